Source: an optimization exercise on an open RTL-to-GDS flow (aim: small area). Production flows keep margins and buffers that such runs may drop. Where RTL was checked, it was by simulation tests only, not by an equivalence proof against the original. The runs stand in the order in which they began. Some may have run side by side, so a run need not build on the results above it, and the first need not be the original design. Not every run is shown, and edits may drop behaviour that the tests do not exercise. The RTL of run 1 was laid out without a check of its function.

## design/flow/run.sh

```bash
#!/bin/bash
# synth_recipe.tcl (not shown) runs the flow's synth.tcl, then flattens the netlist and writes it again
# the make line also repeats each setting of config.mk as NAME=value (left out here)
make -C /OpenROAD-flow-scripts/flow DESIGN_CONFIG=/design/flow/config.mk WORK_HOME=/design/flow/orfs CLKGATE_MAP_FILE= SYNTH_SCRIPT=/design/flow/synth_recipe.tcl finish
```

## design/flow/config.mk

```make
export PLATFORM = sky130hd
export DESIGN_NAME = pe_tile_new_unq1
export DESIGN_NICKNAME = pe_tile_new_unq1
export VERILOG_FILES = /design/flow/design.v
export SDC_FILE = /design/flow/constraint.sdc
export NUM_CORES = 4
export LEC_CHECK = 0
export CAP_MARGIN = 20
export CORE_MARGIN = 2
export CORE_UTILIZATION = 40
export SLEW_MARGIN = 20
```

## design/flow/constraint.sdc

```tcl
create_clock -name core_clock -period 20.0 [get_ports {clk}]
set_input_delay 4.0000 -clock core_clock [delete_from_list [all_inputs] [get_ports {clk}]]
set_output_delay 4.0000 -clock core_clock [all_outputs]
set_load 0.01 [all_outputs]
```

## design/flow/design.v

```verilog
module test_full_add  #(
  parameter DataWidth = 16
) (
  input  [DataWidth-1:0]        a,
  input  [DataWidth-1:0]        b,
  input                         c_in,
  output logic [DataWidth-1:0]  res,
  output logic                  c_out
);
assign {c_out, res} = a + b + c_in;
endmodule
module  test_cmpr(
  input  a_msb,
  input  b_msb,
  input  diff_msb,
  input  is_signed,
  input  eq,
  output lte,
  output gte
);
logic lte_signed;
logic lte_unsigned;
logic gte_signed;
logic gte_unsigned;
assign lte_unsigned = (~(a_msb ^ b_msb) & diff_msb) |
                      (~a_msb & b_msb) |
                      eq;
assign lte_signed   = (~(a_msb ^ b_msb) & diff_msb) |
                      (a_msb & ~b_msb) |
                      eq;
assign gte_unsigned = (~(a_msb ^ b_msb) & ~diff_msb) |
                      (a_msb & ~b_msb);
assign gte_signed   = (~(a_msb ^ b_msb) & ~diff_msb) |
                      (~a_msb & b_msb);
assign lte = is_signed ? lte_signed : lte_unsigned;
assign gte = is_signed ? gte_signed : gte_unsigned;
endmodule
module  test_mult_add  #(
  parameter DataWidth = 16
) (
  input                  is_signed,
  input  [DataWidth-1:0] a,
  input  [DataWidth-1:0] b,
  output logic [2*DataWidth-1:0] res,
  output logic                   c_out
);
  logic signed [2*(DataWidth+1)-1:0] res_signed;
  logic [1:0] nc_res_signed_msb;
  assign nc_res_signed_msb = res_signed[2*(DataWidth+1)-1:2*(DataWidth+1)-2];
  logic signed [DataWidth:0] a_ext;
  logic signed [DataWidth:0] b_ext;
  assign a_ext = $signed({is_signed & a[DataWidth-1], a});
  assign b_ext = $signed({is_signed & b[DataWidth-1], b});
  assign res_signed = a_ext*b_ext;
  assign res = $unsigned(res_signed[2*DataWidth-1:0]);
  assign c_out = 1'b0;
endmodule
module  test_shifter_unq1  #(
  parameter DataWidth = 16,
  parameter B_MSB = $clog2(DataWidth)-1+0
) (
  input                  is_signed,
  input                  dir_left,
  input  [DataWidth-1:0] a,
  input  [B_MSB:0]       b,
  output logic [DataWidth-1:0] res
);
logic [DataWidth-1:0] lshift_val;
logic [DataWidth-1:0] rshift_val;
logic [DataWidth-1:0] shift_inp;
logic [DataWidth-1:0] shift_res;
logic [DataWidth-1:0] a_reverse;
assign shift_inp = dir_left ? a_reverse : a;
assign shift_res =  is_signed ? (shift_inp >>> b): (shift_inp >> b); 
assign rshift_val = shift_res; 
genvar g_i;
generate
  for(g_i = 0; g_i < DataWidth; g_i++) begin: GEN_L_SHIFT
    assign a_reverse[g_i]  = a[DataWidth-1-g_i];
    assign lshift_val[g_i] = shift_res[DataWidth-1-g_i];
  end
endgenerate
assign res = dir_left ? lshift_val: rshift_val;
endmodule
module   test_pe_comp_unq1  #(
  parameter DataWidth = 16
) (
  input [8:0]                    op_code,
  input  [DataWidth-1:0]         op_a,
  input  [DataWidth-1:0]         op_b,
  input                          op_d_p,
  output logic [DataWidth-1:0]   res,
  output logic                   res_p
);
localparam DATA_MSB      = DataWidth - 1;
localparam PE_ADD_OP     = 6'h0;
localparam PE_SUB_OP     = 6'h1;
localparam PE_ABS_OP     = 6'h3;
localparam PE_GTE_MAX_OP = 6'h4;
localparam PE_LTE_MIN_OP = 6'h5;
localparam PE_EQ_OP      = 6'h6;
localparam PE_SEL_OP     = 6'h8;
localparam PE_RSHFT_OP   = 6'hF;
localparam PE_LSHFT_OP   = 6'h11;
localparam PE_MULT_0_OP  = 6'hB;
localparam PE_MULT_1_OP  = 6'hC;
localparam PE_MULT_2_OP  = 6'hD;
localparam PE_RELU       = 6'hE;
localparam PE_OR_OP      = 6'h12;
localparam PE_AND_OP     = 6'h13;
localparam PE_XOR_OP     = 6'h14;
logic [2*DataWidth-1:0] mult_res;
logic [8:0]        nc_op_code;
assign             nc_op_code = op_code;
logic [DATA_MSB:0] res_w;
logic              res_p_w;
logic                 is_signed;
logic                 cmpr_lte;
logic                 cmpr_gte;
logic                 cmpr_eq;
localparam NUM_ADDERS = 1;
localparam ADD_MSB = NUM_ADDERS - 1;
logic [DATA_MSB:0]  add_a     [ADD_MSB:0];
logic [DATA_MSB:0]  add_b     [ADD_MSB:0];
logic               add_c_in  [ADD_MSB:0];
wire [DATA_MSB:0]  add_res   [ADD_MSB:0];
wire               add_c_out [ADD_MSB:0];
genvar ggg;
generate
  for(ggg=0;ggg<NUM_ADDERS;ggg=ggg+1) begin : GEN_ADD
  test_full_add #(.DataWidth(DataWidth)) full_add
    (
      .a     (add_a[ggg]),
      .b     (add_b[ggg]),
      .c_in  (add_c_in[ggg]),
      .res   (add_res[ggg]),
      .c_out (add_c_out[ggg])
    );
  end
endgenerate
assign cmpr_eq   =  ~|(op_a ^ op_b);
test_cmpr  cmpr
(
  .a_msb     (op_a[DATA_MSB]),
  .b_msb     (op_b[DATA_MSB]),
  .diff_msb  (add_res[0][DATA_MSB]),
  .is_signed (is_signed),
  .eq        (cmpr_eq),
  .lte       (cmpr_lte),
  .gte       (cmpr_gte)
);
logic                 mult_c_out;
test_mult_add #(.DataWidth(DataWidth)) test_mult_add
(
  .is_signed (is_signed),
  .a  (op_a),
  .b  (op_b),
  .res   (mult_res),
  .c_out (mult_c_out)
);
logic [DATA_MSB:0] shift_res;
test_shifter_unq1 #(.DataWidth(DataWidth)) test_shifter
(
  .is_signed (is_signed),
  .dir_left(op_code[5:0]==PE_LSHFT_OP),
  .a  (op_a),
  .b   (op_b[$clog2(DataWidth)-1+0:0]),
  .res (shift_res)
);
assign is_signed   = op_code[6];
logic diff_sign;
assign diff_sign = add_res[0][DATA_MSB];
always_comb begin : proc_alu
  add_a[0] = op_a;
  add_b[0] = op_b;
  add_c_in[0] = 1'b0;
  res_w   = add_res[ADD_MSB];
  res_p_w = add_c_out[ADD_MSB];
  unique case (op_code[5:0])
    PE_ADD_OP: begin
        add_c_in[0] = op_d_p;
        res_p_w     = add_c_out[0];
      end
    PE_SUB_OP: begin
        add_b[0]    = ~op_b;
        add_c_in[0] = 1'b1;
      end
    PE_ABS_OP: begin
        add_a[0]    = ~op_a;
        add_c_in[0] = 1'b1;
        res_p_w     = op_a[DATA_MSB];
        res_w       = diff_sign ? op_a : add_res[0];
    end
    PE_GTE_MAX_OP: begin
        add_b[0]    = ~op_b;
        add_c_in[0] = 1'b1;
        res_p_w     = cmpr_gte;
        res_w       = res_p_w ? op_a : op_b;
      end
    PE_LTE_MIN_OP: begin
        add_b[0]    = ~op_b;
        add_c_in[0] = 1'b1;
        res_p_w     = cmpr_lte;
        res_w       = res_p_w ? op_a : op_b;
      end
    PE_EQ_OP: begin
        res_p_w = cmpr_eq;
        res_w   = op_b;
      end
    PE_SEL_OP: begin
        res_w = op_d_p ? op_a : op_b;
      end
    PE_RSHFT_OP: begin
        res_w = shift_res;
      end
    PE_LSHFT_OP: begin
        res_w = shift_res;
      end
    PE_MULT_0_OP: begin
        res_w   = mult_res[DATA_MSB:0];
        res_p_w = mult_c_out;
      end
    PE_MULT_1_OP: begin
        res_w   = mult_res[3*DataWidth/2-1:DataWidth/2];
        res_p_w = mult_c_out;
      end
    PE_MULT_2_OP: begin
        res_w   = mult_res[2*DataWidth-1:DataWidth];
        res_p_w = mult_c_out;
      end
    PE_RELU: begin
        res_w   = diff_sign ? mult_res[2*DataWidth-1:DataWidth] : op_a;
        res_p_w = op_a[DATA_MSB];
      end
    PE_OR_OP: begin
        res_w = op_a | op_b;
      end
    PE_AND_OP: begin
        res_w = op_a & op_b;
      end
    PE_XOR_OP: begin
        res_w = op_a ^ op_b;
      end
    default: begin
        res_w   = op_a;
        res_p_w = op_d_p;
      end
  endcase
end
assign res   = res_w;
assign res_p = res_p_w;
endmodule
module  test_opt_reg  #(
  parameter DataWidth = 16
) (
  input                  clk,
  input                  clk_en,
  input                  rst_n,
  input                  load,
  input  [DataWidth-1:0] val,
  input  [1:0]           mode,
  input        [DataWidth-1:0] data_in,
  output logic [DataWidth-1:0] res
);
logic [DataWidth-1:0] data_in_reg;
logic [DataWidth-1:0] data_in_reg_next;
logic                 data_in_le;
localparam REG_VALID  = 2'h1;  
localparam REG_BYPASS = 2'h2;  
localparam REG_DELAY  = 2'h3;  
assign data_in_reg_next = load ? val : data_in;
assign data_in_le       = load | (mode == REG_DELAY) |
                          ((mode == REG_VALID) & clk_en);
always_ff @(posedge clk) begin  
   if(data_in_le) begin
      data_in_reg <= data_in_reg_next;
   end
end
assign res = (mode == REG_BYPASS) ? data_in : data_in_reg;
endmodule
module  test_lut  #(
  parameter DataWidth = 16
) (
  input                  cfg_clk,
  input                  cfg_rst_n,
  input  [31:0]          cfg_d,
  input  [7:0]           cfg_a,
  input                  cfg_en,
  input  [DataWidth-1:0] op_a_in,
  input  [DataWidth-1:0] op_b_in,
  input               op_c_in,
  output logic [DataWidth-1:0] res
);
genvar ggg;
generate
  for (ggg = 0; ggg < DataWidth; ggg = ggg +1) begin : GEN_LUT
    logic [7:0] lut;
    always_ff @(posedge cfg_clk or negedge cfg_rst_n) begin
      if(~cfg_rst_n) begin
        lut   <= 8'h0;
      end else if(cfg_en && (cfg_a == $unsigned(ggg/4)) ) begin
        lut   <= cfg_d[7: 0];
      end
    end
     assign res[ggg] = 0;
  end
endgenerate
logic [31:0] nc_cfg_d;
assign nc_cfg_d = cfg_d;
endmodule
module   test_pe_unq1  #(
  parameter DataWidth = 16
) (
  input                clk,
  input                rst_n,
  input                clk_en,
  input         [31:0] cfg_d,
  input         [7:0]  cfg_a,
  input                cfg_en,
  input  [DataWidth-1:0]        data0, 
  input  [DataWidth-1:0]        data1, 
  input                         bit0, 
  input                         bit1, 
  input                         bit2, 
  output logic [DataWidth-1:0]  res,
  output logic                  res_p
);
logic  [DataWidth-1:0]        op_a;
logic  [DataWidth-1:0]        op_b;
logic                         op_d_p;
logic                         op_e_p;
logic                         op_f_p;
logic [DataWidth-1:0] comp_res;
logic                 comp_res_p;
logic                 res_p_w;
logic [15:0] inp_code;
logic [15:0] op_code;
always_ff @(posedge clk) begin  
   if(cfg_en && (&cfg_a)) begin
    inp_code <= cfg_d[31:16];
    op_code  <= cfg_d[15:0];
  end
end
logic [15:0] nc_inp_code;
assign nc_inp_code = inp_code;
logic [15:0] nc_op_code;
assign nc_op_code = op_code;
test_opt_reg #(.DataWidth(DataWidth)) test_opt_reg_a
(
  .clk        (clk),
  .clk_en     (clk_en),
  .rst_n      (rst_n),
  .load       (cfg_en && (cfg_a == 8'hF0)),
  .val        (cfg_d[DataWidth-1:0]),
  .mode       (inp_code[1:0]),
  .data_in    (data0), 
  .res        (op_a)
);
logic                 op_b_ld;
logic [DataWidth-1:0] op_b_val;
  assign op_b_ld  = cfg_en && (cfg_a == 8'hF1);
  assign op_b_val = cfg_d[DataWidth-1:0];
test_opt_reg #(.DataWidth(DataWidth)) test_opt_reg_b
(
  .clk        (clk),
  .clk_en     (clk_en),
  .rst_n      (rst_n),
  .load       (op_b_ld),
  .val        (op_b_val),
  .mode       (inp_code[3:2]),
  .data_in    (data1), 
  .res        (op_b)
);
test_opt_reg #(.DataWidth(1)) test_opt_reg_d
(
  .clk        (clk),
  .clk_en     (clk_en),
  .rst_n      (rst_n),
  .load       (cfg_en && (cfg_a == 8'hF3)),
  .val        (cfg_d[0]),
  .mode       (inp_code[9:8]),
  .data_in    (bit0), 
  .res        (op_d_p)
);
test_opt_reg #(.DataWidth(1)) test_opt_reg_e
(
  .clk        (clk),
  .clk_en     (clk_en),
  .rst_n      (rst_n),
  .load       (cfg_en && (cfg_a == 8'hF4)),
  .val        (cfg_d[0]),
  .mode       (inp_code[11:10]),
  .data_in    (bit1), 
  .res        (op_e_p)
);
test_opt_reg #(.DataWidth(1)) test_opt_reg_f
(
  .clk        (clk),
  .clk_en     (clk_en),
  .rst_n      (rst_n),
  .load       (cfg_en && (cfg_a == 8'hF5)),
  .val        (cfg_d[0]),
  .mode       (inp_code[13:12]),
  .data_in    (bit2), 
  .res        (op_f_p)
);
test_pe_comp_unq1  test_pe_comp
(
  .op_code (op_code[8:0]),
  .op_a     (op_a),
  .op_b     (op_b),
  .op_d_p   (op_d_p),
  .res      (comp_res),
  .res_p    (comp_res_p)
);
logic res_lut;
test_lut #(.DataWidth(1)) test_lut
(
  .cfg_clk  (clk),
  .cfg_rst_n(rst_n),
  .cfg_d    (cfg_d),
  .cfg_a    (cfg_a),
  .cfg_en   (cfg_en),
  .op_a_in  (op_d_p),
  .op_b_in  (op_e_p),
  .op_c_in  (op_f_p),
  .res      (res_lut)
);
  assign res_p_w = op_code[8] ? res_lut : comp_res_p;
  assign res   = comp_res;
  assign res_p = res_p_w;
endmodule
module cb_unq1 (
clk, reset,
in_0,
in_1,
in_2,
in_3,
in_4,
in_5,
in_6,
in_7,
in_8,
in_9,
out,
config_addr,
config_data,
config_en
);
  input  clk;
  input  reset;
  input  config_en;
  input [31:0] config_data;
  /*verilator lint_off UNUSED*/
  input [31:0] config_addr;
  /*verilator lint_on UNUSED*/
  output reg [15:0] out;
  input [15:0] in_0;
  input [15:0] in_1;
  input [15:0] in_2;
  input [15:0] in_3;
  input [15:0] in_4;
  input [15:0] in_5;
  input [15:0] in_6;
  input [15:0] in_7;
  input [15:0] in_8;
  input [15:0] in_9;
  /*verilator lint_off UNUSED*/
  reg [31:0] config_cb;
  /*verilator lint_on UNUSED*/
  always @(posedge clk) begin
    if (reset==1'b1) begin
      config_cb <= 32'd0;
    end else begin
      if (config_en==1'b1) begin
         case (config_addr[31:24])
           8'd0: config_cb[31:0] <= config_data;
           default: ;
         endcase
      end
    end
  end
  always @(*) begin
    case (config_cb[3:0])
        4'd0: out = in_0;
        4'd1: out = in_1;
        4'd2: out = in_2;
        4'd3: out = in_3;
        4'd4: out = in_4;
        4'd5: out = in_5;
        4'd6: out = in_6;
        4'd7: out = in_7;
        4'd8: out = in_8;
        4'd9: out = in_9;
        default: out = config_cb[19:4];
    endcase
  end
endmodule
module cb_unq2 (
clk, reset,
in_0,
in_1,
in_2,
in_3,
in_4,
in_5,
in_6,
in_7,
in_8,
in_9,
out,
config_addr,
config_data,
config_en
);
  input  clk;
  input  reset;
  input  config_en;
  input [31:0] config_data;
  /*verilator lint_off UNUSED*/
  input [31:0] config_addr;
  /*verilator lint_on UNUSED*/
  output reg [0:0] out;
  input [0:0] in_0;
  input [0:0] in_1;
  input [0:0] in_2;
  input [0:0] in_3;
  input [0:0] in_4;
  input [0:0] in_5;
  input [0:0] in_6;
  input [0:0] in_7;
  input [0:0] in_8;
  input [0:0] in_9;
  /*verilator lint_off UNUSED*/
  reg [31:0] config_cb;
  /*verilator lint_on UNUSED*/
  always @(posedge clk) begin
    if (reset==1'b1) begin
      config_cb <= 32'd0;
    end else begin
      if (config_en==1'b1) begin
         case (config_addr[31:24])
           8'd0: config_cb[31:0] <= config_data;
           default: ;
         endcase
      end
    end
  end
  always @(*) begin
    case (config_cb[3:0])
        4'd0: out = in_0;
        4'd1: out = in_1;
        4'd2: out = in_2;
        4'd3: out = in_3;
        4'd4: out = in_4;
        4'd5: out = in_5;
        4'd6: out = in_6;
        4'd7: out = in_7;
        4'd8: out = in_8;
        4'd9: out = in_9;
        default: out = config_cb[4:4];
    endcase
  end
endmodule
module sb_unq1 (
clk, reset,
pe_output_0,
out_0_0,
in_0_0,
out_0_1,
in_0_1,
out_0_2,
in_0_2,
out_0_3,
in_0_3,
out_0_4,
in_0_4,
out_1_0,
in_1_0,
out_1_1,
in_1_1,
out_1_2,
in_1_2,
out_1_3,
in_1_3,
out_1_4,
in_1_4,
out_2_0,
in_2_0,
out_2_1,
in_2_1,
out_2_2,
in_2_2,
out_2_3,
in_2_3,
out_2_4,
in_2_4,
out_3_0,
in_3_0,
out_3_1,
in_3_1,
out_3_2,
in_3_2,
out_3_3,
in_3_3,
out_3_4,
in_3_4,
config_addr,
config_data,
config_en,
reg_1_0,
reg_1_1,
reg_1_2,
reg_1_3,
reg_1_4,
reg_2_0,
reg_2_1,
reg_2_2,
reg_2_3,
reg_2_4
);
  input  clk;
  input  reset;
  input  config_en;
  input [31:0] config_data;
  /*verilator lint_off UNUSED*/
  input [31:0] config_addr;
  /*verilator lint_on UNUSED*/
  input [15:0] pe_output_0;
  output [15:0] out_0_0;
  input [15:0] in_0_0;
  output [15:0] out_0_1;
  input [15:0] in_0_1;
  output [15:0] out_0_2;
  input [15:0] in_0_2;
  output [15:0] out_0_3;
  input [15:0] in_0_3;
  output [15:0] out_0_4;
  input [15:0] in_0_4;
  output [15:0] out_1_0;
  input [15:0] in_1_0;
  output [15:0] out_1_1;
  input [15:0] in_1_1;
  output [15:0] out_1_2;
  input [15:0] in_1_2;
  output [15:0] out_1_3;
  input [15:0] in_1_3;
  output [15:0] out_1_4;
  input [15:0] in_1_4;
  output [15:0] out_2_0;
  input [15:0] in_2_0;
  output [15:0] out_2_1;
  input [15:0] in_2_1;
  output [15:0] out_2_2;
  input [15:0] in_2_2;
  output [15:0] out_2_3;
  input [15:0] in_2_3;
  output [15:0] out_2_4;
  input [15:0] in_2_4;
  output [15:0] out_3_0;
  input [15:0] in_3_0;
  output [15:0] out_3_1;
  input [15:0] in_3_1;
  output [15:0] out_3_2;
  input [15:0] in_3_2;
  output [15:0] out_3_3;
  input [15:0] in_3_3;
  output [15:0] out_3_4;
  input [15:0] in_3_4;
  /*verilator lint_off UNUSED*/
  reg [63:0] config_sb;
  /*verilator lint_on UNUSED*/
  always @(posedge clk) begin
    if (reset==1'b1) begin
      config_sb <= 64'd0;
    end else begin
      if (config_en==1'b1) begin
         case (config_addr[31:24])
           8'd0: config_sb[31:0] <= config_data;
           8'd1: config_sb[63:32] <= config_data;
           default: ;
         endcase
      end
    end
  end
  reg [15:0] out_0_0_i;
  always @(*) begin
    case (config_sb[1:0])
        2'd0: out_0_0_i = in_1_0;
        2'd1: out_0_0_i = in_2_0;
        2'd2: out_0_0_i = in_3_0;
        2'd3: out_0_0_i = pe_output_0;
    endcase
  end
  reg [15:0] out_0_0_id1;
  always @(posedge clk) begin
    out_0_0_id1 <= out_0_0_i;
  end
  assign out_0_0 = config_sb[40]?out_0_0_id1:out_0_0_i; 
  reg [15:0] out_0_1_i;
  always @(*) begin
    case (config_sb[3:2])
        2'd0: out_0_1_i = in_1_1;
        2'd1: out_0_1_i = in_2_1;
        2'd2: out_0_1_i = in_3_1;
        2'd3: out_0_1_i = pe_output_0;
    endcase
  end
  reg [15:0] out_0_1_id1;
  always @(posedge clk) begin
    out_0_1_id1 <= out_0_1_i;
  end
  assign out_0_1 = config_sb[41]?out_0_1_id1:out_0_1_i; 
  reg [15:0] out_0_2_i;
  always @(*) begin
    case (config_sb[5:4])
        2'd0: out_0_2_i = in_1_2;
        2'd1: out_0_2_i = in_2_2;
        2'd2: out_0_2_i = in_3_2;
        2'd3: out_0_2_i = pe_output_0;
    endcase
  end
  reg [15:0] out_0_2_id1;
  always @(posedge clk) begin
    out_0_2_id1 <= out_0_2_i;
  end
  assign out_0_2 = config_sb[42]?out_0_2_id1:out_0_2_i; 
  reg [15:0] out_0_3_i;
  always @(*) begin
    case (config_sb[7:6])
        2'd0: out_0_3_i = in_1_3;
        2'd1: out_0_3_i = in_2_3;
        2'd2: out_0_3_i = in_3_3;
        2'd3: out_0_3_i = pe_output_0;
    endcase
  end
  reg [15:0] out_0_3_id1;
  always @(posedge clk) begin
    out_0_3_id1 <= out_0_3_i;
  end
  assign out_0_3 = config_sb[43]?out_0_3_id1:out_0_3_i; 
  reg [15:0] out_0_4_i;
  always @(*) begin
    case (config_sb[9:8])
        2'd0: out_0_4_i = in_1_4;
        2'd1: out_0_4_i = in_2_4;
        2'd2: out_0_4_i = in_3_4;
        2'd3: out_0_4_i = pe_output_0;
    endcase
  end
  reg [15:0] out_0_4_id1;
  always @(posedge clk) begin
    out_0_4_id1 <= out_0_4_i;
  end
  assign out_0_4 = config_sb[44]?out_0_4_id1:out_0_4_i; 
  reg [15:0] out_1_0_i;
  always @(*) begin
    case (config_sb[11:10])
        2'd0: out_1_0_i = in_0_0;
        2'd1: out_1_0_i = in_2_0;
        2'd2: out_1_0_i = in_3_0;
        2'd3: out_1_0_i = pe_output_0;
    endcase
  end
  reg [15:0] out_1_0_id1;
  always @(posedge clk) begin
    out_1_0_id1 <= out_1_0_i;
  end
  assign out_1_0 = config_sb[45]?out_1_0_id1:out_1_0_i; 
  reg [15:0] out_1_1_i;
  always @(*) begin
    case (config_sb[13:12])
        2'd0: out_1_1_i = in_0_1;
        2'd1: out_1_1_i = in_2_1;
        2'd2: out_1_1_i = in_3_1;
        2'd3: out_1_1_i = pe_output_0;
    endcase
  end
  reg [15:0] out_1_1_id1;
  always @(posedge clk) begin
    out_1_1_id1 <= out_1_1_i;
  end
  assign out_1_1 = config_sb[46]?out_1_1_id1:out_1_1_i; 
  reg [15:0] out_1_2_i;
  always @(*) begin
    case (config_sb[15:14])
        2'd0: out_1_2_i = in_0_2;
        2'd1: out_1_2_i = in_2_2;
        2'd2: out_1_2_i = in_3_2;
        2'd3: out_1_2_i = pe_output_0;
    endcase
  end
  reg [15:0] out_1_2_id1;
  always @(posedge clk) begin
    out_1_2_id1 <= out_1_2_i;
  end
  assign out_1_2 = config_sb[47]?out_1_2_id1:out_1_2_i; 
  reg [15:0] out_1_3_i;
  always @(*) begin
    case (config_sb[17:16])
        2'd0: out_1_3_i = in_0_3;
        2'd1: out_1_3_i = in_2_3;
        2'd2: out_1_3_i = in_3_3;
        2'd3: out_1_3_i = pe_output_0;
    endcase
  end
  reg [15:0] out_1_3_id1;
  always @(posedge clk) begin
    out_1_3_id1 <= out_1_3_i;
  end
  assign out_1_3 = config_sb[48]?out_1_3_id1:out_1_3_i; 
  reg [15:0] out_1_4_i;
  always @(*) begin
    case (config_sb[19:18])
        2'd0: out_1_4_i = in_0_4;
        2'd1: out_1_4_i = in_2_4;
        2'd2: out_1_4_i = in_3_4;
        2'd3: out_1_4_i = pe_output_0;
    endcase
  end
  reg [15:0] out_1_4_id1;
  always @(posedge clk) begin
    out_1_4_id1 <= out_1_4_i;
  end
  assign out_1_4 = config_sb[49]?out_1_4_id1:out_1_4_i; 
  reg [15:0] out_2_0_i;
  always @(*) begin
    case (config_sb[21:20])
        2'd0: out_2_0_i = in_0_0;
        2'd1: out_2_0_i = in_1_0;
        2'd2: out_2_0_i = in_3_0;
        2'd3: out_2_0_i = pe_output_0;
    endcase
  end
  reg [15:0] out_2_0_id1;
  always @(posedge clk) begin
    out_2_0_id1 <= out_2_0_i;
  end
  assign out_2_0 = config_sb[50]?out_2_0_id1:out_2_0_i; 
  reg [15:0] out_2_1_i;
  always @(*) begin
    case (config_sb[23:22])
        2'd0: out_2_1_i = in_0_1;
        2'd1: out_2_1_i = in_1_1;
        2'd2: out_2_1_i = in_3_1;
        2'd3: out_2_1_i = pe_output_0;
    endcase
  end
  reg [15:0] out_2_1_id1;
  always @(posedge clk) begin
    out_2_1_id1 <= out_2_1_i;
  end
  assign out_2_1 = config_sb[51]?out_2_1_id1:out_2_1_i; 
  reg [15:0] out_2_2_i;
  always @(*) begin
    case (config_sb[25:24])
        2'd0: out_2_2_i = in_0_2;
        2'd1: out_2_2_i = in_1_2;
        2'd2: out_2_2_i = in_3_2;
        2'd3: out_2_2_i = pe_output_0;
    endcase
  end
  reg [15:0] out_2_2_id1;
  always @(posedge clk) begin
    out_2_2_id1 <= out_2_2_i;
  end
  assign out_2_2 = config_sb[52]?out_2_2_id1:out_2_2_i; 
  reg [15:0] out_2_3_i;
  always @(*) begin
    case (config_sb[27:26])
        2'd0: out_2_3_i = in_0_3;
        2'd1: out_2_3_i = in_1_3;
        2'd2: out_2_3_i = in_3_3;
        2'd3: out_2_3_i = pe_output_0;
    endcase
  end
  reg [15:0] out_2_3_id1;
  always @(posedge clk) begin
    out_2_3_id1 <= out_2_3_i;
  end
  assign out_2_3 = config_sb[53]?out_2_3_id1:out_2_3_i; 
  reg [15:0] out_2_4_i;
  always @(*) begin
    case (config_sb[29:28])
        2'd0: out_2_4_i = in_0_4;
        2'd1: out_2_4_i = in_1_4;
        2'd2: out_2_4_i = in_3_4;
        2'd3: out_2_4_i = pe_output_0;
    endcase
  end
  reg [15:0] out_2_4_id1;
  always @(posedge clk) begin
    out_2_4_id1 <= out_2_4_i;
  end
  assign out_2_4 = config_sb[54]?out_2_4_id1:out_2_4_i; 
  reg [15:0] out_3_0_i;
  always @(*) begin
    case (config_sb[31:30])
        2'd0: out_3_0_i = in_0_0;
        2'd1: out_3_0_i = in_1_0;
        2'd2: out_3_0_i = in_2_0;
        2'd3: out_3_0_i = pe_output_0;
    endcase
  end
  reg [15:0] out_3_0_id1;
  always @(posedge clk) begin
    out_3_0_id1 <= out_3_0_i;
  end
  assign out_3_0 = config_sb[55]?out_3_0_id1:out_3_0_i; 
  reg [15:0] out_3_1_i;
  always @(*) begin
    case (config_sb[33:32])
        2'd0: out_3_1_i = in_0_1;
        2'd1: out_3_1_i = in_1_1;
        2'd2: out_3_1_i = in_2_1;
        2'd3: out_3_1_i = pe_output_0;
    endcase
  end
  reg [15:0] out_3_1_id1;
  always @(posedge clk) begin
    out_3_1_id1 <= out_3_1_i;
  end
  assign out_3_1 = config_sb[56]?out_3_1_id1:out_3_1_i; 
  reg [15:0] out_3_2_i;
  always @(*) begin
    case (config_sb[35:34])
        2'd0: out_3_2_i = in_0_2;
        2'd1: out_3_2_i = in_1_2;
        2'd2: out_3_2_i = in_2_2;
        2'd3: out_3_2_i = pe_output_0;
    endcase
  end
  reg [15:0] out_3_2_id1;
  always @(posedge clk) begin
    out_3_2_id1 <= out_3_2_i;
  end
  assign out_3_2 = config_sb[57]?out_3_2_id1:out_3_2_i; 
  reg [15:0] out_3_3_i;
  always @(*) begin
    case (config_sb[37:36])
        2'd0: out_3_3_i = in_0_3;
        2'd1: out_3_3_i = in_1_3;
        2'd2: out_3_3_i = in_2_3;
        2'd3: out_3_3_i = pe_output_0;
    endcase
  end
  reg [15:0] out_3_3_id1;
  always @(posedge clk) begin
    out_3_3_id1 <= out_3_3_i;
  end
  assign out_3_3 = config_sb[58]?out_3_3_id1:out_3_3_i; 
  reg [15:0] out_3_4_i;
  always @(*) begin
    case (config_sb[39:38])
        2'd0: out_3_4_i = in_0_4;
        2'd1: out_3_4_i = in_1_4;
        2'd2: out_3_4_i = in_2_4;
        2'd3: out_3_4_i = pe_output_0;
    endcase
  end
  reg [15:0] out_3_4_id1;
  always @(posedge clk) begin
    out_3_4_id1 <= out_3_4_i;
  end
  assign out_3_4 = config_sb[59]?out_3_4_id1:out_3_4_i; 
  output [15:0] reg_1_0;
  assign reg_1_0 = out_1_0_id1;
  output [15:0] reg_1_1;
  assign reg_1_1 = out_1_1_id1;
  output [15:0] reg_1_2;
  assign reg_1_2 = out_1_2_id1;
  output [15:0] reg_1_3;
  assign reg_1_3 = out_1_3_id1;
  output [15:0] reg_1_4;
  assign reg_1_4 = out_1_4_id1;
  output [15:0] reg_2_0;
  assign reg_2_0 = out_2_0_id1;
  output [15:0] reg_2_1;
  assign reg_2_1 = out_2_1_id1;
  output [15:0] reg_2_2;
  assign reg_2_2 = out_2_2_id1;
  output [15:0] reg_2_3;
  assign reg_2_3 = out_2_3_id1;
  output [15:0] reg_2_4;
  assign reg_2_4 = out_2_4_id1;
endmodule
module sb_unq2 (
clk, reset,
pe_output_0,
out_0_0,
in_0_0,
out_0_1,
in_0_1,
out_0_2,
in_0_2,
out_0_3,
in_0_3,
out_0_4,
in_0_4,
out_1_0,
in_1_0,
out_1_1,
in_1_1,
out_1_2,
in_1_2,
out_1_3,
in_1_3,
out_1_4,
in_1_4,
out_2_0,
in_2_0,
out_2_1,
in_2_1,
out_2_2,
in_2_2,
out_2_3,
in_2_3,
out_2_4,
in_2_4,
out_3_0,
in_3_0,
out_3_1,
in_3_1,
out_3_2,
in_3_2,
out_3_3,
in_3_3,
out_3_4,
in_3_4,
config_addr,
config_data,
config_en,
reg_1_0,
reg_1_1,
reg_1_2,
reg_1_3,
reg_1_4,
reg_2_0,
reg_2_1,
reg_2_2,
reg_2_3,
reg_2_4
);
  input  clk;
  input  reset;
  input  config_en;
  input [31:0] config_data;
  /*verilator lint_off UNUSED*/
  input [31:0] config_addr;
  /*verilator lint_on UNUSED*/
  input [0:0] pe_output_0;
  output [0:0] out_0_0;
  input [0:0] in_0_0;
  output [0:0] out_0_1;
  input [0:0] in_0_1;
  output [0:0] out_0_2;
  input [0:0] in_0_2;
  output [0:0] out_0_3;
  input [0:0] in_0_3;
  output [0:0] out_0_4;
  input [0:0] in_0_4;
  output [0:0] out_1_0;
  input [0:0] in_1_0;
  output [0:0] out_1_1;
  input [0:0] in_1_1;
  output [0:0] out_1_2;
  input [0:0] in_1_2;
  output [0:0] out_1_3;
  input [0:0] in_1_3;
  output [0:0] out_1_4;
  input [0:0] in_1_4;
  output [0:0] out_2_0;
  input [0:0] in_2_0;
  output [0:0] out_2_1;
  input [0:0] in_2_1;
  output [0:0] out_2_2;
  input [0:0] in_2_2;
  output [0:0] out_2_3;
  input [0:0] in_2_3;
  output [0:0] out_2_4;
  input [0:0] in_2_4;
  output [0:0] out_3_0;
  input [0:0] in_3_0;
  output [0:0] out_3_1;
  input [0:0] in_3_1;
  output [0:0] out_3_2;
  input [0:0] in_3_2;
  output [0:0] out_3_3;
  input [0:0] in_3_3;
  output [0:0] out_3_4;
  input [0:0] in_3_4;
  /*verilator lint_off UNUSED*/
  reg [63:0] config_sb;
  /*verilator lint_on UNUSED*/
  always @(posedge clk) begin
    if (reset==1'b1) begin
      config_sb <= 64'd0;
    end else begin
      if (config_en==1'b1) begin
         case (config_addr[31:24])
           8'd0: config_sb[31:0] <= config_data;
           8'd1: config_sb[63:32] <= config_data;
           default: ;
         endcase
      end
    end
  end
  reg [0:0] out_0_0_i;
  always @(*) begin
    case (config_sb[1:0])
        2'd0: out_0_0_i = in_1_0;
        2'd1: out_0_0_i = in_2_0;
        2'd2: out_0_0_i = in_3_0;
        2'd3: out_0_0_i = pe_output_0;
    endcase
  end
  reg [0:0] out_0_0_id1;
  always @(posedge clk) begin
    out_0_0_id1 <= out_0_0_i;
  end
  assign out_0_0 = config_sb[40]?out_0_0_id1:out_0_0_i; 
  reg [0:0] out_0_1_i;
  always @(*) begin
    case (config_sb[3:2])
        2'd0: out_0_1_i = in_1_1;
        2'd1: out_0_1_i = in_2_1;
        2'd2: out_0_1_i = in_3_1;
        2'd3: out_0_1_i = pe_output_0;
    endcase
  end
  reg [0:0] out_0_1_id1;
  always @(posedge clk) begin
    out_0_1_id1 <= out_0_1_i;
  end
  assign out_0_1 = config_sb[41]?out_0_1_id1:out_0_1_i; 
  reg [0:0] out_0_2_i;
  always @(*) begin
    case (config_sb[5:4])
        2'd0: out_0_2_i = in_1_2;
        2'd1: out_0_2_i = in_2_2;
        2'd2: out_0_2_i = in_3_2;
        2'd3: out_0_2_i = pe_output_0;
    endcase
  end
  reg [0:0] out_0_2_id1;
  always @(posedge clk) begin
    out_0_2_id1 <= out_0_2_i;
  end
  assign out_0_2 = config_sb[42]?out_0_2_id1:out_0_2_i; 
  reg [0:0] out_0_3_i;
  always @(*) begin
    case (config_sb[7:6])
        2'd0: out_0_3_i = in_1_3;
        2'd1: out_0_3_i = in_2_3;
        2'd2: out_0_3_i = in_3_3;
        2'd3: out_0_3_i = pe_output_0;
    endcase
  end
  reg [0:0] out_0_3_id1;
  always @(posedge clk) begin
    out_0_3_id1 <= out_0_3_i;
  end
  assign out_0_3 = config_sb[43]?out_0_3_id1:out_0_3_i; 
  reg [0:0] out_0_4_i;
  always @(*) begin
    case (config_sb[9:8])
        2'd0: out_0_4_i = in_1_4;
        2'd1: out_0_4_i = in_2_4;
        2'd2: out_0_4_i = in_3_4;
        2'd3: out_0_4_i = pe_output_0;
    endcase
  end
  reg [0:0] out_0_4_id1;
  always @(posedge clk) begin
    out_0_4_id1 <= out_0_4_i;
  end
  assign out_0_4 = config_sb[44]?out_0_4_id1:out_0_4_i; 
  reg [0:0] out_1_0_i;
  always @(*) begin
    case (config_sb[11:10])
        2'd0: out_1_0_i = in_0_0;
        2'd1: out_1_0_i = in_2_0;
        2'd2: out_1_0_i = in_3_0;
        2'd3: out_1_0_i = pe_output_0;
    endcase
  end
  reg [0:0] out_1_0_id1;
  always @(posedge clk) begin
    out_1_0_id1 <= out_1_0_i;
  end
  assign out_1_0 = config_sb[45]?out_1_0_id1:out_1_0_i; 
  reg [0:0] out_1_1_i;
  always @(*) begin
    case (config_sb[13:12])
        2'd0: out_1_1_i = in_0_1;
        2'd1: out_1_1_i = in_2_1;
        2'd2: out_1_1_i = in_3_1;
        2'd3: out_1_1_i = pe_output_0;
    endcase
  end
  reg [0:0] out_1_1_id1;
  always @(posedge clk) begin
    out_1_1_id1 <= out_1_1_i;
  end
  assign out_1_1 = config_sb[46]?out_1_1_id1:out_1_1_i; 
  reg [0:0] out_1_2_i;
  always @(*) begin
    case (config_sb[15:14])
        2'd0: out_1_2_i = in_0_2;
        2'd1: out_1_2_i = in_2_2;
        2'd2: out_1_2_i = in_3_2;
        2'd3: out_1_2_i = pe_output_0;
    endcase
  end
  reg [0:0] out_1_2_id1;
  always @(posedge clk) begin
    out_1_2_id1 <= out_1_2_i;
  end
  assign out_1_2 = config_sb[47]?out_1_2_id1:out_1_2_i; 
  reg [0:0] out_1_3_i;
  always @(*) begin
    case (config_sb[17:16])
        2'd0: out_1_3_i = in_0_3;
        2'd1: out_1_3_i = in_2_3;
        2'd2: out_1_3_i = in_3_3;
        2'd3: out_1_3_i = pe_output_0;
    endcase
  end
  reg [0:0] out_1_3_id1;
  always @(posedge clk) begin
    out_1_3_id1 <= out_1_3_i;
  end
  assign out_1_3 = config_sb[48]?out_1_3_id1:out_1_3_i; 
  reg [0:0] out_1_4_i;
  always @(*) begin
    case (config_sb[19:18])
        2'd0: out_1_4_i = in_0_4;
        2'd1: out_1_4_i = in_2_4;
        2'd2: out_1_4_i = in_3_4;
        2'd3: out_1_4_i = pe_output_0;
    endcase
  end
  reg [0:0] out_1_4_id1;
  always @(posedge clk) begin
    out_1_4_id1 <= out_1_4_i;
  end
  assign out_1_4 = config_sb[49]?out_1_4_id1:out_1_4_i; 
  reg [0:0] out_2_0_i;
  always @(*) begin
    case (config_sb[21:20])
        2'd0: out_2_0_i = in_0_0;
        2'd1: out_2_0_i = in_1_0;
        2'd2: out_2_0_i = in_3_0;
        2'd3: out_2_0_i = pe_output_0;
    endcase
  end
  reg [0:0] out_2_0_id1;
  always @(posedge clk) begin
    out_2_0_id1 <= out_2_0_i;
  end
  assign out_2_0 = config_sb[50]?out_2_0_id1:out_2_0_i; 
  reg [0:0] out_2_1_i;
  always @(*) begin
    case (config_sb[23:22])
        2'd0: out_2_1_i = in_0_1;
        2'd1: out_2_1_i = in_1_1;
        2'd2: out_2_1_i = in_3_1;
        2'd3: out_2_1_i = pe_output_0;
    endcase
  end
  reg [0:0] out_2_1_id1;
  always @(posedge clk) begin
    out_2_1_id1 <= out_2_1_i;
  end
  assign out_2_1 = config_sb[51]?out_2_1_id1:out_2_1_i; 
  reg [0:0] out_2_2_i;
  always @(*) begin
    case (config_sb[25:24])
        2'd0: out_2_2_i = in_0_2;
        2'd1: out_2_2_i = in_1_2;
        2'd2: out_2_2_i = in_3_2;
        2'd3: out_2_2_i = pe_output_0;
    endcase
  end
  reg [0:0] out_2_2_id1;
  always @(posedge clk) begin
    out_2_2_id1 <= out_2_2_i;
  end
  assign out_2_2 = config_sb[52]?out_2_2_id1:out_2_2_i; 
  reg [0:0] out_2_3_i;
  always @(*) begin
    case (config_sb[27:26])
        2'd0: out_2_3_i = in_0_3;
        2'd1: out_2_3_i = in_1_3;
        2'd2: out_2_3_i = in_3_3;
        2'd3: out_2_3_i = pe_output_0;
    endcase
  end
  reg [0:0] out_2_3_id1;
  always @(posedge clk) begin
    out_2_3_id1 <= out_2_3_i;
  end
  assign out_2_3 = config_sb[53]?out_2_3_id1:out_2_3_i; 
  reg [0:0] out_2_4_i;
  always @(*) begin
    case (config_sb[29:28])
        2'd0: out_2_4_i = in_0_4;
        2'd1: out_2_4_i = in_1_4;
        2'd2: out_2_4_i = in_3_4;
        2'd3: out_2_4_i = pe_output_0;
    endcase
  end
  reg [0:0] out_2_4_id1;
  always @(posedge clk) begin
    out_2_4_id1 <= out_2_4_i;
  end
  assign out_2_4 = config_sb[54]?out_2_4_id1:out_2_4_i; 
  reg [0:0] out_3_0_i;
  always @(*) begin
    case (config_sb[31:30])
        2'd0: out_3_0_i = in_0_0;
        2'd1: out_3_0_i = in_1_0;
        2'd2: out_3_0_i = in_2_0;
        2'd3: out_3_0_i = pe_output_0;
    endcase
  end
  reg [0:0] out_3_0_id1;
  always @(posedge clk) begin
    out_3_0_id1 <= out_3_0_i;
  end
  assign out_3_0 = config_sb[55]?out_3_0_id1:out_3_0_i; 
  reg [0:0] out_3_1_i;
  always @(*) begin
    case (config_sb[33:32])
        2'd0: out_3_1_i = in_0_1;
        2'd1: out_3_1_i = in_1_1;
        2'd2: out_3_1_i = in_2_1;
        2'd3: out_3_1_i = pe_output_0;
    endcase
  end
  reg [0:0] out_3_1_id1;
  always @(posedge clk) begin
    out_3_1_id1 <= out_3_1_i;
  end
  assign out_3_1 = config_sb[56]?out_3_1_id1:out_3_1_i; 
  reg [0:0] out_3_2_i;
  always @(*) begin
    case (config_sb[35:34])
        2'd0: out_3_2_i = in_0_2;
        2'd1: out_3_2_i = in_1_2;
        2'd2: out_3_2_i = in_2_2;
        2'd3: out_3_2_i = pe_output_0;
    endcase
  end
  reg [0:0] out_3_2_id1;
  always @(posedge clk) begin
    out_3_2_id1 <= out_3_2_i;
  end
  assign out_3_2 = config_sb[57]?out_3_2_id1:out_3_2_i; 
  reg [0:0] out_3_3_i;
  always @(*) begin
    case (config_sb[37:36])
        2'd0: out_3_3_i = in_0_3;
        2'd1: out_3_3_i = in_1_3;
        2'd2: out_3_3_i = in_2_3;
        2'd3: out_3_3_i = pe_output_0;
    endcase
  end
  reg [0:0] out_3_3_id1;
  always @(posedge clk) begin
    out_3_3_id1 <= out_3_3_i;
  end
  assign out_3_3 = config_sb[58]?out_3_3_id1:out_3_3_i; 
  reg [0:0] out_3_4_i;
  always @(*) begin
    case (config_sb[39:38])
        2'd0: out_3_4_i = in_0_4;
        2'd1: out_3_4_i = in_1_4;
        2'd2: out_3_4_i = in_2_4;
        2'd3: out_3_4_i = pe_output_0;
    endcase
  end
  reg [0:0] out_3_4_id1;
  always @(posedge clk) begin
    out_3_4_id1 <= out_3_4_i;
  end
  assign out_3_4 = config_sb[59]?out_3_4_id1:out_3_4_i; 
  output [0:0] reg_1_0;
  assign reg_1_0 = out_1_0_id1;
  output [0:0] reg_1_1;
  assign reg_1_1 = out_1_1_id1;
  output [0:0] reg_1_2;
  assign reg_1_2 = out_1_2_id1;
  output [0:0] reg_1_3;
  assign reg_1_3 = out_1_3_id1;
  output [0:0] reg_1_4;
  assign reg_1_4 = out_1_4_id1;
  output [0:0] reg_2_0;
  assign reg_2_0 = out_2_0_id1;
  output [0:0] reg_2_1;
  assign reg_2_1 = out_2_1_id1;
  output [0:0] reg_2_2;
  assign reg_2_2 = out_2_2_id1;
  output [0:0] reg_2_3;
  assign reg_2_3 = out_2_3_id1;
  output [0:0] reg_2_4;
  assign reg_2_4 = out_2_4_id1;
endmodule
module pe_tile_new_unq1 (
clk,
config_addr,
config_data,
out_BUS16_S0_T0,
in_BUS16_S0_T0,
out_BUS16_S0_T1,
in_BUS16_S0_T1,
out_BUS16_S0_T2,
in_BUS16_S0_T2,
out_BUS16_S0_T3,
in_BUS16_S0_T3,
out_BUS16_S0_T4,
in_BUS16_S0_T4,
out_BUS16_S1_T0,
in_BUS16_S1_T0,
out_BUS16_S1_T1,
in_BUS16_S1_T1,
out_BUS16_S1_T2,
in_BUS16_S1_T2,
out_BUS16_S1_T3,
in_BUS16_S1_T3,
out_BUS16_S1_T4,
in_BUS16_S1_T4,
out_BUS16_S2_T0,
in_BUS16_S2_T0,
out_BUS16_S2_T1,
in_BUS16_S2_T1,
out_BUS16_S2_T2,
in_BUS16_S2_T2,
out_BUS16_S2_T3,
in_BUS16_S2_T3,
out_BUS16_S2_T4,
in_BUS16_S2_T4,
out_BUS16_S3_T0,
in_BUS16_S3_T0,
out_BUS16_S3_T1,
in_BUS16_S3_T1,
out_BUS16_S3_T2,
in_BUS16_S3_T2,
out_BUS16_S3_T3,
in_BUS16_S3_T3,
out_BUS16_S3_T4,
in_BUS16_S3_T4,
out_BUS1_S0_T0,
in_BUS1_S0_T0,
out_BUS1_S0_T1,
in_BUS1_S0_T1,
out_BUS1_S0_T2,
in_BUS1_S0_T2,
out_BUS1_S0_T3,
in_BUS1_S0_T3,
out_BUS1_S0_T4,
in_BUS1_S0_T4,
out_BUS1_S1_T0,
in_BUS1_S1_T0,
out_BUS1_S1_T1,
in_BUS1_S1_T1,
out_BUS1_S1_T2,
in_BUS1_S1_T2,
out_BUS1_S1_T3,
in_BUS1_S1_T3,
out_BUS1_S1_T4,
in_BUS1_S1_T4,
out_BUS1_S2_T0,
in_BUS1_S2_T0,
out_BUS1_S2_T1,
in_BUS1_S2_T1,
out_BUS1_S2_T2,
in_BUS1_S2_T2,
out_BUS1_S2_T3,
in_BUS1_S2_T3,
out_BUS1_S2_T4,
in_BUS1_S2_T4,
out_BUS1_S3_T0,
in_BUS1_S3_T0,
out_BUS1_S3_T1,
in_BUS1_S3_T1,
out_BUS1_S3_T2,
in_BUS1_S3_T2,
out_BUS1_S3_T3,
in_BUS1_S3_T3,
out_BUS1_S3_T4,
in_BUS1_S3_T4,
reset,
tile_id
);
  input clk;
  input [31:0] config_addr;
  input [31:0] config_data;
  output [15:0] out_BUS16_S0_T0;
  input [15:0] in_BUS16_S0_T0;
  output [15:0] out_BUS16_S0_T1;
  input [15:0] in_BUS16_S0_T1;
  output [15:0] out_BUS16_S0_T2;
  input [15:0] in_BUS16_S0_T2;
  output [15:0] out_BUS16_S0_T3;
  input [15:0] in_BUS16_S0_T3;
  output [15:0] out_BUS16_S0_T4;
  input [15:0] in_BUS16_S0_T4;
  output [15:0] out_BUS16_S1_T0;
  input [15:0] in_BUS16_S1_T0;
  output [15:0] out_BUS16_S1_T1;
  input [15:0] in_BUS16_S1_T1;
  output [15:0] out_BUS16_S1_T2;
  input [15:0] in_BUS16_S1_T2;
  output [15:0] out_BUS16_S1_T3;
  input [15:0] in_BUS16_S1_T3;
  output [15:0] out_BUS16_S1_T4;
  input [15:0] in_BUS16_S1_T4;
  output [15:0] out_BUS16_S2_T0;
  input [15:0] in_BUS16_S2_T0;
  output [15:0] out_BUS16_S2_T1;
  input [15:0] in_BUS16_S2_T1;
  output [15:0] out_BUS16_S2_T2;
  input [15:0] in_BUS16_S2_T2;
  output [15:0] out_BUS16_S2_T3;
  input [15:0] in_BUS16_S2_T3;
  output [15:0] out_BUS16_S2_T4;
  input [15:0] in_BUS16_S2_T4;
  output [15:0] out_BUS16_S3_T0;
  input [15:0] in_BUS16_S3_T0;
  output [15:0] out_BUS16_S3_T1;
  input [15:0] in_BUS16_S3_T1;
  output [15:0] out_BUS16_S3_T2;
  input [15:0] in_BUS16_S3_T2;
  output [15:0] out_BUS16_S3_T3;
  input [15:0] in_BUS16_S3_T3;
  output [15:0] out_BUS16_S3_T4;
  input [15:0] in_BUS16_S3_T4;
  output [0:0] out_BUS1_S0_T0;
  input [0:0] in_BUS1_S0_T0;
  output [0:0] out_BUS1_S0_T1;
  input [0:0] in_BUS1_S0_T1;
  output [0:0] out_BUS1_S0_T2;
  input [0:0] in_BUS1_S0_T2;
  output [0:0] out_BUS1_S0_T3;
  input [0:0] in_BUS1_S0_T3;
  output [0:0] out_BUS1_S0_T4;
  input [0:0] in_BUS1_S0_T4;
  output [0:0] out_BUS1_S1_T0;
  input [0:0] in_BUS1_S1_T0;
  output [0:0] out_BUS1_S1_T1;
  input [0:0] in_BUS1_S1_T1;
  output [0:0] out_BUS1_S1_T2;
  input [0:0] in_BUS1_S1_T2;
  output [0:0] out_BUS1_S1_T3;
  input [0:0] in_BUS1_S1_T3;
  output [0:0] out_BUS1_S1_T4;
  input [0:0] in_BUS1_S1_T4;
  output [0:0] out_BUS1_S2_T0;
  input [0:0] in_BUS1_S2_T0;
  output [0:0] out_BUS1_S2_T1;
  input [0:0] in_BUS1_S2_T1;
  output [0:0] out_BUS1_S2_T2;
  input [0:0] in_BUS1_S2_T2;
  output [0:0] out_BUS1_S2_T3;
  input [0:0] in_BUS1_S2_T3;
  output [0:0] out_BUS1_S2_T4;
  input [0:0] in_BUS1_S2_T4;
  output [0:0] out_BUS1_S3_T0;
  input [0:0] in_BUS1_S3_T0;
  output [0:0] out_BUS1_S3_T1;
  input [0:0] in_BUS1_S3_T1;
  output [0:0] out_BUS1_S3_T2;
  input [0:0] in_BUS1_S3_T2;
  output [0:0] out_BUS1_S3_T3;
  input [0:0] in_BUS1_S3_T3;
  output [0:0] out_BUS1_S3_T4;
  input [0:0] in_BUS1_S3_T4;
  input [15:0] tile_id;
  input reset;
  wire [15:0] fb_BUS16_S1_T0;
  wire [15:0] fb_BUS16_S1_T1;
  wire [15:0] fb_BUS16_S1_T2;
  wire [15:0] fb_BUS16_S1_T3;
  wire [15:0] fb_BUS16_S1_T4;
  wire [15:0] fb_BUS16_S2_T0;
  wire [15:0] fb_BUS16_S2_T1;
  wire [15:0] fb_BUS16_S2_T2;
  wire [15:0] fb_BUS16_S2_T3;
  wire [15:0] fb_BUS16_S2_T4;
  wire [0:0] fb_BUS1_S1_T0;
  wire [0:0] fb_BUS1_S1_T1;
  wire [0:0] fb_BUS1_S1_T2;
  wire [0:0] fb_BUS1_S1_T3;
  wire [0:0] fb_BUS1_S1_T4;
  wire [0:0] fb_BUS1_S2_T0;
  wire [0:0] fb_BUS1_S2_T1;
  wire [0:0] fb_BUS1_S2_T2;
  wire [0:0] fb_BUS1_S2_T3;
  wire [0:0] fb_BUS1_S2_T4;
  reg config_en_pe;
   always @(*) begin
     if (reset) begin
        config_en_pe = 1'b0;
     end else begin
        if ((config_addr[15:0]==tile_id)&&(config_addr[23:16]==8'd0)) begin
          config_en_pe = 1'b1;
        end else begin
          config_en_pe = 1'b0;
        end
     end
   end
  /*verilator lint_off UNUSED*/
  reg [31:0] opcode;
  /*verilator lint_on UNUSED*/
  always @(posedge clk) begin
    if (reset) begin
       opcode <= 32'd0;
    end else begin
       if ((config_addr[15:0]==tile_id)&&(config_addr[23:16]==8'd1)) begin
         opcode <= config_data;
       end
    end
  end
  reg config_en_cb_data0;
  always @(*) begin
    if (reset) begin
       config_en_cb_data0 = 1'b0;
    end else begin
       if ((config_addr[15:0]==tile_id)&&(config_addr[23:16]==8'd2)) begin
         config_en_cb_data0 = 1'b1;
       end else begin
         config_en_cb_data0 = 1'b0;
       end
    end
  end
  wire [15:0] data0;
  cb_unq1  cb_data0
  (
    .clk(clk),
    .reset(reset),
    .out(data0),
    .in_0(in_BUS16_S2_T0),
    .in_1(in_BUS16_S2_T1),
    .in_2(in_BUS16_S2_T2),
    .in_3(in_BUS16_S2_T3),
    .in_4(in_BUS16_S2_T4),
    .in_5(fb_BUS16_S2_T0),
    .in_6(fb_BUS16_S2_T1),
    .in_7(fb_BUS16_S2_T2),
    .in_8(fb_BUS16_S2_T3),
    .in_9(fb_BUS16_S2_T4),
    .config_addr(config_addr),
    .config_data(config_data),
    .config_en(config_en_cb_data0)
  );
  reg config_en_cb_data1;
  always @(*) begin
    if (reset) begin
       config_en_cb_data1 = 1'b0;
    end else begin
       if ((config_addr[15:0]==tile_id)&&(config_addr[23:16]==8'd3)) begin
         config_en_cb_data1 = 1'b1;
       end else begin
         config_en_cb_data1 = 1'b0;
       end
    end
  end
  wire [15:0] data1;
  cb_unq1  cb_data1
  (
    .clk(clk),
    .reset(reset),
    .out(data1),
    .in_0(in_BUS16_S1_T0),
    .in_1(in_BUS16_S1_T1),
    .in_2(in_BUS16_S1_T2),
    .in_3(in_BUS16_S1_T3),
    .in_4(in_BUS16_S1_T4),
    .in_5(fb_BUS16_S1_T0),
    .in_6(fb_BUS16_S1_T1),
    .in_7(fb_BUS16_S1_T2),
    .in_8(fb_BUS16_S1_T3),
    .in_9(fb_BUS16_S1_T4),
    .config_addr(config_addr),
    .config_data(config_data),
    .config_en(config_en_cb_data1)
  );
  reg config_en_cb_bit0;
  always @(*) begin
    if (reset) begin
       config_en_cb_bit0 = 1'b0;
    end else begin
       if ((config_addr[15:0]==tile_id)&&(config_addr[23:16]==8'd4)) begin
         config_en_cb_bit0 = 1'b1;
       end else begin
         config_en_cb_bit0 = 1'b0;
       end
    end
  end
  wire bit0;
  cb_unq2  cb_bit0
  (
    .clk(clk),
    .reset(reset),
    .out(bit0),
    .in_0(in_BUS1_S2_T0),
    .in_1(in_BUS1_S2_T1),
    .in_2(in_BUS1_S2_T2),
    .in_3(in_BUS1_S2_T3),
    .in_4(in_BUS1_S2_T4),
    .in_5(fb_BUS1_S2_T0),
    .in_6(fb_BUS1_S2_T1),
    .in_7(fb_BUS1_S2_T2),
    .in_8(fb_BUS1_S2_T3),
    .in_9(fb_BUS1_S2_T4),
    .config_addr(config_addr),
    .config_data(config_data),
    .config_en(config_en_cb_bit0)
  );
  reg config_en_cb_bit1;
  always @(*) begin
    if (reset) begin
       config_en_cb_bit1 = 1'b0;
    end else begin
       if ((config_addr[15:0]==tile_id)&&(config_addr[23:16]==8'd5)) begin
         config_en_cb_bit1 = 1'b1;
       end else begin
         config_en_cb_bit1 = 1'b0;
       end
    end
  end
  wire bit1;
  cb_unq2  cb_bit1
  (
    .clk(clk),
    .reset(reset),
    .out(bit1),
    .in_0(in_BUS1_S1_T0),
    .in_1(in_BUS1_S1_T1),
    .in_2(in_BUS1_S1_T2),
    .in_3(in_BUS1_S1_T3),
    .in_4(in_BUS1_S1_T4),
    .in_5(fb_BUS1_S1_T0),
    .in_6(fb_BUS1_S1_T1),
    .in_7(fb_BUS1_S1_T2),
    .in_8(fb_BUS1_S1_T3),
    .in_9(fb_BUS1_S1_T4),
    .config_addr(config_addr),
    .config_data(config_data),
    .config_en(config_en_cb_bit1)
  );
  reg config_en_cb_bit2;
  always @(*) begin
    if (reset) begin
       config_en_cb_bit2 = 1'b0;
    end else begin
       if ((config_addr[15:0]==tile_id)&&(config_addr[23:16]==8'd6)) begin
         config_en_cb_bit2 = 1'b1;
       end else begin
         config_en_cb_bit2 = 1'b0;
       end
    end
  end
  wire bit2;
  cb_unq2  cb_bit2
  (
    .clk(clk),
    .reset(reset),
    .out(bit2),
    .in_0(in_BUS1_S2_T0),
    .in_1(in_BUS1_S2_T1),
    .in_2(in_BUS1_S2_T2),
    .in_3(in_BUS1_S2_T3),
    .in_4(in_BUS1_S2_T4),
    .in_5(fb_BUS1_S2_T0),
    .in_6(fb_BUS1_S2_T1),
    .in_7(fb_BUS1_S2_T2),
    .in_8(fb_BUS1_S2_T3),
    .in_9(fb_BUS1_S2_T4),
    .config_addr(config_addr),
    .config_data(config_data),
    .config_en(config_en_cb_bit2)
  );
  reg config_en_sb_wide;
  always @(*) begin
    if (reset) begin
       config_en_sb_wide = 1'b0;
    end else begin
       if ((config_addr[15:0]==tile_id)&&(config_addr[23:16]==8'd7)) begin
         config_en_sb_wide = 1'b1;
       end else begin
         config_en_sb_wide = 1'b0;
       end
    end
  end
  wire [15:0] pe_out_res;
  sb_unq1  sb_wide
  (
    .reg_1_0(fb_BUS16_S1_T0),
    .reg_1_1(fb_BUS16_S1_T1),
    .reg_1_2(fb_BUS16_S1_T2),
    .reg_1_3(fb_BUS16_S1_T3),
    .reg_1_4(fb_BUS16_S1_T4),
    .reg_2_0(fb_BUS16_S2_T0),
    .reg_2_1(fb_BUS16_S2_T1),
    .reg_2_2(fb_BUS16_S2_T2),
    .reg_2_3(fb_BUS16_S2_T3),
    .reg_2_4(fb_BUS16_S2_T4),
    .clk(clk),
    .reset(reset),
    .pe_output_0(pe_out_res),
    .out_0_0(out_BUS16_S0_T0),
    .in_0_0(in_BUS16_S0_T0),
    .out_0_1(out_BUS16_S0_T1),
    .in_0_1(in_BUS16_S0_T1),
    .out_0_2(out_BUS16_S0_T2),
    .in_0_2(in_BUS16_S0_T2),
    .out_0_3(out_BUS16_S0_T3),
    .in_0_3(in_BUS16_S0_T3),
    .out_0_4(out_BUS16_S0_T4),
    .in_0_4(in_BUS16_S0_T4),
    .out_1_0(out_BUS16_S1_T0),
    .in_1_0(in_BUS16_S1_T0),
    .out_1_1(out_BUS16_S1_T1),
    .in_1_1(in_BUS16_S1_T1),
    .out_1_2(out_BUS16_S1_T2),
    .in_1_2(in_BUS16_S1_T2),
    .out_1_3(out_BUS16_S1_T3),
    .in_1_3(in_BUS16_S1_T3),
    .out_1_4(out_BUS16_S1_T4),
    .in_1_4(in_BUS16_S1_T4),
    .out_2_0(out_BUS16_S2_T0),
    .in_2_0(in_BUS16_S2_T0),
    .out_2_1(out_BUS16_S2_T1),
    .in_2_1(in_BUS16_S2_T1),
    .out_2_2(out_BUS16_S2_T2),
    .in_2_2(in_BUS16_S2_T2),
    .out_2_3(out_BUS16_S2_T3),
    .in_2_3(in_BUS16_S2_T3),
    .out_2_4(out_BUS16_S2_T4),
    .in_2_4(in_BUS16_S2_T4),
    .out_3_0(out_BUS16_S3_T0),
    .in_3_0(in_BUS16_S3_T0),
    .out_3_1(out_BUS16_S3_T1),
    .in_3_1(in_BUS16_S3_T1),
    .out_3_2(out_BUS16_S3_T2),
    .in_3_2(in_BUS16_S3_T2),
    .out_3_3(out_BUS16_S3_T3),
    .in_3_3(in_BUS16_S3_T3),
    .out_3_4(out_BUS16_S3_T4),
    .in_3_4(in_BUS16_S3_T4),
    .config_addr(config_addr),
    .config_data(config_data),
    .config_en(config_en_sb_wide)
  );
  reg config_en_sb_1bit;
  always @(*) begin
    if (reset) begin
       config_en_sb_1bit = 1'b0;
    end else begin
       if ((config_addr[15:0]==tile_id)&&(config_addr[23:16]==8'd8)) begin
         config_en_sb_1bit = 1'b1;
       end else begin
         config_en_sb_1bit = 1'b0;
       end
    end
  end
  wire pe_out_res_p;
  sb_unq2  sb_1b
  (
    .reg_1_0(fb_BUS1_S1_T0),
    .reg_1_1(fb_BUS1_S1_T1),
    .reg_1_2(fb_BUS1_S1_T2),
    .reg_1_3(fb_BUS1_S1_T3),
    .reg_1_4(fb_BUS1_S1_T4),
    .reg_2_0(fb_BUS1_S2_T0),
    .reg_2_1(fb_BUS1_S2_T1),
    .reg_2_2(fb_BUS1_S2_T2),
    .reg_2_3(fb_BUS1_S2_T3),
    .reg_2_4(fb_BUS1_S2_T4),
    .clk(clk),
    .reset(reset),
    .pe_output_0(pe_out_res_p),
    .out_0_0(out_BUS1_S0_T0),
    .in_0_0(in_BUS1_S0_T0),
    .out_0_1(out_BUS1_S0_T1),
    .in_0_1(in_BUS1_S0_T1),
    .out_0_2(out_BUS1_S0_T2),
    .in_0_2(in_BUS1_S0_T2),
    .out_0_3(out_BUS1_S0_T3),
    .in_0_3(in_BUS1_S0_T3),
    .out_0_4(out_BUS1_S0_T4),
    .in_0_4(in_BUS1_S0_T4),
    .out_1_0(out_BUS1_S1_T0),
    .in_1_0(in_BUS1_S1_T0),
    .out_1_1(out_BUS1_S1_T1),
    .in_1_1(in_BUS1_S1_T1),
    .out_1_2(out_BUS1_S1_T2),
    .in_1_2(in_BUS1_S1_T2),
    .out_1_3(out_BUS1_S1_T3),
    .in_1_3(in_BUS1_S1_T3),
    .out_1_4(out_BUS1_S1_T4),
    .in_1_4(in_BUS1_S1_T4),
    .out_2_0(out_BUS1_S2_T0),
    .in_2_0(in_BUS1_S2_T0),
    .out_2_1(out_BUS1_S2_T1),
    .in_2_1(in_BUS1_S2_T1),
    .out_2_2(out_BUS1_S2_T2),
    .in_2_2(in_BUS1_S2_T2),
    .out_2_3(out_BUS1_S2_T3),
    .in_2_3(in_BUS1_S2_T3),
    .out_2_4(out_BUS1_S2_T4),
    .in_2_4(in_BUS1_S2_T4),
    .out_3_0(out_BUS1_S3_T0),
    .in_3_0(in_BUS1_S3_T0),
    .out_3_1(out_BUS1_S3_T1),
    .in_3_1(in_BUS1_S3_T1),
    .out_3_2(out_BUS1_S3_T2),
    .in_3_2(in_BUS1_S3_T2),
    .out_3_3(out_BUS1_S3_T3),
    .in_3_3(in_BUS1_S3_T3),
    .out_3_4(out_BUS1_S3_T4),
    .in_3_4(in_BUS1_S3_T4),
    .config_addr(config_addr),
    .config_data(config_data),
    .config_en(config_en_sb_1bit)
  );
test_pe_unq1  test_pe
 (
  .clk(clk),
  .rst_n(~reset),
  .clk_en(1'b1),
  .cfg_d(config_data[31:0]),
  .cfg_a(config_addr[31:24]),
  .cfg_en(config_en_pe),
  .data0(data0),
  .data1(data1),
  .bit0(bit0),
  .bit1(bit1),
  .bit2(bit2),
  .res(pe_out_res),
  .res_p(pe_out_res_p)
);
endmodule
```

==> results.json, run 1 <==
{
  "cts_buffers": 71,
  "syn_inst": 6355,
  "cp-start-kind": "input pin",
  "avgSynthCellArea_sq_um": 8.027,
  "synth_largest_area_cell": "dfxtp_1",
  "globalplace.congestion": 1.054,
  "worstMarginPinSlew_ns": 1.262,
  "drt_iter0_drc": 8918,
  "timing_worst_setup_path_type": "in -> out",
  "tritoncts": "built",
  "fmax_mhz": 53.16,
  "synth_area_sq_um": 51010,
  "antenna_left": 0,
  "die-area_sq_um": 130400,
  "drive_gt1_frac": 0.09501,
  "synth_warnings": 16,
  "synth-async-reset-ratio": 0,
  "reg_top3": "sb_1b.config_sb x60, sb_wide.config_sb x60",
  "cp.required_ns": 16.00,
  "grt_max_degree": 90,
  "core_area_sq_um": 127000,
  "antenna_found_initial": 31,
  "port_buffers": 761,
  "clock-root-buffer": "clkbuf_16",
  "final.min_clock_period_ns": 18.81,
  "htreeDepth": 3,
  "drc": 0,
  "area_growth_pct": 23.29,
  "design_area_sq_um": 62890,
  "synth-seq-area-share": 0.2259,
  "synth_common_cells": "nor2_1 (812), nand2_1 (579), mux2i_1 (536), dfxtp_1 (505), a21oi_1 (491)",
  "drt-total-wl_mm": 302.5,
  "cpPeakStageDelay_ns": 0.69,
  "die_x_microns": 361.1,
  "placed_area_sq_um": 60430,
  "crit_path_end_kind": "output pin",
  "synth_ff_type": "dfxtp_1",
  "grt-ovfl-total": 0,
  "yosys.area.top_type_share": 0.1982,
  "grt_pass1_wl_mm": 414.9,
  "cts_resized": 0,
  "yosysMostFrequentCell": "nor2_1",
  "track_usage": 0.4444,
  "setup-tns-final_ns": 0,
  "synth_edf_count": 47,
  "fp-row-count": 131,
  "period_share": 0.9405,
  "clock_sinks": 552,
  "cp_common_cell": "fa_1",
  "slew_viol_final": 0,
  "dr.pass1.iters": 6,
  "fin_nets": 7695,
  "vias": 56610,
  "io-pin-count": 762,
  "vias_per_cell": 6.586,
  "die_h_microns": 361.1,
  "cts_setup_buffers": 0,
  "final_cells": 8595,
  "initial_core_util": 0.4016,
  "status": "complete, no violations",
  "slew_headroom": 0.1534,
  "hp-class": "reg -> reg",
  "post_cts_hold_buffer_count": 0,
  "grt_pass1_vias": 52870,
  "grt_setup_unrepaired": "no",
  "hold_viol": 0,
  "setup_violations": 0,
  "ys_seq_elements": 552,
  "finish.utilization": 0.4951,
  "max_cap_viol_count": 0,
  "cp.arrival_ns": 14.81,
  "synth_cell_types": 117,
  "place_inst": 8447,
  "yosys-top-cells-area": "dfxtp_1 (20%), fa_1 (11%), mux2i_1 (11%)",
  "clkLatencyLatePin_ns": 0.69,
  "crit_slowest_cell": "nand2_2",
  "clkTransAtPathRegs_ns": 0.06,
  "fin_skew_ns": 0.08493,
  "place_hpwl_mm": 230.8,
  "crit_fanout": 17,
  "post_drt_wl_per_cell_microns": 35.19,
  "max-clock-path-buffers": 3
}
layer usage:
metal | GRT usage | vias to the layer above | wire length, microns
li1 | - | 23460 | -
met1 | 0.6016 | 27770 | 119700
met2 | 0.6236 | 4416 | 121900
met3 | 0.1357 | 940 | 40630
met4 | 0.2501 | 24 | 20070
met5 | 0 | - | 140
metrics by stage:
step / hold slack, ns / setup slack (ns)
floorplan: 0.4551 / 4.467
finish: 0.4547 / 1.190
CTS: 0.4548 / 1.574
global route: 0.4978 / 1.050
global placement: 0.4431 / 1.716
detailed placement: 0.4472 / 1.599
kinds of logic after synthesis:
kind of cell,count (synthesis),share of synthesized area
AND/OR/NAND/NOR,1965,0.1753
AO/OA/AOI/OAI,1698,0.2173
buffers and inverters,948,0.07472
multiplexers,682,0.1470
flip-flops,552,0.2259
adder cells (fa/ha/maj),415,0.1436
XOR/XNOR,95,0.01631
worst max-delay path: cells and delay by family:
family,cells,cell delay [ns]
buffers and inverters,9,2.47
adder cells (fa/ha/maj),7,3.26
AND/OR/NAND/NOR,6,1.60
AO/OA/AOI/OAI,12,3.43
layout make-up:
type / count / area (sq um)
Fill cell: 12350 / 64140
Multi-Input combinational cell: 4855 / 35950
Sequential cell: 552 / 11530
Timing Repair Buffer: 979 / 9392
Tap cell: 1662 / 2079
Clock buffer: 97 / 2007
Inverter: 399 / 1498
Clock inverter: 33 / 391.6
Antenna cell: 18 / 45.04
cell usage in the layout (no fill, tap or decap), types with 20 or more instances in the layout:
cell type        count
nor2_1             808
clkdlybuf4s50_1    760
nand2_1            578
mux2i_1            536
dfxtp_1            496
a21oi_1            488
inv_1              381
o21ai_0            343
fa_1               284
buf_4              207
ha_1               131
o221ai_1           117
nor3_1             111
o21ai_1            110
mux2_2             101
xnor2_1             76
clkbuf_16           73
nor2b_1             71
a211oi_1            66
a221o_1             57
nand3_1             56
nand3b_1            49
o22ai_1             49
edfxtp_1            47
a221oi_1            46
a21o_1              45
nor3b_1             44
o21ai_2             43
mux4_2              42
a31oi_1             41
and2_1              38
nand2b_1            37
a22oi_1             34
o31ai_1             28
o311ai_0            27
nor4b_1             22
or3_1               21
nand4_1             20
a31o_2              20
path summary, 6_finish.rpt:
kind / startpoint / to / slack (ns) / depth (start not counted)
max reg2reg: cb_data0.config_cb[1] / sb_wide.out_2_0_id1[12] / 8.05 / 29
min reg2reg: sb_wide.config_sb[17] / sb_wide.config_sb[17] / 0.45 / 2
max: in_BUS16_S2_T2[5] / out_BUS16_S3_T1[12] / 1.19 / 34
min: sb_wide.config_sb[17] / sb_wide.config_sb[17] / 0.45 / 2
Power of run 1 is not shown: the default activity estimate is doubtful for this run.
==> inputs of run 2 (changes only) <==
==> design/flow/design.v (replaced) <==
module pe_tile_new_unq1 (
clk,
config_addr,
config_data,
out_BUS16_S0_T0,
in_BUS16_S0_T0,
out_BUS16_S0_T1,
in_BUS16_S0_T1,
out_BUS16_S0_T2,
in_BUS16_S0_T2,
out_BUS16_S0_T3,
in_BUS16_S0_T3,
out_BUS16_S0_T4,
in_BUS16_S0_T4,
out_BUS16_S1_T0,
in_BUS16_S1_T0,
out_BUS16_S1_T1,
in_BUS16_S1_T1,
out_BUS16_S1_T2,
in_BUS16_S1_T2,
out_BUS16_S1_T3,
in_BUS16_S1_T3,
out_BUS16_S1_T4,
in_BUS16_S1_T4,
out_BUS16_S2_T0,
in_BUS16_S2_T0,
out_BUS16_S2_T1,
in_BUS16_S2_T1,
out_BUS16_S2_T2,
in_BUS16_S2_T2,
out_BUS16_S2_T3,
in_BUS16_S2_T3,
out_BUS16_S2_T4,
in_BUS16_S2_T4,
out_BUS16_S3_T0,
in_BUS16_S3_T0,
out_BUS16_S3_T1,
in_BUS16_S3_T1,
out_BUS16_S3_T2,
in_BUS16_S3_T2,
out_BUS16_S3_T3,
in_BUS16_S3_T3,
out_BUS16_S3_T4,
in_BUS16_S3_T4,
out_BUS1_S0_T0,
in_BUS1_S0_T0,
out_BUS1_S0_T1,
in_BUS1_S0_T1,
out_BUS1_S0_T2,
in_BUS1_S0_T2,
out_BUS1_S0_T3,
in_BUS1_S0_T3,
out_BUS1_S0_T4,
in_BUS1_S0_T4,
out_BUS1_S1_T0,
in_BUS1_S1_T0,
out_BUS1_S1_T1,
in_BUS1_S1_T1,
out_BUS1_S1_T2,
in_BUS1_S1_T2,
out_BUS1_S1_T3,
in_BUS1_S1_T3,
out_BUS1_S1_T4,
in_BUS1_S1_T4,
out_BUS1_S2_T0,
in_BUS1_S2_T0,
out_BUS1_S2_T1,
in_BUS1_S2_T1,
out_BUS1_S2_T2,
in_BUS1_S2_T2,
out_BUS1_S2_T3,
in_BUS1_S2_T3,
out_BUS1_S2_T4,
in_BUS1_S2_T4,
out_BUS1_S3_T0,
in_BUS1_S3_T0,
out_BUS1_S3_T1,
in_BUS1_S3_T1,
out_BUS1_S3_T2,
in_BUS1_S3_T2,
out_BUS1_S3_T3,
in_BUS1_S3_T3,
out_BUS1_S3_T4,
in_BUS1_S3_T4,
reset,
tile_id
);
  input clk;
  input [31:0] config_addr;
  input [31:0] config_data;
  output [15:0] out_BUS16_S0_T0;
  input [15:0] in_BUS16_S0_T0;
  output [15:0] out_BUS16_S0_T1;
  input [15:0] in_BUS16_S0_T1;
  output [15:0] out_BUS16_S0_T2;
  input [15:0] in_BUS16_S0_T2;
  output [15:0] out_BUS16_S0_T3;
  input [15:0] in_BUS16_S0_T3;
  output [15:0] out_BUS16_S0_T4;
  input [15:0] in_BUS16_S0_T4;
  output [15:0] out_BUS16_S1_T0;
  input [15:0] in_BUS16_S1_T0;
  output [15:0] out_BUS16_S1_T1;
  input [15:0] in_BUS16_S1_T1;
  output [15:0] out_BUS16_S1_T2;
  input [15:0] in_BUS16_S1_T2;
  output [15:0] out_BUS16_S1_T3;
  input [15:0] in_BUS16_S1_T3;
  output [15:0] out_BUS16_S1_T4;
  input [15:0] in_BUS16_S1_T4;
  output [15:0] out_BUS16_S2_T0;
  input [15:0] in_BUS16_S2_T0;
  output [15:0] out_BUS16_S2_T1;
  input [15:0] in_BUS16_S2_T1;
  output [15:0] out_BUS16_S2_T2;
  input [15:0] in_BUS16_S2_T2;
  output [15:0] out_BUS16_S2_T3;
  input [15:0] in_BUS16_S2_T3;
  output [15:0] out_BUS16_S2_T4;
  input [15:0] in_BUS16_S2_T4;
  output [15:0] out_BUS16_S3_T0;
  input [15:0] in_BUS16_S3_T0;
  output [15:0] out_BUS16_S3_T1;
  input [15:0] in_BUS16_S3_T1;
  output [15:0] out_BUS16_S3_T2;
  input [15:0] in_BUS16_S3_T2;
  output [15:0] out_BUS16_S3_T3;
  input [15:0] in_BUS16_S3_T3;
  output [15:0] out_BUS16_S3_T4;
  input [15:0] in_BUS16_S3_T4;
  output [0:0] out_BUS1_S0_T0;
  input [0:0] in_BUS1_S0_T0;
  output [0:0] out_BUS1_S0_T1;
  input [0:0] in_BUS1_S0_T1;
  output [0:0] out_BUS1_S0_T2;
  input [0:0] in_BUS1_S0_T2;
  output [0:0] out_BUS1_S0_T3;
  input [0:0] in_BUS1_S0_T3;
  output [0:0] out_BUS1_S0_T4;
  input [0:0] in_BUS1_S0_T4;
  output [0:0] out_BUS1_S1_T0;
  input [0:0] in_BUS1_S1_T0;
  output [0:0] out_BUS1_S1_T1;
  input [0:0] in_BUS1_S1_T1;
  output [0:0] out_BUS1_S1_T2;
  input [0:0] in_BUS1_S1_T2;
  output [0:0] out_BUS1_S1_T3;
  input [0:0] in_BUS1_S1_T3;
  output [0:0] out_BUS1_S1_T4;
  input [0:0] in_BUS1_S1_T4;
  output [0:0] out_BUS1_S2_T0;
  input [0:0] in_BUS1_S2_T0;
  output [0:0] out_BUS1_S2_T1;
  input [0:0] in_BUS1_S2_T1;
  output [0:0] out_BUS1_S2_T2;
  input [0:0] in_BUS1_S2_T2;
  output [0:0] out_BUS1_S2_T3;
  input [0:0] in_BUS1_S2_T3;
  output [0:0] out_BUS1_S2_T4;
  input [0:0] in_BUS1_S2_T4;
  output [0:0] out_BUS1_S3_T0;
  input [0:0] in_BUS1_S3_T0;
  output [0:0] out_BUS1_S3_T1;
  input [0:0] in_BUS1_S3_T1;
  output [0:0] out_BUS1_S3_T2;
  input [0:0] in_BUS1_S3_T2;
  output [0:0] out_BUS1_S3_T3;
  input [0:0] in_BUS1_S3_T3;
  output [0:0] out_BUS1_S3_T4;
  input [0:0] in_BUS1_S3_T4;
  input [15:0] tile_id;
  input reset;
  wire [15:0] in16 [0:19];
  wire        in1  [0:19];
  wire [15:0] o16  [0:19];
  wire        o1   [0:19];
  assign in16[0] = in_BUS16_S0_T0;
  assign in1[0] = in_BUS1_S0_T0;
  assign out_BUS16_S0_T0 = o16[0];
  assign out_BUS1_S0_T0 = o1[0];
  assign in16[1] = in_BUS16_S0_T1;
  assign in1[1] = in_BUS1_S0_T1;
  assign out_BUS16_S0_T1 = o16[1];
  assign out_BUS1_S0_T1 = o1[1];
  assign in16[2] = in_BUS16_S0_T2;
  assign in1[2] = in_BUS1_S0_T2;
  assign out_BUS16_S0_T2 = o16[2];
  assign out_BUS1_S0_T2 = o1[2];
  assign in16[3] = in_BUS16_S0_T3;
  assign in1[3] = in_BUS1_S0_T3;
  assign out_BUS16_S0_T3 = o16[3];
  assign out_BUS1_S0_T3 = o1[3];
  assign in16[4] = in_BUS16_S0_T4;
  assign in1[4] = in_BUS1_S0_T4;
  assign out_BUS16_S0_T4 = o16[4];
  assign out_BUS1_S0_T4 = o1[4];
  assign in16[5] = in_BUS16_S1_T0;
  assign in1[5] = in_BUS1_S1_T0;
  assign out_BUS16_S1_T0 = o16[5];
  assign out_BUS1_S1_T0 = o1[5];
  assign in16[6] = in_BUS16_S1_T1;
  assign in1[6] = in_BUS1_S1_T1;
  assign out_BUS16_S1_T1 = o16[6];
  assign out_BUS1_S1_T1 = o1[6];
  assign in16[7] = in_BUS16_S1_T2;
  assign in1[7] = in_BUS1_S1_T2;
  assign out_BUS16_S1_T2 = o16[7];
  assign out_BUS1_S1_T2 = o1[7];
  assign in16[8] = in_BUS16_S1_T3;
  assign in1[8] = in_BUS1_S1_T3;
  assign out_BUS16_S1_T3 = o16[8];
  assign out_BUS1_S1_T3 = o1[8];
  assign in16[9] = in_BUS16_S1_T4;
  assign in1[9] = in_BUS1_S1_T4;
  assign out_BUS16_S1_T4 = o16[9];
  assign out_BUS1_S1_T4 = o1[9];
  assign in16[10] = in_BUS16_S2_T0;
  assign in1[10] = in_BUS1_S2_T0;
  assign out_BUS16_S2_T0 = o16[10];
  assign out_BUS1_S2_T0 = o1[10];
  assign in16[11] = in_BUS16_S2_T1;
  assign in1[11] = in_BUS1_S2_T1;
  assign out_BUS16_S2_T1 = o16[11];
  assign out_BUS1_S2_T1 = o1[11];
  assign in16[12] = in_BUS16_S2_T2;
  assign in1[12] = in_BUS1_S2_T2;
  assign out_BUS16_S2_T2 = o16[12];
  assign out_BUS1_S2_T2 = o1[12];
  assign in16[13] = in_BUS16_S2_T3;
  assign in1[13] = in_BUS1_S2_T3;
  assign out_BUS16_S2_T3 = o16[13];
  assign out_BUS1_S2_T3 = o1[13];
  assign in16[14] = in_BUS16_S2_T4;
  assign in1[14] = in_BUS1_S2_T4;
  assign out_BUS16_S2_T4 = o16[14];
  assign out_BUS1_S2_T4 = o1[14];
  assign in16[15] = in_BUS16_S3_T0;
  assign in1[15] = in_BUS1_S3_T0;
  assign out_BUS16_S3_T0 = o16[15];
  assign out_BUS1_S3_T0 = o1[15];
  assign in16[16] = in_BUS16_S3_T1;
  assign in1[16] = in_BUS1_S3_T1;
  assign out_BUS16_S3_T1 = o16[16];
  assign out_BUS1_S3_T1 = o1[16];
  assign in16[17] = in_BUS16_S3_T2;
  assign in1[17] = in_BUS1_S3_T2;
  assign out_BUS16_S3_T2 = o16[17];
  assign out_BUS1_S3_T2 = o1[17];
  assign in16[18] = in_BUS16_S3_T3;
  assign in1[18] = in_BUS1_S3_T3;
  assign out_BUS16_S3_T3 = o16[18];
  assign out_BUS1_S3_T3 = o1[18];
  assign in16[19] = in_BUS16_S3_T4;
  assign in1[19] = in_BUS1_S3_T4;
  assign out_BUS16_S3_T4 = o16[19];
  assign out_BUS1_S3_T4 = o1[19];
  wire        hit  = (config_addr[15:0] == tile_id) & ~reset;
  wire [7:0]  blk  = config_addr[23:16];
  wire [7:0]  fld  = config_addr[31:24];
  wire [31:0] cdat = config_data & {32{~reset}};
  wire we_sb16_lo = reset | (hit & (blk == 8'd7) & (fld == 8'd0));
  wire we_sb16_hi = reset | (hit & (blk == 8'd7) & (fld == 8'd1));
  wire we_sb1_lo  = reset | (hit & (blk == 8'd8) & (fld == 8'd0));
  wire we_sb1_hi  = reset | (hit & (blk == 8'd8) & (fld == 8'd1));
  wire we_cba     = reset | (hit & (blk == 8'd2) & (fld == 8'd0));
  wire we_cbb     = reset | (hit & (blk == 8'd3) & (fld == 8'd0));
  wire we_cbd     = reset | (hit & (blk == 8'd4) & (fld == 8'd0));
  wire pe_hit     = hit & (blk == 8'd0);
  wire we_code    = pe_hit & (fld == 8'hFF);
  wire ld_a       = pe_hit & (fld == 8'hF0);
  wire ld_b       = pe_hit & (fld == 8'hF1);
  wire ld_d       = pe_hit & (fld == 8'hF3);
  reg [39:0] sb16_sel;
  reg [19:0] sb16_rg;
  reg [39:0] sb1_sel;
  reg [19:0] sb1_rg;
  always @(posedge clk) begin
    if (we_sb16_lo) sb16_sel[31:0] <= cdat[31:0];
    if (we_sb16_hi) begin sb16_sel[39:32] <= cdat[7:0]; sb16_rg <= cdat[27:8]; end
    if (we_sb1_lo)  sb1_sel[31:0]  <= cdat[31:0];
    if (we_sb1_hi)  begin sb1_sel[39:32]  <= cdat[7:0]; sb1_rg  <= cdat[27:8]; end
  end
  wire       cb_cst_in = cdat[3] & (cdat[2] | cdat[1]);
  wire [3:0] cb_v_in   = cb_cst_in ? cdat[7:4] : cdat[3:0];
  reg        cba_cst, cbb_cst;
  reg [15:0] cba_v, cbb_v;
  reg [3:0]  cbd_c;
  always @(posedge clk) begin
    if (we_cba) begin cba_cst <= cb_cst_in; cba_v <= {cdat[19:8], cb_v_in}; end
    if (we_cbb) begin cbb_cst <= cb_cst_in; cbb_v <= {cdat[19:8], cb_v_in}; end
    if (we_cbd) cbd_c <= cb_cst_in ? {3'b101, cdat[4]} : cdat[3:0];
  end
  wire [15:0] res;
  wire        res_p;
  wire [15:0] pipe16 [0:19];
  wire        pipe1  [0:19];
  genvar k;
  generate for (k = 0; k < 20; k = k + 1) begin : g_sb
    localparam integer S = k / 5;
    localparam integer T = k % 5;
    localparam integer A0 = 5 * ((S == 0) ? 1 : 0) + T;
    localparam integer A1 = 5 * ((S <= 1) ? 2 : 1) + T;
    localparam integer A2 = 5 * ((S == 3) ? 2 : 3) + T;
    wire [1:0] sl = sb16_sel[2*k+1:2*k];
    wire e0 = (sl == 2'd0), e1 = (sl == 2'd1), e2 = (sl == 2'd2), e3 = (sl == 2'd3);
    wire [15:0] src = ({16{e0}} & in16[A0]) | ({16{e1}} & in16[A1]) |
                      ({16{e2}} & in16[A2]) | ({16{e3}} & res);
    reg [15:0] q;
    always @(posedge clk) q <= src;
    assign pipe16[k] = q;
    assign o16[k] = sb16_rg[k] ? q : src;
    wire [1:0] sl1 = sb1_sel[2*k+1:2*k];
    wire src1 = (sl1 == 2'd0) ? in1[A0] : (sl1 == 2'd1) ? in1[A1] :
                (sl1 == 2'd2) ? in1[A2] : res_p;
    reg q1;
    always @(posedge clk) q1 <= src1;
    assign pipe1[k] = q1;
    assign o1[k] = sb1_rg[k] ? q1 : src1;
  end endgenerate
  function automatic [15:0] cb16(input cst, input [15:0] v,
      input [15:0] i0, input [15:0] i1, input [15:0] i2, input [15:0] i3, input [15:0] i4,
      input [15:0] f0, input [15:0] f1, input [15:0] f2, input [15:0] f3, input [15:0] f4);
    reg [9:0] e;
    begin
      e[0] = ~cst & (v[3:0] == 4'd0);
      e[1] = ~cst & (v[3:0] == 4'd1);
      e[2] = ~cst & (v[3:0] == 4'd2);
      e[3] = ~cst & (v[3:0] == 4'd3);
      e[4] = ~cst & (v[3:0] == 4'd4);
      e[5] = ~cst & (v[3:0] == 4'd5);
      e[6] = ~cst & (v[3:0] == 4'd6);
      e[7] = ~cst & (v[3:0] == 4'd7);
      e[8] = ~cst & v[3] & ~v[0];
      e[9] = ~cst & v[3] & v[0];
      cb16 = ({16{cst}} & v) |
             ({16{e[0]}} & i0) | ({16{e[1]}} & i1) | ({16{e[2]}} & i2) | ({16{e[3]}} & i3) |
             ({16{e[4]}} & i4) | ({16{e[5]}} & f0) | ({16{e[6]}} & f1) | ({16{e[7]}} & f2) |
             ({16{e[8]}} & f3) | ({16{e[9]}} & f4);
    end
  endfunction
  wire [15:0] data0 = cb16(cba_cst, cba_v, in16[10], in16[11], in16[12], in16[13], in16[14],
                           pipe16[10], pipe16[11], pipe16[12], pipe16[13], pipe16[14]);
  wire [15:0] data1 = cb16(cbb_cst, cbb_v, in16[5], in16[6], in16[7], in16[8], in16[9],
                           pipe16[5], pipe16[6], pipe16[7], pipe16[8], pipe16[9]);
  reg bit0;
  always @(*) begin
    case (cbd_c)
      4'd0: bit0 = in1[10];
      4'd1: bit0 = in1[11];
      4'd2: bit0 = in1[12];
      4'd3: bit0 = in1[13];
      4'd4: bit0 = in1[14];
      4'd5: bit0 = pipe1[10];
      4'd6: bit0 = pipe1[11];
      4'd7: bit0 = pipe1[12];
      4'd8: bit0 = pipe1[13];
      4'd9: bit0 = pipe1[14];
      default: bit0 = cbd_c[0];
    endcase
  end
  reg [5:0]  op;
  reg        sgn;
  reg        pz;         
  reg [1:0]  mode_a, mode_b, mode_d;
  reg [15:0] ra, rb;
  reg        rd;
  always @(posedge clk) begin
    if (we_code) begin
      op  <= config_data[5:0];
      sgn <= config_data[6];
      pz  <= config_data[8];
      mode_a <= config_data[17:16];
      mode_b <= config_data[19:18];
      mode_d <= config_data[25:24];
    end
    if (ld_a | mode_a[0]) ra <= ld_a ? config_data[15:0] : data0;
    if (ld_b | mode_b[0]) rb <= ld_b ? config_data[15:0] : data1;
    if (ld_d | mode_d[0]) rd <= ld_d ? config_data[0] : bit0;
  end
  wire [15:0] a = (mode_a == 2'd2) ? data0 : ra;
  wire [15:0] b = (mode_b == 2'd2) ? data1 : rb;
  wire        d = (mode_d == 2'd2) ? bit0  : rd;
  wire o_add  = (op == 6'h00);
  wire o_sub  = (op == 6'h01);
  wire o_abs  = (op == 6'h03);
  wire o_max  = (op == 6'h04);
  wire o_min  = (op == 6'h05);
  wire o_eq   = (op == 6'h06);
  wire o_sel  = (op == 6'h08);
  wire o_rsh  = (op == 6'h0F);
  wire o_lsh  = (op == 6'h11);
  wire o_m0   = (op == 6'h0B);
  wire o_m1   = (op == 6'h0C);
  wire o_m2   = (op == 6'h0D);
  wire o_relu = (op == 6'h0E);
  wire o_or   = (op == 6'h12);
  wire o_and  = (op == 6'h13);
  wire o_xor  = (op == 6'h14);
  wire o_dflt = ~(o_add | o_sub | o_abs | o_max | o_min | o_eq | o_sel | o_rsh | o_lsh |
                  o_m0 | o_m1 | o_m2 | o_relu | o_or | o_and | o_xor);
  wire inv_a = o_abs;
  wire inv_b = o_sub | o_max | o_min | o_eq;
  wire cin   = o_add ? d : (o_sub | o_abs | o_max | o_min | o_eq);
  wire [15:0] xa = a ^ {16{inv_a}};
  wire [15:0] xb = b ^ {16{inv_b}};
  wire [16:0] ac;
  wire [15:0] S;
  assign ac[0] = cin;
  genvar g;
  generate for (g = 0; g < 16; g = g + 1) begin : g_add
    assign S[g] = xa[g] ^ xb[g] ^ ac[g];
    assign ac[g+1] = (xa[g] & xb[g]) | (xa[g] & ac[g]) | (xb[g] & ac[g]);
  end endgenerate
  wire cout = ac[16];
  wire s15  = S[15];
  wire eq   = ~|S;           
  wire a15 = a[15], b15 = b[15];
  wire lte = sgn ? ((~(a15 ^ b15) & s15) | (a15 & ~b15) | eq)
                 : ((~(a15 ^ b15) & s15) | (~a15 & b15) | eq);
  wire gte = sgn ? ((~(a15 ^ b15) & ~s15) | (~a15 & b15))
                 : ((~(a15 ^ b15) & ~s15) | (a15 & ~b15));
  wire        shf  = o_rsh | o_lsh;
  wire [3:0]  n    = b[3:0];
  wire [3:0]  m    = o_rsh ? (4'd0 - n) : n;
  wire [15:0] oh   = 16'd1 << m;
  wire [15:0] mb   = shf ? oh : b;
  wire        msgn = sgn & ~shf;
  wire [15:0] ma   = a;
  wire [31:0] P;
  wire mpp_0_0 = ma[0] & mb[0];
  wire mpp_0_1 = ma[1] & mb[0];
  wire mpp_0_2 = ma[2] & mb[0];
  wire mpp_0_3 = ma[3] & mb[0];
  wire mpp_0_4 = ma[4] & mb[0];
  wire mpp_0_5 = ma[5] & mb[0];
  wire mpp_0_6 = ma[6] & mb[0];
  wire mpp_0_7 = ma[7] & mb[0];
  wire mpp_0_8 = ma[8] & mb[0];
  wire mpp_0_9 = ma[9] & mb[0];
  wire mpp_0_10 = ma[10] & mb[0];
  wire mpp_0_11 = ma[11] & mb[0];
  wire mpp_0_12 = ma[12] & mb[0];
  wire mpp_0_13 = ma[13] & mb[0];
  wire mpp_0_14 = ma[14] & mb[0];
  wire mpp_0_15 = (ma[15] & mb[0]) ^ msgn;
  wire mpp_1_0 = ma[0] & mb[1];
  wire mpp_1_1 = ma[1] & mb[1];
  wire mpp_1_2 = ma[2] & mb[1];
  wire mpp_1_3 = ma[3] & mb[1];
  wire mpp_1_4 = ma[4] & mb[1];
  wire mpp_1_5 = ma[5] & mb[1];
  wire mpp_1_6 = ma[6] & mb[1];
  wire mpp_1_7 = ma[7] & mb[1];
  wire mpp_1_8 = ma[8] & mb[1];
  wire mpp_1_9 = ma[9] & mb[1];
  wire mpp_1_10 = ma[10] & mb[1];
  wire mpp_1_11 = ma[11] & mb[1];
  wire mpp_1_12 = ma[12] & mb[1];
  wire mpp_1_13 = ma[13] & mb[1];
  wire mpp_1_14 = ma[14] & mb[1];
  wire mpp_1_15 = (ma[15] & mb[1]) ^ msgn;
  wire mpp_2_0 = ma[0] & mb[2];
  wire mpp_2_1 = ma[1] & mb[2];
  wire mpp_2_2 = ma[2] & mb[2];
  wire mpp_2_3 = ma[3] & mb[2];
  wire mpp_2_4 = ma[4] & mb[2];
  wire mpp_2_5 = ma[5] & mb[2];
  wire mpp_2_6 = ma[6] & mb[2];
  wire mpp_2_7 = ma[7] & mb[2];
  wire mpp_2_8 = ma[8] & mb[2];
  wire mpp_2_9 = ma[9] & mb[2];
  wire mpp_2_10 = ma[10] & mb[2];
  wire mpp_2_11 = ma[11] & mb[2];
  wire mpp_2_12 = ma[12] & mb[2];
  wire mpp_2_13 = ma[13] & mb[2];
  wire mpp_2_14 = ma[14] & mb[2];
  wire mpp_2_15 = (ma[15] & mb[2]) ^ msgn;
  wire mpp_3_0 = ma[0] & mb[3];
  wire mpp_3_1 = ma[1] & mb[3];
  wire mpp_3_2 = ma[2] & mb[3];
  wire mpp_3_3 = ma[3] & mb[3];
  wire mpp_3_4 = ma[4] & mb[3];
  wire mpp_3_5 = ma[5] & mb[3];
  wire mpp_3_6 = ma[6] & mb[3];
  wire mpp_3_7 = ma[7] & mb[3];
  wire mpp_3_8 = ma[8] & mb[3];
  wire mpp_3_9 = ma[9] & mb[3];
  wire mpp_3_10 = ma[10] & mb[3];
  wire mpp_3_11 = ma[11] & mb[3];
  wire mpp_3_12 = ma[12] & mb[3];
  wire mpp_3_13 = ma[13] & mb[3];
  wire mpp_3_14 = ma[14] & mb[3];
  wire mpp_3_15 = (ma[15] & mb[3]) ^ msgn;
  wire mpp_4_0 = ma[0] & mb[4];
  wire mpp_4_1 = ma[1] & mb[4];
  wire mpp_4_2 = ma[2] & mb[4];
  wire mpp_4_3 = ma[3] & mb[4];
  wire mpp_4_4 = ma[4] & mb[4];
  wire mpp_4_5 = ma[5] & mb[4];
  wire mpp_4_6 = ma[6] & mb[4];
  wire mpp_4_7 = ma[7] & mb[4];
  wire mpp_4_8 = ma[8] & mb[4];
  wire mpp_4_9 = ma[9] & mb[4];
  wire mpp_4_10 = ma[10] & mb[4];
  wire mpp_4_11 = ma[11] & mb[4];
  wire mpp_4_12 = ma[12] & mb[4];
  wire mpp_4_13 = ma[13] & mb[4];
  wire mpp_4_14 = ma[14] & mb[4];
  wire mpp_4_15 = (ma[15] & mb[4]) ^ msgn;
  wire mpp_5_0 = ma[0] & mb[5];
  wire mpp_5_1 = ma[1] & mb[5];
  wire mpp_5_2 = ma[2] & mb[5];
  wire mpp_5_3 = ma[3] & mb[5];
  wire mpp_5_4 = ma[4] & mb[5];
  wire mpp_5_5 = ma[5] & mb[5];
  wire mpp_5_6 = ma[6] & mb[5];
  wire mpp_5_7 = ma[7] & mb[5];
  wire mpp_5_8 = ma[8] & mb[5];
  wire mpp_5_9 = ma[9] & mb[5];
  wire mpp_5_10 = ma[10] & mb[5];
  wire mpp_5_11 = ma[11] & mb[5];
  wire mpp_5_12 = ma[12] & mb[5];
  wire mpp_5_13 = ma[13] & mb[5];
  wire mpp_5_14 = ma[14] & mb[5];
  wire mpp_5_15 = (ma[15] & mb[5]) ^ msgn;
  wire mpp_6_0 = ma[0] & mb[6];
  wire mpp_6_1 = ma[1] & mb[6];
  wire mpp_6_2 = ma[2] & mb[6];
  wire mpp_6_3 = ma[3] & mb[6];
  wire mpp_6_4 = ma[4] & mb[6];
  wire mpp_6_5 = ma[5] & mb[6];
  wire mpp_6_6 = ma[6] & mb[6];
  wire mpp_6_7 = ma[7] & mb[6];
  wire mpp_6_8 = ma[8] & mb[6];
  wire mpp_6_9 = ma[9] & mb[6];
  wire mpp_6_10 = ma[10] & mb[6];
  wire mpp_6_11 = ma[11] & mb[6];
  wire mpp_6_12 = ma[12] & mb[6];
  wire mpp_6_13 = ma[13] & mb[6];
  wire mpp_6_14 = ma[14] & mb[6];
  wire mpp_6_15 = (ma[15] & mb[6]) ^ msgn;
  wire mpp_7_0 = ma[0] & mb[7];
  wire mpp_7_1 = ma[1] & mb[7];
  wire mpp_7_2 = ma[2] & mb[7];
  wire mpp_7_3 = ma[3] & mb[7];
  wire mpp_7_4 = ma[4] & mb[7];
  wire mpp_7_5 = ma[5] & mb[7];
  wire mpp_7_6 = ma[6] & mb[7];
  wire mpp_7_7 = ma[7] & mb[7];
  wire mpp_7_8 = ma[8] & mb[7];
  wire mpp_7_9 = ma[9] & mb[7];
  wire mpp_7_10 = ma[10] & mb[7];
  wire mpp_7_11 = ma[11] & mb[7];
  wire mpp_7_12 = ma[12] & mb[7];
  wire mpp_7_13 = ma[13] & mb[7];
  wire mpp_7_14 = ma[14] & mb[7];
  wire mpp_7_15 = (ma[15] & mb[7]) ^ msgn;
  wire mpp_8_0 = ma[0] & mb[8];
  wire mpp_8_1 = ma[1] & mb[8];
  wire mpp_8_2 = ma[2] & mb[8];
  wire mpp_8_3 = ma[3] & mb[8];
  wire mpp_8_4 = ma[4] & mb[8];
  wire mpp_8_5 = ma[5] & mb[8];
  wire mpp_8_6 = ma[6] & mb[8];
  wire mpp_8_7 = ma[7] & mb[8];
  wire mpp_8_8 = ma[8] & mb[8];
  wire mpp_8_9 = ma[9] & mb[8];
  wire mpp_8_10 = ma[10] & mb[8];
  wire mpp_8_11 = ma[11] & mb[8];
  wire mpp_8_12 = ma[12] & mb[8];
  wire mpp_8_13 = ma[13] & mb[8];
  wire mpp_8_14 = ma[14] & mb[8];
  wire mpp_8_15 = (ma[15] & mb[8]) ^ msgn;
  wire mpp_9_0 = ma[0] & mb[9];
  wire mpp_9_1 = ma[1] & mb[9];
  wire mpp_9_2 = ma[2] & mb[9];
  wire mpp_9_3 = ma[3] & mb[9];
  wire mpp_9_4 = ma[4] & mb[9];
  wire mpp_9_5 = ma[5] & mb[9];
  wire mpp_9_6 = ma[6] & mb[9];
  wire mpp_9_7 = ma[7] & mb[9];
  wire mpp_9_8 = ma[8] & mb[9];
  wire mpp_9_9 = ma[9] & mb[9];
  wire mpp_9_10 = ma[10] & mb[9];
  wire mpp_9_11 = ma[11] & mb[9];
  wire mpp_9_12 = ma[12] & mb[9];
  wire mpp_9_13 = ma[13] & mb[9];
  wire mpp_9_14 = ma[14] & mb[9];
  wire mpp_9_15 = (ma[15] & mb[9]) ^ msgn;
  wire mpp_10_0 = ma[0] & mb[10];
  wire mpp_10_1 = ma[1] & mb[10];
  wire mpp_10_2 = ma[2] & mb[10];
  wire mpp_10_3 = ma[3] & mb[10];
  wire mpp_10_4 = ma[4] & mb[10];
  wire mpp_10_5 = ma[5] & mb[10];
  wire mpp_10_6 = ma[6] & mb[10];
  wire mpp_10_7 = ma[7] & mb[10];
  wire mpp_10_8 = ma[8] & mb[10];
  wire mpp_10_9 = ma[9] & mb[10];
  wire mpp_10_10 = ma[10] & mb[10];
  wire mpp_10_11 = ma[11] & mb[10];
  wire mpp_10_12 = ma[12] & mb[10];
  wire mpp_10_13 = ma[13] & mb[10];
  wire mpp_10_14 = ma[14] & mb[10];
  wire mpp_10_15 = (ma[15] & mb[10]) ^ msgn;
  wire mpp_11_0 = ma[0] & mb[11];
  wire mpp_11_1 = ma[1] & mb[11];
  wire mpp_11_2 = ma[2] & mb[11];
  wire mpp_11_3 = ma[3] & mb[11];
  wire mpp_11_4 = ma[4] & mb[11];
  wire mpp_11_5 = ma[5] & mb[11];
  wire mpp_11_6 = ma[6] & mb[11];
  wire mpp_11_7 = ma[7] & mb[11];
  wire mpp_11_8 = ma[8] & mb[11];
  wire mpp_11_9 = ma[9] & mb[11];
  wire mpp_11_10 = ma[10] & mb[11];
  wire mpp_11_11 = ma[11] & mb[11];
  wire mpp_11_12 = ma[12] & mb[11];
  wire mpp_11_13 = ma[13] & mb[11];
  wire mpp_11_14 = ma[14] & mb[11];
  wire mpp_11_15 = (ma[15] & mb[11]) ^ msgn;
  wire mpp_12_0 = ma[0] & mb[12];
  wire mpp_12_1 = ma[1] & mb[12];
  wire mpp_12_2 = ma[2] & mb[12];
  wire mpp_12_3 = ma[3] & mb[12];
  wire mpp_12_4 = ma[4] & mb[12];
  wire mpp_12_5 = ma[5] & mb[12];
  wire mpp_12_6 = ma[6] & mb[12];
  wire mpp_12_7 = ma[7] & mb[12];
  wire mpp_12_8 = ma[8] & mb[12];
  wire mpp_12_9 = ma[9] & mb[12];
  wire mpp_12_10 = ma[10] & mb[12];
  wire mpp_12_11 = ma[11] & mb[12];
  wire mpp_12_12 = ma[12] & mb[12];
  wire mpp_12_13 = ma[13] & mb[12];
  wire mpp_12_14 = ma[14] & mb[12];
  wire mpp_12_15 = (ma[15] & mb[12]) ^ msgn;
  wire mpp_13_0 = ma[0] & mb[13];
  wire mpp_13_1 = ma[1] & mb[13];
  wire mpp_13_2 = ma[2] & mb[13];
  wire mpp_13_3 = ma[3] & mb[13];
  wire mpp_13_4 = ma[4] & mb[13];
  wire mpp_13_5 = ma[5] & mb[13];
  wire mpp_13_6 = ma[6] & mb[13];
  wire mpp_13_7 = ma[7] & mb[13];
  wire mpp_13_8 = ma[8] & mb[13];
  wire mpp_13_9 = ma[9] & mb[13];
  wire mpp_13_10 = ma[10] & mb[13];
  wire mpp_13_11 = ma[11] & mb[13];
  wire mpp_13_12 = ma[12] & mb[13];
  wire mpp_13_13 = ma[13] & mb[13];
  wire mpp_13_14 = ma[14] & mb[13];
  wire mpp_13_15 = (ma[15] & mb[13]) ^ msgn;
  wire mpp_14_0 = ma[0] & mb[14];
  wire mpp_14_1 = ma[1] & mb[14];
  wire mpp_14_2 = ma[2] & mb[14];
  wire mpp_14_3 = ma[3] & mb[14];
  wire mpp_14_4 = ma[4] & mb[14];
  wire mpp_14_5 = ma[5] & mb[14];
  wire mpp_14_6 = ma[6] & mb[14];
  wire mpp_14_7 = ma[7] & mb[14];
  wire mpp_14_8 = ma[8] & mb[14];
  wire mpp_14_9 = ma[9] & mb[14];
  wire mpp_14_10 = ma[10] & mb[14];
  wire mpp_14_11 = ma[11] & mb[14];
  wire mpp_14_12 = ma[12] & mb[14];
  wire mpp_14_13 = ma[13] & mb[14];
  wire mpp_14_14 = ma[14] & mb[14];
  wire mpp_14_15 = (ma[15] & mb[14]) ^ msgn;
  wire mpp_15_0 = (ma[0] & mb[15]) ^ msgn;
  wire mpp_15_1 = (ma[1] & mb[15]) ^ msgn;
  wire mpp_15_2 = (ma[2] & mb[15]) ^ msgn;
  wire mpp_15_3 = (ma[3] & mb[15]) ^ msgn;
  wire mpp_15_4 = (ma[4] & mb[15]) ^ msgn;
  wire mpp_15_5 = (ma[5] & mb[15]) ^ msgn;
  wire mpp_15_6 = (ma[6] & mb[15]) ^ msgn;
  wire mpp_15_7 = (ma[7] & mb[15]) ^ msgn;
  wire mpp_15_8 = (ma[8] & mb[15]) ^ msgn;
  wire mpp_15_9 = (ma[9] & mb[15]) ^ msgn;
  wire mpp_15_10 = (ma[10] & mb[15]) ^ msgn;
  wire mpp_15_11 = (ma[11] & mb[15]) ^ msgn;
  wire mpp_15_12 = (ma[12] & mb[15]) ^ msgn;
  wire mpp_15_13 = (ma[13] & mb[15]) ^ msgn;
  wire mpp_15_14 = (ma[14] & mb[15]) ^ msgn;
  wire mpp_15_15 = ma[15] & mb[15];
  wire mhs0 = mpp_0_13 ^ mpp_1_12;
  wire mhc0 = mpp_0_13 & mpp_1_12;
  wire mfs0 = mpp_0_14 ^ mpp_1_13 ^ mpp_2_12;
  wire mfc0 = (mpp_0_14 & mpp_1_13) | (mpp_0_14 & mpp_2_12) | (mpp_1_13 & mpp_2_12);
  wire mhs1 = mpp_3_11 ^ mpp_4_10;
  wire mhc1 = mpp_3_11 & mpp_4_10;
  wire mfs1 = mpp_0_15 ^ mpp_1_14 ^ mpp_2_13;
  wire mfc1 = (mpp_0_15 & mpp_1_14) | (mpp_0_15 & mpp_2_13) | (mpp_1_14 & mpp_2_13);
  wire mfs2 = mpp_3_12 ^ mpp_4_11 ^ mpp_5_10;
  wire mfc2 = (mpp_3_12 & mpp_4_11) | (mpp_3_12 & mpp_5_10) | (mpp_4_11 & mpp_5_10);
  wire mhs2 = mpp_6_9 ^ mpp_7_8;
  wire mhc2 = mpp_6_9 & mpp_7_8;
  wire mfs3 = mpp_1_15 ^ mpp_2_14 ^ mpp_3_13;
  wire mfc3 = (mpp_1_15 & mpp_2_14) | (mpp_1_15 & mpp_3_13) | (mpp_2_14 & mpp_3_13);
  wire mfs4 = mpp_4_12 ^ mpp_5_11 ^ mpp_6_10;
  wire mfc4 = (mpp_4_12 & mpp_5_11) | (mpp_4_12 & mpp_6_10) | (mpp_5_11 & mpp_6_10);
  wire mfs5 = mpp_7_9 ^ mpp_8_8 ^ mpp_9_7;
  wire mfc5 = (mpp_7_9 & mpp_8_8) | (mpp_7_9 & mpp_9_7) | (mpp_8_8 & mpp_9_7);
  wire mfs6 = mpp_2_15 ^ mpp_3_14 ^ mpp_4_13;
  wire mfc6 = (mpp_2_15 & mpp_3_14) | (mpp_2_15 & mpp_4_13) | (mpp_3_14 & mpp_4_13);
  wire mfs7 = mpp_5_12 ^ mpp_6_11 ^ mpp_7_10;
  wire mfc7 = (mpp_5_12 & mpp_6_11) | (mpp_5_12 & mpp_7_10) | (mpp_6_11 & mpp_7_10);
  wire mfs8 = mpp_3_15 ^ mpp_4_14 ^ mpp_5_13;
  wire mfc8 = (mpp_3_15 & mpp_4_14) | (mpp_3_15 & mpp_5_13) | (mpp_4_14 & mpp_5_13);
  wire mhs3 = mpp_0_9 ^ mpp_1_8;
  wire mhc3 = mpp_0_9 & mpp_1_8;
  wire mfs9 = mpp_0_10 ^ mpp_1_9 ^ mpp_2_8;
  wire mfc9 = (mpp_0_10 & mpp_1_9) | (mpp_0_10 & mpp_2_8) | (mpp_1_9 & mpp_2_8);
  wire mhs4 = mpp_3_7 ^ mpp_4_6;
  wire mhc4 = mpp_3_7 & mpp_4_6;
  wire mfs10 = mpp_0_11 ^ mpp_1_10 ^ mpp_2_9;
  wire mfc10 = (mpp_0_11 & mpp_1_10) | (mpp_0_11 & mpp_2_9) | (mpp_1_10 & mpp_2_9);
  wire mfs11 = mpp_3_8 ^ mpp_4_7 ^ mpp_5_6;
  wire mfc11 = (mpp_3_8 & mpp_4_7) | (mpp_3_8 & mpp_5_6) | (mpp_4_7 & mpp_5_6);
  wire mhs5 = mpp_6_5 ^ mpp_7_4;
  wire mhc5 = mpp_6_5 & mpp_7_4;
  wire mfs12 = mpp_0_12 ^ mpp_1_11 ^ mpp_2_10;
  wire mfc12 = (mpp_0_12 & mpp_1_11) | (mpp_0_12 & mpp_2_10) | (mpp_1_11 & mpp_2_10);
  wire mfs13 = mpp_3_9 ^ mpp_4_8 ^ mpp_5_7;
  wire mfc13 = (mpp_3_9 & mpp_4_8) | (mpp_3_9 & mpp_5_7) | (mpp_4_8 & mpp_5_7);
  wire mfs14 = mpp_6_6 ^ mpp_7_5 ^ mpp_8_4;
  wire mfc14 = (mpp_6_6 & mpp_7_5) | (mpp_6_6 & mpp_8_4) | (mpp_7_5 & mpp_8_4);
  wire mhs6 = mpp_9_3 ^ mpp_10_2;
  wire mhc6 = mpp_9_3 & mpp_10_2;
  wire mfs15 = mhs0 ^ mpp_2_11 ^ mpp_3_10;
  wire mfc15 = (mhs0 & mpp_2_11) | (mhs0 & mpp_3_10) | (mpp_2_11 & mpp_3_10);
  wire mfs16 = mpp_4_9 ^ mpp_5_8 ^ mpp_6_7;
  wire mfc16 = (mpp_4_9 & mpp_5_8) | (mpp_4_9 & mpp_6_7) | (mpp_5_8 & mpp_6_7);
  wire mfs17 = mpp_7_6 ^ mpp_8_5 ^ mpp_9_4;
  wire mfc17 = (mpp_7_6 & mpp_8_5) | (mpp_7_6 & mpp_9_4) | (mpp_8_5 & mpp_9_4);
  wire mfs18 = mpp_10_3 ^ mpp_11_2 ^ mpp_12_1;
  wire mfc18 = (mpp_10_3 & mpp_11_2) | (mpp_10_3 & mpp_12_1) | (mpp_11_2 & mpp_12_1);
  wire mfs19 = mfs0 ^ mhs1 ^ mpp_5_9;
  wire mfc19 = (mfs0 & mhs1) | (mfs0 & mpp_5_9) | (mhs1 & mpp_5_9);
  wire mfs20 = mpp_6_8 ^ mpp_7_7 ^ mpp_8_6;
  wire mfc20 = (mpp_6_8 & mpp_7_7) | (mpp_6_8 & mpp_8_6) | (mpp_7_7 & mpp_8_6);
  wire mfs21 = mpp_9_5 ^ mpp_10_4 ^ mpp_11_3;
  wire mfc21 = (mpp_9_5 & mpp_10_4) | (mpp_9_5 & mpp_11_3) | (mpp_10_4 & mpp_11_3);
  wire mfs22 = mpp_12_2 ^ mpp_13_1 ^ mpp_14_0;
  wire mfc22 = (mpp_12_2 & mpp_13_1) | (mpp_12_2 & mpp_14_0) | (mpp_13_1 & mpp_14_0);
  wire mfs23 = mfs1 ^ mfs2 ^ mhs2;
  wire mfc23 = (mfs1 & mfs2) | (mfs1 & mhs2) | (mfs2 & mhs2);
  wire mfs24 = mpp_8_7 ^ mpp_9_6 ^ mpp_10_5;
  wire mfc24 = (mpp_8_7 & mpp_9_6) | (mpp_8_7 & mpp_10_5) | (mpp_9_6 & mpp_10_5);
  wire mfs25 = mpp_11_4 ^ mpp_12_3 ^ mpp_13_2;
  wire mfc25 = (mpp_11_4 & mpp_12_3) | (mpp_11_4 & mpp_13_2) | (mpp_12_3 & mpp_13_2);
  wire mfs26 = mpp_14_1 ^ mpp_15_0 ^ mfc0;
  wire mfc26 = (mpp_14_1 & mpp_15_0) | (mpp_14_1 & mfc0) | (mpp_15_0 & mfc0);
  wire mfs27 = mfs3 ^ mfs4 ^ mfs5;
  wire mfc27 = (mfs3 & mfs4) | (mfs3 & mfs5) | (mfs4 & mfs5);
  wire mfs28 = mpp_10_6 ^ mpp_11_5 ^ mpp_12_4;
  wire mfc28 = (mpp_10_6 & mpp_11_5) | (mpp_10_6 & mpp_12_4) | (mpp_11_5 & mpp_12_4);
  wire mfs29 = mpp_13_3 ^ mpp_14_2 ^ mpp_15_1;
  wire mfc29 = (mpp_13_3 & mpp_14_2) | (mpp_13_3 & mpp_15_1) | (mpp_14_2 & mpp_15_1);
  wire mfs30 = msgn ^ mfc1 ^ mfc2;
  wire mfc30 = (msgn & mfc1) | (msgn & mfc2) | (mfc1 & mfc2);
  wire mfs31 = mfs6 ^ mfs7 ^ mpp_8_9;
  wire mfc31 = (mfs6 & mfs7) | (mfs6 & mpp_8_9) | (mfs7 & mpp_8_9);
  wire mfs32 = mpp_9_8 ^ mpp_10_7 ^ mpp_11_6;
  wire mfc32 = (mpp_9_8 & mpp_10_7) | (mpp_9_8 & mpp_11_6) | (mpp_10_7 & mpp_11_6);
  wire mfs33 = mpp_12_5 ^ mpp_13_4 ^ mpp_14_3;
  wire mfc33 = (mpp_12_5 & mpp_13_4) | (mpp_12_5 & mpp_14_3) | (mpp_13_4 & mpp_14_3);
  wire mfs34 = mpp_15_2 ^ mfc3 ^ mfc4;
  wire mfc34 = (mpp_15_2 & mfc3) | (mpp_15_2 & mfc4) | (mfc3 & mfc4);
  wire mfs35 = mfs8 ^ mpp_6_12 ^ mpp_7_11;
  wire mfc35 = (mfs8 & mpp_6_12) | (mfs8 & mpp_7_11) | (mpp_6_12 & mpp_7_11);
  wire mfs36 = mpp_8_10 ^ mpp_9_9 ^ mpp_10_8;
  wire mfc36 = (mpp_8_10 & mpp_9_9) | (mpp_8_10 & mpp_10_8) | (mpp_9_9 & mpp_10_8);
  wire mfs37 = mpp_11_7 ^ mpp_12_6 ^ mpp_13_5;
  wire mfc37 = (mpp_11_7 & mpp_12_6) | (mpp_11_7 & mpp_13_5) | (mpp_12_6 & mpp_13_5);
  wire mfs38 = mpp_14_4 ^ mpp_15_3 ^ mfc6;
  wire mfc38 = (mpp_14_4 & mpp_15_3) | (mpp_14_4 & mfc6) | (mpp_15_3 & mfc6);
  wire mfs39 = mpp_4_15 ^ mpp_5_14 ^ mpp_6_13;
  wire mfc39 = (mpp_4_15 & mpp_5_14) | (mpp_4_15 & mpp_6_13) | (mpp_5_14 & mpp_6_13);
  wire mfs40 = mpp_7_12 ^ mpp_8_11 ^ mpp_9_10;
  wire mfc40 = (mpp_7_12 & mpp_8_11) | (mpp_7_12 & mpp_9_10) | (mpp_8_11 & mpp_9_10);
  wire mfs41 = mpp_10_9 ^ mpp_11_8 ^ mpp_12_7;
  wire mfc41 = (mpp_10_9 & mpp_11_8) | (mpp_10_9 & mpp_12_7) | (mpp_11_8 & mpp_12_7);
  wire mfs42 = mpp_13_6 ^ mpp_14_5 ^ mpp_15_4;
  wire mfc42 = (mpp_13_6 & mpp_14_5) | (mpp_13_6 & mpp_15_4) | (mpp_14_5 & mpp_15_4);
  wire mfs43 = mpp_5_15 ^ mpp_6_14 ^ mpp_7_13;
  wire mfc43 = (mpp_5_15 & mpp_6_14) | (mpp_5_15 & mpp_7_13) | (mpp_6_14 & mpp_7_13);
  wire mfs44 = mpp_8_12 ^ mpp_9_11 ^ mpp_10_10;
  wire mfc44 = (mpp_8_12 & mpp_9_11) | (mpp_8_12 & mpp_10_10) | (mpp_9_11 & mpp_10_10);
  wire mfs45 = mpp_11_9 ^ mpp_12_8 ^ mpp_13_7;
  wire mfc45 = (mpp_11_9 & mpp_12_8) | (mpp_11_9 & mpp_13_7) | (mpp_12_8 & mpp_13_7);
  wire mfs46 = mpp_6_15 ^ mpp_7_14 ^ mpp_8_13;
  wire mfc46 = (mpp_6_15 & mpp_7_14) | (mpp_6_15 & mpp_8_13) | (mpp_7_14 & mpp_8_13);
  wire mfs47 = mpp_9_12 ^ mpp_10_11 ^ mpp_11_10;
  wire mfc47 = (mpp_9_12 & mpp_10_11) | (mpp_9_12 & mpp_11_10) | (mpp_10_11 & mpp_11_10);
  wire mfs48 = mpp_7_15 ^ mpp_8_14 ^ mpp_9_13;
  wire mfc48 = (mpp_7_15 & mpp_8_14) | (mpp_7_15 & mpp_9_13) | (mpp_8_14 & mpp_9_13);
  wire mhs7 = mpp_0_6 ^ mpp_1_5;
  wire mhc7 = mpp_0_6 & mpp_1_5;
  wire mfs49 = mpp_0_7 ^ mpp_1_6 ^ mpp_2_5;
  wire mfc49 = (mpp_0_7 & mpp_1_6) | (mpp_0_7 & mpp_2_5) | (mpp_1_6 & mpp_2_5);
  wire mhs8 = mpp_3_4 ^ mpp_4_3;
  wire mhc8 = mpp_3_4 & mpp_4_3;
  wire mfs50 = mpp_0_8 ^ mpp_1_7 ^ mpp_2_6;
  wire mfc50 = (mpp_0_8 & mpp_1_7) | (mpp_0_8 & mpp_2_6) | (mpp_1_7 & mpp_2_6);
  wire mfs51 = mpp_3_5 ^ mpp_4_4 ^ mpp_5_3;
  wire mfc51 = (mpp_3_5 & mpp_4_4) | (mpp_3_5 & mpp_5_3) | (mpp_4_4 & mpp_5_3);
  wire mhs9 = mpp_6_2 ^ mpp_7_1;
  wire mhc9 = mpp_6_2 & mpp_7_1;
  wire mfs52 = mhs3 ^ mpp_2_7 ^ mpp_3_6;
  wire mfc52 = (mhs3 & mpp_2_7) | (mhs3 & mpp_3_6) | (mpp_2_7 & mpp_3_6);
  wire mfs53 = mpp_4_5 ^ mpp_5_4 ^ mpp_6_3;
  wire mfc53 = (mpp_4_5 & mpp_5_4) | (mpp_4_5 & mpp_6_3) | (mpp_5_4 & mpp_6_3);
  wire mfs54 = mpp_7_2 ^ mpp_8_1 ^ mpp_9_0;
  wire mfc54 = (mpp_7_2 & mpp_8_1) | (mpp_7_2 & mpp_9_0) | (mpp_8_1 & mpp_9_0);
  wire mfs55 = mfs9 ^ mhs4 ^ mpp_5_5;
  wire mfc55 = (mfs9 & mhs4) | (mfs9 & mpp_5_5) | (mhs4 & mpp_5_5);
  wire mfs56 = mpp_6_4 ^ mpp_7_3 ^ mpp_8_2;
  wire mfc56 = (mpp_6_4 & mpp_7_3) | (mpp_6_4 & mpp_8_2) | (mpp_7_3 & mpp_8_2);
  wire mfs57 = mpp_9_1 ^ mpp_10_0 ^ mhc3;
  wire mfc57 = (mpp_9_1 & mpp_10_0) | (mpp_9_1 & mhc3) | (mpp_10_0 & mhc3);
  wire mfs58 = mfs10 ^ mfs11 ^ mhs5;
  wire mfc58 = (mfs10 & mfs11) | (mfs10 & mhs5) | (mfs11 & mhs5);
  wire mfs59 = mpp_8_3 ^ mpp_9_2 ^ mpp_10_1;
  wire mfc59 = (mpp_8_3 & mpp_9_2) | (mpp_8_3 & mpp_10_1) | (mpp_9_2 & mpp_10_1);
  wire mfs60 = mpp_11_0 ^ mfc9 ^ mhc4;
  wire mfc60 = (mpp_11_0 & mfc9) | (mpp_11_0 & mhc4) | (mfc9 & mhc4);
  wire mfs61 = mfs12 ^ mfs13 ^ mfs14;
  wire mfc61 = (mfs12 & mfs13) | (mfs12 & mfs14) | (mfs13 & mfs14);
  wire mfs62 = mhs6 ^ mpp_11_1 ^ mpp_12_0;
  wire mfc62 = (mhs6 & mpp_11_1) | (mhs6 & mpp_12_0) | (mpp_11_1 & mpp_12_0);
  wire mfs63 = mfc10 ^ mfc11 ^ mhc5;
  wire mfc63 = (mfc10 & mfc11) | (mfc10 & mhc5) | (mfc11 & mhc5);
  wire mfs64 = mfs15 ^ mfs16 ^ mfs17;
  wire mfc64 = (mfs15 & mfs16) | (mfs15 & mfs17) | (mfs16 & mfs17);
  wire mfs65 = mfs18 ^ mpp_13_0 ^ mfc12;
  wire mfc65 = (mfs18 & mpp_13_0) | (mfs18 & mfc12) | (mpp_13_0 & mfc12);
  wire mfs66 = mfc13 ^ mfc14 ^ mhc6;
  wire mfc66 = (mfc13 & mfc14) | (mfc13 & mhc6) | (mfc14 & mhc6);
  wire mfs67 = mfs19 ^ mfs20 ^ mfs21;
  wire mfc67 = (mfs19 & mfs20) | (mfs19 & mfs21) | (mfs20 & mfs21);
  wire mfs68 = mfs22 ^ mhc0 ^ mfc15;
  wire mfc68 = (mfs22 & mhc0) | (mfs22 & mfc15) | (mhc0 & mfc15);
  wire mfs69 = mfc16 ^ mfc17 ^ mfc18;
  wire mfc69 = (mfc16 & mfc17) | (mfc16 & mfc18) | (mfc17 & mfc18);
  wire mfs70 = mfs23 ^ mfs24 ^ mfs25;
  wire mfc70 = (mfs23 & mfs24) | (mfs23 & mfs25) | (mfs24 & mfs25);
  wire mfs71 = mfs26 ^ mhc1 ^ mfc19;
  wire mfc71 = (mfs26 & mhc1) | (mfs26 & mfc19) | (mhc1 & mfc19);
  wire mfs72 = mfc20 ^ mfc21 ^ mfc22;
  wire mfc72 = (mfc20 & mfc21) | (mfc20 & mfc22) | (mfc21 & mfc22);
  wire mfs73 = mfs27 ^ mfs28 ^ mfs29;
  wire mfc73 = (mfs27 & mfs28) | (mfs27 & mfs29) | (mfs28 & mfs29);
  wire mfs74 = mfs30 ^ mhc2 ^ mfc23;
  wire mfc74 = (mfs30 & mhc2) | (mfs30 & mfc23) | (mhc2 & mfc23);
  wire mfs75 = mfc24 ^ mfc25 ^ mfc26;
  wire mfc75 = (mfc24 & mfc25) | (mfc24 & mfc26) | (mfc25 & mfc26);
  wire mfs76 = mfs31 ^ mfs32 ^ mfs33;
  wire mfc76 = (mfs31 & mfs32) | (mfs31 & mfs33) | (mfs32 & mfs33);
  wire mfs77 = mfs34 ^ mfc5 ^ mfc27;
  wire mfc77 = (mfs34 & mfc5) | (mfs34 & mfc27) | (mfc5 & mfc27);
  wire mfs78 = mfc28 ^ mfc29 ^ mfc30;
  wire mfc78 = (mfc28 & mfc29) | (mfc28 & mfc30) | (mfc29 & mfc30);
  wire mfs79 = mfs35 ^ mfs36 ^ mfs37;
  wire mfc79 = (mfs35 & mfs36) | (mfs35 & mfs37) | (mfs36 & mfs37);
  wire mfs80 = mfs38 ^ mfc7 ^ mfc31;
  wire mfc80 = (mfs38 & mfc7) | (mfs38 & mfc31) | (mfc7 & mfc31);
  wire mfs81 = mfc32 ^ mfc33 ^ mfc34;
  wire mfc81 = (mfc32 & mfc33) | (mfc32 & mfc34) | (mfc33 & mfc34);
  wire mfs82 = mfs39 ^ mfs40 ^ mfs41;
  wire mfc82 = (mfs39 & mfs40) | (mfs39 & mfs41) | (mfs40 & mfs41);
  wire mfs83 = mfs42 ^ mfc8 ^ mfc35;
  wire mfc83 = (mfs42 & mfc8) | (mfs42 & mfc35) | (mfc8 & mfc35);
  wire mfs84 = mfc36 ^ mfc37 ^ mfc38;
  wire mfc84 = (mfc36 & mfc37) | (mfc36 & mfc38) | (mfc37 & mfc38);
  wire mfs85 = mfs43 ^ mfs44 ^ mfs45;
  wire mfc85 = (mfs43 & mfs44) | (mfs43 & mfs45) | (mfs44 & mfs45);
  wire mfs86 = mpp_14_6 ^ mpp_15_5 ^ mfc39;
  wire mfc86 = (mpp_14_6 & mpp_15_5) | (mpp_14_6 & mfc39) | (mpp_15_5 & mfc39);
  wire mfs87 = mfc40 ^ mfc41 ^ mfc42;
  wire mfc87 = (mfc40 & mfc41) | (mfc40 & mfc42) | (mfc41 & mfc42);
  wire mfs88 = mfs46 ^ mfs47 ^ mpp_12_9;
  wire mfc88 = (mfs46 & mfs47) | (mfs46 & mpp_12_9) | (mfs47 & mpp_12_9);
  wire mfs89 = mpp_13_8 ^ mpp_14_7 ^ mpp_15_6;
  wire mfc89 = (mpp_13_8 & mpp_14_7) | (mpp_13_8 & mpp_15_6) | (mpp_14_7 & mpp_15_6);
  wire mfs90 = mfc43 ^ mfc44 ^ mfc45;
  wire mfc90 = (mfc43 & mfc44) | (mfc43 & mfc45) | (mfc44 & mfc45);
  wire mfs91 = mfs48 ^ mpp_10_12 ^ mpp_11_11;
  wire mfc91 = (mfs48 & mpp_10_12) | (mfs48 & mpp_11_11) | (mpp_10_12 & mpp_11_11);
  wire mfs92 = mpp_12_10 ^ mpp_13_9 ^ mpp_14_8;
  wire mfc92 = (mpp_12_10 & mpp_13_9) | (mpp_12_10 & mpp_14_8) | (mpp_13_9 & mpp_14_8);
  wire mfs93 = mpp_15_7 ^ mfc46 ^ mfc47;
  wire mfc93 = (mpp_15_7 & mfc46) | (mpp_15_7 & mfc47) | (mfc46 & mfc47);
  wire mfs94 = mpp_8_15 ^ mpp_9_14 ^ mpp_10_13;
  wire mfc94 = (mpp_8_15 & mpp_9_14) | (mpp_8_15 & mpp_10_13) | (mpp_9_14 & mpp_10_13);
  wire mfs95 = mpp_11_12 ^ mpp_12_11 ^ mpp_13_10;
  wire mfc95 = (mpp_11_12 & mpp_12_11) | (mpp_11_12 & mpp_13_10) | (mpp_12_11 & mpp_13_10);
  wire mfs96 = mpp_14_9 ^ mpp_15_8 ^ mfc48;
  wire mfc96 = (mpp_14_9 & mpp_15_8) | (mpp_14_9 & mfc48) | (mpp_15_8 & mfc48);
  wire mfs97 = mpp_9_15 ^ mpp_10_14 ^ mpp_11_13;
  wire mfc97 = (mpp_9_15 & mpp_10_14) | (mpp_9_15 & mpp_11_13) | (mpp_10_14 & mpp_11_13);
  wire mfs98 = mpp_12_12 ^ mpp_13_11 ^ mpp_14_10;
  wire mfc98 = (mpp_12_12 & mpp_13_11) | (mpp_12_12 & mpp_14_10) | (mpp_13_11 & mpp_14_10);
  wire mfs99 = mpp_10_15 ^ mpp_11_14 ^ mpp_12_13;
  wire mfc99 = (mpp_10_15 & mpp_11_14) | (mpp_10_15 & mpp_12_13) | (mpp_11_14 & mpp_12_13);
  wire mhs10 = mpp_0_4 ^ mpp_1_3;
  wire mhc10 = mpp_0_4 & mpp_1_3;
  wire mfs100 = mpp_0_5 ^ mpp_1_4 ^ mpp_2_3;
  wire mfc100 = (mpp_0_5 & mpp_1_4) | (mpp_0_5 & mpp_2_3) | (mpp_1_4 & mpp_2_3);
  wire mhs11 = mpp_3_2 ^ mpp_4_1;
  wire mhc11 = mpp_3_2 & mpp_4_1;
  wire mfs101 = mhs7 ^ mpp_2_4 ^ mpp_3_3;
  wire mfc101 = (mhs7 & mpp_2_4) | (mhs7 & mpp_3_3) | (mpp_2_4 & mpp_3_3);
  wire mfs102 = mpp_4_2 ^ mpp_5_1 ^ mpp_6_0;
  wire mfc102 = (mpp_4_2 & mpp_5_1) | (mpp_4_2 & mpp_6_0) | (mpp_5_1 & mpp_6_0);
  wire mfs103 = mfs49 ^ mhs8 ^ mpp_5_2;
  wire mfc103 = (mfs49 & mhs8) | (mfs49 & mpp_5_2) | (mhs8 & mpp_5_2);
  wire mfs104 = mpp_6_1 ^ mpp_7_0 ^ mhc7;
  wire mfc104 = (mpp_6_1 & mpp_7_0) | (mpp_6_1 & mhc7) | (mpp_7_0 & mhc7);
  wire mfs105 = mfs50 ^ mfs51 ^ mhs9;
  wire mfc105 = (mfs50 & mfs51) | (mfs50 & mhs9) | (mfs51 & mhs9);
  wire mfs106 = mpp_8_0 ^ mfc49 ^ mhc8;
  wire mfc106 = (mpp_8_0 & mfc49) | (mpp_8_0 & mhc8) | (mfc49 & mhc8);
  wire mfs107 = mfs52 ^ mfs53 ^ mfs54;
  wire mfc107 = (mfs52 & mfs53) | (mfs52 & mfs54) | (mfs53 & mfs54);
  wire mfs108 = mfc50 ^ mfc51 ^ mhc9;
  wire mfc108 = (mfc50 & mfc51) | (mfc50 & mhc9) | (mfc51 & mhc9);
  wire mfs109 = mfs55 ^ mfs56 ^ mfs57;
  wire mfc109 = (mfs55 & mfs56) | (mfs55 & mfs57) | (mfs56 & mfs57);
  wire mfs110 = mfc52 ^ mfc53 ^ mfc54;
  wire mfc110 = (mfc52 & mfc53) | (mfc52 & mfc54) | (mfc53 & mfc54);
  wire mfs111 = mfs58 ^ mfs59 ^ mfs60;
  wire mfc111 = (mfs58 & mfs59) | (mfs58 & mfs60) | (mfs59 & mfs60);
  wire mfs112 = mfc55 ^ mfc56 ^ mfc57;
  wire mfc112 = (mfc55 & mfc56) | (mfc55 & mfc57) | (mfc56 & mfc57);
  wire mfs113 = mfs61 ^ mfs62 ^ mfs63;
  wire mfc113 = (mfs61 & mfs62) | (mfs61 & mfs63) | (mfs62 & mfs63);
  wire mfs114 = mfc58 ^ mfc59 ^ mfc60;
  wire mfc114 = (mfc58 & mfc59) | (mfc58 & mfc60) | (mfc59 & mfc60);
  wire mfs115 = mfs64 ^ mfs65 ^ mfs66;
  wire mfc115 = (mfs64 & mfs65) | (mfs64 & mfs66) | (mfs65 & mfs66);
  wire mfs116 = mfc61 ^ mfc62 ^ mfc63;
  wire mfc116 = (mfc61 & mfc62) | (mfc61 & mfc63) | (mfc62 & mfc63);
  wire mfs117 = mfs67 ^ mfs68 ^ mfs69;
  wire mfc117 = (mfs67 & mfs68) | (mfs67 & mfs69) | (mfs68 & mfs69);
  wire mfs118 = mfc64 ^ mfc65 ^ mfc66;
  wire mfc118 = (mfc64 & mfc65) | (mfc64 & mfc66) | (mfc65 & mfc66);
  wire mfs119 = mfs70 ^ mfs71 ^ mfs72;
  wire mfc119 = (mfs70 & mfs71) | (mfs70 & mfs72) | (mfs71 & mfs72);
  wire mfs120 = mfc67 ^ mfc68 ^ mfc69;
  wire mfc120 = (mfc67 & mfc68) | (mfc67 & mfc69) | (mfc68 & mfc69);
  wire mfs121 = mfs73 ^ mfs74 ^ mfs75;
  wire mfc121 = (mfs73 & mfs74) | (mfs73 & mfs75) | (mfs74 & mfs75);
  wire mfs122 = mfc70 ^ mfc71 ^ mfc72;
  wire mfc122 = (mfc70 & mfc71) | (mfc70 & mfc72) | (mfc71 & mfc72);
  wire mfs123 = mfs76 ^ mfs77 ^ mfs78;
  wire mfc123 = (mfs76 & mfs77) | (mfs76 & mfs78) | (mfs77 & mfs78);
  wire mfs124 = mfc73 ^ mfc74 ^ mfc75;
  wire mfc124 = (mfc73 & mfc74) | (mfc73 & mfc75) | (mfc74 & mfc75);
  wire mfs125 = mfs79 ^ mfs80 ^ mfs81;
  wire mfc125 = (mfs79 & mfs80) | (mfs79 & mfs81) | (mfs80 & mfs81);
  wire mfs126 = mfc76 ^ mfc77 ^ mfc78;
  wire mfc126 = (mfc76 & mfc77) | (mfc76 & mfc78) | (mfc77 & mfc78);
  wire mfs127 = mfs82 ^ mfs83 ^ mfs84;
  wire mfc127 = (mfs82 & mfs83) | (mfs82 & mfs84) | (mfs83 & mfs84);
  wire mfs128 = mfc79 ^ mfc80 ^ mfc81;
  wire mfc128 = (mfc79 & mfc80) | (mfc79 & mfc81) | (mfc80 & mfc81);
  wire mfs129 = mfs85 ^ mfs86 ^ mfs87;
  wire mfc129 = (mfs85 & mfs86) | (mfs85 & mfs87) | (mfs86 & mfs87);
  wire mfs130 = mfc82 ^ mfc83 ^ mfc84;
  wire mfc130 = (mfc82 & mfc83) | (mfc82 & mfc84) | (mfc83 & mfc84);
  wire mfs131 = mfs88 ^ mfs89 ^ mfs90;
  wire mfc131 = (mfs88 & mfs89) | (mfs88 & mfs90) | (mfs89 & mfs90);
  wire mfs132 = mfc85 ^ mfc86 ^ mfc87;
  wire mfc132 = (mfc85 & mfc86) | (mfc85 & mfc87) | (mfc86 & mfc87);
  wire mfs133 = mfs91 ^ mfs92 ^ mfs93;
  wire mfc133 = (mfs91 & mfs92) | (mfs91 & mfs93) | (mfs92 & mfs93);
  wire mfs134 = mfc88 ^ mfc89 ^ mfc90;
  wire mfc134 = (mfc88 & mfc89) | (mfc88 & mfc90) | (mfc89 & mfc90);
  wire mfs135 = mfs94 ^ mfs95 ^ mfs96;
  wire mfc135 = (mfs94 & mfs95) | (mfs94 & mfs96) | (mfs95 & mfs96);
  wire mfs136 = mfc91 ^ mfc92 ^ mfc93;
  wire mfc136 = (mfc91 & mfc92) | (mfc91 & mfc93) | (mfc92 & mfc93);
  wire mfs137 = mfs97 ^ mfs98 ^ mpp_15_9;
  wire mfc137 = (mfs97 & mfs98) | (mfs97 & mpp_15_9) | (mfs98 & mpp_15_9);
  wire mfs138 = mfc94 ^ mfc95 ^ mfc96;
  wire mfc138 = (mfc94 & mfc95) | (mfc94 & mfc96) | (mfc95 & mfc96);
  wire mfs139 = mfs99 ^ mpp_13_12 ^ mpp_14_11;
  wire mfc139 = (mfs99 & mpp_13_12) | (mfs99 & mpp_14_11) | (mpp_13_12 & mpp_14_11);
  wire mfs140 = mpp_15_10 ^ mfc97 ^ mfc98;
  wire mfc140 = (mpp_15_10 & mfc97) | (mpp_15_10 & mfc98) | (mfc97 & mfc98);
  wire mfs141 = mpp_11_15 ^ mpp_12_14 ^ mpp_13_13;
  wire mfc141 = (mpp_11_15 & mpp_12_14) | (mpp_11_15 & mpp_13_13) | (mpp_12_14 & mpp_13_13);
  wire mfs142 = mpp_14_12 ^ mpp_15_11 ^ mfc99;
  wire mfc142 = (mpp_14_12 & mpp_15_11) | (mpp_14_12 & mfc99) | (mpp_15_11 & mfc99);
  wire mfs143 = mpp_12_15 ^ mpp_13_14 ^ mpp_14_13;
  wire mfc143 = (mpp_12_15 & mpp_13_14) | (mpp_12_15 & mpp_14_13) | (mpp_13_14 & mpp_14_13);
  wire mhs12 = mpp_0_3 ^ mpp_1_2;
  wire mhc12 = mpp_0_3 & mpp_1_2;
  wire mfs144 = mhs10 ^ mpp_2_2 ^ mpp_3_1;
  wire mfc144 = (mhs10 & mpp_2_2) | (mhs10 & mpp_3_1) | (mpp_2_2 & mpp_3_1);
  wire mfs145 = mfs100 ^ mhs11 ^ mpp_5_0;
  wire mfc145 = (mfs100 & mhs11) | (mfs100 & mpp_5_0) | (mhs11 & mpp_5_0);
  wire mfs146 = mfs101 ^ mfs102 ^ mfc100;
  wire mfc146 = (mfs101 & mfs102) | (mfs101 & mfc100) | (mfs102 & mfc100);
  wire mfs147 = mfs103 ^ mfs104 ^ mfc101;
  wire mfc147 = (mfs103 & mfs104) | (mfs103 & mfc101) | (mfs104 & mfc101);
  wire mfs148 = mfs105 ^ mfs106 ^ mfc103;
  wire mfc148 = (mfs105 & mfs106) | (mfs105 & mfc103) | (mfs106 & mfc103);
  wire mfs149 = mfs107 ^ mfs108 ^ mfc105;
  wire mfc149 = (mfs107 & mfs108) | (mfs107 & mfc105) | (mfs108 & mfc105);
  wire mfs150 = mfs109 ^ mfs110 ^ mfc107;
  wire mfc150 = (mfs109 & mfs110) | (mfs109 & mfc107) | (mfs110 & mfc107);
  wire mfs151 = mfs111 ^ mfs112 ^ mfc109;
  wire mfc151 = (mfs111 & mfs112) | (mfs111 & mfc109) | (mfs112 & mfc109);
  wire mfs152 = mfs113 ^ mfs114 ^ mfc111;
  wire mfc152 = (mfs113 & mfs114) | (mfs113 & mfc111) | (mfs114 & mfc111);
  wire mfs153 = mfs115 ^ mfs116 ^ mfc113;
  wire mfc153 = (mfs115 & mfs116) | (mfs115 & mfc113) | (mfs116 & mfc113);
  wire mfs154 = mfs117 ^ mfs118 ^ mfc115;
  wire mfc154 = (mfs117 & mfs118) | (mfs117 & mfc115) | (mfs118 & mfc115);
  wire mfs155 = mfs119 ^ mfs120 ^ mfc117;
  wire mfc155 = (mfs119 & mfs120) | (mfs119 & mfc117) | (mfs120 & mfc117);
  wire mfs156 = mfs121 ^ mfs122 ^ mfc119;
  wire mfc156 = (mfs121 & mfs122) | (mfs121 & mfc119) | (mfs122 & mfc119);
  wire mfs157 = mfs123 ^ mfs124 ^ mfc121;
  wire mfc157 = (mfs123 & mfs124) | (mfs123 & mfc121) | (mfs124 & mfc121);
  wire mfs158 = mfs125 ^ mfs126 ^ mfc123;
  wire mfc158 = (mfs125 & mfs126) | (mfs125 & mfc123) | (mfs126 & mfc123);
  wire mfs159 = mfs127 ^ mfs128 ^ mfc125;
  wire mfc159 = (mfs127 & mfs128) | (mfs127 & mfc125) | (mfs128 & mfc125);
  wire mfs160 = mfs129 ^ mfs130 ^ mfc127;
  wire mfc160 = (mfs129 & mfs130) | (mfs129 & mfc127) | (mfs130 & mfc127);
  wire mfs161 = mfs131 ^ mfs132 ^ mfc129;
  wire mfc161 = (mfs131 & mfs132) | (mfs131 & mfc129) | (mfs132 & mfc129);
  wire mfs162 = mfs133 ^ mfs134 ^ mfc131;
  wire mfc162 = (mfs133 & mfs134) | (mfs133 & mfc131) | (mfs134 & mfc131);
  wire mfs163 = mfs135 ^ mfs136 ^ mfc133;
  wire mfc163 = (mfs135 & mfs136) | (mfs135 & mfc133) | (mfs136 & mfc133);
  wire mfs164 = mfs137 ^ mfs138 ^ mfc135;
  wire mfc164 = (mfs137 & mfs138) | (mfs137 & mfc135) | (mfs138 & mfc135);
  wire mfs165 = mfs139 ^ mfs140 ^ mfc137;
  wire mfc165 = (mfs139 & mfs140) | (mfs139 & mfc137) | (mfs140 & mfc137);
  wire mfs166 = mfs141 ^ mfs142 ^ mfc139;
  wire mfc166 = (mfs141 & mfs142) | (mfs141 & mfc139) | (mfs142 & mfc139);
  wire mfs167 = mfs143 ^ mpp_15_12 ^ mfc141;
  wire mfc167 = (mfs143 & mpp_15_12) | (mfs143 & mfc141) | (mpp_15_12 & mfc141);
  wire mfs168 = mpp_13_15 ^ mpp_14_14 ^ mpp_15_13;
  wire mfc168 = (mpp_13_15 & mpp_14_14) | (mpp_13_15 & mpp_15_13) | (mpp_14_14 & mpp_15_13);
  wire mhs13 = mpp_0_2 ^ mpp_1_1;
  wire mhc13 = mpp_0_2 & mpp_1_1;
  wire mfs169 = mhs12 ^ mpp_2_1 ^ mpp_3_0;
  wire mfc169 = (mhs12 & mpp_2_1) | (mhs12 & mpp_3_0) | (mpp_2_1 & mpp_3_0);
  wire mfs170 = mfs144 ^ mpp_4_0 ^ mhc12;
  wire mfc170 = (mfs144 & mpp_4_0) | (mfs144 & mhc12) | (mpp_4_0 & mhc12);
  wire mfs171 = mfs145 ^ mhc10 ^ mfc144;
  wire mfc171 = (mfs145 & mhc10) | (mfs145 & mfc144) | (mhc10 & mfc144);
  wire mfs172 = mfs146 ^ mhc11 ^ mfc145;
  wire mfc172 = (mfs146 & mhc11) | (mfs146 & mfc145) | (mhc11 & mfc145);
  wire mfs173 = mfs147 ^ mfc102 ^ mfc146;
  wire mfc173 = (mfs147 & mfc102) | (mfs147 & mfc146) | (mfc102 & mfc146);
  wire mfs174 = mfs148 ^ mfc104 ^ mfc147;
  wire mfc174 = (mfs148 & mfc104) | (mfs148 & mfc147) | (mfc104 & mfc147);
  wire mfs175 = mfs149 ^ mfc106 ^ mfc148;
  wire mfc175 = (mfs149 & mfc106) | (mfs149 & mfc148) | (mfc106 & mfc148);
  wire mfs176 = mfs150 ^ mfc108 ^ mfc149;
  wire mfc176 = (mfs150 & mfc108) | (mfs150 & mfc149) | (mfc108 & mfc149);
  wire mfs177 = mfs151 ^ mfc110 ^ mfc150;
  wire mfc177 = (mfs151 & mfc110) | (mfs151 & mfc150) | (mfc110 & mfc150);
  wire mfs178 = mfs152 ^ mfc112 ^ mfc151;
  wire mfc178 = (mfs152 & mfc112) | (mfs152 & mfc151) | (mfc112 & mfc151);
  wire mfs179 = mfs153 ^ mfc114 ^ mfc152;
  wire mfc179 = (mfs153 & mfc114) | (mfs153 & mfc152) | (mfc114 & mfc152);
  wire mfs180 = mfs154 ^ mfc116 ^ mfc153;
  wire mfc180 = (mfs154 & mfc116) | (mfs154 & mfc153) | (mfc116 & mfc153);
  wire mfs181 = mfs155 ^ mfc118 ^ mfc154;
  wire mfc181 = (mfs155 & mfc118) | (mfs155 & mfc154) | (mfc118 & mfc154);
  wire mfs182 = mfs156 ^ mfc120 ^ mfc155;
  wire mfc182 = (mfs156 & mfc120) | (mfs156 & mfc155) | (mfc120 & mfc155);
  wire mfs183 = mfs157 ^ mfc122 ^ mfc156;
  wire mfc183 = (mfs157 & mfc122) | (mfs157 & mfc156) | (mfc122 & mfc156);
  wire mfs184 = mfs158 ^ mfc124 ^ mfc157;
  wire mfc184 = (mfs158 & mfc124) | (mfs158 & mfc157) | (mfc124 & mfc157);
  wire mfs185 = mfs159 ^ mfc126 ^ mfc158;
  wire mfc185 = (mfs159 & mfc126) | (mfs159 & mfc158) | (mfc126 & mfc158);
  wire mfs186 = mfs160 ^ mfc128 ^ mfc159;
  wire mfc186 = (mfs160 & mfc128) | (mfs160 & mfc159) | (mfc128 & mfc159);
  wire mfs187 = mfs161 ^ mfc130 ^ mfc160;
  wire mfc187 = (mfs161 & mfc130) | (mfs161 & mfc160) | (mfc130 & mfc160);
  wire mfs188 = mfs162 ^ mfc132 ^ mfc161;
  wire mfc188 = (mfs162 & mfc132) | (mfs162 & mfc161) | (mfc132 & mfc161);
  wire mfs189 = mfs163 ^ mfc134 ^ mfc162;
  wire mfc189 = (mfs163 & mfc134) | (mfs163 & mfc162) | (mfc134 & mfc162);
  wire mfs190 = mfs164 ^ mfc136 ^ mfc163;
  wire mfc190 = (mfs164 & mfc136) | (mfs164 & mfc163) | (mfc136 & mfc163);
  wire mfs191 = mfs165 ^ mfc138 ^ mfc164;
  wire mfc191 = (mfs165 & mfc138) | (mfs165 & mfc164) | (mfc138 & mfc164);
  wire mfs192 = mfs166 ^ mfc140 ^ mfc165;
  wire mfc192 = (mfs166 & mfc140) | (mfs166 & mfc165) | (mfc140 & mfc165);
  wire mfs193 = mfs167 ^ mfc142 ^ mfc166;
  wire mfc193 = (mfs167 & mfc142) | (mfs167 & mfc166) | (mfc142 & mfc166);
  wire mfs194 = mfs168 ^ mfc143 ^ mfc167;
  wire mfc194 = (mfs168 & mfc143) | (mfs168 & mfc167) | (mfc143 & mfc167);
  wire mfs195 = mpp_14_15 ^ mpp_15_14 ^ mfc168;
  wire mfc195 = (mpp_14_15 & mpp_15_14) | (mpp_14_15 & mfc168) | (mpp_15_14 & mfc168);
  wire mhs14 = mpp_0_1 ^ mpp_1_0;
  wire mhc14 = mpp_0_1 & mpp_1_0;
  wire mfs196 = mhs13 ^ mpp_2_0 ^ mhc14;
  wire mfc196 = (mhs13 & mpp_2_0) | (mhs13 & mhc14) | (mpp_2_0 & mhc14);
  wire mfs197 = mfs169 ^ mhc13 ^ mfc196;
  wire mfc197 = (mfs169 & mhc13) | (mfs169 & mfc196) | (mhc13 & mfc196);
  wire mfs198 = mfs170 ^ mfc169 ^ mfc197;
  wire mfc198 = (mfs170 & mfc169) | (mfs170 & mfc197) | (mfc169 & mfc197);
  wire mfs199 = mfs171 ^ mfc170 ^ mfc198;
  wire mfc199 = (mfs171 & mfc170) | (mfs171 & mfc198) | (mfc170 & mfc198);
  wire mfs200 = mfs172 ^ mfc171 ^ mfc199;
  wire mfc200 = (mfs172 & mfc171) | (mfs172 & mfc199) | (mfc171 & mfc199);
  wire mfs201 = mfs173 ^ mfc172 ^ mfc200;
  wire mfc201 = (mfs173 & mfc172) | (mfs173 & mfc200) | (mfc172 & mfc200);
  wire mfs202 = mfs174 ^ mfc173 ^ mfc201;
  wire mfc202 = (mfs174 & mfc173) | (mfs174 & mfc201) | (mfc173 & mfc201);
  wire mfs203 = mfs175 ^ mfc174 ^ mfc202;
  wire mfc203 = (mfs175 & mfc174) | (mfs175 & mfc202) | (mfc174 & mfc202);
  wire mfs204 = mfs176 ^ mfc175 ^ mfc203;
  wire mfc204 = (mfs176 & mfc175) | (mfs176 & mfc203) | (mfc175 & mfc203);
  wire mfs205 = mfs177 ^ mfc176 ^ mfc204;
  wire mfc205 = (mfs177 & mfc176) | (mfs177 & mfc204) | (mfc176 & mfc204);
  wire mfs206 = mfs178 ^ mfc177 ^ mfc205;
  wire mfc206 = (mfs178 & mfc177) | (mfs178 & mfc205) | (mfc177 & mfc205);
  wire mfs207 = mfs179 ^ mfc178 ^ mfc206;
  wire mfc207 = (mfs179 & mfc178) | (mfs179 & mfc206) | (mfc178 & mfc206);
  wire mfs208 = mfs180 ^ mfc179 ^ mfc207;
  wire mfc208 = (mfs180 & mfc179) | (mfs180 & mfc207) | (mfc179 & mfc207);
  wire mfs209 = mfs181 ^ mfc180 ^ mfc208;
  wire mfc209 = (mfs181 & mfc180) | (mfs181 & mfc208) | (mfc180 & mfc208);
  wire mfs210 = mfs182 ^ mfc181 ^ mfc209;
  wire mfc210 = (mfs182 & mfc181) | (mfs182 & mfc209) | (mfc181 & mfc209);
  wire mfs211 = mfs183 ^ mfc182 ^ mfc210;
  wire mfc211 = (mfs183 & mfc182) | (mfs183 & mfc210) | (mfc182 & mfc210);
  wire mfs212 = mfs184 ^ mfc183 ^ mfc211;
  wire mfc212 = (mfs184 & mfc183) | (mfs184 & mfc211) | (mfc183 & mfc211);
  wire mfs213 = mfs185 ^ mfc184 ^ mfc212;
  wire mfc213 = (mfs185 & mfc184) | (mfs185 & mfc212) | (mfc184 & mfc212);
  wire mfs214 = mfs186 ^ mfc185 ^ mfc213;
  wire mfc214 = (mfs186 & mfc185) | (mfs186 & mfc213) | (mfc185 & mfc213);
  wire mfs215 = mfs187 ^ mfc186 ^ mfc214;
  wire mfc215 = (mfs187 & mfc186) | (mfs187 & mfc214) | (mfc186 & mfc214);
  wire mfs216 = mfs188 ^ mfc187 ^ mfc215;
  wire mfc216 = (mfs188 & mfc187) | (mfs188 & mfc215) | (mfc187 & mfc215);
  wire mfs217 = mfs189 ^ mfc188 ^ mfc216;
  wire mfc217 = (mfs189 & mfc188) | (mfs189 & mfc216) | (mfc188 & mfc216);
  wire mfs218 = mfs190 ^ mfc189 ^ mfc217;
  wire mfc218 = (mfs190 & mfc189) | (mfs190 & mfc217) | (mfc189 & mfc217);
  wire mfs219 = mfs191 ^ mfc190 ^ mfc218;
  wire mfc219 = (mfs191 & mfc190) | (mfs191 & mfc218) | (mfc190 & mfc218);
  wire mfs220 = mfs192 ^ mfc191 ^ mfc219;
  wire mfc220 = (mfs192 & mfc191) | (mfs192 & mfc219) | (mfc191 & mfc219);
  wire mfs221 = mfs193 ^ mfc192 ^ mfc220;
  wire mfc221 = (mfs193 & mfc192) | (mfs193 & mfc220) | (mfc192 & mfc220);
  wire mfs222 = mfs194 ^ mfc193 ^ mfc221;
  wire mfc222 = (mfs194 & mfc193) | (mfs194 & mfc221) | (mfc193 & mfc221);
  wire mfs223 = mfs195 ^ mfc194 ^ mfc222;
  wire mfc223 = (mfs195 & mfc194) | (mfs195 & mfc222) | (mfc194 & mfc222);
  wire mfs224 = mpp_15_15 ^ mfc195 ^ mfc223;
  wire mfc224 = (mpp_15_15 & mfc195) | (mpp_15_15 & mfc223) | (mfc195 & mfc223);
  assign P = {(msgn ^ mfc224), mfs224, mfs223, mfs222, mfs221, mfs220, mfs219, mfs218, mfs217, mfs216, mfs215, mfs214, mfs213, mfs212, mfs211, mfs210, mfs209, mfs208, mfs207, mfs206, mfs205, mfs204, mfs203, mfs202, mfs201, mfs200, mfs199, mfs198, mfs197, mfs196, mhs14, mpp_0_0};
  wire rsh_hi = o_rsh & (n != 4'd0);
  wire use_pl = o_m0 | o_lsh | (o_rsh & ~rsh_hi);
  wire use_pm = o_m1;
  wire use_ph = o_m2 | (o_relu & s15) | rsh_hi;
  wire use_s  = o_add | o_sub | (o_abs & ~s15);
  wire pick_a = o_dflt | o_abs | o_relu | (o_max & gte) | (o_min & lte) | (o_sel & d);
  wire pick_b = o_eq | (o_max & ~gte) | (o_min & ~lte) | (o_sel & ~d);
  wire [3:0] tt = pick_a ? 4'b1100 : pick_b ? 4'b1010 : o_or ? 4'b1110 :
                  o_and ? 4'b1000 : o_xor ? 4'b0110 : 4'b0000;
  wire use_t = ~(use_pl | use_pm | use_ph | use_s);
  generate for (g = 0; g < 16; g = g + 1) begin : g_res
    wire tv = tt[{a[g], b[g]}];
    assign res[g] = (use_t & tv) | (use_s & S[g]) | (use_pl & P[g]) |
                    (use_pm & P[g+8]) | (use_ph & P[g+16]);
  end endgenerate
  wire rp = (o_add | o_sub | o_sel | shf | o_or | o_and | o_xor) ? cout :
            (o_abs | o_relu) ? a15 :
            o_max ? gte : o_min ? lte : o_eq ? eq :
            (o_m0 | o_m1 | o_m2) ? 1'b0 : d;
  assign res_p = rp & ~pz;
endmodule
--- a/design/flow/config.mk
+++ b/design/flow/config.mk
@@ -6,6 +6,8 @@
 export NUM_CORES = 4
 export LEC_CHECK = 0
+export ABC_AREA = 1
 export CAP_MARGIN = 20
 export CORE_MARGIN = 2
-export CORE_UTILIZATION = 40
+export CORE_UTILIZATION = 55
+export PLACE_DENSITY = 0.65
 export SLEW_MARGIN = 20
==> results.json, run 2 <==
{
  "fp-row-count": 99,
  "synth_common_cells": "nand2_1 (2407), nor2_1 (734), inv_1 (707), dfxtp_1 (340), a221oi_1 (254)",
  "grt-ovfl-total": 784,
  "htreeDepth": 2,
  "initial_core_util": 0.5552,
  "post_cts_hold_buffer_count": 0,
  "ys_seq_elements": 545,
  "post-place-ws_ns": -2.192,
  "yosysMostFrequentCell": "nand2_1",
  "synth_cell_types": 48,
  "synth_largest_area_cell": "nand2_1",
  "clock-root-buffer": "clkbuf_16",
  "die_x_microns": 275.4,
  "status": "did not finish",
  "yosys.area.top_type_share": 0.2231,
  "yosys-top-cells-area": "nand2_1 (22%), dfxtp_1 (17%), edfxtp_1 (15%)",
  "synth-seq-area-share": 0.3200,
  "track_usage": 0.8271,
  "place_hpwl_mm": 178.3,
  "grt_pass1_wl_mm": 460.5,
  "synth_edf_count": 205,
  "syn_inst": 5941,
  "globalplace.congestion": 1.157,
  "error": "[ERROR GRT-0116] Global routing finished with congestion. Check the congestion regions in the DRC Viewer.",
  "failing_step": "global routing",
  "synth_area_sq_um": 40500,
  "place_inst": 7909,
  "max-clock-path-buffers": 3,
  "avgSynthCellArea_sq_um": 6.818,
  "cts_buffers": 61,
  "io-pin-count": 762,
  "synth_ff_type": "dfxtp_1",
  "grt_pass1_vias": 65370,
  "clock_sinks": 545,
  "synth-async-reset-ratio": 0,
  "die_h_microns": 275.4,
  "grt_max_degree": 37,
  "port_buffers": 761,
  "synth_warnings": 1
}
[run 2: cell families after synthesis]
group,count (synthesis),synth area share
AND/OR/NAND/NOR,3435,0.3333
buffers and inverters,994,0.09576
AO/OA/AOI/OAI,637,0.1109
flip-flops,545,0.3200
adder cells (fa/ha/maj),258,0.1244
XOR/XNOR,72,0.01557
[run 2: worst max-delay path by stage]
| stage | endpoint | cells after the start | from | slack, ns |
|---|---|---|---|---|
| CTS | out_BUS16_S0_T4[15] | 68 | in_BUS16_S1_T0[2] | -1.33 |
| global placement | out_BUS16_S3_T2[14] | 65 | in_BUS16_S1_T4[0] | -2.01 |
| floorplan | out_BUS16_S3_T4[14] | 64 | in_BUS16_S1_T4[0] | -0.21 |
| detailed placement | out_BUS16_S3_T2[14] | 65 | in_BUS16_S1_T4[0] | -2.19 |
[run 2: routing by layer]
metal  track usage  overflow
met5        0.4085         8
met1        0.8130        33
met3        0.7167        31
met4        0.8272       275
met2        0.9718       437
[run 2: through the flow]
stage / cell area (sq um) / hold WS (ns)
4_1_cts: 61680 / 0.5667
3_5_place_dp: 52590 / 0.5524
3_3_place_gp: 52580 / 0.5470
2_1_floorplan: 40720 / 0.5185
[run 2: what timing repair did]
item,in CTS
cloned,6
buffers inserted,764
setup endpoints to repair,269
pin swaps,135
gates resized for setup,959
==> inputs of run 3 (changes only) <==
==> design/flow/design.v (replaced) <==
module pe_tile_new_unq1 (
clk,
config_addr,
config_data,
out_BUS16_S0_T0,
in_BUS16_S0_T0,
out_BUS16_S0_T1,
in_BUS16_S0_T1,
out_BUS16_S0_T2,
in_BUS16_S0_T2,
out_BUS16_S0_T3,
in_BUS16_S0_T3,
out_BUS16_S0_T4,
in_BUS16_S0_T4,
out_BUS16_S1_T0,
in_BUS16_S1_T0,
out_BUS16_S1_T1,
in_BUS16_S1_T1,
out_BUS16_S1_T2,
in_BUS16_S1_T2,
out_BUS16_S1_T3,
in_BUS16_S1_T3,
out_BUS16_S1_T4,
in_BUS16_S1_T4,
out_BUS16_S2_T0,
in_BUS16_S2_T0,
out_BUS16_S2_T1,
in_BUS16_S2_T1,
out_BUS16_S2_T2,
in_BUS16_S2_T2,
out_BUS16_S2_T3,
in_BUS16_S2_T3,
out_BUS16_S2_T4,
in_BUS16_S2_T4,
out_BUS16_S3_T0,
in_BUS16_S3_T0,
out_BUS16_S3_T1,
in_BUS16_S3_T1,
out_BUS16_S3_T2,
in_BUS16_S3_T2,
out_BUS16_S3_T3,
in_BUS16_S3_T3,
out_BUS16_S3_T4,
in_BUS16_S3_T4,
out_BUS1_S0_T0,
in_BUS1_S0_T0,
out_BUS1_S0_T1,
in_BUS1_S0_T1,
out_BUS1_S0_T2,
in_BUS1_S0_T2,
out_BUS1_S0_T3,
in_BUS1_S0_T3,
out_BUS1_S0_T4,
in_BUS1_S0_T4,
out_BUS1_S1_T0,
in_BUS1_S1_T0,
out_BUS1_S1_T1,
in_BUS1_S1_T1,
out_BUS1_S1_T2,
in_BUS1_S1_T2,
out_BUS1_S1_T3,
in_BUS1_S1_T3,
out_BUS1_S1_T4,
in_BUS1_S1_T4,
out_BUS1_S2_T0,
in_BUS1_S2_T0,
out_BUS1_S2_T1,
in_BUS1_S2_T1,
out_BUS1_S2_T2,
in_BUS1_S2_T2,
out_BUS1_S2_T3,
in_BUS1_S2_T3,
out_BUS1_S2_T4,
in_BUS1_S2_T4,
out_BUS1_S3_T0,
in_BUS1_S3_T0,
out_BUS1_S3_T1,
in_BUS1_S3_T1,
out_BUS1_S3_T2,
in_BUS1_S3_T2,
out_BUS1_S3_T3,
in_BUS1_S3_T3,
out_BUS1_S3_T4,
in_BUS1_S3_T4,
reset,
tile_id
);
  input clk;
  input [31:0] config_addr;
  input [31:0] config_data;
  output [15:0] out_BUS16_S0_T0;
  input [15:0] in_BUS16_S0_T0;
  output [15:0] out_BUS16_S0_T1;
  input [15:0] in_BUS16_S0_T1;
  output [15:0] out_BUS16_S0_T2;
  input [15:0] in_BUS16_S0_T2;
  output [15:0] out_BUS16_S0_T3;
  input [15:0] in_BUS16_S0_T3;
  output [15:0] out_BUS16_S0_T4;
  input [15:0] in_BUS16_S0_T4;
  output [15:0] out_BUS16_S1_T0;
  input [15:0] in_BUS16_S1_T0;
  output [15:0] out_BUS16_S1_T1;
  input [15:0] in_BUS16_S1_T1;
  output [15:0] out_BUS16_S1_T2;
  input [15:0] in_BUS16_S1_T2;
  output [15:0] out_BUS16_S1_T3;
  input [15:0] in_BUS16_S1_T3;
  output [15:0] out_BUS16_S1_T4;
  input [15:0] in_BUS16_S1_T4;
  output [15:0] out_BUS16_S2_T0;
  input [15:0] in_BUS16_S2_T0;
  output [15:0] out_BUS16_S2_T1;
  input [15:0] in_BUS16_S2_T1;
  output [15:0] out_BUS16_S2_T2;
  input [15:0] in_BUS16_S2_T2;
  output [15:0] out_BUS16_S2_T3;
  input [15:0] in_BUS16_S2_T3;
  output [15:0] out_BUS16_S2_T4;
  input [15:0] in_BUS16_S2_T4;
  output [15:0] out_BUS16_S3_T0;
  input [15:0] in_BUS16_S3_T0;
  output [15:0] out_BUS16_S3_T1;
  input [15:0] in_BUS16_S3_T1;
  output [15:0] out_BUS16_S3_T2;
  input [15:0] in_BUS16_S3_T2;
  output [15:0] out_BUS16_S3_T3;
  input [15:0] in_BUS16_S3_T3;
  output [15:0] out_BUS16_S3_T4;
  input [15:0] in_BUS16_S3_T4;
  output [0:0] out_BUS1_S0_T0;
  input [0:0] in_BUS1_S0_T0;
  output [0:0] out_BUS1_S0_T1;
  input [0:0] in_BUS1_S0_T1;
  output [0:0] out_BUS1_S0_T2;
  input [0:0] in_BUS1_S0_T2;
  output [0:0] out_BUS1_S0_T3;
  input [0:0] in_BUS1_S0_T3;
  output [0:0] out_BUS1_S0_T4;
  input [0:0] in_BUS1_S0_T4;
  output [0:0] out_BUS1_S1_T0;
  input [0:0] in_BUS1_S1_T0;
  output [0:0] out_BUS1_S1_T1;
  input [0:0] in_BUS1_S1_T1;
  output [0:0] out_BUS1_S1_T2;
  input [0:0] in_BUS1_S1_T2;
  output [0:0] out_BUS1_S1_T3;
  input [0:0] in_BUS1_S1_T3;
  output [0:0] out_BUS1_S1_T4;
  input [0:0] in_BUS1_S1_T4;
  output [0:0] out_BUS1_S2_T0;
  input [0:0] in_BUS1_S2_T0;
  output [0:0] out_BUS1_S2_T1;
  input [0:0] in_BUS1_S2_T1;
  output [0:0] out_BUS1_S2_T2;
  input [0:0] in_BUS1_S2_T2;
  output [0:0] out_BUS1_S2_T3;
  input [0:0] in_BUS1_S2_T3;
  output [0:0] out_BUS1_S2_T4;
  input [0:0] in_BUS1_S2_T4;
  output [0:0] out_BUS1_S3_T0;
  input [0:0] in_BUS1_S3_T0;
  output [0:0] out_BUS1_S3_T1;
  input [0:0] in_BUS1_S3_T1;
  output [0:0] out_BUS1_S3_T2;
  input [0:0] in_BUS1_S3_T2;
  output [0:0] out_BUS1_S3_T3;
  input [0:0] in_BUS1_S3_T3;
  output [0:0] out_BUS1_S3_T4;
  input [0:0] in_BUS1_S3_T4;
  input [15:0] tile_id;
  input reset;
  wire [15:0] in16 [0:19];
  wire        in1  [0:19];
  wire [15:0] o16  [0:19];
  wire        o1   [0:19];
  assign in16[0] = in_BUS16_S0_T0;
  assign in1[0] = in_BUS1_S0_T0;
  assign out_BUS16_S0_T0 = o16[0];
  assign out_BUS1_S0_T0 = o1[0];
  assign in16[1] = in_BUS16_S0_T1;
  assign in1[1] = in_BUS1_S0_T1;
  assign out_BUS16_S0_T1 = o16[1];
  assign out_BUS1_S0_T1 = o1[1];
  assign in16[2] = in_BUS16_S0_T2;
  assign in1[2] = in_BUS1_S0_T2;
  assign out_BUS16_S0_T2 = o16[2];
  assign out_BUS1_S0_T2 = o1[2];
  assign in16[3] = in_BUS16_S0_T3;
  assign in1[3] = in_BUS1_S0_T3;
  assign out_BUS16_S0_T3 = o16[3];
  assign out_BUS1_S0_T3 = o1[3];
  assign in16[4] = in_BUS16_S0_T4;
  assign in1[4] = in_BUS1_S0_T4;
  assign out_BUS16_S0_T4 = o16[4];
  assign out_BUS1_S0_T4 = o1[4];
  assign in16[5] = in_BUS16_S1_T0;
  assign in1[5] = in_BUS1_S1_T0;
  assign out_BUS16_S1_T0 = o16[5];
  assign out_BUS1_S1_T0 = o1[5];
  assign in16[6] = in_BUS16_S1_T1;
  assign in1[6] = in_BUS1_S1_T1;
  assign out_BUS16_S1_T1 = o16[6];
  assign out_BUS1_S1_T1 = o1[6];
  assign in16[7] = in_BUS16_S1_T2;
  assign in1[7] = in_BUS1_S1_T2;
  assign out_BUS16_S1_T2 = o16[7];
  assign out_BUS1_S1_T2 = o1[7];
  assign in16[8] = in_BUS16_S1_T3;
  assign in1[8] = in_BUS1_S1_T3;
  assign out_BUS16_S1_T3 = o16[8];
  assign out_BUS1_S1_T3 = o1[8];
  assign in16[9] = in_BUS16_S1_T4;
  assign in1[9] = in_BUS1_S1_T4;
  assign out_BUS16_S1_T4 = o16[9];
  assign out_BUS1_S1_T4 = o1[9];
  assign in16[10] = in_BUS16_S2_T0;
  assign in1[10] = in_BUS1_S2_T0;
  assign out_BUS16_S2_T0 = o16[10];
  assign out_BUS1_S2_T0 = o1[10];
  assign in16[11] = in_BUS16_S2_T1;
  assign in1[11] = in_BUS1_S2_T1;
  assign out_BUS16_S2_T1 = o16[11];
  assign out_BUS1_S2_T1 = o1[11];
  assign in16[12] = in_BUS16_S2_T2;
  assign in1[12] = in_BUS1_S2_T2;
  assign out_BUS16_S2_T2 = o16[12];
  assign out_BUS1_S2_T2 = o1[12];
  assign in16[13] = in_BUS16_S2_T3;
  assign in1[13] = in_BUS1_S2_T3;
  assign out_BUS16_S2_T3 = o16[13];
  assign out_BUS1_S2_T3 = o1[13];
  assign in16[14] = in_BUS16_S2_T4;
  assign in1[14] = in_BUS1_S2_T4;
  assign out_BUS16_S2_T4 = o16[14];
  assign out_BUS1_S2_T4 = o1[14];
  assign in16[15] = in_BUS16_S3_T0;
  assign in1[15] = in_BUS1_S3_T0;
  assign out_BUS16_S3_T0 = o16[15];
  assign out_BUS1_S3_T0 = o1[15];
  assign in16[16] = in_BUS16_S3_T1;
  assign in1[16] = in_BUS1_S3_T1;
  assign out_BUS16_S3_T1 = o16[16];
  assign out_BUS1_S3_T1 = o1[16];
  assign in16[17] = in_BUS16_S3_T2;
  assign in1[17] = in_BUS1_S3_T2;
  assign out_BUS16_S3_T2 = o16[17];
  assign out_BUS1_S3_T2 = o1[17];
  assign in16[18] = in_BUS16_S3_T3;
  assign in1[18] = in_BUS1_S3_T3;
  assign out_BUS16_S3_T3 = o16[18];
  assign out_BUS1_S3_T3 = o1[18];
  assign in16[19] = in_BUS16_S3_T4;
  assign in1[19] = in_BUS1_S3_T4;
  assign out_BUS16_S3_T4 = o16[19];
  assign out_BUS1_S3_T4 = o1[19];
  wire        hit  = (config_addr[15:0] == tile_id) & ~reset;
  wire [7:0]  blk  = config_addr[23:16];
  wire [7:0]  fld  = config_addr[31:24];
  wire [31:0] cdat = config_data & {32{~reset}};
  wire we_sb16_lo = reset | (hit & (blk == 8'd7) & (fld == 8'd0));
  wire we_sb16_hi = reset | (hit & (blk == 8'd7) & (fld == 8'd1));
  wire we_sb1_lo  = reset | (hit & (blk == 8'd8) & (fld == 8'd0));
  wire we_sb1_hi  = reset | (hit & (blk == 8'd8) & (fld == 8'd1));
  wire we_cba     = reset | (hit & (blk == 8'd2) & (fld == 8'd0));
  wire we_cbb     = reset | (hit & (blk == 8'd3) & (fld == 8'd0));
  wire we_cbd     = reset | (hit & (blk == 8'd4) & (fld == 8'd0));
  wire pe_hit     = hit & (blk == 8'd0);
  wire we_code    = pe_hit & (fld == 8'hFF);
  wire ld_a       = pe_hit & (fld == 8'hF0);
  wire ld_b       = pe_hit & (fld == 8'hF1);
  wire ld_d       = pe_hit & (fld == 8'hF3);
  reg [39:0] sb16_sel;
  reg [19:0] sb16_rg;
  reg [39:0] sb1_sel;
  reg [19:0] sb1_rg;
  always @(posedge clk) begin
    if (we_sb16_lo) sb16_sel[31:0] <= cdat[31:0];
    if (we_sb16_hi) begin sb16_sel[39:32] <= cdat[7:0]; sb16_rg <= cdat[27:8]; end
    if (we_sb1_lo)  sb1_sel[31:0]  <= cdat[31:0];
    if (we_sb1_hi)  begin sb1_sel[39:32]  <= cdat[7:0]; sb1_rg  <= cdat[27:8]; end
  end
  wire       cb_cst_in = cdat[3] & (cdat[2] | cdat[1]);
  wire [3:0] cb_v_in   = cb_cst_in ? cdat[7:4] : cdat[3:0];
  reg        cba_cst, cbb_cst;
  reg [15:0] cba_v, cbb_v;
  reg [3:0]  cbd_c;
  always @(posedge clk) begin
    if (we_cba) begin cba_cst <= cb_cst_in; cba_v <= {cdat[19:8], cb_v_in}; end
    if (we_cbb) begin cbb_cst <= cb_cst_in; cbb_v <= {cdat[19:8], cb_v_in}; end
    if (we_cbd) cbd_c <= cb_cst_in ? {3'b101, cdat[4]} : cdat[3:0];
  end
  wire [15:0] res;
  wire        res_p;
  wire [15:0] pipe16 [0:19];
  wire        pipe1  [0:19];
  genvar k;
  generate for (k = 0; k < 20; k = k + 1) begin : g_sb
    localparam integer S = k / 5;
    localparam integer T = k % 5;
    localparam integer A0 = 5 * ((S == 0) ? 1 : 0) + T;
    localparam integer A1 = 5 * ((S <= 1) ? 2 : 1) + T;
    localparam integer A2 = 5 * ((S == 3) ? 2 : 3) + T;
    wire [1:0] sl = sb16_sel[2*k+1:2*k];
    wire e0 = (sl == 2'd0), e1 = (sl == 2'd1), e2 = (sl == 2'd2), e3 = (sl == 2'd3);
    wire [15:0] src = ({16{e0}} & in16[A0]) | ({16{e1}} & in16[A1]) |
                      ({16{e2}} & in16[A2]) | ({16{e3}} & res);
    reg [15:0] q;
    always @(posedge clk) q <= src;
    assign pipe16[k] = q;
    assign o16[k] = sb16_rg[k] ? q : src;
    wire [1:0] sl1 = sb1_sel[2*k+1:2*k];
    wire src1 = (sl1 == 2'd0) ? in1[A0] : (sl1 == 2'd1) ? in1[A1] :
                (sl1 == 2'd2) ? in1[A2] : res_p;
    reg q1;
    always @(posedge clk) q1 <= src1;
    assign pipe1[k] = q1;
    assign o1[k] = sb1_rg[k] ? q1 : src1;
  end endgenerate
  function automatic [15:0] cb16(input cst, input [15:0] v,
      input [15:0] i0, input [15:0] i1, input [15:0] i2, input [15:0] i3, input [15:0] i4,
      input [15:0] f0, input [15:0] f1, input [15:0] f2, input [15:0] f3, input [15:0] f4);
    reg [9:0] e;
    begin
      e[0] = ~cst & (v[3:0] == 4'd0);
      e[1] = ~cst & (v[3:0] == 4'd1);
      e[2] = ~cst & (v[3:0] == 4'd2);
      e[3] = ~cst & (v[3:0] == 4'd3);
      e[4] = ~cst & (v[3:0] == 4'd4);
      e[5] = ~cst & (v[3:0] == 4'd5);
      e[6] = ~cst & (v[3:0] == 4'd6);
      e[7] = ~cst & (v[3:0] == 4'd7);
      e[8] = ~cst & v[3] & ~v[0];
      e[9] = ~cst & v[3] & v[0];
      cb16 = ({16{cst}} & v) |
             ({16{e[0]}} & i0) | ({16{e[1]}} & i1) | ({16{e[2]}} & i2) | ({16{e[3]}} & i3) |
             ({16{e[4]}} & i4) | ({16{e[5]}} & f0) | ({16{e[6]}} & f1) | ({16{e[7]}} & f2) |
             ({16{e[8]}} & f3) | ({16{e[9]}} & f4);
    end
  endfunction
  wire [15:0] data0 = cb16(cba_cst, cba_v, in16[10], in16[11], in16[12], in16[13], in16[14],
                           pipe16[10], pipe16[11], pipe16[12], pipe16[13], pipe16[14]);
  wire [15:0] data1 = cb16(cbb_cst, cbb_v, in16[5], in16[6], in16[7], in16[8], in16[9],
                           pipe16[5], pipe16[6], pipe16[7], pipe16[8], pipe16[9]);
  reg bit0;
  always @(*) begin
    case (cbd_c)
      4'd0: bit0 = in1[10];
      4'd1: bit0 = in1[11];
      4'd2: bit0 = in1[12];
      4'd3: bit0 = in1[13];
      4'd4: bit0 = in1[14];
      4'd5: bit0 = pipe1[10];
      4'd6: bit0 = pipe1[11];
      4'd7: bit0 = pipe1[12];
      4'd8: bit0 = pipe1[13];
      4'd9: bit0 = pipe1[14];
      default: bit0 = cbd_c[0];
    endcase
  end
  reg [5:0]  op;
  reg        sgn;
  reg        pz;         
  reg [1:0]  mode_a, mode_b, mode_d;
  reg [15:0] ra, rb;
  reg        rd;
  always @(posedge clk) begin
    if (we_code) begin
      op  <= config_data[5:0];
      sgn <= config_data[6];
      pz  <= config_data[8];
      mode_a <= config_data[17:16];
      mode_b <= config_data[19:18];
      mode_d <= config_data[25:24];
    end
    if (ld_a | mode_a[0]) ra <= ld_a ? config_data[15:0] : data0;
    if (ld_b | mode_b[0]) rb <= ld_b ? config_data[15:0] : data1;
    if (ld_d | mode_d[0]) rd <= ld_d ? config_data[0] : bit0;
  end
  wire [15:0] a = (mode_a == 2'd2) ? data0 : ra;
  wire [15:0] b = (mode_b == 2'd2) ? data1 : rb;
  wire        d = (mode_d == 2'd2) ? bit0  : rd;
  wire o_add  = (op == 6'h00);
  wire o_sub  = (op == 6'h01);
  wire o_abs  = (op == 6'h03);
  wire o_max  = (op == 6'h04);
  wire o_min  = (op == 6'h05);
  wire o_eq   = (op == 6'h06);
  wire o_sel  = (op == 6'h08);
  wire o_rsh  = (op == 6'h0F);
  wire o_lsh  = (op == 6'h11);
  wire o_m0   = (op == 6'h0B);
  wire o_m1   = (op == 6'h0C);
  wire o_m2   = (op == 6'h0D);
  wire o_relu = (op == 6'h0E);
  wire o_or   = (op == 6'h12);
  wire o_and  = (op == 6'h13);
  wire o_xor  = (op == 6'h14);
  wire o_dflt = ~(o_add | o_sub | o_abs | o_max | o_min | o_eq | o_sel | o_rsh | o_lsh |
                  o_m0 | o_m1 | o_m2 | o_relu | o_or | o_and | o_xor);
  wire inv_a = o_abs;
  wire inv_b = o_sub | o_max | o_min | o_eq;
  wire cin   = o_add ? d : (o_sub | o_abs | o_max | o_min | o_eq);
  wire [15:0] xa = a ^ {16{inv_a}};
  wire [15:0] xb = b ^ {16{inv_b}};
  wire [15:0] S;
  wire        cout;
  wire ac1;
  pe_fa u_afa0 (.a(xa[0]), .b(xb[0]), .c(cin), .s(S[0]), .co(ac1));
  wire ac2;
  pe_fa u_afa1 (.a(xa[1]), .b(xb[1]), .c(ac1), .s(S[1]), .co(ac2));
  wire ac3;
  pe_fa u_afa2 (.a(xa[2]), .b(xb[2]), .c(ac2), .s(S[2]), .co(ac3));
  wire ac4;
  pe_fa u_afa3 (.a(xa[3]), .b(xb[3]), .c(ac3), .s(S[3]), .co(ac4));
  wire acb0 = ac4;
  wire as0_4 = xa[4] ^ xb[4];
  wire ac0_5 = xa[4] & xb[4];
  wire as0_5, ac0_6;
  pe_fa u_afa5 (.a(xa[5]), .b(xb[5]), .c(ac0_5), .s(as0_5), .co(ac0_6));
  wire as0_6, ac0_7;
  pe_fa u_afa6 (.a(xa[6]), .b(xb[6]), .c(ac0_6), .s(as0_6), .co(ac0_7));
  wire as0_7, ac0_8;
  pe_fa u_afa7 (.a(xa[7]), .b(xb[7]), .c(ac0_7), .s(as0_7), .co(ac0_8));
  wire apre_4 = 1'b1;
  assign S[4] = as0_4 ^ (acb0 & apre_4);
  wire apre_5 = (apre_4 & as0_4);
  assign S[5] = as0_5 ^ (acb0 & apre_5);
  wire apre_6 = (apre_5 & as0_5);
  assign S[6] = as0_6 ^ (acb0 & apre_6);
  wire apre_7 = (apre_6 & as0_6);
  assign S[7] = as0_7 ^ (acb0 & apre_7);
  wire aco0 = ac0_8 | (acb0 & (apre_7 & as0_7));
  wire acb1 = aco0;
  wire as0_8 = xa[8] ^ xb[8];
  wire ac0_9 = xa[8] & xb[8];
  wire as0_9, ac0_10;
  pe_fa u_afa9 (.a(xa[9]), .b(xb[9]), .c(ac0_9), .s(as0_9), .co(ac0_10));
  wire as0_10, ac0_11;
  pe_fa u_afa10 (.a(xa[10]), .b(xb[10]), .c(ac0_10), .s(as0_10), .co(ac0_11));
  wire as0_11, ac0_12;
  pe_fa u_afa11 (.a(xa[11]), .b(xb[11]), .c(ac0_11), .s(as0_11), .co(ac0_12));
  wire apre_8 = 1'b1;
  assign S[8] = as0_8 ^ (acb1 & apre_8);
  wire apre_9 = (apre_8 & as0_8);
  assign S[9] = as0_9 ^ (acb1 & apre_9);
  wire apre_10 = (apre_9 & as0_9);
  assign S[10] = as0_10 ^ (acb1 & apre_10);
  wire apre_11 = (apre_10 & as0_10);
  assign S[11] = as0_11 ^ (acb1 & apre_11);
  wire aco1 = ac0_12 | (acb1 & (apre_11 & as0_11));
  wire acb2 = aco1;
  wire as0_12 = xa[12] ^ xb[12];
  wire ac0_13 = xa[12] & xb[12];
  wire as0_13, ac0_14;
  pe_fa u_afa13 (.a(xa[13]), .b(xb[13]), .c(ac0_13), .s(as0_13), .co(ac0_14));
  wire as0_14, ac0_15;
  pe_fa u_afa14 (.a(xa[14]), .b(xb[14]), .c(ac0_14), .s(as0_14), .co(ac0_15));
  wire as0_15, ac0_16;
  pe_fa u_afa15 (.a(xa[15]), .b(xb[15]), .c(ac0_15), .s(as0_15), .co(ac0_16));
  wire apre_12 = 1'b1;
  assign S[12] = as0_12 ^ (acb2 & apre_12);
  wire apre_13 = (apre_12 & as0_12);
  assign S[13] = as0_13 ^ (acb2 & apre_13);
  wire apre_14 = (apre_13 & as0_13);
  assign S[14] = as0_14 ^ (acb2 & apre_14);
  wire apre_15 = (apre_14 & as0_14);
  assign S[15] = as0_15 ^ (acb2 & apre_15);
  wire aco2 = ac0_16 | (acb2 & (apre_15 & as0_15));
  assign cout = aco2;
  wire s15  = S[15];
  wire eq   = ~|S;           
  wire a15 = a[15], b15 = b[15];
  wire lte = sgn ? ((~(a15 ^ b15) & s15) | (a15 & ~b15) | eq)
                 : ((~(a15 ^ b15) & s15) | (~a15 & b15) | eq);
  wire gte = sgn ? ((~(a15 ^ b15) & ~s15) | (~a15 & b15))
                 : ((~(a15 ^ b15) & ~s15) | (a15 & ~b15));
  wire        shf  = o_rsh | o_lsh;
  wire [3:0]  n    = b[3:0];
  reg  [15:0] oh;
  integer ii;
  always @(*) begin
    for (ii = 0; ii < 16; ii = ii + 1)
      oh[ii] = o_rsh ? (n == ((16 - ii) & 15)) : (n == ii);
  end
  wire [15:0] mb   = shf ? oh : b;
  wire        msgn = sgn & ~shf;
  wire [15:0] ma   = a;
  wire [31:0] P;
  wire mpn_0_0 = ~(ma[0] & mb[0]);
  wire mpn_0_1 = ~(ma[1] & mb[0]);
  wire mpn_0_2 = ~(ma[2] & mb[0]);
  wire mpn_0_3 = ~(ma[3] & mb[0]);
  wire mpn_0_4 = ~(ma[4] & mb[0]);
  wire mpn_0_5 = ~(ma[5] & mb[0]);
  wire mpn_0_6 = ~(ma[6] & mb[0]);
  wire mpn_0_7 = ~(ma[7] & mb[0]);
  wire mpn_0_8 = ~(ma[8] & mb[0]);
  wire mpn_0_9 = ~(ma[9] & mb[0]);
  wire mpn_0_10 = ~(ma[10] & mb[0]);
  wire mpn_0_11 = ~(ma[11] & mb[0]);
  wire mpn_0_12 = ~(ma[12] & mb[0]);
  wire mpn_0_13 = ~(ma[13] & mb[0]);
  wire mpn_0_14 = ~(ma[14] & mb[0]);
  wire mpn_0_15 = ~(ma[15] & mb[0]) ^ msgn;
  wire mpn_1_0 = ~(ma[0] & mb[1]);
  wire mpn_1_1 = ~(ma[1] & mb[1]);
  wire mpn_1_2 = ~(ma[2] & mb[1]);
  wire mpn_1_3 = ~(ma[3] & mb[1]);
  wire mpn_1_4 = ~(ma[4] & mb[1]);
  wire mpn_1_5 = ~(ma[5] & mb[1]);
  wire mpn_1_6 = ~(ma[6] & mb[1]);
  wire mpn_1_7 = ~(ma[7] & mb[1]);
  wire mpn_1_8 = ~(ma[8] & mb[1]);
  wire mpn_1_9 = ~(ma[9] & mb[1]);
  wire mpn_1_10 = ~(ma[10] & mb[1]);
  wire mpn_1_11 = ~(ma[11] & mb[1]);
  wire mpn_1_12 = ~(ma[12] & mb[1]);
  wire mpn_1_13 = ~(ma[13] & mb[1]);
  wire mpn_1_14 = ~(ma[14] & mb[1]);
  wire mpn_1_15 = ~(ma[15] & mb[1]) ^ msgn;
  wire mpn_2_0 = ~(ma[0] & mb[2]);
  wire mpn_2_1 = ~(ma[1] & mb[2]);
  wire mpn_2_2 = ~(ma[2] & mb[2]);
  wire mpn_2_3 = ~(ma[3] & mb[2]);
  wire mpn_2_4 = ~(ma[4] & mb[2]);
  wire mpn_2_5 = ~(ma[5] & mb[2]);
  wire mpn_2_6 = ~(ma[6] & mb[2]);
  wire mpn_2_7 = ~(ma[7] & mb[2]);
  wire mpn_2_8 = ~(ma[8] & mb[2]);
  wire mpn_2_9 = ~(ma[9] & mb[2]);
  wire mpn_2_10 = ~(ma[10] & mb[2]);
  wire mpn_2_11 = ~(ma[11] & mb[2]);
  wire mpn_2_12 = ~(ma[12] & mb[2]);
  wire mpn_2_13 = ~(ma[13] & mb[2]);
  wire mpn_2_14 = ~(ma[14] & mb[2]);
  wire mpn_2_15 = ~(ma[15] & mb[2]) ^ msgn;
  wire mpn_3_0 = ~(ma[0] & mb[3]);
  wire mpn_3_1 = ~(ma[1] & mb[3]);
  wire mpn_3_2 = ~(ma[2] & mb[3]);
  wire mpn_3_3 = ~(ma[3] & mb[3]);
  wire mpn_3_4 = ~(ma[4] & mb[3]);
  wire mpn_3_5 = ~(ma[5] & mb[3]);
  wire mpn_3_6 = ~(ma[6] & mb[3]);
  wire mpn_3_7 = ~(ma[7] & mb[3]);
  wire mpn_3_8 = ~(ma[8] & mb[3]);
  wire mpn_3_9 = ~(ma[9] & mb[3]);
  wire mpn_3_10 = ~(ma[10] & mb[3]);
  wire mpn_3_11 = ~(ma[11] & mb[3]);
  wire mpn_3_12 = ~(ma[12] & mb[3]);
  wire mpn_3_13 = ~(ma[13] & mb[3]);
  wire mpn_3_14 = ~(ma[14] & mb[3]);
  wire mpn_3_15 = ~(ma[15] & mb[3]) ^ msgn;
  wire mpn_4_0 = ~(ma[0] & mb[4]);
  wire mpn_4_1 = ~(ma[1] & mb[4]);
  wire mpn_4_2 = ~(ma[2] & mb[4]);
  wire mpn_4_3 = ~(ma[3] & mb[4]);
  wire mpn_4_4 = ~(ma[4] & mb[4]);
  wire mpn_4_5 = ~(ma[5] & mb[4]);
  wire mpn_4_6 = ~(ma[6] & mb[4]);
  wire mpn_4_7 = ~(ma[7] & mb[4]);
  wire mpn_4_8 = ~(ma[8] & mb[4]);
  wire mpn_4_9 = ~(ma[9] & mb[4]);
  wire mpn_4_10 = ~(ma[10] & mb[4]);
  wire mpn_4_11 = ~(ma[11] & mb[4]);
  wire mpn_4_12 = ~(ma[12] & mb[4]);
  wire mpn_4_13 = ~(ma[13] & mb[4]);
  wire mpn_4_14 = ~(ma[14] & mb[4]);
  wire mpn_4_15 = ~(ma[15] & mb[4]) ^ msgn;
  wire mpn_5_0 = ~(ma[0] & mb[5]);
  wire mpn_5_1 = ~(ma[1] & mb[5]);
  wire mpn_5_2 = ~(ma[2] & mb[5]);
  wire mpn_5_3 = ~(ma[3] & mb[5]);
  wire mpn_5_4 = ~(ma[4] & mb[5]);
  wire mpn_5_5 = ~(ma[5] & mb[5]);
  wire mpn_5_6 = ~(ma[6] & mb[5]);
  wire mpn_5_7 = ~(ma[7] & mb[5]);
  wire mpn_5_8 = ~(ma[8] & mb[5]);
  wire mpn_5_9 = ~(ma[9] & mb[5]);
  wire mpn_5_10 = ~(ma[10] & mb[5]);
  wire mpn_5_11 = ~(ma[11] & mb[5]);
  wire mpn_5_12 = ~(ma[12] & mb[5]);
  wire mpn_5_13 = ~(ma[13] & mb[5]);
  wire mpn_5_14 = ~(ma[14] & mb[5]);
  wire mpn_5_15 = ~(ma[15] & mb[5]) ^ msgn;
  wire mpn_6_0 = ~(ma[0] & mb[6]);
  wire mpn_6_1 = ~(ma[1] & mb[6]);
  wire mpn_6_2 = ~(ma[2] & mb[6]);
  wire mpn_6_3 = ~(ma[3] & mb[6]);
  wire mpn_6_4 = ~(ma[4] & mb[6]);
  wire mpn_6_5 = ~(ma[5] & mb[6]);
  wire mpn_6_6 = ~(ma[6] & mb[6]);
  wire mpn_6_7 = ~(ma[7] & mb[6]);
  wire mpn_6_8 = ~(ma[8] & mb[6]);
  wire mpn_6_9 = ~(ma[9] & mb[6]);
  wire mpn_6_10 = ~(ma[10] & mb[6]);
  wire mpn_6_11 = ~(ma[11] & mb[6]);
  wire mpn_6_12 = ~(ma[12] & mb[6]);
  wire mpn_6_13 = ~(ma[13] & mb[6]);
  wire mpn_6_14 = ~(ma[14] & mb[6]);
  wire mpn_6_15 = ~(ma[15] & mb[6]) ^ msgn;
  wire mpn_7_0 = ~(ma[0] & mb[7]);
  wire mpn_7_1 = ~(ma[1] & mb[7]);
  wire mpn_7_2 = ~(ma[2] & mb[7]);
  wire mpn_7_3 = ~(ma[3] & mb[7]);
  wire mpn_7_4 = ~(ma[4] & mb[7]);
  wire mpn_7_5 = ~(ma[5] & mb[7]);
  wire mpn_7_6 = ~(ma[6] & mb[7]);
  wire mpn_7_7 = ~(ma[7] & mb[7]);
  wire mpn_7_8 = ~(ma[8] & mb[7]);
  wire mpn_7_9 = ~(ma[9] & mb[7]);
  wire mpn_7_10 = ~(ma[10] & mb[7]);
  wire mpn_7_11 = ~(ma[11] & mb[7]);
  wire mpn_7_12 = ~(ma[12] & mb[7]);
  wire mpn_7_13 = ~(ma[13] & mb[7]);
  wire mpn_7_14 = ~(ma[14] & mb[7]);
  wire mpn_7_15 = ~(ma[15] & mb[7]) ^ msgn;
  wire mpn_8_0 = ~(ma[0] & mb[8]);
  wire mpn_8_1 = ~(ma[1] & mb[8]);
  wire mpn_8_2 = ~(ma[2] & mb[8]);
  wire mpn_8_3 = ~(ma[3] & mb[8]);
  wire mpn_8_4 = ~(ma[4] & mb[8]);
  wire mpn_8_5 = ~(ma[5] & mb[8]);
  wire mpn_8_6 = ~(ma[6] & mb[8]);
  wire mpn_8_7 = ~(ma[7] & mb[8]);
  wire mpn_8_8 = ~(ma[8] & mb[8]);
  wire mpn_8_9 = ~(ma[9] & mb[8]);
  wire mpn_8_10 = ~(ma[10] & mb[8]);
  wire mpn_8_11 = ~(ma[11] & mb[8]);
  wire mpn_8_12 = ~(ma[12] & mb[8]);
  wire mpn_8_13 = ~(ma[13] & mb[8]);
  wire mpn_8_14 = ~(ma[14] & mb[8]);
  wire mpn_8_15 = ~(ma[15] & mb[8]) ^ msgn;
  wire mpn_9_0 = ~(ma[0] & mb[9]);
  wire mpn_9_1 = ~(ma[1] & mb[9]);
  wire mpn_9_2 = ~(ma[2] & mb[9]);
  wire mpn_9_3 = ~(ma[3] & mb[9]);
  wire mpn_9_4 = ~(ma[4] & mb[9]);
  wire mpn_9_5 = ~(ma[5] & mb[9]);
  wire mpn_9_6 = ~(ma[6] & mb[9]);
  wire mpn_9_7 = ~(ma[7] & mb[9]);
  wire mpn_9_8 = ~(ma[8] & mb[9]);
  wire mpn_9_9 = ~(ma[9] & mb[9]);
  wire mpn_9_10 = ~(ma[10] & mb[9]);
  wire mpn_9_11 = ~(ma[11] & mb[9]);
  wire mpn_9_12 = ~(ma[12] & mb[9]);
  wire mpn_9_13 = ~(ma[13] & mb[9]);
  wire mpn_9_14 = ~(ma[14] & mb[9]);
  wire mpn_9_15 = ~(ma[15] & mb[9]) ^ msgn;
  wire mpn_10_0 = ~(ma[0] & mb[10]);
  wire mpn_10_1 = ~(ma[1] & mb[10]);
  wire mpn_10_2 = ~(ma[2] & mb[10]);
  wire mpn_10_3 = ~(ma[3] & mb[10]);
  wire mpn_10_4 = ~(ma[4] & mb[10]);
  wire mpn_10_5 = ~(ma[5] & mb[10]);
  wire mpn_10_6 = ~(ma[6] & mb[10]);
  wire mpn_10_7 = ~(ma[7] & mb[10]);
  wire mpn_10_8 = ~(ma[8] & mb[10]);
  wire mpn_10_9 = ~(ma[9] & mb[10]);
  wire mpn_10_10 = ~(ma[10] & mb[10]);
  wire mpn_10_11 = ~(ma[11] & mb[10]);
  wire mpn_10_12 = ~(ma[12] & mb[10]);
  wire mpn_10_13 = ~(ma[13] & mb[10]);
  wire mpn_10_14 = ~(ma[14] & mb[10]);
  wire mpn_10_15 = ~(ma[15] & mb[10]) ^ msgn;
  wire mpn_11_0 = ~(ma[0] & mb[11]);
  wire mpn_11_1 = ~(ma[1] & mb[11]);
  wire mpn_11_2 = ~(ma[2] & mb[11]);
  wire mpn_11_3 = ~(ma[3] & mb[11]);
  wire mpn_11_4 = ~(ma[4] & mb[11]);
  wire mpn_11_5 = ~(ma[5] & mb[11]);
  wire mpn_11_6 = ~(ma[6] & mb[11]);
  wire mpn_11_7 = ~(ma[7] & mb[11]);
  wire mpn_11_8 = ~(ma[8] & mb[11]);
  wire mpn_11_9 = ~(ma[9] & mb[11]);
  wire mpn_11_10 = ~(ma[10] & mb[11]);
  wire mpn_11_11 = ~(ma[11] & mb[11]);
  wire mpn_11_12 = ~(ma[12] & mb[11]);
  wire mpn_11_13 = ~(ma[13] & mb[11]);
  wire mpn_11_14 = ~(ma[14] & mb[11]);
  wire mpn_11_15 = ~(ma[15] & mb[11]) ^ msgn;
  wire mpn_12_0 = ~(ma[0] & mb[12]);
  wire mpn_12_1 = ~(ma[1] & mb[12]);
  wire mpn_12_2 = ~(ma[2] & mb[12]);
  wire mpn_12_3 = ~(ma[3] & mb[12]);
  wire mpn_12_4 = ~(ma[4] & mb[12]);
  wire mpn_12_5 = ~(ma[5] & mb[12]);
  wire mpn_12_6 = ~(ma[6] & mb[12]);
  wire mpn_12_7 = ~(ma[7] & mb[12]);
  wire mpn_12_8 = ~(ma[8] & mb[12]);
  wire mpn_12_9 = ~(ma[9] & mb[12]);
  wire mpn_12_10 = ~(ma[10] & mb[12]);
  wire mpn_12_11 = ~(ma[11] & mb[12]);
  wire mpn_12_12 = ~(ma[12] & mb[12]);
  wire mpn_12_13 = ~(ma[13] & mb[12]);
  wire mpn_12_14 = ~(ma[14] & mb[12]);
  wire mpn_12_15 = ~(ma[15] & mb[12]) ^ msgn;
  wire mpn_13_0 = ~(ma[0] & mb[13]);
  wire mpn_13_1 = ~(ma[1] & mb[13]);
  wire mpn_13_2 = ~(ma[2] & mb[13]);
  wire mpn_13_3 = ~(ma[3] & mb[13]);
  wire mpn_13_4 = ~(ma[4] & mb[13]);
  wire mpn_13_5 = ~(ma[5] & mb[13]);
  wire mpn_13_6 = ~(ma[6] & mb[13]);
  wire mpn_13_7 = ~(ma[7] & mb[13]);
  wire mpn_13_8 = ~(ma[8] & mb[13]);
  wire mpn_13_9 = ~(ma[9] & mb[13]);
  wire mpn_13_10 = ~(ma[10] & mb[13]);
  wire mpn_13_11 = ~(ma[11] & mb[13]);
  wire mpn_13_12 = ~(ma[12] & mb[13]);
  wire mpn_13_13 = ~(ma[13] & mb[13]);
  wire mpn_13_14 = ~(ma[14] & mb[13]);
  wire mpn_13_15 = ~(ma[15] & mb[13]) ^ msgn;
  wire mpn_14_0 = ~(ma[0] & mb[14]);
  wire mpn_14_1 = ~(ma[1] & mb[14]);
  wire mpn_14_2 = ~(ma[2] & mb[14]);
  wire mpn_14_3 = ~(ma[3] & mb[14]);
  wire mpn_14_4 = ~(ma[4] & mb[14]);
  wire mpn_14_5 = ~(ma[5] & mb[14]);
  wire mpn_14_6 = ~(ma[6] & mb[14]);
  wire mpn_14_7 = ~(ma[7] & mb[14]);
  wire mpn_14_8 = ~(ma[8] & mb[14]);
  wire mpn_14_9 = ~(ma[9] & mb[14]);
  wire mpn_14_10 = ~(ma[10] & mb[14]);
  wire mpn_14_11 = ~(ma[11] & mb[14]);
  wire mpn_14_12 = ~(ma[12] & mb[14]);
  wire mpn_14_13 = ~(ma[13] & mb[14]);
  wire mpn_14_14 = ~(ma[14] & mb[14]);
  wire mpn_14_15 = ~(ma[15] & mb[14]) ^ msgn;
  wire mpn_15_0 = ~(ma[0] & mb[15]) ^ msgn;
  wire mpn_15_1 = ~(ma[1] & mb[15]) ^ msgn;
  wire mpn_15_2 = ~(ma[2] & mb[15]) ^ msgn;
  wire mpn_15_3 = ~(ma[3] & mb[15]) ^ msgn;
  wire mpn_15_4 = ~(ma[4] & mb[15]) ^ msgn;
  wire mpn_15_5 = ~(ma[5] & mb[15]) ^ msgn;
  wire mpn_15_6 = ~(ma[6] & mb[15]) ^ msgn;
  wire mpn_15_7 = ~(ma[7] & mb[15]) ^ msgn;
  wire mpn_15_8 = ~(ma[8] & mb[15]) ^ msgn;
  wire mpn_15_9 = ~(ma[9] & mb[15]) ^ msgn;
  wire mpn_15_10 = ~(ma[10] & mb[15]) ^ msgn;
  wire mpn_15_11 = ~(ma[11] & mb[15]) ^ msgn;
  wire mpn_15_12 = ~(ma[12] & mb[15]) ^ msgn;
  wire mpn_15_13 = ~(ma[13] & mb[15]) ^ msgn;
  wire mpn_15_14 = ~(ma[14] & mb[15]) ^ msgn;
  wire mpn_15_15 = ~(ma[15] & mb[15]);
  wire msgn_n = ~msgn;
  wire mhs0, mhc0;
  pe_fa u_ha0 (.a(mpn_0_13), .b(mpn_1_12), .c(1'b1), .s(mhs0), .co(mhc0));
  wire mfs0, mfc0;
  pe_fa u_fa0 (.a(mpn_0_14), .b(mpn_1_13), .c(mpn_2_12), .s(mfs0), .co(mfc0));
  wire mhs1, mhc1;
  pe_fa u_ha1 (.a(mpn_3_11), .b(mpn_4_10), .c(1'b1), .s(mhs1), .co(mhc1));
  wire mfs1, mfc1;
  pe_fa u_fa1 (.a(mpn_0_15), .b(mpn_1_14), .c(mpn_2_13), .s(mfs1), .co(mfc1));
  wire mfs2, mfc2;
  pe_fa u_fa2 (.a(mpn_3_12), .b(mpn_4_11), .c(mpn_5_10), .s(mfs2), .co(mfc2));
  wire mhs2, mhc2;
  pe_fa u_ha2 (.a(mpn_6_9), .b(mpn_7_8), .c(1'b1), .s(mhs2), .co(mhc2));
  wire mfs3, mfc3;
  pe_fa u_fa3 (.a(mpn_1_15), .b(mpn_2_14), .c(mpn_3_13), .s(mfs3), .co(mfc3));
  wire mfs4, mfc4;
  pe_fa u_fa4 (.a(mpn_4_12), .b(mpn_5_11), .c(mpn_6_10), .s(mfs4), .co(mfc4));
  wire mfs5, mfc5;
  pe_fa u_fa5 (.a(mpn_7_9), .b(mpn_8_8), .c(mpn_9_7), .s(mfs5), .co(mfc5));
  wire mfs6, mfc6;
  pe_fa u_fa6 (.a(mpn_2_15), .b(mpn_3_14), .c(mpn_4_13), .s(mfs6), .co(mfc6));
  wire mfs7, mfc7;
  pe_fa u_fa7 (.a(mpn_5_12), .b(mpn_6_11), .c(mpn_7_10), .s(mfs7), .co(mfc7));
  wire mfs8, mfc8;
  pe_fa u_fa8 (.a(mpn_3_15), .b(mpn_4_14), .c(mpn_5_13), .s(mfs8), .co(mfc8));
  wire mhs3, mhc3;
  pe_fa u_ha3 (.a(mpn_0_9), .b(mpn_1_8), .c(1'b1), .s(mhs3), .co(mhc3));
  wire mfs9, mfc9;
  pe_fa u_fa9 (.a(mpn_0_10), .b(mpn_1_9), .c(mpn_2_8), .s(mfs9), .co(mfc9));
  wire mhs4, mhc4;
  pe_fa u_ha4 (.a(mpn_3_7), .b(mpn_4_6), .c(1'b1), .s(mhs4), .co(mhc4));
  wire mfs10, mfc10;
  pe_fa u_fa10 (.a(mpn_0_11), .b(mpn_1_10), .c(mpn_2_9), .s(mfs10), .co(mfc10));
  wire mfs11, mfc11;
  pe_fa u_fa11 (.a(mpn_3_8), .b(mpn_4_7), .c(mpn_5_6), .s(mfs11), .co(mfc11));
  wire mhs5, mhc5;
  pe_fa u_ha5 (.a(mpn_6_5), .b(mpn_7_4), .c(1'b1), .s(mhs5), .co(mhc5));
  wire mfs12, mfc12;
  pe_fa u_fa12 (.a(mpn_0_12), .b(mpn_1_11), .c(mpn_2_10), .s(mfs12), .co(mfc12));
  wire mfs13, mfc13;
  pe_fa u_fa13 (.a(mpn_3_9), .b(mpn_4_8), .c(mpn_5_7), .s(mfs13), .co(mfc13));
  wire mfs14, mfc14;
  pe_fa u_fa14 (.a(mpn_6_6), .b(mpn_7_5), .c(mpn_8_4), .s(mfs14), .co(mfc14));
  wire mhs6, mhc6;
  pe_fa u_ha6 (.a(mpn_9_3), .b(mpn_10_2), .c(1'b1), .s(mhs6), .co(mhc6));
  wire mfs15, mfc15;
  pe_fa u_fa15 (.a(mhs0), .b(mpn_2_11), .c(mpn_3_10), .s(mfs15), .co(mfc15));
  wire mfs16, mfc16;
  pe_fa u_fa16 (.a(mpn_4_9), .b(mpn_5_8), .c(mpn_6_7), .s(mfs16), .co(mfc16));
  wire mfs17, mfc17;
  pe_fa u_fa17 (.a(mpn_7_6), .b(mpn_8_5), .c(mpn_9_4), .s(mfs17), .co(mfc17));
  wire mfs18, mfc18;
  pe_fa u_fa18 (.a(mpn_10_3), .b(mpn_11_2), .c(mpn_12_1), .s(mfs18), .co(mfc18));
  wire mfs19, mfc19;
  pe_fa u_fa19 (.a(mfs0), .b(mhs1), .c(mpn_5_9), .s(mfs19), .co(mfc19));
  wire mfs20, mfc20;
  pe_fa u_fa20 (.a(mpn_6_8), .b(mpn_7_7), .c(mpn_8_6), .s(mfs20), .co(mfc20));
  wire mfs21, mfc21;
  pe_fa u_fa21 (.a(mpn_9_5), .b(mpn_10_4), .c(mpn_11_3), .s(mfs21), .co(mfc21));
  wire mfs22, mfc22;
  pe_fa u_fa22 (.a(mpn_12_2), .b(mpn_13_1), .c(mpn_14_0), .s(mfs22), .co(mfc22));
  wire mfs23, mfc23;
  pe_fa u_fa23 (.a(mfs1), .b(mfs2), .c(mhs2), .s(mfs23), .co(mfc23));
  wire mfs24, mfc24;
  pe_fa u_fa24 (.a(mpn_8_7), .b(mpn_9_6), .c(mpn_10_5), .s(mfs24), .co(mfc24));
  wire mfs25, mfc25;
  pe_fa u_fa25 (.a(mpn_11_4), .b(mpn_12_3), .c(mpn_13_2), .s(mfs25), .co(mfc25));
  wire mfs26, mfc26;
  pe_fa u_fa26 (.a(mpn_14_1), .b(mpn_15_0), .c(mfc0), .s(mfs26), .co(mfc26));
  wire mfs27, mfc27;
  pe_fa u_fa27 (.a(mfs3), .b(mfs4), .c(mfs5), .s(mfs27), .co(mfc27));
  wire mfs28, mfc28;
  pe_fa u_fa28 (.a(mpn_10_6), .b(mpn_11_5), .c(mpn_12_4), .s(mfs28), .co(mfc28));
  wire mfs29, mfc29;
  pe_fa u_fa29 (.a(mpn_13_3), .b(mpn_14_2), .c(mpn_15_1), .s(mfs29), .co(mfc29));
  wire mfs30, mfc30;
  pe_fa u_fa30 (.a(msgn_n), .b(mfc1), .c(mfc2), .s(mfs30), .co(mfc30));
  wire mfs31, mfc31;
  pe_fa u_fa31 (.a(mfs6), .b(mfs7), .c(mpn_8_9), .s(mfs31), .co(mfc31));
  wire mfs32, mfc32;
  pe_fa u_fa32 (.a(mpn_9_8), .b(mpn_10_7), .c(mpn_11_6), .s(mfs32), .co(mfc32));
  wire mfs33, mfc33;
  pe_fa u_fa33 (.a(mpn_12_5), .b(mpn_13_4), .c(mpn_14_3), .s(mfs33), .co(mfc33));
  wire mfs34, mfc34;
  pe_fa u_fa34 (.a(mpn_15_2), .b(mfc3), .c(mfc4), .s(mfs34), .co(mfc34));
  wire mfs35, mfc35;
  pe_fa u_fa35 (.a(mfs8), .b(mpn_6_12), .c(mpn_7_11), .s(mfs35), .co(mfc35));
  wire mfs36, mfc36;
  pe_fa u_fa36 (.a(mpn_8_10), .b(mpn_9_9), .c(mpn_10_8), .s(mfs36), .co(mfc36));
  wire mfs37, mfc37;
  pe_fa u_fa37 (.a(mpn_11_7), .b(mpn_12_6), .c(mpn_13_5), .s(mfs37), .co(mfc37));
  wire mfs38, mfc38;
  pe_fa u_fa38 (.a(mpn_14_4), .b(mpn_15_3), .c(mfc6), .s(mfs38), .co(mfc38));
  wire mfs39, mfc39;
  pe_fa u_fa39 (.a(mpn_4_15), .b(mpn_5_14), .c(mpn_6_13), .s(mfs39), .co(mfc39));
  wire mfs40, mfc40;
  pe_fa u_fa40 (.a(mpn_7_12), .b(mpn_8_11), .c(mpn_9_10), .s(mfs40), .co(mfc40));
  wire mfs41, mfc41;
  pe_fa u_fa41 (.a(mpn_10_9), .b(mpn_11_8), .c(mpn_12_7), .s(mfs41), .co(mfc41));
  wire mfs42, mfc42;
  pe_fa u_fa42 (.a(mpn_13_6), .b(mpn_14_5), .c(mpn_15_4), .s(mfs42), .co(mfc42));
  wire mfs43, mfc43;
  pe_fa u_fa43 (.a(mpn_5_15), .b(mpn_6_14), .c(mpn_7_13), .s(mfs43), .co(mfc43));
  wire mfs44, mfc44;
  pe_fa u_fa44 (.a(mpn_8_12), .b(mpn_9_11), .c(mpn_10_10), .s(mfs44), .co(mfc44));
  wire mfs45, mfc45;
  pe_fa u_fa45 (.a(mpn_11_9), .b(mpn_12_8), .c(mpn_13_7), .s(mfs45), .co(mfc45));
  wire mfs46, mfc46;
  pe_fa u_fa46 (.a(mpn_6_15), .b(mpn_7_14), .c(mpn_8_13), .s(mfs46), .co(mfc46));
  wire mfs47, mfc47;
  pe_fa u_fa47 (.a(mpn_9_12), .b(mpn_10_11), .c(mpn_11_10), .s(mfs47), .co(mfc47));
  wire mfs48, mfc48;
  pe_fa u_fa48 (.a(mpn_7_15), .b(mpn_8_14), .c(mpn_9_13), .s(mfs48), .co(mfc48));
  wire mhs7, mhc7;
  pe_fa u_ha7 (.a(mpn_0_6), .b(mpn_1_5), .c(1'b1), .s(mhs7), .co(mhc7));
  wire mfs49, mfc49;
  pe_fa u_fa49 (.a(mpn_0_7), .b(mpn_1_6), .c(mpn_2_5), .s(mfs49), .co(mfc49));
  wire mhs8, mhc8;
  pe_fa u_ha8 (.a(mpn_3_4), .b(mpn_4_3), .c(1'b1), .s(mhs8), .co(mhc8));
  wire mfs50, mfc50;
  pe_fa u_fa50 (.a(mpn_0_8), .b(mpn_1_7), .c(mpn_2_6), .s(mfs50), .co(mfc50));
  wire mfs51, mfc51;
  pe_fa u_fa51 (.a(mpn_3_5), .b(mpn_4_4), .c(mpn_5_3), .s(mfs51), .co(mfc51));
  wire mhs9, mhc9;
  pe_fa u_ha9 (.a(mpn_6_2), .b(mpn_7_1), .c(1'b1), .s(mhs9), .co(mhc9));
  wire mfs52, mfc52;
  pe_fa u_fa52 (.a(mhs3), .b(mpn_2_7), .c(mpn_3_6), .s(mfs52), .co(mfc52));
  wire mfs53, mfc53;
  pe_fa u_fa53 (.a(mpn_4_5), .b(mpn_5_4), .c(mpn_6_3), .s(mfs53), .co(mfc53));
  wire mfs54, mfc54;
  pe_fa u_fa54 (.a(mpn_7_2), .b(mpn_8_1), .c(mpn_9_0), .s(mfs54), .co(mfc54));
  wire mfs55, mfc55;
  pe_fa u_fa55 (.a(mfs9), .b(mhs4), .c(mpn_5_5), .s(mfs55), .co(mfc55));
  wire mfs56, mfc56;
  pe_fa u_fa56 (.a(mpn_6_4), .b(mpn_7_3), .c(mpn_8_2), .s(mfs56), .co(mfc56));
  wire mfs57, mfc57;
  pe_fa u_fa57 (.a(mpn_9_1), .b(mpn_10_0), .c(mhc3), .s(mfs57), .co(mfc57));
  wire mfs58, mfc58;
  pe_fa u_fa58 (.a(mfs10), .b(mfs11), .c(mhs5), .s(mfs58), .co(mfc58));
  wire mfs59, mfc59;
  pe_fa u_fa59 (.a(mpn_8_3), .b(mpn_9_2), .c(mpn_10_1), .s(mfs59), .co(mfc59));
  wire mfs60, mfc60;
  pe_fa u_fa60 (.a(mpn_11_0), .b(mfc9), .c(mhc4), .s(mfs60), .co(mfc60));
  wire mfs61, mfc61;
  pe_fa u_fa61 (.a(mfs12), .b(mfs13), .c(mfs14), .s(mfs61), .co(mfc61));
  wire mfs62, mfc62;
  pe_fa u_fa62 (.a(mhs6), .b(mpn_11_1), .c(mpn_12_0), .s(mfs62), .co(mfc62));
  wire mfs63, mfc63;
  pe_fa u_fa63 (.a(mfc10), .b(mfc11), .c(mhc5), .s(mfs63), .co(mfc63));
  wire mfs64, mfc64;
  pe_fa u_fa64 (.a(mfs15), .b(mfs16), .c(mfs17), .s(mfs64), .co(mfc64));
  wire mfs65, mfc65;
  pe_fa u_fa65 (.a(mfs18), .b(mpn_13_0), .c(mfc12), .s(mfs65), .co(mfc65));
  wire mfs66, mfc66;
  pe_fa u_fa66 (.a(mfc13), .b(mfc14), .c(mhc6), .s(mfs66), .co(mfc66));
  wire mfs67, mfc67;
  pe_fa u_fa67 (.a(mfs19), .b(mfs20), .c(mfs21), .s(mfs67), .co(mfc67));
  wire mfs68, mfc68;
  pe_fa u_fa68 (.a(mfs22), .b(mhc0), .c(mfc15), .s(mfs68), .co(mfc68));
  wire mfs69, mfc69;
  pe_fa u_fa69 (.a(mfc16), .b(mfc17), .c(mfc18), .s(mfs69), .co(mfc69));
  wire mfs70, mfc70;
  pe_fa u_fa70 (.a(mfs23), .b(mfs24), .c(mfs25), .s(mfs70), .co(mfc70));
  wire mfs71, mfc71;
  pe_fa u_fa71 (.a(mfs26), .b(mhc1), .c(mfc19), .s(mfs71), .co(mfc71));
  wire mfs72, mfc72;
  pe_fa u_fa72 (.a(mfc20), .b(mfc21), .c(mfc22), .s(mfs72), .co(mfc72));
  wire mfs73, mfc73;
  pe_fa u_fa73 (.a(mfs27), .b(mfs28), .c(mfs29), .s(mfs73), .co(mfc73));
  wire mfs74, mfc74;
  pe_fa u_fa74 (.a(mfs30), .b(mhc2), .c(mfc23), .s(mfs74), .co(mfc74));
  wire mfs75, mfc75;
  pe_fa u_fa75 (.a(mfc24), .b(mfc25), .c(mfc26), .s(mfs75), .co(mfc75));
  wire mfs76, mfc76;
  pe_fa u_fa76 (.a(mfs31), .b(mfs32), .c(mfs33), .s(mfs76), .co(mfc76));
  wire mfs77, mfc77;
  pe_fa u_fa77 (.a(mfs34), .b(mfc5), .c(mfc27), .s(mfs77), .co(mfc77));
  wire mfs78, mfc78;
  pe_fa u_fa78 (.a(mfc28), .b(mfc29), .c(mfc30), .s(mfs78), .co(mfc78));
  wire mfs79, mfc79;
  pe_fa u_fa79 (.a(mfs35), .b(mfs36), .c(mfs37), .s(mfs79), .co(mfc79));
  wire mfs80, mfc80;
  pe_fa u_fa80 (.a(mfs38), .b(mfc7), .c(mfc31), .s(mfs80), .co(mfc80));
  wire mfs81, mfc81;
  pe_fa u_fa81 (.a(mfc32), .b(mfc33), .c(mfc34), .s(mfs81), .co(mfc81));
  wire mfs82, mfc82;
  pe_fa u_fa82 (.a(mfs39), .b(mfs40), .c(mfs41), .s(mfs82), .co(mfc82));
  wire mfs83, mfc83;
  pe_fa u_fa83 (.a(mfs42), .b(mfc8), .c(mfc35), .s(mfs83), .co(mfc83));
  wire mfs84, mfc84;
  pe_fa u_fa84 (.a(mfc36), .b(mfc37), .c(mfc38), .s(mfs84), .co(mfc84));
  wire mfs85, mfc85;
  pe_fa u_fa85 (.a(mfs43), .b(mfs44), .c(mfs45), .s(mfs85), .co(mfc85));
  wire mfs86, mfc86;
  pe_fa u_fa86 (.a(mpn_14_6), .b(mpn_15_5), .c(mfc39), .s(mfs86), .co(mfc86));
  wire mfs87, mfc87;
  pe_fa u_fa87 (.a(mfc40), .b(mfc41), .c(mfc42), .s(mfs87), .co(mfc87));
  wire mfs88, mfc88;
  pe_fa u_fa88 (.a(mfs46), .b(mfs47), .c(mpn_12_9), .s(mfs88), .co(mfc88));
  wire mfs89, mfc89;
  pe_fa u_fa89 (.a(mpn_13_8), .b(mpn_14_7), .c(mpn_15_6), .s(mfs89), .co(mfc89));
  wire mfs90, mfc90;
  pe_fa u_fa90 (.a(mfc43), .b(mfc44), .c(mfc45), .s(mfs90), .co(mfc90));
  wire mfs91, mfc91;
  pe_fa u_fa91 (.a(mfs48), .b(mpn_10_12), .c(mpn_11_11), .s(mfs91), .co(mfc91));
  wire mfs92, mfc92;
  pe_fa u_fa92 (.a(mpn_12_10), .b(mpn_13_9), .c(mpn_14_8), .s(mfs92), .co(mfc92));
  wire mfs93, mfc93;
  pe_fa u_fa93 (.a(mpn_15_7), .b(mfc46), .c(mfc47), .s(mfs93), .co(mfc93));
  wire mfs94, mfc94;
  pe_fa u_fa94 (.a(mpn_8_15), .b(mpn_9_14), .c(mpn_10_13), .s(mfs94), .co(mfc94));
  wire mfs95, mfc95;
  pe_fa u_fa95 (.a(mpn_11_12), .b(mpn_12_11), .c(mpn_13_10), .s(mfs95), .co(mfc95));
  wire mfs96, mfc96;
  pe_fa u_fa96 (.a(mpn_14_9), .b(mpn_15_8), .c(mfc48), .s(mfs96), .co(mfc96));
  wire mfs97, mfc97;
  pe_fa u_fa97 (.a(mpn_9_15), .b(mpn_10_14), .c(mpn_11_13), .s(mfs97), .co(mfc97));
  wire mfs98, mfc98;
  pe_fa u_fa98 (.a(mpn_12_12), .b(mpn_13_11), .c(mpn_14_10), .s(mfs98), .co(mfc98));
  wire mfs99, mfc99;
  pe_fa u_fa99 (.a(mpn_10_15), .b(mpn_11_14), .c(mpn_12_13), .s(mfs99), .co(mfc99));
  wire mhs10, mhc10;
  pe_fa u_ha10 (.a(mpn_0_4), .b(mpn_1_3), .c(1'b1), .s(mhs10), .co(mhc10));
  wire mfs100, mfc100;
  pe_fa u_fa100 (.a(mpn_0_5), .b(mpn_1_4), .c(mpn_2_3), .s(mfs100), .co(mfc100));
  wire mhs11, mhc11;
  pe_fa u_ha11 (.a(mpn_3_2), .b(mpn_4_1), .c(1'b1), .s(mhs11), .co(mhc11));
  wire mfs101, mfc101;
  pe_fa u_fa101 (.a(mhs7), .b(mpn_2_4), .c(mpn_3_3), .s(mfs101), .co(mfc101));
  wire mfs102, mfc102;
  pe_fa u_fa102 (.a(mpn_4_2), .b(mpn_5_1), .c(mpn_6_0), .s(mfs102), .co(mfc102));
  wire mfs103, mfc103;
  pe_fa u_fa103 (.a(mfs49), .b(mhs8), .c(mpn_5_2), .s(mfs103), .co(mfc103));
  wire mfs104, mfc104;
  pe_fa u_fa104 (.a(mpn_6_1), .b(mpn_7_0), .c(mhc7), .s(mfs104), .co(mfc104));
  wire mfs105, mfc105;
  pe_fa u_fa105 (.a(mfs50), .b(mfs51), .c(mhs9), .s(mfs105), .co(mfc105));
  wire mfs106, mfc106;
  pe_fa u_fa106 (.a(mpn_8_0), .b(mfc49), .c(mhc8), .s(mfs106), .co(mfc106));
  wire mfs107, mfc107;
  pe_fa u_fa107 (.a(mfs52), .b(mfs53), .c(mfs54), .s(mfs107), .co(mfc107));
  wire mfs108, mfc108;
  pe_fa u_fa108 (.a(mfc50), .b(mfc51), .c(mhc9), .s(mfs108), .co(mfc108));
  wire mfs109, mfc109;
  pe_fa u_fa109 (.a(mfs55), .b(mfs56), .c(mfs57), .s(mfs109), .co(mfc109));
  wire mfs110, mfc110;
  pe_fa u_fa110 (.a(mfc52), .b(mfc53), .c(mfc54), .s(mfs110), .co(mfc110));
  wire mfs111, mfc111;
  pe_fa u_fa111 (.a(mfs58), .b(mfs59), .c(mfs60), .s(mfs111), .co(mfc111));
  wire mfs112, mfc112;
  pe_fa u_fa112 (.a(mfc55), .b(mfc56), .c(mfc57), .s(mfs112), .co(mfc112));
  wire mfs113, mfc113;
  pe_fa u_fa113 (.a(mfs61), .b(mfs62), .c(mfs63), .s(mfs113), .co(mfc113));
  wire mfs114, mfc114;
  pe_fa u_fa114 (.a(mfc58), .b(mfc59), .c(mfc60), .s(mfs114), .co(mfc114));
  wire mfs115, mfc115;
  pe_fa u_fa115 (.a(mfs64), .b(mfs65), .c(mfs66), .s(mfs115), .co(mfc115));
  wire mfs116, mfc116;
  pe_fa u_fa116 (.a(mfc61), .b(mfc62), .c(mfc63), .s(mfs116), .co(mfc116));
  wire mfs117, mfc117;
  pe_fa u_fa117 (.a(mfs67), .b(mfs68), .c(mfs69), .s(mfs117), .co(mfc117));
  wire mfs118, mfc118;
  pe_fa u_fa118 (.a(mfc64), .b(mfc65), .c(mfc66), .s(mfs118), .co(mfc118));
  wire mfs119, mfc119;
  pe_fa u_fa119 (.a(mfs70), .b(mfs71), .c(mfs72), .s(mfs119), .co(mfc119));
  wire mfs120, mfc120;
  pe_fa u_fa120 (.a(mfc67), .b(mfc68), .c(mfc69), .s(mfs120), .co(mfc120));
  wire mfs121, mfc121;
  pe_fa u_fa121 (.a(mfs73), .b(mfs74), .c(mfs75), .s(mfs121), .co(mfc121));
  wire mfs122, mfc122;
  pe_fa u_fa122 (.a(mfc70), .b(mfc71), .c(mfc72), .s(mfs122), .co(mfc122));
  wire mfs123, mfc123;
  pe_fa u_fa123 (.a(mfs76), .b(mfs77), .c(mfs78), .s(mfs123), .co(mfc123));
  wire mfs124, mfc124;
  pe_fa u_fa124 (.a(mfc73), .b(mfc74), .c(mfc75), .s(mfs124), .co(mfc124));
  wire mfs125, mfc125;
  pe_fa u_fa125 (.a(mfs79), .b(mfs80), .c(mfs81), .s(mfs125), .co(mfc125));
  wire mfs126, mfc126;
  pe_fa u_fa126 (.a(mfc76), .b(mfc77), .c(mfc78), .s(mfs126), .co(mfc126));
  wire mfs127, mfc127;
  pe_fa u_fa127 (.a(mfs82), .b(mfs83), .c(mfs84), .s(mfs127), .co(mfc127));
  wire mfs128, mfc128;
  pe_fa u_fa128 (.a(mfc79), .b(mfc80), .c(mfc81), .s(mfs128), .co(mfc128));
  wire mfs129, mfc129;
  pe_fa u_fa129 (.a(mfs85), .b(mfs86), .c(mfs87), .s(mfs129), .co(mfc129));
  wire mfs130, mfc130;
  pe_fa u_fa130 (.a(mfc82), .b(mfc83), .c(mfc84), .s(mfs130), .co(mfc130));
  wire mfs131, mfc131;
  pe_fa u_fa131 (.a(mfs88), .b(mfs89), .c(mfs90), .s(mfs131), .co(mfc131));
  wire mfs132, mfc132;
  pe_fa u_fa132 (.a(mfc85), .b(mfc86), .c(mfc87), .s(mfs132), .co(mfc132));
  wire mfs133, mfc133;
  pe_fa u_fa133 (.a(mfs91), .b(mfs92), .c(mfs93), .s(mfs133), .co(mfc133));
  wire mfs134, mfc134;
  pe_fa u_fa134 (.a(mfc88), .b(mfc89), .c(mfc90), .s(mfs134), .co(mfc134));
  wire mfs135, mfc135;
  pe_fa u_fa135 (.a(mfs94), .b(mfs95), .c(mfs96), .s(mfs135), .co(mfc135));
  wire mfs136, mfc136;
  pe_fa u_fa136 (.a(mfc91), .b(mfc92), .c(mfc93), .s(mfs136), .co(mfc136));
  wire mfs137, mfc137;
  pe_fa u_fa137 (.a(mfs97), .b(mfs98), .c(mpn_15_9), .s(mfs137), .co(mfc137));
  wire mfs138, mfc138;
  pe_fa u_fa138 (.a(mfc94), .b(mfc95), .c(mfc96), .s(mfs138), .co(mfc138));
  wire mfs139, mfc139;
  pe_fa u_fa139 (.a(mfs99), .b(mpn_13_12), .c(mpn_14_11), .s(mfs139), .co(mfc139));
  wire mfs140, mfc140;
  pe_fa u_fa140 (.a(mpn_15_10), .b(mfc97), .c(mfc98), .s(mfs140), .co(mfc140));
  wire mfs141, mfc141;
  pe_fa u_fa141 (.a(mpn_11_15), .b(mpn_12_14), .c(mpn_13_13), .s(mfs141), .co(mfc141));
  wire mfs142, mfc142;
  pe_fa u_fa142 (.a(mpn_14_12), .b(mpn_15_11), .c(mfc99), .s(mfs142), .co(mfc142));
  wire mfs143, mfc143;
  pe_fa u_fa143 (.a(mpn_12_15), .b(mpn_13_14), .c(mpn_14_13), .s(mfs143), .co(mfc143));
  wire mhs12, mhc12;
  pe_fa u_ha12 (.a(mpn_0_3), .b(mpn_1_2), .c(1'b1), .s(mhs12), .co(mhc12));
  wire mfs144, mfc144;
  pe_fa u_fa144 (.a(mhs10), .b(mpn_2_2), .c(mpn_3_1), .s(mfs144), .co(mfc144));
  wire mfs145, mfc145;
  pe_fa u_fa145 (.a(mfs100), .b(mhs11), .c(mpn_5_0), .s(mfs145), .co(mfc145));
  wire mfs146, mfc146;
  pe_fa u_fa146 (.a(mfs101), .b(mfs102), .c(mfc100), .s(mfs146), .co(mfc146));
  wire mfs147, mfc147;
  pe_fa u_fa147 (.a(mfs103), .b(mfs104), .c(mfc101), .s(mfs147), .co(mfc147));
  wire mfs148, mfc148;
  pe_fa u_fa148 (.a(mfs105), .b(mfs106), .c(mfc103), .s(mfs148), .co(mfc148));
  wire mfs149, mfc149;
  pe_fa u_fa149 (.a(mfs107), .b(mfs108), .c(mfc105), .s(mfs149), .co(mfc149));
  wire mfs150, mfc150;
  pe_fa u_fa150 (.a(mfs109), .b(mfs110), .c(mfc107), .s(mfs150), .co(mfc150));
  wire mfs151, mfc151;
  pe_fa u_fa151 (.a(mfs111), .b(mfs112), .c(mfc109), .s(mfs151), .co(mfc151));
  wire mfs152, mfc152;
  pe_fa u_fa152 (.a(mfs113), .b(mfs114), .c(mfc111), .s(mfs152), .co(mfc152));
  wire mfs153, mfc153;
  pe_fa u_fa153 (.a(mfs115), .b(mfs116), .c(mfc113), .s(mfs153), .co(mfc153));
  wire mfs154, mfc154;
  pe_fa u_fa154 (.a(mfs117), .b(mfs118), .c(mfc115), .s(mfs154), .co(mfc154));
  wire mfs155, mfc155;
  pe_fa u_fa155 (.a(mfs119), .b(mfs120), .c(mfc117), .s(mfs155), .co(mfc155));
  wire mfs156, mfc156;
  pe_fa u_fa156 (.a(mfs121), .b(mfs122), .c(mfc119), .s(mfs156), .co(mfc156));
  wire mfs157, mfc157;
  pe_fa u_fa157 (.a(mfs123), .b(mfs124), .c(mfc121), .s(mfs157), .co(mfc157));
  wire mfs158, mfc158;
  pe_fa u_fa158 (.a(mfs125), .b(mfs126), .c(mfc123), .s(mfs158), .co(mfc158));
  wire mfs159, mfc159;
  pe_fa u_fa159 (.a(mfs127), .b(mfs128), .c(mfc125), .s(mfs159), .co(mfc159));
  wire mfs160, mfc160;
  pe_fa u_fa160 (.a(mfs129), .b(mfs130), .c(mfc127), .s(mfs160), .co(mfc160));
  wire mfs161, mfc161;
  pe_fa u_fa161 (.a(mfs131), .b(mfs132), .c(mfc129), .s(mfs161), .co(mfc161));
  wire mfs162, mfc162;
  pe_fa u_fa162 (.a(mfs133), .b(mfs134), .c(mfc131), .s(mfs162), .co(mfc162));
  wire mfs163, mfc163;
  pe_fa u_fa163 (.a(mfs135), .b(mfs136), .c(mfc133), .s(mfs163), .co(mfc163));
  wire mfs164, mfc164;
  pe_fa u_fa164 (.a(mfs137), .b(mfs138), .c(mfc135), .s(mfs164), .co(mfc164));
  wire mfs165, mfc165;
  pe_fa u_fa165 (.a(mfs139), .b(mfs140), .c(mfc137), .s(mfs165), .co(mfc165));
  wire mfs166, mfc166;
  pe_fa u_fa166 (.a(mfs141), .b(mfs142), .c(mfc139), .s(mfs166), .co(mfc166));
  wire mfs167, mfc167;
  pe_fa u_fa167 (.a(mfs143), .b(mpn_15_12), .c(mfc141), .s(mfs167), .co(mfc167));
  wire mfs168, mfc168;
  pe_fa u_fa168 (.a(mpn_13_15), .b(mpn_14_14), .c(mpn_15_13), .s(mfs168), .co(mfc168));
  wire mhs13, mhc13;
  pe_fa u_ha13 (.a(mpn_0_2), .b(mpn_1_1), .c(1'b1), .s(mhs13), .co(mhc13));
  wire mfs169, mfc169;
  pe_fa u_fa169 (.a(mhs12), .b(mpn_2_1), .c(mpn_3_0), .s(mfs169), .co(mfc169));
  wire mfs170, mfc170;
  pe_fa u_fa170 (.a(mfs144), .b(mpn_4_0), .c(mhc12), .s(mfs170), .co(mfc170));
  wire mfs171, mfc171;
  pe_fa u_fa171 (.a(mfs145), .b(mhc10), .c(mfc144), .s(mfs171), .co(mfc171));
  wire mfs172, mfc172;
  pe_fa u_fa172 (.a(mfs146), .b(mhc11), .c(mfc145), .s(mfs172), .co(mfc172));
  wire mfs173, mfc173;
  pe_fa u_fa173 (.a(mfs147), .b(mfc102), .c(mfc146), .s(mfs173), .co(mfc173));
  wire mfs174, mfc174;
  pe_fa u_fa174 (.a(mfs148), .b(mfc104), .c(mfc147), .s(mfs174), .co(mfc174));
  wire mfs175, mfc175;
  pe_fa u_fa175 (.a(mfs149), .b(mfc106), .c(mfc148), .s(mfs175), .co(mfc175));
  wire mfs176, mfc176;
  pe_fa u_fa176 (.a(mfs150), .b(mfc108), .c(mfc149), .s(mfs176), .co(mfc176));
  wire mfs177, mfc177;
  pe_fa u_fa177 (.a(mfs151), .b(mfc110), .c(mfc150), .s(mfs177), .co(mfc177));
  wire mfs178, mfc178;
  pe_fa u_fa178 (.a(mfs152), .b(mfc112), .c(mfc151), .s(mfs178), .co(mfc178));
  wire mfs179, mfc179;
  pe_fa u_fa179 (.a(mfs153), .b(mfc114), .c(mfc152), .s(mfs179), .co(mfc179));
  wire mfs180, mfc180;
  pe_fa u_fa180 (.a(mfs154), .b(mfc116), .c(mfc153), .s(mfs180), .co(mfc180));
  wire mfs181, mfc181;
  pe_fa u_fa181 (.a(mfs155), .b(mfc118), .c(mfc154), .s(mfs181), .co(mfc181));
  wire mfs182, mfc182;
  pe_fa u_fa182 (.a(mfs156), .b(mfc120), .c(mfc155), .s(mfs182), .co(mfc182));
  wire mfs183, mfc183;
  pe_fa u_fa183 (.a(mfs157), .b(mfc122), .c(mfc156), .s(mfs183), .co(mfc183));
  wire mfs184, mfc184;
  pe_fa u_fa184 (.a(mfs158), .b(mfc124), .c(mfc157), .s(mfs184), .co(mfc184));
  wire mfs185, mfc185;
  pe_fa u_fa185 (.a(mfs159), .b(mfc126), .c(mfc158), .s(mfs185), .co(mfc185));
  wire mfs186, mfc186;
  pe_fa u_fa186 (.a(mfs160), .b(mfc128), .c(mfc159), .s(mfs186), .co(mfc186));
  wire mfs187, mfc187;
  pe_fa u_fa187 (.a(mfs161), .b(mfc130), .c(mfc160), .s(mfs187), .co(mfc187));
  wire mfs188, mfc188;
  pe_fa u_fa188 (.a(mfs162), .b(mfc132), .c(mfc161), .s(mfs188), .co(mfc188));
  wire mfs189, mfc189;
  pe_fa u_fa189 (.a(mfs163), .b(mfc134), .c(mfc162), .s(mfs189), .co(mfc189));
  wire mfs190, mfc190;
  pe_fa u_fa190 (.a(mfs164), .b(mfc136), .c(mfc163), .s(mfs190), .co(mfc190));
  wire mfs191, mfc191;
  pe_fa u_fa191 (.a(mfs165), .b(mfc138), .c(mfc164), .s(mfs191), .co(mfc191));
  wire mfs192, mfc192;
  pe_fa u_fa192 (.a(mfs166), .b(mfc140), .c(mfc165), .s(mfs192), .co(mfc192));
  wire mfs193, mfc193;
  pe_fa u_fa193 (.a(mfs167), .b(mfc142), .c(mfc166), .s(mfs193), .co(mfc193));
  wire mfs194, mfc194;
  pe_fa u_fa194 (.a(mfs168), .b(mfc143), .c(mfc167), .s(mfs194), .co(mfc194));
  wire mfs195, mfc195;
  pe_fa u_fa195 (.a(mpn_14_15), .b(mpn_15_14), .c(mfc168), .s(mfs195), .co(mfc195));
  wire mhs14, mhc14;
  pe_fa u_ha14 (.a(mpn_0_1), .b(mpn_1_0), .c(1'b1), .s(mhs14), .co(mhc14));
  wire mfs196, mfc196;
  pe_fa u_fa196 (.a(mhs13), .b(mpn_2_0), .c(mhc14), .s(mfs196), .co(mfc196));
  wire mfs197, mfc197;
  pe_fa u_fa197 (.a(mfs169), .b(mhc13), .c(mfc196), .s(mfs197), .co(mfc197));
  wire mfs198, mfc198;
  pe_fa u_fa198 (.a(mfs170), .b(mfc169), .c(mfc197), .s(mfs198), .co(mfc198));
  wire mfs199, mfc199;
  pe_fa u_fa199 (.a(mfs171), .b(mfc170), .c(mfc198), .s(mfs199), .co(mfc199));
  wire mhs15, mhc15;
  pe_fa u_ha15 (.a(mfs172), .b(mfc171), .c(1'b1), .s(mhs15), .co(mhc15));
  wire mfs200, mfc200;
  pe_fa u_fa200 (.a(mfs173), .b(mfc172), .c(mhc15), .s(mfs200), .co(mfc200));
  wire mfs201, mfc201;
  pe_fa u_fa201 (.a(mfs174), .b(mfc173), .c(mfc200), .s(mfs201), .co(mfc201));
  wire mfs202, mfc202;
  pe_fa u_fa202 (.a(mfs175), .b(mfc174), .c(mfc201), .s(mfs202), .co(mfc202));
  wire cb0 = ~mfc199;
  wire ms0_6 = ~mhs15;
  wire mpre_6 = 1'b1;
  wire ms0_7 = ~mfs200;
  wire mpre_7 = (mpre_6 & ms0_6);
  wire ms0_8 = ~mfs201;
  wire mpre_8 = (mpre_7 & ms0_7);
  wire ms0_9 = ~mfs202;
  wire mpre_9 = (mpre_8 & ms0_8);
  wire cbo0 = ~mfc202 | (cb0 & (mpre_9 & ms0_9));
  wire mhs16, mhc16;
  pe_fa u_ha16 (.a(mfs176), .b(mfc175), .c(1'b1), .s(mhs16), .co(mhc16));
  wire mfs203, mfc203;
  pe_fa u_fa203 (.a(mfs177), .b(mfc176), .c(mhc16), .s(mfs203), .co(mfc203));
  wire mfs204, mfc204;
  pe_fa u_fa204 (.a(mfs178), .b(mfc177), .c(mfc203), .s(mfs204), .co(mfc204));
  wire mfs205, mfc205;
  pe_fa u_fa205 (.a(mfs179), .b(mfc178), .c(mfc204), .s(mfs205), .co(mfc205));
  wire cb1 = cbo0;
  wire ms0_10 = ~mhs16;
  wire mpre_10 = 1'b1;
  wire ms0_11 = ~mfs203;
  wire mpre_11 = (mpre_10 & ms0_10);
  wire ms0_12 = ~mfs204;
  wire mpre_12 = (mpre_11 & ms0_11);
  wire ms0_13 = ~mfs205;
  wire mpre_13 = (mpre_12 & ms0_12);
  wire cbo1 = ~mfc205 | (cb1 & (mpre_13 & ms0_13));
  wire mhs17, mhc17;
  pe_fa u_ha17 (.a(mfs180), .b(mfc179), .c(1'b1), .s(mhs17), .co(mhc17));
  wire mfs206, mfc206;
  pe_fa u_fa206 (.a(mfs181), .b(mfc180), .c(mhc17), .s(mfs206), .co(mfc206));
  wire mfs207, mfc207;
  pe_fa u_fa207 (.a(mfs182), .b(mfc181), .c(mfc206), .s(mfs207), .co(mfc207));
  wire mfs208, mfc208;
  pe_fa u_fa208 (.a(mfs183), .b(mfc182), .c(mfc207), .s(mfs208), .co(mfc208));
  wire mfs209, mfc209;
  pe_fa u_fa209 (.a(mfs184), .b(mfc183), .c(mfc208), .s(mfs209), .co(mfc209));
  wire cb2 = cbo1;
  wire ms0_14 = ~mhs17;
  wire mpre_14 = 1'b1;
  wire ms0_15 = ~mfs206;
  wire mpre_15 = (mpre_14 & ms0_14);
  wire ms0_16 = ~mfs207;
  wire mpre_16 = (mpre_15 & ms0_15);
  wire ms0_17 = ~mfs208;
  wire mpre_17 = (mpre_16 & ms0_16);
  wire ms0_18 = ~mfs209;
  wire mpre_18 = (mpre_17 & ms0_17);
  wire cbo2 = ~mfc209 | (cb2 & (mpre_18 & ms0_18));
  wire mhs18, mhc18;
  pe_fa u_ha18 (.a(mfs185), .b(mfc184), .c(1'b1), .s(mhs18), .co(mhc18));
  wire mfs210, mfc210;
  pe_fa u_fa210 (.a(mfs186), .b(mfc185), .c(mhc18), .s(mfs210), .co(mfc210));
  wire mfs211, mfc211;
  pe_fa u_fa211 (.a(mfs187), .b(mfc186), .c(mfc210), .s(mfs211), .co(mfc211));
  wire mfs212, mfc212;
  pe_fa u_fa212 (.a(mfs188), .b(mfc187), .c(mfc211), .s(mfs212), .co(mfc212));
  wire mfs213, mfc213;
  pe_fa u_fa213 (.a(mfs189), .b(mfc188), .c(mfc212), .s(mfs213), .co(mfc213));
  wire cb3 = cbo2;
  wire ms0_19 = ~mhs18;
  wire mpre_19 = 1'b1;
  wire ms0_20 = ~mfs210;
  wire mpre_20 = (mpre_19 & ms0_19);
  wire ms0_21 = ~mfs211;
  wire mpre_21 = (mpre_20 & ms0_20);
  wire ms0_22 = ~mfs212;
  wire mpre_22 = (mpre_21 & ms0_21);
  wire ms0_23 = ~mfs213;
  wire mpre_23 = (mpre_22 & ms0_22);
  wire cbo3 = ~mfc213 | (cb3 & (mpre_23 & ms0_23));
  wire mhs19, mhc19;
  pe_fa u_ha19 (.a(mfs190), .b(mfc189), .c(1'b1), .s(mhs19), .co(mhc19));
  wire mfs214, mfc214;
  pe_fa u_fa214 (.a(mfs191), .b(mfc190), .c(mhc19), .s(mfs214), .co(mfc214));
  wire mfs215, mfc215;
  pe_fa u_fa215 (.a(mfs192), .b(mfc191), .c(mfc214), .s(mfs215), .co(mfc215));
  wire mfs216, mfc216;
  pe_fa u_fa216 (.a(mfs193), .b(mfc192), .c(mfc215), .s(mfs216), .co(mfc216));
  wire cb4 = cbo3;
  wire ms0_24 = ~mhs19;
  wire mpre_24 = 1'b1;
  wire ms0_25 = ~mfs214;
  wire mpre_25 = (mpre_24 & ms0_24);
  wire ms0_26 = ~mfs215;
  wire mpre_26 = (mpre_25 & ms0_25);
  wire ms0_27 = ~mfs216;
  wire mpre_27 = (mpre_26 & ms0_26);
  wire cbo4 = ~mfc216 | (cb4 & (mpre_27 & ms0_27));
  wire mhs20, mhc20;
  pe_fa u_ha20 (.a(mfs194), .b(mfc193), .c(1'b1), .s(mhs20), .co(mhc20));
  wire mfs217, mfc217;
  pe_fa u_fa217 (.a(mfs195), .b(mfc194), .c(mhc20), .s(mfs217), .co(mfc217));
  wire mfs218, mfc218;
  pe_fa u_fa218 (.a(mpn_15_15), .b(mfc195), .c(mfc217), .s(mfs218), .co(mfc218));
  wire cb5 = cbo4;
  wire ms0_28 = ~mhs20;
  wire mpre_28 = 1'b1;
  wire ms0_29 = ~mfs217;
  wire mpre_29 = (mpre_28 & ms0_28);
  wire ms0_30 = ~mfs218;
  wire mpre_30 = (mpre_29 & ms0_29);
  wire ms0_31 = (msgn_n ^ mfc218);
  wire mpre_31 = (mpre_30 & ms0_30);
  assign P = {(ms0_31 ^ (cb5 & mpre_31)), (ms0_30 ^ (cb5 & mpre_30)), (ms0_29 ^ (cb5 & mpre_29)), (ms0_28 ^ (cb5 & mpre_28)), (ms0_27 ^ (cb4 & mpre_27)), (ms0_26 ^ (cb4 & mpre_26)), (ms0_25 ^ (cb4 & mpre_25)), (ms0_24 ^ (cb4 & mpre_24)), (ms0_23 ^ (cb3 & mpre_23)), (ms0_22 ^ (cb3 & mpre_22)), (ms0_21 ^ (cb3 & mpre_21)), (ms0_20 ^ (cb3 & mpre_20)), (ms0_19 ^ (cb3 & mpre_19)), (ms0_18 ^ (cb2 & mpre_18)), (ms0_17 ^ (cb2 & mpre_17)), (ms0_16 ^ (cb2 & mpre_16)), (ms0_15 ^ (cb2 & mpre_15)), (ms0_14 ^ (cb2 & mpre_14)), (ms0_13 ^ (cb1 & mpre_13)), (ms0_12 ^ (cb1 & mpre_12)), (ms0_11 ^ (cb1 & mpre_11)), (ms0_10 ^ (cb1 & mpre_10)), (ms0_9 ^ (cb0 & mpre_9)), (ms0_8 ^ (cb0 & mpre_8)), (ms0_7 ^ (cb0 & mpre_7)), (ms0_6 ^ (cb0 & mpre_6)), ~mfs199, ~mfs198, ~mfs197, ~mfs196, ~mhs14, ~mpn_0_0};
  genvar g;
  wire rsh_hi = o_rsh & (n != 4'd0);
  wire use_pl = o_m0 | o_lsh | (o_rsh & ~rsh_hi);
  wire use_pm = o_m1;
  wire use_ph = o_m2 | (o_relu & s15) | rsh_hi;
  wire use_s  = o_add | o_sub | (o_abs & ~s15);
  wire pick_a = o_dflt | o_abs | o_relu | (o_max & gte) | (o_min & lte) | (o_sel & d);
  wire pick_b = o_eq | (o_max & ~gte) | (o_min & ~lte) | (o_sel & ~d);
  wire [3:0] tt = pick_a ? 4'b1100 : pick_b ? 4'b1010 : o_or ? 4'b1110 :
                  o_and ? 4'b1000 : o_xor ? 4'b0110 : 4'b0000;
  wire use_t = ~(use_pl | use_pm | use_ph | use_s);
  generate for (g = 0; g < 16; g = g + 1) begin : g_res
    wire tv = tt[{a[g], b[g]}];
    assign res[g] = (use_t & tv) | (use_s & S[g]) | (use_pl & P[g]) |
                    (use_pm & P[g+8]) | (use_ph & P[g+16]);
  end endgenerate
  wire rp = (o_add | o_sub | o_sel | shf | o_or | o_and | o_xor) ? cout :
            (o_abs | o_relu) ? a15 :
            o_max ? gte : o_min ? lte : o_eq ? eq :
            (o_m0 | o_m1 | o_m2) ? 1'b0 : d;
  assign res_p = rp & ~pz;
endmodule
module pe_fa (input a, input b, input c, output s, output co);
  assign s  = a ^ b ^ c;
  assign co = (a & b) | (a & c) | (b & c);
endmodule
module pe_nha (input a, input b, output s, output co);
  assign s  = ~(a ^ b);
  assign co = a | b;
endmodule
==> design/flow/flow/run.sh (new file) <==
#!/bin/bash
# Own layout flow: the standard flow (standard.sh) with two changes.
#  1. Synthesis maps the logic with an area-oriented ABC script (flow/abc_area.script,
#     ABC's &nf mapper) in place of ORFS's delay-oriented one. Everything else in
#     synthesis, including the registers, is ORFS's own, unchanged.
#  2. The port buffers that placement adds are sky130_fd_sc_hd__buf_1.
# Each step's full output goes to a log file in this folder.
set -euo pipefail
W=$PWD
rm -rf "$W/scripts_area"
mkdir -p "$W/scripts_area"
cp -r "$FLOW_HOME/scripts/." "$W/scripts_area/"
cp "$W/flow/abc_area.script" "$W/scripts_area/abc_area.script"
SCRIPTS_DIR="$W/scripts_area" bash standard.sh synth > "$W/synth.log" 2>&1
export BUFFER_PORTS_ARGS="-buffer_cell sky130_fd_sc_hd__buf_1"
bash standard.sh > "$W/layout.log" 2>&1
==> design/flow/flow/abc_area.script (new file) <==
strash
&get -n
&st
&dch
&nf -R 1000
&put
topo
==> design/flow/standard.sh (new file) <==
#!/bin/bash
# synth_recipe.tcl (not shown) runs the flow's synth.tcl, then flattens the netlist and writes it again
# the make line also repeats each setting of config.mk as NAME=value (left out here)
make -C /OpenROAD-flow-scripts/flow DESIGN_CONFIG=/design/flow/config.mk WORK_HOME=/design/flow/orfs CLKGATE_MAP_FILE= SYNTH_SCRIPT=/design/flow/synth_recipe.tcl "${@:-finish}"
--- a/design/flow/config.mk
+++ b/design/flow/config.mk
@@ -9,5 +9,5 @@
 export CAP_MARGIN = 20
 export CORE_MARGIN = 2
-export CORE_UTILIZATION = 55
-export PLACE_DENSITY = 0.65
+export CORE_UTILIZATION = 40
 export SLEW_MARGIN = 20
+export SYNTH_HIERARCHICAL = 1
removed: design/flow/run.sh
==> results.json, run 3 <==
{
  "status": "complete, no violations",
  "cts_buffers": 66,
  "htreeDepth": 3,
  "clock_sinks": 545,
  "vias_per_cell": 6.895,
  "cp-start-kind": "input pin",
  "synth_largest_area_cell": "dfxtp_1",
  "clock-root-buffer": "clkbuf_16",
  "cp.arrival_ns": 15.48,
  "use_met2": 0.6774,
  "cp.required_ns": 16.00,
  "crit_path_end_kind": "output pin",
  "fmax_mhz": 51.34,
  "area_growth_pct": 23.36,
  "yosysMostFrequentCell": "nand2_1",
  "final_cell_mix": "nand2_1 (855), buf_1 (758), a222oi_1 (395)",
  "ys_seq_elements": 545,
  "yosys-top-cells-area": "dfxtp_1 (19%), edfxtp_1 (18%), fa_1 (14%)",
  "crit_family": "adder cells",
  "synth-seq-area-share": 0.3704,
  "cpPeakStageDelay_ns": 0.55,
  "synth_ff_type": "dfxtp_1",
  "path_buf_inv": 5,
  "dr.pass1.iters": 15,
  "worstMarginPinSlew_ns": 1.285,
  "crit_slowest_cell": "fa_1",
  "grt_pass1_wl_mm": 292.5,
  "synth.area.mux_share": 0.1251,
  "synth_top_family_by_area": "compound AO/OA/AOI/OAI gates",
  "final.min_clock_period_ns": 19.48,
  "hold-path-cell-count": 1,
  "grt_setup_unrepaired": "no",
  "die_h_microns": 299.8,
  "antenna_found_initial": 36,
  "clkTransAtPathRegs_ns": 0.06,
  "design_area_sq_um": 43170,
  "vias": 38360,
  "place_hpwl_mm": 171.0,
  "post_cts_hold_buffer_count": 0,
  "globalplace.congestion": 1.078,
  "slew_headroom": 0.1419,
  "fp-row-count": 108,
  "met1_usage": 0.5746,
  "regMostFlops": "g_sb.q",
  "avgSynthCellArea_sq_um": 10.51,
  "grt-ovfl-total": 0,
  "core_area_sq_um": 86750,
  "drc": 0,
  "synth_xor_xnor_area_share": 0.02503,
  "largest_register_ffs": 320,
  "place_inst": 5424,
  "synth_area_sq_um": 34990,
  "fin_nets": 5026,
  "drt_iter0_drc": 8958,
  "grt_pass1_vias": 36090,
  "synth_common_cells": "nand2_1 (855), a222oi_1 (395), mux2_1 (347), dfxtp_1 (340), fa_1 (253)",
  "final_cells": 5563,
  "cp_common_cell": "fa_1",
  "slew_viol_final": 0,
  "setup_violations": 0,
  "synth_edf_count": 205,
  "initial_core_util": 0.4034,
  "crit_fanout": 16,
  "cts_resized": 0,
  "synth_simple_gate_area_frac": 0.1518,
  "synth-compound-area-share": 0.1759,
  "grt_max_degree": 43,
  "synth-async-reset-ratio": 0,
  "fin_skew_ns": 0.05492,
  "busiest_layer": "met2",
  "yosys.area.top_type_share": 0.1945,
  "placed_area_sq_um": 40800,
  "layout_setup_ws_ns": 0.5222,
  "hp-class": "reg -> reg",
  "clkLatencyLatePin_ns": 0.66,
  "io-pin-count": 762,
  "post_drt_wl_per_cell_microns": 39.20,
  "track_usage": 0.4680,
  "cts_setup_buffers": 0,
  "reg_top3": "g_sb.q x320, sb16_sel x40, sb1_sel x40",
  "final_common_cell": "nand2_1",
  "tritoncts": "built",
  "worstRegToRegCells": 39,
  "max-clock-path-buffers": 3,
  "synth_warnings": 7,
  "max_cap_viol_count": 0,
  "die_x_microns": 299.8,
  "drt-total-wl_mm": 218.1,
  "hold_viol": 0,
  "timing_worst_setup_path_type": "in -> out",
  "die-area_sq_um": 89870,
  "setup-tns-final_ns": 0,
  "drive_gt1_frac": 0.07335,
  "post-place-ws_ns": 0.1280,
  "syn_inst": 3330,
  "antenna_left": 0,
  "period_share": 0.9739,
  "synth-adder-area-share": 0.1497,
  "cp.depth": 39,
  "port_buffers": 761,
  "grtUsageMet3": 0.1629,
  "synth_cell_types": 49
}
-- run 3: worst paths after layout --
path                     startpoint                  end  slack (ns)
setup / recovery  in_BUS16_S1_T1[3]  out_BUS16_S1_T2[12]        0.52
hold / removal            mode_d[0]                   rd        0.51
setup reg to reg            cbb_cst        g_sb[2].q[13]        7.62
hold reg to reg           mode_d[0]                   rd        0.51
-- run 3: metal layers --
| layer | vias to the layer above | wire [microns] |
|---|---|---|
| met4 | 22 | 20760 |
| met5 | - | 152 |
| met2 | 3532 | 90220 |
| met1 | 18860 | 75510 |
| met3 | 951 | 31450 |
| li1 | 14990 | - |
-- run 3: area by class of cell --
cell class | instances | area, sq um
Timing Repair Buffer | 919 | 4125
Sequential cell | 545 | 12960
Clock buffer | 94 | 1848
Fill cell | 8378 | 43580
Clock inverter | 27 | 425.4
Inverter | 18 | 67.56
Antenna cell | 18 | 45.04
Multi-Input combinational cell | 2787 | 22250
Tap cell | 1155 | 1445
-- run 3: per-module statistics from Yosys, one instance, submodules excluded --
module | cells | copies in the design | cell area (sq um)
pe_fa | 1 | 253 | 20.02
pe_tile_new_unq1 | 3077 | 1 | 29930
-- run 3: logic make-up after synthesis --
family / after synthesis
mux: 369
compound gates: 764
fa+ha+maj: 267
simple gates: 1266
buf+inv: 18
xor+xnor: 100
flops: 545
other cells: 1
-- run 3: worst register-to-register path: cells and delay by family (launching register included) --
kind	cells	cell delay, ns
xor+xnor	1	0.07
fa+ha+maj	12	5.38
compound gates	7	1.87
simple gates	16	3.58
flops	1	0.69
buf+inv	3	0.63
-- run 3: metrics by stage --
stage / util / hold WS, ns
after floorplan: - / 0.5091
after global placement: 0.4699 / 0.5184
after detailed placement: 0.4703 / 0.5274
after CTS: 0.4965 / 0.5053
after global routing: 0.4973 / 0.5277
final: 0.4976 / 0.5062
Power of run 3 is not shown: the default activity estimate is doubtful for this run.
==> inputs of run 4 (changes only) <==
--- a/design/flow/design.v
+++ b/design/flow/design.v
@@ -271,26 +271,282 @@
   wire ld_b       = pe_hit & (fld == 8'hF1);
   wire ld_d       = pe_hit & (fld == 8'hF3);
-  reg [39:0] sb16_sel;
-  reg [19:0] sb16_rg;
-  reg [39:0] sb1_sel;
-  reg [19:0] sb1_rg;
-  always @(posedge clk) begin
-    if (we_sb16_lo) sb16_sel[31:0] <= cdat[31:0];
-    if (we_sb16_hi) begin sb16_sel[39:32] <= cdat[7:0]; sb16_rg <= cdat[27:8]; end
-    if (we_sb1_lo)  sb1_sel[31:0]  <= cdat[31:0];
-    if (we_sb1_hi)  begin sb1_sel[39:32]  <= cdat[7:0]; sb1_rg  <= cdat[27:8]; end
-  end
+  wire en_a, en_b, en_d;
+  wire we_sb16_lo_n = ~we_sb16_lo;
+  wire we_sb16_hi_n = ~we_sb16_hi;
+  wire we_sb1_lo_n = ~we_sb1_lo;
+  wire we_sb1_hi_n = ~we_sb1_hi;
+  wire we_cba_n = ~we_cba;
+  wire we_cbb_n = ~we_cbb;
+  wire we_cbd_n = ~we_cbd;
+  wire we_code_n = ~we_code;
+  wire en_a_n = ~en_a;
+  wire en_b_n = ~en_b;
+  wire en_d_n = ~en_d;
+  reg  [31:0] sb16_lo;
+  wire [31:0] sb16_lo_nx;
+  wire [31:0] sb16_lo_d = cdat[31:0];
+  pe_ao22 u_sb16_lo_0 (.a1(we_sb16_lo), .a2(sb16_lo_d[0]), .b1(we_sb16_lo_n), .b2(sb16_lo[0]), .x(sb16_lo_nx[0]));
+  pe_ao22 u_sb16_lo_1 (.a1(we_sb16_lo), .a2(sb16_lo_d[1]), .b1(we_sb16_lo_n), .b2(sb16_lo[1]), .x(sb16_lo_nx[1]));
+  pe_ao22 u_sb16_lo_2 (.a1(we_sb16_lo), .a2(sb16_lo_d[2]), .b1(we_sb16_lo_n), .b2(sb16_lo[2]), .x(sb16_lo_nx[2]));
+  pe_ao22 u_sb16_lo_3 (.a1(we_sb16_lo), .a2(sb16_lo_d[3]), .b1(we_sb16_lo_n), .b2(sb16_lo[3]), .x(sb16_lo_nx[3]));
+  pe_ao22 u_sb16_lo_4 (.a1(we_sb16_lo), .a2(sb16_lo_d[4]), .b1(we_sb16_lo_n), .b2(sb16_lo[4]), .x(sb16_lo_nx[4]));
+  pe_ao22 u_sb16_lo_5 (.a1(we_sb16_lo), .a2(sb16_lo_d[5]), .b1(we_sb16_lo_n), .b2(sb16_lo[5]), .x(sb16_lo_nx[5]));
+  pe_ao22 u_sb16_lo_6 (.a1(we_sb16_lo), .a2(sb16_lo_d[6]), .b1(we_sb16_lo_n), .b2(sb16_lo[6]), .x(sb16_lo_nx[6]));
+  pe_ao22 u_sb16_lo_7 (.a1(we_sb16_lo), .a2(sb16_lo_d[7]), .b1(we_sb16_lo_n), .b2(sb16_lo[7]), .x(sb16_lo_nx[7]));
+  pe_ao22 u_sb16_lo_8 (.a1(we_sb16_lo), .a2(sb16_lo_d[8]), .b1(we_sb16_lo_n), .b2(sb16_lo[8]), .x(sb16_lo_nx[8]));
+  pe_ao22 u_sb16_lo_9 (.a1(we_sb16_lo), .a2(sb16_lo_d[9]), .b1(we_sb16_lo_n), .b2(sb16_lo[9]), .x(sb16_lo_nx[9]));
+  pe_ao22 u_sb16_lo_10 (.a1(we_sb16_lo), .a2(sb16_lo_d[10]), .b1(we_sb16_lo_n), .b2(sb16_lo[10]), .x(sb16_lo_nx[10]));
+  pe_ao22 u_sb16_lo_11 (.a1(we_sb16_lo), .a2(sb16_lo_d[11]), .b1(we_sb16_lo_n), .b2(sb16_lo[11]), .x(sb16_lo_nx[11]));
+  pe_ao22 u_sb16_lo_12 (.a1(we_sb16_lo), .a2(sb16_lo_d[12]), .b1(we_sb16_lo_n), .b2(sb16_lo[12]), .x(sb16_lo_nx[12]));
+  pe_ao22 u_sb16_lo_13 (.a1(we_sb16_lo), .a2(sb16_lo_d[13]), .b1(we_sb16_lo_n), .b2(sb16_lo[13]), .x(sb16_lo_nx[13]));
+  pe_ao22 u_sb16_lo_14 (.a1(we_sb16_lo), .a2(sb16_lo_d[14]), .b1(we_sb16_lo_n), .b2(sb16_lo[14]), .x(sb16_lo_nx[14]));
+  pe_ao22 u_sb16_lo_15 (.a1(we_sb16_lo), .a2(sb16_lo_d[15]), .b1(we_sb16_lo_n), .b2(sb16_lo[15]), .x(sb16_lo_nx[15]));
+  pe_ao22 u_sb16_lo_16 (.a1(we_sb16_lo), .a2(sb16_lo_d[16]), .b1(we_sb16_lo_n), .b2(sb16_lo[16]), .x(sb16_lo_nx[16]));
+  pe_ao22 u_sb16_lo_17 (.a1(we_sb16_lo), .a2(sb16_lo_d[17]), .b1(we_sb16_lo_n), .b2(sb16_lo[17]), .x(sb16_lo_nx[17]));
+  pe_ao22 u_sb16_lo_18 (.a1(we_sb16_lo), .a2(sb16_lo_d[18]), .b1(we_sb16_lo_n), .b2(sb16_lo[18]), .x(sb16_lo_nx[18]));
+  pe_ao22 u_sb16_lo_19 (.a1(we_sb16_lo), .a2(sb16_lo_d[19]), .b1(we_sb16_lo_n), .b2(sb16_lo[19]), .x(sb16_lo_nx[19]));
+  pe_ao22 u_sb16_lo_20 (.a1(we_sb16_lo), .a2(sb16_lo_d[20]), .b1(we_sb16_lo_n), .b2(sb16_lo[20]), .x(sb16_lo_nx[20]));
+  pe_ao22 u_sb16_lo_21 (.a1(we_sb16_lo), .a2(sb16_lo_d[21]), .b1(we_sb16_lo_n), .b2(sb16_lo[21]), .x(sb16_lo_nx[21]));
+  pe_ao22 u_sb16_lo_22 (.a1(we_sb16_lo), .a2(sb16_lo_d[22]), .b1(we_sb16_lo_n), .b2(sb16_lo[22]), .x(sb16_lo_nx[22]));
+  pe_ao22 u_sb16_lo_23 (.a1(we_sb16_lo), .a2(sb16_lo_d[23]), .b1(we_sb16_lo_n), .b2(sb16_lo[23]), .x(sb16_lo_nx[23]));
+  pe_ao22 u_sb16_lo_24 (.a1(we_sb16_lo), .a2(sb16_lo_d[24]), .b1(we_sb16_lo_n), .b2(sb16_lo[24]), .x(sb16_lo_nx[24]));
+  pe_ao22 u_sb16_lo_25 (.a1(we_sb16_lo), .a2(sb16_lo_d[25]), .b1(we_sb16_lo_n), .b2(sb16_lo[25]), .x(sb16_lo_nx[25]));
+  pe_ao22 u_sb16_lo_26 (.a1(we_sb16_lo), .a2(sb16_lo_d[26]), .b1(we_sb16_lo_n), .b2(sb16_lo[26]), .x(sb16_lo_nx[26]));
+  pe_ao22 u_sb16_lo_27 (.a1(we_sb16_lo), .a2(sb16_lo_d[27]), .b1(we_sb16_lo_n), .b2(sb16_lo[27]), .x(sb16_lo_nx[27]));
+  pe_ao22 u_sb16_lo_28 (.a1(we_sb16_lo), .a2(sb16_lo_d[28]), .b1(we_sb16_lo_n), .b2(sb16_lo[28]), .x(sb16_lo_nx[28]));
+  pe_ao22 u_sb16_lo_29 (.a1(we_sb16_lo), .a2(sb16_lo_d[29]), .b1(we_sb16_lo_n), .b2(sb16_lo[29]), .x(sb16_lo_nx[29]));
+  pe_ao22 u_sb16_lo_30 (.a1(we_sb16_lo), .a2(sb16_lo_d[30]), .b1(we_sb16_lo_n), .b2(sb16_lo[30]), .x(sb16_lo_nx[30]));
+  pe_ao22 u_sb16_lo_31 (.a1(we_sb16_lo), .a2(sb16_lo_d[31]), .b1(we_sb16_lo_n), .b2(sb16_lo[31]), .x(sb16_lo_nx[31]));
+  always @(posedge clk) sb16_lo <= sb16_lo_nx;
+  reg  [27:0] sb16_hi;
+  wire [27:0] sb16_hi_nx;
+  wire [27:0] sb16_hi_d = cdat[27:0];
+  pe_ao22 u_sb16_hi_0 (.a1(we_sb16_hi), .a2(sb16_hi_d[0]), .b1(we_sb16_hi_n), .b2(sb16_hi[0]), .x(sb16_hi_nx[0]));
+  pe_ao22 u_sb16_hi_1 (.a1(we_sb16_hi), .a2(sb16_hi_d[1]), .b1(we_sb16_hi_n), .b2(sb16_hi[1]), .x(sb16_hi_nx[1]));
+  pe_ao22 u_sb16_hi_2 (.a1(we_sb16_hi), .a2(sb16_hi_d[2]), .b1(we_sb16_hi_n), .b2(sb16_hi[2]), .x(sb16_hi_nx[2]));
+  pe_ao22 u_sb16_hi_3 (.a1(we_sb16_hi), .a2(sb16_hi_d[3]), .b1(we_sb16_hi_n), .b2(sb16_hi[3]), .x(sb16_hi_nx[3]));
+  pe_ao22 u_sb16_hi_4 (.a1(we_sb16_hi), .a2(sb16_hi_d[4]), .b1(we_sb16_hi_n), .b2(sb16_hi[4]), .x(sb16_hi_nx[4]));
+  pe_ao22 u_sb16_hi_5 (.a1(we_sb16_hi), .a2(sb16_hi_d[5]), .b1(we_sb16_hi_n), .b2(sb16_hi[5]), .x(sb16_hi_nx[5]));
+  pe_ao22 u_sb16_hi_6 (.a1(we_sb16_hi), .a2(sb16_hi_d[6]), .b1(we_sb16_hi_n), .b2(sb16_hi[6]), .x(sb16_hi_nx[6]));
+  pe_ao22 u_sb16_hi_7 (.a1(we_sb16_hi), .a2(sb16_hi_d[7]), .b1(we_sb16_hi_n), .b2(sb16_hi[7]), .x(sb16_hi_nx[7]));
+  pe_ao22 u_sb16_hi_8 (.a1(we_sb16_hi), .a2(sb16_hi_d[8]), .b1(we_sb16_hi_n), .b2(sb16_hi[8]), .x(sb16_hi_nx[8]));
+  pe_ao22 u_sb16_hi_9 (.a1(we_sb16_hi), .a2(sb16_hi_d[9]), .b1(we_sb16_hi_n), .b2(sb16_hi[9]), .x(sb16_hi_nx[9]));
+  pe_ao22 u_sb16_hi_10 (.a1(we_sb16_hi), .a2(sb16_hi_d[10]), .b1(we_sb16_hi_n), .b2(sb16_hi[10]), .x(sb16_hi_nx[10]));
+  pe_ao22 u_sb16_hi_11 (.a1(we_sb16_hi), .a2(sb16_hi_d[11]), .b1(we_sb16_hi_n), .b2(sb16_hi[11]), .x(sb16_hi_nx[11]));
+  pe_ao22 u_sb16_hi_12 (.a1(we_sb16_hi), .a2(sb16_hi_d[12]), .b1(we_sb16_hi_n), .b2(sb16_hi[12]), .x(sb16_hi_nx[12]));
+  pe_ao22 u_sb16_hi_13 (.a1(we_sb16_hi), .a2(sb16_hi_d[13]), .b1(we_sb16_hi_n), .b2(sb16_hi[13]), .x(sb16_hi_nx[13]));
+  pe_ao22 u_sb16_hi_14 (.a1(we_sb16_hi), .a2(sb16_hi_d[14]), .b1(we_sb16_hi_n), .b2(sb16_hi[14]), .x(sb16_hi_nx[14]));
+  pe_ao22 u_sb16_hi_15 (.a1(we_sb16_hi), .a2(sb16_hi_d[15]), .b1(we_sb16_hi_n), .b2(sb16_hi[15]), .x(sb16_hi_nx[15]));
+  pe_ao22 u_sb16_hi_16 (.a1(we_sb16_hi), .a2(sb16_hi_d[16]), .b1(we_sb16_hi_n), .b2(sb16_hi[16]), .x(sb16_hi_nx[16]));
+  pe_ao22 u_sb16_hi_17 (.a1(we_sb16_hi), .a2(sb16_hi_d[17]), .b1(we_sb16_hi_n), .b2(sb16_hi[17]), .x(sb16_hi_nx[17]));
+  pe_ao22 u_sb16_hi_18 (.a1(we_sb16_hi), .a2(sb16_hi_d[18]), .b1(we_sb16_hi_n), .b2(sb16_hi[18]), .x(sb16_hi_nx[18]));
+  pe_ao22 u_sb16_hi_19 (.a1(we_sb16_hi), .a2(sb16_hi_d[19]), .b1(we_sb16_hi_n), .b2(sb16_hi[19]), .x(sb16_hi_nx[19]));
+  pe_ao22 u_sb16_hi_20 (.a1(we_sb16_hi), .a2(sb16_hi_d[20]), .b1(we_sb16_hi_n), .b2(sb16_hi[20]), .x(sb16_hi_nx[20]));
+  pe_ao22 u_sb16_hi_21 (.a1(we_sb16_hi), .a2(sb16_hi_d[21]), .b1(we_sb16_hi_n), .b2(sb16_hi[21]), .x(sb16_hi_nx[21]));
+  pe_ao22 u_sb16_hi_22 (.a1(we_sb16_hi), .a2(sb16_hi_d[22]), .b1(we_sb16_hi_n), .b2(sb16_hi[22]), .x(sb16_hi_nx[22]));
+  pe_ao22 u_sb16_hi_23 (.a1(we_sb16_hi), .a2(sb16_hi_d[23]), .b1(we_sb16_hi_n), .b2(sb16_hi[23]), .x(sb16_hi_nx[23]));
+  pe_ao22 u_sb16_hi_24 (.a1(we_sb16_hi), .a2(sb16_hi_d[24]), .b1(we_sb16_hi_n), .b2(sb16_hi[24]), .x(sb16_hi_nx[24]));
+  pe_ao22 u_sb16_hi_25 (.a1(we_sb16_hi), .a2(sb16_hi_d[25]), .b1(we_sb16_hi_n), .b2(sb16_hi[25]), .x(sb16_hi_nx[25]));
+  pe_ao22 u_sb16_hi_26 (.a1(we_sb16_hi), .a2(sb16_hi_d[26]), .b1(we_sb16_hi_n), .b2(sb16_hi[26]), .x(sb16_hi_nx[26]));
+  pe_ao22 u_sb16_hi_27 (.a1(we_sb16_hi), .a2(sb16_hi_d[27]), .b1(we_sb16_hi_n), .b2(sb16_hi[27]), .x(sb16_hi_nx[27]));
+  always @(posedge clk) sb16_hi <= sb16_hi_nx;
+  reg  [31:0] sb1_lo;
+  wire [31:0] sb1_lo_nx;
+  wire [31:0] sb1_lo_d = cdat[31:0];
+  pe_ao22 u_sb1_lo_0 (.a1(we_sb1_lo), .a2(sb1_lo_d[0]), .b1(we_sb1_lo_n), .b2(sb1_lo[0]), .x(sb1_lo_nx[0]));
+  pe_ao22 u_sb1_lo_1 (.a1(we_sb1_lo), .a2(sb1_lo_d[1]), .b1(we_sb1_lo_n), .b2(sb1_lo[1]), .x(sb1_lo_nx[1]));
+  pe_ao22 u_sb1_lo_2 (.a1(we_sb1_lo), .a2(sb1_lo_d[2]), .b1(we_sb1_lo_n), .b2(sb1_lo[2]), .x(sb1_lo_nx[2]));
+  pe_ao22 u_sb1_lo_3 (.a1(we_sb1_lo), .a2(sb1_lo_d[3]), .b1(we_sb1_lo_n), .b2(sb1_lo[3]), .x(sb1_lo_nx[3]));
+  pe_ao22 u_sb1_lo_4 (.a1(we_sb1_lo), .a2(sb1_lo_d[4]), .b1(we_sb1_lo_n), .b2(sb1_lo[4]), .x(sb1_lo_nx[4]));
+  pe_ao22 u_sb1_lo_5 (.a1(we_sb1_lo), .a2(sb1_lo_d[5]), .b1(we_sb1_lo_n), .b2(sb1_lo[5]), .x(sb1_lo_nx[5]));
+  pe_ao22 u_sb1_lo_6 (.a1(we_sb1_lo), .a2(sb1_lo_d[6]), .b1(we_sb1_lo_n), .b2(sb1_lo[6]), .x(sb1_lo_nx[6]));
+  pe_ao22 u_sb1_lo_7 (.a1(we_sb1_lo), .a2(sb1_lo_d[7]), .b1(we_sb1_lo_n), .b2(sb1_lo[7]), .x(sb1_lo_nx[7]));
+  pe_ao22 u_sb1_lo_8 (.a1(we_sb1_lo), .a2(sb1_lo_d[8]), .b1(we_sb1_lo_n), .b2(sb1_lo[8]), .x(sb1_lo_nx[8]));
+  pe_ao22 u_sb1_lo_9 (.a1(we_sb1_lo), .a2(sb1_lo_d[9]), .b1(we_sb1_lo_n), .b2(sb1_lo[9]), .x(sb1_lo_nx[9]));
+  pe_ao22 u_sb1_lo_10 (.a1(we_sb1_lo), .a2(sb1_lo_d[10]), .b1(we_sb1_lo_n), .b2(sb1_lo[10]), .x(sb1_lo_nx[10]));
+  pe_ao22 u_sb1_lo_11 (.a1(we_sb1_lo), .a2(sb1_lo_d[11]), .b1(we_sb1_lo_n), .b2(sb1_lo[11]), .x(sb1_lo_nx[11]));
+  pe_ao22 u_sb1_lo_12 (.a1(we_sb1_lo), .a2(sb1_lo_d[12]), .b1(we_sb1_lo_n), .b2(sb1_lo[12]), .x(sb1_lo_nx[12]));
+  pe_ao22 u_sb1_lo_13 (.a1(we_sb1_lo), .a2(sb1_lo_d[13]), .b1(we_sb1_lo_n), .b2(sb1_lo[13]), .x(sb1_lo_nx[13]));
+  pe_ao22 u_sb1_lo_14 (.a1(we_sb1_lo), .a2(sb1_lo_d[14]), .b1(we_sb1_lo_n), .b2(sb1_lo[14]), .x(sb1_lo_nx[14]));
+  pe_ao22 u_sb1_lo_15 (.a1(we_sb1_lo), .a2(sb1_lo_d[15]), .b1(we_sb1_lo_n), .b2(sb1_lo[15]), .x(sb1_lo_nx[15]));
+  pe_ao22 u_sb1_lo_16 (.a1(we_sb1_lo), .a2(sb1_lo_d[16]), .b1(we_sb1_lo_n), .b2(sb1_lo[16]), .x(sb1_lo_nx[16]));
+  pe_ao22 u_sb1_lo_17 (.a1(we_sb1_lo), .a2(sb1_lo_d[17]), .b1(we_sb1_lo_n), .b2(sb1_lo[17]), .x(sb1_lo_nx[17]));
+  pe_ao22 u_sb1_lo_18 (.a1(we_sb1_lo), .a2(sb1_lo_d[18]), .b1(we_sb1_lo_n), .b2(sb1_lo[18]), .x(sb1_lo_nx[18]));
+  pe_ao22 u_sb1_lo_19 (.a1(we_sb1_lo), .a2(sb1_lo_d[19]), .b1(we_sb1_lo_n), .b2(sb1_lo[19]), .x(sb1_lo_nx[19]));
+  pe_ao22 u_sb1_lo_20 (.a1(we_sb1_lo), .a2(sb1_lo_d[20]), .b1(we_sb1_lo_n), .b2(sb1_lo[20]), .x(sb1_lo_nx[20]));
+  pe_ao22 u_sb1_lo_21 (.a1(we_sb1_lo), .a2(sb1_lo_d[21]), .b1(we_sb1_lo_n), .b2(sb1_lo[21]), .x(sb1_lo_nx[21]));
+  pe_ao22 u_sb1_lo_22 (.a1(we_sb1_lo), .a2(sb1_lo_d[22]), .b1(we_sb1_lo_n), .b2(sb1_lo[22]), .x(sb1_lo_nx[22]));
+  pe_ao22 u_sb1_lo_23 (.a1(we_sb1_lo), .a2(sb1_lo_d[23]), .b1(we_sb1_lo_n), .b2(sb1_lo[23]), .x(sb1_lo_nx[23]));
+  pe_ao22 u_sb1_lo_24 (.a1(we_sb1_lo), .a2(sb1_lo_d[24]), .b1(we_sb1_lo_n), .b2(sb1_lo[24]), .x(sb1_lo_nx[24]));
+  pe_ao22 u_sb1_lo_25 (.a1(we_sb1_lo), .a2(sb1_lo_d[25]), .b1(we_sb1_lo_n), .b2(sb1_lo[25]), .x(sb1_lo_nx[25]));
+  pe_ao22 u_sb1_lo_26 (.a1(we_sb1_lo), .a2(sb1_lo_d[26]), .b1(we_sb1_lo_n), .b2(sb1_lo[26]), .x(sb1_lo_nx[26]));
+  pe_ao22 u_sb1_lo_27 (.a1(we_sb1_lo), .a2(sb1_lo_d[27]), .b1(we_sb1_lo_n), .b2(sb1_lo[27]), .x(sb1_lo_nx[27]));
+  pe_ao22 u_sb1_lo_28 (.a1(we_sb1_lo), .a2(sb1_lo_d[28]), .b1(we_sb1_lo_n), .b2(sb1_lo[28]), .x(sb1_lo_nx[28]));
+  pe_ao22 u_sb1_lo_29 (.a1(we_sb1_lo), .a2(sb1_lo_d[29]), .b1(we_sb1_lo_n), .b2(sb1_lo[29]), .x(sb1_lo_nx[29]));
+  pe_ao22 u_sb1_lo_30 (.a1(we_sb1_lo), .a2(sb1_lo_d[30]), .b1(we_sb1_lo_n), .b2(sb1_lo[30]), .x(sb1_lo_nx[30]));
+  pe_ao22 u_sb1_lo_31 (.a1(we_sb1_lo), .a2(sb1_lo_d[31]), .b1(we_sb1_lo_n), .b2(sb1_lo[31]), .x(sb1_lo_nx[31]));
+  always @(posedge clk) sb1_lo <= sb1_lo_nx;
+  reg  [27:0] sb1_hi;
+  wire [27:0] sb1_hi_nx;
+  wire [27:0] sb1_hi_d = cdat[27:0];
+  pe_ao22 u_sb1_hi_0 (.a1(we_sb1_hi), .a2(sb1_hi_d[0]), .b1(we_sb1_hi_n), .b2(sb1_hi[0]), .x(sb1_hi_nx[0]));
+  pe_ao22 u_sb1_hi_1 (.a1(we_sb1_hi), .a2(sb1_hi_d[1]), .b1(we_sb1_hi_n), .b2(sb1_hi[1]), .x(sb1_hi_nx[1]));
+  pe_ao22 u_sb1_hi_2 (.a1(we_sb1_hi), .a2(sb1_hi_d[2]), .b1(we_sb1_hi_n), .b2(sb1_hi[2]), .x(sb1_hi_nx[2]));
+  pe_ao22 u_sb1_hi_3 (.a1(we_sb1_hi), .a2(sb1_hi_d[3]), .b1(we_sb1_hi_n), .b2(sb1_hi[3]), .x(sb1_hi_nx[3]));
+  pe_ao22 u_sb1_hi_4 (.a1(we_sb1_hi), .a2(sb1_hi_d[4]), .b1(we_sb1_hi_n), .b2(sb1_hi[4]), .x(sb1_hi_nx[4]));
+  pe_ao22 u_sb1_hi_5 (.a1(we_sb1_hi), .a2(sb1_hi_d[5]), .b1(we_sb1_hi_n), .b2(sb1_hi[5]), .x(sb1_hi_nx[5]));
+  pe_ao22 u_sb1_hi_6 (.a1(we_sb1_hi), .a2(sb1_hi_d[6]), .b1(we_sb1_hi_n), .b2(sb1_hi[6]), .x(sb1_hi_nx[6]));
+  pe_ao22 u_sb1_hi_7 (.a1(we_sb1_hi), .a2(sb1_hi_d[7]), .b1(we_sb1_hi_n), .b2(sb1_hi[7]), .x(sb1_hi_nx[7]));
+  pe_ao22 u_sb1_hi_8 (.a1(we_sb1_hi), .a2(sb1_hi_d[8]), .b1(we_sb1_hi_n), .b2(sb1_hi[8]), .x(sb1_hi_nx[8]));
+  pe_ao22 u_sb1_hi_9 (.a1(we_sb1_hi), .a2(sb1_hi_d[9]), .b1(we_sb1_hi_n), .b2(sb1_hi[9]), .x(sb1_hi_nx[9]));
+  pe_ao22 u_sb1_hi_10 (.a1(we_sb1_hi), .a2(sb1_hi_d[10]), .b1(we_sb1_hi_n), .b2(sb1_hi[10]), .x(sb1_hi_nx[10]));
+  pe_ao22 u_sb1_hi_11 (.a1(we_sb1_hi), .a2(sb1_hi_d[11]), .b1(we_sb1_hi_n), .b2(sb1_hi[11]), .x(sb1_hi_nx[11]));
+  pe_ao22 u_sb1_hi_12 (.a1(we_sb1_hi), .a2(sb1_hi_d[12]), .b1(we_sb1_hi_n), .b2(sb1_hi[12]), .x(sb1_hi_nx[12]));
+  pe_ao22 u_sb1_hi_13 (.a1(we_sb1_hi), .a2(sb1_hi_d[13]), .b1(we_sb1_hi_n), .b2(sb1_hi[13]), .x(sb1_hi_nx[13]));
+  pe_ao22 u_sb1_hi_14 (.a1(we_sb1_hi), .a2(sb1_hi_d[14]), .b1(we_sb1_hi_n), .b2(sb1_hi[14]), .x(sb1_hi_nx[14]));
+  pe_ao22 u_sb1_hi_15 (.a1(we_sb1_hi), .a2(sb1_hi_d[15]), .b1(we_sb1_hi_n), .b2(sb1_hi[15]), .x(sb1_hi_nx[15]));
+  pe_ao22 u_sb1_hi_16 (.a1(we_sb1_hi), .a2(sb1_hi_d[16]), .b1(we_sb1_hi_n), .b2(sb1_hi[16]), .x(sb1_hi_nx[16]));
+  pe_ao22 u_sb1_hi_17 (.a1(we_sb1_hi), .a2(sb1_hi_d[17]), .b1(we_sb1_hi_n), .b2(sb1_hi[17]), .x(sb1_hi_nx[17]));
+  pe_ao22 u_sb1_hi_18 (.a1(we_sb1_hi), .a2(sb1_hi_d[18]), .b1(we_sb1_hi_n), .b2(sb1_hi[18]), .x(sb1_hi_nx[18]));
+  pe_ao22 u_sb1_hi_19 (.a1(we_sb1_hi), .a2(sb1_hi_d[19]), .b1(we_sb1_hi_n), .b2(sb1_hi[19]), .x(sb1_hi_nx[19]));
+  pe_ao22 u_sb1_hi_20 (.a1(we_sb1_hi), .a2(sb1_hi_d[20]), .b1(we_sb1_hi_n), .b2(sb1_hi[20]), .x(sb1_hi_nx[20]));
+  pe_ao22 u_sb1_hi_21 (.a1(we_sb1_hi), .a2(sb1_hi_d[21]), .b1(we_sb1_hi_n), .b2(sb1_hi[21]), .x(sb1_hi_nx[21]));
+  pe_ao22 u_sb1_hi_22 (.a1(we_sb1_hi), .a2(sb1_hi_d[22]), .b1(we_sb1_hi_n), .b2(sb1_hi[22]), .x(sb1_hi_nx[22]));
+  pe_ao22 u_sb1_hi_23 (.a1(we_sb1_hi), .a2(sb1_hi_d[23]), .b1(we_sb1_hi_n), .b2(sb1_hi[23]), .x(sb1_hi_nx[23]));
+  pe_ao22 u_sb1_hi_24 (.a1(we_sb1_hi), .a2(sb1_hi_d[24]), .b1(we_sb1_hi_n), .b2(sb1_hi[24]), .x(sb1_hi_nx[24]));
+  pe_ao22 u_sb1_hi_25 (.a1(we_sb1_hi), .a2(sb1_hi_d[25]), .b1(we_sb1_hi_n), .b2(sb1_hi[25]), .x(sb1_hi_nx[25]));
+  pe_ao22 u_sb1_hi_26 (.a1(we_sb1_hi), .a2(sb1_hi_d[26]), .b1(we_sb1_hi_n), .b2(sb1_hi[26]), .x(sb1_hi_nx[26]));
+  pe_ao22 u_sb1_hi_27 (.a1(we_sb1_hi), .a2(sb1_hi_d[27]), .b1(we_sb1_hi_n), .b2(sb1_hi[27]), .x(sb1_hi_nx[27]));
+  always @(posedge clk) sb1_hi <= sb1_hi_nx;
+  wire [39:0] sb16_sel = {sb16_hi[7:0], sb16_lo};
+  wire [19:0] sb16_rg  = sb16_hi[27:8];
+  wire [39:0] sb1_sel  = {sb1_hi[7:0], sb1_lo};
+  wire [19:0] sb1_rg   = sb1_hi[27:8];
   wire       cb_cst_in = cdat[3] & (cdat[2] | cdat[1]);
   wire [3:0] cb_v_in   = cb_cst_in ? cdat[7:4] : cdat[3:0];
-  reg        cba_cst, cbb_cst;
-  reg [15:0] cba_v, cbb_v;
-  reg [3:0]  cbd_c;
-  always @(posedge clk) begin
-    if (we_cba) begin cba_cst <= cb_cst_in; cba_v <= {cdat[19:8], cb_v_in}; end
-    if (we_cbb) begin cbb_cst <= cb_cst_in; cbb_v <= {cdat[19:8], cb_v_in}; end
-    if (we_cbd) cbd_c <= cb_cst_in ? {3'b101, cdat[4]} : cdat[3:0];
-  end
+  reg  [16:0] cba;
+  wire [16:0] cba_nx;
+  wire [16:0] cba_d = {cdat[19:8], cb_v_in, cb_cst_in};
+  pe_ao22 u_cba_0 (.a1(we_cba), .a2(cba_d[0]), .b1(we_cba_n), .b2(cba[0]), .x(cba_nx[0]));
+  pe_ao22 u_cba_1 (.a1(we_cba), .a2(cba_d[1]), .b1(we_cba_n), .b2(cba[1]), .x(cba_nx[1]));
+  pe_ao22 u_cba_2 (.a1(we_cba), .a2(cba_d[2]), .b1(we_cba_n), .b2(cba[2]), .x(cba_nx[2]));
+  pe_ao22 u_cba_3 (.a1(we_cba), .a2(cba_d[3]), .b1(we_cba_n), .b2(cba[3]), .x(cba_nx[3]));
+  pe_ao22 u_cba_4 (.a1(we_cba), .a2(cba_d[4]), .b1(we_cba_n), .b2(cba[4]), .x(cba_nx[4]));
+  pe_ao22 u_cba_5 (.a1(we_cba), .a2(cba_d[5]), .b1(we_cba_n), .b2(cba[5]), .x(cba_nx[5]));
+  pe_ao22 u_cba_6 (.a1(we_cba), .a2(cba_d[6]), .b1(we_cba_n), .b2(cba[6]), .x(cba_nx[6]));
+  pe_ao22 u_cba_7 (.a1(we_cba), .a2(cba_d[7]), .b1(we_cba_n), .b2(cba[7]), .x(cba_nx[7]));
+  pe_ao22 u_cba_8 (.a1(we_cba), .a2(cba_d[8]), .b1(we_cba_n), .b2(cba[8]), .x(cba_nx[8]));
+  pe_ao22 u_cba_9 (.a1(we_cba), .a2(cba_d[9]), .b1(we_cba_n), .b2(cba[9]), .x(cba_nx[9]));
+  pe_ao22 u_cba_10 (.a1(we_cba), .a2(cba_d[10]), .b1(we_cba_n), .b2(cba[10]), .x(cba_nx[10]));
+  pe_ao22 u_cba_11 (.a1(we_cba), .a2(cba_d[11]), .b1(we_cba_n), .b2(cba[11]), .x(cba_nx[11]));
+  pe_ao22 u_cba_12 (.a1(we_cba), .a2(cba_d[12]), .b1(we_cba_n), .b2(cba[12]), .x(cba_nx[12]));
+  pe_ao22 u_cba_13 (.a1(we_cba), .a2(cba_d[13]), .b1(we_cba_n), .b2(cba[13]), .x(cba_nx[13]));
+  pe_ao22 u_cba_14 (.a1(we_cba), .a2(cba_d[14]), .b1(we_cba_n), .b2(cba[14]), .x(cba_nx[14]));
+  pe_ao22 u_cba_15 (.a1(we_cba), .a2(cba_d[15]), .b1(we_cba_n), .b2(cba[15]), .x(cba_nx[15]));
+  pe_ao22 u_cba_16 (.a1(we_cba), .a2(cba_d[16]), .b1(we_cba_n), .b2(cba[16]), .x(cba_nx[16]));
+  always @(posedge clk) cba <= cba_nx;
+  reg  [16:0] cbb;
+  wire [16:0] cbb_nx;
+  wire [16:0] cbb_d = {cdat[19:8], cb_v_in, cb_cst_in};
+  pe_ao22 u_cbb_0 (.a1(we_cbb), .a2(cbb_d[0]), .b1(we_cbb_n), .b2(cbb[0]), .x(cbb_nx[0]));
+  pe_ao22 u_cbb_1 (.a1(we_cbb), .a2(cbb_d[1]), .b1(we_cbb_n), .b2(cbb[1]), .x(cbb_nx[1]));
+  pe_ao22 u_cbb_2 (.a1(we_cbb), .a2(cbb_d[2]), .b1(we_cbb_n), .b2(cbb[2]), .x(cbb_nx[2]));
+  pe_ao22 u_cbb_3 (.a1(we_cbb), .a2(cbb_d[3]), .b1(we_cbb_n), .b2(cbb[3]), .x(cbb_nx[3]));
+  pe_ao22 u_cbb_4 (.a1(we_cbb), .a2(cbb_d[4]), .b1(we_cbb_n), .b2(cbb[4]), .x(cbb_nx[4]));
+  pe_ao22 u_cbb_5 (.a1(we_cbb), .a2(cbb_d[5]), .b1(we_cbb_n), .b2(cbb[5]), .x(cbb_nx[5]));
+  pe_ao22 u_cbb_6 (.a1(we_cbb), .a2(cbb_d[6]), .b1(we_cbb_n), .b2(cbb[6]), .x(cbb_nx[6]));
+  pe_ao22 u_cbb_7 (.a1(we_cbb), .a2(cbb_d[7]), .b1(we_cbb_n), .b2(cbb[7]), .x(cbb_nx[7]));
+  pe_ao22 u_cbb_8 (.a1(we_cbb), .a2(cbb_d[8]), .b1(we_cbb_n), .b2(cbb[8]), .x(cbb_nx[8]));
+  pe_ao22 u_cbb_9 (.a1(we_cbb), .a2(cbb_d[9]), .b1(we_cbb_n), .b2(cbb[9]), .x(cbb_nx[9]));
+  pe_ao22 u_cbb_10 (.a1(we_cbb), .a2(cbb_d[10]), .b1(we_cbb_n), .b2(cbb[10]), .x(cbb_nx[10]));
+  pe_ao22 u_cbb_11 (.a1(we_cbb), .a2(cbb_d[11]), .b1(we_cbb_n), .b2(cbb[11]), .x(cbb_nx[11]));
+  pe_ao22 u_cbb_12 (.a1(we_cbb), .a2(cbb_d[12]), .b1(we_cbb_n), .b2(cbb[12]), .x(cbb_nx[12]));
+  pe_ao22 u_cbb_13 (.a1(we_cbb), .a2(cbb_d[13]), .b1(we_cbb_n), .b2(cbb[13]), .x(cbb_nx[13]));
+  pe_ao22 u_cbb_14 (.a1(we_cbb), .a2(cbb_d[14]), .b1(we_cbb_n), .b2(cbb[14]), .x(cbb_nx[14]));
+  pe_ao22 u_cbb_15 (.a1(we_cbb), .a2(cbb_d[15]), .b1(we_cbb_n), .b2(cbb[15]), .x(cbb_nx[15]));
+  pe_ao22 u_cbb_16 (.a1(we_cbb), .a2(cbb_d[16]), .b1(we_cbb_n), .b2(cbb[16]), .x(cbb_nx[16]));
+  always @(posedge clk) cbb <= cbb_nx;
+  reg  [3:0] cbd_c;
+  wire [3:0] cbd_c_nx;
+  wire [3:0] cbd_c_d = cb_cst_in ? {3'b101, cdat[4]} : cdat[3:0];
+  pe_ao22 u_cbd_c_0 (.a1(we_cbd), .a2(cbd_c_d[0]), .b1(we_cbd_n), .b2(cbd_c[0]), .x(cbd_c_nx[0]));
+  pe_ao22 u_cbd_c_1 (.a1(we_cbd), .a2(cbd_c_d[1]), .b1(we_cbd_n), .b2(cbd_c[1]), .x(cbd_c_nx[1]));
+  pe_ao22 u_cbd_c_2 (.a1(we_cbd), .a2(cbd_c_d[2]), .b1(we_cbd_n), .b2(cbd_c[2]), .x(cbd_c_nx[2]));
+  pe_ao22 u_cbd_c_3 (.a1(we_cbd), .a2(cbd_c_d[3]), .b1(we_cbd_n), .b2(cbd_c[3]), .x(cbd_c_nx[3]));
+  always @(posedge clk) cbd_c <= cbd_c_nx;
+  wire        cba_cst = cba[0], cbb_cst = cbb[0];
+  wire [15:0] cba_v = cba[16:1], cbb_v = cbb[16:1];
   wire [15:0] res;
   wire        res_p;
+  wire [15:0] res_n [0:3];
+  wire        res_p_n [0:3];
+  pe_inv u_rn0_0 (.a(res[0]), .y(res_n[0][0]));
+  pe_inv u_rn0_1 (.a(res[1]), .y(res_n[0][1]));
+  pe_inv u_rn0_2 (.a(res[2]), .y(res_n[0][2]));
+  pe_inv u_rn0_3 (.a(res[3]), .y(res_n[0][3]));
+  pe_inv u_rn0_4 (.a(res[4]), .y(res_n[0][4]));
+  pe_inv u_rn0_5 (.a(res[5]), .y(res_n[0][5]));
+  pe_inv u_rn0_6 (.a(res[6]), .y(res_n[0][6]));
+  pe_inv u_rn0_7 (.a(res[7]), .y(res_n[0][7]));
+  pe_inv u_rn0_8 (.a(res[8]), .y(res_n[0][8]));
+  pe_inv u_rn0_9 (.a(res[9]), .y(res_n[0][9]));
+  pe_inv u_rn0_10 (.a(res[10]), .y(res_n[0][10]));
+  pe_inv u_rn0_11 (.a(res[11]), .y(res_n[0][11]));
+  pe_inv u_rn0_12 (.a(res[12]), .y(res_n[0][12]));
+  pe_inv u_rn0_13 (.a(res[13]), .y(res_n[0][13]));
+  pe_inv u_rn0_14 (.a(res[14]), .y(res_n[0][14]));
+  pe_inv u_rn0_15 (.a(res[15]), .y(res_n[0][15]));
+  pe_inv u_rpn0 (.a(res_p), .y(res_p_n[0]));
+  pe_inv u_rn1_0 (.a(res[0]), .y(res_n[1][0]));
+  pe_inv u_rn1_1 (.a(res[1]), .y(res_n[1][1]));
+  pe_inv u_rn1_2 (.a(res[2]), .y(res_n[1][2]));
+  pe_inv u_rn1_3 (.a(res[3]), .y(res_n[1][3]));
+  pe_inv u_rn1_4 (.a(res[4]), .y(res_n[1][4]));
+  pe_inv u_rn1_5 (.a(res[5]), .y(res_n[1][5]));
+  pe_inv u_rn1_6 (.a(res[6]), .y(res_n[1][6]));
+  pe_inv u_rn1_7 (.a(res[7]), .y(res_n[1][7]));
+  pe_inv u_rn1_8 (.a(res[8]), .y(res_n[1][8]));
+  pe_inv u_rn1_9 (.a(res[9]), .y(res_n[1][9]));
+  pe_inv u_rn1_10 (.a(res[10]), .y(res_n[1][10]));
+  pe_inv u_rn1_11 (.a(res[11]), .y(res_n[1][11]));
+  pe_inv u_rn1_12 (.a(res[12]), .y(res_n[1][12]));
+  pe_inv u_rn1_13 (.a(res[13]), .y(res_n[1][13]));
+  pe_inv u_rn1_14 (.a(res[14]), .y(res_n[1][14]));
+  pe_inv u_rn1_15 (.a(res[15]), .y(res_n[1][15]));
+  pe_inv u_rpn1 (.a(res_p), .y(res_p_n[1]));
+  pe_inv u_rn2_0 (.a(res[0]), .y(res_n[2][0]));
+  pe_inv u_rn2_1 (.a(res[1]), .y(res_n[2][1]));
+  pe_inv u_rn2_2 (.a(res[2]), .y(res_n[2][2]));
+  pe_inv u_rn2_3 (.a(res[3]), .y(res_n[2][3]));
+  pe_inv u_rn2_4 (.a(res[4]), .y(res_n[2][4]));
+  pe_inv u_rn2_5 (.a(res[5]), .y(res_n[2][5]));
+  pe_inv u_rn2_6 (.a(res[6]), .y(res_n[2][6]));
+  pe_inv u_rn2_7 (.a(res[7]), .y(res_n[2][7]));
+  pe_inv u_rn2_8 (.a(res[8]), .y(res_n[2][8]));
+  pe_inv u_rn2_9 (.a(res[9]), .y(res_n[2][9]));
+  pe_inv u_rn2_10 (.a(res[10]), .y(res_n[2][10]));
+  pe_inv u_rn2_11 (.a(res[11]), .y(res_n[2][11]));
+  pe_inv u_rn2_12 (.a(res[12]), .y(res_n[2][12]));
+  pe_inv u_rn2_13 (.a(res[13]), .y(res_n[2][13]));
+  pe_inv u_rn2_14 (.a(res[14]), .y(res_n[2][14]));
+  pe_inv u_rn2_15 (.a(res[15]), .y(res_n[2][15]));
+  pe_inv u_rpn2 (.a(res_p), .y(res_p_n[2]));
+  pe_inv u_rn3_0 (.a(res[0]), .y(res_n[3][0]));
+  pe_inv u_rn3_1 (.a(res[1]), .y(res_n[3][1]));
+  pe_inv u_rn3_2 (.a(res[2]), .y(res_n[3][2]));
+  pe_inv u_rn3_3 (.a(res[3]), .y(res_n[3][3]));
+  pe_inv u_rn3_4 (.a(res[4]), .y(res_n[3][4]));
+  pe_inv u_rn3_5 (.a(res[5]), .y(res_n[3][5]));
+  pe_inv u_rn3_6 (.a(res[6]), .y(res_n[3][6]));
+  pe_inv u_rn3_7 (.a(res[7]), .y(res_n[3][7]));
+  pe_inv u_rn3_8 (.a(res[8]), .y(res_n[3][8]));
+  pe_inv u_rn3_9 (.a(res[9]), .y(res_n[3][9]));
+  pe_inv u_rn3_10 (.a(res[10]), .y(res_n[3][10]));
+  pe_inv u_rn3_11 (.a(res[11]), .y(res_n[3][11]));
+  pe_inv u_rn3_12 (.a(res[12]), .y(res_n[3][12]));
+  pe_inv u_rn3_13 (.a(res[13]), .y(res_n[3][13]));
+  pe_inv u_rn3_14 (.a(res[14]), .y(res_n[3][14]));
+  pe_inv u_rn3_15 (.a(res[15]), .y(res_n[3][15]));
+  pe_inv u_rpn3 (.a(res_p), .y(res_p_n[3]));
   wire [15:0] pipe16 [0:19];
   wire        pipe1  [0:19];
@@ -303,44 +559,64 @@
     localparam integer A2 = 5 * ((S == 3) ? 2 : 3) + T;
     wire [1:0] sl = sb16_sel[2*k+1:2*k];
-    wire e0 = (sl == 2'd0), e1 = (sl == 2'd1), e2 = (sl == 2'd2), e3 = (sl == 2'd3);
-    wire [15:0] src = ({16{e0}} & in16[A0]) | ({16{e1}} & in16[A1]) |
-                      ({16{e2}} & in16[A2]) | ({16{e3}} & res);
-    reg [15:0] q;
+    wire e0 = (sl == 2'd0), e1 = (sl == 2'd1), e2 = (sl == 2'd2), e3n = (sl != 2'd3);
+    wire rg = sb16_rg[k], rgn = ~sb16_rg[k];
+    wire [15:0] src;
+    reg  [15:0] q;
+    genvar i;
+    for (i = 0; i < 16; i = i + 1) begin : g_bit
+      wire x;
+      pe_aoi222 u_x (.a1(e0), .a2(in16[A0][i]), .b1(e1), .b2(in16[A1][i]), .c1(e2), .c2(in16[A2][i]), .y(x));
+      pe_oai21  u_s (.a1(e3n), .a2(res_n[k/5][i]), .b1(x), .y(src[i]));
+      pe_ao22   u_o (.a1(rg), .a2(q[i]), .b1(rgn), .b2(src[i]), .x(o16[k][i]));
+    end
     always @(posedge clk) q <= src;
     assign pipe16[k] = q;
-    assign o16[k] = sb16_rg[k] ? q : src;
     wire [1:0] sl1 = sb1_sel[2*k+1:2*k];
-    wire src1 = (sl1 == 2'd0) ? in1[A0] : (sl1 == 2'd1) ? in1[A1] :
-                (sl1 == 2'd2) ? in1[A2] : res_p;
+    wire f0 = (sl1 == 2'd0), f1 = (sl1 == 2'd1), f2 = (sl1 == 2'd2), f3n = (sl1 != 2'd3);
+    wire rg1 = sb1_rg[k], rg1n = ~sb1_rg[k];
+    wire x1, src1;
     reg q1;
+    pe_aoi222 u_x1 (.a1(f0), .a2(in1[A0]), .b1(f1), .b2(in1[A1]), .c1(f2), .c2(in1[A2]), .y(x1));
+    pe_oai21  u_s1 (.a1(f3n), .a2(res_p_n[k/5]), .b1(x1), .y(src1));
+    pe_ao22   u_o1 (.a1(rg1), .a2(q1), .b1(rg1n), .b2(src1), .x(o1[k]));
     always @(posedge clk) q1 <= src1;
     assign pipe1[k] = q1;
-    assign o1[k] = sb1_rg[k] ? q1 : src1;
   end endgenerate
-  function automatic [15:0] cb16(input cst, input [15:0] v,
-      input [15:0] i0, input [15:0] i1, input [15:0] i2, input [15:0] i3, input [15:0] i4,
-      input [15:0] f0, input [15:0] f1, input [15:0] f2, input [15:0] f3, input [15:0] f4);
-    reg [9:0] e;
-    begin
-      e[0] = ~cst & (v[3:0] == 4'd0);
-      e[1] = ~cst & (v[3:0] == 4'd1);
-      e[2] = ~cst & (v[3:0] == 4'd2);
-      e[3] = ~cst & (v[3:0] == 4'd3);
-      e[4] = ~cst & (v[3:0] == 4'd4);
-      e[5] = ~cst & (v[3:0] == 4'd5);
-      e[6] = ~cst & (v[3:0] == 4'd6);
-      e[7] = ~cst & (v[3:0] == 4'd7);
-      e[8] = ~cst & v[3] & ~v[0];
-      e[9] = ~cst & v[3] & v[0];
-      cb16 = ({16{cst}} & v) |
-             ({16{e[0]}} & i0) | ({16{e[1]}} & i1) | ({16{e[2]}} & i2) | ({16{e[3]}} & i3) |
-             ({16{e[4]}} & i4) | ({16{e[5]}} & f0) | ({16{e[6]}} & f1) | ({16{e[7]}} & f2) |
-             ({16{e[8]}} & f3) | ({16{e[9]}} & f4);
-    end
-  endfunction
-  wire [15:0] data0 = cb16(cba_cst, cba_v, in16[10], in16[11], in16[12], in16[13], in16[14],
-                           pipe16[10], pipe16[11], pipe16[12], pipe16[13], pipe16[14]);
-  wire [15:0] data1 = cb16(cbb_cst, cbb_v, in16[5], in16[6], in16[7], in16[8], in16[9],
-                           pipe16[5], pipe16[6], pipe16[7], pipe16[8], pipe16[9]);
+  wire [9:0] ea, eb;
+  assign ea[0] = ~cba_cst & (cba_v[3:0] == 4'd0);
+  assign ea[1] = ~cba_cst & (cba_v[3:0] == 4'd1);
+  assign ea[2] = ~cba_cst & (cba_v[3:0] == 4'd2);
+  assign ea[3] = ~cba_cst & (cba_v[3:0] == 4'd3);
+  assign ea[4] = ~cba_cst & (cba_v[3:0] == 4'd4);
+  assign ea[5] = ~cba_cst & (cba_v[3:0] == 4'd5);
+  assign ea[6] = ~cba_cst & (cba_v[3:0] == 4'd6);
+  assign ea[7] = ~cba_cst & (cba_v[3:0] == 4'd7);
+  assign ea[8] = ~cba_cst & cba_v[3] & ~cba_v[0];
+  assign ea[9] = ~cba_cst & cba_v[3] & cba_v[0];
+  assign eb[0] = ~cbb_cst & (cbb_v[3:0] == 4'd0);
+  assign eb[1] = ~cbb_cst & (cbb_v[3:0] == 4'd1);
+  assign eb[2] = ~cbb_cst & (cbb_v[3:0] == 4'd2);
+  assign eb[3] = ~cbb_cst & (cbb_v[3:0] == 4'd3);
+  assign eb[4] = ~cbb_cst & (cbb_v[3:0] == 4'd4);
+  assign eb[5] = ~cbb_cst & (cbb_v[3:0] == 4'd5);
+  assign eb[6] = ~cbb_cst & (cbb_v[3:0] == 4'd6);
+  assign eb[7] = ~cbb_cst & (cbb_v[3:0] == 4'd7);
+  assign eb[8] = ~cbb_cst & cbb_v[3] & ~cbb_v[0];
+  assign eb[9] = ~cbb_cst & cbb_v[3] & cbb_v[0];
+  wire [15:0] data0, data1;
+  genvar j;
+  generate for (j = 0; j < 16; j = j + 1) begin : g_cb
+    wire xa0, xa1, xa2, xa3, xb0, xb1, xb2, xb3;
+    pe_aoi222 u_a0 (.a1(ea[0]), .a2(in16[10][j]), .b1(ea[1]), .b2(in16[11][j]), .c1(ea[2]), .c2(in16[12][j]), .y(xa0));
+    pe_aoi222 u_a1 (.a1(ea[3]), .a2(in16[13][j]), .b1(ea[4]), .b2(in16[14][j]), .c1(ea[5]), .c2(pipe16[10][j]), .y(xa1));
+    pe_aoi222 u_a2 (.a1(ea[6]), .a2(pipe16[11][j]), .b1(ea[7]), .b2(pipe16[12][j]), .c1(ea[8]), .c2(pipe16[13][j]), .y(xa2));
+    pe_aoi22  u_a3 (.a1(ea[9]), .a2(pipe16[14][j]), .b1(cba_cst), .b2(cba_v[j]), .y(xa3));
+    pe_nand4  u_a4 (.a(xa0), .b(xa1), .c(xa2), .d(xa3), .y(data0[j]));
+    pe_aoi222 u_b0 (.a1(eb[0]), .a2(in16[5][j]), .b1(eb[1]), .b2(in16[6][j]), .c1(eb[2]), .c2(in16[7][j]), .y(xb0));
+    pe_aoi222 u_b1 (.a1(eb[3]), .a2(in16[8][j]), .b1(eb[4]), .b2(in16[9][j]), .c1(eb[5]), .c2(pipe16[5][j]), .y(xb1));
+    pe_aoi222 u_b2 (.a1(eb[6]), .a2(pipe16[6][j]), .b1(eb[7]), .b2(pipe16[7][j]), .c1(eb[8]), .c2(pipe16[8][j]), .y(xb2));
+    pe_aoi22  u_b3 (.a1(eb[9]), .a2(pipe16[9][j]), .b1(cbb_cst), .b2(cbb_v[j]), .y(xb3));
+    pe_nand4  u_b4 (.a(xb0), .b(xb1), .c(xb2), .d(xb3), .y(data1[j]));
+  end endgenerate
   reg bit0;
   always @(*) begin
@@ -359,25 +635,85 @@
     endcase
   end
-  reg [5:0]  op;
-  reg        sgn;
-  reg        pz;         
-  reg [1:0]  mode_a, mode_b, mode_d;
-  reg [15:0] ra, rb;
-  reg        rd;
-  always @(posedge clk) begin
-    if (we_code) begin
-      op  <= config_data[5:0];
-      sgn <= config_data[6];
-      pz  <= config_data[8];
-      mode_a <= config_data[17:16];
-      mode_b <= config_data[19:18];
-      mode_d <= config_data[25:24];
-    end
-    if (ld_a | mode_a[0]) ra <= ld_a ? config_data[15:0] : data0;
-    if (ld_b | mode_b[0]) rb <= ld_b ? config_data[15:0] : data1;
-    if (ld_d | mode_d[0]) rd <= ld_d ? config_data[0] : bit0;
-  end
-  wire [15:0] a = (mode_a == 2'd2) ? data0 : ra;
-  wire [15:0] b = (mode_b == 2'd2) ? data1 : rb;
+  wire [15:0] na, nb, a, b;
+  wire        nd;
+  reg  [13:0] code;
+  wire [13:0] code_nx;
+  wire [13:0] code_d = {config_data[25:24], config_data[19:16], config_data[8], config_data[6:0]};
+  pe_ao22 u_code_0 (.a1(we_code), .a2(code_d[0]), .b1(we_code_n), .b2(code[0]), .x(code_nx[0]));
+  pe_ao22 u_code_1 (.a1(we_code), .a2(code_d[1]), .b1(we_code_n), .b2(code[1]), .x(code_nx[1]));
+  pe_ao22 u_code_2 (.a1(we_code), .a2(code_d[2]), .b1(we_code_n), .b2(code[2]), .x(code_nx[2]));
+  pe_ao22 u_code_3 (.a1(we_code), .a2(code_d[3]), .b1(we_code_n), .b2(code[3]), .x(code_nx[3]));
+  pe_ao22 u_code_4 (.a1(we_code), .a2(code_d[4]), .b1(we_code_n), .b2(code[4]), .x(code_nx[4]));
+  pe_ao22 u_code_5 (.a1(we_code), .a2(code_d[5]), .b1(we_code_n), .b2(code[5]), .x(code_nx[5]));
+  pe_ao22 u_code_6 (.a1(we_code), .a2(code_d[6]), .b1(we_code_n), .b2(code[6]), .x(code_nx[6]));
+  pe_ao22 u_code_7 (.a1(we_code), .a2(code_d[7]), .b1(we_code_n), .b2(code[7]), .x(code_nx[7]));
+  pe_ao22 u_code_8 (.a1(we_code), .a2(code_d[8]), .b1(we_code_n), .b2(code[8]), .x(code_nx[8]));
+  pe_ao22 u_code_9 (.a1(we_code), .a2(code_d[9]), .b1(we_code_n), .b2(code[9]), .x(code_nx[9]));
+  pe_ao22 u_code_10 (.a1(we_code), .a2(code_d[10]), .b1(we_code_n), .b2(code[10]), .x(code_nx[10]));
+  pe_ao22 u_code_11 (.a1(we_code), .a2(code_d[11]), .b1(we_code_n), .b2(code[11]), .x(code_nx[11]));
+  pe_ao22 u_code_12 (.a1(we_code), .a2(code_d[12]), .b1(we_code_n), .b2(code[12]), .x(code_nx[12]));
+  pe_ao22 u_code_13 (.a1(we_code), .a2(code_d[13]), .b1(we_code_n), .b2(code[13]), .x(code_nx[13]));
+  always @(posedge clk) code <= code_nx;
+  reg  [15:0] ra;
+  wire [15:0] ra_nx;
+  wire [15:0] ra_d = na;
+  pe_ao22 u_ra_0 (.a1(en_a), .a2(ra_d[0]), .b1(en_a_n), .b2(ra[0]), .x(ra_nx[0]));
+  pe_ao22 u_ra_1 (.a1(en_a), .a2(ra_d[1]), .b1(en_a_n), .b2(ra[1]), .x(ra_nx[1]));
+  pe_ao22 u_ra_2 (.a1(en_a), .a2(ra_d[2]), .b1(en_a_n), .b2(ra[2]), .x(ra_nx[2]));
+  pe_ao22 u_ra_3 (.a1(en_a), .a2(ra_d[3]), .b1(en_a_n), .b2(ra[3]), .x(ra_nx[3]));
+  pe_ao22 u_ra_4 (.a1(en_a), .a2(ra_d[4]), .b1(en_a_n), .b2(ra[4]), .x(ra_nx[4]));
+  pe_ao22 u_ra_5 (.a1(en_a), .a2(ra_d[5]), .b1(en_a_n), .b2(ra[5]), .x(ra_nx[5]));
+  pe_ao22 u_ra_6 (.a1(en_a), .a2(ra_d[6]), .b1(en_a_n), .b2(ra[6]), .x(ra_nx[6]));
+  pe_ao22 u_ra_7 (.a1(en_a), .a2(ra_d[7]), .b1(en_a_n), .b2(ra[7]), .x(ra_nx[7]));
+  pe_ao22 u_ra_8 (.a1(en_a), .a2(ra_d[8]), .b1(en_a_n), .b2(ra[8]), .x(ra_nx[8]));
+  pe_ao22 u_ra_9 (.a1(en_a), .a2(ra_d[9]), .b1(en_a_n), .b2(ra[9]), .x(ra_nx[9]));
+  pe_ao22 u_ra_10 (.a1(en_a), .a2(ra_d[10]), .b1(en_a_n), .b2(ra[10]), .x(ra_nx[10]));
+  pe_ao22 u_ra_11 (.a1(en_a), .a2(ra_d[11]), .b1(en_a_n), .b2(ra[11]), .x(ra_nx[11]));
+  pe_ao22 u_ra_12 (.a1(en_a), .a2(ra_d[12]), .b1(en_a_n), .b2(ra[12]), .x(ra_nx[12]));
+  pe_ao22 u_ra_13 (.a1(en_a), .a2(ra_d[13]), .b1(en_a_n), .b2(ra[13]), .x(ra_nx[13]));
+  pe_ao22 u_ra_14 (.a1(en_a), .a2(ra_d[14]), .b1(en_a_n), .b2(ra[14]), .x(ra_nx[14]));
+  pe_ao22 u_ra_15 (.a1(en_a), .a2(ra_d[15]), .b1(en_a_n), .b2(ra[15]), .x(ra_nx[15]));
+  always @(posedge clk) ra <= ra_nx;
+  reg  [15:0] rb;
+  wire [15:0] rb_nx;
+  wire [15:0] rb_d = nb;
+  pe_ao22 u_rb_0 (.a1(en_b), .a2(rb_d[0]), .b1(en_b_n), .b2(rb[0]), .x(rb_nx[0]));
+  pe_ao22 u_rb_1 (.a1(en_b), .a2(rb_d[1]), .b1(en_b_n), .b2(rb[1]), .x(rb_nx[1]));
+  pe_ao22 u_rb_2 (.a1(en_b), .a2(rb_d[2]), .b1(en_b_n), .b2(rb[2]), .x(rb_nx[2]));
+  pe_ao22 u_rb_3 (.a1(en_b), .a2(rb_d[3]), .b1(en_b_n), .b2(rb[3]), .x(rb_nx[3]));
+  pe_ao22 u_rb_4 (.a1(en_b), .a2(rb_d[4]), .b1(en_b_n), .b2(rb[4]), .x(rb_nx[4]));
+  pe_ao22 u_rb_5 (.a1(en_b), .a2(rb_d[5]), .b1(en_b_n), .b2(rb[5]), .x(rb_nx[5]));
+  pe_ao22 u_rb_6 (.a1(en_b), .a2(rb_d[6]), .b1(en_b_n), .b2(rb[6]), .x(rb_nx[6]));
+  pe_ao22 u_rb_7 (.a1(en_b), .a2(rb_d[7]), .b1(en_b_n), .b2(rb[7]), .x(rb_nx[7]));
+  pe_ao22 u_rb_8 (.a1(en_b), .a2(rb_d[8]), .b1(en_b_n), .b2(rb[8]), .x(rb_nx[8]));
+  pe_ao22 u_rb_9 (.a1(en_b), .a2(rb_d[9]), .b1(en_b_n), .b2(rb[9]), .x(rb_nx[9]));
+  pe_ao22 u_rb_10 (.a1(en_b), .a2(rb_d[10]), .b1(en_b_n), .b2(rb[10]), .x(rb_nx[10]));
+  pe_ao22 u_rb_11 (.a1(en_b), .a2(rb_d[11]), .b1(en_b_n), .b2(rb[11]), .x(rb_nx[11]));
+  pe_ao22 u_rb_12 (.a1(en_b), .a2(rb_d[12]), .b1(en_b_n), .b2(rb[12]), .x(rb_nx[12]));
+  pe_ao22 u_rb_13 (.a1(en_b), .a2(rb_d[13]), .b1(en_b_n), .b2(rb[13]), .x(rb_nx[13]));
+  pe_ao22 u_rb_14 (.a1(en_b), .a2(rb_d[14]), .b1(en_b_n), .b2(rb[14]), .x(rb_nx[14]));
+  pe_ao22 u_rb_15 (.a1(en_b), .a2(rb_d[15]), .b1(en_b_n), .b2(rb[15]), .x(rb_nx[15]));
+  always @(posedge clk) rb <= rb_nx;
+  reg  rd;
+  wire rd_nx;
+  wire rd_d = nd;
+  pe_ao22 u_rd_0 (.a1(en_d), .a2(rd_d), .b1(en_d_n), .b2(rd), .x(rd_nx));
+  always @(posedge clk) rd <= rd_nx;
+  wire [5:0] op = code[5:0];
+  wire       sgn = code[6];
+  wire       pz  = code[7];         
+  wire [1:0] mode_a = code[9:8], mode_b = code[11:10], mode_d = code[13:12];
+  assign en_a = ld_a | mode_a[0];
+  assign en_b = ld_b | mode_b[0];
+  assign en_d = ld_d | mode_d[0];
+  assign nd = ld_d ? config_data[0] : bit0;
+  wire byp_a = (mode_a == 2'd2), byp_b = (mode_b == 2'd2);
+  wire byp_an = ~byp_a, byp_bn = ~byp_b, ld_an = ~ld_a, ld_bn = ~ld_b;
+  generate for (j = 0; j < 16; j = j + 1) begin : g_op
+    pe_ao22 u_na (.a1(ld_a), .a2(config_data[j]), .b1(ld_an), .b2(data0[j]), .x(na[j]));
+    pe_ao22 u_nb (.a1(ld_b), .a2(config_data[j]), .b1(ld_bn), .b2(data1[j]), .x(nb[j]));
+    pe_ao22 u_a  (.a1(byp_a), .a2(data0[j]), .b1(byp_an), .b2(ra[j]), .x(a[j]));
+    pe_ao22 u_b  (.a1(byp_b), .a2(data1[j]), .b1(byp_bn), .b2(rb[j]), .x(b[j]));
+  end endgenerate
   wire        d = (mode_d == 2'd2) ? bit0  : rd;
   wire o_add  = (op == 6'h00);
@@ -431,5 +767,7 @@
   wire apre_7 = (apre_6 & as0_6);
   assign S[7] = as0_7 ^ (acb0 & apre_7);
-  wire aco0 = ac0_8 | (acb0 & (apre_7 & as0_7));
+  wire aall0 = (apre_7 & as0_7);
+  wire aco0;
+  pe_a21o u_aco0 (.a1(acb0), .a2(aall0), .b1(ac0_8), .x(aco0));
   wire acb1 = aco0;
   wire as0_8 = xa[8] ^ xb[8];
@@ -449,5 +787,7 @@
   wire apre_11 = (apre_10 & as0_10);
   assign S[11] = as0_11 ^ (acb1 & apre_11);
-  wire aco1 = ac0_12 | (acb1 & (apre_11 & as0_11));
+  wire aall1 = (apre_11 & as0_11);
+  wire aco1;
+  pe_a21o u_aco1 (.a1(acb1), .a2(aall1), .b1(ac0_12), .x(aco1));
   wire acb2 = aco1;
   wire as0_12 = xa[12] ^ xb[12];
@@ -467,5 +807,7 @@
   wire apre_15 = (apre_14 & as0_14);
   assign S[15] = as0_15 ^ (acb2 & apre_15);
-  wire aco2 = ac0_16 | (acb2 & (apre_15 & as0_15));
+  wire aall2 = (apre_15 & as0_15);
+  wire aco2;
+  pe_a21o u_aco2 (.a1(acb2), .a2(aall2), .b1(ac0_16), .x(aco2));
   assign cout = aco2;
   wire s15  = S[15];
@@ -1192,5 +1534,7 @@
   wire ms0_9 = ~mfs202;
   wire mpre_9 = (mpre_8 & ms0_8);
-  wire cbo0 = ~mfc202 | (cb0 & (mpre_9 & ms0_9));
+  wire mall0 = (mpre_9 & ms0_9);
+  wire cbo0;
+  pe_a21o u_cbo0 (.a1(cb0), .a2(mall0), .b1(~mfc202), .x(cbo0));
   wire mhs16, mhc16;
   pe_fa u_ha16 (.a(mfs176), .b(mfc175), .c(1'b1), .s(mhs16), .co(mhc16));
@@ -1210,5 +1554,7 @@
   wire ms0_13 = ~mfs205;
   wire mpre_13 = (mpre_12 & ms0_12);
-  wire cbo1 = ~mfc205 | (cb1 & (mpre_13 & ms0_13));
+  wire mall1 = (mpre_13 & ms0_13);
+  wire cbo1;
+  pe_a21o u_cbo1 (.a1(cb1), .a2(mall1), .b1(~mfc205), .x(cbo1));
   wire mhs17, mhc17;
   pe_fa u_ha17 (.a(mfs180), .b(mfc179), .c(1'b1), .s(mhs17), .co(mhc17));
@@ -1232,5 +1578,7 @@
   wire ms0_18 = ~mfs209;
   wire mpre_18 = (mpre_17 & ms0_17);
-  wire cbo2 = ~mfc209 | (cb2 & (mpre_18 & ms0_18));
+  wire mall2 = (mpre_18 & ms0_18);
+  wire cbo2;
+  pe_a21o u_cbo2 (.a1(cb2), .a2(mall2), .b1(~mfc209), .x(cbo2));
   wire mhs18, mhc18;
   pe_fa u_ha18 (.a(mfs185), .b(mfc184), .c(1'b1), .s(mhs18), .co(mhc18));
@@ -1254,5 +1602,7 @@
   wire ms0_23 = ~mfs213;
   wire mpre_23 = (mpre_22 & ms0_22);
-  wire cbo3 = ~mfc213 | (cb3 & (mpre_23 & ms0_23));
+  wire mall3 = (mpre_23 & ms0_23);
+  wire cbo3;
+  pe_a21o u_cbo3 (.a1(cb3), .a2(mall3), .b1(~mfc213), .x(cbo3));
   wire mhs19, mhc19;
   pe_fa u_ha19 (.a(mfs190), .b(mfc189), .c(1'b1), .s(mhs19), .co(mhc19));
@@ -1272,5 +1622,7 @@
   wire ms0_27 = ~mfs216;
   wire mpre_27 = (mpre_26 & ms0_26);
-  wire cbo4 = ~mfc216 | (cb4 & (mpre_27 & ms0_27));
+  wire mall4 = (mpre_27 & ms0_27);
+  wire cbo4;
+  pe_a21o u_cbo4 (.a1(cb4), .a2(mall4), .b1(~mfc216), .x(cbo4));
   wire mhs20, mhc20;
   pe_fa u_ha20 (.a(mfs194), .b(mfc193), .c(1'b1), .s(mhs20), .co(mhc20));
@@ -1311,4 +1663,25 @@
   assign res_p = rp & ~pz;
 endmodule
+module pe_aoi222 (input a1, input a2, input b1, input b2, input c1, input c2, output y);
+  assign y = ~((a1 & a2) | (b1 & b2) | (c1 & c2));
+endmodule
+module pe_oai21 (input a1, input a2, input b1, output y);
+  assign y = ~((a1 | a2) & b1);
+endmodule
+module pe_aoi22 (input a1, input a2, input b1, input b2, output y);
+  assign y = ~((a1 & a2) | (b1 & b2));
+endmodule
+module pe_nand4 (input a, input b, input c, input d, output y);
+  assign y = ~(a & b & c & d);
+endmodule
+module pe_a21o (input a1, input a2, input b1, output x);
+  assign x = (a1 & a2) | b1;
+endmodule
+module pe_inv (input a, output y);
+  assign y = ~a;
+endmodule
+module pe_ao22 (input a1, input a2, input b1, input b2, output x);
+  assign x = (a1 & a2) | (b1 & b2);
+endmodule
 module pe_fa (input a, input b, input c, output s, output co);
   assign s  = a ^ b ^ c;
==> design/flow/flow/run.sh (replaced) <==
#!/bin/bash
# Own layout flow: the standard flow (standard.sh) with three changes.
#  1. Synthesis maps the logic with an area-oriented ABC script (flow/abc_area.script,
#     ABC's &nf mapper) in place of ORFS's delay-oriented one. Everything else in
#     synthesis, including the registers, is ORFS's own, unchanged.
#  2. The port buffers that placement adds are sky130_fd_sc_hd__buf_1.
#  3. Clock tree synthesis builds the tree from sky130_fd_sc_hd__clkbuf_8 without dummy loads,
#     clustering up to 12 flip-flops within 60 um per leaf buffer.
# Each step's full output goes to a log file in this folder.
set -euo pipefail
W=$PWD
rm -rf "$W/scripts_area"
mkdir -p "$W/scripts_area"
cp -r "$FLOW_HOME/scripts/." "$W/scripts_area/"
cp "$W/flow/abc_area.script" "$W/scripts_area/abc_area.script"
SCRIPTS_DIR="$W/scripts_area" bash standard.sh synth > "$W/synth.log" 2>&1
export BUFFER_PORTS_ARGS="-buffer_cell sky130_fd_sc_hd__buf_1"
export CTS_ARGS="-sink_clustering_enable -repair_clock_nets -dont_use_dummy_load -buf_list sky130_fd_sc_hd__clkbuf_8 -sink_clustering_size 12 -sink_clustering_max_diameter 60"
bash standard.sh > "$W/layout.log" 2>&1
--- a/design/flow/config.mk
+++ b/design/flow/config.mk
@@ -9,5 +9,7 @@
 export CAP_MARGIN = 20
 export CORE_MARGIN = 2
-export CORE_UTILIZATION = 40
+export CORE_UTILIZATION = 35
+export GPL_TIMING_DRIVEN = 0
+export SETUP_SLACK_MARGIN = 0.3
 export SLEW_MARGIN = 20
 export SYNTH_HIERARCHICAL = 1
==> results.json, run 4 <==
{
  "synth_edf_count": 0,
  "die_x_microns": 314.1,
  "die_h_microns": 314.1,
  "cp.arrival_ns": 15.77,
  "yosys-top-cells-area": "dfxtp_1 (32%), a22o_1 (16%), fa_1 (15%)",
  "avgSynthCellArea_sq_um": 10.03,
  "synth-seq-area-share": 0.3243,
  "synth_largest_area_cell": "dfxtp_1",
  "area_growth_pct": 20.58,
  "reg2reg_to": "g_sb[1].q[10]",
  "worstMarginPinSlew_ns": 1.447,
  "cpPeakStageDelay_ns": 1.27,
  "fin_skew_ns": 0.08058,
  "placed_area_sq_um": 39070,
  "slew_viol_final": 0,
  "grt_max_degree": 34,
  "clock_sinks": 545,
  "drive_gt1_frac": 0.06986,
  "crit_path_end_kind": "output pin",
  "largest_register_ffs": 320,
  "fp-row-count": 113,
  "vias": 40870,
  "timing_worst_setup_path_type": "in -> out",
  "cp-start-kind": "input pin",
  "syn_inst": 3353,
  "yosys.area.top_type_share": 0.3243,
  "synth_cell_types": 50,
  "dr.pass1.iters": 14,
  "cp_common_cell": "fa_1",
  "grt_setup_unrepaired": "yes",
  "drt-total-wl_mm": 241.9,
  "drt_iter0_drc": 9746,
  "cts_buffers": 59,
  "max_cap_viol_count": 0,
  "clkTransAtPathRegs_ns": 0.08,
  "track_usage": 0.4702,
  "cp.required_ns": 16.00,
  "vias_per_cell": 7.277,
  "antenna_left": 0,
  "place_inst": 5445,
  "drc": 0,
  "timing.hold.ws_ns": 0.4784,
  "htreeDepth": 2,
  "globalplace.congestion": 1.109,
  "synth_area_sq_um": 33650,
  "hp-class": "reg -> reg",
  "hold_path.startpoint": "rd",
  "hold_viol": 0,
  "reg_top3": "g_sb.q x320, sb16_lo x32, sb1_lo x32",
  "reg2reg_from": "cbb[0]",
  "period_share": 0.9886,
  "design_area_sq_um": 40570,
  "synth_common_cells": "a22o_1 (609), dfxtp_1 (545), a222oi_1 (447), o21ai_0 (364), nand2_1 (349)",
  "initial_core_util": 0.3536,
  "crit_fanout": 12,
  "regMostFlops": "g_sb.q",
  "synth-async-reset-ratio": 0,
  "holdPathEnd": "rd",
  "ys_seq_elements": 545,
  "setup-tns-final_ns": 0,
  "max-clock-path-buffers": 3,
  "final.min_clock_period_ns": 19.77,
  "synth_ff_type": "dfxtp_1",
  "hold-path-cell-count": 1,
  "grt_pass1_vias": 37020,
  "final_cell_mix": "buf_1 (760), a22o_1 (603), dfxtp_1 (545)",
  "post_drt_wl_per_cell_microns": 43.06,
  "port_buffers": 761,
  "clkLatencyLatePin_ns": 0.80,
  "grt-ovfl-total": 0,
  "setup_violations": 0,
  "io-pin-count": 762,
  "final_cells": 5617,
  "clock-root-buffer": "clkbuf_8",
  "status": "complete, no violations",
  "antenna_found_initial": 90,
  "grt_pass1_wl_mm": 319.1,
  "fin_nets": 4971,
  "crit_slowest_cell": "a222oi_1",
  "place_hpwl_mm": 188.0,
  "tritoncts": "built",
  "worstRegToRegCells": 33,
  "core_area_sq_um": 95150,
  "slew_headroom": 0.03528,
  "post_cts_hold_buffer_count": 0,
  "rrSetupSlack_ns": 7.02,
  "fmax_mhz": 50.58,
  "yosysMostFrequentCell": "a22o_1",
  "synth_warnings": 7,
  "final_common_cell": "buf_1",
  "die-area_sq_um": 98630
}
## run 4: cell types whose count changed after synthesis, sizes merged, moves of 30 or more
cell	delta
nor2	-54
nor2b	+38
a222oi	+52
nand2	-506
a22o	+609
nand4	+30
o21ai	+162
clkinv	+124
dfxtp	+205
mux2	-344
edfxtp	-205
## run 4: timing repair
action | CTS | global route
setup buffers | 12 | 14
gates resized for setup | 37 | 52
setup endpoints to repair | 237 | 257
pin swaps | 10 | 6
## run 4: per-module statistics from Yosys (local to each module, per instance)
module | area, sq um | flops+latches
pe_a21o | 7.507 | 0
pe_aoi22 | 7.507 | 0
pe_nand4 | 6.256 | 0
pe_tile_new_unq1 | 16430 | 545
pe_aoi222 | 10.01 | 0
pe_ao22 | 8.758 | 0
pe_oai21 | 5.005 | 0
pe_inv | 3.754 | 0
pe_fa | 20.02 | 0
## run 4: worst max path at each step
stage,from,to,cells past startpoint
floorplan,in_BUS16_S1_T0[3],out_BUS16_S0_T0[15],31
global placement,in_BUS16_S1_T0[2],out_BUS16_S0_T3[15],33
detailed placement,in_BUS16_S1_T0[2],out_BUS16_S0_T3[15],34
CTS,in_BUS16_S1_T0[2],out_BUS16_S2_T3[15],35
global route,in_BUS16_S1_T3[0],out_BUS16_S2_T2[13],34
finish,in_BUS16_S1_T0[1],out_BUS16_S3_T1[10],32
## run 4: cell type report
type / instances / area, sq um
multi-input combinational: 2686 / 22820
tap: 1265 / 1583
fill: 9661 / 54580
timing repair buffer: 848 / 3656
antenna: 72 / 180.2
sequential: 545 / 10910
clock buffer: 59 / 812.0
inverter: 142 / 611.8
## run 4: kinds of logic after synthesis
group / Yosys count / share of synthesized area
fa+ha+maj: 267 / 0.1557
xor+xnor: 102 / 0.02655
compound gates: 1551 / 0.3727
flops: 545 / 0.3243
simple gates: 740 / 0.1032
mux: 5 / 0.001599
other cells: 1 / 0.0001115
buf+inv: 142 / 0.01584
## run 4: critical path, delay by kind of cell
family	cells	cell delay, ns
adders and majority gates	11	5.26
AOI/OAI and AO/OA	7	3.29
buffers and inverters	5	1.73
and+or+nand+nor	9	1.46
## run 4: stage by stage
stage	util	worst slack, ns
after global routing	0.4253	0.2296
after detailed placement	0.4106	-0.7462
after floorplan	-	2.518
final	0.4264	0.2290
after global placement	0.4010	-2.239
after CTS	0.4206	0.1063
## run 4: metal layers
metal / vias up / GRT usage / share of wire
li1: 15760 / - / -
met1: 20350 / 0.5682 / 0.36
met2: 3733 / 0.6782 / 0.41
met3: 990 / 0.1781 / 0.14
met4: 36 / 0.3482 / 0.093
met5: - / 0.008704 / 0.0013
Power of run 4 is not shown: the default activity estimate is doubtful for this run.

separate check: timing with driven ports:
In the flow no input, the clock included, has a driving cell. The finished layouts below were timed again as built, in two steps. Step 1 assumes that a clkbuf_16 drives the clock port and a buf_2 every other input. Step 2 moves the port delays by t, midway between the first and last clock arrival at a register: inputs arrive t later, outputs are due t later. That takes back most of the time a late clock gives input paths. Slacks: ideal ports / drivers / drivers and shift; pairs: ideal ports / drivers.
| run | t (ns) | slack for setup (ns) | hold slack, ns | slew at the worst register clock pin (ns) | cell pins on the clock port's net |
|---|---|---|---|---|---|
| run 1 | 0.720 | 1.190 / 1.109 / 1.109 | 0.455 / 0.455 / 0.455 | 0.07 / 0.07 | 1 |
| run 3 | 0.709 | 0.522 / 0.498 / 0.498 | 0.506 / 0.506 / 0.506 | 0.07 / 0.07 | 1 |
| run 4 | 0.840 | 0.229 / 0.196 / 0.196 | 0.478 / 0.478 / 0.478 | 0.09 / 0.09 | 1 |
After both steps every run listed still meets setup and hold. The setup slack of run 1, which loses most, moves by -0.081 ns with the drivers and by -0.081 ns with both steps.
